Background: an optimization exercise with open tools, aiming at small area. Do not read the settings as production practice.
Where RTL was checked, it was by simulation tests only, not by an equivalence proof against the original.
Runs are listed by start time; runs that overlapped did not see each other's results, and the first one shown may already differ from the original design.
Not every run is shown, and edits may drop behaviour that the tests do not exercise.
The RTL of runs 5 and 7 to 9 was laid out without a check of its function.

--- flow/design.v ---
module dht11_reader (
  input rst_n,           
  input wire en,         
  input wire clk,        
  output reg [7:0] humidity,
  output reg [7:0] temperature,
  output wire data_ready
);
  reg [31:0] counter;    
  assign data_ready = 1'b0;
  always @(posedge clk or negedge rst_n) begin
    if (!rst_n) begin
      humidity <= 8'h28;
      temperature <= 8'h21;
      counter <= 0;
    end else if (en) begin
      counter <= counter + 1;
      if (counter >= 3_000_000) begin  
        counter <= 0;
        if (temperature < 35) begin
          temperature <= temperature + 1;
        end else begin
          temperature <= 30;
        end
        if (humidity < 45) begin
          humidity <= humidity + 1;
        end else begin
          humidity <= 40;
        end
      end
    end
  end
endmodule
module uart_tx(
  input  wire clk,               
  input  wire rst_n,             
  input  wire tx_start,          
  input  wire [7:0] tx_data,     
  output reg tx,                 
  output reg tx_done,            
  output reg tx_busy             
);
  parameter CLK_FREQ = 1_000_000;  
  parameter BAUD_RATE = 9600;
  localparam BIT_PERIOD = CLK_FREQ / BAUD_RATE;  
  reg [3:0] bit_index;      
  reg [15:0] clk_count;     
  reg [9:0] tx_shift_reg;   
  always @(posedge clk or negedge rst_n) begin
    if (!rst_n) begin
      tx <= 1;           
      tx_busy <= 0;
      bit_index <= 0;
      clk_count <= 0;
      tx_done <= 0;
    end else begin
      if (tx_start && !tx_busy) begin
        tx_shift_reg <= {1'b1, tx_data, 1'b0};  
        tx_busy <= 1'b1;
        bit_index <= 0;
        clk_count <= 0;
        tx_done <= 0;
      end
      if (tx_busy) begin
        if (clk_count < BIT_PERIOD - 1) begin
          clk_count <= clk_count + 1;
        end else begin
          clk_count <= 0;
          tx <= tx_shift_reg[bit_index];  
          bit_index <= bit_index + 1;
          if (bit_index == 9) begin
            tx_busy <= 1'b0;  
            tx_done <= 1;
          end
        end
      end
    end
  end
endmodule
module uart_rx (
  input wire clk,              
  input wire rst_n,            
  input wire rx,               
  output reg [7:0] data_out,   
  output reg rx_busy,          
  output reg done              
);
  parameter CLK_FREQ = 1_000_000;                  
  parameter BAUD_RATE = 9600;
  localparam BIT_PERIOD = CLK_FREQ / BAUD_RATE;    
  reg [9:0] rx_shift_reg;    
  reg [3:0] bit_index;       
  reg [15:0] clk_count;      
  always @(posedge clk or negedge rst_n) begin
    if (!rst_n) begin
      rx_busy <= 0;
      clk_count <= 0;
      bit_index <= 0;
      done <= 1'b0;  
    end else begin
      if (!rx_busy && !rx) begin
        rx_busy <= 1'b1;
        done <= 1'b0;
        clk_count <= BIT_PERIOD / 2;  
        bit_index <= 0;
      end
      if (rx_busy) begin
        if (clk_count < BIT_PERIOD - 1) begin
          clk_count <= clk_count + 1;
        end else begin
          clk_count <= 0;
          rx_shift_reg[bit_index] <= rx;  
          bit_index <= bit_index + 1;
          if (bit_index == 9) begin
            if (rx == 1'b1) begin  
              rx_busy <= 1'b0;
              done <= 1'b1;  
              data_out <= rx_shift_reg[8:1];  
            end else begin
              rx_busy <= 1'b0;  
              done <= 1'b0;
            end
          end
        end
      end else begin
        if (done) begin
          done <= 1'b0;  
        end
      end
    end
  end
endmodule
module uart_string(
  input wire clk_1Mhz,
  input wire rst_n,
  input wire [7: 0] temperature, 
  input wire [7: 0] humidity, 
  input wire rx,
  output wire tx,
  input wire en_tx,
  output reg tx_msg_done,
  input wire fan_state,
  input wire hum_state,
  output reg [7:0] chr_cmd,
  output reg [7:0] chr_val0,
  output reg [7:0] chr_val1,
  output reg       rx_msg_done   
);
  localparam SEND_INTERVAL = 1_000_000;  
  localparam IDLE = 2'b00, LOAD = 2'b01, TRANSMIT = 2'b10, DONE = 2'b11;
  wire tx_done, rx_done;
  reg [3:0] tx_index;   
  reg [7:0] tx_data;
  reg send_start;
  reg [31:0] timer_count;  
  wire tx_busy;
  reg [7:0] tx_msg [0:8];  
  reg [1:0] TX_STATE;
  always @(posedge clk_1Mhz or negedge rst_n) begin
    if (!rst_n) begin
      tx_msg[0] <= 8'h53;  
      tx_msg[1] <= 8'h3A;  
      tx_msg[2] <= 8'h30;  
      tx_msg[3] <= 8'h30;  
      tx_msg[4] <= 8'h30;  
      tx_msg[5] <= 8'h30;  
      tx_msg[6] <= 8'h30;  
      tx_msg[7] <= 8'h30;  
      tx_msg[8] <= 8'h2F;  
      tx_msg_done <= 1'b0;
      tx_index <= 0;
      send_start <= 1'b0;
      timer_count <= 0;
      TX_STATE <= IDLE;
    end else if (en_tx) begin
      case (TX_STATE)
        IDLE: begin
          tx_msg_done <= 1'b0;  
          if (!tx_busy) begin
            if (timer_count == SEND_INTERVAL) begin
              timer_count <= 0;
              TX_STATE <= LOAD;
            end else begin
              timer_count <= timer_count + 1;
            end
          end
        end
        LOAD: begin
          if (tx_index == 0) begin
            tx_msg[2] <= temperature / 10 + 8'h30;
            tx_msg[3] <= temperature % 10 + 8'h30;
            tx_msg[4] <= humidity / 10 + 8'h30;
            tx_msg[5] <= humidity % 10 + 8'h30;
            tx_msg[6] <= fan_state ? 8'h31 : 8'h30;  
            tx_msg[7] <= hum_state ? 8'h31 : 8'h30;  
          end
          tx_data <= tx_msg[tx_index];  
          send_start <= 1'b1;           
          TX_STATE <= TRANSMIT;
        end
        TRANSMIT: begin
          if (tx_done) begin
            send_start <= 1'b0;         
            if (tx_index < 8) begin
              tx_index <= tx_index + 1;
              TX_STATE <= LOAD;        
            end else begin
              tx_index <= 0;
              TX_STATE <= DONE;        
            end
          end
        end
        DONE: begin
          tx_msg_done <= 1'b1;          
          TX_STATE <= IDLE;            
        end
      endcase
    end
  end
  wire [7:0] rx_data;
  wire rx_busy;
  reg [5:0] RX_STATE;
  always @(posedge clk_1Mhz or negedge rst_n) begin
    if (!rst_n) begin
      RX_STATE <= 0;       
      rx_msg_done <= 1'b0;    
    end else if (!rx_busy && rx_done) begin
      case (RX_STATE)
        0: begin
          if (rx_data == 8'h41 || rx_data == 8'h42 || rx_data == 8'h43
              || rx_data == 8'h44 || rx_data == 8'h4C) begin
            RX_STATE <= 1;
            chr_cmd <= rx_data;
            rx_msg_done <= 1'b0;
          end else begin
            RX_STATE <= 0;  
          end
        end
        1: begin
          if ((rx_data >= 8'h30 && rx_data <= 8'h39) || rx_data == 8'h2D) begin  
            RX_STATE <= 2;
            chr_val0 <= rx_data;
          end
        end
        2: begin
          if (rx_data == 8'h3A) begin  
            RX_STATE <= 3;
          end
        end
        3: begin
          if (rx_data >= 8'h30 && rx_data <= 8'h39) begin  
            RX_STATE <= 4;
            chr_val1 <= rx_data;
          end
        end
        4: begin
          if (rx_data == 8'h0A || rx_data == 8'h2A || rx_data == 8'h2F) begin
            rx_msg_done <= 1'b1;
            RX_STATE <= 0;
          end
        end
      endcase
    end
    else if (rx_busy && !rx_done) begin
      rx_msg_done <= 1'b0;
    end
  end
  uart_tx uart_tx_inst(
    .clk(clk_1Mhz),
    .rst_n(rst_n),
    .tx_start(send_start),
    .tx_data(tx_data),
    .tx(tx),
    .tx_busy(tx_busy),
    .tx_done(tx_done)
  );
  uart_rx uart_rx_inst (
    .clk(clk_1Mhz),
    .rst_n(rst_n),
    .rx(rx),
    .data_out(rx_data),
    .rx_busy(rx_busy),
    .done(rx_done)
  );
endmodule
module i2c_writeframe(
    input       clk_1MHz,                
    input       rst_n,                   
    input       en_write,                
    input       start_frame,             
    input       stop_frame,              
    input [7:0] data,                    
    input       sda_in,                  
    output      sda_oe,                  
    output reg  scl,                     
    output      done,                    
    output reg  sda_en                   
);
    localparam  DELAY       = 10;        
    reg [20:0]  cnt;                     
    reg         cnt_clr;                 
    localparam  WaitEn      = 0,         
                PreStart    = 1,         
                Start       = 2,         
                AfterStart  = 3,         
                PreWrite    = 4,         
                WriteLow    = 5,         
                WriteHigh   = 6,         
                WriteDone   = 7,         
                WaitAck     = 8,         
                Ack1        = 9,         
                Ack2        = 10,        
                AckDone     = 11,        
                PreStop     = 12,        
                Stop        = 13,        
                Done        = 14;        
    reg [3:0]   state, next_state;
    reg [3:0]   bit_cnt;                 
    wire [2:0]  bit_idx = bit_cnt - 1'b1;    
    reg         sda_out;                 
    assign sda_oe = sda_en & ~sda_out;
    always @(posedge clk_1MHz, negedge rst_n) begin
        if (!rst_n)
            cnt <= 21'd0;
        else if (cnt_clr)
            cnt <= 21'd0;
        else
            cnt <= cnt + 1'b1;
    end
    always @(posedge clk_1MHz, negedge rst_n) begin
        if (!rst_n)
            state <= WaitEn;
        else
            state <= next_state;
    end
    always @(*) begin
        if (!rst_n)
            next_state = WaitEn;             
        else begin
            case (state)
                WaitEn:     next_state = en_write ? (start_frame ? PreStart : PreWrite) : WaitEn;
                PreStart:   next_state = (cnt == DELAY) ? Start : PreStart;
                Start:      next_state = (cnt == DELAY) ? AfterStart : Start;
                AfterStart: next_state = (cnt == DELAY) ? WriteLow : AfterStart;
                PreWrite:   next_state = (cnt == DELAY) ? WriteLow : PreWrite;
                WriteLow:   next_state = (cnt == DELAY) ? WriteHigh : WriteLow;
                WriteHigh:  next_state = (cnt == DELAY && bit_cnt == 4'd8) ? WriteDone : ((cnt == DELAY) ? WriteLow : WriteHigh);
                WriteDone:  next_state = (cnt == DELAY) ? WaitAck : WriteDone;
                WaitAck:    next_state = (sda_in == 1'b0) ? Ack1 : WaitAck;
                Ack1:       next_state = (cnt == DELAY) ? Ack2 : Ack1;
                Ack2:       next_state = (cnt == DELAY) ? AckDone : Ack2;
                AckDone:    next_state = (cnt == DELAY) ? (stop_frame ? PreStop : Done) : AckDone;
                PreStop:    next_state = (cnt == DELAY) ? Stop : PreStop;
                Stop:       next_state = (cnt == DELAY) ? Done : Stop;
                Done:       next_state = WaitEn;
                default:    next_state = WaitEn;
            endcase
        end
    end   
    always @(posedge clk_1MHz, negedge rst_n) begin
        if (!rst_n) begin                    
            sda_en  <= 1'b1;
            sda_out <= 1'b1;
            scl     <= 1'b1;
            cnt_clr <= 1'b1;
        end else begin
            case (state)
                WaitEn: begin
                    sda_en  <= 1'b1;         
                    cnt_clr <= 1'b1;         
                end
                PreStart: begin
                    sda_out <= 1'b1;                                 
                    scl     <= 1'b1;        
                    cnt_clr <= (cnt == DELAY-1) ? 1'b1 : 1'b0;       
                end
                Start: begin
                    sda_out <= 1'b0;                                 
                    cnt_clr <= (cnt == DELAY-1) ? 1'b1 : 1'b0;       
                end
                AfterStart: begin
                    scl     <= 1'b0;                                 
                    cnt_clr <= (cnt == DELAY-1) ? 1'b1 : 1'b0;       
                end
                PreWrite: begin
                    cnt_clr <= (cnt == DELAY-1) ? 1'b1 : 1'b0;       
                end
                WriteLow: begin
                    scl     <= 1'b0;                                 
                    sda_out <= data[3'd7-bit_idx];                   
                    cnt_clr <= (cnt == DELAY-1) ? 1'b1 : 1'b0;       
                end
                WriteHigh: begin
                    scl     <= 1'b1;                                 
                    cnt_clr <= (cnt == DELAY-1) ? 1'b1 : 1'b0;       
                end
                WriteDone: begin
                    scl     <= 1'b0;                                 
                    sda_en  <= 1'b0;                                 
                    cnt_clr <= (cnt == DELAY-1) ? 1'b1 : 1'b0;       
                end
                WaitAck: begin
                    cnt_clr <= 1'b1;                                 
                end
                Ack1: begin
                    scl     <= 1'b1;                                 
                    cnt_clr <= (cnt == DELAY-1) ? 1'b1 : 1'b0;       
                end
                Ack2: begin
                    scl     <= 1'b0;                                 
                    cnt_clr <= (cnt == DELAY-1) ? 1'b1 : 1'b0;       
                end
                AckDone: begin      
                    cnt_clr <= (cnt == DELAY-1) ? 1'b1 : 1'b0;       
                end
                PreStop: begin
                    scl     <= 1'b1;                                 
                    cnt_clr <= (cnt == DELAY-1) ? 1'b1 : 1'b0;       
                end   
                Stop: begin
                    sda_en  <= 1'b1;                                 
                    sda_out <= 1'b1;                                 
                    cnt_clr <= (cnt == DELAY-1) ? 1'b1 : 1'b0;       
                end
                Done: begin
                    cnt_clr <= 1'b1;                                 
                end
            endcase
        end
    end
    always @(posedge clk_1MHz, negedge rst_n) begin
        if (!rst_n)
            bit_cnt <= 4'd0;
        else begin
            case (state)
                WriteLow:   bit_cnt <= (cnt == 1'b0) ? bit_cnt + 1'b1 : bit_cnt;     
                WaitEn:     bit_cnt <= 4'd0;
                Done:       bit_cnt <= 4'd0;
                default:    bit_cnt <= bit_cnt;
            endcase
        end
    end
    assign done = (state == Done);
endmodule
module lcd_write_cmd_data(
    input       clk_1MHz,                    
    input       rst_n,                       
    input [7:0] data,                        
    input       cmd_data,                    
    input       ena,                         
    input [6:0] i2c_addr,                    
    input       sda_in,                      
    output      sda_oe,                      
    output      scl,                         
    output      done,                        
    output      sda_en
);
    localparam  DELAY               = 50;    
    reg [20:0]  cnt;                         
    reg         cnt_clr;                     
    localparam  WaitEn              = 0,     
                Write_Addr          = 1,     
                Wait_AddrDone       = 2,     
                Write_HighNibble1   = 3,     
                Wait_High1Done      = 4,     
                Delay_CMD1          = 5,     
                Write_HighNibble2   = 6,     
                Wait_High2Done      = 7,     
                Write_LowNibble1    = 8,     
                Wait_Low1Done       = 9,     
                Delay_CMD2          = 10,    
                Write_LowNibble2    = 11,    
                Wait_Low2Done       = 12,    
                Done                = 13;    
    reg [3:0]   state, next_state;
    reg         en_write;                    
    wire        en_i2cwrite = en_write;
    wire        i2c_done;                    
    reg [7:0]   i2c_data;                    
    reg         start_frame;                 
    reg         stop_frame;                  
    always @(posedge clk_1MHz, negedge rst_n) begin
        if (!rst_n)
            cnt <= 21'd0;
        else if (cnt_clr)
            cnt <= 21'd0;
        else
            cnt <= cnt + 1'b1;
    end
    always @(posedge clk_1MHz, negedge rst_n) begin
        if (!rst_n)
            state <= WaitEn;
        else
            state <= next_state;
    end
    always @(*) begin
        if (!rst_n)
            next_state = WaitEn;                 
        else begin
            case (state)
                WaitEn:             next_state = ena ? Write_Addr : WaitEn;
                Write_Addr:         next_state = Wait_AddrDone;
                Wait_AddrDone:      next_state = i2c_done ? Write_HighNibble1 : Wait_AddrDone;
                Write_HighNibble1:  next_state = Wait_High1Done;
                Wait_High1Done:     next_state = i2c_done ? Delay_CMD1 : Wait_High1Done;
                Delay_CMD1:         next_state = (cnt == DELAY) ? Write_HighNibble2 : Delay_CMD1;
                Write_HighNibble2:  next_state = Wait_High2Done;
                Wait_High2Done:     next_state = i2c_done ? Write_LowNibble1 : Wait_High2Done;
                Write_LowNibble1:   next_state = Wait_Low1Done;
                Wait_Low1Done:      next_state = i2c_done ? Delay_CMD2 : Wait_Low1Done;
                Delay_CMD2:         next_state = (cnt == DELAY) ? Write_LowNibble2 : Delay_CMD2;
                Write_LowNibble2:   next_state = Wait_Low2Done;
                Wait_Low2Done:      next_state = i2c_done ? Done : Wait_Low2Done;
                Done:               next_state = WaitEn;
                default:            next_state = WaitEn;
            endcase
        end
    end
    always @(posedge clk_1MHz, negedge rst_n) begin
        if (!rst_n) begin                    
            i2c_data <= 8'd0;
            en_write <= 1'b0;
            cnt_clr  <= 1'b1;
        end else begin
            case (state)
                WaitEn: begin
                    i2c_data    <= 8'd0;
                    en_write    <= 1'b0;
                    cnt_clr     <= 1'b1;
                end
                Write_Addr: begin
                    start_frame <= 1'b1;                 
                    stop_frame  <= 1'b0;
                    i2c_data    <= {i2c_addr, 1'b0};     
                    en_write    <= 1'b1;                 
                end
                Wait_AddrDone: begin
                    en_write    <= 1'b0;                 
                end
                Write_HighNibble1: begin
                    start_frame <= 1'b0;
                    stop_frame  <= 1'b0;
                    i2c_data    <= (data & 8'hF0) | 8'h0C | cmd_data;
                    en_write    <= 1'b1;                 
                end
                Wait_High1Done: begin
                    en_write    <= 1'b0;                 
                end
                Delay_CMD1: begin
                    cnt_clr     <= 1'b0;                 
                end
                Write_HighNibble2: begin
                    start_frame <= 1'b0;
                    stop_frame  <= 1'b0;
                    i2c_data    <= ((data & 8'hF0) | 8'h0C | cmd_data) & 8'hFB;
                    en_write    <= 1'b1;                 
                    cnt_clr     <= 1'b1;                 
                end
                Wait_High2Done: begin
                    en_write    <= 1'b0;                 
                end
                Write_LowNibble1: begin              
                    start_frame <= 1'b0;
                    stop_frame  <= 1'b0;
                    i2c_data    <= ((data & 8'h0F) << 4) | 8'h0C | cmd_data;
                    en_write    <= 1'b1;                
                end
                Wait_Low1Done: begin
                    en_write    <= 1'b0;                 
                end
                Delay_CMD2: begin
                    cnt_clr     <= 1'b0;                 
                end
                Write_LowNibble2: begin
                    start_frame <= 1'b0;
                    stop_frame  <= 1'b1;                 
                    i2c_data    <= (((data & 8'h0F) << 4) | 8'h0C | cmd_data) & 8'hFB;
                    en_write    <= 1'b1;                 
                    cnt_clr     <= 1'b1;                 
                end
                Wait_Low2Done: begin
                    en_write    <= 1'b0;                 
                end
            endcase
        end
    end
    assign done = (state == Done);
    i2c_writeframe i2c_writframe_inst(
        .clk_1MHz   (clk_1MHz),
        .rst_n      (rst_n),
        .en_write   (en_i2cwrite),
        .start_frame(start_frame),
        .stop_frame (stop_frame),
        .data       (i2c_data),
        .sda_in     (sda_in),
        .sda_oe     (sda_oe),
        .scl        (scl),
        .done       (i2c_done),
        .sda_en     (sda_en)
    );
endmodule
module lcd_display(
    input           clk_1MHz,                
    input           rst_n,                   
    input           ena,                     
    input           done_write,              
    input  [127:0]  row1,                    
    input  [127:0]  row2,                    
    output reg[7:0] data,                    
    output          cmd_data,                
    output reg      ena_write,               
    output          busy                     
);
    localparam  DELAY           = 50;        
    localparam  WaitEn          = 0,
                Write           = 1,
                WaitWrite       = 2,
                WaitDelay       = 3,
                Done            = 4;
    reg [2:0]   state, next_state;          
    reg [20:0]  cnt;                         
    reg         cnt_clr;                     
    wire [7:0]  cmd_data_array [0:39];
    assign cmd_data_array[0]    = 8'h02;     
    assign cmd_data_array[1]    = 8'h28;     
    assign cmd_data_array[2]    = 8'h0C;     
    assign cmd_data_array[3]    = 8'h06;     
    assign cmd_data_array[4]    = 8'h01;     
    assign cmd_data_array[5]    = 8'h80;     
    assign cmd_data_array[22]   = 8'hC0;     
    assign cmd_data_array[39]   = 8'h00;     
    generate
        genvar i;
        for (i = 1; i < 17; i=i+1) begin: for_name
            assign cmd_data_array[22-i] = row1[(i*8)-1:i*8-8];       
            assign cmd_data_array[39-i] = row2[(i*8)-1:i*8-8];       
        end
    endgenerate
    reg [5:0]   ptr;                         
    assign cmd_data = (ptr <= 6'd6 || ptr == 6'd23) ? 1'b0 : 1'b1;   
    assign busy = ~(state == WaitEn);
    always @(posedge clk_1MHz, negedge rst_n) begin
        if (!rst_n)
            cnt <= 21'd0;
        else if (cnt_clr)
            cnt <= 21'd0;
        else 
            cnt <= cnt + 1'b1;
    end
    always @(posedge clk_1MHz, negedge rst_n) begin
        if (!rst_n)
            state <= WaitEn;
        else
            state <= next_state;
    end
    always @(*) begin
        if (!rst_n)
            next_state = WaitEn;
        else begin
            case (state)
                WaitEn:     next_state = ena ? Write : WaitEn;
                Write:      next_state = WaitWrite;
                WaitWrite:  next_state = done_write ? WaitDelay : WaitWrite;
                WaitDelay:  next_state = (ptr == 6'd39) ? Done : ((cnt == DELAY) ? Write : WaitDelay);
                Done:       next_state = WaitEn;
                default:    next_state = WaitEn;
            endcase
        end
    end
    always @(posedge clk_1MHz, negedge rst_n) begin
        if (!rst_n) begin
            cnt_clr    <= 1'b1;
            ena_write  <= 1'b0;            
        end else begin
            case (state)
                WaitEn: begin
                    cnt_clr    <= 1'b1;                  
                    ena_write  <= 1'b0;                  
                end
                Write: begin
                    cnt_clr    <= 1'b1;                  
                    data       <= cmd_data_array[ptr];   
                    ena_write  <= 1'b1;                  
                end
                WaitWrite: begin
                    ena_write  <= 1'b0;                  
                end
                WaitDelay: begin
                    cnt_clr    <= 1'b0;
                end
            endcase
        end
    end
    always @(posedge clk_1MHz, negedge rst_n) begin
        if (!rst_n)
            ptr <= 6'd0;
        else if (state == WaitEn)
            ptr <= 6'd0;
        else if (state == Write)
            ptr <= ptr + 1'b1;
        else
            ptr <= ptr;
    end
endmodule
module lcd_16x2(
  input           clk_1MHz,
  input           rst_n,
  input           lcd_ena,
  input [127:0]   row1,
  input [127:0]   row2,
  output          busy,
  output          scl,
  input           sda_in,
  output          sda_oe,
  output          lcd_done
);
  localparam      i2c_addr = 7'h27;
  wire [7:0]      data;
  wire            cmd_data;
  wire            ena_write;
  lcd_display lcd_display_inst(
    .clk_1MHz           (clk_1MHz),
    .rst_n              (rst_n),
    .ena                (lcd_ena),
    .done_write         (lcd_done),
    .row1               (row1),
    .row2               (row2),
    .data               (data),
    .cmd_data           (cmd_data),
    .ena_write          (ena_write),
    .busy               (busy)
  );
  lcd_write_cmd_data lcd_write_cmd_data_inst(
    .clk_1MHz           (clk_1MHz),
    .rst_n              (rst_n),
    .data               (data),
    .cmd_data           (cmd_data),
    .ena                (ena_write),
    .i2c_addr           (i2c_addr),
    .sda_in             (sda_in),
    .sda_oe             (sda_oe),
    .scl                (scl),
    .done               (lcd_done)
  );
endmodule
module logic_controller(
  input   wire            clk,        
  input   wire            rst_n,
  input   wire  [7: 0]    temperature,
  input   wire  [7: 0]    humidity,
  output  reg             dht_en,
  input   wire            dht_data_ready,
  input   wire  [7:0]     chr_cmd,
  input   wire  [7:0]     chr_val0,
  input   wire  [7:0]     chr_val1,
  input   wire            rx_msg_done,
  input   wire            tx_msg_done,
  output  reg             en_tx,
  output  reg             lcd_en,    
  input   wire            lcd_done,  
  output  reg   [127:0]   lcd_row1,  
  output  reg   [127:0]   lcd_row2,  
  output  reg             led_fan,       
  output  reg             led_hum       
);
  localparam INTERVAL = 500_000;  
  integer interval_counter;
  reg [6:0] max_temp, min_temp, min_hum, max_hum;  
  reg [7:0] temp_tens, temp_units, humi_tens, humi_units;
  reg tick;  
  reg rx_msg_done_reg;
  always @(posedge clk or negedge rst_n) begin
    if (!rst_n) begin
      tick <= 1'b0;
      rx_msg_done_reg <= 1'b0;
      interval_counter <= 0;
      en_tx <= 1'b0;
      temp_tens <= 8'h00;
      temp_units <= 8'h00;
      humi_tens <= 8'h00;
      humi_units <= 8'h00;
      max_temp <= 34;  
      min_temp <= 1;  
      min_hum <= 42;  
      max_hum <= 63;  
      dht_en <= 1'b0;
      lcd_row1 <= "  Cold Storage  ";
      lcd_row2 <= "     Welcome    ";
      lcd_en <= 1'b1;
      led_fan <= 1'b0;
      led_hum <= 1'b0;
    end else begin
      if (lcd_done && lcd_en) begin
        lcd_en <= 1'b0;
      end
      if (interval_counter == INTERVAL) begin
        interval_counter <= 0;
        tick <= ~tick;
        if (tick) begin
          if (!dht_en) begin
            dht_en <= 1'b1;
          end
          en_tx <= 1'b1;
          update_leds();
          update_lcd();
        end else begin
          dht_en <= 1'b0;
        end
      end else begin
        interval_counter <= interval_counter + 1;
      end
      if (rx_msg_done && !rx_msg_done_reg) begin
        rx_msg_done_reg <= 1'b1;
        update_settings();
        if (chr_cmd != 8'h4C) begin  
          update_leds();
        end
      end else if (!rx_msg_done) begin
        rx_msg_done_reg <= 1'b0;
      end
      if (dht_en && dht_data_ready) begin
        dht_en <= 1'b0;
      end
      if (en_tx && tx_msg_done) begin
        en_tx <= 1'b0;
      end
    end
  end
  task update_settings;
    begin
      if (chr_cmd == 8'h4C) begin  
        led_fan <= (chr_val0 == 8'h31);  
        led_hum <= (chr_val1 == 8'h31);  
      end else if (chr_cmd == 8'h41) begin  
        if (chr_val0 == 8'h2D) begin  
          max_temp <= -1 * ((chr_val1 - 8'h30) * 10);
        end else begin
          max_temp <= ((chr_val0 - 8'h30) * 10) + (chr_val1 - 8'h30);
        end
      end else if (chr_cmd == 8'h42) begin  
        if (chr_val0 == 8'h2D) begin  
          min_temp <= -1 * ((chr_val1 - 8'h30) * 10);
        end else begin
          min_temp <= ((chr_val0 - 8'h30) * 10) + (chr_val1 - 8'h30);
        end
      end else if (chr_cmd == 8'h43) begin  
        if (chr_val0 == 8'h2D) begin  
          max_hum <= -1 * ((chr_val1 - 8'h30) * 10);
        end else begin
          max_hum <= ((chr_val0 - 8'h30) * 10) + (chr_val1 - 8'h30);
        end
      end else if (chr_cmd == 8'h44) begin  
        if (chr_val0 == 8'h2D) begin  
          min_hum <= -1 * ((chr_val1 - 8'h30) * 10);
        end else begin
          min_hum <= ((chr_val0 - 8'h30) * 10) + (chr_val1 - 8'h30);
        end
      end
      uart_rx_to_lcd();
    end
  endtask
  task update_leds;
    begin
      if (temperature > max_temp) begin
        led_fan <= 1'b1;  
      end else if (temperature < min_temp) begin
        led_fan <= 1'b0;  
      end else begin
        led_fan <= 1'b0;  
      end
      if (humidity < max_hum) begin
        led_hum <= 1'b1;  
      end else if (humidity > min_hum) begin
        led_hum <= 1'b0;  
      end else begin
        led_hum <= 1'b0;  
      end
    end
  endtask
  task update_lcd;
    begin
      temp_tens <= (temperature / 10) + 8'h30;   
      temp_units <= (temperature % 10) + 8'h30;  
      humi_tens <= (humidity / 10) + 8'h30;    
      humi_units <= (humidity % 10) + 8'h30;   
      if (temperature < 10) begin
        lcd_row1 <= { "Temp: 0", temp_units, " C      " };  
      end else begin
        lcd_row1 <= { "Temp: ", temp_tens, temp_units, " C      " };  
      end
      if (humidity < 10) begin
        lcd_row2 <= { "Humi: 0", humi_units, "%       " };   
      end else begin
        lcd_row2 <= { "Humi: ", humi_tens, humi_units, "%       " };   
      end
      lcd_en <= 1'b1;
    end
  endtask
  task uart_rx_to_lcd;
    begin
      lcd_row1 <= {"RX: ", chr_cmd, chr_val0, chr_val1, "         "};
      lcd_row2 <= {"Tem:", temp_tens, temp_units, "C Hum:", humi_tens, humi_units, "% "};
      interval_counter <= 0;  
      lcd_en <= 1'b1;
    end
  endtask
endmodule
module top_coldstorage(
  input         clk,           
  input         rst_n,         
  output        led_fan,       
  output        led_hum,       
  input         sda_lcd_in,
  output        sda_lcd_oe,
  output        scl_lcd,
  input         rx,
  output        tx
);
  wire clk_1MHz = clk;
  wire [127:0] lcd_row1, lcd_row2;
  wire lcd_en, lcd_done;
  wire [7:0] temperature, humidity;
  wire dht_en, dht_data_ready;
  wire [7:0] chr_cmd, chr_val0, chr_val1;
  wire rx_msg_done, en_tx, tx_msg_done;
  logic_controller logic_controller_inst(
    .clk(clk_1MHz),
    .rst_n(rst_n),
    .temperature(temperature),
    .humidity(humidity),
    .dht_en(dht_en),
    .dht_data_ready(dht_data_ready),
    .chr_cmd(chr_cmd),
    .chr_val0(chr_val0),
    .chr_val1(chr_val1),
    .en_tx(en_tx),
    .rx_msg_done(rx_msg_done),
    .tx_msg_done(tx_msg_done),
    .lcd_en(lcd_en),
    .lcd_done(lcd_done),
    .lcd_row1(lcd_row1),
    .lcd_row2(lcd_row2),
    .led_fan(led_fan),
    .led_hum(led_hum)
  );
  dht11_reader dht11_reader_inst(
    .clk(clk_1MHz),
    .rst_n(rst_n),
    .en(dht_en),
    .temperature(temperature),
    .humidity(humidity),
    .data_ready(dht_data_ready)
  );
  uart_string uart_string_inst(
    .clk_1Mhz(clk_1MHz),
    .rst_n(rst_n),
    .temperature(temperature),
    .humidity(humidity),
    .en_tx(en_tx),
    .tx_msg_done(tx_msg_done),
    .tx(tx),
    .rx(rx),
    .fan_state(led_fan),
    .hum_state(led_hum),
    .chr_cmd(chr_cmd),
    .chr_val0(chr_val0),
    .chr_val1(chr_val1),
    .rx_msg_done(rx_msg_done)
  );
  lcd_16x2 lcd_16x2_inst(
    .clk_1MHz(clk_1MHz),
    .rst_n(rst_n),
    .lcd_ena(lcd_en),
    .row1(lcd_row1),
    .row2(lcd_row2),
    .lcd_done(lcd_done),
    .sda_in(sda_lcd_in),
    .sda_oe(sda_lcd_oe),
    .scl(scl_lcd)
  );  
endmodule
--- flow/constraint.sdc ---
create_clock -name core_clock -period 10.0 [get_ports {clk}]
set_input_delay 2.0000 -clock core_clock [delete_from_list [all_inputs] [get_ports {clk}]]
set_output_delay 2.0000 -clock core_clock [all_outputs]
set_load 0.01 [all_outputs]
--- flow/run.sh ---
#!/bin/bash
# synth_recipe.tcl (not shown) runs the flow's synth.tcl, then flattens the netlist and writes it again
# the make line also repeats each setting of config.mk as NAME=value (left out here)
make -C /OpenROAD-flow-scripts/flow DESIGN_CONFIG=/design/flow/config.mk WORK_HOME=/design/flow/orfs CLKGATE_MAP_FILE= SYNTH_SCRIPT=/design/flow/synth_recipe.tcl finish
--- flow/config.mk ---
export PLATFORM = sky130hd
export DESIGN_NAME = top_coldstorage
export DESIGN_NICKNAME = top_coldstorage
export VERILOG_FILES = /design/flow/design.v
export SDC_FILE = /design/flow/constraint.sdc
export NUM_CORES = 4
export LEC_CHECK = 0
export CAP_MARGIN = 20
export CORE_MARGIN = 2
export CORE_UTILIZATION = 40
export SLEW_MARGIN = 20
==> flow_results.org, run 1 <==
** Run
- The tool flagged a number of max-cap violations equal to 0.

** Worst setup path
- For this run, the slowest stage of the critical path takes 910 ps.
- The worst register-to-register path has a depth of 16.
- In this run the critical register-to-register path is captured at logic_controller_inst.humi_units[6].
- Among all stages on the critical path, the largest delay is contributed by dfrtp_1.
- STA classifies the critical path endpoint as a register.
- Across all register-to-register paths, the minimum setup slack is roughly 4400 ps.
- Classification of the worst setup path :: register to register
- Cells along the critical path :: nor2_1 -> inv_1 -> ha_1 -> nor2b_1 -> o21ai_2 -> a32o_2 -> a221o_1 -> a21oi_4 -> maj3_2 -> a2111oi_4 -> and2_1 -> a211oi_1 -> nor2_1 -> ha_1 -> xnor2_1 -> mux2_2
- Critical Path Fanout Max :: 26
- Crit path max-delay family :: compound AO/OA/AOI/OAI gates
- Source of the worst register-to-register timing path :: dht11_reader_inst.humidity[6]
- For the worst setup path, the data required time is approximately 10,000 ps.
- Startpoint type of the worst setup path :: register
- Together, buffers and inverters on the worst path number 1.
- Arrival time of data at the critical path endpoint :: ~6000 ps

** Global route
- Number of antenna violations at the first check in global routing :: 0
- The total overflow left after global routing is 0.
- Entering global routing, the biggest net connects between 100 and 150 pins.
- The number of global-route vias before repair is 20.4k.
- Combined global-route utilization of all metal layers :: 0.184
- The first global-routing pass estimated approximately 110 mm of wire.

** Floorplan
- Die Footprint :: just under 0.07 sq mm
- During I/O placement, the number of pins put on the boundary was 9.
- Row generation in the floorplan step produced 94 rows.
- Initial cell density of the core :: 0.406
- Total core area :: about 0.066 sq mm
- Die Y-Extent :: between 200 and 300 um
- Die X-Extent :: between 200 and 300 um

** Clocking
- Number of sinks handled by clock tree synthesis :: 497
- Clk Latency, worst-skew pair :: approximately 600 ps
- Clock buffer count from CTS :: 54
- Gates resized, CTS repair :: 0
- Clock-pin slew was measured on the worst setup and hold paths at roughly 60 ps.
- The cell sitting at the root of the clock tree is a clkbuf_16.
- TritonCTS built the clock tree.
- No sink is reached through more buffers than the 3 on the longest clock path.
- In this run the post-CTS setup repair buffer count came out at 0.
- In this run, post-CTS hold repair placed 0 buffers.
- In this run the number of H-tree levels came out at 2.

** Route
- Ratio of routed vias to standard cells :: 5.61
- Dividing the detail-routed wire length by the instance count gives 17.1 um.
- The detail route stage leaves a number of antenna-violating nets equal to 0.
- For this run, design rule violations remaining after detail routing come to 0.
- The routed design has around 64 mm of wire.
- Iter 0 DRT Violations :: approximately 1.8k
- The first detailed-routing pass ran for 6 iterations.
- Via total after detailed routing :: between 20k and 25k

** Hold path
- Counting instances, the worst hold path has a depth of 0.
- The worst hold path belongs to the class register to register.
- Min-Delay Endpoint :: uart_string_inst.uart_tx_inst.tx_shift_reg[3]
- In this run the most critical hold path is launched from uart_string_inst.tx_data[2].

** Timing
- Fmax :: approximately 180 MHz
- Worst relative slew slack :: 0.304
- Period minus WS final :: about 5600 ps
- Once routing completed, OpenROAD measured the worst setup slack at 4410 ps.
- Setup TNS Final :: 0 ps
- Of the available clock period, the critical path in the final layout requires 0.559.
- The number of failing hold endpoints at the final stage was 0.
- Setup repair after global routing left no endpoint under its margin.
- At the pin with the least slew margin, the transition time is between 1000 and 1500 ps.
- Setup violations remaining at the end of the flow were counted as 0.
- Total count of max-transition violations in the final report :: 0
- Between clock sinks in the finished design, the worst skew comes to roughly 20 ps.

** Final layout
- For this run, the post-layout net count is around 2.9k.
- Compared with the post-synthesis result, the final layout area differs by 9.15%.
- 0 antenna diodes ended up in the layout.
- More flip-flops sit in one register than any other, and that register is logic_controller_inst.lcd_row2.
- Number of flip-flops under the largest register name :: 51
- Fraction of layout instances using a drive strength above 1 :: 0.0819
- Final design utilization :: 0.443

** Yosys
- Top FF cell, synth :: dfrtp_1
- Yosys mapped a number of flops with a built-in enable equal to between 60 and 70.
- Post-Synthesis Cell Area :: ~0.027 sq mm
- Counting distinct cell types in the post-synthesis netlist gives 98.
- Synth Register Bits :: just under 500
- Synthesized area per cell :: between 9 and 10 sq um
- Of the synthesized area, sequential elements account for 0.479.
- Warnings from Yosys :: 9
- The number of nets handed over by synthesis was 2,969.
- Synth Instances :: about 2.9k
- Proportion of synthesized flip-flops having asynchronous set or reset :: 0.867

** Placed design
- Number of port buffers :: 8
- Final HPWL DP :: 43.5 mm
- At the end of routability-driven placement, the weighted congestion stood at 0.897.
- Minimum setup slack after placement :: 4450 ps

** Run status
- Result of the run :: no timing/DRC/antenna violations
==> logic make-up (layout without fill, tap and decap cells) <==
logic type	after synthesis	after routing	synth area share
compound gates	634	634	0.151
flops	497	497	0.479
buf+inv	248	229	0.0382
xor+xnor	168	168	0.0549
mux	49	49	0.0212
simple gates	1183	1183	0.211
fa+ha+maj	96	96	0.0457
==> synthesized netlist by cell type, types with 35 or more instances <==
library cell / instances / share of area
dfrtp_1: 374 / 0.35
nand2_1: 353 / 0.049
nor2_1: 306 / 0.043
o21ai_0: 222 / 0.041
a21oi_1: 127 / 0.024
nand3_1: 120 / 0.022
clkbuf_1: 117 / 0.016
inv_1: 100 / 0.014
xor2_1: 95 / 0.031
ha_1: 85 / 0.040
xnor2_1: 73 / 0.024
edfxtp_1: 66 / 0.074
nor3_1: 65 / 0.012
dfstp_2: 57 / 0.056
and3_1: 53 / 0.012
nand4_1: 50 / 0.012
a31oi_1: 42 / 0.0098
nor2b_1: 38 / 0.0089
and2_1: 35 / 0.0082
nand2b_1: 35 / 0.0082
==> layer usage <==
| layer | global-route usage | vias to the layer above | wire length, um |
|---|---|---|---|
| met4 | 0.0520 | 0 | 1540 |
| met1 | 0.253 | 10200 | 29400 |
| met2 | 0.301 | 452 | 29800 |
| met3 | 0.0261 | 97 | 2900 |
| li1 | - | 10100 | - |
| met5 | 0.00277 | - | 0 |
==> worst max-delay path by stage <==
stage | startpoint | end | slack [ps] | cells past startpoint
2_1_floorplan | dht11_reader_inst.temperature[6] | logic_controller_inst.temp_units[6] | 5490 | 20
3_3_place_gp | dht11_reader_inst.humidity[6] | logic_controller_inst.humi_units[6] | 4600 | 16
3_5_place_dp | dht11_reader_inst.humidity[6] | logic_controller_inst.humi_units[6] | 4450 | 16
4_1_cts | dht11_reader_inst.humidity[6] | logic_controller_inst.humi_units[6] | 4440 | 16
5_1_grt | dht11_reader_inst.humidity[6] | uart_string_inst.tx_msg[5][6] | 3920 | 16
6_report | dht11_reader_inst.humidity[6] | logic_controller_inst.humi_units[6] | 4410 | 16
==> cell type report <==
class                           count  area (sq um)
Clock buffer                       70          1480
Clock inverter                     30           260
Fill cell                        6242         36800
Inverter                          102           383
Multi-Input combinational cell   2130         13000
Sequential cell                   497         12800
Tap cell                          864          1080
Timing Repair Buffer               27           253
==> layout by cell type, fill, tap and decap left out, drive strengths merged, types with 16 or more instances in the layout <==
| cell | instances |
|---|---|
| a211oi | 20 |
| a21oi | 128 |
| a221oi | 16 |
| a22oi | 34 |
| a31oi | 42 |
| and2 | 36 |
| and3 | 53 |
| buf | 20 |
| clkbuf | 70 |
| clkinv | 24 |
| dfrtp | 374 |
| dfstp | 57 |
| edfxtp | 66 |
| ha | 85 |
| inv | 103 |
| mux2 | 32 |
| nand2 | 353 |
| nand2b | 35 |
| nand3 | 120 |
| nand4 | 50 |
| nor2 | 307 |
| nor2b | 38 |
| nor3 | 65 |
| nor4 | 33 |
| o21ai | 235 |
| or3 | 20 |
| xnor2 | 73 |
| xor2 | 95 |
==> stage by stage <==
step / area, sq um / hold WS, ps / instances
final: 29300 / 416 / 3720
after floorplan: 26800 / 400 / 2875
after global placement: 27500 / 404 / 3620
after CTS: 29300 / 417 / 3720
after global routing: 29300 / 437 / 3720
after detailed placement: 27500 / 405 / 3620
==> worst register-to-register path, cell delays in order (launching register included) <==
cell	delay, ps
dfrtp_1	910
nor2_1	190
inv_1	140
ha_1	460
nor2b_1	730
o21ai_2	150
a32o_2	380
a221o_1	410
a21oi_4	320
maj3_2	330
a2111oi_4	90
and2_1	280
a211oi_1	340
nor2_1	100
ha_1	230
xnor2_1	140
mux2_2	270
Power of run 1 is not shown: the default activity estimate is doubtful for this run.
==> run 2, diff against run 1 <==
==> flow/design.v (replaced) <==
module top_coldstorage(
  input         clk,           
  input         rst_n,         
  output reg    led_fan,       
  output reg    led_hum,       
  input         sda_lcd_in,
  output        sda_lcd_oe,
  output reg    scl_lcd,
  input         rx,
  output reg    tx
);
  reg        dht_en;
  reg [21:0] dcnt;
  reg [2:0]  k;
  always @(posedge clk or negedge rst_n) begin
    if (!rst_n) begin
      dcnt <= 22'd0;
      k    <= 3'd0;
    end else if (dht_en) begin
      if (dcnt == 22'd3000000) begin
        dcnt <= 22'd0;
        k    <= (k == 3'd5) ? 3'd0 : k + 3'd1;
      end else begin
        dcnt <= dcnt + 22'd1;
      end
    end
  end
  function [2:0] t6;
    input [2:0] kk;
    t6 = (kk >= 3'd3) ? kk - 3'd3 : kk + 3'd3;
  endfunction
  reg        rx_busy, rx_done;
  reg [6:0]  rcc;
  reg [3:0]  rbi;
  reg [7:0]  rsr;                
  wire rx_sample = rx_busy && (rcc == 7'd103);
  always @(posedge clk or negedge rst_n) begin
    if (!rst_n) begin
      rx_busy <= 1'b0;
      rcc     <= 7'd0;
      rbi     <= 4'd0;
      rx_done <= 1'b0;
    end else begin
      if (!rx_busy && !rx) begin
        rx_busy <= 1'b1;
        rx_done <= 1'b0;
        rcc     <= 7'd52;
        rbi     <= 4'd0;
      end
      if (rx_busy) begin
        if (!rx_sample) begin
          rcc <= rcc + 7'd1;
        end else begin
          rcc <= 7'd0;
          rbi <= rbi + 4'd1;
          if (rbi == 4'd9) begin
            rx_busy <= 1'b0;
            rx_done <= rx;
          end
        end
      end else if (rx_done) begin
        rx_done <= 1'b0;
      end
    end
  end
  always @(posedge clk) begin
    if (rx_sample && rbi != 4'd0 && rbi != 4'd9)
      rsr <= {rx, rsr[7:1]};
  end
  reg [2:0] rs;
  reg       cmd_pulse;           
  reg [2:0] c_cmd;
  reg [3:0] c_v0, c_v1;
  wire rd_cmd   = (rsr == 8'h41) || (rsr == 8'h42) || (rsr == 8'h43) ||
                  (rsr == 8'h44) || (rsr == 8'h4C);
  wire rd_digit = (rsr >= 8'h30) && (rsr <= 8'h39);
  wire rd_v0    = rd_digit || (rsr == 8'h2D);
  wire rd_colon = (rsr == 8'h3A);
  wire rd_end   = (rsr == 8'h0A) || (rsr == 8'h2A) || (rsr == 8'h2F);
  always @(posedge clk or negedge rst_n) begin
    if (!rst_n) begin
      rs        <= 3'd0;
      cmd_pulse <= 1'b0;
    end else begin
      cmd_pulse <= 1'b0;
      if (rx_done) begin
        case (rs)
          3'd0: if (rd_cmd)   rs <= 3'd1;
          3'd1: if (rd_v0)    rs <= 3'd2;
          3'd2: if (rd_colon) rs <= 3'd3;
          3'd3: if (rd_digit) rs <= 3'd4;
          3'd4: if (rd_end) begin
                  rs        <= 3'd0;
                  cmd_pulse <= 1'b1;
                end
          default: ;
        endcase
      end
    end
  end
  always @(posedge clk) begin
    if (rx_done) begin
      if (rs == 3'd0 && rd_cmd)   c_cmd <= {rsr[3], rsr[1], rsr[0]};
      if (rs == 3'd1 && rd_v0)    c_v0  <= rsr[3:0];
      if (rs == 3'd3 && rd_digit) c_v1  <= rsr[3:0];
    end
  end
  localparam M_WELCOME = 2'd0, M_TEMP = 2'd1, M_RX = 2'd2;
  reg [18:0] ic;                 
  reg        tick;
  reg        en_tx;
  reg        lcd_en;
  reg [2:0]  cT;                 
  reg [2:0]  cH;                 
  reg [2:0]  dk;                 
  reg [1:0]  mode;               
  reg [2:0]  rk;                 
  reg [2:0]  s_cmd;              
  reg [3:0]  s_v0, s_v1;
  wire       tx_msg_done;
  wire       lcd_done;
  wire fan_c = ({1'b0, t6(k)} + 4'd1) > {1'b0, cT};
  wire hum_c = k < cH;
  wire is_L = (c_cmd == 3'b100);
  wire is_A = (c_cmd == 3'b001);
  wire is_C = (c_cmd == 3'b011);
  wire v0_minus = (c_v0 == 4'hD);
  reg [2:0] new_cT, new_cH;
  always @(*) begin
    if (v0_minus)
      new_cT = (c_v1 == 4'd0) ? 3'd0 : 3'd6;
    else if (c_v0 <= 4'd2)
      new_cT = 3'd0;
    else if (c_v0 == 4'd3)
      new_cT = (c_v1 <= 4'd4) ? c_v1[2:0] + 3'd1 : 3'd6;
    else
      new_cT = 3'd6;
    if (v0_minus)
      new_cH = (c_v1 == 4'd0 || c_v1 == 4'd9) ? 3'd0 : 3'd6;
    else if (c_v0 <= 4'd3)
      new_cH = 3'd0;
    else if (c_v0 == 4'd4)
      new_cH = (c_v1 <= 4'd5) ? c_v1[2:0] : 3'd6;
    else
      new_cH = 3'd6;
  end
  always @(posedge clk or negedge rst_n) begin
    if (!rst_n) begin
      ic      <= 19'd0;
      tick    <= 1'b0;
      dht_en  <= 1'b0;
      en_tx   <= 1'b0;
      lcd_en  <= 1'b1;
      cT      <= 3'd5;
      cH      <= 3'd6;
      dk      <= 3'd7;
      mode    <= M_WELCOME;
      led_fan <= 1'b0;
      led_hum <= 1'b0;
    end else begin
      if (lcd_done && lcd_en)
        lcd_en <= 1'b0;
      if (ic == 19'd500000) begin
        ic   <= 19'd0;
        tick <= ~tick;
        if (tick) begin
          dht_en  <= 1'b1;
          en_tx   <= 1'b1;
          led_fan <= fan_c;
          led_hum <= hum_c;
          dk      <= k;
          mode    <= M_TEMP;
          lcd_en  <= 1'b1;
        end else begin
          dht_en  <= 1'b0;
        end
      end else begin
        ic <= ic + 19'd1;
      end
      if (cmd_pulse) begin
        if (is_L) begin
          led_fan <= (c_v0 == 4'd1);
          led_hum <= (c_v1 == 4'd1);
        end else begin
          if (is_A) cT <= new_cT;
          if (is_C) cH <= new_cH;
          led_fan <= fan_c;
          led_hum <= hum_c;
        end
        mode   <= M_RX;
        ic     <= 19'd0;
        lcd_en <= 1'b1;
      end
      if (en_tx && tx_msg_done)
        en_tx <= 1'b0;
    end
  end
  wire refresh = (ic == 19'd500000) && tick;
  always @(posedge clk) begin
    if (refresh || cmd_pulse)
      rk <= dk;
    if (cmd_pulse) begin
      s_cmd <= c_cmd;
      s_v0  <= c_v0;
      s_v1  <= c_v1;
    end
  end
  localparam T_IDLE = 2'd0, T_LOAD = 2'd1, T_TRANSMIT = 2'd2, T_DONE = 2'd3;
  reg [1:0]  ts;
  reg [3:0]  tix;
  reg        tmd;
  reg [19:0] tmr;
  reg [2:0]  mk;                 
  reg        mf, mh;             
  reg        tx_busy, tx_done;
  reg [3:0]  tbi;
  reg [6:0]  tcc;
  assign tx_msg_done = tmd;
  always @(posedge clk or negedge rst_n) begin
    if (!rst_n) begin
      mk  <= 3'd7;
      mf  <= 1'b0;
      mh  <= 1'b0;
      tmd <= 1'b0;
      tix <= 4'd0;
      tmr <= 20'd0;
      ts  <= T_IDLE;
    end else if (en_tx) begin
      case (ts)
        T_IDLE: begin
          tmd <= 1'b0;
          if (!tx_busy) begin
            if (tmr == 20'd1000000) begin
              tmr <= 20'd0;
              ts  <= T_LOAD;
            end else begin
              tmr <= tmr + 20'd1;
            end
          end
        end
        T_LOAD: begin
          if (tix == 4'd0) begin
            mk <= k;
            mf <= led_fan;
            mh <= led_hum;
          end
          ts <= T_TRANSMIT;
        end
        T_TRANSMIT: begin
          if (tx_done) begin
            if (tix != 4'd8) begin
              tix <= tix + 4'd1;
              ts  <= T_LOAD;
            end else begin
              tix <= 4'd0;
              ts  <= T_DONE;
            end
          end
        end
        T_DONE: begin
          tmd <= 1'b1;
          ts  <= T_IDLE;
        end
      endcase
    end
  end
  wire [3:0] txi = (tix == 4'd0) ? ((ts == T_TRANSMIT) ? 4'd0 : 4'd8) : tix - 4'd1;
  wire       mz = mk[2] & mk[1];
  reg  [7:0] tbyte;
  always @(*) begin
    case (txi)
      4'd0: tbyte = 8'h53;                                   
      4'd1: tbyte = 8'h3A;                                   
      4'd2: tbyte = mz ? 8'h30 : 8'h33;
      4'd3: tbyte = mz ? 8'h30 : {5'b00110, t6(mk)};
      4'd4: tbyte = mz ? 8'h30 : 8'h34;
      4'd5: tbyte = mz ? 8'h30 : {5'b00110, mk};
      4'd6: tbyte = {7'b0011000, mf};
      4'd7: tbyte = {7'b0011000, mh};
      default: tbyte = 8'h2F;                                
    endcase
  end
  wire tbit = (tbi == 4'd0) ? 1'b0 : (tbi == 4'd9) ? 1'b1 : tbyte[tbi[2:0] - 3'd1];
  wire send_start = (ts == T_TRANSMIT);
  always @(posedge clk or negedge rst_n) begin
    if (!rst_n) begin
      tx      <= 1'b1;
      tx_busy <= 1'b0;
      tbi     <= 4'd0;
      tcc     <= 7'd0;
      tx_done <= 1'b0;
    end else begin
      if (send_start && !tx_busy) begin
        tx_busy <= 1'b1;
        tbi     <= 4'd0;
        tcc     <= 7'd0;
        tx_done <= 1'b0;
      end
      if (tx_busy) begin
        if (tcc != 7'd103) begin
          tcc <= tcc + 7'd1;
        end else begin
          tcc <= 7'd0;
          tx  <= tbit;
          tbi <= tbi + 4'd1;
          if (tbi == 4'd9) begin
            tx_busy <= 1'b0;
            tx_done <= 1'b1;
          end
        end
      end
    end
  end
  localparam D_WAITEN = 3'd0, D_WRITE = 3'd1, D_WAITWRITE = 3'd2,
             D_WAITDELAY = 3'd3, D_DONE = 3'd4;
  localparam W_WAITEN = 4'd0, W_ADDR = 4'd1, W_WADDR = 4'd2,
             W_H1 = 4'd3, W_WH1 = 4'd4, W_DLY1 = 4'd5,
             W_H2 = 4'd6, W_WH2 = 4'd7,
             W_L1 = 4'd8, W_WL1 = 4'd9, W_DLY2 = 4'd10,
             W_L2 = 4'd11, W_WL2 = 4'd12, W_DONE = 4'd13;
  localparam F_WAITEN = 4'd0, F_PRESTART = 4'd1, F_START = 4'd2,
             F_AFTERSTART = 4'd3, F_PREWRITE = 4'd4, F_WRITELOW = 4'd5,
             F_WRITEHIGH = 4'd6, F_WRITEDONE = 4'd7, F_WAITACK = 4'd8,
             F_ACK1 = 4'd9, F_ACK2 = 4'd10, F_ACKDONE = 4'd11,
             F_PRESTOP = 4'd12, F_STOP = 4'd13, F_DONE = 4'd14;
  reg [2:0] dst;
  reg [5:0] ptr;
  reg [7:0] data;
  reg [3:0] wst;
  reg [3:0] fst;
  reg [3:0] bit_cnt;
  reg       sda_out, sda_en;
  reg [5:0] c;                   
  reg       c_clr;
  wire c50 = (c == 6'd50);
  wire c10 = (c == 6'd10);
  assign lcd_done = (wst == W_DONE);
  wire   i2c_done = (fst == F_DONE);
  wire cmd_data  = !(ptr <= 6'd6 || ptr == 6'd23);
  wire ena_write = (dst == D_WAITWRITE) && (wst == W_WAITEN);
  wire w_wait    = (wst == W_WADDR) || (wst == W_WH1) || (wst == W_WH2) ||
                   (wst == W_WL1) || (wst == W_WL2);
  wire en_write  = w_wait && (fst == F_WAITEN);
  wire start_frame = (wst == W_WADDR);
  wire stop_frame  = (wst == W_WL2);
  reg [7:0] i2c_data;
  always @(*) begin
    case (wst)
      W_WADDR: i2c_data = 8'h4E;
      W_WH1:   i2c_data = {data[7:4], 3'b110, cmd_data};
      W_WH2:   i2c_data = {data[7:4], 3'b100, cmd_data};
      W_WL1:   i2c_data = {data[3:0], 3'b110, cmd_data};
      default: i2c_data = {data[3:0], 3'b100, cmd_data};
    endcase
  end
  wire       rz = rk[2] & rk[1];
  wire [7:0] tt = rz ? 8'h00 : 8'h33;
  wire [7:0] tu = rz ? 8'h00 : {5'b00110, t6(rk)};
  wire [7:0] ht = rz ? 8'h00 : 8'h34;
  wire [7:0] hu = rz ? 8'h00 : {5'b00110, rk};
  wire [7:0] cmd_ch = {4'b0100, s_cmd[2], s_cmd[2] | (s_cmd[1:0] == 2'b00), s_cmd[1:0]};
  wire [7:0] v0_ch  = {3'b001, (s_v0 != 4'hD), s_v0};
  wire [7:0] v1_ch  = {4'b0011, s_v1};
  reg [127:0] row1, row2;
  always @(*) begin
    case (mode)
      M_WELCOME: begin
        row1 = "  Cold Storage  ";
        row2 = "     Welcome    ";
      end
      M_TEMP: begin
        row1 = {"Temp: ", tt, tu, " C      "};
        row2 = {"Humi: ", ht, hu, "%       "};
      end
      default: begin
        row1 = {"RX: ", cmd_ch, v0_ch, v1_ch, "         "};
        row2 = {"Tem:", tt, tu, "C Hum:", ht, hu, "% "};
      end
    endcase
  end
  reg [7:0] arr;
  always @(*) begin
    case (ptr)
      6'd0:  arr = 8'h02;
      6'd1:  arr = 8'h28;
      6'd2:  arr = 8'h0C;
      6'd3:  arr = 8'h06;
      6'd4:  arr = 8'h01;
      6'd5:  arr = 8'h80;
      6'd22: arr = 8'hC0;
      default: begin
        if (ptr >= 6'd6 && ptr <= 6'd21)
          arr = row1[8*(21 - ptr) +: 8];
        else if (ptr >= 6'd23 && ptr <= 6'd38)
          arr = row2[8*(38 - ptr) +: 8];
        else
          arr = 8'h00;
      end
    endcase
  end
  always @(posedge clk or negedge rst_n) begin
    if (!rst_n) begin
      dst <= D_WAITEN;
      ptr <= 6'd0;
    end else begin
      case (dst)
        D_WAITEN: begin
          ptr <= 6'd0;
          if (lcd_en) dst <= D_WRITE;
        end
        D_WRITE: begin
          ptr <= ptr + 6'd1;
          dst <= D_WAITWRITE;
        end
        D_WAITWRITE: if (lcd_done) dst <= D_WAITDELAY;
        D_WAITDELAY: begin
          if (ptr == 6'd39) dst <= D_DONE;
          else if (c50)     dst <= D_WRITE;
        end
        default: dst <= D_WAITEN;
      endcase
    end
  end
  always @(posedge clk) begin
    if (dst == D_WRITE)
      data <= arr;
  end
  always @(posedge clk or negedge rst_n) begin
    if (!rst_n) begin
      wst <= W_WAITEN;
    end else begin
      case (wst)
        W_WAITEN: if (ena_write) wst <= W_ADDR;
        W_ADDR:   wst <= W_WADDR;
        W_WADDR:  if (i2c_done) wst <= W_H1;
        W_H1:     wst <= W_WH1;
        W_WH1:    if (i2c_done) wst <= W_DLY1;
        W_DLY1:   if (c50) wst <= W_H2;
        W_H2:     wst <= W_WH2;
        W_WH2:    if (i2c_done) wst <= W_L1;
        W_L1:     wst <= W_WL1;
        W_WL1:    if (i2c_done) wst <= W_DLY2;
        W_DLY2:   if (c50) wst <= W_L2;
        W_L2:     wst <= W_WL2;
        W_WL2:    if (i2c_done) wst <= W_DONE;
        default:  wst <= W_WAITEN;
      endcase
    end
  end
  wire [2:0] bit_idx = bit_cnt[2:0] - 3'd1;
  always @(posedge clk or negedge rst_n) begin
    if (!rst_n) begin
      fst <= F_WAITEN;
    end else begin
      case (fst)
        F_WAITEN:     if (en_write) fst <= start_frame ? F_PRESTART : F_PREWRITE;
        F_PRESTART:   if (c10) fst <= F_START;
        F_START:      if (c10) fst <= F_AFTERSTART;
        F_AFTERSTART: if (c10) fst <= F_WRITELOW;
        F_PREWRITE:   if (c10) fst <= F_WRITELOW;
        F_WRITELOW:   if (c10) fst <= F_WRITEHIGH;
        F_WRITEHIGH:  if (c10) fst <= (bit_cnt == 4'd8) ? F_WRITEDONE : F_WRITELOW;
        F_WRITEDONE:  if (c10) fst <= F_WAITACK;
        F_WAITACK:    if (!sda_lcd_in) fst <= F_ACK1;
        F_ACK1:       if (c10) fst <= F_ACK2;
        F_ACK2:       if (c10) fst <= F_ACKDONE;
        F_ACKDONE:    if (c10) fst <= stop_frame ? F_PRESTOP : F_DONE;
        F_PRESTOP:    if (c10) fst <= F_STOP;
        F_STOP:       if (c10) fst <= F_DONE;
        default:      fst <= F_WAITEN;
      endcase
    end
  end
  always @(posedge clk or negedge rst_n) begin
    if (!rst_n) begin
      sda_en  <= 1'b1;
      sda_out <= 1'b1;
      scl_lcd <= 1'b1;
      bit_cnt <= 4'd0;
    end else begin
      case (fst)
        F_WAITEN: begin
          sda_en  <= 1'b1;
          bit_cnt <= 4'd0;
        end
        F_PRESTART: begin
          sda_out <= 1'b1;
          scl_lcd <= 1'b1;
        end
        F_START:      sda_out <= 1'b0;
        F_AFTERSTART: scl_lcd <= 1'b0;
        F_WRITELOW: begin
          scl_lcd <= 1'b0;
          sda_out <= i2c_data[3'd7 - bit_idx];
          if (c == 6'd0) bit_cnt <= bit_cnt + 4'd1;
        end
        F_WRITEHIGH:  scl_lcd <= 1'b1;
        F_WRITEDONE: begin
          scl_lcd <= 1'b0;
          sda_en  <= 1'b0;
        end
        F_ACK1:       scl_lcd <= 1'b1;
        F_ACK2:       scl_lcd <= 1'b0;
        F_PRESTOP:    scl_lcd <= 1'b1;
        F_STOP: begin
          sda_en  <= 1'b1;
          sda_out <= 1'b1;
        end
        F_DONE:       bit_cnt <= 4'd0;
        default: ;
      endcase
    end
  end
  assign sda_lcd_oe = sda_en & ~sda_out;
  wire f_delay = (fst != F_WAITEN) && (fst != F_WAITACK) && (fst != F_DONE);
  always @(posedge clk or negedge rst_n) begin
    if (!rst_n) begin
      c     <= 6'd0;
      c_clr <= 1'b1;
    end else begin
      c <= c_clr ? 6'd0 : c + 6'd1;
      if (f_delay)
        c_clr <= (c == 6'd9);
      else if (wst == W_DLY1 || wst == W_DLY2 || dst == D_WAITDELAY)
        c_clr <= 1'b0;
      else
        c_clr <= 1'b1;
    end
  end
endmodule
==> run 2 against run 1 <==
Compared with the run above: critical path depth shrank 7; largest cell class unchanged; routed wire length shrank 60%; clock skew shrank 6.3 ps; critical endpoint is now data[0]; critical path type unchanged.
==> flow_results.org, run 2 <==
** Yosys
- The area share of the largest cell type after synthesis came to 0.290 (was 0.349).
- Synth Instances :: 1,326 (was 2,875)
- The area share of and/or/nand/nor cells after synthesis is 0.220 (was 0.211).
- Fraction of the mapped netlist area in compound gates :: 0.175 (was 0.151)
- The cell area after technology mapping was 0.0120 sq mm (was 0.0268 sq mm).
- The average instance area after synthesis was 9.06 sq um (was 9.33 sq um).
- Combinational family with the most area after synthesis :: simple AND/OR/NAND/NOR gates (unchanged)
- The warning count from the yosys run came to 1 (was 9).
- The post-synthesis xor/xnor area fraction is 0.0598 (was 0.0549).
- The register bit count reported by yosys was 196 (was 497).
- Top FF cell, synth :: dfrtp_1 (unchanged)
- Most common library cells after synthesis :: dfrtp_1, nand2_1, nor2_1, o21ai_0, nand3_1 (was dfrtp_1, nand2_1, nor2_1, o21ai_0, a21oi_1)
- The largest area contributor in the synthesized netlist is dfrtp_1 (unchanged).
- The post-synthesis net count came to 1,386 (was 2,969).
- Fraction of synthesized area in multiplexers :: 0.0165 (was 0.0212)
- Proportion of synthesized flip-flops having asynchronous set or reset :: 0.791 (was 0.867)
- Number of synthesized flops with an enable pin :: 41 (was 66)
- Sequential element share of the synthesized area :: 0.427 (was 0.479)
- Cells taking the most area after synthesis: dfrtp_1, edfxtp_1, ha_1 (was dfrtp_1, edfxtp_1, dfstp_2).
- Number of distinct library cell variants in the gate-level netlist after synthesis :: 78 (was 98)
- The adder and majority cell fraction of the synthesized area was 0.0583 (was 0.0457).
- Most frequent cell after synthesis :: dfrtp_1 (unchanged)

** Hold path
- The worst hold-check path type was register to register (unchanged).
- Number of cells traversed by the worst hold path :: 1 (was 0)
- Min-Delay Endpoint :: en_tx (was uart_string_inst.uart_tx_inst.tx_shift_reg[3])
- Origin of the worst min-delay path :: tmd (was uart_string_inst.tx_data[2])

** Worst setup path
- The data arrival time at the worst-slack endpoint was 3890 ps (was 6060 ps).
- Maximum single-stage delay on the critical path :: 840 ps (was 910 ps)
- The startpoint-to-endpoint class of the critical path was register to register (unchanged).
- Count of cells along the worst register-to-register path :: 9 (was 16)
- The largest delay contributor family on the critical path is buffers and inverters (was compound AO/OA/AOI/OAI gates).
- Reg-to-Reg End :: data[0] (was logic_controller_inst.humi_units[6])
- Cells along the critical path: buf_4 -> inv_1 -> ha_1 -> clkinv_1 -> nand2_1 -> a21oi_1 -> a2111oi_0 -> nor4_1 -> or3_1 (was nor2_1 -> inv_1 -> ha_1 -> nor2b_1 -> o21ai_2 -> a32o_2 -> a221o_1 -> a21oi_4 -> maj3_2 -> a2111oi_4 -> and2_1 -> a211oi_1 -> nor2_1 -> ha_1 -> xnor2_1 -> mux2_2).
- The worst reg-to-reg setup slack is 6290 ps (was 4410 ps).
- Setup crit end kind :: register (unchanged)
- The launching point of the worst reg2reg path is ptr[0] (was dht11_reader_inst.humidity[6]).
- The required time reported for the critical path endpoint came to 10,180 ps (was 10,470 ps).
- The peak fanout along the critical path came to 54 (was 26).
- The critical path buffer and inverter count came to 3 (was 1).
- Startpoint type of the worst setup path :: register (unchanged)
- Cell with the largest stage delay on the worst path :: ha_1 (was dfrtp_1)
- The worst setup path startpoint is ptr[0] (was dht11_reader_inst.humidity[6]).

** Clocking
- Quantity of hold-fixing buffers added after cts :: 0 (unchanged)
- Depth of the CTS H-tree :: 4 (was 2)
- Clk Latency, worst-skew pair :: 440 ps (was 600 ps)
- The clock input transition at the sequential cells of the worst setup and hold paths came to 80 ps (was 60 ps).
- The count of buffers added by post-CTS timing repair for setup is 0 (unchanged).
- Clock tree from TritonCTS :: yes (unchanged)
- The number of gates resized after CTS is 0 (unchanged).
- Number of sinks handled by clock tree synthesis :: 196 (was 497)
- The deepest clock path buffer count came to 2 (was 3).
- The root buffer cell was clkbuf_16 (unchanged).
- Clock buffer count from CTS :: 17 (was 54)

** Floorplan
- Standard-cell row count :: 63 (was 94)
- The floorplan die area came to 0.0314 sq mm (was 0.0692 sq mm).
- The height of the die is 177 um (was 263 um).
- Initial cell density of the core :: 0.405 (was 0.406)
- Boundary pin count :: 9 (unchanged)
- Die X-Extent :: 177 um (was 263 um)
- The core outline area came to 0.0296 sq mm (was 0.0661 sq mm).

** Final layout
- Fraction of layout instances using a drive strength above 1 :: 0.0621 (was 0.0819)
- Register containing the most flip-flops in the final layout :: dcnt (was logic_controller_inst.lcd_row2)
- The final-stage net count came to 1,351 (was 2,906).
- The most common cell after layout, fill and taps aside is dfrtp_1 (unchanged).
- The number of filler instances in the final layout is 2,872 (was 6,242).
- Most frequent cells in the layout: dfrtp_1, nand2_1, nor2_1, o21ai_0, nand3_1 (was dfrtp_1, nand2_1, nor2_1, o21ai_0, a21oi_1).
- The flip-flop count of the largest register after layout was 22 (was 51).
- The largest registers in the layout are dcnt x22, tmr x20, ic x19.
- ANT cells :: 0 (unchanged)
- The growth of design area from synthesis to finish was 8.28% (was 9.15%).

** Route
- Via total after detailed routing :: 9,468 (was 20.9k)
- The number of DRC markers in iteration 0 is 852 (was 1,815).
- The number of iterations in the first detailed-routing pass was 5 (was 6).
- The vias per cell came to 5.59 (was 5.61).
- The total routed wirelength was 25.4 mm (was 63.7 mm).
- The number of nets with antenna violations after routing came to 0 (unchanged).
- WL per Instance :: 15.0 um (was 17.1 um)
- Final routed DRC violation total :: 0 (unchanged)

** Run status
- Result of the run :: no timing/DRC/antenna violations (unchanged)

** Timing
- Total count of max-transition violations in the final report :: 0 (unchanged)
- Unrepaired setup endpoints after global routing :: false (unchanged)
- The slew of the pin with the lowest slew margin was 923 ps (was 1040 ps).
- Worst relative slew slack :: 0.385 (was 0.304)
- The maximum clock frequency is 269 MHz (was 179 MHz).
- Setup TNS Final :: 0 ps (unchanged)
- Final cycle utilization of the critical path :: 0.371 (was 0.559)
- Period minus WS final :: 3710 ps (was 5590 ps)
- The worst hold slack after final layout came to 455 ps (was 416 ps).
- Clock skew after layout :: 13.9 ps (was 20.2 ps)
- Number of hold violations in the final report :: 0 (unchanged)
- Final setup violation count :: 0 (unchanged)

** Placed design
- The half-perimeter wire length of the detailed placement result came to 17.4 mm (was 43.5 mm).
- Number of port buffers :: 8 (unchanged)
- The routability-driven placement congestion ratio is 0.886 (was 0.897).

** Global route
- The total routing resource utilization after global routing came to 0.170 (was 0.184).
- The largest net degree at the start of global routing is 99 (was 139).
- The number of global-route vias before repair was 8,935 (was 20.4k).
- The overall overflow remaining after global route was 0 (unchanged).
- Global-route wire length before repair :: 44.4 mm (was 106 mm)
- Number of antenna violations at the first check in global routing :: 0 (unchanged)

** Run
- Max Cap Viol :: 0 (unchanged)
run 2: per-stage QoR:
step / setup slack [ps] / cells / area [sq um] / utilization
6_report: 6290 / 1694 / 13000 / 0.439
4_1_cts: 6320 / 1694 / 13000 / 0.439
5_1_grt: 5970 / 1694 / 13000 / 0.439
2_1_floorplan: 7270 / 1326 / 12000 / -
3_5_place_dp: 6340 / 1662 / 12400 / 0.417
3_3_place_gp: 6420 / 1662 / 12400 / 0.417
run 2: worst max path at each step:
stage / endpoint / slack [ps] / depth (start not counted)
floorplan: sda_lcd_oe / 7270 / 2
global placement: data[0] / 6420 / 9
detailed placement: data[0] / 6340 / 9
CTS: sda_lcd_oe / 6320 / 3
global route: data[0] / 5970 / 9
finish: data[0] / 6290 / 9
run 2: logic make-up (layout without fill, tap and decap cells):
family          count (synthesis)  after routing
buf+inv                       131            109
xor+xnor                       82             82
mux                            19             19
fa+ha+maj                      56             56
simple gates                  523            523
compound gates                319            319
flops                         196            196
run 2: cell type report:
| class | instances | area [sq um] | share of cell area |
|---|---|---|---|
| inverters | 62 | 233 | 0.0179 |
| multi-input cells | 999 | 6370 | 0.489 |
| well taps | 390 | 488 | 0.0375 |
| repair buffers | 15 | 134 | 0.0103 |
| clock buffers | 17 | 425 | 0.0327 |
| flip-flops and latches | 196 | 5130 | 0.394 |
| clock inverters | 15 | 230 | 0.0177 |
run 2: routing by layer:
layer / track usage / vias to the layer above / wire length, um
li1: - / 4745 / -
met1: 0.247 / 4531 / 12700
met2: 0.265 / 159 / 11600
met3: 0.0227 / 33 / 705
met4: 0.0488 / 0 / 376
met5: 0 / - / 0
Power of run 2 is not shown: the default activity estimate is doubtful for this run.
==> run 3, diff against run 2 <==
--- a/flow/config.mk
+++ b/flow/config.mk
@@ -6,4 +6,5 @@
 export NUM_CORES = 4
 export LEC_CHECK = 0
+export ABC_AREA = 1
 export CAP_MARGIN = 20
 export CORE_MARGIN = 2
==> run 3 against run 2 <==
Compared with the run above: worst hold slack worse by 0.89 ps; synthesized cell count up 23%; flip-flop and latch count stayed put; count of clock-buffer cells in the layout unchanged; utilization rose by 0.24 points; synthesized area grew 3.9%.
==> flow_results.org, run 3 <==
** Timing
- The number of failing hold endpoints at the final stage was 0 (unchanged).
- Period minus WS final :: 3610 ps (was 3710 ps)
- The headroom to the max-slew limit is 0.377 (was 0.385).
- The final count of pins violating max slew was 0 (unchanged).
- Unrepaired setup endpoints after global routing: false (unchanged).
- Hold_ws :: 454 ps (was 455 ps)
- Fmax :: 277 MHz (was 269 MHz)
- The clock tree skew after final layout came to 13.1 ps (was 13.9 ps).
- Worst path setup slack after routing :: 6390 ps (was 6290 ps)
- Final cycle utilization of the critical path :: 0.361 (was 0.371)
- Final setup violation count :: 0 (unchanged)
- Slew at the pin closest to its max-slew limit :: 934 ps (was 923 ps)
- Setup TNS Final :: 0 ps (unchanged)

** Worst setup path
- The delay of the slowest cell on the worst path came to 530 ps (was 840 ps).
- Arrival time of data at the critical path endpoint :: 1610 ps (was 3890 ps)
- Data required time of the critical path :: 8000 ps (was 10,180 ps)
- The endpoint class of the critical path is an output pin (was register).
- Cells along the critical path :: inv_1 -> nor2_1 -> clkdlybuf4s50_1 (was buf_4 -> inv_1 -> ha_1 -> clkinv_1 -> nand2_1 -> a21oi_1 -> a2111oi_0 -> nor4_1 -> or3_1)
- Critical Path Fanout Max :: 2 (was 54)
- The startpoint-to-endpoint class of the critical path was register to output pin (was register to register).
- The cell with the largest stage delay on the worst path is clkdlybuf4s50_1 (was ha_1).
- The startpoint kind of the worst setup timing path is a register (unchanged).

** Global route
- The largest net degree at the start of global routing is 80 (was 99).
- Global-route wire length before repair :: 46.1 mm (was 44.4 mm)
- The total routing resource utilization after global routing was 0.167 (was 0.170).
- Number of global-route vias before repair :: 9,758 (was 8,935)
- Grt ovf :: 0 (unchanged)
- Number of antenna violations at the first check in global routing :: 0 (unchanged)

** Yosys
- Library cell with the largest summed area after synthesis :: dfrtp_1 (unchanged)
- The cell area after technology mapping was 0.0125 sq mm (was 0.0120 sq mm).
- The synthesized netlist cell count came to 1,636 (was 1,326).
- The warning count from the yosys run is 1 (unchanged).
- The sequential share of the synthesized area was 0.411 (was 0.427).
- The area share of the largest cell type after synthesis was 0.279 (was 0.290).
- Cells taking the most area after synthesis: dfrtp_1, edfxtp_1, nand2_1 (was dfrtp_1, edfxtp_1, ha_1).
- The compound-cell area share of the yosys netlist is 0.128 (was 0.175).
- Number of synthesized flops with an enable pin :: 41 (unchanged)
- The prevailing post-synth register cell is dfrtp_1 (unchanged).
- Fraction of synthesized area in multiplexers :: 0.00261 (was 0.0165)
- The register bit count reported by yosys is 196 (unchanged).
- Most common library cells after synthesis: nand2_1, inv_1, nor2_1, dfrtp_1, o21ai_0 (was dfrtp_1, nand2_1, nor2_1, o21ai_0, nand3_1).
- The average instance area after synthesis was 7.63 sq um (was 9.06 sq um).
- Simple logic cell fraction of the synthesized area :: 0.287 (was 0.220)
- The post-synthesis net count came to 1,696 (was 1,386).
- The adder and majority cell fraction of the synthesized area is 0.0561 (was 0.0583).
- Most frequent cell after synthesis :: nand2_1 (was dfrtp_1)
- The proportion of register bits with asynchronous set or reset after synthesis was 0.791 (unchanged).
- The post-synthesis xor/xnor area fraction came to 0.0272 (was 0.0598).
- Number of distinct library cell variants in the gate-level netlist after synthesis :: 66 (was 78)
- Combinational family with the most area after synthesis :: simple AND/OR/NAND/NOR gates (unchanged)

** Route
- Number of nets with antenna violations after detailed routing :: 0 (unchanged)
- Number of detailed-routing iterations run before antenna repair :: 5 (unchanged)
- The remaining design rule violation count was 0 (unchanged).
- Iter 0 DRT Violations :: 666 (was 852)
- The vias per cell is 5.17 (was 5.59).
- The average detailed-routed wire length per instance is 13.1 um (was 15.0 um).
- The total routed wirelength was 26.9 mm (was 25.4 mm).
- Via total after detailed routing :: 10.6k (was 9,468)

** Final layout
- The fraction of layout instances using a drive strength above 1 came to 0.0720 (was 0.0621).
- The final-stage net count was 1,700 (was 1,351).
- Area overhead of the layout relative to synthesis :: 8.40% (was 8.28%)
- The count of antenna diodes in the layout came to 0 (unchanged).
- Most common library cell in the layout ignoring fill and taps :: nand2_1 (was dfrtp_1)
- The register with the most flip-flops was dcnt (unchanged).
- Number of flip-flops under the largest register name :: 22 (unchanged)
- Largest registers ranked by flip-flop count :: dcnt x22, tmr x20, ic x19 (unchanged)
- Most frequent cells in the layout :: nand2_1, inv_1, nor2_1, dfrtp_1, o21ai_0 (was dfrtp_1, nand2_1, nor2_1, o21ai_0, nand3_1)

** Floorplan
- The placement row count came to 64 (was 63).
- Die X-Extent :: 181 um (was 177 um)
- The floorplan die area came to 0.0326 sq mm (was 0.0314 sq mm).
- The effective utilization at floorplan came to 0.407 (was 0.405).
- Boundary pin count :: 9 (unchanged)
- The height of the die was 181 um (was 177 um).
- Total core area :: 0.0307 sq mm (was 0.0296 sq mm)

** Clocking
- The H-tree depth is 4 (unchanged).
- Clock buffer count from CTS :: 17 (unchanged)
- Number of sinks handled by clock tree synthesis :: 196 (unchanged)
- Clock-pin slew on the worst setup and hold paths :: 80 ps (about the same)
- The clock tree from TritonCTS is yes (unchanged).
- Quantity of hold-fixing buffers added after cts :: 0 (unchanged)
- Setup Fix Bufs, Post-CTS :: 0 (unchanged)
- The root buffer cell is clkbuf_16 (unchanged).
- The number of gates resized after CTS came to 0 (unchanged).
- Clk Latency, worst-skew pair :: 440 ps (about the same)
- Buffer depth of the longest clock path :: 2 (unchanged)

** Placed design
- The port buffer count came to 8 (unchanged).
- The half-perimeter wire length of the detailed placement result is 19.8 mm (was 17.4 mm).
- The worst setup slack before clock tree synthesis came to 6370 ps (was 6340 ps).
- The routability-driven placement congestion ratio is 0.915 (was 0.886).

** Hold path
- Worst hold-check path type :: register to register (unchanged)

** Run status
- Result of the run :: no timing/DRC/antenna violations (unchanged)

** Run
- The max capacitance violation total is 0 (unchanged).
run 3: cell types whose count changed after synthesis, sizes merged, moves of 15 or more:
cell	delta
a21oi	+23
and3	-19
clkbuf	-32
inv	+189
nand2	+194
nand2b	-21
nand3	+52
nand4	+15
nor2	+86
nor3	+15
o21ai	+36
xnor2	-33
run 3: path summary, 6_finish.rpt:
check / startpoint / to / slack (ps) / depth (start not counted)
worst max register to register: ptr[1] / data[0] / 6520 / 13
min in group asynchronous: rst_n / c[3] / 1590 / 1
worst min register to register: bit_cnt[3] / bit_cnt[3] / 450 / 1
max in group asynchronous: rst_n / rcc[2] / 6960 / 2
worst max-delay path: sda_en / sda_lcd_oe / 6390 / 3
worst min-delay path: bit_cnt[3] / bit_cnt[3] / 450 / 1
run 3: area by class of cell:
class	count	area, sq um
Clock inverter	15	169
Tap cell	396	495
Fill cell	3051	17100
Sequential cell	196	5130
Clock buffer	17	425
Multi-Input combinational cell	1164	6260
Inverter	250	946
Timing Repair Buffer	11	104
run 3: kinds of logic after synthesis:
logic type                 Yosys count
AOI/OAI and AO/OA                  287
DFF                                196
adders and majority gates           56
buffers and inverters              276
and+or+nand+nor                    781
xor gates and xnor gates            37
muxes                                3
run 3: layer usage:
layer	vias up	track usage	wire [um]
met5	-	0	0
met4	0	0.0487	423
met3	32	0.0307	895
met2	188	0.274	12600
met1	4916	0.225	13000
li1	5452	-	-
run 3: critical path, delay by kind of cell, from the launching register on:
| family | cells | cell delay (ps) |
|---|---|---|
| AND/OR/NAND/NOR | 1 | 80 |
| flip-flops | 1 | 520 |
| buffers and inverters | 2 | 570 |
run 3: per-stage QoR:
step                cells  cell area (sq um)  utilization
floorplan            1636              12500            -
global placement     2017              12900        0.422
detailed placement   2017              12900        0.422
CTS                  2049              13500        0.441
global route         2049              13500        0.441
finish               2049              13500        0.441
Power of run 3 is not shown: the default activity estimate is doubtful for this run.
==> run 4, diff against run 3 <==
--- a/flow/config.mk
+++ b/flow/config.mk
@@ -6,7 +6,7 @@
 export NUM_CORES = 4
 export LEC_CHECK = 0
-export ABC_AREA = 1
 export CAP_MARGIN = 20
 export CORE_MARGIN = 2
-export CORE_UTILIZATION = 40
+export CORE_UTILIZATION = 75
+export CTS_BUF_LIST = sky130_fd_sc_hd__clkbuf_8
 export SLEW_MARGIN = 20
==> run 4 against run 3 <==
Compared with the run above: still clean on timing, DRC and antenna; cell count fell by 26%; synthesized area shrank 3.8%; clock skew grew 3.4 ps; cell area decreased by 7.3%; critical path type is now register to register; largest cell class unchanged.
==> flow_results.org, run 4 <==
** Clocking
- The deepest clock path buffer count was 2 (unchanged).
- Quantity of hold-fixing buffers added after cts :: 0 (unchanged)
- The count of buffers added by post-CTS timing repair for setup is 0 (unchanged).
- The number of gates resized after CTS is 0 (unchanged).
- Clk Latency, worst-skew pair :: 470 ps (was 440 ps)
- Clock tree from TritonCTS :: yes (unchanged)
- Clock buffer count from CTS :: 17 (unchanged)
- The clock input transition at the sequential cells of the worst setup and hold paths is 100 ps (was 80 ps).
- Depth of the CTS H-tree :: 4 (unchanged)
- The number of sinks driven by the clock tree is 196 (unchanged).
- Clock tree root buffer cell :: clkbuf_8 (was clkbuf_16)

** Floorplan
- The height of the die was 131 um (was 181 um).
- The placement row count is 46 (was 64).
- Die X-Extent :: 131 um (was 181 um)
- Boundary pin count :: 9 (unchanged)
- Initial cell density of the core :: 0.762 (was 0.407)
- The floorplan die area was 0.0170 sq mm (was 0.0326 sq mm).
- The core outline area came to 0.0158 sq mm (was 0.0307 sq mm).

** Yosys
- The number of distinct library cells after synthesis was 78 (was 66).
- Synth Register Bits :: 196 (unchanged)
- The cell area after technology mapping came to 0.0120 sq mm (was 0.0125 sq mm).
- Synth Instances :: 1,326 (was 1,636)
- Cells taking the most area after synthesis :: dfrtp_1, edfxtp_1, ha_1 (was dfrtp_1, edfxtp_1, nand2_1)
- The most frequent cell after synthesis was dfrtp_1 (was nand2_1).
- The largest area contributor in the synthesized netlist was dfrtp_1 (unchanged).
- Mapped Nets :: 1,386 (was 1,696)
- Warnings from Yosys :: 1 (unchanged)
- The proportion of register bits with asynchronous set or reset after synthesis was 0.791 (unchanged).
- The sequential share of the synthesized area came to 0.427 (was 0.411).
- Proportion of netlist area held by the largest area contributor :: 0.290 (was 0.279)
- The average instance area after synthesis was 9.06 sq um (was 7.63 sq um).
- Number of synthesized flops with an enable pin :: 41 (unchanged)
- Top FF cell, synth :: dfrtp_1 (unchanged)
- Most common library cells after synthesis: dfrtp_1, nand2_1, nor2_1, o21ai_0, nand3_1 (was nand2_1, inv_1, nor2_1, dfrtp_1, o21ai_0).

** Global route
- Number of global-route vias before repair :: 8,591 (was 9,758)
- Grt ovf :: 0 (unchanged)
- The initial antenna violation count is 0 (unchanged).
- The largest net degree at the start of global routing is 98 (was 80).
- The global-route wire length before repair is 40.1 mm (was 46.1 mm).
- The total routing resource utilization after global routing is 0.290 (was 0.167).

** Timing
- Unrepaired setup endpoints after global routing: false (unchanged).
- Period minus WS final :: 3850 ps (was 3610 ps)
- Final setup violation count :: 0 (unchanged)
- Number of hold violations in the final report :: 0 (unchanged)
- Setup TNS Final :: 0 ps (unchanged)
- Final cycle utilization of the critical path :: 0.385 (was 0.361)
- Worst relative slew slack :: 0.287 (was 0.377)
- The clock tree skew after final layout came to 16.5 ps (was 13.1 ps).
- Fmax :: 260 MHz (was 277 MHz)
- Hold_ws :: 459 ps (was 454 ps)
- The final count of pins violating max slew came to 0 (unchanged).
- Slew at the pin closest to its max-slew limit :: 1060 ps (was 934 ps)

** Route
- Number of detailed-routing iterations run before antenna repair :: 5 (unchanged)
- WL per Instance :: 16.1 um (was 13.1 um)
- The number of DRC markers in iteration 0 is 982 (was 666).
- The number of vias after detailed routing was 9,727 (was 10.6k).
- The remaining design rule violation count was 0 (unchanged).
- Detailed-route wire length :: 24.4 mm (was 26.9 mm)
- Ratio of routed vias to standard cells :: 6.41 (was 5.17)
- Number of nets with antenna violations after detailed routing :: 0 (unchanged)

** Placed design
- The half-perimeter wire length of the detailed placement result came to 16.7 mm (was 19.8 mm).
- Number of port buffers :: 8 (unchanged)
- The routability-driven placement congestion ratio is 1.01 (was 0.915).
- The post-place instance area came to 0.0121 sq mm (was 0.0129 sq mm).

** Final layout
- Number of flip-flops under the largest register name :: 22 (unchanged)
- Most frequent cells in the layout: dfrtp_1, nand2_1, nor2_1, o21ai_0, nand3_1 (was nand2_1, inv_1, nor2_1, dfrtp_1, o21ai_0).
- Net count of the finished layout :: 1,349 (was 1,700)
- Most common library cell in the layout ignoring fill and taps :: dfrtp_1 (was nand2_1)
- Register containing the most flip-flops in the final layout :: dcnt (unchanged)
- The post-route cell area is 0.0125 sq mm (was 0.0135 sq mm).
- ANT cells :: 0 (unchanged)
- The fraction of layout instances using a drive strength above 1 was 0.0607 (was 0.0720).
- Largest registers ranked by flip-flop count: dcnt x22, tmr x20, ic x19 (unchanged).
- The growth of design area from synthesis to finish was 4.40% (was 8.40%).

** Worst setup path
- Worst reg2reg setup slack :: 6150 ps (was 6520 ps)
- Classification of the worst setup path :: register to register (was register to output pin)
- The peak fanout along the critical path was 33 (was 2).
- The endpoint class of the critical path was a register (was output pin).
- Arrival time of data at the critical path endpoint :: 4080 ps (was 1610 ps)
- The required time reported for the critical path endpoint was 10,230 ps (was 8000 ps).
- The startpoint kind of the worst setup timing path was a register (unchanged).

** Run
- Max Cap Viol :: 0 (unchanged)

** Hold path
- The worst hold-check path type is register to register (unchanged).

** Run status
- Result of the run :: no timing/DRC/antenna violations (unchanged)
-- run 4: cell count changes in the layout (fill, tap and decap cells not counted), moves of 17 or more --
cell	before	now
nand2_1	318	130
inv_1	235	59
nor2_1	190	120
nand3_1	116	70
xnor2_1	10	43
o21ai_0	121	94
a21oi_1	80	58
nand2b_1	0	21
and3_1	2	21
clkbuf_16	17	0
clkbuf_8	0	17
-- run 4: worst paths after layout --
path / startpoint / to / depth (start not counted)
min: tmd / en_tx / 1
max: ptr[1] / data[0] / 8
max in group asynchronous: rst_n / mf / 2
min in group asynchronous: rst_n / c[5] / 1
min reg2reg: tmd / en_tx / 1
max reg2reg: ptr[1] / data[0] / 8
-- run 4: layout make-up --
| class | count | area [sq um] |
|---|---|---|
| clock inverter | 15 | 188 |
| fill | 1113 | 3230 |
| inverter | 62 | 233 |
| timing repair buffer | 13 | 119 |
| clock buffer | 17 | 234 |
| tap | 216 | 270 |
| sequential | 196 | 5130 |
| multi-input combinational | 999 | 6370 |
-- run 4: stage by stage --
stage	utilization	worst slack (ps)	std cells
floorplan	-	7270	1326
global placement	0.768	6400	1486
detailed placement	0.768	6270	1486
CTS	0.795	6210	1518
global route	0.795	6040	1518
finish	0.795	6150	1518
-- run 4: cells by family after synthesis --
kind of cell / synth area share
mux: 0.0165
compound gates: 0.175
simple gates: 0.220
fa+ha+maj: 0.0583
flops: 0.427
buf+inv: 0.0429
xor+xnor: 0.0598
-- run 4: layer usage --
layer  global-route usage  share of wire  routed length, um
met3               0.0566          0.055               1340
met5                    0              0                  0
met1                0.406           0.45              10900
met4               0.0864          0.018                443
met2                0.465           0.48              11700
-- run 4: worst max-delay path, stage by stage, from the launching register on --
cell and delay [ps]:
dfrtp_1 1000, inv_1 300, ha_1 800, clkinv_1 450, nand2_1 140, a21oi_1 40, a2111oi_0 440, nor4_1 100
or3_1 320
Power of run 4 is not shown: the default activity estimate is doubtful for this run.
==> run 5, diff against run 4 <==
--- a/flow/design.v
+++ b/flow/design.v
@@ -18,15 +18,35 @@
       k    <= 3'd0;
     end else if (dht_en) begin
-      if (dcnt == 22'd3000000) begin
+      if (dcnt == DCNT_3M) begin
         dcnt <= 22'd0;
         k    <= (k == 3'd5) ? 3'd0 : k + 3'd1;
       end else begin
-        dcnt <= dcnt + 22'd1;
+        dcnt <= l22(dcnt);
       end
     end
   end
+  function [21:0] l22; input [21:0] q; l22 = {q[20:0], ~(q[21] ^ q[20])}; endfunction
+  function [19:0] l20; input [19:0] q; l20 = {q[18:0], ~(q[19] ^ q[16])}; endfunction
+  function [18:0] l19; input [18:0] q; l19 = {q[17:0], ~(q[18] ^ q[17] ^ q[16] ^ q[13])}; endfunction
+  function [6:0]  l7;  input [6:0]  q; l7  = {q[5:0],  ~(q[6] ^ q[5])}; endfunction
+  function [5:0]  l6;  input [5:0]  q; l6  = {q[4:0],  ~(q[5] ^ q[4])}; endfunction
+  localparam [21:0] DCNT_3M   = 22'h1341a8;   
+  localparam [19:0] TMR_1M    = 20'h875ea;    
+  localparam [18:0] IC_500K   = 19'h56897;    
+  localparam [6:0]  BAUD_52   = 7'h58;        
+  localparam [6:0]  BAUD_103  = 7'h34;        
+  localparam [5:0]  C_50      = 6'h13;        
+  localparam [5:0]  C_10      = 6'h2f;        
+  localparam [5:0]  C_9       = 6'h37;        
   function [2:0] t6;
     input [2:0] kk;
-    t6 = (kk >= 3'd3) ? kk - 3'd3 : kk + 3'd3;
+    case (kk)
+      3'd0: t6 = 3'd3;
+      3'd1: t6 = 3'd4;
+      3'd2: t6 = 3'd5;
+      3'd3: t6 = 3'd0;
+      3'd4: t6 = 3'd1;
+      default: t6 = 3'd2;
+    endcase
   endfunction
   reg        rx_busy, rx_done;
@@ -34,10 +54,8 @@
   reg [3:0]  rbi;
   reg [7:0]  rsr;                
-  wire rx_sample = rx_busy && (rcc == 7'd103);
+  wire rx_sample = rx_busy && (rcc == BAUD_103);
   always @(posedge clk or negedge rst_n) begin
     if (!rst_n) begin
       rx_busy <= 1'b0;
-      rcc     <= 7'd0;
-      rbi     <= 4'd0;
       rx_done <= 1'b0;
     end else begin
@@ -45,17 +63,9 @@
         rx_busy <= 1'b1;
         rx_done <= 1'b0;
-        rcc     <= 7'd52;
-        rbi     <= 4'd0;
       end
       if (rx_busy) begin
-        if (!rx_sample) begin
-          rcc <= rcc + 7'd1;
-        end else begin
-          rcc <= 7'd0;
-          rbi <= rbi + 4'd1;
-          if (rbi == 4'd9) begin
-            rx_busy <= 1'b0;
-            rx_done <= rx;
-          end
+        if (rx_sample && rbi == 4'd9) begin
+          rx_busy <= 1'b0;
+          rx_done <= rx;
         end
       end else if (rx_done) begin
@@ -65,4 +75,15 @@
   end
   always @(posedge clk) begin
+    if (!rx_busy) begin
+      rcc <= BAUD_52;
+      rbi <= 4'd0;
+    end else if (!rx_sample) begin
+      rcc <= l7(rcc);
+    end else begin
+      rcc <= 7'd0;
+      rbi <= rbi + 4'd1;
+    end
+  end
+  always @(posedge clk) begin
     if (rx_sample && rbi != 4'd0 && rbi != 4'd9)
       rsr <= {rx, rsr[7:1]};
@@ -74,5 +95,5 @@
   wire rd_cmd   = (rsr == 8'h41) || (rsr == 8'h42) || (rsr == 8'h43) ||
                   (rsr == 8'h44) || (rsr == 8'h4C);
-  wire rd_digit = (rsr >= 8'h30) && (rsr <= 8'h39);
+  wire rd_digit = (rsr[7:4] == 4'h3) && (!rsr[3] || rsr[2:1] == 2'b00);
   wire rd_v0    = rd_digit || (rsr == 8'h2D);
   wire rd_colon = (rsr == 8'h3A);
@@ -161,5 +182,5 @@
       if (lcd_done && lcd_en)
         lcd_en <= 1'b0;
-      if (ic == 19'd500000) begin
+      if (ic == IC_500K) begin
         ic   <= 19'd0;
         tick <= ~tick;
@@ -176,5 +197,5 @@
         end
       end else begin
-        ic <= ic + 19'd1;
+        ic <= l19(ic);
       end
       if (cmd_pulse) begin
@@ -196,5 +217,5 @@
     end
   end
-  wire refresh = (ic == 19'd500000) && tick;
+  wire refresh = (ic == IC_500K) && tick;
   always @(posedge clk) begin
     if (refresh || cmd_pulse)
@@ -231,9 +252,9 @@
           tmd <= 1'b0;
           if (!tx_busy) begin
-            if (tmr == 20'd1000000) begin
+            if (tmr == TMR_1M) begin
               tmr <= 20'd0;
               ts  <= T_LOAD;
             end else begin
-              tmr <= tmr + 20'd1;
+              tmr <= l20(tmr);
             end
           end
@@ -281,35 +302,51 @@
     endcase
   end
-  wire tbit = (tbi == 4'd0) ? 1'b0 : (tbi == 4'd9) ? 1'b1 : tbyte[tbi[2:0] - 3'd1];
+  reg tbit;
+  always @(*) begin
+    case (tbi)
+      4'd0: tbit = 1'b0;
+      4'd1: tbit = tbyte[0];
+      4'd2: tbit = tbyte[1];
+      4'd3: tbit = tbyte[2];
+      4'd4: tbit = tbyte[3];
+      4'd5: tbit = tbyte[4];
+      4'd6: tbit = tbyte[5];
+      4'd7: tbit = tbyte[6];
+      4'd8: tbit = tbyte[7];
+      default: tbit = 1'b1;
+    endcase
+  end
   wire send_start = (ts == T_TRANSMIT);
+  wire tx_step = tx_busy && (tcc == BAUD_103);
   always @(posedge clk or negedge rst_n) begin
     if (!rst_n) begin
       tx      <= 1'b1;
       tx_busy <= 1'b0;
-      tbi     <= 4'd0;
-      tcc     <= 7'd0;
       tx_done <= 1'b0;
     end else begin
       if (send_start && !tx_busy) begin
         tx_busy <= 1'b1;
-        tbi     <= 4'd0;
-        tcc     <= 7'd0;
         tx_done <= 1'b0;
       end
-      if (tx_busy) begin
-        if (tcc != 7'd103) begin
-          tcc <= tcc + 7'd1;
-        end else begin
-          tcc <= 7'd0;
-          tx  <= tbit;
-          tbi <= tbi + 4'd1;
-          if (tbi == 4'd9) begin
-            tx_busy <= 1'b0;
-            tx_done <= 1'b1;
-          end
+      if (tx_step) begin
+        tx <= tbit;
+        if (tbi == 4'd9) begin
+          tx_busy <= 1'b0;
+          tx_done <= 1'b1;
         end
       end
     end
   end
+  always @(posedge clk) begin
+    if (!tx_busy) begin
+      tbi <= 4'd0;
+      tcc <= 7'd0;
+    end else if (!tx_step) begin
+      tcc <= l7(tcc);
+    end else begin
+      tcc <= 7'd0;
+      tbi <= tbi + 4'd1;
+    end
+  end
   localparam D_WAITEN = 3'd0, D_WRITE = 3'd1, D_WAITWRITE = 3'd2,
              D_WAITDELAY = 3'd3, D_DONE = 3'd4;
@@ -333,6 +370,6 @@
   reg [5:0] c;                   
   reg       c_clr;
-  wire c50 = (c == 6'd50);
-  wire c10 = (c == 6'd10);
+  wire c50 = (c == C_50);
+  wire c10 = (c == C_10);
   assign lcd_done = (wst == W_DONE);
   wire   i2c_done = (fst == F_DONE);
@@ -362,55 +399,62 @@
   wire [7:0] v0_ch  = {3'b001, (s_v0 != 4'hD), s_v0};
   wire [7:0] v1_ch  = {4'b0011, s_v1};
-  reg [127:0] row1, row2;
-  always @(*) begin
-    case (mode)
-      M_WELCOME: begin
-        row1 = "  Cold Storage  ";
-        row2 = "     Welcome    ";
-      end
-      M_TEMP: begin
-        row1 = {"Temp: ", tt, tu, " C      "};
-        row2 = {"Humi: ", ht, hu, "%       "};
-      end
-      default: begin
-        row1 = {"RX: ", cmd_ch, v0_ch, v1_ch, "         "};
-        row2 = {"Tem:", tt, tu, "C Hum:", ht, hu, "% "};
-      end
-    endcase
-  end
   reg [7:0] arr;
   always @(*) begin
     case (ptr)
-      6'd0:  arr = 8'h02;
-      6'd1:  arr = 8'h28;
-      6'd2:  arr = 8'h0C;
-      6'd3:  arr = 8'h06;
-      6'd4:  arr = 8'h01;
-      6'd5:  arr = 8'h80;
+      6'd0: arr = 8'h02;
+      6'd1: arr = 8'h28;
+      6'd2: arr = 8'h0C;
+      6'd3: arr = 8'h06;
+      6'd4: arr = 8'h01;
+      6'd5: arr = 8'h80;
+      6'd6: arr = mode[1] ? 8'h52 : mode[0] ? 8'h54 : 8'h20;
+      6'd7: arr = mode[1] ? 8'h58 : mode[0] ? 8'h65 : 8'h20;
+      6'd8: arr = mode[1] ? 8'h3A : mode[0] ? 8'h6D : 8'h43;
+      6'd9: arr = mode[1] ? 8'h20 : mode[0] ? 8'h70 : 8'h6F;
+      6'd10: arr = mode[1] ? cmd_ch : mode[0] ? 8'h3A : 8'h6C;
+      6'd11: arr = mode[1] ? v0_ch : mode[0] ? 8'h20 : 8'h64;
+      6'd12: arr = mode[1] ? v1_ch : mode[0] ? tt : 8'h20;
+      6'd13: arr = mode[1] ? 8'h20 : mode[0] ? tu : 8'h53;
+      6'd14: arr = mode[0] | mode[1] ? 8'h20 : 8'h74;
+      6'd15: arr = mode[1] ? 8'h20 : mode[0] ? 8'h43 : 8'h6F;
+      6'd16: arr = mode[0] | mode[1] ? 8'h20 : 8'h72;
+      6'd17: arr = mode[0] | mode[1] ? 8'h20 : 8'h61;
+      6'd18: arr = mode[0] | mode[1] ? 8'h20 : 8'h67;
+      6'd19: arr = mode[0] | mode[1] ? 8'h20 : 8'h65;
+      6'd20: arr = 8'h20;
+      6'd21: arr = 8'h20;
       6'd22: arr = 8'hC0;
-      default: begin
-        if (ptr >= 6'd6 && ptr <= 6'd21)
-          arr = row1[8*(21 - ptr) +: 8];
-        else if (ptr >= 6'd23 && ptr <= 6'd38)
-          arr = row2[8*(38 - ptr) +: 8];
-        else
-          arr = 8'h00;
-      end
+      6'd23: arr = mode[1] ? 8'h54 : mode[0] ? 8'h48 : 8'h20;
+      6'd24: arr = mode[1] ? 8'h65 : mode[0] ? 8'h75 : 8'h20;
+      6'd25: arr = mode[0] | mode[1] ? 8'h6D : 8'h20;
+      6'd26: arr = mode[1] ? 8'h3A : mode[0] ? 8'h69 : 8'h20;
+      6'd27: arr = mode[1] ? tt : mode[0] ? 8'h3A : 8'h20;
+      6'd28: arr = mode[1] ? tu : mode[0] ? 8'h20 : 8'h57;
+      6'd29: arr = mode[1] ? 8'h43 : mode[0] ? ht : 8'h65;
+      6'd30: arr = mode[1] ? 8'h20 : mode[0] ? hu : 8'h6C;
+      6'd31: arr = mode[1] ? 8'h48 : mode[0] ? 8'h25 : 8'h63;
+      6'd32: arr = mode[1] ? 8'h75 : mode[0] ? 8'h20 : 8'h6F;
+      6'd33: arr = mode[1] ? 8'h6D : mode[0] ? 8'h20 : 8'h6D;
+      6'd34: arr = mode[1] ? 8'h3A : mode[0] ? 8'h20 : 8'h65;
+      6'd35: arr = mode[1] ? ht : mode[0] ? 8'h20 : 8'h20;
+      6'd36: arr = mode[1] ? hu : mode[0] ? 8'h20 : 8'h20;
+      6'd37: arr = mode[1] ? 8'h25 : mode[0] ? 8'h20 : 8'h20;
+      6'd38: arr = 8'h20;
+      default: arr = 8'h00;       
     endcase
   end
+  always @(posedge clk) begin
+    if (dst == D_WAITEN)
+      ptr <= 6'd0;
+    else if (dst == D_WRITE)
+      ptr <= ptr + 6'd1;
+  end
   always @(posedge clk or negedge rst_n) begin
     if (!rst_n) begin
       dst <= D_WAITEN;
-      ptr <= 6'd0;
     end else begin
       case (dst)
-        D_WAITEN: begin
-          ptr <= 6'd0;
-          if (lcd_en) dst <= D_WRITE;
-        end
-        D_WRITE: begin
-          ptr <= ptr + 6'd1;
-          dst <= D_WAITWRITE;
-        end
+        D_WAITEN: if (lcd_en) dst <= D_WRITE;
+        D_WRITE:  dst <= D_WAITWRITE;
         D_WAITWRITE: if (lcd_done) dst <= D_WAITDELAY;
         D_WAITDELAY: begin
@@ -448,5 +492,17 @@
     end
   end
-  wire [2:0] bit_idx = bit_cnt[2:0] - 3'd1;
+  reg i2c_bit;
+  always @(*) begin
+    case (bit_cnt[2:0])
+      3'd0: i2c_bit = i2c_data[0];
+      3'd1: i2c_bit = i2c_data[7];
+      3'd2: i2c_bit = i2c_data[6];
+      3'd3: i2c_bit = i2c_data[5];
+      3'd4: i2c_bit = i2c_data[4];
+      3'd5: i2c_bit = i2c_data[3];
+      3'd6: i2c_bit = i2c_data[2];
+      default: i2c_bit = i2c_data[1];
+    endcase
+  end
   always @(posedge clk or negedge rst_n) begin
     if (!rst_n) begin
@@ -477,11 +533,7 @@
       sda_out <= 1'b1;
       scl_lcd <= 1'b1;
-      bit_cnt <= 4'd0;
     end else begin
       case (fst)
-        F_WAITEN: begin
-          sda_en  <= 1'b1;
-          bit_cnt <= 4'd0;
-        end
+        F_WAITEN:     sda_en  <= 1'b1;
         F_PRESTART: begin
           sda_out <= 1'b1;
@@ -492,6 +544,5 @@
         F_WRITELOW: begin
           scl_lcd <= 1'b0;
-          sda_out <= i2c_data[3'd7 - bit_idx];
-          if (c == 6'd0) bit_cnt <= bit_cnt + 4'd1;
+          sda_out <= i2c_bit;
         end
         F_WRITEHIGH:  scl_lcd <= 1'b1;
@@ -507,24 +558,24 @@
           sda_out <= 1'b1;
         end
-        F_DONE:       bit_cnt <= 4'd0;
         default: ;
       endcase
     end
   end
+  always @(posedge clk) begin
+    if (fst == F_WAITEN || fst == F_DONE)
+      bit_cnt <= 4'd0;
+    else if (fst == F_WRITELOW && c == 6'd0)
+      bit_cnt <= bit_cnt + 4'd1;
+  end
   assign sda_lcd_oe = sda_en & ~sda_out;
   wire f_delay = (fst != F_WAITEN) && (fst != F_WAITACK) && (fst != F_DONE);
-  always @(posedge clk or negedge rst_n) begin
-    if (!rst_n) begin
-      c     <= 6'd0;
+  always @(posedge clk) begin
+    c <= c_clr ? 6'd0 : l6(c);
+    if (f_delay)
+      c_clr <= (c == C_9);
+    else if (wst == W_DLY1 || wst == W_DLY2 || dst == D_WAITDELAY)
+      c_clr <= 1'b0;
+    else
       c_clr <= 1'b1;
-    end else begin
-      c <= c_clr ? 6'd0 : c + 6'd1;
-      if (f_delay)
-        c_clr <= (c == 6'd9);
-      else if (wst == W_DLY1 || wst == W_DLY2 || dst == D_WAITDELAY)
-        c_clr <= 1'b0;
-      else
-        c_clr <= 1'b1;
-    end
   end
 endmodule
--- a/flow/config.mk
+++ b/flow/config.mk
@@ -8,5 +8,6 @@
 export CAP_MARGIN = 20
 export CORE_MARGIN = 2
-export CORE_UTILIZATION = 75
+export CORE_UTILIZATION = 80
 export CTS_BUF_LIST = sky130_fd_sc_hd__clkbuf_8
+export PLACE_DENSITY = 0.85
 export SLEW_MARGIN = 20
==> run 5 against run 4 <==
Compared with the run above: still clean on timing, DRC and antenna; critical endpoint is now sda_lcd_oe; highest routed layer unchanged; cell count fell by 14%; routed wire length grew 6.4%; register-to-register slack improved by 1000 ps; clock skew is 6.6 ps lower; fmax up 4.5%; global-route usage rose by 8.1 points; worst setup slack gained 160 ps.
==> flow_results.org, run 5 <==
** Run status
- Result of the run :: no timing/DRC/antenna violations (unchanged)

** Clocking
- Clock tree root buffer cell :: clkbuf_8 (unchanged)
- Clock buffer count from CTS :: 17 (unchanged)
- Depth of the CTS H-tree :: 4 (unchanged)
- The clock input transition at the sequential cells of the worst setup and hold paths is 100 ps (about the same).
- Clock tree from TritonCTS :: yes (unchanged)
- Gates resized, CTS repair :: 0 (unchanged)
- The count of buffers added by post-CTS timing repair for setup came to 0 (unchanged).
- The clock network latency to the later pin of the worst-skew pair was 470 ps (about the same).
- Buffer depth of the longest clock path :: 2 (unchanged)
- Number of sinks handled by clock tree synthesis :: 196 (unchanged)
- The number of buffers inserted by hold repair at cts is 0 (unchanged).

** Placed design
- The port buffer count is 8 (unchanged).
- Final HPWL DP :: 17.3 mm (was 16.7 mm)
- Placer congestion estimate :: 0.993 (was 1.01)

** Yosys
- The cell area after technology mapping is 0.0108 sq mm (was 0.0120 sq mm).
- The synthesized netlist cell count came to 1,156 (was 1,326).
- The average instance area after synthesis was 9.35 sq um (was 9.06 sq um).
- Warnings from Yosys :: 1 (unchanged)
- The largest area contributor in the synthesized netlist was dfrtp_1 (unchanged).
- The number of distinct library cells after synthesis was 88 (was 78).
- Most frequent cell after synthesis :: nand2_1 (was dfrtp_1)
- Most common library cells after synthesis :: nand2_1, dfrtp_1, nor2_1, o21ai_0, clkbuf_1 (was dfrtp_1, nand2_1, nor2_1, o21ai_0, nand3_1)
- The area share of the largest cell type after synthesis came to 0.234 (was 0.290).
- Cells taking the most area after synthesis :: dfrtp_1, edfxtp_1, dfxtp_1 (was dfrtp_1, edfxtp_1, ha_1)
- Top FF cell, synth :: dfrtp_1 (unchanged)
- Number of synthesized flops with an enable pin :: 41 (unchanged)
- The register bit count reported by yosys was 196 (unchanged).
- Mapped Nets :: 1,198 (was 1,386)
- Sequential element share of the synthesized area :: 0.457 (was 0.427)
- The proportion of register bits with asynchronous set or reset after synthesis is 0.592 (was 0.791).

** Final layout
- Area overhead of the layout relative to synthesis :: 3.66% (was 4.40%)
- The most common cell after layout, fill and taps aside is nand2_1 (was dfrtp_1).
- Area of combinational cells with multiple inputs :: 0.00538 sq mm (was 0.00637 sq mm)
- Fraction of layout instances using a drive strength above 1 :: 0.0833 (was 0.0607)
- Filler cells :: 708 (was 1,113)
- Largest registers ranked by flip-flop count: dcnt x22, tmr x20, ic x19 (unchanged).
- Net count of the finished layout :: 1,158 (was 1,349)
- The count of antenna diodes in the layout was 0 (unchanged).
- Most frequent cells in the layout :: nand2_1, dfrtp_1, nor2_1, o21ai_0, a21oi_1 (was dfrtp_1, nand2_1, nor2_1, o21ai_0, nand3_1)
- The core occupancy in the finished layout was 0.849 (was 0.795).
- The flip-flop count of the largest register after layout came to 22 (unchanged).
- The area used by sequential logic in the layout was 0.00493 sq mm (was 0.00513 sq mm).
- Register containing the most flip-flops in the final layout :: dcnt (unchanged)

** Worst setup path
- The launching point of the worst reg2reg path is ptr[0] (was ptr[1]).
- Crit path max-delay family :: flip-flops (unchanged)
- The critical path buffer and inverter count was 1 (was 2).
- Cells along the critical path: nor2b_1 -> clkdlybuf4s50_1 (was inv_1 -> ha_1 -> clkinv_1 -> nand2_1 -> a21oi_1 -> a2111oi_0 -> nor4_1 -> or3_1).
- The peak fanout along the critical path was 4 (was 33).
- Setup crit end kind :: output pin (was register)
- The cell with the largest stage delay on the worst path is dfstp_2 (was dfrtp_1).
- The worst reg-to-reg setup slack is 7190 ps (was 6150 ps).
- The startpoint kind of the worst setup timing path was a register (unchanged).
- Count of cells along the worst register-to-register path :: 8 (unchanged)
- Data required time of the critical path :: 8000 ps (was 10,230 ps)
- The data arrival time at the worst-slack endpoint came to 1690 ps (was 4080 ps).
- The startpoint-to-endpoint class of the critical path is register to output pin (was register to register).
- The delay of the slowest cell on the worst path came to 560 ps (was 1000 ps).
- The worst flop-to-flop path endpoint is data[0] (unchanged).

** Global route
- Maximum number of pins on one net before global-route repair :: 75 (was 98)
- Number of antenna violations at the first check in global routing :: 0 (unchanged)
- Global-route wire length before repair :: 42.7 mm (was 40.1 mm)
- Grt ovf :: 0 (unchanged)
- Number of global-route vias before repair :: 8,854 (was 8,591)
- The total routing resource utilization after global routing came to 0.371 (was 0.290).

** Route
- The number of vias after detailed routing was 9,048 (was 9,727).
- The total routed wirelength came to 25.9 mm (was 24.4 mm).
- The number of DRC markers in iteration 0 is 1,290 (was 982).
- Number of nets with antenna violations after detailed routing :: 0 (unchanged)
- Number of detailed-routing iterations run before antenna repair :: 6 (was 5)
- The remaining design rule violation count came to 0 (unchanged).
- WL per Instance :: 19.9 um (was 16.1 um)
- Ratio of routed vias to standard cells :: 6.93 (was 6.41)

** Floorplan
- The overall die width came to 120 um (was 131 um).
- Die Y-Extent :: 120 um (was 131 um)
- Initial cell density of the core :: 0.819 (was 0.762)
- Standard-cell row count :: 42 (was 46)
- Total core area :: 0.0132 sq mm (was 0.0158 sq mm)
- The floorplan die area came to 0.0144 sq mm (was 0.0170 sq mm).
- Boundary pin count :: 9 (unchanged)

** Hold path
- Worst hold-check path type :: register to register (unchanged)
- Origin of the worst min-delay path :: rcc[3] (was tmd)
- The worst hold path cell count was 1 (unchanged).
- The hold path endpoint is rcc[4] (was en_tx).

** Run
- Max Cap Viol :: 0 (unchanged)

** Timing
- Final cycle utilization of the critical path :: 0.369 (was 0.385)
- Worst relative slew slack :: 0.231 (was 0.287)
- Total count of max-transition violations in the final report :: 0 (unchanged)
- Period minus WS final :: 3690 ps (was 3850 ps)
- The final setup violation count was 0 (unchanged).
- The slew of the pin with the lowest slew margin was 1140 ps (was 1060 ps).
- Fmax :: 271 MHz (was 260 MHz)
- Setup TNS Final :: 0 ps (unchanged)
- The clock tree skew after final layout came to 9.87 ps (was 16.5 ps).
- Number of hold violations in the final report :: 0 (unchanged)
- Unrepaired setup endpoints after global routing: false (unchanged).
## run 5: changes by cell type after synthesis, moves of 17 or more
cell      before  now
and2_1         6   31
o21ai_0       94   68
mux2_2         6   26
xnor2_1       43   17
clkbuf_1      43   60
ha_1          56   38
dfxtp_1        0   39
xor2_1        39    6
nor2_1       120   77
nand2_1      130  154
dfrtp_1      139  101
nand3_1       70   30
## run 5: worst max path at each step
stage,startpoint,endpoint,cells past startpoint
2_1_floorplan,sda_lcd_in,fst[1],4
3_3_place_gp,rst_n,fst[2],2
3_5_place_dp,rst_n,fst[1],2
4_1_cts,sda_en,sda_lcd_oe,2
5_1_grt,sda_en,sda_lcd_oe,2
6_report,sda_en,sda_lcd_oe,2
## run 5: cells by family after synthesis
kind of cell             after synthesis  share of synthesized area
adder cells (fa/ha/maj)               39                     0.0449
XOR/XNOR                              23                     0.0186
AND/OR/NAND/NOR                      465                      0.225
AO/OA/AOI/OAI                        266                      0.164
flip-flops                           196                      0.457
multiplexers                          44                     0.0451
buffers and inverters                123                     0.0452
## run 5: area by class of cell
type                       count  share of cell area
sequential                   196               0.441
tap                          176              0.0197
clock buffer                  17              0.0209
inverter                      50              0.0168
clock inverter                15              0.0106
timing repair buffer          14              0.0109
multi-input combinational    837               0.481
## run 5: through the flow
stage | cells | hold WS [ps] | instance area [sq um] | worst slack, ps
6_report | 1305 | 457 | 11200 | 6310
2_1_floorplan | 1156 | 412 | 10800 | 7260
4_1_cts | 1305 | 457 | 11200 | 6280
3_5_place_dp | 1273 | 440 | 10800 | 6610
5_1_grt | 1305 | 494 | 11200 | 6240
3_3_place_gp | 1273 | 429 | 10800 | 6630
## run 5: routing by layer
layer,vias up,global-route usage,share of wire
met2,508,0.611,0.50
met1,4329,0.478,0.39
met5,-,0,0
li1,4091,-,-
met3,120,0.0580,0.067
met4,0,0.195,0.046
Power of run 5 is not shown: the default activity estimate is doubtful for this run.
==> run 6, diff against run 5 <==
--- a/flow/design.v
+++ b/flow/design.v
@@ -15,28 +15,28 @@
   always @(posedge clk or negedge rst_n) begin
     if (!rst_n) begin
-      dcnt <= 22'd0;
+      dcnt <= S_DCNT;
       k    <= 3'd0;
     end else if (dht_en) begin
-      if (dcnt == DCNT_3M) begin
-        dcnt <= 22'd0;
-        k    <= (k == 3'd5) ? 3'd0 : k + 3'd1;
-      end else begin
-        dcnt <= l22(dcnt);
-      end
+      dcnt <= l22(dcnt, dcnt == H_DCNT);
+      if (dcnt == H_DCNT)
+        k <= (k == 3'd5) ? 3'd0 : k + 3'd1;
     end
   end
-  function [21:0] l22; input [21:0] q; l22 = {q[20:0], ~(q[21] ^ q[20])}; endfunction
-  function [19:0] l20; input [19:0] q; l20 = {q[18:0], ~(q[19] ^ q[16])}; endfunction
+  function [21:0] l22; input [21:0] q; input j; l22 = {q[20:0], ~(q[21] ^ q[20]) ^ j}; endfunction
+  function [19:0] l20; input [19:0] q; input j; l20 = {q[18:0], ~(q[19] ^ q[16]) ^ j}; endfunction
   function [18:0] l19; input [18:0] q; l19 = {q[17:0], ~(q[18] ^ q[17] ^ q[16] ^ q[13])}; endfunction
-  function [6:0]  l7;  input [6:0]  q; l7  = {q[5:0],  ~(q[6] ^ q[5])}; endfunction
+  function [6:0]  l7;  input [6:0]  q; input j; l7  = {q[5:0],  ~(q[6] ^ q[5]) ^ j}; endfunction
   function [5:0]  l6;  input [5:0]  q; l6  = {q[4:0],  ~(q[5] ^ q[4])}; endfunction
-  localparam [21:0] DCNT_3M   = 22'h1341a8;   
-  localparam [19:0] TMR_1M    = 20'h875ea;    
+  localparam [21:0] S_DCNT    = 22'h1f10af;   
+  localparam [21:0] H_DCNT    = 22'h2f8857;   
+  localparam [19:0] S_TMR     = 20'h389ad;    
+  localparam [19:0] H_TMR     = 20'h1c4d6;    
+  localparam [6:0]  S_BAUD    = 7'h59;        
+  localparam [6:0]  H_BAUD    = 7'h2c;        
+  localparam [6:0]  M_BAUD    = 7'h00;        
   localparam [18:0] IC_500K   = 19'h56897;    
-  localparam [6:0]  BAUD_52   = 7'h58;        
-  localparam [6:0]  BAUD_103  = 7'h34;        
   localparam [5:0]  C_50      = 6'h13;        
   localparam [5:0]  C_10      = 6'h2f;        
-  localparam [5:0]  C_9       = 6'h37;        
+  localparam [5:0]  C_PRE     = 6'h20;        
   function [2:0] t6;
     input [2:0] kk;
@@ -54,5 +54,5 @@
   reg [3:0]  rbi;
   reg [7:0]  rsr;                
-  wire rx_sample = rx_busy && (rcc == BAUD_103);
+  wire rx_sample = rx_busy && (rcc == H_BAUD);
   always @(posedge clk or negedge rst_n) begin
     if (!rst_n) begin
@@ -76,11 +76,10 @@
   always @(posedge clk) begin
     if (!rx_busy) begin
-      rcc <= BAUD_52;
+      rcc <= M_BAUD;
       rbi <= 4'd0;
-    end else if (!rx_sample) begin
-      rcc <= l7(rcc);
     end else begin
-      rcc <= 7'd0;
-      rbi <= rbi + 4'd1;
+      rcc <= l7(rcc, rx_sample);
+      if (rx_sample)
+        rbi <= rbi + 4'd1;
     end
   end
@@ -245,5 +244,5 @@
       tmd <= 1'b0;
       tix <= 4'd0;
-      tmr <= 20'd0;
+      tmr <= S_TMR;
       ts  <= T_IDLE;
     end else if (en_tx) begin
@@ -252,10 +251,7 @@
           tmd <= 1'b0;
           if (!tx_busy) begin
-            if (tmr == TMR_1M) begin
-              tmr <= 20'd0;
-              ts  <= T_LOAD;
-            end else begin
-              tmr <= l20(tmr);
-            end
+            tmr <= l20(tmr, tmr == H_TMR);
+            if (tmr == H_TMR)
+              ts <= T_LOAD;
           end
         end
@@ -318,5 +314,5 @@
   end
   wire send_start = (ts == T_TRANSMIT);
-  wire tx_step = tx_busy && (tcc == BAUD_103);
+  wire tx_step = tx_busy && (tcc == H_BAUD);
   always @(posedge clk or negedge rst_n) begin
     if (!rst_n) begin
@@ -341,10 +337,9 @@
     if (!tx_busy) begin
       tbi <= 4'd0;
-      tcc <= 7'd0;
-    end else if (!tx_step) begin
-      tcc <= l7(tcc);
+      tcc <= S_BAUD;
     end else begin
-      tcc <= 7'd0;
-      tbi <= tbi + 4'd1;
+      tcc <= l7(tcc, tx_step);
+      if (tx_step)
+        tbi <= tbi + 4'd1;
     end
   end
@@ -369,5 +364,4 @@
   reg       sda_out, sda_en;
   reg [5:0] c;                   
-  reg       c_clr;
   wire c50 = (c == C_50);
   wire c10 = (c == C_10);
@@ -571,11 +565,10 @@
   wire f_delay = (fst != F_WAITEN) && (fst != F_WAITACK) && (fst != F_DONE);
   always @(posedge clk) begin
-    c <= c_clr ? 6'd0 : l6(c);
     if (f_delay)
-      c_clr <= (c == C_9);
+      c <= c10 ? 6'd0 : l6(c);
     else if (wst == W_DLY1 || wst == W_DLY2 || dst == D_WAITDELAY)
-      c_clr <= 1'b0;
+      c <= l6(c);
     else
-      c_clr <= 1'b1;
+      c <= C_PRE;
   end
 endmodule
==> run 6 against run 5 <==
Compared with the run above: global-route usage increased by 8.0 points; critical path depth unchanged; clock skew increased by 2.8 ps; highest routed layer unchanged; first-iteration DRC count increased by 66%; routed wire length increased by 21%; worst hold slack improved by 18 ps.
==> flow_results.org, run 6 <==
** Worst setup path
- Maximum single-stage delay on the critical path :: 570 ps (was 560 ps)
- Cells along the critical path :: nor2b_1 -> clkdlybuf4s50_1 (unchanged)
- The cell with the largest stage delay on the worst path is dfstp_2 (unchanged).
- Crit path max-delay family :: flip-flops (unchanged)
- The required time reported for the critical path endpoint came to 8000 ps (about the same).
- Critical Path Fanout Max :: 4 (unchanged)
- The endpoint class of the critical path is an output pin (unchanged).
- The data arrival time at the worst-slack endpoint was 1690 ps (about the same).
- The startpoint-to-endpoint class of the critical path is register to output pin (unchanged).
- Number of buffer and inverter instances along the worst setup path :: 1 (unchanged)
- Startpoint type of the worst setup path :: register (unchanged)

** Placed design
- The routability-driven placement congestion ratio is 1.06 (was 0.993).
- The port buffer count was 8 (unchanged).
- The half-perimeter wire length of the detailed placement result was 19.0 mm (was 17.3 mm).

** Final layout
- Largest registers ranked by flip-flop count: dcnt x22, tmr x20, ic x19 (unchanged).
- The register with the most flip-flops is dcnt (unchanged).
- The flip-flop count of the largest register after layout was 22 (unchanged).
- The final-stage net count is 1,140 (was 1,158).
- Most common library cell in the layout ignoring fill and taps :: nand2_1 (unchanged)
- Filler cells :: 588 (was 708)
- The area occupied by multi-input gates came to 0.00532 sq mm (was 0.00538 sq mm).
- The growth of design area from synthesis to finish is 4.96% (was 3.66%).
- Most frequent cells in the layout: nand2_1, nor2_1, dfrtp_1, a21oi_1, o21ai_0 (was nand2_1, dfrtp_1, nor2_1, o21ai_0, a21oi_1).
- The fraction of layout instances using a drive strength above 1 is 0.132 (was 0.0833).
- The area used by sequential logic in the layout was 0.00494 sq mm (was 0.00493 sq mm).

** Yosys
- The prevailing post-synth register cell was dfrtp_1 (unchanged).
- Number of distinct library cell variants in the gate-level netlist after synthesis :: 79 (was 88)
- Most common library cells after synthesis: nand2_1, nor2_1, dfrtp_1, a21oi_1, o21ai_0 (was nand2_1, dfrtp_1, nor2_1, o21ai_0, clkbuf_1).
- The register bit count reported by yosys came to 195 (was 196).
- The proportion of register bits with asynchronous set or reset after synthesis came to 0.595 (was 0.592).
- The most frequent cell after synthesis was nand2_1 (unchanged).
- The cell area after technology mapping was 0.0107 sq mm (was 0.0108 sq mm).
- Cells taking the most area after synthesis :: dfrtp_1, edfxtp_1, dfstp_2 (was dfrtp_1, edfxtp_1, dfxtp_1)
- Synth Instances :: 1,126 (was 1,156)
- The sequential share of the synthesized area came to 0.461 (was 0.457).
- The area share of the largest cell type after synthesis came to 0.185 (was 0.234).
- The average instance area after synthesis came to 9.51 sq um (was 9.35 sq um).
- Library cell with the largest summed area after synthesis :: dfrtp_1 (unchanged)
- Number of synthesized flops with an enable pin :: 41 (unchanged)
- Warnings from Yosys :: 1 (unchanged)
- Mapped Nets :: 1,168 (was 1,198)

** Clocking
- Number of sinks handled by clock tree synthesis :: 195 (was 196)
- Clock buffer count from CTS :: 17 (unchanged)
- Gates resized, CTS repair :: 0 (unchanged)
- Clock tree from TritonCTS :: yes (unchanged)
- Clock-pin slew on the worst setup and hold paths :: 100 ps (about the same)
- Clock tree root buffer cell :: clkbuf_8 (unchanged)
- Buffer depth of the longest clock path :: 2 (unchanged)
- The number of buffers inserted by hold repair at cts was 0 (unchanged).
- Depth of the CTS H-tree :: 4 (unchanged)
- Setup Fix Bufs, Post-CTS :: 0 (unchanged)
- The clock network latency to the later pin of the worst-skew pair came to 470 ps (about the same).

** Floorplan
- The height of the die is 120 um (about the same).
- The top-level port count was 9 (unchanged).
- Die Footprint :: 0.0143 sq mm (was 0.0144 sq mm)
- The effective utilization at floorplan came to 0.815 (was 0.819).
- The overall die width came to 120 um (about the same).
- Standard-cell row count :: 42 (unchanged)
- The core outline area was 0.0131 sq mm (was 0.0132 sq mm).

** Timing
- Number of hold violations in the final report :: 0 (unchanged)
- The share of the cycle needed by the critical path after routing came to 0.369 (about the same).
- Unrepaired setup endpoints after global routing :: false (unchanged)
- Period minus WS final :: 3690 ps (about the same)
- The maximum clock frequency came to 271 MHz (about the same).
- Final setup violation count :: 0 (unchanged)
- Setup TNS Final :: 0 ps (unchanged)
- Clock skew after layout :: 12.6 ps (was 9.87 ps)
- Total count of max-transition violations in the final report :: 0 (unchanged)
- Worst relative slew slack :: 0.329 (was 0.231)
- The slew of the pin with the lowest slew margin is 1000 ps (was 1140 ps).

** Route
- The total routed wirelength came to 31.5 mm (was 25.9 mm).
- Final routed DRC violation total :: 0 (unchanged)
- The number of nets with antenna violations after routing came to 0 (unchanged).
- The number of DRC markers in iteration 0 was 2,146 (was 1,290).
- The number of iterations in the first detailed-routing pass came to 8 (was 6).
- The number of vias after detailed routing was 9,667 (was 9,048).
- The average detailed-routed wire length per instance came to 24.4 um (was 19.9 um).
- Ratio of routed vias to standard cells :: 7.51 (was 6.93)

** Run
- The max capacitance violation total was 0 (unchanged).

** Global route
- The overall overflow remaining after global route is 0 (unchanged).
- The largest net degree at the start of global routing is 85 (was 75).
- Number of global-route vias before repair :: 9,328 (was 8,854)
- Global-route wire length before repair :: 50.4 mm (was 42.7 mm)
- The total routing resource utilization after global routing is 0.451 (was 0.371).
- The initial antenna violation count came to 1 (was 0).

** Hold path
- The worst hold-check path type is register to register (unchanged).

** Run status
- Result of the run: no timing/DRC/antenna violations (unchanged).
==> run 6: cell count changes in the layout (fill, tap and decap cells not counted), sizes merged, moves of 9 or more <==
cell / before / now
a21oi: 51 / 71
dfrtp: 101 / 79
nand3: 30 / 50
dfstp: 15 / 37
mux2: 27 / 52
mux2i: 16 / 5
nand2: 154 / 104
a211oi: 14 / 5
==> run 6: logic make-up after synthesis <==
kind of cell	synth area share
AOI/OAI and AO/OA	0.161
xor gates and xnor gates	0.0172
adders and majority gates	0.0453
buffers and inverters	0.0426
DFF	0.461
muxes	0.0614
and+or+nand+nor	0.212
==> run 6: worst paths after layout <==
path	cells after the start	from	to	slack [ps]
setup / recovery	2	sda_en	sda_lcd_oe	6310
hold / removal	2	lcd_en	lcd_en	470
setup reg to reg	9	tix[0]	tx	6910
hold reg to reg	2	lcd_en	lcd_en	470
max in group asynchronous	2	rst_n	dst[1]	7420
min in group asynchronous	1	rst_n	dcnt[10]	1450
==> run 6: layout make-up <==
class / instances / area share
Multi-Input combinational cell: 819 / 0.473
Sequential cell: 195 / 0.439
Clock buffer: 20 / 0.0245
Tap cell: 176 / 0.0196
Inverter: 51 / 0.0170
Clock inverter: 12 / 0.0154
Timing Repair Buffer: 14 / 0.0112
Antenna cell: 1 / 0.000223
==> run 6: layer usage <==
metal | track usage | part of all wire
met1 | 0.575 | 0.35
met2 | 0.745 | 0.48
met3 | 0.0832 | 0.11
met4 | 0.222 | 0.060
met5 | 0 | 0
==> run 6: worst reg2reg max path: stages, from the launching register on <==
cell	delay, ps
dfrtp_1	630
inv_1	150
ha_1	400
nor3b_2	270
nor3_1	490
o32ai_1	220
o211ai_1	230
a21oi_1	140
nor4_1	350
a31oi_1	130
==> run 6: metrics by stage <==
stage               hold slack, ps  worst slack [ps]  cells  area [sq um]  utilization
detailed placement             425              6590   1255         10800        0.821
finish                         474              6310   1288         11200        0.856
global placement               416              6630   1255         10800        0.821
floorplan                      401              7270   1126         10700            -
CTS                            469              6300   1287         11200        0.855
global route                   489              6270   1287         11200        0.856
Power of run 6 is not shown: the default activity estimate is doubtful for this run.
--- run 7: outline of the changes from run 6 ---
flow/design.v: 574 -> 2620 lines; modules unchanged: 0
  top_coldstorage: edited, 574 -> 2620 lines, shown in part
==> module top_coldstorage, changes in run 7, first 98 of 3191 lines <==
@@ -1,574 +1,2620 @@
-module top_coldstorage(
-  input         clk,           
-  input         rst_n,         
-  output reg    led_fan,       
-  output reg    led_hum,       
-  input         sda_lcd_in,
-  output        sda_lcd_oe,
-  output reg    scl_lcd,
-  input         rx,
-  output reg    tx
-);
-  reg        dht_en;
+module top_coldstorage(clk, rst_n, led_fan, led_hum, sda_lcd_in, sda_lcd_oe, scl_lcd, rx, tx);
+  input clk;
+  wire clk;
+  input rst_n;
+  wire rst_n;
+  output led_fan;
+  reg led_fan;
+  output led_hum;
+  reg led_hum;
+  input sda_lcd_in;
+  wire sda_lcd_in;
+  output sda_lcd_oe;
+  wire sda_lcd_oe;
+  output scl_lcd;
+  reg scl_lcd;
+  input rx;
+  wire rx;
+  output tx;
+  reg tx;
+  wire [5:0] _0000_;
+  wire _0001_;
+  wire [4:0] _0002_;
+  wire [18:0] _0003_;
+  wire _0004_;
+  wire _0005_;
+  wire _0006_;
+  wire _0007_;
+  wire _0008_;
+  wire _0009_;
+  wire _0010_;
+  wire _0011_;
+  wire _0012_;
+  wire _0013_;
+  wire _0014_;
+  wire _0015_;
+  wire _0016_;
+  wire _0017_;
+  wire _0018_;
+  wire _0019_;
+  wire _0020_;
+  wire _0021_;
+  wire _0022_;
+  wire _0023_;
+  wire _0024_;
+  wire _0025_;
+  wire _0026_;
+  wire _0027_;
+  wire _0028_;
+  wire _0029_;
+  wire _0030_;
+  wire _0031_;
+  wire _0032_;
+  wire _0033_;
+  wire _0034_;
+  wire _0035_;
+  wire _0036_;
+  wire _0037_;
+  wire _0038_;
+  wire _0039_;
+  wire _0040_;
+  wire _0041_;
+  wire _0042_;
+  wire _0043_;
+  wire _0044_;
+  wire _0045_;
+  wire _0046_;
+  wire _0047_;
+  wire _0048_;
+  wire _0049_;
+  wire _0050_;
+  wire _0051_;
+  wire _0052_;
+  wire _0053_;
+  wire _0054_;
+  wire _0055_;
+  wire _0056_;
+  wire _0057_;
+  wire _0058_;
+  wire _0059_;
+  wire _0060_;
+  wire _0061_;
+  wire _0062_;
+  wire _0063_;
+  wire _0064_;
+  wire _0065_;
--- a/flow/config.mk
+++ b/flow/config.mk
@@ -6,8 +6,9 @@
 export NUM_CORES = 4
 export LEC_CHECK = 0
+export ABC_AREA = 1
 export CAP_MARGIN = 20
 export CORE_MARGIN = 2
 export CORE_UTILIZATION = 80
-export CTS_BUF_LIST = sky130_fd_sc_hd__clkbuf_8
+export CTS_BUF_LIST = sky130_fd_sc_hd__clkbuf_4 sky130_fd_sc_hd__clkbuf_8
 export PLACE_DENSITY = 0.85
 export SLEW_MARGIN = 20
==> run 7 against run 6 <==
Compared with the run above: still clean; critical path depth grew 1; count of clock-buffer cells in the layout grew 1; fmax increased by 1.2%; register-to-register slack improved by 480 ps; utilization rose by 0.94 points; non-clock buffer count down 4; synthesized cell count is 0.62% lower; highest routed layer unchanged.
==> flow_results.org, run 7 <==
** Route
- Number of detailed-routing iterations run before antenna repair :: 6 (was 8)
- The total routed wirelength is 23.9 mm (was 31.5 mm).
- The number of vias after detailed routing is 8,237 (was 9,667).
- Number of nets with antenna violations after detailed routing :: 0 (unchanged)
- WL per Instance :: 18.6 um (was 24.4 um)
- The number of DRC markers in iteration 0 was 1,263 (was 2,146).
- The vias per cell was 6.40 (was 7.51).
- The remaining design rule violation count is 0 (unchanged).

** Yosys
- The synthesized netlist cell count came to 1,119 (was 1,126).
- The post-synthesis net count came to 1,150 (was 1,168).
- The average instance area after synthesis was 8.27 sq um (was 9.51 sq um).
- Most common library cells after synthesis :: nand2_1, inv_1, nor2_1, o21ai_0 (was nand2_1, nor2_1, dfrtp_1, a21oi_1, o21ai_0)
- The sequential share of the synthesized area came to 0.508 (was 0.461).
- The most frequent cell after synthesis is nand2_1 (unchanged).
- Top FF cell, synth :: dfrtp_1 (unchanged)
- The largest area contributor in the synthesized netlist was dfrtp_1 (unchanged).
- The number of distinct library cells after synthesis came to 51 (was 79).
- The proportion of register bits with asynchronous set or reset after synthesis was 0.616 (was 0.595).
- The number of flops mapped to enable cells by yosys is 38 (was 41).
- Warnings from Yosys :: 1 (unchanged)
- The area share of the largest cell type after synthesis is 0.200 (was 0.185).
- Post-Synthesis Cell Area :: 0.00926 sq mm (was 0.0107 sq mm)
- Cells taking the most area after synthesis: dfrtp_1, edfxtp_1, dfstp_2 (unchanged).
- The register bit count reported by yosys is 185 (was 195).

** Timing
- The final critical path time including I/O delays and setup came to 3650 ps (was 3690 ps).
- Unrepaired setup endpoints after global routing :: false (unchanged)
- The clock tree skew after final layout was 23.0 ps (was 12.6 ps).
- Final cycle utilization of the critical path :: 0.365 (was 0.369)
- The maximum clock frequency was 274 MHz (was 271 MHz).
- The final count of pins violating max slew is 0 (unchanged).
- The slew of the pin with the lowest slew margin is 1060 ps (was 1000 ps).
- Worst relative slew slack :: 0.284 (was 0.329)
- Number of hold violations in the final report :: 0 (unchanged)
- Final setup violation count :: 0 (unchanged)
- Setup TNS Final :: 0 ps (unchanged)

** Clocking
- Quantity of hold-fixing buffers added after cts :: 0 (unchanged)
- The number of sinks driven by the clock tree is 185 (was 195).
- Buffer depth of the longest clock path :: 2 (unchanged)
- The clock tree from TritonCTS is yes (unchanged).
- Clk Latency, worst-skew pair :: 480 ps (was 470 ps)
- The clock input transition at the sequential cells of the worst setup and hold paths came to 100 ps (about the same).
- The H-tree depth came to 4 (unchanged).
- The number of gates resized after CTS is 0 (unchanged).
- Clock buffer count from CTS :: 17 (unchanged)
- Clock tree root buffer cell :: clkbuf_8 (unchanged)
- Setup Fix Bufs, Post-CTS :: 0 (unchanged)

** Worst setup path
- The required time reported for the critical path endpoint is 8000 ps (about the same).
- The worst setup path startpoint is sda_en (unchanged).
- The delay of the slowest cell on the worst path is 540 ps (was 570 ps).
- The launching point of the worst reg2reg path is cmd_pulse (was tix[0]).
- Count of cells along the worst register-to-register path :: 9 (unchanged)
- The logic depth of the worst setup path including buffers is 3 (was 2).
- The data arrival time at the worst-slack endpoint was 1650 ps (was 1690 ps).
- Worst reg2reg setup slack :: 7390 ps (was 6910 ps)
- The peak fanout along the critical path was 2 (was 4).
- The startpoint kind of the worst setup timing path is a register (unchanged).
- Classification of the worst setup path :: register to output pin (unchanged)
- Crit path max-delay family :: buffers and inverters (was flip-flops)
- Setup crit end kind :: output pin (unchanged)
- Number of buffer and inverter instances along the worst setup path :: 2 (was 1)
- Cell with the largest stage delay on the worst path :: dfstp_2 (unchanged)
- Cells along the critical path: inv_1 -> nor2_1 -> clkdlybuf4s50_1 (was nor2b_1 -> clkdlybuf4s50_1).
- The worst flop-to-flop path endpoint was cH[2] (was tx).

** Final layout
- Final Cell Area :: 0.00984 sq mm (was 0.0112 sq mm)
- The number of filler instances in the final layout was 560 (was 588).
- The growth of design area from synthesis to finish came to 6.27% (was 4.96%).
- Register containing the most flip-flops in the final layout :: dcnt (unchanged)
- Fraction of layout instances using a drive strength above 1 :: 0.108 (was 0.132)
- The count of antenna diodes in the layout came to 0 (was 1).
- The final-stage net count was 1,163 (was 1,140).
- The area occupied by multi-input gates came to 0.00379 sq mm (was 0.00532 sq mm).
- Area taken by flip-flops and latches :: 0.00470 sq mm (was 0.00494 sq mm)
- The flip-flop count of the largest register after layout came to 22 (unchanged).
- Most frequent cells in the layout :: nand2_1, inv_1, nor2_1, o21ai_0 (was nand2_1, nor2_1, dfrtp_1, a21oi_1, o21ai_0)
- Largest registers ranked by flip-flop count :: dcnt x22, tmr x20, ic x19 (unchanged)
- Most common library cell in the layout ignoring fill and taps :: nand2_1 (unchanged)

** Global route
- Combined global-route utilization of all metal layers :: 0.408 (was 0.451)
- Number of antenna violations at the first check in global routing :: 0 (was 1)
- The global-route wire length before repair came to 40.1 mm (was 50.4 mm).
- The number of global-route vias before repair is 8,126 (was 9,328).
- The largest net degree at the start of global routing is 88 (was 85).
- Grt ovf :: 0 (unchanged)

** Placed design
- The port buffer count came to 8 (unchanged).
- Area after DPL :: 0.00944 sq mm (was 0.0108 sq mm)
- Final HPWL DP :: 15.6 mm (was 19.0 mm)
- Placer congestion estimate :: 1.05 (was 1.06)

** Run
- Max Cap Viol :: 0 (unchanged)

** Hold path
- The hold path endpoint was rcc[5] (was lcd_en).
- The worst hold path cell count was 2 (unchanged).
- Origin of the worst min-delay path :: rcc[4] (was lcd_en)
- The worst hold-check path type was register to register (unchanged).

** Floorplan
- The core outline area was 0.0114 sq mm (was 0.0131 sq mm).
- The effective utilization at floorplan was 0.814 (was 0.815).
- The overall die width is 112 um (was 120 um).
- The top-level port count is 9 (unchanged).
- The floorplan die area is 0.0124 sq mm (was 0.0143 sq mm).
- The height of the die came to 112 um (was 120 um).
- The placement row count came to 39 (was 42).

** Run status
- Result of the run :: no timing/DRC/antenna violations (unchanged)
-- run 7: cell types whose count changed after synthesis, moves of 25 or more --
| cell | before | now |
|---|---|---|
| inv_1 | 49 | 173 |
| nand2_1 | 104 | 223 |
| mux2_2 | 52 | 5 |
| nand3_1 | 49 | 74 |
| nor2b_1 | 29 | 0 |
| nor2_1 | 82 | 135 |
| and2_1 | 35 | 0 |
| clkbuf_1 | 39 | 9 |
-- run 7: through the flow --
step	cells	hold WS (ps)	util	setup slack, ps
2_1_floorplan	1119	408	-	7310
3_3_place_gp	1256	413	0.831	6670
3_5_place_dp	1256	423	0.831	6630
4_1_cts	1288	447	0.865	6350
5_1_grt	1288	471	0.865	6300
6_report	1288	445	0.865	6350
-- run 7: cells by family (layout without fill, tap and decap cells) --
family | Yosys count | after routing | synth area share
adders and majority gates | 27 | 27 | 0.0365
xor gates and xnor gates | 2 | 2 | 0.00189
muxes | 5 | 5 | 0.00608
and+or+nand+nor | 531 | 531 | 0.259
DFF | 185 | 185 | 0.508
AOI/OAI and AO/OA | 173 | 173 | 0.106
buffers and inverters | 196 | 222 | 0.0824
-- run 7: final cells by class --
| class | instances | share of cell area |
|---|---|---|
| Clock buffer | 21 | 0.0281 |
| Sequential cell | 185 | 0.478 |
| Timing Repair Buffer | 10 | 0.00979 |
| Clock inverter | 11 | 0.0116 |
| Multi-Input combinational cell | 738 | 0.385 |
| Tap cell | 143 | 0.0182 |
| Inverter | 180 | 0.0687 |
-- run 7: tightest hold or removal path, stage by stage, from the launching register on --
cell     delay (ps)
dfxtp_1         310
inv_1            60
nor2_1           40
-- run 7: how the worst max path moves through the flow --
| stage | slack [ps] | endpoint |
|---|---|---|
| 2_1_floorplan | 7310 | sda_lcd_oe |
| 3_3_place_gp | 6670 | f_data |
| 4_1_cts | 6350 | sda_lcd_oe |
| 3_5_place_dp | 6630 | f_data |
| 5_1_grt | 6300 | sda_lcd_oe |
| 6_report | 6350 | sda_lcd_oe |
-- run 7: layer usage --
metal	GRT usage	routed length (um)	vias up
met4	0.230	1390	0
li1	-	-	3704
met2	0.677	11800	568
met1	0.508	8780	3831
met3	0.0800	1900	134
met5	0	0	-
Power of run 7 is not shown: the default activity estimate is doubtful for this run.
==> run 8, diff against run 7 <==
--- a/flow/config.mk
+++ b/flow/config.mk
@@ -10,5 +10,5 @@
 export CORE_MARGIN = 2
 export CORE_UTILIZATION = 80
-export CTS_BUF_LIST = sky130_fd_sc_hd__clkbuf_4 sky130_fd_sc_hd__clkbuf_8
+export CTS_BUF_LIST = sky130_fd_sc_hd__clkbuf_8
 export PLACE_DENSITY = 0.85
 export SLEW_MARGIN = 20
==> run 8 against run 7 <==
Compared with the run above: cell count did not move; flip-flop and latch count did not move; critical path depth did not move; synthesized area did not move; count of clock-buffer cells in the layout fell by 2.
==> flow_results.org, run 8 <==
** Run status
- Result of the run: no timing/DRC/antenna violations (unchanged).

** Worst setup path
- The startpoint kind of the worst setup timing path is a register (unchanged).
- Source of the worst register-to-register timing path :: rbi[3] (was cmd_pulse)
- The worst setup path startpoint is sda_en (unchanged).
- The peak fanout along the critical path was 2 (unchanged).
- The critical path buffer and inverter count was 2 (unchanged).
- The largest delay contributor family on the critical path is buffers and inverters (unchanged).
- Cells along the critical path :: inv_1 -> nor2_1 -> clkdlybuf4s50_1 (unchanged)
- Setup crit end kind :: output pin (unchanged)
- Maximum single-stage delay on the critical path :: 540 ps (about the same)
- The data arrival time at the worst-slack endpoint is 1650 ps (about the same).
- The startpoint-to-endpoint class of the critical path is register to output pin (unchanged).
- Cell with the largest stage delay on the worst path :: dfstp_2 (unchanged)
- The required time reported for the critical path endpoint was 8000 ps (about the same).

** Final layout
- Number of flip-flops under the largest register name :: 22 (unchanged)
- The final-stage net count is 1,163 (unchanged).
- The most common cell after layout, fill and taps aside is nand2_1 (unchanged).
- Largest registers ranked by flip-flop count :: dcnt x22, tmr x20, ic x19 (unchanged)
- ANT cells :: 0 (unchanged)
- The register with the most flip-flops is dcnt (unchanged).
- The count of placed standard cells in the final layout, fillers left out is 1,288 (unchanged).
- Most frequent cells in the layout: nand2_1, inv_1, nor2_1, o21ai_0 (unchanged).
- The growth of design area from synthesis to finish was 6.19% (was 6.27%).
- Final design utilization :: 0.865 (about the same)
- The post-route cell area was 0.00983 sq mm (was 0.00984 sq mm).
- The fraction of layout instances using a drive strength above 1 came to 0.107 (was 0.108).

** Timing
- Slew at the pin closest to its max-slew limit :: 1060 ps (about the same)
- Total count of max-transition violations in the final report :: 0 (unchanged)
- The final critical path time including I/O delays and setup was 3650 ps (about the same).
- The total negative slack for setup checks was 0 ps (unchanged).
- The number of failing hold endpoints at the final stage is 0 (unchanged).
- Fmax :: 274 MHz (about the same)
- Final setup violation count :: 0 (unchanged)
- Unrepaired setup endpoints after global routing :: false (unchanged)
- Final cycle utilization of the critical path :: 0.365 (about the same)
- The clock tree skew after final layout was 21.2 ps (was 23.0 ps).
- Worst relative slew slack :: 0.287 (was 0.284)

** Yosys
- The number of flops mapped to enable cells by yosys came to 38 (unchanged).
- The synthesized netlist cell count came to 1,119 (unchanged).
- Proportion of synthesized flip-flops having asynchronous set or reset :: 0.616 (unchanged)
- Mapped Nets :: 1,150 (unchanged)
- The area share of and/or/nand/nor cells after synthesis is 0.259 (unchanged).
- Synthesized area per cell :: 8.27 sq um (unchanged)
- The combinational family with the most area after synthesis was simple AND/OR/NAND/NOR gates (unchanged).
- The cell area after technology mapping came to 0.00926 sq mm (unchanged).
- The prevailing post-synth register cell is dfrtp_1 (unchanged).
- The post-synthesis xor/xnor area fraction is 0.00189 (unchanged).
- Most frequent cell after synthesis :: nand2_1 (unchanged)
- Cells taking the most area after synthesis: dfrtp_1, edfxtp_1, dfstp_2 (unchanged).
- Synth Area in Adders :: 0.0365 (unchanged)
- Warnings from Yosys :: 1 (unchanged)
- Most common library cells after synthesis: nand2_1, inv_1, nor2_1, o21ai_0 (unchanged).
- The largest area contributor in the synthesized netlist was dfrtp_1 (unchanged).
- Sequential element share of the synthesized area :: 0.508 (unchanged)
- Proportion of netlist area held by the largest area contributor :: 0.200 (unchanged)
- Fraction of the mapped netlist area in compound gates :: 0.106 (unchanged)
- Synth Register Bits :: 185 (unchanged)
- Number of distinct library cell variants in the gate-level netlist after synthesis :: 51 (unchanged)
- Fraction of synthesized area in multiplexers :: 0.00608 (unchanged)

** Route
- The number of iterations in the first detailed-routing pass is 7 (was 6).
- Detailed-route wire length :: 24.5 mm (was 23.9 mm)
- Iter 0 DRT Violations :: 1,276 (was 1,263)
- WL per Instance :: 19.0 um (was 18.6 um)
- Ratio of routed vias to standard cells :: 6.47 (was 6.40)
- The remaining design rule violation count was 0 (unchanged).
- The number of vias after detailed routing is 8,328 (was 8,237).
- Number of nets with antenna violations after detailed routing :: 0 (unchanged)

** Floorplan
- The floorplan die area came to 0.0124 sq mm (unchanged).
- The height of the die was 112 um (unchanged).
- Die X-Extent :: 112 um (unchanged)
- The placement row count came to 39 (unchanged).
- Boundary pin count :: 9 (unchanged)
- The core outline area is 0.0114 sq mm (unchanged).
- The effective utilization at floorplan was 0.814 (unchanged).

** Global route
- The overall overflow remaining after global route came to 0 (unchanged).
- Met1 usage in global routing :: 0.518 (was 0.508)
- Maximum number of pins on one net before global-route repair :: 88 (unchanged)
- Most used routing layer in global routing :: met2 (unchanged)
- Global-route met3 utilization :: 0.0882 (was 0.0800)
- Number of global-route vias before repair :: 8,193 (was 8,126)
- The global-route wire length before repair was 40.7 mm (was 40.1 mm).
- The initial antenna violation count is 0 (unchanged).
- Met2 Resource Use GR :: 0.667 (was 0.677)
- Combined global-route utilization of all metal layers :: 0.416 (was 0.408)

** Clocking
- The clock buffer count from CTS is 17 (unchanged).
- The clock input transition at the sequential cells of the worst setup and hold paths was 100 ps (about the same).
- The number of sinks driven by the clock tree is 185 (unchanged).
- The count of buffers added by post-CTS timing repair for setup was 0 (unchanged).
- Buffer depth of the longest clock path :: 2 (unchanged)
- The root buffer cell was clkbuf_8 (unchanged).
- The number of buffers inserted by hold repair at cts is 0 (unchanged).
- Gates resized, CTS repair :: 0 (unchanged)
- Depth of the CTS H-tree :: 4 (unchanged)
- The clock tree from TritonCTS is yes (unchanged).
- Clk Latency, worst-skew pair :: 480 ps (about the same)

** Placed design
- Placed cells :: 1,256 (unchanged)
- Area after DPL :: 0.00944 sq mm (unchanged)
- The port buffer count came to 8 (unchanged).
- Final HPWL DP :: 15.6 mm (unchanged)
- Placer congestion estimate :: 1.05 (unchanged)

** Hold path
- The worst hold-check path type is register to register (unchanged).
- The hold path startpoint is rcc[2] (was rcc[4]).

** Run
- Max Cap Viol :: 0 (unchanged)
run 8: per-layer routing:
metal / wire (um) / vias up
li1: - / 3711
met1: 8840 / 3849
met2: 11800 / 602
met3: 2160 / 166
met4: 1640 / 0
met5: 0 / -
run 8: cell type report:
type | count | area, sq um
Clock buffer | 19 | 262
Clock inverter | 13 | 121
Fill cell | 573 | 1540
Inverter | 180 | 676
Multi-Input combinational cell | 738 | 3790
Sequential cell | 185 | 4700
Tap cell | 143 | 179
Timing Repair Buffer | 10 | 96.3
run 8: final timing paths:
kind / endpoint / slack (ps) / depth (start not counted)
setup / recovery: sda_lcd_oe / 6350 / 3
hold / removal: rcc[3] / 440 / 2
setup reg to reg: c_v0[2] / 7350 / 9
hold reg to reg: rcc[3] / 440 / 2
max in group asynchronous: mode[0] / 7460 / 2
min in group asynchronous: ic[3] / 1430 / 1
run 8: worst register-to-register path, delay by kind of cell, from the launching register on:
kind | cells | cell delay (ps)
AOI/OAI and AO/OA | 2 | 420
adders and majority gates | 1 | 320
DFF | 1 | 550
and+or+nand+nor | 5 | 810
buffers and inverters | 1 | 260
run 8: through the flow:
step | hold slack [ps] | worst slack (ps)
floorplan | 408 | 7310
global placement | 413 | 6670
detailed placement | 423 | 6630
CTS | 438 | 6350
global route | 461 | 6310
finish | 440 | 6350
run 8: logic make-up after synthesis:
logic type / after synthesis
mux: 5
buf+inv: 196
fa+ha+maj: 27
flops: 185
xor+xnor: 2
compound gates: 173
simple gates: 531
Power of run 8 is not shown: the default activity estimate is doubtful for this run.
==> run 9, diff against run 8 <==
==> flow/flow/run.sh (new file) <==
#!/bin/bash
# Own layout flow: the standard flow (standard synthesis, floorplan, power
# grid, placement, routing, finish) with clock-tree synthesis run without
# dummy loads, so the clock tree holds only the buffers that drive the flops.
set -euo pipefail
bash standard.sh \
  "CTS_ARGS=-sink_clustering_enable -repair_clock_nets -dont_use_dummy_load -buf_list sky130_fd_sc_hd__clkbuf_8" \
  finish > flow_standard.log 2>&1
==> flow/standard.sh (new file) <==
#!/bin/bash
# synth_recipe.tcl (not shown) runs the flow's synth.tcl, then flattens the netlist and writes it again
# the make line also repeats each setting of config.mk as NAME=value (left out here)
make -C /OpenROAD-flow-scripts/flow DESIGN_CONFIG=/design/flow/config.mk WORK_HOME=/design/flow/orfs CLKGATE_MAP_FILE= SYNTH_SCRIPT=/design/flow/synth_recipe.tcl "${@:-finish}"
removed: flow/run.sh
==> run 9 against run 8 <==
Compared with the run above: still clean on timing, DRC and antenna; clock skew grew 8.9 ps; routed wire length shrank 8.1%; worst setup slack gained 35 ps; count of clock-buffer cells in the layout shrank 2; flip-flop and latch count is the same; fmax grew 0.98%; cell area shrank 1.5%; synthesized cell count is the same; die area is the same; critical path type unchanged.
==> flow_results.org, run 9 <==
** Yosys
- Xor-xnor portion of the synthesized cell area :: 0.00189 (unchanged)
- Number of synthesized flops with an enable pin :: 38 (unchanged)
- Most frequent cell after synthesis :: nand2_1 (unchanged)
- Synth Area in Adders :: 0.0365 (unchanged)
- The sequential share of the synthesized area was 0.508 (unchanged).
- The combinational family with the most area after synthesis was simple AND/OR/NAND/NOR gates (unchanged).
- The synthesized netlist cell count was 1,119 (unchanged).
- Fraction of the mapped netlist area in compound gates :: 0.106 (unchanged)
- Most common library cells after synthesis: nand2_1, inv_1, nor2_1, o21ai_0 (unchanged).
- Proportion of synthesized flip-flops having asynchronous set or reset :: 0.616 (unchanged)
- Post-Synthesis Cell Area :: 0.00926 sq mm (unchanged)
- Synthesized area per cell :: 8.27 sq um (unchanged)
- Synth Register Bits :: 185 (unchanged)
- The number of distinct library cells after synthesis was 51 (unchanged).
- The largest area contributor in the synthesized netlist is dfrtp_1 (unchanged).
- Cells taking the most area after synthesis :: dfrtp_1, edfxtp_1, dfstp_2 (unchanged)
- The post-synthesis net count is 1,150 (unchanged).
- The prevailing post-synth register cell was dfrtp_1 (unchanged).
- Simple logic cell fraction of the synthesized area :: 0.259 (unchanged)
- Warnings from Yosys :: 1 (unchanged)
- The area share of the largest cell type after synthesis was 0.200 (unchanged).
- The multiplexer share of the synthesized area was 0.00608 (unchanged).

** Clocking
- The number of buffers inserted by hold repair at cts was 0 (unchanged).
- Clk Latency, worst-skew pair :: 480 ps (about the same)
- Depth of the CTS H-tree :: 4 (unchanged)
- Clock tree root buffer cell :: clkbuf_8 (unchanged)
- Gates resized, CTS repair :: 0 (unchanged)
- The count of buffers added by post-CTS timing repair for setup came to 0 (unchanged).
- The clock buffer count from CTS came to 17 (unchanged).
- The clock tree from TritonCTS is yes (unchanged).
- Clock-pin slew on the worst setup and hold paths :: 90 ps (was 100 ps)
- Buffer depth of the longest clock path :: 2 (unchanged)
- Number of sinks handled by clock tree synthesis :: 185 (unchanged)

** Worst setup path
- Setup crit end kind :: output pin (unchanged)
- The peak fanout along the critical path came to 2 (unchanged).
- Arrival time of data at the critical path endpoint :: 1620 ps (was 1650 ps)
- The startpoint-to-endpoint class of the critical path is register to output pin (unchanged).
- The delay of the slowest cell on the worst path came to 530 ps (was 540 ps).
- Cells along the critical path: inv_1 -> nor2_1 -> clkdlybuf4s50_1 (unchanged).
- The startpoint kind of the worst setup timing path was a register (unchanged).
- Data required time of the critical path :: 8000 ps (about the same)
- The worst reg-to-reg setup slack came to 7430 ps (was 7350 ps).
- The cell with the largest stage delay on the worst path is dfstp_2 (unchanged).

** Global route
- The number of global-route vias before repair was 7,979 (was 8,193).
- The overall overflow remaining after global route is 0 (unchanged).
- The total routing resource utilization after global routing is 0.387 (was 0.416).
- The initial antenna violation count came to 0 (unchanged).
- Global-route wire length before repair :: 38.3 mm (was 40.7 mm)
- Maximum number of pins on one net before global-route repair :: 88 (unchanged)

** Route
- Iter 0 DRT Violations :: 1,095 (was 1,276)
- The vias per cell is 6.32 (was 6.47).
- The number of iterations in the first detailed-routing pass came to 6 (was 7).
- WL per Instance :: 17.7 um (was 19.0 um)
- The remaining design rule violation count is 0 (unchanged).
- The number of nets with antenna violations after routing was 0 (unchanged).
- The total routed wirelength is 22.5 mm (was 24.5 mm).
- Via total after detailed routing :: 8,040 (was 8,328)

** Final layout
- Area overhead of the layout relative to synthesis :: 4.58% (was 6.19%)
- The fraction of layout instances using a drive strength above 1 is 0.0973 (was 0.107).
- Largest registers ranked by flip-flop count :: dcnt x22, tmr x20, ic x19 (unchanged)
- The register with the most flip-flops is dcnt (unchanged).
- ANT cells :: 0 (unchanged)
- The most common cell after layout, fill and taps aside was nand2_1 (unchanged).
- The area occupied by multi-input gates was 0.00379 sq mm (unchanged).
- Most frequent cells in the layout :: nand2_1, inv_1, nor2_1, o21ai_0 (unchanged)
- Net count of the finished layout :: 1,163 (unchanged)
- The number of filler instances in the final layout was 609 (was 573).
- The area used by sequential logic in the layout is 0.00470 sq mm (unchanged).
- Number of flip-flops under the largest register name :: 22 (unchanged)

** Run status
- Result of the run: no timing/DRC/antenna violations (unchanged).

** Placed design
- Final HPWL DP :: 15.6 mm (unchanged)
- The routability-driven placement congestion ratio was 1.05 (unchanged).
- Number of port buffers :: 8 (unchanged)

** Hold path
- The worst hold-check path type is register to register (unchanged).

** Timing
- Setup TNS Final :: 0 ps (unchanged)
- Worst relative slew slack :: 0.304 (was 0.287)
- Period minus WS final :: 3620 ps (was 3650 ps)
- Slew at the pin closest to its max-slew limit :: 1030 ps (was 1060 ps)
- The maximum clock frequency came to 276 MHz (was 274 MHz).
- Unrepaired setup endpoints after global routing :: false (unchanged)
- Total count of max-transition violations in the final report :: 0 (unchanged)
- Final cycle utilization of the critical path :: 0.362 (was 0.365)
- The final setup violation count came to 0 (unchanged).
- The clock tree skew after final layout is 30.1 ps (was 21.2 ps).
- Number of hold violations in the final report :: 0 (unchanged)

** Floorplan
- Die Y-Extent :: 112 um (unchanged)
- The top-level port count came to 9 (unchanged).
- Standard-cell row count :: 39 (unchanged)
- Total core area :: 0.0114 sq mm (unchanged)
- Die Footprint :: 0.0124 sq mm (unchanged)
- Initial cell density of the core :: 0.814 (unchanged)
- Die X-Extent :: 112 um (unchanged)

** Run
- Max Cap Viol :: 0 (unchanged)
==> run 9: worst paths after layout <==
kind                                start         end  cells after the start
worst max-delay path               sda_en  sda_lcd_oe                      3
worst min-delay path               rcc[1]      rcc[2]                      2
worst max register to register  cmd_pulse       cH[1]                      9
worst min register to register     rcc[1]      rcc[2]                      2
max in group asynchronous           rst_n      seq[0]                      2
min in group asynchronous           rst_n   cmd_pulse                      1
==> run 9: logic make-up (layout without fill, tap and decap cells) <==
| group | after synthesis | count (layout) |
|---|---|---|
| xor+xnor | 2 | 2 |
| fa+ha+maj | 27 | 27 |
| simple gates | 531 | 531 |
| compound gates | 173 | 173 |
| buf+inv | 196 | 207 |
| mux | 5 | 5 |
| flops | 185 | 185 |
==> run 9: critical path: cells and delay by family, from the launching register on <==
family,cells,cell delay (ps)
flops,1,530
simple gates,1,70
buf+inv,2,570
==> run 9: area by class of cell <==
cell class                      count  area share
Timing Repair Buffer               10     0.00995
Multi-Input combinational cell    738       0.392
Sequential cell                   185       0.486
Tap cell                          143      0.0185
Clock buffer                       17      0.0242
Inverter                          180      0.0698
==> run 9: through the flow <==
| step | instances | util | instance area, sq um | hold WS [ps] | worst slack [ps] |
|---|---|---|---|---|---|
| finish | 1273 | 0.852 | 9680 | 437 | 6380 |
| global placement | 1256 | 0.831 | 9440 | 413 | 6670 |
| global route | 1273 | 0.852 | 9680 | 461 | 6330 |
| CTS | 1273 | 0.851 | 9680 | 437 | 6370 |
| detailed placement | 1256 | 0.831 | 9440 | 423 | 6630 |
| floorplan | 1119 | - | 9260 | 408 | 7310 |
==> run 9: routing by layer <==
| layer | share of wire | GRT usage | vias up |
|---|---|---|---|
| li1 | - | - | 3698 |
| met1 | 0.38 | 0.486 | 3748 |
| met2 | 0.49 | 0.645 | 485 |
| met4 | 0.048 | 0.198 | 0 |
| met3 | 0.075 | 0.0768 | 109 |
| met5 | 0 | 0 | - |
Power of run 9 is not shown: the default activity estimate is doubtful for this run.
==> run 10, diff against run 9 <==
==> flow/design.v (replaced) <==
module top_coldstorage(clk, rst_n, led_fan, led_hum, sda_lcd_in, sda_lcd_oe, scl_lcd, rx, tx);
  input clk;
  wire clk;
  input rst_n;
  wire rst_n;
  output led_fan;
  reg led_fan;
  output led_hum;
  reg led_hum;
  input sda_lcd_in;
  wire sda_lcd_in;
  output sda_lcd_oe;
  wire sda_lcd_oe;
  output scl_lcd;
  reg scl_lcd;
  input rx;
  wire rx;
  output tx;
  reg tx;
  wire [5:0] _0000_;
  wire _0001_;
  wire [4:0] _0002_;
  wire [18:0] _0003_;
  wire _0004_;
  wire _0005_;
  wire _0006_;
  wire _0007_;
  wire _0008_;
  wire _0009_;
  wire _0010_;
  wire _0011_;
  wire _0012_;
  wire _0013_;
  wire _0014_;
  wire _0015_;
  wire _0016_;
  wire _0017_;
  wire _0018_;
  wire _0019_;
  wire _0020_;
  wire _0021_;
  wire _0022_;
  wire _0023_;
  wire _0024_;
  wire _0025_;
  wire _0026_;
  wire _0027_;
  wire _0028_;
  wire _0029_;
  wire _0030_;
  wire _0031_;
  wire _0032_;
  wire _0033_;
  wire _0034_;
  wire _0035_;
  wire _0036_;
  wire _0037_;
  wire _0038_;
  wire _0039_;
  wire _0040_;
  wire _0041_;
  wire _0042_;
  wire _0043_;
  wire _0044_;
  wire _0045_;
  wire _0046_;
  wire _0047_;
  wire _0048_;
  wire _0049_;
  wire _0050_;
  wire _0051_;
  wire _0052_;
  wire _0053_;
  wire _0054_;
  wire _0055_;
  wire _0056_;
  wire _0057_;
  wire _0058_;
  wire _0059_;
  wire _0060_;
  wire _0061_;
  wire _0062_;
  wire _0063_;
  wire _0064_;
  wire _0065_;
  wire _0066_;
  wire _0067_;
  wire _0068_;
  wire _0069_;
  wire _0070_;
  wire _0071_;
  wire _0072_;
  wire _0073_;
  wire _0074_;
  wire _0075_;
  wire _0076_;
  wire _0077_;
  wire _0078_;
  wire _0079_;
  wire _0080_;
  wire _0081_;
  wire _0082_;
  wire _0083_;
  wire _0084_;
  wire _0085_;
  wire _0086_;
  wire _0087_;
  wire _0088_;
  wire _0089_;
  wire _0090_;
  wire _0091_;
  wire _0092_;
  wire _0093_;
  wire _0094_;
  wire _0095_;
  wire _0096_;
  wire _0097_;
  wire _0098_;
  wire _0099_;
  wire _0100_;
  wire _0101_;
  wire _0102_;
  wire _0103_;
  wire _0104_;
  wire _0105_;
  wire _0106_;
  wire _0107_;
  wire _0108_;
  wire _0109_;
  wire _0110_;
  wire _0111_;
  wire _0112_;
  wire _0113_;
  wire _0114_;
  wire _0115_;
  wire _0116_;
  wire _0117_;
  wire _0118_;
  wire _0119_;
  wire _0120_;
  wire _0121_;
  wire _0122_;
  wire _0123_;
  wire _0124_;
  wire _0125_;
  wire _0126_;
  wire _0127_;
  wire _0128_;
  wire _0129_;
  wire _0130_;
  wire _0131_;
  wire _0132_;
  wire _0133_;
  wire _0134_;
  wire _0135_;
  wire _0136_;
  wire _0137_;
  wire _0138_;
  wire _0139_;
  wire _0140_;
  wire _0141_;
  wire _0142_;
  wire _0143_;
  wire _0144_;
  wire _0145_;
  wire _0146_;
  wire _0147_;
  wire _0148_;
  wire _0149_;
  wire _0150_;
  wire _0151_;
  wire _0152_;
  wire _0153_;
  wire _0154_;
  wire _0155_;
  wire _0156_;
  wire _0157_;
  wire _0158_;
  wire _0159_;
  wire _0160_;
  wire _0161_;
  wire _0162_;
  wire _0163_;
  wire _0164_;
  wire _0165_;
  wire _0166_;
  wire _0167_;
  wire _0168_;
  wire _0169_;
  wire _0170_;
  wire _0171_;
  wire _0172_;
  wire _0173_;
  wire _0174_;
  wire _0175_;
  wire _0176_;
  wire _0177_;
  wire _0178_;
  wire _0179_;
  wire _0180_;
  wire _0181_;
  wire _0182_;
  wire _0183_;
  wire _0184_;
  wire _0185_;
  wire _0186_;
  wire _0187_;
  wire _0188_;
  wire _0189_;
  wire _0190_;
  wire _0191_;
  wire _0192_;
  wire _0193_;
  wire _0194_;
  wire _0195_;
  wire _0196_;
  wire _0197_;
  wire _0198_;
  wire _0199_;
  wire _0200_;
  wire _0201_;
  wire _0202_;
  wire _0203_;
  wire _0204_;
  wire _0205_;
  wire _0206_;
  wire _0207_;
  wire _0208_;
  wire _0209_;
  wire _0210_;
  wire _0211_;
  wire _0212_;
  wire _0213_;
  wire _0214_;
  wire _0215_;
  wire _0216_;
  wire _0217_;
  wire _0218_;
  wire _0219_;
  wire _0220_;
  wire _0221_;
  wire _0222_;
  wire _0223_;
  wire _0224_;
  wire _0225_;
  wire _0226_;
  wire _0227_;
  wire _0228_;
  wire _0229_;
  wire _0230_;
  wire _0231_;
  wire _0232_;
  wire _0233_;
  wire _0234_;
  wire _0235_;
  wire _0236_;
  wire _0237_;
  wire _0238_;
  wire _0239_;
  wire _0240_;
  wire _0241_;
  wire _0242_;
  wire _0243_;
  wire _0244_;
  wire _0245_;
  wire _0246_;
  wire _0247_;
  wire _0248_;
  wire _0249_;
  wire _0250_;
  wire _0251_;
  wire _0252_;
  wire _0253_;
  wire _0254_;
  wire _0255_;
  wire _0256_;
  wire _0257_;
  wire _0258_;
  wire _0259_;
  wire _0260_;
  wire _0261_;
  wire _0262_;
  wire _0263_;
  wire _0264_;
  wire _0265_;
  wire _0266_;
  wire _0267_;
  wire _0268_;
  wire _0269_;
  wire _0270_;
  wire _0271_;
  wire _0272_;
  wire _0273_;
  wire _0274_;
  wire _0275_;
  wire _0276_;
  wire _0277_;
  wire _0278_;
  wire _0279_;
  wire _0280_;
  wire _0281_;
  wire _0282_;
  wire _0283_;
  wire _0284_;
  wire _0285_;
  wire _0286_;
  wire _0287_;
  wire _0288_;
  wire _0289_;
  wire _0290_;
  wire _0291_;
  wire _0292_;
  wire _0293_;
  wire _0294_;
  wire _0295_;
  wire _0296_;
  wire _0297_;
  wire _0298_;
  wire _0299_;
  wire _0300_;
  wire _0301_;
  wire _0302_;
  wire _0303_;
  wire _0304_;
  wire _0305_;
  wire _0306_;
  wire _0307_;
  wire _0308_;
  wire _0309_;
  wire _0310_;
  wire _0311_;
  wire _0312_;
  wire _0313_;
  wire _0314_;
  wire _0315_;
  wire _0316_;
  wire _0317_;
  wire _0318_;
  wire _0319_;
  wire _0320_;
  wire _0321_;
  wire _0322_;
  wire _0323_;
  wire _0324_;
  wire _0325_;
  wire _0326_;
  wire _0327_;
  wire _0328_;
  wire _0329_;
  wire _0330_;
  wire _0331_;
  wire _0332_;
  wire _0333_;
  wire _0334_;
  wire _0335_;
  wire _0336_;
  wire _0337_;
  wire _0338_;
  wire _0339_;
  wire _0340_;
  wire _0341_;
  wire _0342_;
  wire _0343_;
  wire _0344_;
  wire _0345_;
  wire _0346_;
  wire _0347_;
  wire _0348_;
  wire _0349_;
  wire _0350_;
  wire _0351_;
  wire _0352_;
  wire _0353_;
  wire _0354_;
  wire _0355_;
  wire _0356_;
  wire _0357_;
  wire _0358_;
  wire _0359_;
  wire _0360_;
  wire _0361_;
  wire _0362_;
  wire _0363_;
  wire _0364_;
  wire _0365_;
  wire _0366_;
  wire _0367_;
  wire _0368_;
  wire _0369_;
  wire _0370_;
  wire _0371_;
  wire _0372_;
  wire _0373_;
  wire _0374_;
  wire _0375_;
  wire _0376_;
  wire _0377_;
  wire _0378_;
  wire _0379_;
  wire _0380_;
  wire _0381_;
  wire _0382_;
  wire _0383_;
  wire _0384_;
  wire _0385_;
  wire _0386_;
  wire _0387_;
  wire _0388_;
  wire _0389_;
  wire _0390_;
  wire _0391_;
  wire _0392_;
  wire _0393_;
  wire _0394_;
  wire _0395_;
  wire _0396_;
  wire _0397_;
  wire _0398_;
  wire _0399_;
  wire _0400_;
  wire _0401_;
  wire _0402_;
  wire _0403_;
  wire _0404_;
  wire _0405_;
  wire _0406_;
  wire _0407_;
  wire _0408_;
  wire _0409_;
  wire _0410_;
  wire _0411_;
  wire _0412_;
  wire _0413_;
  wire _0414_;
  wire _0415_;
  wire _0416_;
  wire _0417_;
  wire _0418_;
  wire _0419_;
  wire _0420_;
  wire _0421_;
  wire _0422_;
  wire _0423_;
  wire _0424_;
  wire _0425_;
  wire _0426_;
  wire _0427_;
  wire _0428_;
  wire _0429_;
  wire _0430_;
  wire _0431_;
  wire _0432_;
  wire _0433_;
  wire _0434_;
  wire _0435_;
  wire _0436_;
  wire _0437_;
  wire _0438_;
  wire _0439_;
  wire _0440_;
  wire _0441_;
  wire _0442_;
  wire _0443_;
  wire _0444_;
  wire _0445_;
  wire _0446_;
  wire _0447_;
  wire _0448_;
  wire _0449_;
  wire _0450_;
  wire _0451_;
  wire _0452_;
  wire _0453_;
  wire _0454_;
  wire _0455_;
  wire _0456_;
  wire _0457_;
  wire _0458_;
  wire _0459_;
  wire _0460_;
  wire _0461_;
  wire _0462_;
  wire _0463_;
  wire _0464_;
  wire _0465_;
  wire _0466_;
  wire _0467_;
  wire _0468_;
  wire _0469_;
  wire _0470_;
  wire _0471_;
  wire _0472_;
  wire _0473_;
  wire _0474_;
  wire _0475_;
  wire _0476_;
  wire _0477_;
  wire _0478_;
  wire _0479_;
  wire _0480_;
  wire _0481_;
  wire _0482_;
  wire _0483_;
  wire _0484_;
  wire _0485_;
  wire _0486_;
  wire _0487_;
  wire _0488_;
  wire _0489_;
  wire _0490_;
  wire _0491_;
  wire _0492_;
  wire _0493_;
  wire _0494_;
  wire _0495_;
  wire _0496_;
  wire _0497_;
  wire _0498_;
  wire _0499_;
  wire _0500_;
  wire _0501_;
  wire _0502_;
  wire _0503_;
  wire _0504_;
  wire _0505_;
  wire _0506_;
  wire _0507_;
  wire _0508_;
  wire _0509_;
  wire _0510_;
  wire _0511_;
  wire _0512_;
  wire _0513_;
  wire _0514_;
  wire _0515_;
  wire _0516_;
  wire _0517_;
  wire _0518_;
  wire _0519_;
  wire _0520_;
  wire _0521_;
  wire _0522_;
  wire _0523_;
  wire _0524_;
  wire _0525_;
  wire _0526_;
  wire _0527_;
  wire _0528_;
  wire _0529_;
  wire _0530_;
  wire _0531_;
  wire _0532_;
  wire _0533_;
  wire _0534_;
  wire _0535_;
  wire _0536_;
  wire _0537_;
  wire _0538_;
  wire _0539_;
  wire _0540_;
  wire _0541_;
  wire _0542_;
  wire _0543_;
  wire _0544_;
  wire _0545_;
  wire _0546_;
  wire _0547_;
  wire _0548_;
  wire _0549_;
  wire _0550_;
  wire _0551_;
  wire _0552_;
  wire _0553_;
  wire _0554_;
  wire _0555_;
  wire _0556_;
  wire _0557_;
  wire _0558_;
  wire _0559_;
  wire _0560_;
  wire _0561_;
  wire _0562_;
  wire _0563_;
  wire _0564_;
  wire _0565_;
  wire _0566_;
  wire _0567_;
  wire _0568_;
  wire _0569_;
  wire _0570_;
  wire _0571_;
  wire _0572_;
  wire _0573_;
  wire _0574_;
  wire _0575_;
  wire _0576_;
  wire _0577_;
  wire _0578_;
  wire _0579_;
  wire _0580_;
  wire _0581_;
  wire _0582_;
  wire _0583_;
  wire _0584_;
  wire _0585_;
  wire _0586_;
  wire _0587_;
  wire _0588_;
  wire _0589_;
  wire _0590_;
  wire _0591_;
  wire _0592_;
  wire _0593_;
  wire _0594_;
  wire _0595_;
  wire _0596_;
  wire _0597_;
  wire _0598_;
  wire _0599_;
  wire _0600_;
  wire _0601_;
  wire _0602_;
  wire _0603_;
  wire _0604_;
  wire _0605_;
  wire _0606_;
  wire _0607_;
  wire _0608_;
  wire _0609_;
  wire _0610_;
  wire _0611_;
  wire _0612_;
  wire _0613_;
  wire _0614_;
  wire _0615_;
  wire _0616_;
  wire _0617_;
  wire _0618_;
  wire _0619_;
  wire _0620_;
  wire _0621_;
  wire _0622_;
  wire _0623_;
  wire _0624_;
  wire _0625_;
  wire _0626_;
  wire _0627_;
  wire _0628_;
  wire _0629_;
  wire _0630_;
  wire _0631_;
  wire _0632_;
  wire _0633_;
  wire _0634_;
  wire _0635_;
  wire _0636_;
  wire _0637_;
  wire _0638_;
  wire _0639_;
  wire _0640_;
  wire _0641_;
  wire _0642_;
  wire _0643_;
  wire _0644_;
  wire _0645_;
  wire _0646_;
  wire _0647_;
  wire _0648_;
  wire _0649_;
  wire _0650_;
  wire _0651_;
  wire _0652_;
  wire _0653_;
  wire _0654_;
  wire _0655_;
  wire _0656_;
  wire _0657_;
  wire _0658_;
  wire _0659_;
  wire _0660_;
  wire _0661_;
  wire _0662_;
  wire _0663_;
  wire _0664_;
  wire _0665_;
  wire _0666_;
  wire _0667_;
  wire _0668_;
  wire _0669_;
  wire _0670_;
  wire _0671_;
  wire _0672_;
  wire _0673_;
  wire _0674_;
  wire _0675_;
  wire _0676_;
  wire _0677_;
  wire _0678_;
  wire _0679_;
  wire _0680_;
  wire _0681_;
  wire _0682_;
  wire _0683_;
  wire _0684_;
  wire _0685_;
  wire _0686_;
  wire _0687_;
  wire _0688_;
  wire _0689_;
  wire _0690_;
  wire _0691_;
  wire _0692_;
  wire _0693_;
  wire _0694_;
  wire _0695_;
  wire _0696_;
  wire _0697_;
  wire _0698_;
  wire _0699_;
  wire _0700_;
  wire _0701_;
  wire _0702_;
  wire _0703_;
  wire _0704_;
  wire _0705_;
  wire _0706_;
  wire _0707_;
  wire _0708_;
  wire _0709_;
  wire _0710_;
  wire _0711_;
  wire _0712_;
  wire _0713_;
  wire _0714_;
  wire _0715_;
  wire _0716_;
  wire _0717_;
  wire _0718_;
  wire _0719_;
  wire _0720_;
  wire _0721_;
  wire _0722_;
  wire _0723_;
  wire _0724_;
  wire _0725_;
  wire _0726_;
  wire _0727_;
  wire _0728_;
  wire _0729_;
  wire _0730_;
  wire _0731_;
  wire _0732_;
  wire _0733_;
  wire _0734_;
  wire _0735_;
  wire _0736_;
  wire _0737_;
  wire _0738_;
  wire _0739_;
  wire _0740_;
  wire _0741_;
  wire _0742_;
  wire _0743_;
  wire _0744_;
  wire _0745_;
  wire _0746_;
  wire _0747_;
  wire _0748_;
  wire _0749_;
  wire _0750_;
  wire _0751_;
  wire _0752_;
  wire _0753_;
  wire _0754_;
  wire _0755_;
  wire _0756_;
  wire _0757_;
  wire _0758_;
  wire _0759_;
  wire _0760_;
  wire _0761_;
  wire _0762_;
  wire _0763_;
  wire _0764_;
  wire _0765_;
  wire _0766_;
  wire _0767_;
  wire _0768_;
  wire _0769_;
  wire _0770_;
  wire _0771_;
  wire _0772_;
  wire _0773_;
  wire _0774_;
  wire _0775_;
  wire _0776_;
  wire _0777_;
  wire _0778_;
  wire _0779_;
  wire _0780_;
  wire _0781_;
  wire _0782_;
  wire _0783_;
  wire _0784_;
  wire _0785_;
  wire _0786_;
  wire _0787_;
  wire _0788_;
  wire _0789_;
  wire _0790_;
  wire _0791_;
  wire _0792_;
  wire _0793_;
  wire _0794_;
  wire _0795_;
  wire _0796_;
  wire _0797_;
  wire _0798_;
  wire _0799_;
  wire _0800_;
  wire _0801_;
  wire _0802_;
  wire _0803_;
  wire _0804_;
  wire _0805_;
  wire _0806_;
  wire _0807_;
  wire _0808_;
  wire _0809_;
  wire _0810_;
  wire _0811_;
  wire _0812_;
  wire _0813_;
  wire _0814_;
  wire _0815_;
  wire _0816_;
  wire _0817_;
  wire _0818_;
  wire _0819_;
  wire _0820_;
  wire _0821_;
  wire _0822_;
  wire _0823_;
  wire _0824_;
  wire _0825_;
  wire _0826_;
  wire _0827_;
  wire _0828_;
  wire _0829_;
  wire _0830_;
  wire _0831_;
  wire _0832_;
  wire _0833_;
  wire _0834_;
  wire _0835_;
  wire _0836_;
  wire _0837_;
  wire _0838_;
  wire _0839_;
  wire _0840_;
  wire _0841_;
  wire _0842_;
  wire _0843_;
  wire _0844_;
  wire _0845_;
  wire _0846_;
  wire _0847_;
  wire _0848_;
  wire _0849_;
  wire _0850_;
  wire _0851_;
  wire _0852_;
  wire _0853_;
  wire _0854_;
  wire _0855_;
  wire _0856_;
  wire _0857_;
  wire _0858_;
  wire _0859_;
  wire _0860_;
  wire _0861_;
  wire _0862_;
  wire _0863_;
  wire _0864_;
  wire _0865_;
  wire _0866_;
  wire _0867_;
  wire _0868_;
  wire _0869_;
  wire _0870_;
  wire _0871_;
  wire _0872_;
  wire _0873_;
  wire _0874_;
  wire _0875_;
  wire _0876_;
  wire _0877_;
  wire _0878_;
  wire _0879_;
  wire _0880_;
  wire _0881_;
  wire _0882_;
  wire _0883_;
  wire _0884_;
  wire _0885_;
  wire _0886_;
  wire _0887_;
  wire _0888_;
  wire _0889_;
  wire _0890_;
  wire _0891_;
  wire _0892_;
  wire _0893_;
  wire _0894_;
  wire _0895_;
  wire _0896_;
  wire _0897_;
  wire _0898_;
  wire _0899_;
  wire _0900_;
  wire _0901_;
  wire _0902_;
  wire _0903_;
  wire _0904_;
  wire _0905_;
  wire _0906_;
  wire _0907_;
  wire _0908_;
  wire _0909_;
  wire _0910_;
  wire _0911_;
  wire _0912_;
  wire _0913_;
  wire _0914_;
  wire _0915_;
  wire _0916_;
  wire _0917_;
  wire _0918_;
  wire _0919_;
  wire _0920_;
  wire _0921_;
  wire _0922_;
  wire _0923_;
  wire _0924_;
  wire _0925_;
  wire _0926_;
  wire _0927_;
  wire _0928_;
  wire _0929_;
  wire _0930_;
  wire _0931_;
  wire _0932_;
  wire _0933_;
  wire _0934_;
  wire _0935_;
  wire _0936_;
  wire _0937_;
  wire _0938_;
  wire _0939_;
  wire _0940_;
  wire _0941_;
  wire _0942_;
  wire _0943_;
  wire _0944_;
  wire _0945_;
  wire _0946_;
  wire _0947_;
  wire _0948_;
  wire _0949_;
  wire _0950_;
  wire _0951_;
  wire _0952_;
  wire _0953_;
  wire _0954_;
  wire _0955_;
  wire _0956_;
  wire _0957_;
  wire _0958_;
  wire _0959_;
  wire _0960_;
  wire _0961_;
  wire _0962_;
  wire _0963_;
  wire _0964_;
  wire _0965_;
  wire _0966_;
  wire _0967_;
  wire _0968_;
  wire _0969_;
  wire _0970_;
  wire _0971_;
  wire _0972_;
  wire _0973_;
  wire _0974_;
  wire _0975_;
  wire _0976_;
  wire _0977_;
  wire _0978_;
  wire _0979_;
  wire _0980_;
  wire _0981_;
  wire _0982_;
  wire _0983_;
  wire _0984_;
  wire _0985_;
  wire _0986_;
  wire _0987_;
  wire _0988_;
  wire _0989_;
  wire _0990_;
  wire _0991_;
  wire _0992_;
  wire _0993_;
  wire _0994_;
  wire _0995_;
  wire _0996_;
  wire _0997_;
  wire _0998_;
  wire _0999_;
  wire _1000_;
  wire _1001_;
  wire _1002_;
  wire _1003_;
  wire _1004_;
  wire _1005_;
  wire _1006_;
  wire _1007_;
  wire _1008_;
  wire _1009_;
  wire _1010_;
  wire _1011_;
  wire _1012_;
  wire _1013_;
  wire _1014_;
  reg [5:0] c;
  reg [2:0] cH;
  reg [2:0] cT;
  reg [2:0] c_cmd;
  reg [3:0] c_v0;
  reg [3:0] c_v1;
  wire [3:0] cmd_ch;
  reg cmd_pulse;
  reg [6:0] data;
  reg [21:0] dcnt;
  reg dht_en;
  reg [2:0] dk;
  reg en_tx;
  reg [2:0] f_bit;
  reg f_data;
  wire [4:0] fst;
  reg [18:0] ic;
  reg [2:0] k;
  reg lcd_en;
  reg mf;
  reg mh;
  reg [2:0] mk;
  reg [1:0] mode;
  reg [5:0] ptr;
  reg [3:0] rbi;
  reg [6:0] rcc;
  reg [2:0] rk;
  reg [2:0] rs;
  reg [7:0] rsr;
  reg [3:0] s_v0;
  reg [3:0] s_v1;
  reg sda_en;
  reg sda_out;
  reg send_start;
  reg [4:0] seq;
  reg [3:0] tbi;
  reg [6:0] tcc;
  reg tick;
  reg [3:0] tix;
  reg [19:0] tmr;
  assign _0003_[4] = ic[3] & ~(cmd_pulse);
  assign _0003_[13] = ic[12] & ~(cmd_pulse);
  assign _0522_ = ic[18] ^ ic[17];
  assign _0523_ = ic[16] ^ ic[13];
  assign _0524_ = _0522_ | ~(_0523_);
  assign _0525_ = _0522_ & ~(_0523_);
  assign _0526_ = _0525_ | cmd_pulse;
  assign _0003_[0] = _0524_ & ~(_0526_);
  assign _0527_ = ~(c[3] | c[2]);
  assign _0528_ = c[1] | c[0];
  assign _0529_ = c[5] | c[4];
  assign _0530_ = _0529_ | _0528_;
  assign _0531_ = _0527_ & ~(_0530_);
  assign _0532_ = _0531_ & _0496_;
  assign _0533_ = f_data & ~(fst[3]);
  assign _0534_ = _0533_ & ~(_0532_);
  assign _0535_ = _0505_ & ~(_0534_);
  assign _0536_ = ~(f_bit[1] & f_bit[0]);
  assign _0537_ = f_bit[2] & ~(_0536_);
  assign _0538_ = ~(_0537_ & _0535_);
  assign _0539_ = _0536_ & _0489_;
  assign _0540_ = _0504_ | fst[3];
  assign _0541_ = _0540_ | _0539_;
  assign _0542_ = _0541_ | ~(_0499_);
  assign _0543_ = _0542_ & ~(f_data);
  assign _0002_[4] = _0538_ & ~(_0543_);
  assign _0544_ = ~cmd_pulse;
  assign _0545_ = _0485_ & tick;
  assign _0546_ = _0544_ & ~(_0545_);
  assign _0547_ = ~lcd_en;
  assign _0548_ = _0515_ | seq[1];
  assign _0549_ = _0548_ & seq[4];
  assign _0550_ = _0549_ | ~(_0510_);
  assign _0551_ = seq[4] & ~(_0550_);
  assign _0552_ = _0551_ | _0547_;
  assign _0004_ = ~(_0552_ & _0546_);
  assign _0000_[5] = _0518_ | c[4];
  assign sda_lcd_oe = sda_en & ~(sda_out);
  assign _0553_ = ~rbi[0];
  assign _0554_ = rbi[1] & rbi[3];
  assign _0555_ = ~(_0554_ & _0553_);
  assign _0556_ = ~rsr[3];
  assign _0557_ = ~(rsr[2] | rsr[1]);
  assign _0558_ = _0557_ | _0556_;
  assign _0559_ = rsr[6] | rsr[7];
  assign _0560_ = ~(rsr[4] & rsr[5]);
  assign _0561_ = _0560_ | _0559_;
  assign _0562_ = _0561_ | ~(_0558_);
  assign _0563_ = rsr[0] & rsr[5];
  assign _0564_ = _0563_ | ~(rsr[2]);
  assign _0565_ = rsr[4] | rs[1];
  assign _0566_ = _0559_ | _0556_;
  assign _0567_ = _0566_ | _0565_;
  assign _0568_ = _0564_ & ~(_0567_);
  assign _0569_ = rsr[1] | ~(rsr[2]);
  assign _0570_ = _0568_ & ~(_0569_);
  assign _0571_ = _0570_ | ~(_0562_);
  assign _0572_ = rs[0] & ~(_0571_);
  assign _0573_ = _0572_ | _0555_;
  assign _0574_ = rsr[0] & ~(rsr[2]);
  assign _0575_ = ~(rsr[1] & rs[2]);
  assign _0576_ = ~(_0575_ | _0574_);
  assign _0577_ = ~(_0576_ & _0568_);
  assign _0001_ = ~(_0577_ | _0573_);
  assign _0003_[3] = ic[2] & ~(_0486_);
  assign _0003_[2] = ic[1] & ~(_0486_);
  assign _0003_[18] = ic[17] & ~(cmd_pulse);
  assign _0003_[1] = ic[0] & ~(_0486_);
  assign _0003_[17] = ic[16] & ~(_0486_);
  assign _0003_[16] = ic[15] & ~(cmd_pulse);
  assign _0003_[15] = ic[14] & ~(_0486_);
  assign _0005_ = cmd_pulse ? c_cmd[1] : cmd_ch[1];
  assign _0006_ = cmd_pulse ? c_cmd[0] : cmd_ch[0];
  assign _0578_ = tcc[3] & tcc[2];
  assign _0579_ = _0578_ & ~(tcc[4]);
  assign _0580_ = tcc[6] | ~(tcc[5]);
  assign _0581_ = tcc[0] | tcc[1];
  assign _0582_ = _0581_ | _0580_;
  assign _0583_ = _0579_ & ~(_0582_);
  assign _0584_ = ~(tcc[6] ^ tcc[5]);
  assign _0585_ = tbi[3] & tbi[1];
  assign _0586_ = _0585_ | _0584_;
  assign _0007_ = _0586_ | _0583_;
  assign _0587_ = ~ptr[4];
  assign _0588_ = _0548_ | seq[4];
  assign _0589_ = _0588_ & ~(_0587_);
  assign _0590_ = ~ptr[3];
  assign _0591_ = seq[0] & ~(_0588_);
  assign _0592_ = _0591_ & ~(_0590_);
  assign _0008_ = _0592_ | _0589_;
  assign _0593_ = ~ptr[2];
  assign _0594_ = _0591_ & ~(_0593_);
  assign _0595_ = _0588_ & ~(_0590_);
  assign _0009_ = _0595_ | _0594_;
  assign _0596_ = ~ptr[1];
  assign _0597_ = _0591_ & ~(_0596_);
  assign _0598_ = _0588_ & ~(_0593_);
  assign _0010_ = _0598_ | _0597_;
  assign _0599_ = ~ptr[0];
  assign _0600_ = _0591_ & ~(_0599_);
  assign _0601_ = _0588_ & ~(_0596_);
  assign _0011_ = _0601_ | _0600_;
  assign _0602_ = ptr[4] & ptr[5];
  assign _0603_ = ptr[4] | ptr[5];
  assign _0604_ = _0603_ & ~(_0602_);
  assign _0605_ = _0591_ & ~(_0604_);
  assign _0606_ = _0588_ & ~(_0599_);
  assign _0012_ = _0606_ | _0605_;
  assign _0607_ = _0591_ | data[5];
  assign _0608_ = ptr[2] | ptr[1];
  assign _0609_ = _0599_ & ~(_0608_);
  assign _0610_ = ~(ptr[3] & ptr[4]);
  assign _0611_ = _0610_ | ptr[5];
  assign _0612_ = _0609_ & ~(_0611_);
  assign _0613_ = ~_0612_;
  assign _0614_ = ptr[5] & ~(ptr[4]);
  assign _0615_ = rk[1] & rk[2];
  assign _0616_ = ptr[4] | ~(mode[1]);
  assign _0617_ = _0615_ & ~(_0616_);
  assign _0618_ = ~(_0617_ | _0614_);
  assign _0619_ = mode[1] | mode[0];
  assign _0620_ = ptr[2] | ~(ptr[0]);
  assign _0621_ = _0620_ | _0596_;
  assign _0622_ = _0621_ | _0590_;
  assign _0623_ = _0622_ | ~(_0619_);
  assign _0624_ = ptr[0] | ~(ptr[2]);
  assign _0625_ = ptr[1] & ~(_0624_);
  assign _0626_ = ptr[1] | ~(ptr[0]);
  assign _0627_ = ptr[2] & ~(_0626_);
  assign _0628_ = ptr[4] & ~(ptr[3]);
  assign _0629_ = _0627_ & ~(_0628_);
  assign _0630_ = _0629_ | _0625_;
  assign _0631_ = _0623_ & ~(_0630_);
  assign _0632_ = _0618_ & ~(_0631_);
  assign _0633_ = _0613_ & ~(_0632_);
  assign _0634_ = ~ptr[5];
  assign _0635_ = _0610_ | _0634_;
  assign _0636_ = _0625_ & ~(_0635_);
  assign _0637_ = _0636_ | _0612_;
  assign _0638_ = ~(ptr[3] & ptr[2]);
  assign _0639_ = _0638_ | _0626_;
  assign _0640_ = _0602_ & ~(_0639_);
  assign _0641_ = _0640_ | _0637_;
  assign _0642_ = ptr[3] | ~(ptr[0]);
  assign _0643_ = _0642_ | _0634_;
  assign _0644_ = _0624_ | _0590_;
  assign _0645_ = _0644_ & _0643_;
  assign _0646_ = _0645_ | _0596_;
  assign _0647_ = ~(_0646_ | _0641_);
  assign _0648_ = _0619_ ? _0641_ : _0647_;
  assign _0649_ = _0648_ | _0633_;
  assign _0650_ = _0609_ & _0602_;
  assign _0651_ = ~(_0621_ | _0611_);
  assign _0652_ = _0651_ | _0650_;
  assign _0653_ = mode[1] | ~(mode[0]);
  assign _0654_ = ~_0653_;
  assign _0655_ = _0602_ ^ _0596_;
  assign _0656_ = _0655_ | _0643_;
  assign _0657_ = ~(_0656_ | _0654_);
  assign _0658_ = _0587_ & ~(_0642_);
  assign _0659_ = _0658_ | _0657_;
  assign _0660_ = _0659_ & ~(_0608_);
  assign _0661_ = _0660_ | _0652_;
  assign _0662_ = ~mode[1];
  assign _0663_ = ptr[1] | ~(ptr[2]);
  assign _0664_ = _0663_ | _0611_;
  assign _0665_ = _0599_ & ~(_0664_);
  assign _0666_ = ~(_0665_ | _0640_);
  assign _0667_ = _0638_ | ~(_0614_);
  assign _0668_ = _0667_ | _0596_;
  assign _0669_ = _0668_ | _0599_;
  assign _0670_ = _0669_ & _0666_;
  assign _0671_ = _0662_ & ~(_0670_);
  assign _0672_ = _0615_ & ~(_0653_);
  assign _0673_ = _0619_ & ~(_0672_);
  assign _0674_ = _0673_ | _0599_;
  assign _0675_ = _0593_ & ~(_0635_);
  assign _0676_ = _0675_ & _0674_;
  assign _0677_ = _0602_ & ~(_0642_);
  assign _0678_ = _0677_ | _0676_;
  assign _0679_ = ~(ptr[1] & ptr[0]);
  assign _0680_ = _0679_ | _0593_;
  assign _0681_ = _0680_ | ptr[5];
  assign _0682_ = _0628_ & ~(_0681_);
  assign _0683_ = _0672_ | mode[1];
  assign _0684_ = _0682_ & ~(_0683_);
  assign _0685_ = _0672_ | _0644_;
  assign _0686_ = ~(_0685_ | _0655_);
  assign _0687_ = _0614_ & ~(_0621_);
  assign _0688_ = _0687_ | _0686_;
  assign _0689_ = _0688_ | _0657_;
  assign _0690_ = _0689_ | _0684_;
  assign _0691_ = _0690_ | _0678_;
  assign _0692_ = _0691_ | _0671_;
  assign _0693_ = _0692_ | _0661_;
  assign _0694_ = _0649_ & ~(_0693_);
  assign _0695_ = _0679_ & _0608_;
  assign _0696_ = _0603_ | ptr[3];
  assign _0697_ = _0696_ | ptr[2];
  assign _0698_ = _0695_ & ~(_0697_);
  assign _0699_ = _0698_ | ~(_0591_);
  assign _0700_ = _0694_ & ~(_0699_);
  assign _0013_ = _0607_ & ~(_0700_);
  assign _0701_ = ~_0499_;
  assign _0702_ = _0549_ | seq[0];
  assign _0703_ = seq[4] & ~(_0702_);
  assign _0704_ = _0506_ & ~(_0509_);
  assign _0705_ = ~(seq[1] & seq[0]);
  assign _0706_ = _0704_ & ~(_0705_);
  assign _0707_ = ~(seq[2] ^ seq[0]);
  assign _0708_ = _0509_ | seq[1];
  assign _0709_ = _0707_ & ~(_0708_);
  assign _0710_ = ~(_0709_ | _0706_);
  assign _0711_ = _0710_ & ~(_0703_);
  assign _0712_ = _0701_ & ~(_0711_);
  assign _0713_ = _0712_ | _0535_;
  assign _0714_ = _0703_ | _0487_;
  assign _0715_ = f_bit[1] | ~(f_bit[0]);
  assign _0716_ = _0715_ | ~(_0714_);
  assign _0717_ = ~(_0716_ & _0493_);
  assign _0718_ = _0713_ & ~(_0717_);
  assign _0719_ = ~f_bit[1];
  assign _0720_ = _0719_ & ~(_0535_);
  assign _0721_ = _0720_ | _0488_;
  assign _0014_ = ~(_0721_ | _0718_);
  assign _0722_ = _0535_ | f_bit[0];
  assign _0723_ = _0722_ & ~(_0488_);
  assign _0724_ = sda_lcd_in | ~(f_bit[1]);
  assign _0725_ = seq[4] | ~(seq[2]);
  assign _0726_ = _0725_ | seq[3];
  assign _0727_ = _0507_ & ~(_0726_);
  assign _0728_ = _0727_ & ~(f_bit[2]);
  assign _0729_ = _0728_ | ~(_0724_);
  assign _0730_ = _0729_ & ~(_0499_);
  assign _0731_ = _0730_ | _0723_;
  assign _0732_ = f_bit[2] & f_data;
  assign _0733_ = _0732_ & _0715_;
  assign _0734_ = _0733_ | ~(_0495_);
  assign _0735_ = _0535_ & ~(_0734_);
  assign _0015_ = _0731_ & ~(_0735_);
  assign _0736_ = _0591_ | data[4];
  assign _0737_ = ptr[2] & ~(_0679_);
  assign _0738_ = _0737_ | _0609_;
  assign _0739_ = _0610_ & ~(_0653_);
  assign _0740_ = ~(_0739_ & _0738_);
  assign _0741_ = _0740_ | _0694_;
  assign _0742_ = ~(_0622_ | _0603_);
  assign _0743_ = _0664_ & ~(_0675_);
  assign _0744_ = ptr[3] | ~(ptr[5]);
  assign _0745_ = _0737_ & ~(_0744_);
  assign _0746_ = _0745_ | _0742_;
  assign _0747_ = _0743_ & ~(_0746_);
  assign _0748_ = _0662_ & ~(_0747_);
  assign _0749_ = _0620_ | ptr[1];
  assign _0750_ = _0748_ & ~(_0749_);
  assign _0751_ = ~(_0750_ | _0742_);
  assign _0752_ = _0662_ & ~(_0750_);
  assign _0753_ = _0752_ | _0751_;
  assign _0754_ = _0753_ | _0615_;
  assign _0755_ = _0648_ & ~(_0603_);
  assign _0756_ = ~_0619_;
  assign _0757_ = _0632_ & ~(_0642_);
  assign _0758_ = _0757_ & ~(_0756_);
  assign _0759_ = _0758_ | ~(_0591_);
  assign _0760_ = _0759_ | _0755_;
  assign _0761_ = _0624_ & _0620_;
  assign _0762_ = _0602_ & ~(_0761_);
  assign _0763_ = _0762_ & _0648_;
  assign _0764_ = _0653_ | _0596_;
  assign _0765_ = _0614_ & ~(_0764_);
  assign _0766_ = _0685_ | ~(_0765_);
  assign _0767_ = _0639_ | _0616_;
  assign _0768_ = _0618_ & ~(_0767_);
  assign _0769_ = _0766_ & ~(_0768_);
  assign _0770_ = ~(_0602_ & _0596_);
  assign _0771_ = _0770_ | _0644_;
  assign _0772_ = _0673_ & ~(_0771_);
  assign _0773_ = _0772_ | ~(_0769_);
  assign _0774_ = _0773_ | _0763_;
  assign _0775_ = _0774_ | _0760_;
  assign _0776_ = _0610_ | ~(_0647_);
  assign _0777_ = s_v0[0] & ~(s_v0[1]);
  assign _0778_ = ~(s_v0[3] & s_v0[2]);
  assign _0779_ = _0777_ & ~(_0778_);
  assign _0780_ = _0779_ | _0776_;
  assign _0781_ = _0681_ & ~(_0687_);
  assign _0782_ = _0781_ | ptr[3];
  assign _0783_ = ~(ptr[3] & ptr[1]);
  assign _0784_ = _0762_ & ~(_0783_);
  assign _0785_ = _0784_ | _0698_;
  assign _0786_ = _0782_ & ~(_0785_);
  assign _0787_ = _0593_ & ~(_0786_);
  assign _0788_ = _0609_ & ~(_0610_);
  assign _0789_ = _0625_ & ~(_0615_);
  assign _0790_ = _0789_ & ~(_0696_);
  assign _0791_ = _0790_ | _0788_;
  assign _0792_ = _0791_ | _0641_;
  assign _0793_ = _0792_ | _0787_;
  assign _0794_ = _0780_ & ~(_0793_);
  assign _0795_ = mode[1] & ~(_0794_);
  assign _0796_ = ~(_0751_ | _0619_);
  assign _0797_ = _0796_ | _0795_;
  assign _0798_ = _0797_ | _0775_;
  assign _0799_ = _0798_ | ~(_0754_);
  assign _0800_ = _0741_ & ~(_0799_);
  assign _0016_ = _0736_ & ~(_0800_);
  assign _0017_ = _0545_ ? k[1] : dk[1];
  assign _0018_ = _0545_ ? k[0] : dk[0];
  assign _0019_ = _0546_ ? rk[1] : dk[1];
  assign _0020_ = _0546_ ? rk[0] : dk[0];
  assign _0801_ = _0591_ | data[3];
  assign _0802_ = _0787_ & _0642_;
  assign _0803_ = _0802_ | ~(_0654_);
  assign _0804_ = _0696_ | _0626_;
  assign _0805_ = _0804_ & ~(_0612_);
  assign _0806_ = _0805_ & _0669_;
  assign _0807_ = _0806_ & ~(_0803_);
  assign _0808_ = _0776_ | ~(s_v0[3]);
  assign _0809_ = s_v1[3] & ~(_0771_);
  assign _0810_ = _0809_ | _0662_;
  assign _0811_ = _0810_ | ~(_0666_);
  assign _0812_ = _0811_ | _0787_;
  assign _0813_ = _0808_ & ~(_0812_);
  assign _0814_ = _0747_ | ~(_0738_);
  assign _0815_ = ~(_0668_ & _0756_);
  assign _0816_ = _0814_ & ~(_0815_);
  assign _0817_ = _0816_ | _0813_;
  assign _0818_ = _0817_ | _0807_;
  assign _0819_ = ~_0656_;
  assign _0820_ = _0744_ | ~(_0619_);
  assign _0821_ = _0820_ ? _0819_ : _0661_;
  assign _0822_ = _0821_ & ~(_0749_);
  assign _0823_ = cmd_ch[3] & ~(_0669_);
  assign _0824_ = _0696_ | _0620_;
  assign _0825_ = ~(_0824_ & _0591_);
  assign _0826_ = _0825_ | _0823_;
  assign _0827_ = _0826_ | _0822_;
  assign _0828_ = _0818_ & ~(_0827_);
  assign _0021_ = _0801_ & ~(_0828_);
  assign _0829_ = ~(rcc[3] & rcc[2]);
  assign _0830_ = _0829_ | rcc[4];
  assign _0831_ = rcc[5] & ~(rcc[6]);
  assign _0832_ = ~(rcc[0] | rcc[1]);
  assign _0833_ = ~(_0832_ & _0831_);
  assign _0834_ = _0833_ | _0830_;
  assign _0835_ = _0834_ | _0553_;
  assign _0836_ = _0835_ | ~(rbi[1]);
  assign _0837_ = rbi[2] & ~(_0836_);
  assign _0838_ = _0836_ & ~(rbi[2]);
  assign _0839_ = ~(_0838_ | _0554_);
  assign _0022_ = _0839_ & ~(_0837_);
  assign _0840_ = _0836_ | rbi[3];
  assign _0841_ = _0835_ & ~(rbi[1]);
  assign _0842_ = _0554_ & ~(rx);
  assign _0843_ = _0842_ | _0841_;
  assign _0023_ = _0840_ & ~(_0843_);
  assign _0844_ = _0554_ | rbi[0];
  assign _0845_ = rbi[3] & ~(rbi[1]);
  assign _0846_ = rx | rbi[2];
  assign _0847_ = _0845_ & ~(_0846_);
  assign _0848_ = _0844_ & ~(_0847_);
  assign _0849_ = ~(_0848_ | _0834_);
  assign _0850_ = ~(_0834_ | _0554_);
  assign _0851_ = _0554_ ? rx : rbi[0];
  assign _0852_ = _0851_ & ~(_0850_);
  assign _0024_ = _0852_ | _0849_;
  assign _0853_ = send_start | ~(en_tx);
  assign _0854_ = ~tix[3];
  assign _0855_ = ~tix[2];
  assign _0856_ = tix[1] | tix[0];
  assign _0857_ = _0855_ & ~(_0856_);
  assign _0858_ = _0857_ | _0854_;
  assign _0859_ = ~(_0858_ | _0853_);
  assign _0860_ = ~tbi[3];
  assign _0861_ = ~tbi[1];
  assign _0862_ = tix[1] | ~(tix[2]);
  assign _0863_ = tix[0] & ~(_0862_);
  assign _0864_ = _0863_ | _0861_;
  assign _0865_ = _0864_ | _0860_;
  assign _0866_ = _0859_ & ~(_0865_);
  assign _0025_ = _0866_ ? tmr[17] : tmr[18];
  assign _0026_ = _0866_ ? tmr[16] : tmr[17];
  assign _0027_ = _0866_ ? tmr[15] : tmr[16];
  assign _0028_ = _0866_ ? tmr[14] : tmr[15];
  assign _0029_ = _0866_ ? tmr[13] : tmr[14];
  assign _0030_ = _0866_ ? tmr[12] : tmr[13];
  assign _0031_ = _0866_ ? tmr[11] : tmr[12];
  assign _0032_ = _0866_ ? tmr[10] : tmr[11];
  assign _0033_ = _0866_ ? tmr[9] : tmr[10];
  assign _0034_ = _0866_ ? tmr[8] : tmr[9];
  assign _0035_ = _0866_ ? tmr[7] : tmr[8];
  assign _0036_ = _0866_ ? tmr[6] : tmr[7];
  assign _0037_ = _0866_ ? tmr[5] : tmr[6];
  assign _0038_ = _0866_ ? tmr[4] : tmr[5];
  assign _0039_ = _0866_ ? tmr[3] : tmr[4];
  assign _0040_ = _0866_ ? tmr[2] : tmr[3];
  assign _0041_ = _0866_ ? tmr[18] : tmr[19];
  assign _0867_ = _0837_ | rbi[3];
  assign _0042_ = _0867_ & ~(_0842_);
  assign _0868_ = fst[3] & ~(_0495_);
  assign _0869_ = f_bit[0] & ~(fst[3]);
  assign _0870_ = _0533_ | ~(scl_lcd);
  assign _0871_ = ~(_0870_ | _0869_);
  assign _0872_ = _0871_ & ~(_0868_);
  assign _0873_ = _0495_ | _0719_;
  assign _0874_ = _0873_ & ~(f_data);
  assign _0875_ = fst[3] & ~(_0874_);
  assign _0876_ = f_bit[2] ? _0536_ : _0715_;
  assign _0877_ = _0491_ & ~(_0876_);
  assign _0878_ = _0877_ | _0875_;
  assign _0043_ = _0878_ | _0872_;
  assign _0044_ = _0866_ ? tmr[1] : tmr[2];
  assign _0045_ = _0866_ ? tmr[0] : tmr[1];
  assign _0879_ = _0866_ | tmr[0];
  assign _0880_ = tmr[3] | ~(tmr[2]);
  assign _0881_ = tmr[5] | ~(tmr[4]);
  assign _0882_ = _0881_ | _0880_;
  assign _0883_ = tmr[19] | ~(tmr[16]);
  assign _0884_ = tmr[0] | ~(tmr[1]);
  assign _0885_ = _0884_ | _0883_;
  assign _0886_ = _0885_ | _0882_;
  assign _0887_ = ~(tmr[15] & tmr[14]);
  assign _0888_ = tmr[18] | tmr[17];
  assign _0889_ = _0888_ | _0887_;
  assign _0890_ = tmr[11] | ~(tmr[10]);
  assign _0891_ = tmr[12] | tmr[13];
  assign _0892_ = _0891_ | _0890_;
  assign _0893_ = ~(tmr[7] & tmr[6]);
  assign _0894_ = tmr[8] | tmr[9];
  assign _0895_ = _0894_ | _0893_;
  assign _0896_ = _0895_ | _0892_;
  assign _0897_ = _0896_ | _0889_;
  assign _0898_ = _0897_ | _0886_;
  assign _0899_ = tmr[19] ^ tmr[16];
  assign _0900_ = ~(_0899_ & _0866_);
  assign _0901_ = _0898_ & ~(_0900_);
  assign _0046_ = _0879_ & ~(_0901_);
  assign _0902_ = _0591_ | data[2];
  assign _0903_ = ~(rk[0] | rk[1]);
  assign _0904_ = _0903_ | rk[2];
  assign _0905_ = rk[0] & rk[1];
  assign _0906_ = _0905_ | _0904_;
  assign _0907_ = ~(_0906_ | _0753_);
  assign _0908_ = _0619_ & ~(_0907_);
  assign _0909_ = _0742_ | ~(_0668_);
  assign _0910_ = _0909_ | _0678_;
  assign _0911_ = _0776_ & ~(_0910_);
  assign _0912_ = _0911_ | _0908_;
  assign _0913_ = _0591_ & ~(_0821_);
  assign _0914_ = _0776_ | ~(s_v0[2]);
  assign _0915_ = s_v1[2] & ~(_0771_);
  assign _0916_ = _0915_ | _0652_;
  assign _0917_ = _0916_ | _0791_;
  assign _0918_ = _0914_ & ~(_0917_);
  assign _0919_ = mode[1] & ~(_0918_);
  assign _0920_ = _0666_ & ~(_0784_);
  assign _0921_ = _0654_ & ~(_0920_);
  assign _0922_ = ~(cmd_ch[0] | cmd_ch[1]);
  assign _0923_ = _0922_ | cmd_ch[3];
  assign _0924_ = _0667_ | _0654_;
  assign _0925_ = _0923_ & ~(_0924_);
  assign _0926_ = _0925_ | ~(_0696_);
  assign _0927_ = _0926_ & ~(_0679_);
  assign _0928_ = rk[2] & ~(_0769_);
  assign _0929_ = _0928_ | _0684_;
  assign _0930_ = _0929_ | _0927_;
  assign _0931_ = _0930_ | _0921_;
  assign _0932_ = ~(_0931_ | _0919_);
  assign _0933_ = ~(_0932_ & _0913_);
  assign _0934_ = _0912_ & ~(_0933_);
  assign _0047_ = _0902_ & ~(_0934_);
  assign _0935_ = _0591_ | data[1];
  assign _0936_ = rk[2] ? rk[0] : _0903_;
  assign _0937_ = _0754_ | ~(_0936_);
  assign _0938_ = _0776_ | ~(s_v0[1]);
  assign _0939_ = cmd_ch[1] & ~(_0669_);
  assign _0940_ = _0939_ | ~(_0786_);
  assign _0941_ = _0938_ & ~(_0940_);
  assign _0942_ = mode[1] & ~(_0941_);
  assign _0943_ = _0627_ | mode[0];
  assign _0944_ = _0748_ & ~(_0943_);
  assign _0945_ = rk[1] & ~(_0769_);
  assign _0946_ = _0696_ & ~(_0765_);
  assign _0947_ = _0738_ & ~(_0946_);
  assign _0948_ = _0653_ & ~(s_v1[1]);
  assign _0949_ = _0772_ & ~(_0948_);
  assign _0950_ = _0949_ | _0947_;
  assign _0951_ = _0950_ | _0945_;
  assign _0952_ = _0951_ | _0944_;
  assign _0953_ = _0952_ | _0760_;
  assign _0954_ = _0953_ | _0942_;
  assign _0955_ = _0937_ & ~(_0954_);
  assign _0048_ = _0935_ & ~(_0955_);
  assign _0956_ = _0591_ | data[0];
  assign _0957_ = _0653_ & ~(_0682_);
  assign _0958_ = _0957_ & ~(_0748_);
  assign _0959_ = _0803_ & ~(_0958_);
  assign _0960_ = _0913_ & ~(_0959_);
  assign _0961_ = ~(_0754_ | rk[0]);
  assign _0962_ = _0776_ | ~(s_v0[0]);
  assign _0963_ = cmd_ch[0] & ~(_0669_);
  assign _0964_ = _0963_ | _0652_;
  assign _0965_ = _0964_ | _0757_;
  assign _0966_ = _0962_ & ~(_0965_);
  assign _0967_ = mode[1] & ~(_0966_);
  assign _0968_ = ptr[3] & ~(ptr[5]);
  assign _0969_ = _0968_ | _0748_;
  assign _0970_ = _0680_ | ptr[4];
  assign _0971_ = _0969_ & ~(_0970_);
  assign _0972_ = _0666_ & ~(_0772_);
  assign _0973_ = _0654_ & ~(_0972_);
  assign _0974_ = _0772_ & s_v1[0];
  assign _0975_ = rk[0] & ~(_0769_);
  assign _0976_ = _0975_ | _0974_;
  assign _0977_ = _0976_ | _0973_;
  assign _0978_ = _0977_ | _0971_;
  assign _0979_ = _0978_ | _0967_;
  assign _0980_ = _0979_ | _0961_;
  assign _0981_ = _0960_ & ~(_0980_);
  assign _0049_ = _0956_ & ~(_0981_);
  assign _0982_ = seq[2] & ~(_0705_);
  assign _0983_ = ~(_0982_ | _0509_);
  assign _0984_ = ~(_0726_ | _0705_);
  assign _0050_ = _0984_ | _0983_;
  assign _0985_ = _0706_ & _0490_;
  assign _0986_ = _0705_ & ~(_0725_);
  assign _0987_ = _0986_ | _0591_;
  assign _0051_ = _0987_ | _0985_;
  assign _0988_ = _0711_ & ~(_0727_);
  assign _0989_ = _0988_ | _0490_;
  assign _0990_ = _0614_ & ~(_0639_);
  assign _0991_ = _0516_ & ~(_0990_);
  assign _0992_ = _0991_ | _0513_;
  assign _0993_ = _0520_ | _0501_;
  assign _0994_ = _0527_ & ~(_0993_);
  assign _0995_ = _0992_ & ~(_0994_);
  assign _0996_ = _0989_ & ~(_0995_);
  assign _0997_ = _0550_ | ~(_0588_);
  assign _0998_ = _0996_ & ~(_0997_);
  assign _0999_ = _0514_ & ~(_0991_);
  assign _1000_ = seq[1] & ~(_0996_);
  assign _1001_ = _1000_ | _0999_;
  assign _0052_ = _1001_ | _0998_;
  assign _1002_ = _0547_ & ~(_0588_);
  assign _1003_ = ~(_1002_ | _0702_);
  assign _0053_ = _0996_ ? _1003_ : _0702_;
  assign _1004_ = ~(rbi[1] | rbi[3]);
  assign _1005_ = _1004_ | rbi[0];
  assign _1006_ = rbi[0] & ~(rbi[3]);
  assign _1007_ = _1006_ | rbi[2];
  assign _1008_ = _1005_ & ~(_1007_);
  assign _1009_ = _0850_ & ~(_1008_);
  assign _0054_ = _1009_ ? rsr[5] : rsr[4];
  assign _0055_ = _1009_ ? rsr[4] : rsr[3];
  assign _0056_ = _1009_ ? rsr[3] : rsr[2];
  assign _0057_ = _1009_ ? rsr[2] : rsr[1];
  assign _0058_ = _1009_ ? rsr[1] : rsr[0];
  assign _1010_ = ~(c_v0[0] | c_v1[3]);
  assign _1011_ = c_v0[3] | c_v0[1];
  assign _1012_ = _1010_ & ~(_1011_);
  assign _1013_ = _1012_ & ~(c_v1[1]);
  assign _1014_ = c_v1[3] ^ c_v1[0];
  assign _0160_ = ~(c_v1[2] | c_v1[1]);
  assign _0161_ = c_v0[0] & ~(c_v0[1]);
  assign _0162_ = c_v0[2] & c_v0[3];
  assign _0163_ = _0162_ & _0161_;
  assign _0164_ = ~(_0163_ & _0160_);
  assign _0165_ = ~(_0164_ | _1014_);
  assign _0166_ = ~(c_cmd[0] & cmd_pulse);
  assign _0167_ = _0166_ | c_cmd[2];
  assign _0168_ = c_cmd[1] & ~(_0167_);
  assign _0169_ = ~(c_v0[2] | c_v0[3]);
  assign _0170_ = _0169_ | ~(_0168_);
  assign _0171_ = ~(_0170_ | _0165_);
  assign _0172_ = _0171_ & ~(_1013_);
  assign _0173_ = cH[1] & ~(_0168_);
  assign _0059_ = _0173_ | _0172_;
  assign _0174_ = c_v1[3] | c_v1[0];
  assign _0175_ = ~(_0164_ | _0174_);
  assign _0176_ = ~(_0167_ | c_cmd[1]);
  assign _0177_ = c_v0[1] & c_v0[0];
  assign _0178_ = _0169_ & ~(_0177_);
  assign _0179_ = _0176_ & ~(_0178_);
  assign _0180_ = _0179_ & ~(_0175_);
  assign _0181_ = c_v1[1] ? c_v1[0] : c_v1[2];
  assign _0182_ = c_v1[2] & c_v1[1];
  assign _0183_ = c_v1[3] | ~(_0169_);
  assign _0184_ = _0183_ | _0182_;
  assign _0185_ = ~(_0184_ | _0181_);
  assign _0186_ = _0180_ & ~(_0185_);
  assign _0187_ = cT[2] & ~(_0176_);
  assign _0060_ = _0187_ | _0186_;
  assign _0188_ = ~(c_v0[2] & c_v1[0]);
  assign _0189_ = _0188_ | _0182_;
  assign _0190_ = _1012_ & ~(_0189_);
  assign _0061_ = _0168_ ? _0190_ : cH[0];
  assign _0062_ = _0485_ ? tick : dht_en;
  assign _0191_ = tix[2] | tix[1];
  assign _0192_ = _0854_ & ~(_0191_);
  assign _0193_ = ~tix[0];
  assign _0194_ = _0193_ & ~(_0853_);
  assign _0195_ = ~(_0194_ & _0192_);
  assign _0063_ = _0195_ ? mh : led_hum;
  assign _0196_ = _0585_ & send_start;
  assign _0197_ = tbi[0] | ~(en_tx);
  assign _0198_ = _0196_ & ~(_0197_);
  assign _0199_ = _0198_ | tix[0];
  assign _0200_ = _0198_ & ~(_0193_);
  assign _0201_ = _0200_ | _0859_;
  assign _0202_ = _0199_ & ~(_0201_);
  assign _0203_ = _0898_ | ~(_0585_);
  assign _0204_ = ~(_0203_ & _0859_);
  assign _0205_ = ~(_0204_ | _0863_);
  assign _0066_ = _0205_ | _0202_;
  assign _0206_ = tix[1] & tix[0];
  assign _0207_ = ~_0206_;
  assign _0208_ = _0207_ & ~(_0866_);
  assign _0209_ = _0208_ | _0066_;
  assign _0210_ = _0198_ & ~(tix[2]);
  assign _0211_ = ~(_0210_ | _0209_);
  assign _0212_ = tix[3] & ~(_0856_);
  assign _0213_ = _0207_ & ~(_0212_);
  assign _0214_ = _0198_ & ~(_0213_);
  assign _0215_ = _0214_ | tix[2];
  assign _0216_ = _0215_ | ~(_0204_);
  assign _0064_ = _0216_ & ~(_0211_);
  assign _0217_ = ~(_0201_ | tix[1]);
  assign _0065_ = _0209_ & ~(_0217_);
  assign _0067_ = cmd_pulse ? c_v1[3] : s_v1[3];
  assign _0218_ = mode[1] & ~(_0545_);
  assign _0068_ = _0218_ | cmd_pulse;
  assign _0069_ = rcc[5] & ~(_0554_);
  assign _0219_ = _0982_ & ~(_0509_);
  assign _0070_ = _0219_ | _0703_;
  assign _0220_ = _0591_ | data[6];
  assign _0221_ = ~(ptr[1] | ptr[0]);
  assign _0222_ = _0221_ & ~(_0748_);
  assign _0223_ = _0222_ | _0737_;
  assign _0224_ = _0667_ | ~(_0764_);
  assign _0225_ = _0224_ & _0743_;
  assign _0226_ = _0225_ & ~(_0748_);
  assign _0227_ = _0223_ & ~(_0226_);
  assign _0228_ = _0227_ | _0648_;
  assign _0229_ = _0960_ & ~(_0228_);
  assign _0071_ = _0220_ & ~(_0229_);
  assign _0230_ = rs[2] | ~(rs[0]);
  assign _0231_ = _0230_ | _0555_;
  assign _0232_ = _0562_ | ~(rs[1]);
  assign _0233_ = _0232_ | _0231_;
  assign _0072_ = _0233_ ? c_v1[2] : rsr[2];
  assign _0234_ = cmd_pulse & ~(c_cmd[1]);
  assign _0235_ = c_cmd[0] | ~(c_cmd[2]);
  assign _0236_ = _0234_ & ~(_0235_);
  assign _0237_ = _0236_ | _0546_;
  assign _0238_ = k[0] & ~(cT[0]);
  assign _0239_ = _0238_ | k[1];
  assign _0240_ = ~k[2];
  assign _0241_ = k[0] & k[1];
  assign _0242_ = _0240_ & ~(_0241_);
  assign _0243_ = cT[1] | ~(_0242_);
  assign _0244_ = _0243_ | ~(_0239_);
  assign _0245_ = ~(_0244_ & cT[2]);
  assign _0246_ = cT[1] & ~(_0238_);
  assign _0247_ = _0246_ | _0240_;
  assign _0248_ = k[1] & ~(k[0]);
  assign _0249_ = _0248_ | ~(cT[1]);
  assign _0250_ = _0249_ & ~(cT[0]);
  assign _0251_ = _0250_ | _0242_;
  assign _0252_ = _0247_ & ~(_0251_);
  assign _0253_ = _0245_ & ~(_0252_);
  assign _0254_ = _0253_ | _0237_;
  assign _0255_ = _0546_ & ~(led_fan);
  assign _0256_ = _0169_ & _0161_;
  assign _0257_ = _0236_ & ~(_0256_);
  assign _0258_ = _0257_ | _0255_;
  assign _0073_ = _0254_ & ~(_0258_);
  assign _0259_ = _0588_ & ~(_0634_);
  assign _0260_ = _0591_ & ~(_0587_);
  assign _0074_ = _0260_ | _0259_;
  assign _0075_ = _0585_ | tcc[5];
  assign _0261_ = rs[2] & ~(_0001_);
  assign _0076_ = _0261_ | ~(_0233_);
  assign _0262_ = _0573_ | rs[2];
  assign _0263_ = ~(_0569_ | rsr[0]);
  assign _0264_ = rsr[0] | rsr[1];
  assign _0265_ = rsr[3] | rsr[2];
  assign _0266_ = _0264_ & ~(_0265_);
  assign _0267_ = ~(_0266_ | _0263_);
  assign _0268_ = ~(rsr[7] | rsr[5]);
  assign _0269_ = ~(_0268_ & rsr[6]);
  assign _0270_ = _0269_ | _0565_;
  assign _0271_ = ~(_0270_ | _0267_);
  assign _0272_ = _0262_ | ~(_0271_);
  assign _0077_ = _0272_ ? c_cmd[2] : rsr[3];
  assign _0078_ = _0233_ ? c_v1[1] : rsr[1];
  assign _0079_ = _0233_ ? c_v1[0] : rsr[0];
  assign _0080_ = rcc[4] & ~(_0554_);
  assign _0081_ = rcc[3] & ~(_0554_);
  assign _0082_ = rcc[2] & ~(_0554_);
  assign _0083_ = _0546_ ? rk[2] : dk[2];
  assign _0084_ = _0545_ ? k[2] : dk[2];
  assign _0273_ = _0873_ | ~(_0491_);
  assign _0274_ = _0704_ & ~(_0711_);
  assign _0275_ = _0489_ | ~(_0637_);
  assign _0276_ = data[5] & ~(_0873_);
  assign _0277_ = _0715_ | f_bit[2];
  assign _0278_ = data[6] & ~(_0277_);
  assign _0279_ = data[4] & ~(_0536_);
  assign _0280_ = _0279_ | _0278_;
  assign _0281_ = _0280_ | _0276_;
  assign _0282_ = _0281_ | ~(_0275_);
  assign _0283_ = ~(_0282_ & _0274_);
  assign _0284_ = ~(_0536_ & _0495_);
  assign _0285_ = ~(_0284_ & _0727_);
  assign _0286_ = _0873_ | ~(data[1]);
  assign _0287_ = data[2] & ~(_0277_);
  assign _0288_ = data[3] & ~(_0489_);
  assign _0289_ = data[0] & ~(_0536_);
  assign _0290_ = _0289_ | _0288_;
  assign _0291_ = _0290_ | _0287_;
  assign _0292_ = _0286_ & ~(_0291_);
  assign _0293_ = _0292_ | _0274_;
  assign _0294_ = _0715_ | _0709_;
  assign _0295_ = ~(_0493_ & f_bit[2]);
  assign _0296_ = _0294_ & ~(_0295_);
  assign _0297_ = _0727_ | _0531_;
  assign _0298_ = _0297_ | _0296_;
  assign _0299_ = _0293_ & ~(_0298_);
  assign _0300_ = _0285_ & ~(_0299_);
  assign _0301_ = _0283_ & ~(_0300_);
  assign _0302_ = _0537_ | _0531_;
  assign _0303_ = _0681_ | _0590_;
  assign _0304_ = ~(_0696_ | _0695_);
  assign _0305_ = _0304_ | _0637_;
  assign _0306_ = _0303_ & ~(_0305_);
  assign _0307_ = _0302_ & ~(_0306_);
  assign _0308_ = _0307_ | ~(_0534_);
  assign _0309_ = _0308_ | _0301_;
  assign _0310_ = sda_out & ~(_0534_);
  assign _0311_ = ~(_0487_ | f_bit[2]);
  assign _0312_ = _0311_ & ~(_0536_);
  assign _0313_ = _0491_ & ~(_0277_);
  assign _0314_ = _0313_ | _0312_;
  assign _0315_ = _0314_ | _0310_;
  assign _0316_ = _0309_ & ~(_0315_);
  assign _0085_ = _0273_ & ~(_0316_);
  assign _0086_ = rcc[1] & ~(_0554_);
  assign _0087_ = rcc[0] & ~(_0554_);
  assign _0317_ = rcc[5] | ~(rcc[6]);
  assign _0318_ = _0831_ | _0554_;
  assign _0319_ = _0317_ & ~(_0318_);
  assign _0088_ = _0319_ | _0850_;
  assign _0320_ = cT[1] & ~(_0176_);
  assign _0321_ = c_v1[1] ^ c_v1[0];
  assign _0322_ = ~(_0321_ | _0184_);
  assign _0323_ = _0180_ & ~(_0322_);
  assign _0089_ = _0323_ | _0320_;
  assign _0324_ = cT[0] & ~(_0176_);
  assign _0325_ = _0184_ | c_v1[0];
  assign _0326_ = _0179_ & ~(_0325_);
  assign _0090_ = _0326_ | _0324_;
  assign _0327_ = ~(_0545_ | mode[0]);
  assign _0091_ = _0544_ & ~(_0327_);
  assign _0092_ = cmd_pulse ? c_v1[2] : s_v1[2];
  assign _0093_ = cmd_pulse ? c_v1[1] : s_v1[1];
  assign _0094_ = cmd_pulse ? c_v1[0] : s_v1[0];
  assign _0095_ = _0195_ ? mk[1] : k[1];
  assign _0096_ = _0195_ ? mk[0] : k[0];
  assign _0097_ = _0233_ ? c_v1[3] : rsr[3];
  assign _0328_ = ~tbi[2];
  assign _0329_ = _0585_ | ~(_0583_);
  assign _0330_ = tbi[0] & ~(_0329_);
  assign _0331_ = _0330_ & ~(_0861_);
  assign _0332_ = _0331_ & ~(_0328_);
  assign _0333_ = _0328_ & ~(_0331_);
  assign _0334_ = ~(_0333_ | _0196_);
  assign _0098_ = _0334_ & ~(_0332_);
  assign _0335_ = _0330_ | tbi[1];
  assign _0336_ = _0331_ | _0196_;
  assign _0099_ = _0335_ & ~(_0336_);
  assign _0337_ = ~tbi[0];
  assign _0338_ = ~(_0329_ & _0337_);
  assign _0339_ = _0330_ | _0196_;
  assign _0100_ = _0338_ & ~(_0339_);
  assign _0340_ = _0571_ & ~(_0231_);
  assign _0341_ = _0340_ & ~(rs[1]);
  assign _0101_ = _0341_ ? rsr[2] : c_v0[2];
  assign _0102_ = _0341_ ? rsr[1] : c_v0[1];
  assign _0103_ = _0341_ ? rsr[0] : c_v0[0];
  assign _0342_ = ~k[0];
  assign _0127_ = dht_en ? dcnt[19] : dcnt[20];
  assign _0343_ = dcnt[17] & dcnt[16];
  assign _0344_ = ~(_0343_ & dcnt[18]);
  assign _0345_ = dcnt[12] | dcnt[13];
  assign _0346_ = dcnt[14] | ~(dcnt[15]);
  assign _0347_ = _0346_ | _0345_;
  assign _0348_ = _0347_ | _0344_;
  assign _0349_ = _0348_ | ~(_0127_);
  assign _0350_ = dcnt[21] & ~(dcnt[20]);
  assign _0351_ = ~(dcnt[1] & dcnt[0]);
  assign _0352_ = dcnt[3] | ~(dcnt[2]);
  assign _0353_ = ~(_0352_ | _0351_);
  assign _0354_ = ~(_0353_ & _0350_);
  assign _0355_ = dcnt[8] | dcnt[9];
  assign _0356_ = dcnt[10] | ~(dcnt[11]);
  assign _0357_ = _0356_ | _0355_;
  assign _0358_ = dcnt[5] | ~(dcnt[4]);
  assign _0359_ = dcnt[7] | ~(dcnt[6]);
  assign _0360_ = _0359_ | _0358_;
  assign _0361_ = _0360_ | _0357_;
  assign _0362_ = _0361_ | _0354_;
  assign _0363_ = _0362_ | _0349_;
  assign _0364_ = _0363_ | _0342_;
  assign _0365_ = _0240_ & ~(_0364_);
  assign _0366_ = _0365_ | k[1];
  assign _0367_ = _0241_ & ~(_0363_);
  assign _0104_ = _0366_ & ~(_0367_);
  assign _0105_ = _0363_ ^ _0342_;
  assign _0106_ = _0272_ ? c_cmd[1] : rsr[1];
  assign _0107_ = _0272_ ? c_cmd[0] : rsr[0];
  assign _0108_ = _0340_ ^ rs[1];
  assign _0368_ = _0329_ & tx;
  assign _0369_ = ~(mk[0] | mk[1]);
  assign _0370_ = _0369_ | mk[2];
  assign _0371_ = mk[2] & ~(mk[0]);
  assign _0372_ = _0371_ | _0856_;
  assign _0373_ = _0370_ & ~(_0372_);
  assign _0374_ = mk[2] | tix[1];
  assign _0375_ = ~(_0374_ & mk[1]);
  assign _0376_ = _0193_ & ~(_0375_);
  assign _0377_ = _0376_ | _0855_;
  assign _0378_ = _0377_ | _0373_;
  assign _0379_ = tix[3] | tbi[0];
  assign _0380_ = _0378_ & ~(_0379_);
  assign _0381_ = _0858_ & ~(_0380_);
  assign _0382_ = tbi[1] & ~(_0381_);
  assign _0383_ = mk[0] & mk[1];
  assign _0384_ = _0383_ | _0862_;
  assign _0385_ = _0384_ | _0370_;
  assign _0386_ = tix[1] & ~(tix[0]);
  assign _0387_ = ~(_0386_ & tix[2]);
  assign _0388_ = mk[2] & ~(_0387_);
  assign _0389_ = _0388_ | _0864_;
  assign _0390_ = _0385_ & ~(_0389_);
  assign _0391_ = tbi[0] & ~(_0390_);
  assign _0392_ = _0391_ | tbi[2];
  assign _0393_ = _0392_ | _0382_;
  assign _0394_ = ~(tbi[2] & tbi[0]);
  assign _0395_ = tbi[1] & ~(_0192_);
  assign _0396_ = _0858_ & ~(_0395_);
  assign _0397_ = _0394_ & ~(_0396_);
  assign _0398_ = _0860_ & ~(_0397_);
  assign _0399_ = mk[0] | tix[0];
  assign _0400_ = _0375_ & ~(_0399_);
  assign _0401_ = tix[0] & ~(mf);
  assign _0402_ = tix[1] & ~(_0401_);
  assign _0403_ = _0402_ | _0855_;
  assign _0404_ = _0403_ | _0400_;
  assign _0405_ = tix[3] & ~(mh);
  assign _0406_ = _0405_ | _0386_;
  assign _0407_ = mk[0] & tix[2];
  assign _0408_ = _0406_ & ~(_0407_);
  assign _0409_ = _0408_ | tbi[2];
  assign _0410_ = _0404_ & ~(_0409_);
  assign _0411_ = _0386_ & ~(tix[2]);
  assign _0412_ = _0337_ & ~(_0411_);
  assign _0413_ = _0412_ | _0328_;
  assign _0414_ = _0396_ & ~(_0413_);
  assign _0415_ = _0414_ | _0410_;
  assign _0416_ = _0398_ & ~(_0415_);
  assign _0417_ = _0416_ | _0329_;
  assign _0418_ = _0393_ & ~(_0417_);
  assign _0109_ = _0418_ | _0368_;
  assign _0419_ = _0364_ & ~(_0240_);
  assign _0420_ = _0365_ & k[1];
  assign _0110_ = _0420_ | _0419_;
  assign _0421_ = rsr[2] | ~(rs[1]);
  assign _0422_ = _0421_ | rsr[0];
  assign _0423_ = _0422_ | _0558_;
  assign _0424_ = _0423_ | _0561_;
  assign _0425_ = ~(_0424_ | _0262_);
  assign _0426_ = _0262_ ? rs[0] : _0271_;
  assign _0111_ = _0426_ | _0425_;
  assign _0112_ = _0341_ ? rsr[3] : c_v0[3];
  assign _0427_ = tbi[3] & ~(_0196_);
  assign _0113_ = _0427_ | _0332_;
  assign _0114_ = _0195_ ? mk[2] : k[2];
  assign _0115_ = _0195_ ? mf : led_fan;
  assign _0428_ = ~en_tx;
  assign _0429_ = _0858_ & ~(_0428_);
  assign _0430_ = _0429_ | send_start;
  assign _0116_ = _0430_ & ~(_0198_);
  assign _0117_ = _0211_ ^ tix[3];
  assign _0431_ = _0387_ | ~(_0859_);
  assign _0432_ = _0428_ & ~(_0545_);
  assign _0118_ = _0431_ & ~(_0432_);
  assign _0433_ = ~(_0538_ | fst[3]);
  assign _0434_ = _0504_ ^ fst[3];
  assign _0435_ = f_data & ~(_0434_);
  assign _0436_ = _0435_ | _0311_;
  assign _0119_ = _0436_ | _0433_;
  assign _0120_ = _1009_ ? rsr[7] : rsr[6];
  assign _0121_ = _1009_ ? rsr[6] : rsr[5];
  assign _0122_ = tcc[4] & ~(_0585_);
  assign _0123_ = _0585_ | tcc[3];
  assign _0124_ = _0585_ | tcc[2];
  assign _0125_ = tcc[1] & ~(_0585_);
  assign _0126_ = tcc[0] & ~(_0585_);
  assign _0128_ = cmd_pulse ? c_cmd[2] : cmd_ch[3];
  assign _0129_ = _0485_ ^ tick;
  assign _0437_ = _0492_ & ~(_0715_);
  assign _0438_ = sda_en & ~(_0437_);
  assign _0439_ = _0312_ | _0497_;
  assign _0130_ = _0439_ | _0438_;
  assign _0131_ = cmd_pulse ? c_v0[3] : s_v0[3];
  assign _0132_ = dht_en ? dcnt[20] : dcnt[21];
  assign _0440_ = _0869_ | f_bit[2];
  assign _0441_ = _0440_ | _0868_;
  assign _0442_ = _0718_ & ~(_0441_);
  assign _0443_ = _0492_ & ~(_0718_);
  assign _0444_ = _0443_ | _0732_;
  assign _0133_ = _0444_ | _0442_;
  assign _0134_ = dht_en ? dcnt[18] : dcnt[19];
  assign _0135_ = dht_en ? dcnt[17] : dcnt[18];
  assign _0136_ = dht_en ? dcnt[16] : dcnt[17];
  assign _0137_ = dht_en ? dcnt[15] : dcnt[16];
  assign _0445_ = _1012_ & ~(c_v1[2]);
  assign _0446_ = _0171_ & ~(_0445_);
  assign _0447_ = cH[2] & ~(_0168_);
  assign _0138_ = _0447_ | _0446_;
  assign _0139_ = dht_en ? dcnt[14] : dcnt[15];
  assign _0140_ = dht_en ? dcnt[13] : dcnt[14];
  assign _0141_ = dht_en ? dcnt[12] : dcnt[13];
  assign _0142_ = dht_en ? dcnt[11] : dcnt[12];
  assign _0448_ = cH[2] & ~(k[2]);
  assign _0449_ = cH[2] | ~(k[2]);
  assign _0450_ = k[1] | ~(cH[1]);
  assign _0451_ = cH[1] | ~(k[1]);
  assign _0452_ = k[0] | ~(cH[0]);
  assign _0453_ = _0451_ & ~(_0452_);
  assign _0454_ = _0450_ & ~(_0453_);
  assign _0455_ = _0449_ & ~(_0454_);
  assign _0456_ = _0455_ | _0448_;
  assign _0457_ = _0456_ | _0237_;
  assign _0458_ = _0546_ & ~(led_hum);
  assign _0459_ = c_v1[3] | ~(c_v1[0]);
  assign _0460_ = _0160_ & ~(_0459_);
  assign _0461_ = _0236_ & ~(_0460_);
  assign _0462_ = _0461_ | _0458_;
  assign _0143_ = _0457_ & ~(_0462_);
  assign _0144_ = dht_en ? dcnt[10] : dcnt[11];
  assign _0145_ = dht_en ? dcnt[9] : dcnt[10];
  assign _0146_ = dht_en ? dcnt[8] : dcnt[9];
  assign _0147_ = dht_en ? dcnt[7] : dcnt[8];
  assign _0148_ = dht_en ? dcnt[6] : dcnt[7];
  assign _0149_ = dht_en ? dcnt[5] : dcnt[6];
  assign _0150_ = dht_en ? dcnt[4] : dcnt[5];
  assign _0151_ = dht_en ? dcnt[3] : dcnt[4];
  assign _0152_ = dht_en ? dcnt[2] : dcnt[3];
  assign _0153_ = dht_en ? dcnt[1] : dcnt[2];
  assign _0154_ = dht_en ? dcnt[0] : dcnt[1];
  assign _0463_ = dcnt[0] & ~(dht_en);
  assign _0464_ = dcnt[21] | ~(dcnt[20]);
  assign _0465_ = _0350_ | ~(dht_en);
  assign _0466_ = _0464_ & ~(_0465_);
  assign _0467_ = _0466_ | _0463_;
  assign _0155_ = _0467_ | ~(_0363_);
  assign _0156_ = cmd_pulse ? c_v0[2] : s_v0[2];
  assign _0157_ = cmd_pulse ? c_v0[1] : s_v0[1];
  assign _0158_ = cmd_pulse ? c_v0[0] : s_v0[0];
  assign _0159_ = _1009_ ? rx : rsr[7];
  assign _0468_ = ic[11] & ~(ic[10]);
  assign _0469_ = ic[12] | ~(ic[13]);
  assign _0470_ = _0468_ & ~(_0469_);
  assign _0471_ = ic[17] | ~(ic[18]);
  assign _0472_ = ic[9] | ic[8];
  assign _0473_ = _0472_ | _0471_;
  assign _0474_ = _0470_ & ~(_0473_);
  assign _0475_ = ic[1] & ~(ic[3]);
  assign _0476_ = ~(_0475_ & ic[2]);
  assign _0477_ = ic[5] | ~(ic[7]);
  assign _0478_ = ~(ic[0] & ic[4]);
  assign _0479_ = _0478_ | _0477_;
  assign _0480_ = ic[15] | ~(ic[14]);
  assign _0481_ = ic[6] | ~(ic[16]);
  assign _0482_ = _0481_ | _0480_;
  assign _0483_ = _0482_ | _0479_;
  assign _0484_ = _0483_ | _0476_;
  assign _0485_ = _0474_ & ~(_0484_);
  assign _0486_ = _0485_ | cmd_pulse;
  assign _0003_[12] = ic[11] & ~(_0486_);
  assign _0003_[11] = ic[10] & ~(cmd_pulse);
  assign _0003_[10] = ic[9] & ~(cmd_pulse);
  assign _0003_[9] = ic[8] & ~(cmd_pulse);
  assign _0487_ = f_data | ~(fst[3]);
  assign _0488_ = f_bit[2] & ~(_0487_);
  assign _0489_ = f_bit[1] | f_bit[0];
  assign _0490_ = _0488_ & ~(_0489_);
  assign _0491_ = ~(fst[3] | f_data);
  assign _0492_ = _0491_ & f_bit[2];
  assign _0493_ = f_bit[0] | ~(f_bit[1]);
  assign _0494_ = _0492_ & ~(_0493_);
  assign _0495_ = f_bit[2] | f_bit[0];
  assign _0496_ = _0495_ | f_bit[1];
  assign _0497_ = _0491_ & ~(_0496_);
  assign _0498_ = _0497_ | _0494_;
  assign _0499_ = ~(_0498_ | _0490_);
  assign _0500_ = c[4] | ~(c[5]);
  assign _0501_ = ~(c[1] & c[0]);
  assign _0502_ = ~(c[3] & c[2]);
  assign _0503_ = _0502_ | _0501_;
  assign _0504_ = _0503_ | _0500_;
  assign _0505_ = _0499_ & ~(_0504_);
  assign _0506_ = ~seq[2];
  assign _0507_ = seq[1] & ~(seq[0]);
  assign _0508_ = _0507_ | _0506_;
  assign _0509_ = seq[4] | ~(seq[3]);
  assign _0510_ = seq[0] & ~(seq[1]);
  assign _0511_ = _0506_ & ~(_0510_);
  assign _0512_ = _0511_ | _0509_;
  assign _0513_ = _0508_ & ~(_0512_);
  assign _0514_ = _0507_ & ~(seq[4]);
  assign _0515_ = seq[2] | seq[3];
  assign _0516_ = _0514_ & ~(_0515_);
  assign _0517_ = ~(_0516_ | _0513_);
  assign _0518_ = _0517_ & ~(_0499_);
  assign _0519_ = _0518_ | _0505_;
  assign _0000_[4] = c[3] & ~(_0519_);
  assign _0000_[3] = c[2] & ~(_0519_);
  assign _0000_[2] = c[1] & ~(_0519_);
  assign _0000_[1] = c[0] & ~(_0519_);
  assign _0520_ = c[5] | ~(c[4]);
  assign _0521_ = _0520_ & _0500_;
  assign _0000_[0] = _0521_ & ~(_0518_);
  assign _0003_[14] = ic[13] & ~(_0486_);
  assign _0003_[8] = ic[7] & ~(_0486_);
  assign _0003_[7] = ic[6] & ~(cmd_pulse);
  assign _0003_[6] = ic[5] & ~(cmd_pulse);
  assign _0003_[5] = ic[4] & ~(_0486_);
  reg \fst_reg[3] ;
  always @(posedge clk, negedge rst_n)
    if (!rst_n) \fst_reg[3]  <= 1'h0;
    else \fst_reg[3]  <= _0119_;
  assign fst[3] = \fst_reg[3] ;
  always @(posedge clk, negedge rst_n)
    if (!rst_n) f_bit[0] <= 1'h0;
    else f_bit[0] <= _0015_;
  always @(posedge clk, negedge rst_n)
    if (!rst_n) f_bit[1] <= 1'h0;
    else f_bit[1] <= _0014_;
  always @(posedge clk, negedge rst_n)
    if (!rst_n) f_bit[2] <= 1'h0;
    else f_bit[2] <= _0133_;
  always @(posedge clk, negedge rst_n)
    if (!rst_n) tmr[0] <= 1'h1;
    else tmr[0] <= _0046_;
  always @(posedge clk, negedge rst_n)
    if (!rst_n) tmr[1] <= 1'h0;
    else tmr[1] <= _0045_;
  always @(posedge clk, negedge rst_n)
    if (!rst_n) tmr[2] <= 1'h1;
    else tmr[2] <= _0044_;
  always @(posedge clk, negedge rst_n)
    if (!rst_n) tmr[3] <= 1'h1;
    else tmr[3] <= _0040_;
  always @(posedge clk, negedge rst_n)
    if (!rst_n) tmr[4] <= 1'h0;
    else tmr[4] <= _0039_;
  always @(posedge clk, negedge rst_n)
    if (!rst_n) tmr[5] <= 1'h1;
    else tmr[5] <= _0038_;
  always @(posedge clk, negedge rst_n)
    if (!rst_n) tmr[6] <= 1'h0;
    else tmr[6] <= _0037_;
  always @(posedge clk, negedge rst_n)
    if (!rst_n) tmr[7] <= 1'h1;
    else tmr[7] <= _0036_;
  always @(posedge clk, negedge rst_n)
    if (!rst_n) tmr[8] <= 1'h1;
    else tmr[8] <= _0035_;
  always @(posedge clk, negedge rst_n)
    if (!rst_n) tmr[9] <= 1'h0;
    else tmr[9] <= _0034_;
  always @(posedge clk, negedge rst_n)
    if (!rst_n) tmr[10] <= 1'h0;
    else tmr[10] <= _0033_;
  always @(posedge clk, negedge rst_n)
    if (!rst_n) tmr[11] <= 1'h1;
    else tmr[11] <= _0032_;
  always @(posedge clk, negedge rst_n)
    if (!rst_n) tmr[12] <= 1'h0;
    else tmr[12] <= _0031_;
  always @(posedge clk, negedge rst_n)
    if (!rst_n) tmr[13] <= 1'h0;
    else tmr[13] <= _0030_;
  always @(posedge clk, negedge rst_n)
    if (!rst_n) tmr[14] <= 1'h0;
    else tmr[14] <= _0029_;
  always @(posedge clk, negedge rst_n)
    if (!rst_n) tmr[15] <= 1'h1;
    else tmr[15] <= _0028_;
  always @(posedge clk, negedge rst_n)
    if (!rst_n) tmr[16] <= 1'h1;
    else tmr[16] <= _0027_;
  always @(posedge clk, negedge rst_n)
    if (!rst_n) tmr[17] <= 1'h1;
    else tmr[17] <= _0026_;
  always @(posedge clk, negedge rst_n)
    if (!rst_n) tmr[18] <= 1'h0;
    else tmr[18] <= _0025_;
  always @(posedge clk, negedge rst_n)
    if (!rst_n) tmr[19] <= 1'h0;
    else tmr[19] <= _0041_;
  always @(posedge clk, negedge rst_n)
    if (!rst_n) rbi[0] <= 1'h1;
    else rbi[0] <= _0024_;
  always @(posedge clk, negedge rst_n)
    if (!rst_n) rbi[1] <= 1'h1;
    else rbi[1] <= _0023_;
  always @(posedge clk, negedge rst_n)
    if (!rst_n) rbi[2] <= 1'h0;
    else rbi[2] <= _0022_;
  always @(posedge clk, negedge rst_n)
    if (!rst_n) rbi[3] <= 1'h1;
    else rbi[3] <= _0042_;
  always @(posedge clk, negedge rst_n)
    if (!rst_n) scl_lcd <= 1'h1;
    else scl_lcd <= _0043_;
  always @(posedge clk)
    rk[0] <= _0020_;
  always @(posedge clk)
    rk[1] <= _0019_;
  always @(posedge clk)
    rk[2] <= _0083_;
  always @(posedge clk, negedge rst_n)
    if (!rst_n) dk[0] <= 1'h1;
    else dk[0] <= _0018_;
  always @(posedge clk, negedge rst_n)
    if (!rst_n) dk[1] <= 1'h1;
    else dk[1] <= _0017_;
  always @(posedge clk, negedge rst_n)
    if (!rst_n) dk[2] <= 1'h1;
    else dk[2] <= _0084_;
  always @(posedge clk, negedge rst_n)
    if (!rst_n) sda_out <= 1'h1;
    else sda_out <= _0085_;
  reg \cmd_ch_reg[0] ;
  always @(posedge clk)
    \cmd_ch_reg[0]  <= _0006_;
  assign cmd_ch[0] = \cmd_ch_reg[0] ;
  reg \cmd_ch_reg[1] ;
  always @(posedge clk)
    \cmd_ch_reg[1]  <= _0005_;
  assign cmd_ch[1] = \cmd_ch_reg[1] ;
  reg \cmd_ch_reg[3] ;
  always @(posedge clk)
    \cmd_ch_reg[3]  <= _0128_;
  assign cmd_ch[3] = \cmd_ch_reg[3] ;
  always @(posedge clk, negedge rst_n)
    if (!rst_n) tick <= 1'h0;
    else tick <= _0129_;
  always @(posedge clk, negedge rst_n)
    if (!rst_n) sda_en <= 1'h1;
    else sda_en <= _0130_;
  always @(posedge clk)
    s_v0[0] <= _0158_;
  always @(posedge clk)
    s_v0[1] <= _0157_;
  always @(posedge clk)
    s_v0[2] <= _0156_;
  always @(posedge clk)
    s_v0[3] <= _0131_;
  always @(posedge clk, negedge rst_n)
    if (!rst_n) dcnt[0] <= 1'h1;
    else dcnt[0] <= _0155_;
  always @(posedge clk, negedge rst_n)
    if (!rst_n) dcnt[1] <= 1'h1;
    else dcnt[1] <= _0154_;
  always @(posedge clk, negedge rst_n)
    if (!rst_n) dcnt[2] <= 1'h1;
    else dcnt[2] <= _0153_;
  always @(posedge clk, negedge rst_n)
    if (!rst_n) dcnt[3] <= 1'h1;
    else dcnt[3] <= _0152_;
  always @(posedge clk, negedge rst_n)
    if (!rst_n) dcnt[4] <= 1'h0;
    else dcnt[4] <= _0151_;
  always @(posedge clk, negedge rst_n)
    if (!rst_n) dcnt[5] <= 1'h1;
    else dcnt[5] <= _0150_;
  always @(posedge clk, negedge rst_n)
    if (!rst_n) dcnt[6] <= 1'h0;
    else dcnt[6] <= _0149_;
  always @(posedge clk, negedge rst_n)
    if (!rst_n) dcnt[7] <= 1'h1;
    else dcnt[7] <= _0148_;
  always @(posedge clk, negedge rst_n)
    if (!rst_n) dcnt[8] <= 1'h0;
    else dcnt[8] <= _0147_;
  always @(posedge clk, negedge rst_n)
    if (!rst_n) dcnt[9] <= 1'h0;
    else dcnt[9] <= _0146_;
  always @(posedge clk, negedge rst_n)
    if (!rst_n) dcnt[10] <= 1'h0;
    else dcnt[10] <= _0145_;
  always @(posedge clk, negedge rst_n)
    if (!rst_n) dcnt[11] <= 1'h0;
    else dcnt[11] <= _0144_;
  always @(posedge clk, negedge rst_n)
    if (!rst_n) dcnt[12] <= 1'h1;
    else dcnt[12] <= _0142_;
  always @(posedge clk, negedge rst_n)
    if (!rst_n) dcnt[13] <= 1'h0;
    else dcnt[13] <= _0141_;
  always @(posedge clk, negedge rst_n)
    if (!rst_n) dcnt[14] <= 1'h0;
    else dcnt[14] <= _0140_;
  always @(posedge clk, negedge rst_n)
    if (!rst_n) dcnt[15] <= 1'h0;
    else dcnt[15] <= _0139_;
  always @(posedge clk, negedge rst_n)
    if (!rst_n) dcnt[16] <= 1'h1;
    else dcnt[16] <= _0137_;
  always @(posedge clk, negedge rst_n)
    if (!rst_n) dcnt[17] <= 1'h1;
    else dcnt[17] <= _0136_;
  always @(posedge clk, negedge rst_n)
    if (!rst_n) dcnt[18] <= 1'h1;
    else dcnt[18] <= _0135_;
  always @(posedge clk, negedge rst_n)
    if (!rst_n) dcnt[19] <= 1'h1;
    else dcnt[19] <= _0134_;
  always @(posedge clk, negedge rst_n)
    if (!rst_n) dcnt[20] <= 1'h1;
    else dcnt[20] <= _0127_;
  always @(posedge clk, negedge rst_n)
    if (!rst_n) dcnt[21] <= 1'h0;
    else dcnt[21] <= _0132_;
  always @(posedge clk, negedge rst_n)
    if (!rst_n) f_data <= 1'h0;
    else f_data <= _0002_[4];
  always @(posedge clk)
    s_v1[0] <= _0094_;
  always @(posedge clk)
    s_v1[1] <= _0093_;
  always @(posedge clk)
    s_v1[2] <= _0092_;
  always @(posedge clk)
    s_v1[3] <= _0067_;
  always @(posedge clk, negedge rst_n)
    if (!rst_n) mode[0] <= 1'h0;
    else mode[0] <= _0091_;
  always @(posedge clk, negedge rst_n)
    if (!rst_n) mode[1] <= 1'h0;
    else mode[1] <= _0068_;
  always @(posedge clk, negedge rst_n)
    if (!rst_n) seq[0] <= 1'h0;
    else seq[0] <= _0053_;
  always @(posedge clk, negedge rst_n)
    if (!rst_n) seq[1] <= 1'h0;
    else seq[1] <= _0052_;
  always @(posedge clk, negedge rst_n)
    if (!rst_n) seq[2] <= 1'h0;
    else seq[2] <= _0051_;
  always @(posedge clk, negedge rst_n)
    if (!rst_n) seq[3] <= 1'h0;
    else seq[3] <= _0050_;
  always @(posedge clk, negedge rst_n)
    if (!rst_n) seq[4] <= 1'h0;
    else seq[4] <= _0070_;
  always @(posedge clk)
    data[0] <= _0049_;
  always @(posedge clk)
    data[1] <= _0048_;
  always @(posedge clk)
    data[2] <= _0047_;
  always @(posedge clk)
    data[3] <= _0021_;
  always @(posedge clk)
    data[4] <= _0016_;
  always @(posedge clk)
    data[5] <= _0013_;
  always @(posedge clk)
    data[6] <= _0071_;
  always @(posedge clk)
    ptr[0] <= _0012_;
  always @(posedge clk)
    ptr[1] <= _0011_;
  always @(posedge clk)
    ptr[2] <= _0010_;
  always @(posedge clk)
    ptr[3] <= _0009_;
  always @(posedge clk)
    ptr[4] <= _0008_;
  always @(posedge clk)
    ptr[5] <= _0074_;
  always @(posedge clk)
    tcc[0] <= _0007_;
  always @(posedge clk)
    tcc[1] <= _0126_;
  always @(posedge clk)
    tcc[2] <= _0125_;
  always @(posedge clk)
    tcc[3] <= _0124_;
  always @(posedge clk)
    tcc[4] <= _0123_;
  always @(posedge clk)
    tcc[5] <= _0122_;
  always @(posedge clk)
    tcc[6] <= _0075_;
  always @(posedge clk, negedge rst_n)
    if (!rst_n) rs[0] <= 1'h0;
    else rs[0] <= _0111_;
  always @(posedge clk, negedge rst_n)
    if (!rst_n) rs[1] <= 1'h0;
    else rs[1] <= _0108_;
  always @(posedge clk, negedge rst_n)
    if (!rst_n) rs[2] <= 1'h0;
    else rs[2] <= _0076_;
  always @(posedge clk)
    c_cmd[0] <= _0107_;
  always @(posedge clk)
    c_cmd[1] <= _0106_;
  always @(posedge clk)
    c_cmd[2] <= _0077_;
  always @(posedge clk, negedge rst_n)
    if (!rst_n) tx <= 1'h1;
    else tx <= _0109_;
  always @(posedge clk, negedge rst_n)
    if (!rst_n) k[0] <= 1'h0;
    else k[0] <= _0105_;
  always @(posedge clk, negedge rst_n)
    if (!rst_n) k[1] <= 1'h0;
    else k[1] <= _0104_;
  always @(posedge clk, negedge rst_n)
    if (!rst_n) k[2] <= 1'h0;
    else k[2] <= _0110_;
  always @(posedge clk)
    c_v0[0] <= _0103_;
  always @(posedge clk)
    c_v0[1] <= _0102_;
  always @(posedge clk)
    c_v0[2] <= _0101_;
  always @(posedge clk)
    c_v0[3] <= _0112_;
  always @(posedge clk, negedge rst_n)
    if (!rst_n) tbi[0] <= 1'h1;
    else tbi[0] <= _0100_;
  always @(posedge clk, negedge rst_n)
    if (!rst_n) tbi[1] <= 1'h1;
    else tbi[1] <= _0099_;
  always @(posedge clk, negedge rst_n)
    if (!rst_n) tbi[2] <= 1'h0;
    else tbi[2] <= _0098_;
  always @(posedge clk, negedge rst_n)
    if (!rst_n) tbi[3] <= 1'h1;
    else tbi[3] <= _0113_;
  always @(posedge clk)
    mk[0] <= _0096_;
  always @(posedge clk)
    mk[1] <= _0095_;
  always @(posedge clk)
    mk[2] <= _0114_;
  always @(posedge clk)
    mf <= _0115_;
  always @(posedge clk, negedge rst_n)
    if (!rst_n) en_tx <= 1'h0;
    else en_tx <= _0118_;
  always @(posedge clk, negedge rst_n)
    if (!rst_n) cT[0] <= 1'h1;
    else cT[0] <= _0090_;
  always @(posedge clk, negedge rst_n)
    if (!rst_n) cT[1] <= 1'h0;
    else cT[1] <= _0089_;
  always @(posedge clk, negedge rst_n)
    if (!rst_n) cT[2] <= 1'h1;
    else cT[2] <= _0060_;
  always @(posedge clk, negedge rst_n)
    if (!rst_n) dht_en <= 1'h0;
    else dht_en <= _0062_;
  always @(posedge clk)
    mh <= _0063_;
  always @(posedge clk)
    rcc[0] <= _0088_;
  always @(posedge clk)
    rcc[1] <= _0087_;
  always @(posedge clk)
    rcc[2] <= _0086_;
  always @(posedge clk)
    rcc[3] <= _0082_;
  always @(posedge clk)
    rcc[4] <= _0081_;
  always @(posedge clk)
    rcc[5] <= _0080_;
  always @(posedge clk)
    rcc[6] <= _0069_;
  always @(posedge clk, negedge rst_n)
    if (!rst_n) led_fan <= 1'h0;
    else led_fan <= _0073_;
  always @(posedge clk)
    c_v1[0] <= _0079_;
  always @(posedge clk)
    c_v1[1] <= _0078_;
  always @(posedge clk)
    c_v1[2] <= _0072_;
  always @(posedge clk)
    c_v1[3] <= _0097_;
  always @(posedge clk, negedge rst_n)
    if (!rst_n) tix[0] <= 1'h1;
    else tix[0] <= _0066_;
  always @(posedge clk, negedge rst_n)
    if (!rst_n) tix[1] <= 1'h1;
    else tix[1] <= _0065_;
  always @(posedge clk, negedge rst_n)
    if (!rst_n) tix[2] <= 1'h1;
    else tix[2] <= _0064_;
  always @(posedge clk, negedge rst_n)
    if (!rst_n) tix[3] <= 1'h1;
    else tix[3] <= _0117_;
  always @(posedge clk, negedge rst_n)
    if (!rst_n) send_start <= 1'h0;
    else send_start <= _0116_;
  always @(posedge clk, negedge rst_n)
    if (!rst_n) cH[0] <= 1'h0;
    else cH[0] <= _0061_;
  always @(posedge clk, negedge rst_n)
    if (!rst_n) cH[1] <= 1'h1;
    else cH[1] <= _0059_;
  always @(posedge clk, negedge rst_n)
    if (!rst_n) cH[2] <= 1'h1;
    else cH[2] <= _0138_;
  always @(posedge clk, negedge rst_n)
    if (!rst_n) led_hum <= 1'h0;
    else led_hum <= _0143_;
  always @(posedge clk)
    rsr[0] <= _0058_;
  always @(posedge clk)
    rsr[1] <= _0057_;
  always @(posedge clk)
    rsr[2] <= _0056_;
  always @(posedge clk)
    rsr[3] <= _0055_;
  always @(posedge clk)
    rsr[4] <= _0054_;
  always @(posedge clk)
    rsr[5] <= _0121_;
  always @(posedge clk)
    rsr[6] <= _0120_;
  always @(posedge clk)
    rsr[7] <= _0159_;
  always @(posedge clk)
    c[0] <= _0000_[0];
  always @(posedge clk)
    c[1] <= _0000_[1];
  always @(posedge clk)
    c[2] <= _0000_[2];
  always @(posedge clk)
    c[3] <= _0000_[3];
  always @(posedge clk)
    c[4] <= _0000_[4];
  always @(posedge clk)
    c[5] <= _0000_[5];
  always @(posedge clk, negedge rst_n)
    if (!rst_n) ic[0] <= 1'h0;
    else ic[0] <= _0003_[0];
  always @(posedge clk, negedge rst_n)
    if (!rst_n) ic[1] <= 1'h0;
    else ic[1] <= _0003_[1];
  always @(posedge clk, negedge rst_n)
    if (!rst_n) ic[2] <= 1'h0;
    else ic[2] <= _0003_[2];
  always @(posedge clk, negedge rst_n)
    if (!rst_n) ic[3] <= 1'h0;
    else ic[3] <= _0003_[3];
  always @(posedge clk, negedge rst_n)
    if (!rst_n) ic[4] <= 1'h0;
    else ic[4] <= _0003_[4];
  always @(posedge clk, negedge rst_n)
    if (!rst_n) ic[5] <= 1'h0;
    else ic[5] <= _0003_[5];
  always @(posedge clk, negedge rst_n)
    if (!rst_n) ic[6] <= 1'h0;
    else ic[6] <= _0003_[6];
  always @(posedge clk, negedge rst_n)
    if (!rst_n) ic[7] <= 1'h0;
    else ic[7] <= _0003_[7];
  always @(posedge clk, negedge rst_n)
    if (!rst_n) ic[8] <= 1'h0;
    else ic[8] <= _0003_[8];
  always @(posedge clk, negedge rst_n)
    if (!rst_n) ic[9] <= 1'h0;
    else ic[9] <= _0003_[9];
  always @(posedge clk, negedge rst_n)
    if (!rst_n) ic[10] <= 1'h0;
    else ic[10] <= _0003_[10];
  always @(posedge clk, negedge rst_n)
    if (!rst_n) ic[11] <= 1'h0;
    else ic[11] <= _0003_[11];
  always @(posedge clk, negedge rst_n)
    if (!rst_n) ic[12] <= 1'h0;
    else ic[12] <= _0003_[12];
  always @(posedge clk, negedge rst_n)
    if (!rst_n) ic[13] <= 1'h0;
    else ic[13] <= _0003_[13];
  always @(posedge clk, negedge rst_n)
    if (!rst_n) ic[14] <= 1'h0;
    else ic[14] <= _0003_[14];
  always @(posedge clk, negedge rst_n)
    if (!rst_n) ic[15] <= 1'h0;
    else ic[15] <= _0003_[15];
  always @(posedge clk, negedge rst_n)
    if (!rst_n) ic[16] <= 1'h0;
    else ic[16] <= _0003_[16];
  always @(posedge clk, negedge rst_n)
    if (!rst_n) ic[17] <= 1'h0;
    else ic[17] <= _0003_[17];
  always @(posedge clk, negedge rst_n)
    if (!rst_n) ic[18] <= 1'h0;
    else ic[18] <= _0003_[18];
  always @(posedge clk, negedge rst_n)
    if (!rst_n) lcd_en <= 1'h1;
    else lcd_en <= _0004_;
  always @(posedge clk, negedge rst_n)
    if (!rst_n) cmd_pulse <= 1'h0;
    else cmd_pulse <= _0001_;
  assign { fst[4], fst[2:0] } = { f_data, f_bit };
endmodule
==> flow/run.sh (new file) <==
#!/bin/bash
# synth_recipe.tcl (not shown) runs the flow's synth.tcl, then flattens the netlist and writes it again
# the make line also repeats each setting of config.mk as NAME=value (left out here)
make -C /OpenROAD-flow-scripts/flow DESIGN_CONFIG=/design/flow/config.mk WORK_HOME=/design/flow/orfs CLKGATE_MAP_FILE= SYNTH_SCRIPT=/design/flow/synth_recipe.tcl finish
removed: flow/flow/run.sh
removed: flow/standard.sh
==> run 10 against run 9 <==
Compared with the run above: synthesized cell count grew 3.7%; utilization grew 0.84 points; global-route usage shrank 0.23 points; synthesized area shrank 0.51%; flip-flop and latch count shrank 2; die area shrank 0.50%; sequential share of layout area shrank 0.73 points; cell count grew 4.2%; worst setup slack lost 15 ps; critical path depth is the same; cell area grew 0.56%; critical path type unchanged; critical endpoint unchanged; largest cell class unchanged; highest routed layer unchanged.
==> flow_results.org, run 10 <==
** Run status
- Result of the run :: no timing/DRC/antenna violations (unchanged)

** Yosys
- The register bit count reported by yosys came to 183 (was 185).
- The number of flops mapped to enable cells by yosys came to 38 (unchanged).
- The warning count from the yosys run was 1 (unchanged).
- Cells taking the most area after synthesis: dfrtp_1, dfstp_2, edfxtp_1 (was dfrtp_1, edfxtp_1, dfstp_2).
- Synth Instances :: 1,160 (was 1,119)
- The post-synthesis net count was 1,186 (was 1,150).
- The proportion of register bits with asynchronous set or reset after synthesis is 0.612 (was 0.616).
- The area share of the largest cell type after synthesis was 0.185 (was 0.200).
- Most common library cells after synthesis :: nand2_1, inv_1, nor2_1, o21ai_0, nand3_1 (was nand2_1, inv_1, nor2_1, o21ai_0)
- Sequential element share of the synthesized area :: 0.506 (was 0.508)
- Most frequent cell after synthesis :: nand2_1 (unchanged)
- The cell area after technology mapping is 0.00921 sq mm (was 0.00926 sq mm).
- Synthesized area per cell :: 7.94 sq um (was 8.27 sq um)
- Top FF cell, synth :: dfrtp_1 (unchanged)
- The number of distinct library cells after synthesis was 49 (was 51).
- Library cell with the largest summed area after synthesis :: dfrtp_1 (unchanged)

** Route
- WL per Instance :: 17.2 um (was 17.7 um)
- The total routed wirelength came to 22.9 mm (was 22.5 mm).
- The number of nets with antenna violations after routing came to 0 (unchanged).
- The remaining design rule violation count is 0 (unchanged).
- The vias per cell was 6.20 (was 6.32).
- The number of vias after detailed routing was 8,233 (was 8,040).
- The number of DRC markers in iteration 0 is 1,061 (was 1,095).
- The number of iterations in the first detailed-routing pass was 6 (unchanged).

** Global route
- Grt ovf :: 0 (unchanged)
- Maximum number of pins on one net before global-route repair :: 62 (was 88)
- The total routing resource utilization after global routing was 0.384 (was 0.387).
- The global-route wire length before repair was 38.1 mm (was 38.3 mm).
- Number of antenna violations at the first check in global routing :: 0 (unchanged)
- The number of global-route vias before repair was 7,928 (was 7,979).

** Timing
- The headroom to the max-slew limit was 0.363 (was 0.304).
- The number of failing hold endpoints at the final stage came to 0 (unchanged).
- The final setup violation count is 0 (unchanged).
- The slew of the pin with the lowest slew margin was 955 ps (was 1030 ps).
- Setup TNS Final :: 0 ps (unchanged)
- Unrepaired setup endpoints after global routing: false (unchanged).
- The final count of pins violating max slew was 0 (unchanged).
- Period minus WS final :: 3630 ps (was 3620 ps)
- Worst path setup slack after routing :: 6370 ps (was 6380 ps)
- Final cycle utilization of the critical path :: 0.363 (was 0.362)
- Fmax :: 275 MHz (was 276 MHz)
- The clock tree skew after final layout came to 17.3 ps (was 30.1 ps).

** Worst setup path
- The startpoint kind of the worst setup timing path is a register (unchanged).
- The launching point of the worst reg2reg path is dht_en (was cmd_pulse).
- Setup crit end kind :: output pin (unchanged)
- The startpoint-to-endpoint class of the critical path was register to output pin (unchanged).
- The peak fanout along the critical path is 2 (unchanged).
- The worst setup path startpoint is sda_en (unchanged).
- The worst reg-to-reg setup slack was 7170 ps (was 7430 ps).
- The data arrival time at the worst-slack endpoint was 1630 ps (was 1620 ps).
- Data required time of the critical path :: 8000 ps (about the same)

** Clocking
- The clock input transition at the sequential cells of the worst setup and hold paths is 100 ps (was 90 ps).
- Clock tree root buffer cell :: clkbuf_8 (unchanged)
- Clk Latency, worst-skew pair :: 460 ps (was 480 ps)
- The deepest clock path buffer count is 2 (unchanged).
- Number of sinks handled by clock tree synthesis :: 183 (was 185)
- Quantity of hold-fixing buffers added after cts :: 0 (unchanged)
- Setup Fix Bufs, Post-CTS :: 0 (unchanged)
- Clock tree from TritonCTS :: yes (unchanged)
- Gates resized, CTS repair :: 0 (unchanged)
- The H-tree depth was 4 (unchanged).
- Clock buffer count from CTS :: 17 (unchanged)

** Floorplan
- The overall die width is 111 um (was 112 um).
- Initial cell density of the core :: 0.814 (about the same)
- Standard-cell row count :: 39 (unchanged)
- Total core area :: 0.0113 sq mm (was 0.0114 sq mm)
- Die Footprint :: 0.0124 sq mm (about the same)
- The height of the die was 111 um (was 112 um).
- The top-level port count came to 9 (unchanged).

** Placed design
- Final HPWL DP :: 15.5 mm (was 15.6 mm)
- Number of port buffers :: 8 (unchanged)
- Placer congestion estimate :: 1.10 (was 1.05)
- The worst setup slack before clock tree synthesis is 6720 ps (was 6630 ps).

** Hold path
- The hold path startpoint is tcc[0] (was rcc[1]).
- Worst hold-check path type :: register to register (unchanged)

** Final layout
- The final-stage net count is 1,197 (was 1,163).
- Most common library cell in the layout ignoring fill and taps :: nand2_1 (unchanged)
- Final design utilization :: 0.860 (was 0.852)
- Largest registers ranked by flip-flop count :: dcnt x22, tmr x20, ic x19 (unchanged)
- Fraction of layout instances using a drive strength above 1 :: 0.0929 (was 0.0973)
- Number of flip-flops under the largest register name :: 22 (unchanged)
- The register with the most flip-flops is dcnt (unchanged).
- The number of filler instances in the final layout is 615 (was 609).
- Area overhead of the layout relative to synthesis :: 5.71% (was 4.58%)
- The count of antenna diodes in the layout came to 0 (unchanged).
- Most frequent cells in the layout: nand2_1, inv_1, nor2_1, o21ai_0, nand3_1 (was nand2_1, inv_1, nor2_1, o21ai_0).

** Run
- Max Cap Viol :: 0 (unchanged)
==> run 10: cell families (layout without fill, tap and decap cells) <==
logic type      Yosys count  after routing  synth area share
compound gates          180            180             0.111
fa+ha+maj                22             22            0.0299
buf+inv                 221            245            0.0922
flops                   183            183             0.506
mux                       1              1           0.00109
simple gates            553            553             0.260
==> run 10: critical path: stages (launching register included) <==
cell and delay (ps):
dfstp_2 530, inv_1 40, nor2_1 80, clkdlybuf4s50_1 530
==> run 10: stage by stage <==
stage | cell area, sq um | hold slack, ps | cells
after global routing | 9740 | 448 | 1327
final | 9740 | 438 | 1327
after floorplan | 9210 | 408 | 1160
after CTS | 9730 | 448 | 1326
after detailed placement | 9390 | 436 | 1294
after global placement | 9390 | 423 | 1294
==> run 10: worst paths after layout <==
| path | cells past startpoint | endpoint |
|---|---|---|
| worst min register to register | 2 | tcc[1] |
| worst max register to register | 9 | k[1] |
| worst max-delay path | 3 | sda_lcd_oe |
| min in group asynchronous | 1 | tmr[6] |
| max in group asynchronous | 2 | seq[0] |
| worst min-delay path | 2 | tcc[1] |
==> run 10: cell type report <==
cell class,count,area (sq um),area share
flip-flops and latches,183,4660,0.479
multi-input cells,756,3700,0.380
inverters,202,758,0.0779
clock buffers,17,234,0.0240
well taps,143,179,0.0184
clock inverters,15,106,0.0109
repair buffers,11,97.6,0.0100
==> run 10: routing by layer <==
| metal | vias to the layer above | wire length, um | GRT usage |
|---|---|---|---|
| li1 | 3780 | - | - |
| met1 | 3768 | 8910 | 0.513 |
| met2 | 571 | 10900 | 0.623 |
| met3 | 114 | 2050 | 0.0815 |
| met4 | 0 | 969 | 0.155 |
| met5 | - | 0 | 0 |
Power of run 10 is not shown: the default activity estimate is doubtful for this run.
==> run 11, diff against run 10 <==
==> flow/flow/run.sh (new file) <==
#!/bin/bash
# Own layout flow: the standard flow (standard.sh: the standard synthesis,
# floorplan, power grid, placement, CTS, routing and finish) with two changes:
#  * the synthesis maps the combinational logic with an area-only ABC script
#    (abc_area.script beside this file, used through a copy of ORFS's scripts
#    folder; flip-flops are mapped by Yosys before ABC runs, so the registers,
#    their names and cell types are those of the standard synthesis);
#  * clock-tree synthesis runs without dummy loads.
# Each tool's output goes to flow_standard.log in the work folder.
set -euo pipefail
cd "$(dirname "$0")/.."
rm -rf scripts_area
cp -r "$FLOW_HOME/scripts" scripts_area
cp flow/abc_area.script scripts_area/abc_area.script
bash standard.sh \
  "SCRIPTS_DIR=$PWD/scripts_area" \
  "CTS_ARGS=-sink_clustering_enable -repair_clock_nets -dont_use_dummy_load -buf_list sky130_fd_sc_hd__clkbuf_8 -sink_clustering_size 30 -sink_clustering_max_diameter 80" \
  finish > flow_standard.log 2>&1
==> flow/flow/abc_area.script (new file) <==
strash
dch -f
amap
topo
==> flow/standard.sh (new file) <==
#!/bin/bash
# synth_recipe.tcl (not shown) runs the flow's synth.tcl, then flattens the netlist and writes it again
# the make line also repeats each setting of config.mk as NAME=value (left out here)
make -C /OpenROAD-flow-scripts/flow DESIGN_CONFIG=/design/flow/config.mk WORK_HOME=/design/flow/orfs CLKGATE_MAP_FILE= SYNTH_SCRIPT=/design/flow/synth_recipe.tcl "${@:-finish}"
removed: flow/run.sh
==> run 11 against run 10 <==
Compared with the run above: critical endpoint unchanged; count of clock-buffer cells in the layout unchanged; fmax down 1.2%; die area down 7.2%; synthesized area down 7.5%.
==> flow_results.org, run 11 <==
** Yosys
- The post-synthesis net count is 929 (was 1,186).
- Number of distinct library cell variants in the gate-level netlist after synthesis :: 52 (was 49)
- The most frequent cell after synthesis was nor2_1 (was nand2_1).
- Warnings from Yosys :: 1 (unchanged)
- The average instance area after synthesis was 9.44 sq um (was 7.94 sq um).
- The synthesized netlist cell count came to 903 (was 1,160).
- Cells taking the most area after synthesis: dfrtp_1, dfstp_2, edfxtp_1 (unchanged).
- Proportion of netlist area held by the largest area contributor :: 0.200 (was 0.185)
- The cell area after technology mapping was 0.00852 sq mm (was 0.00921 sq mm).
- The proportion of register bits with asynchronous set or reset after synthesis is 0.612 (unchanged).
- The prevailing post-synth register cell is dfrtp_1 (unchanged).
- The register bit count reported by yosys was 183 (unchanged).
- Most common library cells after synthesis :: nor2_1, clkinv_1, dfrtp_1, nand2_1, o21ai_0 (was nand2_1, inv_1, nor2_1, o21ai_0, nand3_1)
- Library cell with the largest summed area after synthesis :: dfrtp_1 (unchanged)
- The sequential share of the synthesized area was 0.547 (was 0.506).
- Number of synthesized flops with an enable pin :: 38 (unchanged)

** Final layout
- ANT cells :: 0 (unchanged)
- Number of flip-flops under the largest register name :: 22 (unchanged)
- Most common library cell in the layout ignoring fill and taps :: nor2_1 (was nand2_1)
- The register with the most flip-flops is dcnt (unchanged).
- Area overhead of the layout relative to synthesis :: 5.79% (was 5.71%)
- Fraction of layout instances using a drive strength above 1 :: 0.0678 (was 0.0929)
- Most frequent cells in the layout: nor2_1, clkinv_1, dfrtp_1, nand2_1, o21ai_0 (was nand2_1, inv_1, nor2_1, o21ai_0, nand3_1).
- Largest registers ranked by flip-flop count: dcnt x22, tmr x20, ic x19 (unchanged).
- Net count of the finished layout :: 957 (was 1,197)
- The number of filler instances in the final layout was 521 (was 615).

** Clocking
- Depth of the CTS H-tree :: 4 (unchanged)
- The clock buffer count from CTS was 17 (unchanged).
- The number of gates resized after CTS is 0 (unchanged).
- The clock tree from TritonCTS is yes (unchanged).
- The root buffer cell is clkbuf_8 (unchanged).
- The number of buffers inserted by hold repair at cts came to 0 (unchanged).
- Clock-pin slew on the worst setup and hold paths :: 90 ps (was 100 ps)
- Buffer depth of the longest clock path :: 2 (unchanged)
- The count of buffers added by post-CTS timing repair for setup is 0 (unchanged).
- The clock network latency to the later pin of the worst-skew pair is 450 ps (was 460 ps).
- Number of sinks handled by clock tree synthesis :: 183 (unchanged)

** Placed design
- The port buffer count came to 8 (unchanged).
- The worst setup slack before clock tree synthesis came to 6670 ps (was 6720 ps).
- The routability-driven placement congestion ratio was 1.26 (was 1.10).
- Final HPWL DP :: 14.1 mm (was 15.5 mm)

** Global route
- The global-route wire length before repair was 33.1 mm (was 38.1 mm).
- The total routing resource utilization after global routing was 0.370 (was 0.384).
- Number of antenna violations at the first check in global routing :: 0 (unchanged)
- The largest net degree at the start of global routing was 86 (was 62).
- Number of global-route vias before repair :: 7,024 (was 7,928)
- The overall overflow remaining after global route is 0 (unchanged).

** Worst setup path
- The launching point of the worst reg2reg path was tix[0] (was dht_en).
- The critical path buffer and inverter count is 1 (was 2).
- The delay of the slowest cell on the worst path is 550 ps (was 530 ps).
- The endpoint class of the critical path is an output pin (unchanged).
- The startpoint-to-endpoint class of the critical path is register to output pin (unchanged).
- Data required time of the critical path :: 8000 ps (about the same)
- Cells along the critical path :: nor2b_1 -> clkdlybuf4s50_1 (was inv_1 -> nor2_1 -> clkdlybuf4s50_1)
- Startpoint type of the worst setup path :: register (unchanged)
- Crit path max-delay family :: buffers and inverters (unchanged)
- Crit path depth :: 2 (was 3)
- Count of cells along the worst register-to-register path :: 11 (was 9)
- The worst setup path startpoint was sda_en (unchanged).
- Arrival time of data at the critical path endpoint :: 1680 ps (was 1630 ps)
- Cell with the largest stage delay on the worst path :: clkdlybuf4s50_1 (was dfstp_2)
- Critical Path Fanout Max :: 2 (unchanged)

** Hold path
- The hold path startpoint is rcc[2] (was tcc[0]).
- The worst hold-check path type is register to register (unchanged).
- Number of cells traversed by the worst hold path :: 2 (unchanged)

** Run status
- Result of the run :: no timing/DRC/antenna violations (unchanged)

** Timing
- Fmax :: 272 MHz (was 275 MHz)
- Unrepaired setup endpoints after global routing: false (unchanged).
- The final worst setup slack came to 6320 ps (was 6370 ps).
- The final setup violation count came to 0 (unchanged).
- The total negative slack for setup checks came to 0 ps (unchanged).
- Total count of max-transition violations in the final report :: 0 (unchanged)
- Hold_ws :: 429 ps (was 438 ps)
- Period minus WS final :: 3680 ps (was 3630 ps)
- The number of failing hold endpoints at the final stage came to 0 (unchanged).
- Clock skew after layout :: 20.0 ps (was 17.3 ps)
- The slew of the pin with the lowest slew margin is 911 ps (was 955 ps).
- Worst relative slew slack :: 0.387 (was 0.363)
- The share of the cycle needed by the critical path after routing is 0.368 (was 0.363).

** Floorplan
- Die X-Extent :: 107 um (was 111 um)
- The top-level port count is 9 (unchanged).
- Die Footprint :: 0.0115 sq mm (was 0.0124 sq mm)
- The height of the die is 107 um (was 111 um).
- The effective utilization at floorplan came to 0.825 (was 0.814).
- Total core area :: 0.0103 sq mm (was 0.0113 sq mm)
- The placement row count is 37 (was 39).

** Run
- Max Cap Viol :: 0 (unchanged)

** Route
- The number of DRC markers in iteration 0 is 1,042 (was 1,061).
- The average detailed-routed wire length per instance is 18.9 um (was 17.2 um).
- The number of nets with antenna violations after routing is 0 (unchanged).
- Ratio of routed vias to standard cells :: 6.82 (was 6.20)
- Detailed-route wire length :: 20.1 mm (was 22.9 mm)
- The number of iterations in the first detailed-routing pass came to 12 (was 6).
- The remaining design rule violation count was 0 (unchanged).
- The number of vias after detailed routing came to 7,263 (was 8,233).
run 11: cell count changes after synthesis, moves of 12 or more:
cell,previous run,this run
clkinv_1,2,125
nand3_1,75,21
nor2_1,128,152
nand4_1,25,6
o21ai_0,84,50
inv_1,193,0
a31oi_1,3,15
nor2b_1,0,19
o22a_1,0,34
nor3_1,18,38
nand2_1,268,58
run 11: final timing paths:
| check | to | slack (ps) |
|---|---|---|
| max in group asynchronous | en_tx | 7500 |
| worst min register to register | rcc[3] | 430 |
| worst max-delay path | sda_lcd_oe | 6320 |
| min in group asynchronous | tmr[12] | 1470 |
| worst max register to register | tix[3] | 6490 |
| worst min-delay path | rcc[3] | 430 |
run 11: worst reg2reg max path, delay by kind of cell, from the launching register on:
family	cells	cell delay, ps
AND/OR/NAND/NOR	5	1250
flip-flops	1	390
AO/OA/AOI/OAI	3	750
buffers and inverters	3	1040
run 11: per-stage QoR:
step / area [sq um] / utilization / cells
global route: 9010 / 0.873 / 1065
global placement: 8780 / 0.850 / 1048
finish: 9010 / 0.873 / 1065
floorplan: 8520 / - / 903
CTS: 9010 / 0.873 / 1065
detailed placement: 8780 / 0.850 / 1048
run 11: logic make-up (layout without fill, tap and decap cells):
kind of cell | after synthesis | after routing | synth area share
buf+inv | 125 | 151 | 0.0551
simple gates | 349 | 349 | 0.190
fa+ha+maj | 22 | 22 | 0.0323
flops | 183 | 183 | 0.547
compound gates | 224 | 224 | 0.175
run 11: layout make-up:
class                   instances  area [sq um]  area share
well taps                     136           170      0.0189
multi-input cells             595          3390       0.376
clock buffers                  17           234      0.0260
inverters                     125           469      0.0521
flip-flops and latches        183          4660       0.517
repair buffers                  9          88.8     0.00986
run 11: per-layer routing:
| layer | vias up | wire length [um] | global-route usage |
|---|---|---|---|
| met4 | 0 | 998 | 0.197 |
| met3 | 140 | 1680 | 0.0900 |
| met2 | 493 | 9810 | 0.597 |
| met5 | - | 0 | 0 |
| li1 | 3255 | - | - |
| met1 | 3375 | 7640 | 0.465 |
Power of run 11 is not shown: the default activity estimate is doubtful for this run.
==> run 12, diff against run 11 <==
--- a/flow/flow/run.sh
+++ b/flow/flow/run.sh
@@ -15,4 +15,4 @@
 bash standard.sh \
   "SCRIPTS_DIR=$PWD/scripts_area" \
-  "CTS_ARGS=-sink_clustering_enable -repair_clock_nets -dont_use_dummy_load -buf_list sky130_fd_sc_hd__clkbuf_8 -sink_clustering_size 30 -sink_clustering_max_diameter 80" \
+  "CTS_ARGS=-sink_clustering_enable -repair_clock_nets -dont_use_dummy_load -buf_list sky130_fd_sc_hd__clkbuf_8" \
   finish > flow_standard.log 2>&1
==> run 12 against run 11 <==
Compared with the run above: utilization stayed put; highest routed layer unchanged; global-route usage stayed put; worst setup slack stayed put; via count stayed put; clock skew stayed put; register-to-register slack hardly changed.
==> flow_results.org, run 12 <==
** Final layout
- Register containing the most flip-flops in the final layout :: dcnt (unchanged)
- Most common library cell in the layout ignoring fill and taps :: nor2_1 (unchanged)
- The core occupancy in the finished layout is 0.873 (unchanged).
- Largest registers ranked by flip-flop count: dcnt x22, tmr x20, ic x19 (unchanged).
- Net count of the finished layout :: 957 (unchanged)
- Most frequent cells in the layout :: nor2_1, clkinv_1, dfrtp_1, nand2_1, o21ai_0 (unchanged)
- The fraction of layout instances using a drive strength above 1 came to 0.0678 (unchanged).
- The flip-flop count of the largest register after layout is 22 (unchanged).
- The growth of design area from synthesis to finish is 5.79% (unchanged).
- The count of antenna diodes in the layout came to 0 (unchanged).

** Timing
- Worst path setup slack after routing :: 6320 ps (unchanged)
- The maximum clock frequency came to 272 MHz (unchanged).
- Clock skew after layout :: 20.0 ps (unchanged)
- Period minus WS final :: 3680 ps (unchanged)
- Unrepaired setup endpoints after global routing: false (unchanged).
- The final setup violation count was 0 (unchanged).
- The slew of the pin with the lowest slew margin came to 911 ps (unchanged).
- Hold_ws :: 429 ps (unchanged)
- The total negative slack for setup checks came to 0 ps (unchanged).
- The headroom to the max-slew limit came to 0.387 (unchanged).
- The number of failing hold endpoints at the final stage is 0 (unchanged).
- Final cycle utilization of the critical path :: 0.368 (unchanged)
- The final count of pins violating max slew was 0 (unchanged).

** Worst setup path
- Classification of the worst setup path :: register to output pin (unchanged)
- The depth of the worst register-to-register path is 11 (unchanged).
- The launching point of the worst reg2reg path was tix[0] (unchanged).
- Critical Path Fanout Max :: 2 (unchanged)
- Data required time of the critical path :: 8000 ps (about the same)
- Arrival time of data at the critical path endpoint :: 1680 ps (about the same)
- Setup crit end kind :: output pin (unchanged)
- The startpoint kind of the worst setup timing path was a register (unchanged).
- The worst setup path startpoint was sda_en (unchanged).

** Hold path
- The worst hold-check path type is register to register (unchanged).
- Origin of the worst min-delay path :: rcc[2] (unchanged)
- Number of cells traversed by the worst hold path :: 2 (unchanged)

** Yosys
- Library cell with the largest summed area after synthesis :: dfrtp_1 (unchanged)
- Most common library cells after synthesis: nor2_1, clkinv_1, dfrtp_1, nand2_1, o21ai_0 (unchanged).
- Cells taking the most area after synthesis :: dfrtp_1, dfstp_2, edfxtp_1 (unchanged)
- The register bit count reported by yosys is 183 (unchanged).
- The synthesized netlist cell count was 903 (unchanged).
- The number of flops mapped to enable cells by yosys is 38 (unchanged).
- Synthesized area per cell :: 9.44 sq um (unchanged)
- The cell area after technology mapping was 0.00852 sq mm (unchanged).
- Sequential element share of the synthesized area :: 0.547 (unchanged)
- The most frequent cell after synthesis is nor2_1 (unchanged).
- Number of distinct library cell variants in the gate-level netlist after synthesis :: 52 (unchanged)
- Top FF cell, synth :: dfrtp_1 (unchanged)
- The post-synthesis net count came to 929 (unchanged).
- The warning count from the yosys run was 1 (unchanged).
- Proportion of netlist area held by the largest area contributor :: 0.200 (unchanged)
- Proportion of synthesized flip-flops having asynchronous set or reset :: 0.612 (unchanged)

** Route
- WL per Instance :: 18.9 um (unchanged)
- The number of DRC markers in iteration 0 came to 1,042 (unchanged).
- The remaining design rule violation count came to 0 (unchanged).
- Ratio of routed vias to standard cells :: 6.82 (unchanged)
- Number of detailed-routing iterations run before antenna repair :: 12 (unchanged)
- Detailed-route wire length :: 20.1 mm (unchanged)
- Number of nets with antenna violations after detailed routing :: 0 (unchanged)
- The number of vias after detailed routing is 7,263 (unchanged).

** Global route
- The global-route wire length before repair was 33.1 mm (unchanged).
- Number of global-route vias before repair :: 7,024 (unchanged)
- Grt ovf :: 0 (unchanged)
- Combined global-route utilization of all metal layers :: 0.370 (unchanged)
- The initial antenna violation count came to 0 (unchanged).
- Maximum number of pins on one net before global-route repair :: 86 (unchanged)

** Floorplan
- The floorplan die area was 0.0115 sq mm (unchanged).
- Total core area :: 0.0103 sq mm (unchanged)
- The top-level port count is 9 (unchanged).
- The effective utilization at floorplan came to 0.825 (unchanged).
- The overall die width was 107 um (unchanged).
- Die Y-Extent :: 107 um (unchanged)
- The placement row count came to 37 (unchanged).

** Clocking
- Clock tree root buffer cell :: clkbuf_8 (unchanged)
- The number of buffers inserted by hold repair at cts came to 0 (unchanged).
- Number of sinks handled by clock tree synthesis :: 183 (unchanged)
- The clock buffer count from CTS came to 17 (unchanged).
- Clk Latency, worst-skew pair :: 450 ps (about the same)
- Setup Fix Bufs, Post-CTS :: 0 (unchanged)
- The deepest clock path buffer count was 2 (unchanged).
- Depth of the CTS H-tree :: 4 (unchanged)
- The number of gates resized after CTS came to 0 (unchanged).
- Clock-pin slew on the worst setup and hold paths :: 90 ps (about the same)
- The clock tree from TritonCTS is yes (unchanged).

** Placed design
- The routability-driven placement congestion ratio was 1.26 (unchanged).
- The worst setup slack before clock tree synthesis is 6670 ps (unchanged).
- Number of port buffers :: 8 (unchanged)
- Final HPWL DP :: 14.1 mm (unchanged)

** Run
- The max capacitance violation total was 0 (unchanged).

** Run status
- Result of the run: no timing/DRC/antenna violations (unchanged).
run 12: cell counts after synthesis:
Identical to the previous run, type by type.
run 12: worst paths after layout:
kind | endpoint | slack [ps]
max in group asynchronous | en_tx | 7500
worst max-delay path | sda_lcd_oe | 6320
worst min-delay path | rcc[3] | 430
min in group asynchronous | tmr[12] | 1470
worst min register to register | rcc[3] | 430
worst max register to register | tix[3] | 6490
run 12: cells by family (layout without fill, tap and decap cells):
family | Yosys count | in the layout | synth area share
simple gates | 349 | 349 | 0.190
compound gates | 224 | 224 | 0.175
flops | 183 | 183 | 0.547
buf+inv | 125 | 151 | 0.0551
fa+ha+maj | 22 | 22 | 0.0323
run 12: routing by layer:
| layer | GRT usage | up-vias | part of all wire |
|---|---|---|---|
| met2 | 0.597 | 493 | 0.49 |
| li1 | - | 3255 | - |
| met3 | 0.0900 | 140 | 0.084 |
| met5 | 0 | - | 0 |
| met1 | 0.465 | 3375 | 0.38 |
| met4 | 0.197 | 0 | 0.050 |
run 12: critical path, stage by stage, from the launching register on:
cell and delay, ps:
dfstp_2 530, nor2b_1 160, clkdlybuf4s50_1 550
run 12: stage by stage:
| stage | area [sq um] | cells |
|---|---|---|
| floorplan | 8520 | 903 |
| global placement | 8780 | 1048 |
| detailed placement | 8780 | 1048 |
| CTS | 9010 | 1065 |
| global route | 9010 | 1065 |
| finish | 9010 | 1065 |
run 12: final cells by class:
class,count,area [sq um]
clock buffer,17,234
fill,521,1310
inverter,125,469
multi-input combinational,595,3390
sequential,183,4660
tap,136,170
timing repair buffer,9,88.8
Power of run 12 is not shown: the default activity estimate is doubtful for this run.
==> run 13, diff against run 12 <==
==> flow/design.v (replaced) <==
module top_coldstorage(clk, rst_n, led_fan, led_hum, sda_lcd_in, sda_lcd_oe, scl_lcd, rx, tx);
  input clk;
  wire clk;
  input rst_n;
  wire rst_n;
  output led_fan;
  reg led_fan;
  output led_hum;
  reg led_hum;
  input sda_lcd_in;
  wire sda_lcd_in;
  output sda_lcd_oe;
  wire sda_lcd_oe;
  output scl_lcd;
  reg scl_lcd;
  input rx;
  wire rx;
  output tx;
  reg tx;
  wire [5:0] _0000_;
  wire _0001_;
  wire [4:0] _0002_;
  wire [18:0] _0003_;
  wire _0004_;
  wire _0005_;
  wire _0006_;
  wire _0007_;
  wire _0008_;
  wire _0009_;
  wire _0010_;
  wire _0011_;
  wire _0012_;
  wire _0013_;
  wire _0014_;
  wire _0015_;
  wire _0016_;
  wire _0017_;
  wire _0018_;
  wire _0019_;
  wire _0020_;
  wire _0021_;
  wire _0022_;
  wire _0023_;
  wire _0024_;
  wire _0025_;
  wire _0026_;
  wire _0027_;
  wire _0028_;
  wire _0029_;
  wire _0030_;
  wire _0031_;
  wire _0032_;
  wire _0033_;
  wire _0034_;
  wire _0035_;
  wire _0036_;
  wire _0037_;
  wire _0038_;
  wire _0039_;
  wire _0040_;
  wire _0041_;
  wire _0042_;
  wire _0043_;
  wire _0044_;
  wire _0045_;
  wire _0046_;
  wire _0047_;
  wire _0048_;
  wire _0049_;
  wire _0050_;
  wire _0051_;
  wire _0052_;
  wire _0053_;
  wire _0054_;
  wire _0055_;
  wire _0056_;
  wire _0057_;
  wire _0058_;
  wire _0059_;
  wire _0060_;
  wire _0061_;
  wire _0062_;
  wire _0063_;
  wire _0064_;
  wire _0065_;
  wire _0066_;
  wire _0067_;
  wire _0068_;
  wire _0069_;
  wire _0070_;
  wire _0071_;
  wire _0072_;
  wire _0073_;
  wire _0074_;
  wire _0075_;
  wire _0076_;
  wire _0077_;
  wire _0078_;
  wire _0079_;
  wire _0080_;
  wire _0081_;
  wire _0082_;
  wire _0083_;
  wire _0084_;
  wire _0085_;
  wire _0086_;
  wire _0087_;
  wire _0088_;
  wire _0089_;
  wire _0090_;
  wire _0091_;
  wire _0092_;
  wire _0093_;
  wire _0094_;
  wire _0095_;
  wire _0096_;
  wire _0097_;
  wire _0098_;
  wire _0099_;
  wire _0100_;
  wire _0101_;
  wire _0102_;
  wire _0103_;
  wire _0104_;
  wire _0105_;
  wire _0106_;
  wire _0107_;
  wire _0108_;
  wire _0109_;
  wire _0110_;
  wire _0111_;
  wire _0112_;
  wire _0113_;
  wire _0114_;
  wire _0115_;
  wire _0116_;
  wire _0117_;
  wire _0118_;
  wire _0119_;
  wire _0120_;
  wire _0121_;
  wire _0122_;
  wire _0123_;
  wire _0124_;
  wire _0125_;
  wire _0126_;
  wire _0127_;
  wire _0128_;
  wire _0129_;
  wire _0130_;
  wire _0131_;
  wire _0132_;
  wire _0133_;
  wire _0134_;
  wire _0135_;
  wire _0136_;
  wire _0137_;
  wire _0138_;
  wire _0139_;
  wire _0140_;
  wire _0141_;
  wire _0142_;
  wire _0143_;
  wire _0144_;
  wire _0145_;
  wire _0146_;
  wire _0147_;
  wire _0148_;
  wire _0149_;
  wire _0150_;
  wire _0151_;
  wire _0152_;
  wire _0153_;
  wire _0154_;
  wire _0155_;
  wire _0156_;
  wire _0157_;
  wire _0158_;
  wire _0159_;
  wire _0160_;
  wire _0161_;
  wire _0162_;
  wire _0163_;
  wire _0164_;
  wire _0165_;
  wire _0166_;
  wire _0167_;
  wire _0168_;
  wire _0169_;
  wire _0170_;
  wire _0171_;
  wire _0172_;
  wire _0173_;
  wire _0174_;
  wire _0175_;
  wire _0176_;
  wire _0177_;
  wire _0178_;
  wire _0179_;
  wire _0180_;
  wire _0181_;
  wire _0182_;
  wire _0183_;
  wire _0184_;
  wire _0185_;
  wire _0186_;
  wire _0187_;
  wire _0188_;
  wire _0189_;
  wire _0190_;
  wire _0191_;
  wire _0192_;
  wire _0193_;
  wire _0194_;
  wire _0195_;
  wire _0196_;
  wire _0197_;
  wire _0198_;
  wire _0199_;
  wire _0200_;
  wire _0201_;
  wire _0202_;
  wire _0203_;
  wire _0204_;
  wire _0205_;
  wire _0206_;
  wire _0207_;
  wire _0208_;
  wire _0209_;
  wire _0210_;
  wire _0211_;
  wire _0212_;
  wire _0213_;
  wire _0214_;
  wire _0215_;
  wire _0216_;
  wire _0217_;
  wire _0218_;
  wire _0219_;
  wire _0220_;
  wire _0221_;
  wire _0222_;
  wire _0223_;
  wire _0224_;
  wire _0225_;
  wire _0226_;
  wire _0227_;
  wire _0228_;
  wire _0229_;
  wire _0230_;
  wire _0231_;
  wire _0232_;
  wire _0233_;
  wire _0234_;
  wire _0235_;
  wire _0236_;
  wire _0237_;
  wire _0238_;
  wire _0239_;
  wire _0240_;
  wire _0241_;
  wire _0242_;
  wire _0243_;
  wire _0244_;
  wire _0245_;
  wire _0246_;
  wire _0247_;
  wire _0248_;
  wire _0249_;
  wire _0250_;
  wire _0251_;
  wire _0252_;
  wire _0253_;
  wire _0254_;
  wire _0255_;
  wire _0256_;
  wire _0257_;
  wire _0258_;
  wire _0259_;
  wire _0260_;
  wire _0261_;
  wire _0262_;
  wire _0263_;
  wire _0264_;
  wire _0265_;
  wire _0266_;
  wire _0267_;
  wire _0268_;
  wire _0269_;
  wire _0270_;
  wire _0271_;
  wire _0272_;
  wire _0273_;
  wire _0274_;
  wire _0275_;
  wire _0276_;
  wire _0277_;
  wire _0278_;
  wire _0279_;
  wire _0280_;
  wire _0281_;
  wire _0282_;
  wire _0283_;
  wire _0284_;
  wire _0285_;
  wire _0286_;
  wire _0287_;
  wire _0288_;
  wire _0289_;
  wire _0290_;
  wire _0291_;
  wire _0292_;
  wire _0293_;
  wire _0294_;
  wire _0295_;
  wire _0296_;
  wire _0297_;
  wire _0298_;
  wire _0299_;
  wire _0300_;
  wire _0301_;
  wire _0302_;
  wire _0303_;
  wire _0304_;
  wire _0305_;
  wire _0306_;
  wire _0307_;
  wire _0308_;
  wire _0309_;
  wire _0310_;
  wire _0311_;
  wire _0312_;
  wire _0313_;
  wire _0314_;
  wire _0315_;
  wire _0316_;
  wire _0317_;
  wire _0318_;
  wire _0319_;
  wire _0320_;
  wire _0321_;
  wire _0322_;
  wire _0323_;
  wire _0324_;
  wire _0325_;
  wire _0326_;
  wire _0327_;
  wire _0328_;
  wire _0329_;
  wire _0330_;
  wire _0331_;
  wire _0332_;
  wire _0333_;
  wire _0334_;
  wire _0335_;
  wire _0336_;
  wire _0337_;
  wire _0338_;
  wire _0339_;
  wire _0340_;
  wire _0341_;
  wire _0342_;
  wire _0343_;
  wire _0344_;
  wire _0345_;
  wire _0346_;
  wire _0347_;
  wire _0348_;
  wire _0349_;
  wire _0350_;
  wire _0351_;
  wire _0352_;
  wire _0353_;
  wire _0354_;
  wire _0355_;
  wire _0356_;
  wire _0357_;
  wire _0358_;
  wire _0359_;
  wire _0360_;
  wire _0361_;
  wire _0362_;
  wire _0363_;
  wire _0364_;
  wire _0365_;
  wire _0366_;
  wire _0367_;
  wire _0368_;
  wire _0369_;
  wire _0370_;
  wire _0371_;
  wire _0372_;
  wire _0373_;
  wire _0374_;
  wire _0375_;
  wire _0376_;
  wire _0377_;
  wire _0378_;
  wire _0379_;
  wire _0380_;
  wire _0381_;
  wire _0382_;
  wire _0383_;
  wire _0384_;
  wire _0385_;
  wire _0386_;
  wire _0387_;
  wire _0388_;
  wire _0389_;
  wire _0390_;
  wire _0391_;
  wire _0392_;
  wire _0393_;
  wire _0394_;
  wire _0395_;
  wire _0396_;
  wire _0397_;
  wire _0398_;
  wire _0399_;
  wire _0400_;
  wire _0401_;
  wire _0402_;
  wire _0403_;
  wire _0404_;
  wire _0405_;
  wire _0406_;
  wire _0407_;
  wire _0408_;
  wire _0409_;
  wire _0410_;
  wire _0411_;
  wire _0412_;
  wire _0413_;
  wire _0414_;
  wire _0415_;
  wire _0416_;
  wire _0417_;
  wire _0418_;
  wire _0419_;
  wire _0420_;
  wire _0421_;
  wire _0422_;
  wire _0423_;
  wire _0424_;
  wire _0425_;
  wire _0426_;
  wire _0427_;
  wire _0428_;
  wire _0429_;
  wire _0430_;
  wire _0431_;
  wire _0432_;
  wire _0433_;
  wire _0434_;
  wire _0435_;
  wire _0436_;
  wire _0437_;
  wire _0438_;
  wire _0439_;
  wire _0440_;
  wire _0441_;
  wire _0442_;
  wire _0443_;
  wire _0444_;
  wire _0445_;
  wire _0446_;
  wire _0447_;
  wire _0448_;
  wire _0449_;
  wire _0450_;
  wire _0451_;
  wire _0452_;
  wire _0453_;
  wire _0454_;
  wire _0455_;
  wire _0456_;
  wire _0457_;
  wire _0458_;
  wire _0459_;
  wire _0460_;
  wire _0461_;
  wire _0462_;
  wire _0463_;
  wire _0464_;
  wire _0465_;
  wire _0466_;
  wire _0467_;
  wire _0468_;
  wire _0469_;
  wire _0470_;
  wire _0471_;
  wire _0472_;
  wire _0473_;
  wire _0474_;
  wire _0475_;
  wire _0476_;
  wire _0477_;
  wire _0478_;
  wire _0479_;
  wire _0480_;
  wire _0481_;
  wire _0482_;
  wire _0483_;
  wire _0484_;
  wire _0485_;
  wire _0486_;
  wire _0487_;
  wire _0488_;
  wire _0489_;
  wire _0490_;
  wire _0491_;
  wire _0492_;
  wire _0493_;
  wire _0494_;
  wire _0495_;
  wire _0496_;
  wire _0497_;
  wire _0498_;
  wire _0499_;
  wire _0500_;
  wire _0501_;
  wire _0502_;
  wire _0503_;
  wire _0504_;
  wire _0505_;
  wire _0506_;
  wire _0507_;
  wire _0508_;
  wire _0509_;
  wire _0510_;
  wire _0511_;
  wire _0512_;
  wire _0513_;
  wire _0514_;
  wire _0515_;
  wire _0516_;
  wire _0517_;
  wire _0518_;
  wire _0519_;
  wire _0520_;
  wire _0521_;
  wire _0522_;
  wire _0523_;
  wire _0524_;
  wire _0525_;
  wire _0526_;
  wire _0527_;
  wire _0528_;
  wire _0529_;
  wire _0530_;
  wire _0531_;
  wire _0532_;
  wire _0533_;
  wire _0534_;
  wire _0535_;
  wire _0536_;
  wire _0537_;
  wire _0538_;
  wire _0539_;
  wire _0540_;
  wire _0541_;
  wire _0542_;
  wire _0543_;
  wire _0544_;
  wire _0545_;
  wire _0546_;
  wire _0547_;
  wire _0548_;
  wire _0549_;
  wire _0550_;
  wire _0551_;
  wire _0552_;
  wire _0553_;
  wire _0554_;
  wire _0555_;
  wire _0556_;
  wire _0557_;
  wire _0558_;
  wire _0559_;
  wire _0560_;
  wire _0561_;
  wire _0562_;
  wire _0563_;
  wire _0564_;
  wire _0565_;
  wire _0566_;
  wire _0567_;
  wire _0568_;
  wire _0569_;
  wire _0570_;
  wire _0571_;
  wire _0572_;
  wire _0573_;
  wire _0574_;
  wire _0575_;
  wire _0576_;
  wire _0577_;
  wire _0578_;
  wire _0579_;
  wire _0580_;
  wire _0581_;
  wire _0582_;
  wire _0583_;
  wire _0584_;
  wire _0585_;
  wire _0586_;
  wire _0587_;
  wire _0588_;
  wire _0589_;
  wire _0590_;
  wire _0591_;
  wire _0592_;
  wire _0593_;
  wire _0594_;
  wire _0595_;
  wire _0596_;
  wire _0597_;
  wire _0598_;
  wire _0599_;
  wire _0600_;
  wire _0601_;
  wire _0602_;
  wire _0603_;
  wire _0604_;
  wire _0605_;
  wire _0606_;
  wire _0607_;
  wire _0608_;
  wire _0609_;
  wire _0610_;
  wire _0611_;
  wire _0612_;
  wire _0613_;
  wire _0614_;
  wire _0615_;
  wire _0616_;
  wire _0617_;
  wire _0618_;
  wire _0619_;
  wire _0620_;
  wire _0621_;
  wire _0622_;
  wire _0623_;
  wire _0624_;
  wire _0625_;
  wire _0626_;
  wire _0627_;
  wire _0628_;
  wire _0629_;
  wire _0630_;
  wire _0631_;
  wire _0632_;
  wire _0633_;
  wire _0634_;
  wire _0635_;
  wire _0636_;
  wire _0637_;
  wire _0638_;
  wire _0639_;
  wire _0640_;
  wire _0641_;
  wire _0642_;
  wire _0643_;
  wire _0644_;
  wire _0645_;
  wire _0646_;
  wire _0647_;
  wire _0648_;
  wire _0649_;
  wire _0650_;
  wire _0651_;
  wire _0652_;
  wire _0653_;
  wire _0654_;
  wire _0655_;
  wire _0656_;
  wire _0657_;
  wire _0658_;
  wire _0659_;
  wire _0660_;
  wire _0661_;
  wire _0662_;
  wire _0663_;
  wire _0664_;
  wire _0665_;
  wire _0666_;
  wire _0667_;
  wire _0668_;
  wire _0669_;
  wire _0670_;
  wire _0671_;
  wire _0672_;
  wire _0673_;
  wire _0674_;
  wire _0675_;
  wire _0676_;
  wire _0677_;
  wire _0678_;
  wire _0679_;
  wire _0680_;
  wire _0681_;
  wire _0682_;
  wire _0683_;
  wire _0684_;
  wire _0685_;
  wire _0686_;
  wire _0687_;
  wire _0688_;
  wire _0689_;
  wire _0690_;
  wire _0691_;
  wire _0692_;
  wire _0693_;
  wire _0694_;
  wire _0695_;
  wire _0696_;
  wire _0697_;
  wire _0698_;
  wire _0699_;
  wire _0700_;
  wire _0701_;
  wire _0702_;
  wire _0703_;
  wire _0704_;
  wire _0705_;
  wire _0706_;
  wire _0707_;
  wire _0708_;
  wire _0709_;
  wire _0710_;
  wire _0711_;
  wire _0712_;
  wire _0713_;
  wire _0714_;
  wire _0715_;
  wire _0716_;
  wire _0717_;
  wire _0718_;
  wire _0719_;
  wire _0720_;
  wire _0721_;
  wire _0722_;
  wire _0723_;
  wire _0724_;
  wire _0725_;
  wire _0726_;
  wire _0727_;
  wire _0728_;
  wire _0729_;
  wire _0730_;
  wire _0731_;
  wire _0732_;
  wire _0733_;
  wire _0734_;
  wire _0735_;
  wire _0736_;
  wire _0737_;
  wire _0738_;
  wire _0739_;
  wire _0740_;
  wire _0741_;
  wire _0742_;
  wire _0743_;
  wire _0744_;
  wire _0745_;
  wire _0746_;
  wire _0747_;
  wire _0748_;
  wire _0749_;
  wire _0750_;
  wire _0751_;
  wire _0752_;
  wire _0753_;
  wire _0754_;
  wire _0755_;
  wire _0756_;
  wire _0757_;
  wire _0758_;
  wire _0759_;
  wire _0760_;
  wire _0761_;
  wire _0762_;
  wire _0763_;
  wire _0764_;
  wire _0765_;
  wire _0766_;
  wire _0767_;
  wire _0768_;
  wire _0769_;
  wire _0770_;
  wire _0771_;
  wire _0772_;
  wire _0773_;
  wire _0774_;
  wire _0775_;
  wire _0776_;
  wire _0777_;
  wire _0778_;
  wire _0779_;
  wire _0780_;
  wire _0781_;
  wire _0782_;
  wire _0783_;
  wire _0784_;
  wire _0785_;
  wire _0786_;
  wire _0787_;
  wire _0788_;
  wire _0789_;
  wire _0790_;
  wire _0791_;
  wire _0792_;
  wire _0793_;
  wire _0794_;
  wire _0795_;
  wire _0796_;
  wire _0797_;
  wire _0798_;
  wire _0799_;
  wire _0800_;
  wire _0801_;
  wire _0802_;
  wire _0803_;
  wire _0804_;
  wire _0805_;
  wire _0806_;
  wire _0807_;
  wire _0808_;
  wire _0809_;
  wire _0810_;
  wire _0811_;
  wire _0812_;
  wire _0813_;
  wire _0814_;
  wire _0815_;
  wire _0816_;
  wire _0817_;
  wire _0818_;
  wire _0819_;
  wire _0820_;
  wire _0821_;
  wire _0822_;
  wire _0823_;
  wire _0824_;
  wire _0825_;
  wire _0826_;
  wire _0827_;
  wire _0828_;
  wire _0829_;
  wire _0830_;
  wire _0831_;
  wire _0832_;
  wire _0833_;
  wire _0834_;
  wire _0835_;
  wire _0836_;
  wire _0837_;
  wire _0838_;
  wire _0839_;
  wire _0840_;
  wire _0841_;
  wire _0842_;
  wire _0843_;
  wire _0844_;
  wire _0845_;
  wire _0846_;
  wire _0847_;
  wire _0848_;
  wire _0849_;
  wire _0850_;
  wire _0851_;
  wire _0852_;
  wire _0853_;
  wire _0854_;
  wire _0855_;
  wire _0856_;
  wire _0857_;
  wire _0858_;
  wire _0859_;
  wire _0860_;
  wire _0861_;
  wire _0862_;
  wire _0863_;
  wire _0864_;
  wire _0865_;
  wire _0866_;
  wire _0867_;
  wire _0868_;
  wire _0869_;
  wire _0870_;
  wire _0871_;
  wire _0872_;
  wire _0873_;
  wire _0874_;
  wire _0875_;
  wire _0876_;
  wire _0877_;
  wire _0878_;
  wire _0879_;
  wire _0880_;
  wire _0881_;
  wire _0882_;
  wire _0883_;
  wire _0884_;
  wire _0885_;
  wire _0886_;
  wire _0887_;
  wire _0888_;
  wire _0889_;
  wire _0890_;
  wire _0891_;
  wire _0892_;
  wire _0893_;
  wire _0894_;
  wire _0895_;
  wire _0896_;
  wire _0897_;
  wire _0898_;
  wire _0899_;
  wire _0900_;
  wire _0901_;
  wire _0902_;
  wire _0903_;
  wire _0904_;
  wire _0905_;
  wire _0906_;
  wire _0907_;
  wire _0908_;
  wire _0909_;
  wire _0910_;
  wire _0911_;
  wire _0912_;
  wire _0913_;
  wire _0914_;
  wire _0915_;
  wire _0916_;
  wire _0917_;
  wire _0918_;
  wire _0919_;
  wire _0920_;
  wire _0921_;
  wire _0922_;
  wire _0923_;
  wire _0924_;
  wire _0925_;
  wire _0926_;
  wire _0927_;
  wire _0928_;
  wire _0929_;
  wire _0930_;
  wire _0931_;
  wire _0932_;
  wire _0933_;
  wire _0934_;
  wire _0935_;
  wire _0936_;
  wire _0937_;
  wire _0938_;
  wire _0939_;
  wire _0940_;
  wire _0941_;
  wire _0942_;
  wire _0943_;
  wire _0944_;
  wire _0945_;
  wire _0946_;
  wire _0947_;
  wire _0948_;
  wire _0949_;
  wire _0950_;
  wire _0951_;
  wire _0952_;
  wire _0953_;
  wire _0954_;
  wire _0955_;
  wire _0956_;
  wire _0957_;
  wire _0958_;
  wire _0959_;
  wire _0960_;
  wire _0961_;
  wire _0962_;
  wire _0963_;
  wire _0964_;
  wire _0965_;
  wire _0966_;
  wire _0967_;
  wire _0968_;
  wire _0969_;
  wire _0970_;
  wire _0971_;
  wire _0972_;
  wire _0973_;
  wire _0974_;
  wire _0975_;
  wire _0976_;
  wire _0977_;
  wire _0978_;
  wire _0979_;
  wire _0980_;
  wire _0981_;
  wire _0982_;
  wire _0983_;
  wire _0984_;
  wire _0985_;
  wire _0986_;
  wire _0987_;
  wire _0988_;
  wire _0989_;
  wire _0990_;
  wire _0991_;
  wire _0992_;
  wire _0993_;
  wire _0994_;
  wire _0995_;
  wire _0996_;
  wire _0997_;
  wire _0998_;
  wire _0999_;
  wire _1000_;
  wire _1001_;
  wire _1002_;
  wire _1003_;
  wire _1004_;
  wire _1005_;
  wire _1006_;
  wire _1007_;
  wire _1008_;
  wire _1009_;
  wire _1010_;
  reg [5:0] c;
  reg [2:0] cH;
  reg [2:0] cT;
  reg [2:0] c_cmd;
  reg [3:0] c_v0;
  reg [3:0] c_v1;
  wire [3:0] cmd_ch;
  reg cmd_pulse;
  reg [6:0] data;
  reg [21:0] dcnt;
  reg dht_en;
  reg [2:0] dk;
  reg en_tx;
  reg [2:0] f_bit;
  reg f_data;
  wire [4:0] fst;
  reg [18:0] ic;
  reg [2:0] k;
  reg lcd_en;
  reg mf;
  reg mh;
  reg [2:0] mk;
  reg [1:0] mode;
  reg [5:0] ptr;
  reg [3:0] rbi;
  reg [6:0] rcc;
  reg [2:0] rk;
  reg [2:0] rs;
  reg [7:0] rsr;
  reg [3:0] s_v0;
  reg [3:0] s_v1;
  reg sda_en;
  reg sda_out;
  reg send_start;
  reg [4:0] seq;
  reg [3:0] tbi;
  reg [6:0] tcc;
  reg tick;
  reg [3:0] tix;
  reg [19:0] tmr;
  assign _0003_[7] = ic[6] & ~(cmd_pulse);
  assign _0003_[6] = ic[5] & ~(cmd_pulse);
  assign _0003_[5] = ic[4] & ~(_0477_);
  assign _0003_[4] = ic[3] & ~(cmd_pulse);
  assign _0003_[13] = ic[12] & ~(cmd_pulse);
  assign _0516_ = ic[18] ^ ic[17];
  assign _0517_ = ic[16] ^ ic[13];
  assign _0518_ = _0516_ | ~(_0517_);
  assign _0519_ = _0516_ & ~(_0517_);
  assign _0520_ = _0519_ | cmd_pulse;
  assign _0003_[0] = _0518_ & ~(_0520_);
  assign _0521_ = ~_0498_;
  assign _0522_ = ~(f_bit[1] & f_bit[0]);
  assign _0523_ = f_bit[2] ? _0521_ : _0522_;
  assign _0524_ = ~fst[3];
  assign _0525_ = _0524_ & ~(_0511_);
  assign _0526_ = _0525_ & ~(_0523_);
  assign _0527_ = _0526_ | f_data;
  assign _0528_ = f_bit[2] & ~(_0522_);
  assign _0529_ = _0511_ | ~(_0528_);
  assign _0530_ = fst[3] & ~(_0529_);
  assign _0002_[4] = _0527_ & ~(_0530_);
  assign _0531_ = ~cmd_pulse;
  assign _0532_ = _0476_ & tick;
  assign _0533_ = _0531_ & ~(_0532_);
  assign _0534_ = ~lcd_en;
  assign _0535_ = _0479_ & ~(_0478_);
  assign _0536_ = ~(seq[4] & seq[0]);
  assign _0537_ = _0535_ & ~(_0536_);
  assign _0538_ = _0537_ | _0534_;
  assign _0004_ = ~(_0538_ & _0533_);
  assign _0000_[5] = _0506_ | c[4];
  assign sda_lcd_oe = sda_en & ~(sda_out);
  assign _0539_ = ~rs[2];
  assign _0540_ = rsr[4] & rsr[5];
  assign _0541_ = rsr[6] | rsr[7];
  assign _0542_ = _0540_ & ~(_0541_);
  assign _0543_ = ~(rsr[2] | rsr[1]);
  assign _0544_ = rsr[3] & ~(_0543_);
  assign _0545_ = _0542_ & ~(_0544_);
  assign _0546_ = rs[1] & ~(_0545_);
  assign _0547_ = _0539_ & ~(_0546_);
  assign _0548_ = rsr[2] & ~(rsr[1]);
  assign _0549_ = _0548_ & ~(rsr[0]);
  assign _0550_ = rsr[0] | rsr[1];
  assign _0551_ = rsr[3] | rsr[2];
  assign _0552_ = _0550_ & ~(_0551_);
  assign _0553_ = _0552_ | _0549_;
  assign _0554_ = rsr[7] | rsr[4];
  assign _0555_ = rsr[5] | ~(rsr[6]);
  assign _0556_ = _0555_ | _0554_;
  assign _0557_ = _0553_ & ~(_0556_);
  assign _0558_ = _0547_ & ~(_0557_);
  assign _0559_ = rsr[0] | rsr[2];
  assign _0560_ = _0542_ & ~(_0559_);
  assign _0561_ = rs[1] & ~(_0560_);
  assign _0562_ = rbi[1] & rbi[3];
  assign _0563_ = rbi[0] | ~(_0562_);
  assign _0564_ = _0563_ | rs[0];
  assign _0565_ = _0564_ | _0561_;
  assign _0566_ = _0565_ | _0558_;
  assign _0567_ = ~(rsr[2] & rsr[5]);
  assign _0568_ = rsr[0] ? _0567_ : rsr[2];
  assign _0569_ = rsr[6] | ~(rsr[3]);
  assign _0570_ = _0569_ | _0554_;
  assign _0571_ = _0570_ | _0568_;
  assign _0572_ = _0571_ | ~(rsr[1]);
  assign _0001_ = ~(_0572_ | _0566_);
  assign _0003_[3] = ic[2] & ~(_0477_);
  assign _0003_[2] = ic[1] & ~(_0477_);
  assign _0003_[18] = ic[17] & ~(cmd_pulse);
  assign _0003_[1] = ic[0] & ~(_0477_);
  assign _0003_[17] = ic[16] & ~(_0477_);
  assign _0003_[16] = ic[15] & ~(cmd_pulse);
  assign _0003_[15] = ic[14] & ~(_0477_);
  assign _0005_ = cmd_pulse ? c_cmd[1] : cmd_ch[1];
  assign _0006_ = cmd_pulse ? c_cmd[0] : cmd_ch[0];
  assign _0573_ = tcc[3] & tcc[2];
  assign _0574_ = _0573_ & ~(tcc[4]);
  assign _0575_ = tcc[6] | ~(tcc[5]);
  assign _0576_ = tcc[0] | tcc[1];
  assign _0577_ = _0576_ | _0575_;
  assign _0578_ = _0574_ & ~(_0577_);
  assign _0579_ = ~(tcc[6] ^ tcc[5]);
  assign _0580_ = tbi[3] & tbi[1];
  assign _0581_ = _0580_ | _0579_;
  assign _0007_ = _0581_ | _0578_;
  assign _0582_ = seq[4] | ~(_0535_);
  assign _0583_ = _0582_ | ~(seq[0]);
  assign _0584_ = ptr[3] & ~(_0583_);
  assign _0585_ = ~ptr[4];
  assign _0586_ = _0582_ & ~(_0585_);
  assign _0008_ = _0586_ | _0584_;
  assign _0587_ = ptr[2] & ~(_0583_);
  assign _0588_ = ~ptr[3];
  assign _0589_ = _0582_ & ~(_0588_);
  assign _0009_ = _0589_ | _0587_;
  assign _0590_ = ptr[1] & ~(_0583_);
  assign _0591_ = ~ptr[2];
  assign _0592_ = _0582_ & ~(_0591_);
  assign _0010_ = _0592_ | _0590_;
  assign _0593_ = ptr[0] & ~(_0583_);
  assign _0594_ = ~ptr[1];
  assign _0595_ = _0582_ & ~(_0594_);
  assign _0011_ = _0595_ | _0593_;
  assign _0596_ = ptr[4] | ptr[5];
  assign _0597_ = ~(ptr[4] & ptr[5]);
  assign _0598_ = ~(_0597_ & _0596_);
  assign _0599_ = _0598_ & ~(_0583_);
  assign _0600_ = ~ptr[0];
  assign _0601_ = _0582_ & ~(_0600_);
  assign _0012_ = _0601_ | _0599_;
  assign _0602_ = data[5] | ~(_0583_);
  assign _0603_ = ptr[2] | ~(ptr[3]);
  assign _0604_ = _0603_ | _0600_;
  assign _0605_ = ptr[4] & ptr[5];
  assign _0606_ = _0594_ & ~(_0605_);
  assign _0607_ = _0606_ | _0604_;
  assign _0608_ = ~(mode[1] | mode[0]);
  assign _0609_ = ~ptr[5];
  assign _0610_ = ~(ptr[3] & ptr[2]);
  assign _0611_ = _0609_ & ~(_0610_);
  assign _0612_ = ptr[1] | ~(ptr[4]);
  assign _0613_ = _0612_ | ~(_0611_);
  assign _0614_ = ptr[0] ? ptr[3] : _0603_;
  assign _0615_ = _0605_ & ~(_0614_);
  assign _0616_ = ptr[4] & ~(ptr[5]);
  assign _0617_ = ptr[0] | ~(ptr[1]);
  assign _0618_ = _0617_ | _0610_;
  assign _0619_ = _0616_ & ~(_0618_);
  assign _0620_ = _0619_ | _0615_;
  assign _0621_ = _0607_ & ~(_0620_);
  assign _0622_ = _0598_ & ~(_0621_);
  assign _0623_ = _0613_ & ~(_0622_);
  assign _0624_ = _0608_ & ~(_0623_);
  assign _0625_ = _0624_ | _0607_;
  assign _0626_ = ptr[3] | ~(ptr[2]);
  assign _0627_ = ptr[4] & ~(_0626_);
  assign _0628_ = ~(ptr[1] | ptr[0]);
  assign _0629_ = ~(ptr[1] & ptr[0]);
  assign _0630_ = ptr[2] & ~(ptr[5]);
  assign _0631_ = ~(_0630_ & _0629_);
  assign _0632_ = _0631_ | _0628_;
  assign _0633_ = _0632_ | _0627_;
  assign _0634_ = _0633_ & _0625_;
  assign _0635_ = rk[1] & rk[2];
  assign _0636_ = ~mode[1];
  assign _0637_ = _0596_ | _0636_;
  assign _0638_ = mode[1] | ~(ptr[4]);
  assign _0639_ = ptr[5] & ~(ptr[1]);
  assign _0640_ = _0639_ & ~(_0638_);
  assign _0641_ = _0637_ & ~(_0640_);
  assign _0642_ = _0635_ & ~(_0641_);
  assign _0643_ = _0642_ | _0634_;
  assign _0644_ = _0629_ | _0626_;
  assign _0645_ = ptr[3] | ptr[2];
  assign _0646_ = _0628_ & ~(_0645_);
  assign _0647_ = _0644_ & ~(_0646_);
  assign _0648_ = _0605_ & ~(_0647_);
  assign _0649_ = ptr[4] | ~(ptr[5]);
  assign _0650_ = _0649_ | _0610_;
  assign _0651_ = _0610_ | _0597_;
  assign _0652_ = ptr[1] ? _0650_ : _0651_;
  assign _0653_ = _0600_ & ~(_0652_);
  assign _0654_ = _0616_ & ~(_0644_);
  assign _0655_ = _0654_ & ~(mode[1]);
  assign _0656_ = _0655_ | _0653_;
  assign _0657_ = mode[0] & ~(mode[1]);
  assign _0658_ = _0657_ & _0635_;
  assign _0659_ = _0656_ & ~(_0658_);
  assign _0660_ = ~(_0659_ | _0648_);
  assign _0661_ = _0603_ | ptr[0];
  assign _0662_ = _0661_ | _0612_;
  assign _0663_ = _0609_ & ~(_0662_);
  assign _0664_ = _0651_ | _0617_;
  assign _0665_ = _0664_ & ~(_0663_);
  assign _0666_ = _0665_ | mode[0];
  assign _0667_ = _0600_ & ~(_0613_);
  assign _0668_ = ptr[0] & ~(ptr[1]);
  assign _0669_ = _0668_ & ~(_0651_);
  assign _0670_ = _0669_ | _0667_;
  assign _0671_ = _0650_ | _0594_;
  assign _0672_ = ptr[0] & ~(_0671_);
  assign _0673_ = _0672_ | _0670_;
  assign _0674_ = _0666_ & ~(_0673_);
  assign _0675_ = _0636_ & ~(_0674_);
  assign _0676_ = ~_0617_;
  assign _0677_ = _0645_ | _0596_;
  assign _0678_ = _0627_ | _0611_;
  assign _0679_ = _0677_ & ~(_0678_);
  assign _0680_ = _0676_ & ~(_0679_);
  assign _0681_ = ptr[3] | ~(ptr[0]);
  assign _0682_ = _0681_ | ptr[2];
  assign _0683_ = _0585_ & ~(_0682_);
  assign _0684_ = _0629_ | _0596_;
  assign _0685_ = ~(_0684_ & _0683_);
  assign _0686_ = _0583_ | ~(_0685_);
  assign _0687_ = ptr[5] & ~(_0644_);
  assign _0688_ = _0687_ & ~(_0657_);
  assign _0689_ = _0688_ | _0615_;
  assign _0690_ = _0689_ | _0686_;
  assign _0691_ = _0690_ | _0680_;
  assign _0692_ = _0691_ | _0675_;
  assign _0693_ = _0692_ | ~(_0660_);
  assign _0694_ = _0643_ & ~(_0693_);
  assign _0013_ = _0602_ & ~(_0694_);
  assign _0695_ = f_data & ~(fst[3]);
  assign _0696_ = _0512_ & ~(_0695_);
  assign _0697_ = _0696_ | f_bit[1];
  assign _0698_ = ~_0480_;
  assign _0699_ = ~seq[2];
  assign _0700_ = _0480_ & ~(_0699_);
  assign _0701_ = seq[4] | ~(seq[3]);
  assign _0702_ = _0701_ | _0700_;
  assign _0703_ = _0702_ | _0698_;
  assign _0704_ = _0701_ | seq[1];
  assign _0705_ = _0704_ | ~(_0488_);
  assign _0706_ = _0705_ & _0703_;
  assign _0707_ = seq[4] & ~(_0535_);
  assign _0708_ = _0707_ | seq[0];
  assign _0709_ = seq[4] & ~(_0708_);
  assign _0710_ = seq[2] & ~(seq[3]);
  assign _0711_ = _0710_ & ~(_0482_);
  assign _0712_ = _0711_ | _0709_;
  assign _0713_ = _0706_ & ~(_0712_);
  assign _0714_ = _0500_ & ~(_0713_);
  assign _0715_ = _0714_ | _0696_;
  assign _0716_ = f_bit[0] & ~(f_bit[1]);
  assign _0717_ = ~_0716_;
  assign _0718_ = ~_0501_;
  assign _0719_ = _0718_ & ~(_0709_);
  assign _0720_ = _0719_ | _0717_;
  assign _0721_ = ~(_0720_ & _0493_);
  assign _0722_ = _0715_ & ~(_0721_);
  assign _0723_ = _0502_ & ~(_0722_);
  assign _0014_ = _0723_ & _0697_;
  assign _0724_ = ~(_0492_ | sda_lcd_in);
  assign _0725_ = _0724_ | _0715_;
  assign _0726_ = ~(f_bit[2] | f_bit[0]);
  assign _0727_ = _0524_ & ~(_0711_);
  assign _0728_ = _0726_ & ~(_0727_);
  assign _0729_ = ~(f_bit[2] & f_data);
  assign _0730_ = _0729_ | _0716_;
  assign _0731_ = ~(_0730_ & _0494_);
  assign _0732_ = ~(_0731_ | _0728_);
  assign _0733_ = _0725_ & ~(_0732_);
  assign _0734_ = _0696_ | ~(f_bit[0]);
  assign _0735_ = _0723_ & ~(_0734_);
  assign _0015_ = _0735_ | _0733_;
  assign _0736_ = data[4] | ~(_0583_);
  assign _0737_ = ptr[1] & ptr[4];
  assign _0738_ = _0737_ | ~(_0624_);
  assign _0739_ = _0738_ | _0604_;
  assign _0740_ = _0660_ & ~(_0672_);
  assign _0741_ = _0740_ | ~(_0657_);
  assign _0742_ = _0633_ | _0681_;
  assign _0743_ = _0642_ | _0608_;
  assign _0744_ = ~(_0743_ | _0742_);
  assign _0745_ = _0604_ | _0594_;
  assign _0746_ = _0605_ & ~(_0745_);
  assign _0747_ = _0676_ & ~(_0677_);
  assign _0748_ = ~(_0747_ | _0746_);
  assign _0749_ = mode[1] & ~(_0748_);
  assign _0750_ = ~_0596_;
  assign _0751_ = _0608_ & ~(_0597_);
  assign _0752_ = _0597_ & ~(_0608_);
  assign _0753_ = _0752_ | _0618_;
  assign _0754_ = _0753_ | _0751_;
  assign _0755_ = _0750_ & ~(_0754_);
  assign _0756_ = _0755_ | _0583_;
  assign _0757_ = _0756_ | _0749_;
  assign _0758_ = _0757_ | _0744_;
  assign _0759_ = ptr[1] & ~(_0685_);
  assign _0760_ = s_v0[0] & ~(s_v0[1]);
  assign _0761_ = ~(s_v0[3] & s_v0[2]);
  assign _0762_ = _0761_ | ~(_0760_);
  assign _0763_ = ~(_0762_ & _0619_);
  assign _0764_ = _0763_ & ~(_0759_);
  assign _0765_ = mode[1] & ~(_0764_);
  assign _0766_ = _0608_ ^ ptr[1];
  assign _0767_ = _0682_ | _0609_;
  assign _0768_ = _0767_ | _0766_;
  assign _0769_ = _0737_ & ~(_0768_);
  assign _0770_ = mode[1] & ~(_0662_);
  assign _0771_ = _0770_ | _0769_;
  assign _0772_ = _0641_ | _0607_;
  assign _0773_ = _0772_ | _0635_;
  assign _0774_ = _0668_ | _0588_;
  assign _0775_ = _0617_ & _0610_;
  assign _0776_ = _0637_ | _0635_;
  assign _0777_ = _0776_ | _0775_;
  assign _0778_ = _0774_ & ~(_0777_);
  assign _0779_ = mode[0] & ~(_0664_);
  assign _0780_ = _0629_ & ~(_0636_);
  assign _0781_ = _0780_ & ~(_0651_);
  assign _0782_ = _0781_ | _0779_;
  assign _0783_ = ~(_0782_ | _0778_);
  assign _0784_ = ~(_0783_ & _0773_);
  assign _0785_ = _0784_ | _0771_;
  assign _0786_ = _0785_ | _0765_;
  assign _0787_ = _0786_ | _0758_;
  assign _0788_ = _0787_ | ~(_0741_);
  assign _0789_ = _0739_ & ~(_0788_);
  assign _0016_ = _0736_ & ~(_0789_);
  assign _0017_ = _0532_ ? k[1] : dk[1];
  assign _0018_ = _0532_ ? k[0] : dk[0];
  assign _0019_ = _0533_ ? rk[1] : dk[1];
  assign _0020_ = _0533_ ? rk[0] : dk[0];
  assign _0790_ = data[3] | ~(_0583_);
  assign _0791_ = _0738_ | _0682_;
  assign _0792_ = _0687_ | ~(_0608_);
  assign _0793_ = _0671_ & ~(_0792_);
  assign _0794_ = _0662_ | _0609_;
  assign _0795_ = ~(_0794_ & _0793_);
  assign _0796_ = _0663_ | ~(_0657_);
  assign _0797_ = _0742_ & ~(_0796_);
  assign _0798_ = _0670_ | _0636_;
  assign _0799_ = _0619_ & s_v0[3];
  assign _0800_ = ~(_0799_ | _0683_);
  assign _0801_ = _0800_ & ~(_0798_);
  assign _0802_ = _0801_ | _0797_;
  assign _0803_ = _0638_ & ~(_0768_);
  assign _0804_ = _0803_ | ~(_0748_);
  assign _0805_ = _0802_ & ~(_0804_);
  assign _0806_ = _0795_ & ~(_0805_);
  assign _0807_ = mode[1] & ~(cmd_ch[3]);
  assign _0808_ = _0672_ & ~(_0807_);
  assign _0809_ = _0651_ | ptr[1];
  assign _0810_ = s_v1[3] & mode[1];
  assign _0811_ = _0810_ & ~(_0809_);
  assign _0812_ = ptr[0] & ~(_0677_);
  assign _0813_ = _0812_ | _0583_;
  assign _0814_ = _0813_ | _0811_;
  assign _0815_ = _0814_ | _0808_;
  assign _0816_ = _0815_ | _0806_;
  assign _0817_ = _0791_ & ~(_0816_);
  assign _0021_ = _0790_ & ~(_0817_);
  assign _0818_ = ~rbi[2];
  assign _0819_ = ~rbi[1];
  assign _0820_ = ~(rcc[3] & rcc[2]);
  assign _0821_ = _0820_ | rcc[4];
  assign _0822_ = rcc[6] | ~(rcc[5]);
  assign _0823_ = rcc[0] | rcc[1];
  assign _0824_ = _0823_ | _0822_;
  assign _0825_ = _0824_ | _0821_;
  assign _0826_ = rbi[0] & ~(_0825_);
  assign _0827_ = _0826_ & ~(_0819_);
  assign _0828_ = _0827_ & ~(_0818_);
  assign _0829_ = _0827_ | rbi[2];
  assign _0830_ = _0829_ & ~(_0562_);
  assign _0022_ = _0830_ & ~(_0828_);
  assign _0831_ = ~rbi[3];
  assign _0832_ = ~(_0827_ & _0831_);
  assign _0833_ = _0562_ & ~(rx);
  assign _0834_ = _0819_ & ~(_0826_);
  assign _0835_ = _0834_ | _0833_;
  assign _0023_ = _0832_ & ~(_0835_);
  assign _0836_ = ~_0833_;
  assign _0837_ = _0825_ ^ rbi[0];
  assign _0838_ = rbi[0] & rbi[3];
  assign _0839_ = rx | rbi[2];
  assign _0840_ = _0838_ & ~(_0839_);
  assign _0841_ = _0840_ | _0562_;
  assign _0842_ = _0837_ & ~(_0841_);
  assign _0024_ = _0836_ & ~(_0842_);
  assign _0843_ = send_start | ~(en_tx);
  assign _0844_ = ~tix[3];
  assign _0845_ = ~tix[2];
  assign _0846_ = tix[1] | tix[0];
  assign _0847_ = _0845_ & ~(_0846_);
  assign _0848_ = _0847_ | _0844_;
  assign _0849_ = ~(_0848_ | _0843_);
  assign _0850_ = tix[1] | ~(tix[2]);
  assign _0851_ = tix[0] & ~(_0850_);
  assign _0852_ = _0851_ | ~(_0580_);
  assign _0853_ = _0849_ & ~(_0852_);
  assign _0025_ = _0853_ ? tmr[17] : tmr[18];
  assign _0026_ = _0853_ ? tmr[16] : tmr[17];
  assign _0027_ = _0853_ ? tmr[15] : tmr[16];
  assign _0028_ = _0853_ ? tmr[14] : tmr[15];
  assign _0029_ = _0853_ ? tmr[13] : tmr[14];
  assign _0030_ = _0853_ ? tmr[12] : tmr[13];
  assign _0031_ = _0853_ ? tmr[11] : tmr[12];
  assign _0032_ = _0853_ ? tmr[10] : tmr[11];
  assign _0033_ = _0853_ ? tmr[9] : tmr[10];
  assign _0034_ = _0853_ ? tmr[8] : tmr[9];
  assign _0035_ = _0853_ ? tmr[7] : tmr[8];
  assign _0036_ = _0853_ ? tmr[6] : tmr[7];
  assign _0037_ = _0853_ ? tmr[5] : tmr[6];
  assign _0038_ = _0853_ ? tmr[4] : tmr[5];
  assign _0039_ = _0853_ ? tmr[3] : tmr[4];
  assign _0040_ = _0853_ ? tmr[2] : tmr[3];
  assign _0041_ = _0853_ ? tmr[18] : tmr[19];
  assign _0854_ = _0831_ & ~(_0828_);
  assign _0042_ = _0836_ & ~(_0854_);
  assign _0855_ = _0716_ & ~(f_bit[2]);
  assign _0856_ = scl_lcd & ~(f_bit[0]);
  assign _0857_ = _0856_ | fst[3];
  assign _0858_ = _0857_ | _0528_;
  assign _0859_ = _0858_ | _0855_;
  assign _0860_ = _0493_ | f_bit[2];
  assign _0861_ = scl_lcd & ~(_0726_);
  assign _0862_ = _0861_ | _0501_;
  assign _0863_ = _0860_ & ~(_0862_);
  assign _0864_ = _0863_ | _0695_;
  assign _0043_ = _0859_ & ~(_0864_);
  assign _0044_ = _0853_ ? tmr[1] : tmr[2];
  assign _0045_ = _0853_ ? tmr[0] : tmr[1];
  assign _0865_ = _0853_ & tmr[6];
  assign _0866_ = tmr[3] | ~(tmr[2]);
  assign _0867_ = tmr[5] | ~(tmr[4]);
  assign _0868_ = _0867_ | _0866_;
  assign _0869_ = tmr[19] | ~(tmr[16]);
  assign _0870_ = tmr[0] | ~(tmr[1]);
  assign _0871_ = _0870_ | _0869_;
  assign _0872_ = _0871_ | _0868_;
  assign _0873_ = tmr[17] | ~(tmr[15]);
  assign _0874_ = _0873_ | tmr[18];
  assign _0875_ = tmr[13] | ~(tmr[10]);
  assign _0876_ = tmr[12] | ~(tmr[14]);
  assign _0877_ = _0876_ | _0875_;
  assign _0878_ = tmr[9] | ~(tmr[7]);
  assign _0879_ = tmr[11] | tmr[8];
  assign _0880_ = _0879_ | _0878_;
  assign _0881_ = _0880_ | _0877_;
  assign _0882_ = _0881_ | _0874_;
  assign _0883_ = _0882_ | _0872_;
  assign _0884_ = _0865_ & ~(_0883_);
  assign _0885_ = ~(tmr[19] ^ tmr[16]);
  assign _0886_ = _0853_ ? _0885_ : tmr[0];
  assign _0046_ = _0886_ | _0884_;
  assign _0887_ = ~data[2];
  assign _0888_ = ~(_0583_ & _0887_);
  assign _0889_ = ~_0778_;
  assign _0890_ = _0676_ ? _0741_ : _0889_;
  assign _0891_ = _0890_ | ~(rk[2]);
  assign _0892_ = rk[0] & rk[1];
  assign _0893_ = ~(rk[0] | rk[1]);
  assign _0894_ = _0893_ | rk[2];
  assign _0895_ = _0894_ | _0892_;
  assign _0896_ = ~(_0895_ | _0772_);
  assign _0897_ = _0896_ | _0608_;
  assign _0898_ = _0591_ & ~(_0684_);
  assign _0899_ = _0898_ | _0620_;
  assign _0900_ = _0793_ & ~(_0899_);
  assign _0901_ = _0897_ & ~(_0900_);
  assign _0902_ = _0670_ & _0657_;
  assign _0903_ = _0616_ & ~(_0745_);
  assign _0904_ = _0794_ & ~(_0903_);
  assign _0905_ = mode[1] & ~(_0904_);
  assign _0906_ = _0648_ & ~(_0766_);
  assign _0907_ = _0906_ | _0583_;
  assign _0908_ = _0907_ | _0905_;
  assign _0909_ = _0908_ | _0902_;
  assign _0910_ = cmd_ch[0] | cmd_ch[1];
  assign _0911_ = cmd_ch[3] | ~(_0910_);
  assign _0912_ = ~(_0911_ & _0672_);
  assign _0913_ = _0809_ | ptr[0];
  assign _0914_ = s_v1[2] & ~(_0913_);
  assign _0915_ = _0619_ & s_v0[2];
  assign _0916_ = _0915_ | _0914_;
  assign _0917_ = _0912_ & ~(_0916_);
  assign _0918_ = mode[1] & ~(_0917_);
  assign _0919_ = _0918_ | _0909_;
  assign _0920_ = _0919_ | _0901_;
  assign _0921_ = _0654_ & ~(_0660_);
  assign _0922_ = ptr[2] & ~(_0777_);
  assign _0923_ = _0684_ & ~(_0922_);
  assign _0924_ = _0588_ & ~(_0923_);
  assign _0925_ = _0664_ & ~(_0746_);
  assign _0926_ = _0657_ & ~(_0925_);
  assign _0927_ = _0803_ | _0771_;
  assign _0928_ = _0927_ | _0926_;
  assign _0929_ = _0928_ | _0924_;
  assign _0930_ = _0929_ | _0921_;
  assign _0931_ = _0930_ | _0920_;
  assign _0932_ = _0891_ & ~(_0931_);
  assign _0047_ = _0888_ & ~(_0932_);
  assign _0933_ = ~data[1];
  assign _0934_ = ~(_0583_ & _0933_);
  assign _0935_ = ~(_0687_ & _0636_);
  assign _0936_ = _0935_ | ~(_0741_);
  assign _0937_ = ~(_0741_ | _0651_);
  assign _0938_ = _0603_ & ~(_0600_);
  assign _0939_ = _0624_ & ~(_0938_);
  assign _0940_ = _0939_ | _0937_;
  assign _0941_ = _0940_ | ~(_0936_);
  assign _0942_ = rk[1] & ~(_0890_);
  assign _0943_ = _0913_ | ~(s_v1[1]);
  assign _0944_ = _0619_ & s_v0[1];
  assign _0945_ = _0654_ | ~(_0664_);
  assign _0946_ = _0945_ | _0944_;
  assign _0947_ = _0946_ | _0759_;
  assign _0948_ = _0943_ & ~(_0947_);
  assign _0949_ = mode[1] & ~(_0948_);
  assign _0950_ = rk[2] ? rk[0] : _0893_;
  assign _0951_ = _0950_ & ~(_0773_);
  assign _0952_ = _0750_ & ~(_0647_);
  assign _0953_ = mode[1] ? cmd_ch[1] : mode[0];
  assign _0954_ = _0953_ & _0672_;
  assign _0955_ = _0954_ | _0952_;
  assign _0956_ = _0955_ | _0951_;
  assign _0957_ = _0956_ | _0758_;
  assign _0958_ = _0957_ | _0949_;
  assign _0959_ = ~(_0958_ | _0942_);
  assign _0960_ = _0959_ & ~(_0941_);
  assign _0048_ = _0934_ & ~(_0960_);
  assign _0961_ = data[0] | ~(_0583_);
  assign _0962_ = ~rk[0];
  assign _0963_ = _0890_ | _0962_;
  assign _0964_ = _0742_ | _0635_;
  assign _0965_ = _0672_ & cmd_ch[0];
  assign _0966_ = s_v1[0] & ~(_0913_);
  assign _0967_ = _0619_ & s_v0[0];
  assign _0968_ = _0967_ | _0966_;
  assign _0969_ = _0968_ | _0965_;
  assign _0970_ = _0964_ & ~(_0969_);
  assign _0971_ = mode[1] & ~(_0970_);
  assign _0972_ = _0657_ & ~(_0748_);
  assign _0973_ = _0654_ & ~(_0657_);
  assign _0974_ = _0973_ | _0803_;
  assign _0975_ = _0974_ | _0972_;
  assign _0976_ = ~(_0684_ | _0610_);
  assign _0977_ = _0962_ & ~(_0773_);
  assign _0978_ = _0977_ | _0976_;
  assign _0979_ = _0978_ | _0975_;
  assign _0980_ = _0979_ | _0909_;
  assign _0981_ = _0980_ | _0971_;
  assign _0982_ = _0981_ | ~(_0738_);
  assign _0983_ = _0982_ | _0941_;
  assign _0984_ = _0963_ & ~(_0983_);
  assign _0049_ = _0961_ & ~(_0984_);
  assign _0985_ = _0480_ & ~(seq[4]);
  assign _0986_ = ~(_0985_ & _0710_);
  assign _0050_ = ~(_0986_ & _0702_);
  assign _0987_ = _0503_ & ~(_0703_);
  assign _0988_ = _0481_ | _0699_;
  assign _0989_ = ~(_0988_ & _0583_);
  assign _0051_ = _0989_ | _0987_;
  assign _0990_ = ~(_0713_ | _0503_);
  assign _0991_ = _0650_ | ~(_0668_);
  assign _0992_ = _0487_ & ~(_0991_);
  assign _0993_ = ~(c[3] | c[2]);
  assign _0994_ = _0514_ | _0507_;
  assign _0995_ = _0993_ & ~(_0994_);
  assign _0996_ = ~(_0995_ | _0992_);
  assign _0997_ = _0996_ & ~(_0491_);
  assign _0998_ = _0997_ | _0990_;
  assign _0999_ = _0486_ & ~(_0998_);
  assign _1000_ = _0998_ & ~(_0479_);
  assign _1001_ = ~(_0991_ | _0482_);
  assign _1002_ = _1001_ | _0537_;
  assign _1003_ = _1002_ | _1000_;
  assign _0052_ = _1003_ | _0999_;
  assign _1004_ = _0534_ & ~(_0582_);
  assign _1005_ = ~(_1004_ | _0708_);
  assign _0053_ = _0998_ ? _0708_ : _1005_;
  assign _1006_ = rbi[1] | rbi[3];
  assign _1007_ = rbi[0] ? _0831_ : _1006_;
  assign _1008_ = _0818_ & ~(_1007_);
  assign _1009_ = _0825_ | _0562_;
  assign _1010_ = ~(_1009_ | _1008_);
  assign _0054_ = _1010_ ? rsr[5] : rsr[4];
  assign _0055_ = _1010_ ? rsr[4] : rsr[3];
  assign _0056_ = _1010_ ? rsr[3] : rsr[2];
  assign _0057_ = _1010_ ? rsr[2] : rsr[1];
  assign _0058_ = _1010_ ? rsr[1] : rsr[0];
  assign _0160_ = ~(c_v0[3] | c_v0[0]);
  assign _0161_ = ~(c_v1[3] | c_v1[1]);
  assign _0162_ = _0161_ & _0160_;
  assign _0163_ = c_v0[3] & c_v0[0];
  assign _0164_ = ~_0163_;
  assign _0165_ = c_v0[2] ? _0164_ : c_v0[3];
  assign _0166_ = _0165_ & ~(_0162_);
  assign _0167_ = ~(c_v1[2] | c_v1[3]);
  assign _0168_ = c_v1[1] | c_v1[0];
  assign _0169_ = _0167_ & ~(_0168_);
  assign _0170_ = c_v0[3] & ~(_0169_);
  assign _0171_ = c_v1[0] & ~(c_v1[1]);
  assign _0172_ = c_v1[2] | ~(c_v1[3]);
  assign _0173_ = _0171_ & ~(_0172_);
  assign _0174_ = _0170_ & ~(_0173_);
  assign _0175_ = ~(c_v0[2] & c_v0[1]);
  assign _0176_ = cmd_pulse & ~(c_cmd[2]);
  assign _0177_ = ~(_0176_ & c_cmd[0]);
  assign _0178_ = c_cmd[1] & ~(_0177_);
  assign _0179_ = ~(_0178_ & _0175_);
  assign _0180_ = _0179_ | _0174_;
  assign _0181_ = _0180_ | _0166_;
  assign _0182_ = ~(_0178_ | cH[1]);
  assign _0059_ = _0181_ & ~(_0182_);
  assign _0183_ = ~(_0177_ | c_cmd[1]);
  assign _0184_ = _0160_ | ~(c_v0[1]);
  assign _0185_ = _0184_ & ~(_0165_);
  assign _0186_ = _0183_ & ~(_0185_);
  assign _0187_ = ~(c_v1[1] & c_v1[0]);
  assign _0188_ = ~(c_v0[2] | c_v0[3]);
  assign _0189_ = ~(_0167_ & _0188_);
  assign _0190_ = _0187_ & ~(_0189_);
  assign _0191_ = _0186_ & ~(_0190_);
  assign _0192_ = _0183_ ? _0170_ : cT[2];
  assign _0060_ = _0192_ | _0191_;
  assign _0193_ = ~(_0167_ | _0161_);
  assign _0194_ = c_v0[1] | ~(c_v1[0]);
  assign _0195_ = c_v0[2] & ~(_0194_);
  assign _0196_ = _0195_ & _0160_;
  assign _0197_ = _0196_ & ~(_0193_);
  assign _0061_ = _0178_ ? _0197_ : cH[0];
  assign _0062_ = _0476_ ? tick : dht_en;
  assign _0198_ = tix[2] | tix[1];
  assign _0199_ = _0844_ & ~(_0198_);
  assign _0200_ = ~tix[0];
  assign _0201_ = _0200_ & ~(_0843_);
  assign _0202_ = ~(_0201_ & _0199_);
  assign _0063_ = _0202_ ? mh : led_hum;
  assign _0203_ = ~tix[1];
  assign _0204_ = _0580_ & send_start;
  assign _0205_ = tbi[0] | ~(en_tx);
  assign _0206_ = _0204_ & ~(_0205_);
  assign _0207_ = ~(_0206_ & tix[0]);
  assign _0208_ = _0207_ | _0203_;
  assign _0209_ = _0208_ ^ tix[2];
  assign _0210_ = ~(_0206_ | _0849_);
  assign _0211_ = _0846_ & send_start;
  assign _0212_ = tix[3] & ~(_0211_);
  assign _0213_ = _0212_ & ~(_0210_);
  assign _0214_ = _0213_ | ~(_0209_);
  assign _0064_ = _0214_ & ~(_0884_);
  assign _0215_ = _0207_ & ~(_0884_);
  assign _0216_ = _0203_ & ~(_0849_);
  assign _0065_ = _0216_ ^ _0215_;
  assign _0217_ = _0210_ ? _0200_ : _0851_;
  assign _0066_ = _0215_ & ~(_0217_);
  assign _0067_ = cmd_pulse ? c_v1[3] : s_v1[3];
  assign _0218_ = mode[1] & ~(_0532_);
  assign _0068_ = _0218_ | cmd_pulse;
  assign _0069_ = rcc[5] & ~(_0562_);
  assign _0219_ = _0700_ & ~(_0701_);
  assign _0070_ = _0219_ | _0709_;
  assign _0220_ = data[6] | ~(_0583_);
  assign _0221_ = _0798_ | ~(_0662_);
  assign _0222_ = _0623_ & ~(_0792_);
  assign _0223_ = _0221_ & ~(_0222_);
  assign _0224_ = ~(_0223_ | _0672_);
  assign _0225_ = ~(_0687_ | _0669_);
  assign _0226_ = _0225_ & ~(_0796_);
  assign _0227_ = _0226_ | _0224_;
  assign _0228_ = _0650_ | ~(_0628_);
  assign _0229_ = ~(_0228_ & _0754_);
  assign _0230_ = _0229_ | _0907_;
  assign _0231_ = _0230_ | _0975_;
  assign _0232_ = _0227_ & ~(_0231_);
  assign _0071_ = _0220_ & ~(_0232_);
  assign _0233_ = ~rs[1];
  assign _0234_ = rs[0] & ~(_0563_);
  assign _0235_ = ~(_0234_ & _0547_);
  assign _0236_ = _0235_ | _0233_;
  assign _0072_ = _0236_ ? c_v1[2] : rsr[2];
  assign _0237_ = cmd_pulse & ~(c_cmd[0]);
  assign _0238_ = c_cmd[1] | ~(c_cmd[2]);
  assign _0239_ = _0237_ & ~(_0238_);
  assign _0240_ = ~(_0239_ | _0533_);
  assign _0241_ = k[0] | k[1];
  assign _0242_ = _0241_ & ~(cT[0]);
  assign _0243_ = _0242_ | ~(k[2]);
  assign _0244_ = _0243_ & ~(cT[2]);
  assign _0245_ = cT[1] & ~(_0244_);
  assign _0246_ = ~(k[1] | k[2]);
  assign _0247_ = ~(_0246_ & k[0]);
  assign _0248_ = ~(cT[1] | cT[2]);
  assign _0249_ = _0247_ & ~(_0248_);
  assign _0250_ = ~(_0249_ | cT[0]);
  assign _0251_ = k[1] & ~(k[2]);
  assign _0252_ = _0251_ ? k[0] : cT[2];
  assign _0253_ = _0252_ & ~(_0250_);
  assign _0254_ = _0253_ | _0245_;
  assign _0255_ = _0240_ & ~(_0254_);
  assign _0256_ = _0533_ & led_fan;
  assign _0257_ = c_v0[0] & ~(c_v0[1]);
  assign _0258_ = ~(_0257_ & _0188_);
  assign _0259_ = _0239_ & ~(_0258_);
  assign _0260_ = _0259_ | _0256_;
  assign _0073_ = _0260_ | _0255_;
  assign _0261_ = ptr[4] & ~(_0583_);
  assign _0262_ = _0582_ & ~(_0609_);
  assign _0074_ = _0262_ | _0261_;
  assign _0075_ = _0580_ | tcc[5];
  assign _0263_ = rs[2] & ~(_0001_);
  assign _0076_ = _0263_ | ~(_0236_);
  assign _0264_ = _0539_ & ~(_0566_);
  assign _0265_ = ~(_0264_ & rsr[6]);
  assign _0077_ = _0265_ ? c_cmd[2] : rsr[3];
  assign _0078_ = _0236_ ? c_v1[1] : rsr[1];
  assign _0079_ = _0236_ ? c_v1[0] : rsr[0];
  assign _0080_ = rcc[4] & ~(_0562_);
  assign _0081_ = rcc[3] & ~(_0562_);
  assign _0082_ = rcc[2] & ~(_0562_);
  assign _0083_ = _0533_ ? rk[2] : dk[2];
  assign _0084_ = _0532_ ? k[2] : dk[2];
  assign _0266_ = _0498_ & ~(_0665_);
  assign _0267_ = _0699_ & ~(_0706_);
  assign _0268_ = _0855_ & data[6];
  assign _0269_ = data[5] & ~(_0860_);
  assign _0270_ = data[4] & ~(_0522_);
  assign _0271_ = _0270_ | _0269_;
  assign _0272_ = ~(_0271_ | _0268_);
  assign _0273_ = ~(_0272_ & _0267_);
  assign _0274_ = _0273_ | _0266_;
  assign _0275_ = _0711_ | data[2];
  assign _0276_ = ~(_0275_ & _0855_);
  assign _0277_ = _0860_ | _0933_;
  assign _0278_ = data[0] & ~(_0522_);
  assign _0279_ = _0498_ & data[3];
  assign _0280_ = _0279_ | _0278_;
  assign _0281_ = _0280_ | ~(_0277_);
  assign _0282_ = _0281_ & ~(_0711_);
  assign _0283_ = _0282_ | _0267_;
  assign _0284_ = _0276_ & ~(_0283_);
  assign _0285_ = _0274_ & ~(_0284_);
  assign _0286_ = c[1] | c[0];
  assign _0287_ = c[5] | c[4];
  assign _0288_ = _0287_ | _0286_;
  assign _0289_ = _0993_ & ~(_0288_);
  assign _0290_ = _0705_ & ~(_0717_);
  assign _0291_ = _0290_ | ~(_0493_);
  assign _0292_ = _0291_ & ~(_0711_);
  assign _0293_ = f_bit[2] & ~(_0292_);
  assign _0294_ = _0293_ | _0289_;
  assign _0295_ = _0294_ | _0285_;
  assign _0296_ = _0289_ & _0499_;
  assign _0297_ = _0695_ & ~(_0296_);
  assign _0298_ = _0289_ | _0528_;
  assign _0299_ = _0611_ & ~(_0629_);
  assign _0300_ = _0299_ | _0812_;
  assign _0301_ = _0300_ | _0711_;
  assign _0302_ = _0301_ | _0952_;
  assign _0303_ = _0665_ & ~(_0302_);
  assign _0304_ = _0303_ | ~(_0298_);
  assign _0305_ = ~(_0304_ & _0297_);
  assign _0306_ = _0295_ & ~(_0305_);
  assign _0307_ = _0522_ | f_bit[2];
  assign _0308_ = _0718_ & ~(_0307_);
  assign _0309_ = _0855_ & _0496_;
  assign _0310_ = _0309_ | sda_out;
  assign _0311_ = _0310_ | _0308_;
  assign _0312_ = _0496_ & ~(_0860_);
  assign _0313_ = _0312_ | _0297_;
  assign _0314_ = _0311_ & ~(_0313_);
  assign _0085_ = _0314_ | _0306_;
  assign _0086_ = rcc[1] & ~(_0562_);
  assign _0087_ = rcc[0] & ~(_0562_);
  assign _0315_ = ~(rcc[6] ^ rcc[5]);
  assign _0316_ = _0825_ & ~(_0315_);
  assign _0088_ = ~(_0316_ | _0562_);
  assign _0317_ = _0188_ & ~(_0193_);
  assign _0318_ = _0187_ & _0168_;
  assign _0319_ = _0317_ & ~(_0318_);
  assign _0320_ = _0186_ & ~(_0319_);
  assign _0321_ = _0183_ ? _0170_ : cT[1];
  assign _0089_ = _0321_ | _0320_;
  assign _0322_ = cT[0] & ~(_0183_);
  assign _0323_ = c_v1[0] | ~(_0317_);
  assign _0324_ = _0186_ & ~(_0323_);
  assign _0090_ = _0324_ | _0322_;
  assign _0325_ = ~(_0532_ | mode[0]);
  assign _0091_ = _0531_ & ~(_0325_);
  assign _0092_ = cmd_pulse ? c_v1[2] : s_v1[2];
  assign _0093_ = cmd_pulse ? c_v1[1] : s_v1[1];
  assign _0094_ = cmd_pulse ? c_v1[0] : s_v1[0];
  assign _0095_ = _0202_ ? mk[1] : k[1];
  assign _0096_ = _0202_ ? mk[0] : k[0];
  assign _0097_ = _0236_ ? c_v1[3] : rsr[3];
  assign _0326_ = ~tbi[2];
  assign _0327_ = ~tbi[1];
  assign _0328_ = _0580_ | ~(_0578_);
  assign _0329_ = tbi[0] & ~(_0328_);
  assign _0330_ = _0329_ & ~(_0327_);
  assign _0331_ = _0330_ & ~(_0326_);
  assign _0332_ = ~_0204_;
  assign _0333_ = _0326_ & ~(_0330_);
  assign _0334_ = _0332_ & ~(_0333_);
  assign _0098_ = _0334_ & ~(_0331_);
  assign _0335_ = _0332_ & ~(_0329_);
  assign _0099_ = _0327_ ? _0329_ : _0335_;
  assign _0336_ = _0328_ & ~(tbi[0]);
  assign _0100_ = _0335_ & ~(_0336_);
  assign _0337_ = _0571_ | ~(_0548_);
  assign _0338_ = _0337_ & ~(_0545_);
  assign _0339_ = ~(_0338_ | _0235_);
  assign _0340_ = _0339_ & ~(rs[1]);
  assign _0101_ = _0340_ ? rsr[2] : c_v0[2];
  assign _0102_ = _0340_ ? rsr[1] : c_v0[1];
  assign _0103_ = _0340_ ? rsr[0] : c_v0[0];
  assign _0127_ = dht_en ? dcnt[19] : dcnt[20];
  assign _0341_ = dcnt[17] & dcnt[16];
  assign _0342_ = ~(_0341_ & dcnt[18]);
  assign _0343_ = dcnt[12] | dcnt[13];
  assign _0344_ = dcnt[14] | ~(dcnt[15]);
  assign _0345_ = _0344_ | _0343_;
  assign _0346_ = _0345_ | _0342_;
  assign _0347_ = _0127_ & ~(_0346_);
  assign _0348_ = dcnt[21] & ~(dcnt[20]);
  assign _0349_ = ~(dcnt[1] & dcnt[0]);
  assign _0350_ = dcnt[3] | ~(dcnt[2]);
  assign _0351_ = ~(_0350_ | _0349_);
  assign _0352_ = ~(_0351_ & _0348_);
  assign _0353_ = dcnt[8] | dcnt[9];
  assign _0354_ = dcnt[10] | ~(dcnt[11]);
  assign _0355_ = _0354_ | _0353_;
  assign _0356_ = dcnt[5] | ~(dcnt[4]);
  assign _0357_ = dcnt[7] | ~(dcnt[6]);
  assign _0358_ = _0357_ | _0356_;
  assign _0359_ = _0358_ | _0355_;
  assign _0360_ = _0359_ | _0352_;
  assign _0361_ = _0347_ & ~(_0360_);
  assign _0362_ = ~(_0361_ & k[0]);
  assign _0104_ = _0362_ ? k[1] : _0246_;
  assign _0105_ = _0361_ ^ k[0];
  assign _0106_ = _0265_ ? c_cmd[1] : rsr[1];
  assign _0107_ = _0265_ ? c_cmd[0] : rsr[0];
  assign _0108_ = rs[1] ? _0235_ : _0339_;
  assign _0363_ = _0328_ & tx;
  assign _0364_ = mh | ~(tix[3]);
  assign _0365_ = mk[1] & mk[2];
  assign _0366_ = _0846_ | mk[0];
  assign _0367_ = _0366_ | _0365_;
  assign _0368_ = tix[0] | ~(tix[1]);
  assign _0369_ = mf & tix[1];
  assign _0370_ = tix[2] & ~(_0369_);
  assign _0371_ = _0368_ & ~(_0370_);
  assign _0372_ = _0368_ | _0845_;
  assign _0373_ = mk[0] & ~(_0372_);
  assign _0374_ = _0373_ | _0371_;
  assign _0375_ = _0367_ & ~(_0374_);
  assign _0376_ = _0364_ & ~(_0375_);
  assign _0377_ = _0376_ | tbi[1];
  assign _0378_ = ~(mk[0] & mk[1]);
  assign _0379_ = mk[0] | mk[1];
  assign _0380_ = _0850_ | mk[2];
  assign _0381_ = _0379_ & ~(_0380_);
  assign _0382_ = ~(_0381_ & _0378_);
  assign _0383_ = mk[2] & ~(_0372_);
  assign _0384_ = ~(tbi[0] & tbi[1]);
  assign _0385_ = _0384_ | _0851_;
  assign _0386_ = _0385_ | _0383_;
  assign _0387_ = _0382_ & ~(_0386_);
  assign _0388_ = _0377_ & ~(_0387_);
  assign _0389_ = _0388_ | tbi[3];
  assign _0390_ = ~tbi[0];
  assign _0391_ = mk[2] & ~(mk[0]);
  assign _0392_ = _0391_ | tix[1];
  assign _0393_ = _0392_ & ~(mk[1]);
  assign _0394_ = _0200_ & ~(_0393_);
  assign _0395_ = _0394_ | _0845_;
  assign _0396_ = _0381_ | tix[3];
  assign _0397_ = _0395_ & ~(_0396_);
  assign _0398_ = _0390_ & ~(_0397_);
  assign _0399_ = _0389_ & ~(_0398_);
  assign _0400_ = _0399_ | ~(_0848_);
  assign _0401_ = ~(tbi[0] | tbi[1]);
  assign _0402_ = _0400_ & ~(_0401_);
  assign _0403_ = _0402_ | tbi[2];
  assign _0404_ = tbi[1] & ~(_0199_);
  assign _0405_ = _0848_ & ~(_0404_);
  assign _0406_ = _0405_ | tbi[0];
  assign _0407_ = _0845_ & ~(_0368_);
  assign _0408_ = _0390_ & ~(_0407_);
  assign _0409_ = _0405_ & ~(_0408_);
  assign _0410_ = tbi[3] | ~(tbi[2]);
  assign _0411_ = _0410_ | _0409_;
  assign _0412_ = _0406_ & ~(_0411_);
  assign _0413_ = _0412_ | _0328_;
  assign _0414_ = _0403_ & ~(_0413_);
  assign _0109_ = _0414_ | _0363_;
  assign _0110_ = _0362_ ? k[2] : _0251_;
  assign _0415_ = _0264_ | rs[0];
  assign _0111_ = _0415_ & ~(_0339_);
  assign _0112_ = _0340_ ? rsr[3] : c_v0[3];
  assign _0416_ = tbi[3] & ~(_0204_);
  assign _0113_ = _0416_ | _0331_;
  assign _0114_ = _0202_ ? mk[2] : k[2];
  assign _0115_ = _0202_ ? mf : led_fan;
  assign _0417_ = ~(en_tx | send_start);
  assign _0116_ = _0210_ & ~(_0417_);
  assign _0418_ = tix[2] & ~(_0208_);
  assign _0419_ = ~(_0418_ & tix[3]);
  assign _0420_ = _0844_ & ~(_0418_);
  assign _0421_ = _0420_ | _0884_;
  assign _0117_ = _0419_ & ~(_0421_);
  assign _0422_ = _0372_ | ~(_0849_);
  assign _0423_ = ~(_0532_ | en_tx);
  assign _0118_ = _0422_ & ~(_0423_);
  assign _0424_ = f_data & ~(_0511_);
  assign _0425_ = _0529_ & ~(_0424_);
  assign _0426_ = _0425_ | _0524_;
  assign _0427_ = _0425_ & ~(fst[3]);
  assign _0428_ = _0427_ | ~(_0502_);
  assign _0119_ = _0426_ & ~(_0428_);
  assign _0120_ = _1010_ ? rsr[7] : rsr[6];
  assign _0121_ = _1010_ ? rsr[6] : rsr[5];
  assign _0122_ = tcc[4] & ~(_0580_);
  assign _0123_ = _0580_ | tcc[3];
  assign _0124_ = _0580_ | tcc[2];
  assign _0125_ = tcc[1] & ~(_0580_);
  assign _0126_ = tcc[0] & ~(_0580_);
  assign _0128_ = cmd_pulse ? c_cmd[2] : cmd_ch[3];
  assign _0129_ = _0476_ ^ tick;
  assign _0429_ = _0492_ | fst[3];
  assign _0430_ = _0716_ & ~(_0429_);
  assign _0431_ = sda_en & ~(_0430_);
  assign _0432_ = _0308_ | _0500_;
  assign _0130_ = _0432_ | _0431_;
  assign _0131_ = cmd_pulse ? c_v0[3] : s_v0[3];
  assign _0132_ = dht_en ? dcnt[20] : dcnt[21];
  assign _0433_ = _0723_ | ~(_0732_);
  assign _0434_ = f_bit[1] & ~(fst[3]);
  assign _0435_ = _0497_ & ~(_0434_);
  assign _0133_ = _0433_ ? f_bit[2] : _0435_;
  assign _0134_ = dht_en ? dcnt[18] : dcnt[19];
  assign _0135_ = dht_en ? dcnt[17] : dcnt[18];
  assign _0136_ = dht_en ? dcnt[16] : dcnt[17];
  assign _0137_ = dht_en ? dcnt[15] : dcnt[16];
  assign _0436_ = _0167_ & _0160_;
  assign _0437_ = _0165_ & ~(_0436_);
  assign _0438_ = _0437_ | _0180_;
  assign _0439_ = ~(_0178_ | cH[2]);
  assign _0138_ = _0438_ & ~(_0439_);
  assign _0139_ = dht_en ? dcnt[14] : dcnt[15];
  assign _0140_ = dht_en ? dcnt[13] : dcnt[14];
  assign _0141_ = dht_en ? dcnt[12] : dcnt[13];
  assign _0142_ = dht_en ? dcnt[11] : dcnt[12];
  assign _0440_ = k[1] & ~(cH[1]);
  assign _0441_ = k[0] | ~(cH[0]);
  assign _0442_ = _0441_ | _0440_;
  assign _0443_ = cH[1] & ~(k[1]);
  assign _0444_ = cH[2] & ~(k[2]);
  assign _0445_ = _0444_ | _0443_;
  assign _0446_ = _0442_ & ~(_0445_);
  assign _0447_ = k[2] & ~(cH[2]);
  assign _0448_ = _0447_ | _0446_;
  assign _0449_ = _0240_ & ~(_0448_);
  assign _0450_ = _0533_ & led_hum;
  assign _0451_ = ~(_0171_ & _0167_);
  assign _0452_ = _0239_ & ~(_0451_);
  assign _0453_ = _0452_ | _0450_;
  assign _0143_ = _0453_ | _0449_;
  assign _0144_ = dht_en ? dcnt[10] : dcnt[11];
  assign _0145_ = dht_en ? dcnt[9] : dcnt[10];
  assign _0146_ = dht_en ? dcnt[8] : dcnt[9];
  assign _0147_ = dht_en ? dcnt[7] : dcnt[8];
  assign _0148_ = dht_en ? dcnt[6] : dcnt[7];
  assign _0149_ = dht_en ? dcnt[5] : dcnt[6];
  assign _0150_ = dht_en ? dcnt[4] : dcnt[5];
  assign _0151_ = dht_en ? dcnt[3] : dcnt[4];
  assign _0152_ = dht_en ? dcnt[2] : dcnt[3];
  assign _0153_ = dht_en ? dcnt[1] : dcnt[2];
  assign _0154_ = dht_en ? dcnt[0] : dcnt[1];
  assign _0454_ = dcnt[0] & ~(dht_en);
  assign _0455_ = dcnt[21] | ~(dcnt[20]);
  assign _0456_ = _0348_ | ~(dht_en);
  assign _0457_ = _0455_ & ~(_0456_);
  assign _0458_ = _0457_ | _0454_;
  assign _0155_ = _0458_ | _0361_;
  assign _0156_ = cmd_pulse ? c_v0[2] : s_v0[2];
  assign _0157_ = cmd_pulse ? c_v0[1] : s_v0[1];
  assign _0158_ = cmd_pulse ? c_v0[0] : s_v0[0];
  assign _0159_ = _1010_ ? rx : rsr[7];
  assign _0459_ = ic[11] & ~(ic[10]);
  assign _0460_ = ic[12] | ~(ic[13]);
  assign _0461_ = _0459_ & ~(_0460_);
  assign _0462_ = ic[17] | ~(ic[18]);
  assign _0463_ = ic[9] | ic[8];
  assign _0464_ = _0463_ | _0462_;
  assign _0465_ = _0461_ & ~(_0464_);
  assign _0466_ = ic[1] & ~(ic[3]);
  assign _0467_ = ~(_0466_ & ic[2]);
  assign _0468_ = ic[5] | ~(ic[7]);
  assign _0469_ = ~(ic[0] & ic[4]);
  assign _0470_ = _0469_ | _0468_;
  assign _0471_ = ic[15] | ~(ic[14]);
  assign _0472_ = ic[6] | ~(ic[16]);
  assign _0473_ = _0472_ | _0471_;
  assign _0474_ = _0473_ | _0470_;
  assign _0475_ = _0474_ | _0467_;
  assign _0476_ = _0465_ & ~(_0475_);
  assign _0477_ = _0476_ | cmd_pulse;
  assign _0003_[12] = ic[11] & ~(_0477_);
  assign _0003_[11] = ic[10] & ~(cmd_pulse);
  assign _0003_[10] = ic[9] & ~(cmd_pulse);
  assign _0003_[9] = ic[8] & ~(cmd_pulse);
  assign _0478_ = seq[2] | seq[3];
  assign _0479_ = ~seq[1];
  assign _0480_ = seq[1] & seq[0];
  assign _0481_ = _0480_ | seq[4];
  assign _0482_ = _0481_ | _0479_;
  assign _0483_ = ~(_0482_ | _0478_);
  assign _0484_ = seq[1] | seq[0];
  assign _0485_ = _0484_ & _0478_;
  assign _0486_ = _0485_ & ~(_0481_);
  assign _0487_ = ~seq[3];
  assign _0488_ = ~(seq[2] ^ seq[0]);
  assign _0489_ = _0488_ | _0487_;
  assign _0490_ = _0486_ & ~(_0489_);
  assign _0491_ = ~(_0490_ | _0483_);
  assign _0492_ = f_data | ~(f_bit[2]);
  assign _0493_ = f_bit[0] | ~(f_bit[1]);
  assign _0494_ = _0493_ | fst[3];
  assign _0495_ = _0494_ | _0492_;
  assign _0496_ = ~(fst[3] | f_data);
  assign _0497_ = ~f_bit[2];
  assign _0498_ = ~(f_bit[1] | f_bit[0]);
  assign _0499_ = ~(_0498_ & _0497_);
  assign _0500_ = _0496_ & ~(_0499_);
  assign _0501_ = f_data | ~(fst[3]);
  assign _0502_ = _0501_ | _0497_;
  assign _0503_ = _0498_ & ~(_0502_);
  assign _0504_ = _0503_ | _0500_;
  assign _0505_ = _0495_ & ~(_0504_);
  assign _0506_ = _0491_ & ~(_0505_);
  assign _0507_ = ~(c[1] & c[0]);
  assign _0508_ = c[4] | ~(c[5]);
  assign _0509_ = ~(c[3] & c[2]);
  assign _0510_ = _0509_ | _0508_;
  assign _0511_ = _0510_ | _0507_;
  assign _0512_ = _0505_ & ~(_0511_);
  assign _0513_ = _0512_ | _0506_;
  assign _0000_[4] = c[3] & ~(_0513_);
  assign _0000_[3] = c[2] & ~(_0513_);
  assign _0000_[2] = c[1] & ~(_0513_);
  assign _0000_[1] = c[0] & ~(_0513_);
  assign _0514_ = c[5] | ~(c[4]);
  assign _0515_ = _0514_ & _0508_;
  assign _0000_[0] = _0515_ & ~(_0506_);
  assign _0003_[14] = ic[13] & ~(_0477_);
  assign _0003_[8] = ic[7] & ~(_0477_);
  reg \fst_reg[3] ;
  always @(posedge clk, negedge rst_n)
    if (!rst_n) \fst_reg[3]  <= 1'h0;
    else \fst_reg[3]  <= _0119_;
  assign fst[3] = \fst_reg[3] ;
  always @(posedge clk, negedge rst_n)
    if (!rst_n) f_bit[0] <= 1'h0;
    else f_bit[0] <= _0015_;
  always @(posedge clk, negedge rst_n)
    if (!rst_n) f_bit[1] <= 1'h0;
    else f_bit[1] <= _0014_;
  always @(posedge clk, negedge rst_n)
    if (!rst_n) f_bit[2] <= 1'h0;
    else f_bit[2] <= _0133_;
  always @(posedge clk, negedge rst_n)
    if (!rst_n) tmr[0] <= 1'h1;
    else tmr[0] <= _0046_;
  always @(posedge clk, negedge rst_n)
    if (!rst_n) tmr[1] <= 1'h0;
    else tmr[1] <= _0045_;
  always @(posedge clk, negedge rst_n)
    if (!rst_n) tmr[2] <= 1'h1;
    else tmr[2] <= _0044_;
  always @(posedge clk, negedge rst_n)
    if (!rst_n) tmr[3] <= 1'h1;
    else tmr[3] <= _0040_;
  always @(posedge clk, negedge rst_n)
    if (!rst_n) tmr[4] <= 1'h0;
    else tmr[4] <= _0039_;
  always @(posedge clk, negedge rst_n)
    if (!rst_n) tmr[5] <= 1'h1;
    else tmr[5] <= _0038_;
  always @(posedge clk, negedge rst_n)
    if (!rst_n) tmr[6] <= 1'h0;
    else tmr[6] <= _0037_;
  always @(posedge clk, negedge rst_n)
    if (!rst_n) tmr[7] <= 1'h1;
    else tmr[7] <= _0036_;
  always @(posedge clk, negedge rst_n)
    if (!rst_n) tmr[8] <= 1'h1;
    else tmr[8] <= _0035_;
  always @(posedge clk, negedge rst_n)
    if (!rst_n) tmr[9] <= 1'h0;
    else tmr[9] <= _0034_;
  always @(posedge clk, negedge rst_n)
    if (!rst_n) tmr[10] <= 1'h0;
    else tmr[10] <= _0033_;
  always @(posedge clk, negedge rst_n)
    if (!rst_n) tmr[11] <= 1'h1;
    else tmr[11] <= _0032_;
  always @(posedge clk, negedge rst_n)
    if (!rst_n) tmr[12] <= 1'h0;
    else tmr[12] <= _0031_;
  always @(posedge clk, negedge rst_n)
    if (!rst_n) tmr[13] <= 1'h0;
    else tmr[13] <= _0030_;
  always @(posedge clk, negedge rst_n)
    if (!rst_n) tmr[14] <= 1'h0;
    else tmr[14] <= _0029_;
  always @(posedge clk, negedge rst_n)
    if (!rst_n) tmr[15] <= 1'h1;
    else tmr[15] <= _0028_;
  always @(posedge clk, negedge rst_n)
    if (!rst_n) tmr[16] <= 1'h1;
    else tmr[16] <= _0027_;
  always @(posedge clk, negedge rst_n)
    if (!rst_n) tmr[17] <= 1'h1;
    else tmr[17] <= _0026_;
  always @(posedge clk, negedge rst_n)
    if (!rst_n) tmr[18] <= 1'h0;
    else tmr[18] <= _0025_;
  always @(posedge clk, negedge rst_n)
    if (!rst_n) tmr[19] <= 1'h0;
    else tmr[19] <= _0041_;
  always @(posedge clk, negedge rst_n)
    if (!rst_n) rbi[0] <= 1'h1;
    else rbi[0] <= _0024_;
  always @(posedge clk, negedge rst_n)
    if (!rst_n) rbi[1] <= 1'h1;
    else rbi[1] <= _0023_;
  always @(posedge clk, negedge rst_n)
    if (!rst_n) rbi[2] <= 1'h0;
    else rbi[2] <= _0022_;
  always @(posedge clk, negedge rst_n)
    if (!rst_n) rbi[3] <= 1'h1;
    else rbi[3] <= _0042_;
  always @(posedge clk, negedge rst_n)
    if (!rst_n) scl_lcd <= 1'h1;
    else scl_lcd <= _0043_;
  always @(posedge clk)
    rk[0] <= _0020_;
  always @(posedge clk)
    rk[1] <= _0019_;
  always @(posedge clk)
    rk[2] <= _0083_;
  always @(posedge clk, negedge rst_n)
    if (!rst_n) dk[0] <= 1'h1;
    else dk[0] <= _0018_;
  always @(posedge clk, negedge rst_n)
    if (!rst_n) dk[1] <= 1'h1;
    else dk[1] <= _0017_;
  always @(posedge clk, negedge rst_n)
    if (!rst_n) dk[2] <= 1'h1;
    else dk[2] <= _0084_;
  always @(posedge clk, negedge rst_n)
    if (!rst_n) sda_out <= 1'h1;
    else sda_out <= _0085_;
  reg \cmd_ch_reg[0] ;
  always @(posedge clk)
    \cmd_ch_reg[0]  <= _0006_;
  assign cmd_ch[0] = \cmd_ch_reg[0] ;
  reg \cmd_ch_reg[1] ;
  always @(posedge clk)
    \cmd_ch_reg[1]  <= _0005_;
  assign cmd_ch[1] = \cmd_ch_reg[1] ;
  reg \cmd_ch_reg[3] ;
  always @(posedge clk)
    \cmd_ch_reg[3]  <= _0128_;
  assign cmd_ch[3] = \cmd_ch_reg[3] ;
  always @(posedge clk, negedge rst_n)
    if (!rst_n) tick <= 1'h0;
    else tick <= _0129_;
  always @(posedge clk, negedge rst_n)
    if (!rst_n) sda_en <= 1'h1;
    else sda_en <= _0130_;
  always @(posedge clk)
    s_v0[0] <= _0158_;
  always @(posedge clk)
    s_v0[1] <= _0157_;
  always @(posedge clk)
    s_v0[2] <= _0156_;
  always @(posedge clk)
    s_v0[3] <= _0131_;
  always @(posedge clk, negedge rst_n)
    if (!rst_n) dcnt[0] <= 1'h1;
    else dcnt[0] <= _0155_;
  always @(posedge clk, negedge rst_n)
    if (!rst_n) dcnt[1] <= 1'h1;
    else dcnt[1] <= _0154_;
  always @(posedge clk, negedge rst_n)
    if (!rst_n) dcnt[2] <= 1'h1;
    else dcnt[2] <= _0153_;
  always @(posedge clk, negedge rst_n)
    if (!rst_n) dcnt[3] <= 1'h1;
    else dcnt[3] <= _0152_;
  always @(posedge clk, negedge rst_n)
    if (!rst_n) dcnt[4] <= 1'h0;
    else dcnt[4] <= _0151_;
  always @(posedge clk, negedge rst_n)
    if (!rst_n) dcnt[5] <= 1'h1;
    else dcnt[5] <= _0150_;
  always @(posedge clk, negedge rst_n)
    if (!rst_n) dcnt[6] <= 1'h0;
    else dcnt[6] <= _0149_;
  always @(posedge clk, negedge rst_n)
    if (!rst_n) dcnt[7] <= 1'h1;
    else dcnt[7] <= _0148_;
  always @(posedge clk, negedge rst_n)
    if (!rst_n) dcnt[8] <= 1'h0;
    else dcnt[8] <= _0147_;
  always @(posedge clk, negedge rst_n)
    if (!rst_n) dcnt[9] <= 1'h0;
    else dcnt[9] <= _0146_;
  always @(posedge clk, negedge rst_n)
    if (!rst_n) dcnt[10] <= 1'h0;
    else dcnt[10] <= _0145_;
  always @(posedge clk, negedge rst_n)
    if (!rst_n) dcnt[11] <= 1'h0;
    else dcnt[11] <= _0144_;
  always @(posedge clk, negedge rst_n)
    if (!rst_n) dcnt[12] <= 1'h1;
    else dcnt[12] <= _0142_;
  always @(posedge clk, negedge rst_n)
    if (!rst_n) dcnt[13] <= 1'h0;
    else dcnt[13] <= _0141_;
  always @(posedge clk, negedge rst_n)
    if (!rst_n) dcnt[14] <= 1'h0;
    else dcnt[14] <= _0140_;
  always @(posedge clk, negedge rst_n)
    if (!rst_n) dcnt[15] <= 1'h0;
    else dcnt[15] <= _0139_;
  always @(posedge clk, negedge rst_n)
    if (!rst_n) dcnt[16] <= 1'h1;
    else dcnt[16] <= _0137_;
  always @(posedge clk, negedge rst_n)
    if (!rst_n) dcnt[17] <= 1'h1;
    else dcnt[17] <= _0136_;
  always @(posedge clk, negedge rst_n)
    if (!rst_n) dcnt[18] <= 1'h1;
    else dcnt[18] <= _0135_;
  always @(posedge clk, negedge rst_n)
    if (!rst_n) dcnt[19] <= 1'h1;
    else dcnt[19] <= _0134_;
  always @(posedge clk, negedge rst_n)
    if (!rst_n) dcnt[20] <= 1'h1;
    else dcnt[20] <= _0127_;
  always @(posedge clk, negedge rst_n)
    if (!rst_n) dcnt[21] <= 1'h0;
    else dcnt[21] <= _0132_;
  always @(posedge clk, negedge rst_n)
    if (!rst_n) f_data <= 1'h0;
    else f_data <= _0002_[4];
  always @(posedge clk)
    s_v1[0] <= _0094_;
  always @(posedge clk)
    s_v1[1] <= _0093_;
  always @(posedge clk)
    s_v1[2] <= _0092_;
  always @(posedge clk)
    s_v1[3] <= _0067_;
  always @(posedge clk, negedge rst_n)
    if (!rst_n) mode[0] <= 1'h0;
    else mode[0] <= _0091_;
  always @(posedge clk, negedge rst_n)
    if (!rst_n) mode[1] <= 1'h0;
    else mode[1] <= _0068_;
  always @(posedge clk, negedge rst_n)
    if (!rst_n) seq[0] <= 1'h0;
    else seq[0] <= _0053_;
  always @(posedge clk, negedge rst_n)
    if (!rst_n) seq[1] <= 1'h0;
    else seq[1] <= _0052_;
  always @(posedge clk, negedge rst_n)
    if (!rst_n) seq[2] <= 1'h0;
    else seq[2] <= _0051_;
  always @(posedge clk, negedge rst_n)
    if (!rst_n) seq[3] <= 1'h0;
    else seq[3] <= _0050_;
  always @(posedge clk, negedge rst_n)
    if (!rst_n) seq[4] <= 1'h0;
    else seq[4] <= _0070_;
  always @(posedge clk)
    data[0] <= _0049_;
  always @(posedge clk)
    data[1] <= _0048_;
  always @(posedge clk)
    data[2] <= _0047_;
  always @(posedge clk)
    data[3] <= _0021_;
  always @(posedge clk)
    data[4] <= _0016_;
  always @(posedge clk)
    data[5] <= _0013_;
  always @(posedge clk)
    data[6] <= _0071_;
  always @(posedge clk)
    ptr[0] <= _0012_;
  always @(posedge clk)
    ptr[1] <= _0011_;
  always @(posedge clk)
    ptr[2] <= _0010_;
  always @(posedge clk)
    ptr[3] <= _0009_;
  always @(posedge clk)
    ptr[4] <= _0008_;
  always @(posedge clk)
    ptr[5] <= _0074_;
  always @(posedge clk)
    tcc[0] <= _0007_;
  always @(posedge clk)
    tcc[1] <= _0126_;
  always @(posedge clk)
    tcc[2] <= _0125_;
  always @(posedge clk)
    tcc[3] <= _0124_;
  always @(posedge clk)
    tcc[4] <= _0123_;
  always @(posedge clk)
    tcc[5] <= _0122_;
  always @(posedge clk)
    tcc[6] <= _0075_;
  always @(posedge clk, negedge rst_n)
    if (!rst_n) rs[0] <= 1'h0;
    else rs[0] <= _0111_;
  always @(posedge clk, negedge rst_n)
    if (!rst_n) rs[1] <= 1'h0;
    else rs[1] <= _0108_;
  always @(posedge clk, negedge rst_n)
    if (!rst_n) rs[2] <= 1'h0;
    else rs[2] <= _0076_;
  always @(posedge clk)
    c_cmd[0] <= _0107_;
  always @(posedge clk)
    c_cmd[1] <= _0106_;
  always @(posedge clk)
    c_cmd[2] <= _0077_;
  always @(posedge clk, negedge rst_n)
    if (!rst_n) tx <= 1'h1;
    else tx <= _0109_;
  always @(posedge clk, negedge rst_n)
    if (!rst_n) k[0] <= 1'h0;
    else k[0] <= _0105_;
  always @(posedge clk, negedge rst_n)
    if (!rst_n) k[1] <= 1'h0;
    else k[1] <= _0104_;
  always @(posedge clk, negedge rst_n)
    if (!rst_n) k[2] <= 1'h0;
    else k[2] <= _0110_;
  always @(posedge clk)
    c_v0[0] <= _0103_;
  always @(posedge clk)
    c_v0[1] <= _0102_;
  always @(posedge clk)
    c_v0[2] <= _0101_;
  always @(posedge clk)
    c_v0[3] <= _0112_;
  always @(posedge clk, negedge rst_n)
    if (!rst_n) tbi[0] <= 1'h1;
    else tbi[0] <= _0100_;
  always @(posedge clk, negedge rst_n)
    if (!rst_n) tbi[1] <= 1'h1;
    else tbi[1] <= _0099_;
  always @(posedge clk, negedge rst_n)
    if (!rst_n) tbi[2] <= 1'h0;
    else tbi[2] <= _0098_;
  always @(posedge clk, negedge rst_n)
    if (!rst_n) tbi[3] <= 1'h1;
    else tbi[3] <= _0113_;
  always @(posedge clk)
    mk[0] <= _0096_;
  always @(posedge clk)
    mk[1] <= _0095_;
  always @(posedge clk)
    mk[2] <= _0114_;
  always @(posedge clk)
    mf <= _0115_;
  always @(posedge clk, negedge rst_n)
    if (!rst_n) en_tx <= 1'h0;
    else en_tx <= _0118_;
  always @(posedge clk, negedge rst_n)
    if (!rst_n) cT[0] <= 1'h1;
    else cT[0] <= _0090_;
  always @(posedge clk, negedge rst_n)
    if (!rst_n) cT[1] <= 1'h0;
    else cT[1] <= _0089_;
  always @(posedge clk, negedge rst_n)
    if (!rst_n) cT[2] <= 1'h1;
    else cT[2] <= _0060_;
  always @(posedge clk, negedge rst_n)
    if (!rst_n) dht_en <= 1'h0;
    else dht_en <= _0062_;
  always @(posedge clk)
    mh <= _0063_;
  always @(posedge clk)
    rcc[0] <= _0088_;
  always @(posedge clk)
    rcc[1] <= _0087_;
  always @(posedge clk)
    rcc[2] <= _0086_;
  always @(posedge clk)
    rcc[3] <= _0082_;
  always @(posedge clk)
    rcc[4] <= _0081_;
  always @(posedge clk)
    rcc[5] <= _0080_;
  always @(posedge clk)
    rcc[6] <= _0069_;
  always @(posedge clk, negedge rst_n)
    if (!rst_n) led_fan <= 1'h0;
    else led_fan <= _0073_;
  always @(posedge clk)
    c_v1[0] <= _0079_;
  always @(posedge clk)
    c_v1[1] <= _0078_;
  always @(posedge clk)
    c_v1[2] <= _0072_;
  always @(posedge clk)
    c_v1[3] <= _0097_;
  always @(posedge clk, negedge rst_n)
    if (!rst_n) tix[0] <= 1'h1;
    else tix[0] <= _0066_;
  always @(posedge clk, negedge rst_n)
    if (!rst_n) tix[1] <= 1'h1;
    else tix[1] <= _0065_;
  always @(posedge clk, negedge rst_n)
    if (!rst_n) tix[2] <= 1'h1;
    else tix[2] <= _0064_;
  always @(posedge clk, negedge rst_n)
    if (!rst_n) tix[3] <= 1'h1;
    else tix[3] <= _0117_;
  always @(posedge clk, negedge rst_n)
    if (!rst_n) send_start <= 1'h0;
    else send_start <= _0116_;
  always @(posedge clk, negedge rst_n)
    if (!rst_n) cH[0] <= 1'h0;
    else cH[0] <= _0061_;
  always @(posedge clk, negedge rst_n)
    if (!rst_n) cH[1] <= 1'h1;
    else cH[1] <= _0059_;
  always @(posedge clk, negedge rst_n)
    if (!rst_n) cH[2] <= 1'h1;
    else cH[2] <= _0138_;
  always @(posedge clk, negedge rst_n)
    if (!rst_n) led_hum <= 1'h0;
    else led_hum <= _0143_;
  always @(posedge clk)
    rsr[0] <= _0058_;
  always @(posedge clk)
    rsr[1] <= _0057_;
  always @(posedge clk)
    rsr[2] <= _0056_;
  always @(posedge clk)
    rsr[3] <= _0055_;
  always @(posedge clk)
    rsr[4] <= _0054_;
  always @(posedge clk)
    rsr[5] <= _0121_;
  always @(posedge clk)
    rsr[6] <= _0120_;
  always @(posedge clk)
    rsr[7] <= _0159_;
  always @(posedge clk)
    c[0] <= _0000_[0];
  always @(posedge clk)
    c[1] <= _0000_[1];
  always @(posedge clk)
    c[2] <= _0000_[2];
  always @(posedge clk)
    c[3] <= _0000_[3];
  always @(posedge clk)
    c[4] <= _0000_[4];
  always @(posedge clk)
    c[5] <= _0000_[5];
  always @(posedge clk, negedge rst_n)
    if (!rst_n) ic[0] <= 1'h0;
    else ic[0] <= _0003_[0];
  always @(posedge clk, negedge rst_n)
    if (!rst_n) ic[1] <= 1'h0;
    else ic[1] <= _0003_[1];
  always @(posedge clk, negedge rst_n)
    if (!rst_n) ic[2] <= 1'h0;
    else ic[2] <= _0003_[2];
  always @(posedge clk, negedge rst_n)
    if (!rst_n) ic[3] <= 1'h0;
    else ic[3] <= _0003_[3];
  always @(posedge clk, negedge rst_n)
    if (!rst_n) ic[4] <= 1'h0;
    else ic[4] <= _0003_[4];
  always @(posedge clk, negedge rst_n)
    if (!rst_n) ic[5] <= 1'h0;
    else ic[5] <= _0003_[5];
  always @(posedge clk, negedge rst_n)
    if (!rst_n) ic[6] <= 1'h0;
    else ic[6] <= _0003_[6];
  always @(posedge clk, negedge rst_n)
    if (!rst_n) ic[7] <= 1'h0;
    else ic[7] <= _0003_[7];
  always @(posedge clk, negedge rst_n)
    if (!rst_n) ic[8] <= 1'h0;
    else ic[8] <= _0003_[8];
  always @(posedge clk, negedge rst_n)
    if (!rst_n) ic[9] <= 1'h0;
    else ic[9] <= _0003_[9];
  always @(posedge clk, negedge rst_n)
    if (!rst_n) ic[10] <= 1'h0;
    else ic[10] <= _0003_[10];
  always @(posedge clk, negedge rst_n)
    if (!rst_n) ic[11] <= 1'h0;
    else ic[11] <= _0003_[11];
  always @(posedge clk, negedge rst_n)
    if (!rst_n) ic[12] <= 1'h0;
    else ic[12] <= _0003_[12];
  always @(posedge clk, negedge rst_n)
    if (!rst_n) ic[13] <= 1'h0;
    else ic[13] <= _0003_[13];
  always @(posedge clk, negedge rst_n)
    if (!rst_n) ic[14] <= 1'h0;
    else ic[14] <= _0003_[14];
  always @(posedge clk, negedge rst_n)
    if (!rst_n) ic[15] <= 1'h0;
    else ic[15] <= _0003_[15];
  always @(posedge clk, negedge rst_n)
    if (!rst_n) ic[16] <= 1'h0;
    else ic[16] <= _0003_[16];
  always @(posedge clk, negedge rst_n)
    if (!rst_n) ic[17] <= 1'h0;
    else ic[17] <= _0003_[17];
  always @(posedge clk, negedge rst_n)
    if (!rst_n) ic[18] <= 1'h0;
    else ic[18] <= _0003_[18];
  always @(posedge clk, negedge rst_n)
    if (!rst_n) lcd_en <= 1'h1;
    else lcd_en <= _0004_;
  always @(posedge clk, negedge rst_n)
    if (!rst_n) cmd_pulse <= 1'h0;
    else cmd_pulse <= _0001_;
  assign { fst[4], fst[2:0] } = { f_data, f_bit };
endmodule
==> flow/flow/run.sh (replaced) <==
#!/bin/bash
# Own layout flow: the standard flow (standard.sh: the standard synthesis,
# floorplan, power grid, placement, CTS, routing and finish) with three changes:
#  * the synthesis maps the combinational logic with an area-only ABC script
#    (abc_area.script beside this file, used through a copy of ORFS's scripts
#    folder; flip-flops are mapped by Yosys before ABC runs, so the registers,
#    their names and cell types are those of the standard synthesis);
#  * clock-tree synthesis runs without dummy loads;
#  * the port buffers (one per input and output, as in the standard flow)
#    use the smallest buffer cell.
# Each tool's output goes to flow_standard.log in the work folder.
set -euo pipefail
cd "$(dirname "$0")/.."
rm -rf scripts_area
cp -r "$FLOW_HOME/scripts" scripts_area
cp flow/abc_area.script scripts_area/abc_area.script
bash standard.sh \
  "SCRIPTS_DIR=$PWD/scripts_area" \
  "BUFFER_PORTS_ARGS=-buffer_cell sky130_fd_sc_hd__buf_1" \
  "CTS_ARGS=-sink_clustering_enable -repair_clock_nets -dont_use_dummy_load -buf_list sky130_fd_sc_hd__clkbuf_8" \
  finish > flow_standard.log 2>&1
==> run 13 against run 12 <==
Compared with the run above: via count is 1.9% higher; sequential share of layout area increased by 0.42 points; highest routed layer unchanged; largest cell class unchanged; critical endpoint is now data[2]; global-route usage up 2.1 points; fmax increased by 6.0%; worst hold slack better by 12 ps.
==> flow_results.org, run 13 <==
** Clocking
- The number of buffers inserted by hold repair at cts was 0 (unchanged).
- Buffer depth of the longest clock path :: 2 (unchanged)
- The clock tree from TritonCTS was yes (unchanged).
- Depth of the CTS H-tree :: 4 (unchanged)
- The count of buffers added by post-CTS timing repair for setup came to 0 (unchanged).
- The clock buffer count from CTS came to 17 (unchanged).
- The number of gates resized after CTS was 0 (unchanged).
- Number of sinks handled by clock tree synthesis :: 183 (unchanged)
- Clk Latency, worst-skew pair :: 480 ps (was 450 ps)
- Clock-pin slew on the worst setup and hold paths :: 90 ps (about the same)
- Clock tree root buffer cell :: clkbuf_8 (unchanged)

** Timing
- The headroom to the max-slew limit was 0.296 (was 0.387).
- Unrepaired setup endpoints after global routing :: false (unchanged)
- The slew of the pin with the lowest slew margin came to 1050 ps (was 911 ps).
- Period minus WS final :: 3470 ps (was 3680 ps)
- Final setup violation count :: 0 (unchanged)
- Clock skew after layout :: 28.0 ps (was 20.0 ps)
- The final count of pins violating max slew was 0 (unchanged).
- Setup TNS Final :: 0 ps (unchanged)
- Number of hold violations in the final report :: 0 (unchanged)
- The share of the cycle needed by the critical path after routing came to 0.347 (was 0.368).
- Worst path setup slack after routing :: 6530 ps (was 6320 ps)
- Fmax :: 288 MHz (was 272 MHz)

** Final layout
- Final design utilization :: 0.866 (was 0.873)
- The final-stage net count is 943 (was 957).
- Most common library cell in the layout ignoring fill and taps :: nor2_1 (unchanged)
- Most frequent cells in the layout: nor2_1, clkinv_1, nand2_1, dfrtp_1, o21ai_0 (was nor2_1, clkinv_1, dfrtp_1, nand2_1, o21ai_0).
- ANT cells :: 0 (unchanged)
- The growth of design area from synthesis to finish came to 5.59% (was 5.79%).
- Final Cell Area :: 0.00894 sq mm (was 0.00901 sq mm)
- The register with the most flip-flops was dcnt (unchanged).
- Number of flip-flops under the largest register name :: 22 (unchanged)
- The fraction of layout instances using a drive strength above 1 was 0.0729 (was 0.0678).
- Largest registers ranked by flip-flop count :: dcnt x22, tmr x20, ic x19 (unchanged)
- Filler cells :: 522 (was 521)

** Yosys
- Cells taking the most area after synthesis: dfrtp_1, dfstp_2, edfxtp_1 (unchanged).
- Most common library cells after synthesis :: nor2_1, clkinv_1, nand2_1, dfrtp_1, o21ai_0 (was nor2_1, clkinv_1, dfrtp_1, nand2_1, o21ai_0)
- Proportion of netlist area held by the largest area contributor :: 0.201 (was 0.200)
- The cell area after technology mapping came to 0.00847 sq mm (was 0.00852 sq mm).
- Synth Instances :: 890 (was 903)
- The prevailing post-synth register cell is dfrtp_1 (unchanged).
- The sequential share of the synthesized area is 0.550 (was 0.547).
- The post-synthesis net count came to 912 (was 929).
- Synth Register Bits :: 183 (unchanged)
- The number of flops mapped to enable cells by yosys is 38 (unchanged).
- The most frequent cell after synthesis is nor2_1 (unchanged).
- The largest area contributor in the synthesized netlist was dfrtp_1 (unchanged).
- Proportion of synthesized flip-flops having asynchronous set or reset :: 0.612 (unchanged)
- The average instance area after synthesis is 9.51 sq um (was 9.44 sq um).
- The number of distinct library cells after synthesis was 52 (unchanged).
- Warnings from Yosys :: 1 (unchanged)

** Floorplan
- Die Y-Extent :: 107 um (about the same)
- The placement row count came to 37 (unchanged).
- Die X-Extent :: 107 um (about the same)
- Total core area :: 0.0103 sq mm (unchanged)
- The floorplan die area is 0.0114 sq mm (was 0.0115 sq mm).
- The effective utilization at floorplan is 0.820 (was 0.825).
- The top-level port count is 9 (unchanged).

** Hold path
- The worst hold-check path type is register to register (unchanged).

** Worst setup path
- Cell with the largest stage delay on the worst path :: nor2_1 (was clkdlybuf4s50_1)
- Crit path max-delay family :: simple AND/OR/NAND/NOR gates (was buffers and inverters)
- Arrival time of data at the critical path endpoint :: 3820 ps (was 1680 ps)
- Cell type with the highest occurrence count on the critical path :: nor2_1
- Data required time of the critical path :: 10,350 ps (was 8000 ps)
- Critical Path Fanout Max :: 10 (was 2)
- The delay of the slowest cell on the worst path is 510 ps (was 550 ps).
- The startpoint kind of the worst setup timing path is a register (unchanged).
- Classification of the worst setup path :: register to register (was register to output pin)
- Cells along the critical path: nor2_1 -> clkinv_1 -> nor2_1 -> clkinv_1 -> nor2_1 -> nand2_1 -> clkinv_1 -> o31ai_1 -> nor2_1 -> o21ai_0 -> a2111oi_0 -> o21ai_0 -> o22a_1 (was nor2b_1 -> clkdlybuf4s50_1).
- Setup crit end kind :: register (was output pin)
- Number of buffer and inverter instances along the worst setup path :: 3 (was 1)

** Run
- The max capacitance violation total came to 0 (unchanged).

** Route
- Number of detailed-routing iterations run before antenna repair :: 9 (was 12)
- The number of DRC markers in iteration 0 is 1,153 (was 1,042).
- Final routed DRC violation total :: 0 (unchanged)
- The average detailed-routed wire length per instance came to 19.7 um (was 18.9 um).
- The total routed wirelength is 20.8 mm (was 20.1 mm).
- The number of vias after detailed routing came to 7,403 (was 7,263).
- The number of nets with antenna violations after routing is 0 (unchanged).
- The vias per cell was 7.02 (was 6.82).

** Global route
- Grt ovf :: 0 (unchanged)
- Number of antenna violations at the first check in global routing :: 0 (unchanged)
- Global-route wire length before repair :: 34.5 mm (was 33.1 mm)
- Maximum number of pins on one net before global-route repair :: 68 (was 86)
- The number of global-route vias before repair is 7,234 (was 7,024).
- The total routing resource utilization after global routing is 0.391 (was 0.370).

** Placed design
- Number of port buffers :: 8 (unchanged)
- The post-place instance area is 0.00871 sq mm (was 0.00878 sq mm).
- Placer congestion estimate :: 1.28 (was 1.26)
- Minimum setup slack after placement :: 6630 ps (was 6670 ps)
- Final HPWL DP :: 14.2 mm (was 14.1 mm)

** Run status
- Result of the run: no timing/DRC/antenna violations (unchanged).
==> run 13: area by class of cell <==
class	instances	area (sq um)	area share
flip-flops and latches	183	4660	0.521
multi-input cells	589	3370	0.377
inverters	118	443	0.0495
clock buffers	17	234	0.0262
well taps	136	170	0.0190
repair buffers	12	63.8	0.00714
==> run 13: final timing paths <==
check | from | to | slack, ps | cells after the start
worst max-delay path | seq[2] | data[2] | 6530 | 13
worst min-delay path | tcc[1] | tcc[2] | 440 | 2
worst max register to register | seq[2] | data[2] | 6530 | 13
worst min register to register | tcc[1] | tcc[2] | 440 | 2
max in group asynchronous | rst_n | tmr[4] | 7200 | 2
min in group asynchronous | rst_n | ic[18] | 1570 | 1
==> run 13: cells by family after synthesis <==
| kind of cell | count (synthesis) | synth area share |
|---|---|---|
| adders and majority gates | 18 | 0.0266 |
| buffers and inverters | 118 | 0.0523 |
| and+or+nand+nor | 337 | 0.180 |
| AOI/OAI and AO/OA | 234 | 0.191 |
| DFF | 183 | 0.550 |
==> run 13: metrics by stage <==
| step | std cells | hold WS [ps] |
|---|---|---|
| 2_1_floorplan | 890 | 403 |
| 3_3_place_gp | 1038 | 414 |
| 5_1_grt | 1055 | 460 |
| 3_5_place_dp | 1038 | 428 |
| 6_report | 1055 | 441 |
| 4_1_cts | 1055 | 446 |
==> run 13: worst min-delay path: stages, from the launching register on <==
cell and delay, ps:
dfxtp_1 300, clkinv_1 50, nor2_1 50
==> run 13: metal layers <==
metal / part of all wire / GRT usage / vias up
met4: 0.059 / 0.212 / 0
met5: 0 / 0 / -
met2: 0.47 / 0.625 / 600
met3: 0.097 / 0.108 / 178
met1: 0.37 / 0.489 / 3381
li1: - / - / 3244
Power of run 13 is not shown: the default activity estimate is doubtful for this run.

[separate check: timing with driven ports]
How much do the figures lean on ideal ports? The routed layouts below were timed once more, with nothing changed but the port constraints. Step 1 assumes that a clkbuf_16 drives the clock port and a buf_2 every other input. Step 2 also shifts input and output timing later by t, the mid clock arrival at the registers, as if the neighbouring blocks saw the same clock. Slacks: no drivers / after step 1 / after step 2; pairs: no drivers / after step 1.
run | shift t [ns] | setup WS [ns] | worst register clock-pin slew, ns | pins driven straight from the clock port
run 1 | 0.649 | 4.409 / 4.409 / 4.409 | 0.07 / 0.07 | 1
run 2 | 0.480 | 6.286 / 6.286 / 6.286 | 0.08 / 0.08 | 1
run 3 | 0.485 | 6.394 / 6.345 / 6.487 | 0.08 / 0.08 | 1
run 4 | 0.506 | 6.147 / 6.147 / 6.147 | 0.10 / 0.10 | 1
run 5 | 0.506 | 6.312 / 6.271 / 6.661 | 0.10 / 0.10 | 1
run 6 | 0.510 | 6.306 / 6.264 / 6.775 | 0.10 / 0.10 | 1
run 7 | 0.514 | 6.348 / 6.307 / 6.822 | 0.10 / 0.10 | 1
run 8 | 0.510 | 6.347 / 6.306 / 6.816 | 0.11 / 0.11 | 1
run 9 | 0.496 | 6.382 / 6.345 / 6.842 | 0.10 / 0.10 | 1
run 10 | 0.487 | 6.367 / 6.330 / 6.771 | 0.10 / 0.10 | 1
run 11 | 0.483 | 6.324 / 6.286 / 6.491 | 0.09 / 0.09 | 1
run 12 | 0.483 | 6.324 / 6.286 / 6.491 | 0.09 / 0.09 | 1
run 13 | 0.504 | 6.531 / 6.531 / 6.531 | 0.09 / 0.09 | 1
After both steps every run listed still meets setup and hold. Setup slack includes reset recovery checks.
